Source: an optimization exercise on an open RTL-to-GDS flow (aim: small area, a short achievable clock period and few clock cycles per item). Production flows keep margins and buffers that such runs may drop.
Where RTL was checked, it was by simulation tests only, not by an equivalence proof against the original.
Order is by start time. A run may have started before the one above it ended, and the first run may already hold edits.
The series may have gaps, and a smaller design here may also do less where the tests do not look.
No functional check of the RTL was part of runs 1 to 4, 6 to 10, 14, 15, 20 to 25 and 32 to 34.
Power figures rest on the tool's default switching activity, not on a simulated workload.

`flow/run.sh`:
```
#!/bin/bash
# synth_recipe.tcl (not shown) runs the flow's synth.tcl, then flattens the netlist and writes it again
# the make line also repeats each setting of config.mk as NAME=value (left out here)
make -C /OpenROAD-flow-scripts/flow DESIGN_CONFIG=/design/flow/config.mk WORK_HOME=/design/flow/orfs CLKGATE_MAP_FILE= SYNTH_SCRIPT=/design/flow/synth_recipe.tcl finish
```
`flow/constraint.sdc`:
```
create_clock -name core_clock -period 4.0 [get_ports {clk}]
set_input_delay 0.8000 -clock core_clock [delete_from_list [all_inputs] [get_ports {clk}]]
set_output_delay 0.8000 -clock core_clock [all_outputs]
set_load 0.01 [all_outputs]
```
`flow/config.mk`:
```
export PLATFORM = sky130hd
export DESIGN_NAME = Neuron
export DESIGN_NICKNAME = Neuron
export VERILOG_FILES = /design/flow/design.v
export SDC_FILE = /design/flow/constraint.sdc
export NUM_CORES = 4
export LEC_CHECK = 0
export CAP_MARGIN = 20
export CORE_MARGIN = 2
export CORE_UTILIZATION = 40
export PLACE_DENSITY = 0.6
export SLEW_MARGIN = 20
```
`flow/design.v`:
```
module synBusSatRnd ( inp, outp);
   parameter inp_width = 16;
   parameter out_width = 16;
   parameter infrac = 0;
   parameter outfrac = 0;
   parameter round = 0;
   parameter sat = 0;
   parameter datatype = "SS";
   input [inp_width-1:0] inp; 
   output reg [out_width-1:0] outp;
   parameter signed inputIntWidth = inp_width - infrac;
   parameter signed outputIntWidth = out_width - outfrac;
   parameter doRnd = (round >= 1) && ( infrac > outfrac);
   parameter rounded = doRnd ? 1 : 0;
   parameter doSat = (sat == 1) && ( datatype == "SU" || ( rounded + (datatype == "US" ? 1 : 0) + inputIntWidth) > outputIntWidth  );
   parameter maximumWidth = inputIntWidth + outputIntWidth + infrac + outfrac + 2;
   parameter shiftLeftAmount = outfrac - infrac;
   parameter ShiftOutputWidth = maximumWidth + (shiftLeftAmount < 0 ? shiftLeftAmount : 0);
   wire [maximumWidth - 1 : 0] rndInput;
   wire [maximumWidth - 1 : 0] rndOutput;
   wire [ShiftOutputWidth - 1 : 0] shiftOutput;
   generate
	  begin
		 if ( datatype == "SU" || datatype == "SS" )
		   assign rndInput = $signed(inp);
		 else
		   assign rndInput = $unsigned(inp);
		 if (doRnd )
		   begin
			  if(round == 1 || ((datatype=="US" || datatype=="UU") && round==5))   
				begin
				   if( shiftLeftAmount == -1)
					 assign rndOutput = rndInput + { 1'b1 };
				   else
					 assign rndOutput = rndInput + { 1'b1, { -shiftLeftAmount-1{1'b0} } };
				end
			  else
				if (round==4)  
				  begin
					 assign rndOutput = rndInput + { -shiftLeftAmount{1'b1} };
				  end
				else
				  if (round==3)	 
					begin
					   if ( datatype == "SS" || datatype == "SU")
						 assign rndOutput = rndInput + { -shiftLeftAmount{rndInput[ maximumWidth-1]} };
					   else
						 assign rndOutput = rndInput;
					end
				  else
					if(round==2)  
					  begin
						 if( shiftLeftAmount == -1)		
						   assign rndOutput = (rndInput & {1'b1}  ) == { 1'b1 } ? 
											  rndInput + rndInput[1]: 
											  rndInput + { 1'b1};		     
						 else
						   assign rndOutput = (rndInput & { (-shiftLeftAmount) {1'b1} } ) == { 1'b1, { (-shiftLeftAmount  - 1) {1'b0} } } ? 
											  rndInput + {rndInput[ -shiftLeftAmount ] , { -shiftLeftAmount -1 {1'b0}}}: 
											  rndInput + { 1'b1, { - shiftLeftAmount - 1 {1'b0} } };
 					  end
					else
					  if(round==5)  
						begin
						   if( shiftLeftAmount == -1)					    
							 assign rndOutput =rndInput[maximumWidth-1]?
											   rndInput : 
											   rndInput + { 1'b1}; 
						   else
							 assign rndOutput =rndInput[maximumWidth-1]?
											   rndInput + { -shiftLeftAmount-1{1'b1} }: 
											   rndInput + { 1'b1, { - shiftLeftAmount - 1 {1'b0} } }; 				  
						end
           end
		 else
		   assign rndOutput = rndInput;     
		 if ( shiftLeftAmount < 0 )
		   assign shiftOutput = rndOutput[maximumWidth -1 : - shiftLeftAmount];
		 else
		   assign shiftOutput = rndOutput << shiftLeftAmount;
	  end
   endgenerate
   generate
	  begin
		 always@(shiftOutput)
		   if ( doSat )
			 begin
				if ( datatype == "SS" && ( { ShiftOutputWidth - out_width {shiftOutput[ ShiftOutputWidth- 1]}} != shiftOutput[ShiftOutputWidth - 2 : out_width - 1] ) )
				  begin
					 if ( shiftOutput[ ShiftOutputWidth- 1] == 1)
					   outp = { 1'b1, { out_width - 1 {1'b0} } };
					 else
					   outp = { 1'b0, { out_width - 1 {1'b1}}};
				  end
				else if ( datatype == "SU" && ( { ShiftOutputWidth - out_width {1'b0}} != shiftOutput[ShiftOutputWidth - 1 : out_width] ) )
				  begin
					 if ( shiftOutput[ ShiftOutputWidth- 1] == 1)
					   outp = { out_width {1'b0} };
					 else
					   outp = { out_width {1'b1} };
				  end
				else if ( datatype == "UU" && ( { ShiftOutputWidth - out_width {1'b0}} != shiftOutput[ShiftOutputWidth - 1 : out_width] ) )
				  outp = { out_width {1'b1} };
				else if ( datatype == "US" && ( { ShiftOutputWidth - out_width + 1 {1'b0}} != shiftOutput[ShiftOutputWidth - 1 : out_width - 1] ) )
				  outp = { 1'b0, { out_width - 1 {1'b1}}};
				else
				  outp = shiftOutput[out_width - 1 : 0];
			 end
		   else
			 outp = shiftOutput[out_width - 1 : 0];
	  end
   endgenerate
endmodule  
module singleDelayWithEnableGeneric(clk, grst, rst, en, inp,outp);
   parameter   bitwidth = 16;
   input  clk, grst, rst, en;
   input [bitwidth-1:0] inp;
   output [bitwidth-1:0] outp;
   reg [bitwidth-1:0] 	 outreg;
   always @(posedge clk or posedge grst)
     begin
        if (grst==1)
          outreg <= {bitwidth{1'b0}};
        else if (rst==1)
          outreg <= {bitwidth{1'b0}};
        else if (en)
          outreg <= inp;
     end
   assign outp = outreg;
endmodule  
module synDelayWithEnableGeneric(clk, grst, rst, en, inp,outp);
   parameter   preferRAMImpl = 1;
   parameter   bitwidth = 16;
   parameter   delaylength = 100;
   parameter decompRegs = 2;
   parameter decompThresholdMin = 9;
   parameter ramThreshold = 68;
   parameter forceRAMThreshold = 4000;
   parameter cntWidth = ((delaylength) <= (1<<0) ? 0 : (delaylength) <= (1<<1) ? 1 :
						(delaylength) <= (1<<2) ? 2 : (delaylength) <= (1<<3) ? 3 :
						(delaylength) <= (1<<4) ? 4 : (delaylength) <= (1<<5) ? 5 :
						(delaylength) <= (1<<6) ? 6 : (delaylength) <= (1<<7) ? 7 :
						(delaylength) <= (1<<8) ? 8 : (delaylength) <= (1<<9) ? 9 :
						(delaylength) <= (1<<10) ? 10 : (delaylength) <= (1<<11) ? 11 :
						(delaylength) <= (1<<12) ? 12 : (delaylength) <= (1<<13) ? 13 :
						(delaylength) <= (1<<14) ? 14 : (delaylength) <= (1<<15) ? 15 :
						(delaylength) <= (1<<16) ? 16 : (delaylength) <= (1<<17) ? 17 :
						(delaylength) <= (1<<18) ? 18 : (delaylength) <= (1<<19) ? 19 :
						(delaylength) <= (1<<20) ? 20 : (delaylength) <= (1<<21) ? 21 :
						(delaylength) <= (1<<22) ? 22 : (delaylength) <= (1<<23) ? 23 :
						(delaylength) <= (1<<24) ? 24 : (delaylength) <= (1<<25) ? 25 :
						(delaylength) <= (1<<26) ? 26 : (delaylength) <= (1<<27) ? 27 :
						(delaylength) <= (1<<28) ? 28 : (delaylength) <= (1<<29) ? 29 :
						(delaylength) <= (1<<30) ? 30 : (delaylength) <= (1<<31) ? 31 : 32);
   parameter decompThresholdBW = (64 / bitwidth) + 2*decompRegs;
   parameter delayNRLen = delaylength-2*decompRegs > 0 ? delaylength-2*decompRegs : 0;
   parameter resetType = "asynch";
   input  clk, grst, rst, en;
   input [bitwidth-1:0] inp;
   output [bitwidth-1:0] outp;
   reg [bitwidth-1:0] 	 delayline [0:delaylength-1];
   reg [bitwidth-1:0] 	 delayLineClip [0:delayNRLen-1];
   reg [bitwidth-1:0] 	 regsL [0:decompRegs-1];
   reg [bitwidth-1:0] 	 regsR [0:decompRegs-1];
   reg [cntWidth-1:0] 	 cnt;
   reg 					 resetExpired;
   reg 					 cntDone;
   generate
	  begin: GenBlock
		 if ( resetType == "asynch" )
		   begin : asynch_implementation
			  if ((preferRAMImpl == 1 && delaylength > ramThreshold) || (delaylength > forceRAMThreshold && preferRAMImpl != 2 ) )
				begin: implementRAM
				   integer i;
				   always @ (posedge clk or posedge grst)
					 begin
						if (grst==1)
						  begin
							 resetExpired <= 1'b0;
							 cnt <= {cntWidth{1'b0}};
							 for (i=0; i < decompRegs; i=i+1)
							   begin
								  regsL[i] <= {bitwidth{1'b0}};
								  regsR[i] <= {bitwidth{1'b0}};
							   end
						  end
						else if (rst==1)
						  begin
							 resetExpired <= 1'b0;
							 cnt <= {cntWidth{1'b0}};
							 for (i=0; i < decompRegs; i=i+1)
							   begin
								  regsL[i] <= {bitwidth{1'b0}};
								  regsR[i] <= {bitwidth{1'b0}};
							   end
						  end
						else if (en)
						  begin
							 if (cnt == delayNRLen - 1) 
							   begin
								  resetExpired <= 1'b1;
								  cnt <= {cntWidth{1'b0}};
							   end
							 else
							   cnt <= cnt + 1;
							 regsL[0] <= inp;
							 for (i=1; i < decompRegs; i=i+1)
							   begin
								  regsL[i] <= regsL[i-1];
								  regsR[i] <= regsR[i-1];
							   end
							 regsR[0] <= resetExpired ? delayLineClip[cnt] : 0;
						  end
					 end  
				   always @ (posedge clk or posedge grst)
					 begin     
						if(grst==1)
						  begin
							 for (i=0; i < delayNRLen; i=i+1)
							   delayLineClip[i] <= 0;
						  end
						else if (en)
      					  delayLineClip[cnt] <= regsL[decompRegs-1];   
					 end 
				   assign outp = regsR[decompRegs-1];
				end
			  else if(preferRAMImpl == 0 && delaylength >= decompThresholdMin && delaylength >= decompThresholdBW)
				begin : norstshift
				   integer i;
				   always @ (posedge clk or posedge grst)
					 begin
						if(grst==1)
						  begin
							 cnt <= $unsigned(0);
							 cntDone <= 1'b0;
							 for (i=0; i < decompRegs; i=i+1)
							   begin
								  regsL[i] <= {bitwidth{1'b0}};
								  regsR[i] <= {bitwidth{1'b0}};
							   end
						  end
						else if(rst==1)
						  begin
							 cnt <= $unsigned(0);
							 cntDone <= 1'b0;
							 for (i=0; i < decompRegs; i=i+1)
							   begin
								  regsL[i] <= {bitwidth{1'b0}};
								  regsR[i] <= {bitwidth{1'b0}};
							   end
						  end
						else if(en)
						  begin
							 if(cnt == $unsigned(delayNRLen-1))
							   cntDone <= 1'b1;
							 if(!cntDone)
							   cnt <= cnt + 1;
							 regsL[0] <= inp;
							 for (i=1; i < decompRegs; i=i+1)
							   begin
								  regsL[i] <= regsL[i-1];
								  regsR[i] <= regsR[i-1];
							   end
							 regsR[0] <= (cntDone) ? delayLineClip[delayNRLen-1] : {bitwidth{1'b0}};
						  end
					 end  
				   always @ (posedge clk or posedge grst)
					 begin     
						if(grst==1)
						  begin
							 for (i=0; i < delayNRLen; i=i+1)
							   delayLineClip[i] <= 0;
						  end
						else if (en) 
						  begin
							 for (i=1; i < delayNRLen; i=i+1)
							   delayLineClip[i] <= delayLineClip[i-1];
							 delayLineClip[0] <= regsL[decompRegs-1];
						  end
					 end
				   assign outp = regsR[decompRegs-1];
				end  
			  else if(delaylength > 0 || preferRAMImpl == 2)
				begin : RegisterStyle
				   integer i;
				   always @(posedge clk or posedge grst)
					 begin
						if (grst==1)
						  for (i = 0; i < delaylength; i = i + 1)
							delayline[i] <= {bitwidth{1'b0}};
						else if (rst==1)
						  for (i = 0; i < delaylength; i = i + 1)
							delayline[i] <= {bitwidth{1'b0}};
						else if (en)
						  begin
							 for(i = delaylength-1; i>=1; i=i-1)
							   delayline[i] <= delayline[i-1];
							 delayline[0] <= inp;
						  end 
					 end
				   assign outp = delayline[delaylength-1];
				end  
			  else
				begin : nodelay
				   assign outp = inp;
				end
		   end  
		 if ( resetType == "synch" )
		   begin : synch_implementation
			  if ((preferRAMImpl == 1 && delaylength > ramThreshold) || (delaylength > forceRAMThreshold && preferRAMImpl != 2 ) )
				begin: implementRAM
				   integer i;
				   always @ (posedge clk or posedge grst)
					 begin
						if (grst==1 || rst==1)
						  begin
							 resetExpired <= 1'b0;
							 cnt <= {cntWidth{1'b0}};
							 for (i=0; i < decompRegs; i=i+1)
							   begin
								  regsL[i] <= {bitwidth{1'b0}};
								  regsR[i] <= {bitwidth{1'b0}};
							   end
						  end
						else if (en)
						  begin
							 if (cnt == delayNRLen - 1) 
							   begin
								  resetExpired <= 1'b1;
								  cnt <= {cntWidth{1'b0}};
							   end
							 else
							   cnt <= cnt + 1;
							 regsL[0] <= inp;
							 for (i=1; i < decompRegs; i=i+1)
							   begin
								  regsL[i] <= regsL[i-1];
								  regsR[i] <= regsR[i-1];
							   end
							 regsR[0] <= resetExpired ? delayLineClip[cnt] : 0;
						  end
					 end  
				   always @ (posedge clk or posedge grst)
					 begin
						if (grst==1)
						  for (i=0; i < delayNRLen; i=i+1)
							delayLineClip[i] <= 0;
						else if (en)
      					  delayLineClip[cnt] <= regsL[decompRegs-1];             
					 end 
				   assign outp = regsR[decompRegs-1];
				end
			  else if(preferRAMImpl == 0 && delaylength >= decompThresholdMin && delaylength >= decompThresholdBW)
				begin : norstshift
				   integer i;
				   always @ (posedge clk or posedge grst)
					 begin
						if(grst==1 || rst==1)
						  begin
							 cnt <= $unsigned(0);
							 cntDone <= 1'b0;
							 for (i=0; i < decompRegs; i=i+1)
							   begin
								  regsL[i] <= {bitwidth{1'b0}};
								  regsR[i] <= {bitwidth{1'b0}};
							   end
						  end
						else if(en)
						  begin
							 if(cnt == $unsigned(delayNRLen-1))
							   cntDone <= 1'b1;
							 if(!cntDone)
							   cnt <= cnt + 1;
							 regsL[0] <= inp;
							 for (i=1; i < decompRegs; i=i+1)
							   begin
								  regsL[i] <= regsL[i-1];
								  regsR[i] <= regsR[i-1];
							   end
							 regsR[0] <= (cntDone) ? delayLineClip[delayNRLen-1] : {bitwidth{1'b0}};
						  end
					 end  
				   always @ (posedge clk or posedge grst)
					 begin
						if (grst==1)
						  for (i=0; i < delayNRLen; i=i+1)
							delayLineClip[i] <= 0;
						else if (en) 
						  begin
							 for (i=1; i < delayNRLen; i=i+1)
							   delayLineClip[i] <= delayLineClip[i-1];
							 delayLineClip[0] <= regsL[decompRegs-1];
						  end
					 end
				   assign outp = regsR[decompRegs-1];
				end  
			  else if(delaylength > 0 || preferRAMImpl == 2)
				begin : RegisterStyle
				   integer i;
				   always @(posedge clk or posedge grst)
					 begin
						if (grst==1 || rst==1)
						  for (i = 0; i < delaylength; i = i + 1)
							delayline[i] <= {bitwidth{1'b0}};
						else if (en)
						  begin
							 for(i = delaylength-1; i>=1; i=i-1)
							   delayline[i] <= delayline[i-1];
							 delayline[0] <= inp;
						  end 
					 end
				   assign outp = delayline[delaylength-1];
				end  
			  else
				begin : nodelay
				   assign outp = inp;
				end
		   end  
	  end  
   endgenerate
endmodule
module synDelayWithEnable(clk, grst, rst, en, inp,outp);
   parameter  preferRAMImpl = 1;
   parameter  bitwidth = 16;
   parameter  delaylength = 100;
   input  clk, grst, rst, en;
   input [bitwidth-1:0] inp;
   output [bitwidth-1:0] outp;
   generate
      begin: GenBlock
		 if (delaylength == 0)
		   assign outp = inp;
		 else if (delaylength == 1)
		   singleDelayWithEnableGeneric #( .bitwidth(bitwidth)) theDelay ( .clk(clk), .en(en), .grst(grst), .rst(rst), .inp(inp), .outp(outp) );
		 else
		   synDelayWithEnableGeneric #( .bitwidth(bitwidth), .delaylength(delaylength), .preferRAMImpl(preferRAMImpl) ) theDelay ( .clk(clk), .en(en), .grst(grst), .rst(rst), .inp(inp), .outp(outp) );
      end  
   endgenerate
endmodule
module FixedPointMultiplier (
  input clk,
  input GlobalReset,
  input [11:0] WeightPort,  
  input [0:0] PixelPort,  
  output [18:0] Output_syn  
);
wire [11:0] N_1;  
wire [0:0] N_2;  
wire [11:0] N_3;  
wire [0:0] GlobalEnableSignal1;  
wire GlobalResetSel;
  wire GlobalEnable1;
  assign GlobalEnable1 = 1;
  assign GlobalEnableSignal1 = GlobalEnable1;
  assign N_3 = WeightPort;
  assign N_2 = PixelPort;
assign Output_syn = {7'b0000000,N_1};
  generate
  begin: Multiplier_12b_11f_block
    wire        [11:0] tmpOut;
    wire  	    [0:0] tmpin1;
    wire        [11:0] tmpin2;
    wire   	    [0:0] tmpin1_dly;
    wire        [11:0] tmpin2_dly;
    wire        [11:0] med;
    assign med = tmpOut ;
    synDelayWithEnable #( .bitwidth(12), .preferRAMImpl(2), .delaylength(5) ) multOut_block ( .clk(clk), .en(GlobalEnable1), .grst(GlobalResetSel), .rst(1'b0), .inp(med), .outp(N_1) );
    assign tmpin1 = N_2;
    assign tmpin2 = N_3;
    synDelayWithEnable #( .bitwidth(1), .preferRAMImpl(2), .delaylength(1) ) multInp1_block ( .clk(clk), .en(GlobalEnable1), .grst(GlobalResetSel), .rst(1'b0), .inp(tmpin1), .outp(tmpin1_dly) );
    synDelayWithEnable #( .bitwidth(12), .preferRAMImpl(2), .delaylength(1) ) multInp2_block ( .clk(clk), .en(GlobalEnable1), .grst(GlobalResetSel), .rst(1'b0), .inp(tmpin2), .outp(tmpin2_dly) );
    assign tmpOut = tmpin1_dly * tmpin2_dly;
  end  
  endgenerate
assign GlobalResetSel = GlobalReset;
endmodule
module FixedPointAdder (
  input clk,
  input GlobalReset,
  input [18:0] Port2,  
  input [18:0] Port1,  
  output [18:0] Output_syn  
);
wire [18:0] N_1;  
wire [18:0] N_2;  
wire [18:0] N_3;  
wire [0:0] GlobalEnableSignal1;  
wire GlobalResetSel;
  wire GlobalEnable1;
  assign GlobalEnable1 = 1;
  assign GlobalEnableSignal1 = GlobalEnable1;
  assign N_3 = Port2;
  assign N_2 = Port1;
assign Output_syn = N_1;
  generate
  begin: Adder_19b_18f_block
    wire enab;
    wire [19:0] tmpOut;
    wire signed [19:0] tmp_N_2_0;
    wire signed [19:0] tmp_N_3_1;
    wire [19:0] tmpOutPre;
    assign  enab= GlobalEnable1;
    assign tmp_N_2_0 = ($signed(N_2) << 0);
    assign tmp_N_3_1 = ($signed(N_3) << 0);
    assign  tmpOutPre =   tmp_N_2_0 + tmp_N_3_1;
    synDelayWithEnable #( .bitwidth(20), .preferRAMImpl(2), .delaylength(2) ) delayForLatency_block ( .clk(clk), .en(enab), .grst(GlobalResetSel), .rst(1'b0), .inp(tmpOutPre), .outp(tmpOut) );
    synBusSatRnd #( .inp_width(20), .out_width(19), .infrac(18), .outfrac(18), .round(0), .sat(0), .datatype("SS") )
    sat_tmpOut ( .inp(tmpOut), .outp(N_1) );
  end  
  endgenerate
assign GlobalResetSel = GlobalReset;
endmodule
module Neuron (
 input clk,
 input GlobalReset,             
 input Input_Valid,             
 input [11:0] Bias,             
 output Idle,
 input [335:0] Row_Wgt,         
 input [27:0] Row_Pix,          
 output Row_Ready,              
 output [18:0] NeuronOutput,
 output OutputReady);
reg busy;
reg [4:0] rowcnt;    
reg o_OutputReady;
wire start = Input_Valid & ~busy;
wire take = Input_Valid | busy;    
assign Idle = ~busy;
assign Row_Ready = take;
assign OutputReady = o_OutputReady;
always @(posedge clk or negedge GlobalReset) begin
  if (!GlobalReset) begin
    busy <= 1'b0;
    rowcnt <= 5'd0;
    o_OutputReady <= 1'b0;
  end else begin
    if (start) begin
      busy <= 1'b1;
      rowcnt <= 5'd1;
      o_OutputReady <= 1'b0;
    end else if (busy) begin
      rowcnt <= rowcnt + 5'd1;
      if (rowcnt == 5'd27) begin
        busy <= 1'b0;
        o_OutputReady <= 1'b1;
      end
    end
  end
end
wire [11:0] pp [0:27];
genvar g;
generate
for (g = 0; g < 28; g = g + 1) begin : PP
  assign pp[g] = Row_Wgt[12*g +: 12] & {12{Row_Pix[g] & take}};
end
endgenerate
wire a19_fs0;
wire a19_fc0;
wire a19_fs1;
wire a19_fc1;
wire a19_fs2;
wire a19_fc2;
wire a19_fs3;
wire a19_fc3;
wire a19_hs0;
wire a19_hc0;
wire a19_fs4;
wire a19_fc4;
wire a19_fs5;
wire a19_fc5;
wire a19_fs6;
wire a19_fc6;
wire a19_fs7;
wire a19_fc7;
wire a19_fs8;
wire a19_fc8;
wire a19_fs9;
wire a19_fc9;
wire a19_fs10;
wire a19_fc10;
wire a19_fs11;
wire a19_fc11;
wire a19_fs12;
wire a19_fc12;
wire a19_fs13;
wire a19_fc13;
wire a19_fs14;
wire a19_fc14;
wire a19_fs15;
wire a19_fc15;
wire a19_fs16;
wire a19_fc16;
wire a19_fs17;
wire a19_fc17;
wire a19_fs18;
wire a19_fc18;
wire a19_fs19;
wire a19_fc19;
wire a19_fs20;
wire a19_fc20;
wire a19_fs21;
wire a19_fc21;
wire a19_fs22;
wire a19_fc22;
wire a19_fs23;
wire a19_fc23;
wire a19_fs24;
wire a19_fc24;
wire a19_fs25;
wire a19_fc25;
wire a19_fs26;
wire a19_fc26;
wire a19_hs1;
wire a19_hc1;
wire a19_fs27;
wire a19_fc27;
wire a19_fs28;
wire a19_fc28;
wire a19_fs29;
wire a19_fc29;
wire a19_fs30;
wire a19_fc30;
wire a19_fs31;
wire a19_fc31;
wire a19_fs32;
wire a19_fc32;
wire a19_fs33;
wire a19_fc33;
wire a19_fs34;
wire a19_fc34;
wire a19_fs35;
wire a19_fc35;
wire a19_fs36;
wire a19_fc36;
wire a19_fs37;
wire a19_fc37;
wire a19_fs38;
wire a19_fc38;
wire a19_fs39;
wire a19_fc39;
wire a19_fs40;
wire a19_fc40;
wire a19_fs41;
wire a19_fc41;
wire a19_fs42;
wire a19_fc42;
wire a19_fs43;
wire a19_fc43;
wire a19_fs44;
wire a19_fc44;
wire a19_fs45;
wire a19_fc45;
wire a19_fs46;
wire a19_fc46;
wire a19_fs47;
wire a19_fc47;
wire a19_fs48;
wire a19_fc48;
wire a19_fs49;
wire a19_fc49;
wire a19_fs50;
wire a19_fc50;
wire a19_fs51;
wire a19_fc51;
wire a19_fs52;
wire a19_fc52;
wire a19_fs53;
wire a19_fc53;
wire a19_fs54;
wire a19_fc54;
wire a19_fs55;
wire a19_fc55;
wire a19_fs56;
wire a19_fc56;
wire a19_fs57;
wire a19_fc57;
wire a19_fs58;
wire a19_fc58;
wire a19_fs59;
wire a19_fc59;
wire a19_fs60;
wire a19_fc60;
wire a19_fs61;
wire a19_fc61;
wire a19_fs62;
wire a19_fc62;
wire a19_fs63;
wire a19_fc63;
wire a19_fs64;
wire a19_fc64;
wire a19_fs65;
wire a19_fc65;
wire a19_fs66;
wire a19_fc66;
wire a19_fs67;
wire a19_fc67;
wire a19_fs68;
wire a19_fc68;
wire a19_fs69;
wire a19_fc69;
wire a19_fs70;
wire a19_fc70;
wire a19_fs71;
wire a19_fc71;
wire a19_fs72;
wire a19_fc72;
wire a19_fs73;
wire a19_fc73;
wire a19_fs74;
wire a19_fc74;
wire a19_fs75;
wire a19_fc75;
wire a19_fs76;
wire a19_fc76;
wire a19_fs77;
wire a19_fc77;
wire a19_fs78;
wire a19_fc78;
wire a19_fs79;
wire a19_fc79;
wire a19_fs80;
wire a19_fc80;
wire a19_fs81;
wire a19_fc81;
wire a19_fs82;
wire a19_fc82;
wire a19_fs83;
wire a19_fc83;
wire a19_fs84;
wire a19_fc84;
wire a19_fs85;
wire a19_fc85;
wire a19_fs86;
wire a19_fc86;
wire a19_fs87;
wire a19_fc87;
wire a19_fs88;
wire a19_fc88;
wire a19_fs89;
wire a19_fc89;
wire a19_fs90;
wire a19_fc90;
wire a19_fs91;
wire a19_fc91;
wire a19_fs92;
wire a19_fc92;
wire a19_fs93;
wire a19_fc93;
wire a19_fs94;
wire a19_fc94;
wire a19_fs95;
wire a19_fc95;
wire a19_fs96;
wire a19_fc96;
wire a19_fs97;
wire a19_fc97;
wire a19_fs98;
wire a19_fc98;
wire a13_fs99;
wire a13_fc99;
wire a13_fs100;
wire a13_fc100;
wire a13_fs101;
wire a13_fc101;
wire a13_fs102;
wire a13_fc102;
wire a13_fs103;
wire a13_fc103;
wire a13_fs104;
wire a13_fc104;
wire a13_fs105;
wire a13_fc105;
wire a13_hs2;
wire a13_hc2;
wire a13_fs106;
wire a13_fc106;
wire a13_fs107;
wire a13_fc107;
wire a13_fs108;
wire a13_fc108;
wire a13_fs109;
wire a13_fc109;
wire a13_fs110;
wire a13_fc110;
wire a13_hs3;
wire a13_hc3;
wire a13_fs111;
wire a13_fc111;
wire a13_fs112;
wire a13_fc112;
wire a13_fs113;
wire a13_fc113;
wire a13_fs114;
wire a13_fc114;
wire a13_fs115;
wire a13_fc115;
wire a13_fs116;
wire a13_fc116;
wire a13_fs117;
wire a13_fc117;
wire a13_fs118;
wire a13_fc118;
wire a13_fs119;
wire a13_fc119;
wire a13_fs120;
wire a13_fc120;
wire a13_fs121;
wire a13_fc121;
wire a13_fs122;
wire a13_fc122;
wire a13_fs123;
wire a13_fc123;
wire a13_fs124;
wire a13_fc124;
wire a13_fs125;
wire a13_fc125;
wire a13_fs126;
wire a13_fc126;
wire a13_fs127;
wire a13_fc127;
wire a13_fs128;
wire a13_fc128;
wire a13_fs129;
wire a13_fc129;
wire a13_fs130;
wire a13_fc130;
wire a13_fs131;
wire a13_fc131;
wire a13_fs132;
wire a13_fc132;
wire a13_fs133;
wire a13_fc133;
wire a13_fs134;
wire a13_fc134;
wire a13_fs135;
wire a13_fc135;
wire a13_fs136;
wire a13_fc136;
wire a13_fs137;
wire a13_fc137;
wire a13_fs138;
wire a13_fc138;
wire a13_fs139;
wire a13_fc139;
wire a13_fs140;
wire a13_fc140;
wire a13_fs141;
wire a13_fc141;
wire a13_fs142;
wire a13_fc142;
wire a13_fs143;
wire a13_fc143;
wire a13_fs144;
wire a13_fc144;
wire a13_fs145;
wire a13_fc145;
wire a13_fs146;
wire a13_fc146;
wire a13_fs147;
wire a13_fc147;
wire a13_fs148;
wire a13_fc148;
wire a13_fs149;
wire a13_fc149;
wire a13_fs150;
wire a13_fc150;
wire a13_fs151;
wire a13_fc151;
wire a13_fs152;
wire a13_fc152;
wire a13_fs153;
wire a13_fc153;
wire a13_fs154;
wire a13_fc154;
wire a13_fs155;
wire a13_fc155;
wire a13_fs156;
wire a13_fc156;
wire a13_fs157;
wire a13_fc157;
wire a13_fs158;
wire a13_fc158;
wire a13_fs159;
wire a13_fc159;
wire a13_fs160;
wire a13_fc160;
wire a13_fs161;
wire a13_fc161;
wire a13_fs162;
wire a13_fc162;
wire a13_fs163;
wire a13_fc163;
wire a13_fs164;
wire a13_fc164;
wire a13_fs165;
wire a13_fc165;
wire a9_fs166;
wire a9_fc166;
wire a9_fs167;
wire a9_fc167;
wire a9_fs168;
wire a9_fc168;
wire a9_fs169;
wire a9_fc169;
wire a9_fs170;
wire a9_fc170;
wire a9_fs171;
wire a9_fc171;
wire a9_fs172;
wire a9_fc172;
wire a9_fs173;
wire a9_fc173;
wire a9_hs4;
wire a9_hc4;
wire a9_fs174;
wire a9_fc174;
wire a9_fs175;
wire a9_fc175;
wire a9_fs176;
wire a9_fc176;
wire a9_fs177;
wire a9_fc177;
wire a9_fs178;
wire a9_fc178;
wire a9_fs179;
wire a9_fc179;
wire a9_fs180;
wire a9_fc180;
wire a9_fs181;
wire a9_fc181;
wire a9_fs182;
wire a9_fc182;
wire a9_fs183;
wire a9_fc183;
wire a9_fs184;
wire a9_fc184;
wire a9_fs185;
wire a9_fc185;
wire a9_fs186;
wire a9_fc186;
wire a9_fs187;
wire a9_fc187;
wire a9_fs188;
wire a9_fc188;
wire a9_fs189;
wire a9_fc189;
wire a9_fs190;
wire a9_fc190;
wire a9_fs191;
wire a9_fc191;
wire a9_fs192;
wire a9_fc192;
wire a9_fs193;
wire a9_fc193;
wire a9_fs194;
wire a9_fc194;
wire a9_fs195;
wire a9_fc195;
wire a9_fs196;
wire a9_fc196;
wire a9_fs197;
wire a9_fc197;
wire a9_fs198;
wire a9_fc198;
wire a9_fs199;
wire a9_fc199;
wire a9_fs200;
wire a9_fc200;
wire a9_fs201;
wire a9_fc201;
wire a9_fs202;
wire a9_fc202;
wire a9_fs203;
wire a9_fc203;
wire a9_fs204;
wire a9_fc204;
wire a9_fs205;
wire a9_fc205;
wire a9_fs206;
wire a9_fc206;
wire a9_fs207;
wire a9_fc207;
wire a9_fs208;
wire a9_fc208;
wire a9_fs209;
wire a9_fc209;
wire a9_fs210;
wire a9_fc210;
wire a9_fs211;
wire a9_fc211;
wire a9_fs212;
wire a9_fc212;
wire a9_fs213;
wire a9_fc213;
wire a6_fs214;
wire a6_fc214;
wire a6_hs5;
wire a6_hc5;
wire a6_fs215;
wire a6_fc215;
wire a6_fs216;
wire a6_fc216;
wire a6_hs6;
wire a6_hc6;
wire a6_fs217;
wire a6_fc217;
wire a6_fs218;
wire a6_fc218;
wire a6_fs219;
wire a6_fc219;
wire a6_fs220;
wire a6_fc220;
wire a6_fs221;
wire a6_fc221;
wire a6_fs222;
wire a6_fc222;
wire a6_fs223;
wire a6_fc223;
wire a6_fs224;
wire a6_fc224;
wire a6_fs225;
wire a6_fc225;
wire a6_fs226;
wire a6_fc226;
wire a6_fs227;
wire a6_fc227;
wire a6_fs228;
wire a6_fc228;
wire a6_fs229;
wire a6_fc229;
wire a6_fs230;
wire a6_fc230;
wire a6_fs231;
wire a6_fc231;
wire a6_fs232;
wire a6_fc232;
wire a6_fs233;
wire a6_fc233;
wire a6_fs234;
wire a6_fc234;
wire a6_fs235;
wire a6_fc235;
wire a6_fs236;
wire a6_fc236;
wire a6_fs237;
wire a6_fc237;
wire a6_fs238;
wire a6_fc238;
wire a6_fs239;
wire a6_fc239;
wire a6_fs240;
wire a6_fc240;
wire a6_fs241;
wire a6_fc241;
wire a6_fs242;
wire a6_fc242;
wire a6_fs243;
wire a6_fc243;
wire a6_fs244;
wire a6_fc244;
wire a6_fs245;
wire a6_fc245;
wire a6_fs246;
wire a6_fc246;
wire a6_fs247;
wire a6_fc247;
wire a6_fs248;
wire a6_fc248;
wire a6_fs249;
wire a6_fc249;
wire a6_fs250;
wire a6_fc250;
assign a19_fs0 = pp[0][0] ^ pp[1][0] ^ pp[2][0];
assign a19_fc0 = (pp[0][0] & pp[1][0]) | (pp[0][0] & pp[2][0]) | (pp[1][0] & pp[2][0]);
assign a19_fs1 = pp[3][0] ^ pp[4][0] ^ pp[5][0];
assign a19_fc1 = (pp[3][0] & pp[4][0]) | (pp[3][0] & pp[5][0]) | (pp[4][0] & pp[5][0]);
assign a19_fs2 = pp[6][0] ^ pp[7][0] ^ pp[8][0];
assign a19_fc2 = (pp[6][0] & pp[7][0]) | (pp[6][0] & pp[8][0]) | (pp[7][0] & pp[8][0]);
assign a19_fs3 = pp[9][0] ^ pp[10][0] ^ pp[11][0];
assign a19_fc3 = (pp[9][0] & pp[10][0]) | (pp[9][0] & pp[11][0]) | (pp[10][0] & pp[11][0]);
assign a19_hs0 = pp[12][0] ^ pp[13][0];
assign a19_hc0 = pp[12][0] & pp[13][0];
assign a19_fs4 = pp[0][1] ^ pp[1][1] ^ pp[2][1];
assign a19_fc4 = (pp[0][1] & pp[1][1]) | (pp[0][1] & pp[2][1]) | (pp[1][1] & pp[2][1]);
assign a19_fs5 = pp[3][1] ^ pp[4][1] ^ pp[5][1];
assign a19_fc5 = (pp[3][1] & pp[4][1]) | (pp[3][1] & pp[5][1]) | (pp[4][1] & pp[5][1]);
assign a19_fs6 = pp[6][1] ^ pp[7][1] ^ pp[8][1];
assign a19_fc6 = (pp[6][1] & pp[7][1]) | (pp[6][1] & pp[8][1]) | (pp[7][1] & pp[8][1]);
assign a19_fs7 = pp[9][1] ^ pp[10][1] ^ pp[11][1];
assign a19_fc7 = (pp[9][1] & pp[10][1]) | (pp[9][1] & pp[11][1]) | (pp[10][1] & pp[11][1]);
assign a19_fs8 = pp[12][1] ^ pp[13][1] ^ pp[14][1];
assign a19_fc8 = (pp[12][1] & pp[13][1]) | (pp[12][1] & pp[14][1]) | (pp[13][1] & pp[14][1]);
assign a19_fs9 = pp[15][1] ^ pp[16][1] ^ pp[17][1];
assign a19_fc9 = (pp[15][1] & pp[16][1]) | (pp[15][1] & pp[17][1]) | (pp[16][1] & pp[17][1]);
assign a19_fs10 = pp[18][1] ^ pp[19][1] ^ pp[20][1];
assign a19_fc10 = (pp[18][1] & pp[19][1]) | (pp[18][1] & pp[20][1]) | (pp[19][1] & pp[20][1]);
assign a19_fs11 = pp[0][2] ^ pp[1][2] ^ pp[2][2];
assign a19_fc11 = (pp[0][2] & pp[1][2]) | (pp[0][2] & pp[2][2]) | (pp[1][2] & pp[2][2]);
assign a19_fs12 = pp[3][2] ^ pp[4][2] ^ pp[5][2];
assign a19_fc12 = (pp[3][2] & pp[4][2]) | (pp[3][2] & pp[5][2]) | (pp[4][2] & pp[5][2]);
assign a19_fs13 = pp[6][2] ^ pp[7][2] ^ pp[8][2];
assign a19_fc13 = (pp[6][2] & pp[7][2]) | (pp[6][2] & pp[8][2]) | (pp[7][2] & pp[8][2]);
assign a19_fs14 = pp[9][2] ^ pp[10][2] ^ pp[11][2];
assign a19_fc14 = (pp[9][2] & pp[10][2]) | (pp[9][2] & pp[11][2]) | (pp[10][2] & pp[11][2]);
assign a19_fs15 = pp[12][2] ^ pp[13][2] ^ pp[14][2];
assign a19_fc15 = (pp[12][2] & pp[13][2]) | (pp[12][2] & pp[14][2]) | (pp[13][2] & pp[14][2]);
assign a19_fs16 = pp[15][2] ^ pp[16][2] ^ pp[17][2];
assign a19_fc16 = (pp[15][2] & pp[16][2]) | (pp[15][2] & pp[17][2]) | (pp[16][2] & pp[17][2]);
assign a19_fs17 = pp[18][2] ^ pp[19][2] ^ pp[20][2];
assign a19_fc17 = (pp[18][2] & pp[19][2]) | (pp[18][2] & pp[20][2]) | (pp[19][2] & pp[20][2]);
assign a19_fs18 = pp[21][2] ^ pp[22][2] ^ pp[23][2];
assign a19_fc18 = (pp[21][2] & pp[22][2]) | (pp[21][2] & pp[23][2]) | (pp[22][2] & pp[23][2]);
assign a19_fs19 = pp[0][3] ^ pp[1][3] ^ pp[2][3];
assign a19_fc19 = (pp[0][3] & pp[1][3]) | (pp[0][3] & pp[2][3]) | (pp[1][3] & pp[2][3]);
assign a19_fs20 = pp[3][3] ^ pp[4][3] ^ pp[5][3];
assign a19_fc20 = (pp[3][3] & pp[4][3]) | (pp[3][3] & pp[5][3]) | (pp[4][3] & pp[5][3]);
assign a19_fs21 = pp[6][3] ^ pp[7][3] ^ pp[8][3];
assign a19_fc21 = (pp[6][3] & pp[7][3]) | (pp[6][3] & pp[8][3]) | (pp[7][3] & pp[8][3]);
assign a19_fs22 = pp[9][3] ^ pp[10][3] ^ pp[11][3];
assign a19_fc22 = (pp[9][3] & pp[10][3]) | (pp[9][3] & pp[11][3]) | (pp[10][3] & pp[11][3]);
assign a19_fs23 = pp[12][3] ^ pp[13][3] ^ pp[14][3];
assign a19_fc23 = (pp[12][3] & pp[13][3]) | (pp[12][3] & pp[14][3]) | (pp[13][3] & pp[14][3]);
assign a19_fs24 = pp[15][3] ^ pp[16][3] ^ pp[17][3];
assign a19_fc24 = (pp[15][3] & pp[16][3]) | (pp[15][3] & pp[17][3]) | (pp[16][3] & pp[17][3]);
assign a19_fs25 = pp[18][3] ^ pp[19][3] ^ pp[20][3];
assign a19_fc25 = (pp[18][3] & pp[19][3]) | (pp[18][3] & pp[20][3]) | (pp[19][3] & pp[20][3]);
assign a19_fs26 = pp[21][3] ^ pp[22][3] ^ pp[23][3];
assign a19_fc26 = (pp[21][3] & pp[22][3]) | (pp[21][3] & pp[23][3]) | (pp[22][3] & pp[23][3]);
assign a19_hs1 = pp[24][3] ^ pp[25][3];
assign a19_hc1 = pp[24][3] & pp[25][3];
assign a19_fs27 = pp[0][4] ^ pp[1][4] ^ pp[2][4];
assign a19_fc27 = (pp[0][4] & pp[1][4]) | (pp[0][4] & pp[2][4]) | (pp[1][4] & pp[2][4]);
assign a19_fs28 = pp[3][4] ^ pp[4][4] ^ pp[5][4];
assign a19_fc28 = (pp[3][4] & pp[4][4]) | (pp[3][4] & pp[5][4]) | (pp[4][4] & pp[5][4]);
assign a19_fs29 = pp[6][4] ^ pp[7][4] ^ pp[8][4];
assign a19_fc29 = (pp[6][4] & pp[7][4]) | (pp[6][4] & pp[8][4]) | (pp[7][4] & pp[8][4]);
assign a19_fs30 = pp[9][4] ^ pp[10][4] ^ pp[11][4];
assign a19_fc30 = (pp[9][4] & pp[10][4]) | (pp[9][4] & pp[11][4]) | (pp[10][4] & pp[11][4]);
assign a19_fs31 = pp[12][4] ^ pp[13][4] ^ pp[14][4];
assign a19_fc31 = (pp[12][4] & pp[13][4]) | (pp[12][4] & pp[14][4]) | (pp[13][4] & pp[14][4]);
assign a19_fs32 = pp[15][4] ^ pp[16][4] ^ pp[17][4];
assign a19_fc32 = (pp[15][4] & pp[16][4]) | (pp[15][4] & pp[17][4]) | (pp[16][4] & pp[17][4]);
assign a19_fs33 = pp[18][4] ^ pp[19][4] ^ pp[20][4];
assign a19_fc33 = (pp[18][4] & pp[19][4]) | (pp[18][4] & pp[20][4]) | (pp[19][4] & pp[20][4]);
assign a19_fs34 = pp[21][4] ^ pp[22][4] ^ pp[23][4];
assign a19_fc34 = (pp[21][4] & pp[22][4]) | (pp[21][4] & pp[23][4]) | (pp[22][4] & pp[23][4]);
assign a19_fs35 = pp[24][4] ^ pp[25][4] ^ pp[26][4];
assign a19_fc35 = (pp[24][4] & pp[25][4]) | (pp[24][4] & pp[26][4]) | (pp[25][4] & pp[26][4]);
assign a19_fs36 = pp[0][5] ^ pp[1][5] ^ pp[2][5];
assign a19_fc36 = (pp[0][5] & pp[1][5]) | (pp[0][5] & pp[2][5]) | (pp[1][5] & pp[2][5]);
assign a19_fs37 = pp[3][5] ^ pp[4][5] ^ pp[5][5];
assign a19_fc37 = (pp[3][5] & pp[4][5]) | (pp[3][5] & pp[5][5]) | (pp[4][5] & pp[5][5]);
assign a19_fs38 = pp[6][5] ^ pp[7][5] ^ pp[8][5];
assign a19_fc38 = (pp[6][5] & pp[7][5]) | (pp[6][5] & pp[8][5]) | (pp[7][5] & pp[8][5]);
assign a19_fs39 = pp[9][5] ^ pp[10][5] ^ pp[11][5];
assign a19_fc39 = (pp[9][5] & pp[10][5]) | (pp[9][5] & pp[11][5]) | (pp[10][5] & pp[11][5]);
assign a19_fs40 = pp[12][5] ^ pp[13][5] ^ pp[14][5];
assign a19_fc40 = (pp[12][5] & pp[13][5]) | (pp[12][5] & pp[14][5]) | (pp[13][5] & pp[14][5]);
assign a19_fs41 = pp[15][5] ^ pp[16][5] ^ pp[17][5];
assign a19_fc41 = (pp[15][5] & pp[16][5]) | (pp[15][5] & pp[17][5]) | (pp[16][5] & pp[17][5]);
assign a19_fs42 = pp[18][5] ^ pp[19][5] ^ pp[20][5];
assign a19_fc42 = (pp[18][5] & pp[19][5]) | (pp[18][5] & pp[20][5]) | (pp[19][5] & pp[20][5]);
assign a19_fs43 = pp[21][5] ^ pp[22][5] ^ pp[23][5];
assign a19_fc43 = (pp[21][5] & pp[22][5]) | (pp[21][5] & pp[23][5]) | (pp[22][5] & pp[23][5]);
assign a19_fs44 = pp[24][5] ^ pp[25][5] ^ pp[26][5];
assign a19_fc44 = (pp[24][5] & pp[25][5]) | (pp[24][5] & pp[26][5]) | (pp[25][5] & pp[26][5]);
assign a19_fs45 = pp[0][6] ^ pp[1][6] ^ pp[2][6];
assign a19_fc45 = (pp[0][6] & pp[1][6]) | (pp[0][6] & pp[2][6]) | (pp[1][6] & pp[2][6]);
assign a19_fs46 = pp[3][6] ^ pp[4][6] ^ pp[5][6];
assign a19_fc46 = (pp[3][6] & pp[4][6]) | (pp[3][6] & pp[5][6]) | (pp[4][6] & pp[5][6]);
assign a19_fs47 = pp[6][6] ^ pp[7][6] ^ pp[8][6];
assign a19_fc47 = (pp[6][6] & pp[7][6]) | (pp[6][6] & pp[8][6]) | (pp[7][6] & pp[8][6]);
assign a19_fs48 = pp[9][6] ^ pp[10][6] ^ pp[11][6];
assign a19_fc48 = (pp[9][6] & pp[10][6]) | (pp[9][6] & pp[11][6]) | (pp[10][6] & pp[11][6]);
assign a19_fs49 = pp[12][6] ^ pp[13][6] ^ pp[14][6];
assign a19_fc49 = (pp[12][6] & pp[13][6]) | (pp[12][6] & pp[14][6]) | (pp[13][6] & pp[14][6]);
assign a19_fs50 = pp[15][6] ^ pp[16][6] ^ pp[17][6];
assign a19_fc50 = (pp[15][6] & pp[16][6]) | (pp[15][6] & pp[17][6]) | (pp[16][6] & pp[17][6]);
assign a19_fs51 = pp[18][6] ^ pp[19][6] ^ pp[20][6];
assign a19_fc51 = (pp[18][6] & pp[19][6]) | (pp[18][6] & pp[20][6]) | (pp[19][6] & pp[20][6]);
assign a19_fs52 = pp[21][6] ^ pp[22][6] ^ pp[23][6];
assign a19_fc52 = (pp[21][6] & pp[22][6]) | (pp[21][6] & pp[23][6]) | (pp[22][6] & pp[23][6]);
assign a19_fs53 = pp[24][6] ^ pp[25][6] ^ pp[26][6];
assign a19_fc53 = (pp[24][6] & pp[25][6]) | (pp[24][6] & pp[26][6]) | (pp[25][6] & pp[26][6]);
assign a19_fs54 = pp[0][7] ^ pp[1][7] ^ pp[2][7];
assign a19_fc54 = (pp[0][7] & pp[1][7]) | (pp[0][7] & pp[2][7]) | (pp[1][7] & pp[2][7]);
assign a19_fs55 = pp[3][7] ^ pp[4][7] ^ pp[5][7];
assign a19_fc55 = (pp[3][7] & pp[4][7]) | (pp[3][7] & pp[5][7]) | (pp[4][7] & pp[5][7]);
assign a19_fs56 = pp[6][7] ^ pp[7][7] ^ pp[8][7];
assign a19_fc56 = (pp[6][7] & pp[7][7]) | (pp[6][7] & pp[8][7]) | (pp[7][7] & pp[8][7]);
assign a19_fs57 = pp[9][7] ^ pp[10][7] ^ pp[11][7];
assign a19_fc57 = (pp[9][7] & pp[10][7]) | (pp[9][7] & pp[11][7]) | (pp[10][7] & pp[11][7]);
assign a19_fs58 = pp[12][7] ^ pp[13][7] ^ pp[14][7];
assign a19_fc58 = (pp[12][7] & pp[13][7]) | (pp[12][7] & pp[14][7]) | (pp[13][7] & pp[14][7]);
assign a19_fs59 = pp[15][7] ^ pp[16][7] ^ pp[17][7];
assign a19_fc59 = (pp[15][7] & pp[16][7]) | (pp[15][7] & pp[17][7]) | (pp[16][7] & pp[17][7]);
assign a19_fs60 = pp[18][7] ^ pp[19][7] ^ pp[20][7];
assign a19_fc60 = (pp[18][7] & pp[19][7]) | (pp[18][7] & pp[20][7]) | (pp[19][7] & pp[20][7]);
assign a19_fs61 = pp[21][7] ^ pp[22][7] ^ pp[23][7];
assign a19_fc61 = (pp[21][7] & pp[22][7]) | (pp[21][7] & pp[23][7]) | (pp[22][7] & pp[23][7]);
assign a19_fs62 = pp[24][7] ^ pp[25][7] ^ pp[26][7];
assign a19_fc62 = (pp[24][7] & pp[25][7]) | (pp[24][7] & pp[26][7]) | (pp[25][7] & pp[26][7]);
assign a19_fs63 = pp[0][8] ^ pp[1][8] ^ pp[2][8];
assign a19_fc63 = (pp[0][8] & pp[1][8]) | (pp[0][8] & pp[2][8]) | (pp[1][8] & pp[2][8]);
assign a19_fs64 = pp[3][8] ^ pp[4][8] ^ pp[5][8];
assign a19_fc64 = (pp[3][8] & pp[4][8]) | (pp[3][8] & pp[5][8]) | (pp[4][8] & pp[5][8]);
assign a19_fs65 = pp[6][8] ^ pp[7][8] ^ pp[8][8];
assign a19_fc65 = (pp[6][8] & pp[7][8]) | (pp[6][8] & pp[8][8]) | (pp[7][8] & pp[8][8]);
assign a19_fs66 = pp[9][8] ^ pp[10][8] ^ pp[11][8];
assign a19_fc66 = (pp[9][8] & pp[10][8]) | (pp[9][8] & pp[11][8]) | (pp[10][8] & pp[11][8]);
assign a19_fs67 = pp[12][8] ^ pp[13][8] ^ pp[14][8];
assign a19_fc67 = (pp[12][8] & pp[13][8]) | (pp[12][8] & pp[14][8]) | (pp[13][8] & pp[14][8]);
assign a19_fs68 = pp[15][8] ^ pp[16][8] ^ pp[17][8];
assign a19_fc68 = (pp[15][8] & pp[16][8]) | (pp[15][8] & pp[17][8]) | (pp[16][8] & pp[17][8]);
assign a19_fs69 = pp[18][8] ^ pp[19][8] ^ pp[20][8];
assign a19_fc69 = (pp[18][8] & pp[19][8]) | (pp[18][8] & pp[20][8]) | (pp[19][8] & pp[20][8]);
assign a19_fs70 = pp[21][8] ^ pp[22][8] ^ pp[23][8];
assign a19_fc70 = (pp[21][8] & pp[22][8]) | (pp[21][8] & pp[23][8]) | (pp[22][8] & pp[23][8]);
assign a19_fs71 = pp[24][8] ^ pp[25][8] ^ pp[26][8];
assign a19_fc71 = (pp[24][8] & pp[25][8]) | (pp[24][8] & pp[26][8]) | (pp[25][8] & pp[26][8]);
assign a19_fs72 = pp[0][9] ^ pp[1][9] ^ pp[2][9];
assign a19_fc72 = (pp[0][9] & pp[1][9]) | (pp[0][9] & pp[2][9]) | (pp[1][9] & pp[2][9]);
assign a19_fs73 = pp[3][9] ^ pp[4][9] ^ pp[5][9];
assign a19_fc73 = (pp[3][9] & pp[4][9]) | (pp[3][9] & pp[5][9]) | (pp[4][9] & pp[5][9]);
assign a19_fs74 = pp[6][9] ^ pp[7][9] ^ pp[8][9];
assign a19_fc74 = (pp[6][9] & pp[7][9]) | (pp[6][9] & pp[8][9]) | (pp[7][9] & pp[8][9]);
assign a19_fs75 = pp[9][9] ^ pp[10][9] ^ pp[11][9];
assign a19_fc75 = (pp[9][9] & pp[10][9]) | (pp[9][9] & pp[11][9]) | (pp[10][9] & pp[11][9]);
assign a19_fs76 = pp[12][9] ^ pp[13][9] ^ pp[14][9];
assign a19_fc76 = (pp[12][9] & pp[13][9]) | (pp[12][9] & pp[14][9]) | (pp[13][9] & pp[14][9]);
assign a19_fs77 = pp[15][9] ^ pp[16][9] ^ pp[17][9];
assign a19_fc77 = (pp[15][9] & pp[16][9]) | (pp[15][9] & pp[17][9]) | (pp[16][9] & pp[17][9]);
assign a19_fs78 = pp[18][9] ^ pp[19][9] ^ pp[20][9];
assign a19_fc78 = (pp[18][9] & pp[19][9]) | (pp[18][9] & pp[20][9]) | (pp[19][9] & pp[20][9]);
assign a19_fs79 = pp[21][9] ^ pp[22][9] ^ pp[23][9];
assign a19_fc79 = (pp[21][9] & pp[22][9]) | (pp[21][9] & pp[23][9]) | (pp[22][9] & pp[23][9]);
assign a19_fs80 = pp[24][9] ^ pp[25][9] ^ pp[26][9];
assign a19_fc80 = (pp[24][9] & pp[25][9]) | (pp[24][9] & pp[26][9]) | (pp[25][9] & pp[26][9]);
assign a19_fs81 = pp[0][10] ^ pp[1][10] ^ pp[2][10];
assign a19_fc81 = (pp[0][10] & pp[1][10]) | (pp[0][10] & pp[2][10]) | (pp[1][10] & pp[2][10]);
assign a19_fs82 = pp[3][10] ^ pp[4][10] ^ pp[5][10];
assign a19_fc82 = (pp[3][10] & pp[4][10]) | (pp[3][10] & pp[5][10]) | (pp[4][10] & pp[5][10]);
assign a19_fs83 = pp[6][10] ^ pp[7][10] ^ pp[8][10];
assign a19_fc83 = (pp[6][10] & pp[7][10]) | (pp[6][10] & pp[8][10]) | (pp[7][10] & pp[8][10]);
assign a19_fs84 = pp[9][10] ^ pp[10][10] ^ pp[11][10];
assign a19_fc84 = (pp[9][10] & pp[10][10]) | (pp[9][10] & pp[11][10]) | (pp[10][10] & pp[11][10]);
assign a19_fs85 = pp[12][10] ^ pp[13][10] ^ pp[14][10];
assign a19_fc85 = (pp[12][10] & pp[13][10]) | (pp[12][10] & pp[14][10]) | (pp[13][10] & pp[14][10]);
assign a19_fs86 = pp[15][10] ^ pp[16][10] ^ pp[17][10];
assign a19_fc86 = (pp[15][10] & pp[16][10]) | (pp[15][10] & pp[17][10]) | (pp[16][10] & pp[17][10]);
assign a19_fs87 = pp[18][10] ^ pp[19][10] ^ pp[20][10];
assign a19_fc87 = (pp[18][10] & pp[19][10]) | (pp[18][10] & pp[20][10]) | (pp[19][10] & pp[20][10]);
assign a19_fs88 = pp[21][10] ^ pp[22][10] ^ pp[23][10];
assign a19_fc88 = (pp[21][10] & pp[22][10]) | (pp[21][10] & pp[23][10]) | (pp[22][10] & pp[23][10]);
assign a19_fs89 = pp[24][10] ^ pp[25][10] ^ pp[26][10];
assign a19_fc89 = (pp[24][10] & pp[25][10]) | (pp[24][10] & pp[26][10]) | (pp[25][10] & pp[26][10]);
assign a19_fs90 = pp[0][11] ^ pp[1][11] ^ pp[2][11];
assign a19_fc90 = (pp[0][11] & pp[1][11]) | (pp[0][11] & pp[2][11]) | (pp[1][11] & pp[2][11]);
assign a19_fs91 = pp[3][11] ^ pp[4][11] ^ pp[5][11];
assign a19_fc91 = (pp[3][11] & pp[4][11]) | (pp[3][11] & pp[5][11]) | (pp[4][11] & pp[5][11]);
assign a19_fs92 = pp[6][11] ^ pp[7][11] ^ pp[8][11];
assign a19_fc92 = (pp[6][11] & pp[7][11]) | (pp[6][11] & pp[8][11]) | (pp[7][11] & pp[8][11]);
assign a19_fs93 = pp[9][11] ^ pp[10][11] ^ pp[11][11];
assign a19_fc93 = (pp[9][11] & pp[10][11]) | (pp[9][11] & pp[11][11]) | (pp[10][11] & pp[11][11]);
assign a19_fs94 = pp[12][11] ^ pp[13][11] ^ pp[14][11];
assign a19_fc94 = (pp[12][11] & pp[13][11]) | (pp[12][11] & pp[14][11]) | (pp[13][11] & pp[14][11]);
assign a19_fs95 = pp[15][11] ^ pp[16][11] ^ pp[17][11];
assign a19_fc95 = (pp[15][11] & pp[16][11]) | (pp[15][11] & pp[17][11]) | (pp[16][11] & pp[17][11]);
assign a19_fs96 = pp[18][11] ^ pp[19][11] ^ pp[20][11];
assign a19_fc96 = (pp[18][11] & pp[19][11]) | (pp[18][11] & pp[20][11]) | (pp[19][11] & pp[20][11]);
assign a19_fs97 = pp[21][11] ^ pp[22][11] ^ pp[23][11];
assign a19_fc97 = (pp[21][11] & pp[22][11]) | (pp[21][11] & pp[23][11]) | (pp[22][11] & pp[23][11]);
assign a19_fs98 = pp[24][11] ^ pp[25][11] ^ pp[26][11];
assign a19_fc98 = (pp[24][11] & pp[25][11]) | (pp[24][11] & pp[26][11]) | (pp[25][11] & pp[26][11]);
assign a13_fs99 = a19_fs0 ^ a19_fs1 ^ a19_fs2;
assign a13_fc99 = (a19_fs0 & a19_fs1) | (a19_fs0 & a19_fs2) | (a19_fs1 & a19_fs2);
assign a13_fs100 = a19_fs3 ^ a19_hs0 ^ pp[14][0];
assign a13_fc100 = (a19_fs3 & a19_hs0) | (a19_fs3 & pp[14][0]) | (a19_hs0 & pp[14][0]);
assign a13_fs101 = pp[15][0] ^ pp[16][0] ^ pp[17][0];
assign a13_fc101 = (pp[15][0] & pp[16][0]) | (pp[15][0] & pp[17][0]) | (pp[16][0] & pp[17][0]);
assign a13_fs102 = a19_fc0 ^ a19_fc1 ^ a19_fc2;
assign a13_fc102 = (a19_fc0 & a19_fc1) | (a19_fc0 & a19_fc2) | (a19_fc1 & a19_fc2);
assign a13_fs103 = a19_fc3 ^ a19_hc0 ^ a19_fs4;
assign a13_fc103 = (a19_fc3 & a19_hc0) | (a19_fc3 & a19_fs4) | (a19_hc0 & a19_fs4);
assign a13_fs104 = a19_fs5 ^ a19_fs6 ^ a19_fs7;
assign a13_fc104 = (a19_fs5 & a19_fs6) | (a19_fs5 & a19_fs7) | (a19_fs6 & a19_fs7);
assign a13_fs105 = a19_fs8 ^ a19_fs9 ^ a19_fs10;
assign a13_fc105 = (a19_fs8 & a19_fs9) | (a19_fs8 & a19_fs10) | (a19_fs9 & a19_fs10);
assign a13_hs2 = pp[21][1] ^ pp[22][1];
assign a13_hc2 = pp[21][1] & pp[22][1];
assign a13_fs106 = a19_fc4 ^ a19_fc5 ^ a19_fc6;
assign a13_fc106 = (a19_fc4 & a19_fc5) | (a19_fc4 & a19_fc6) | (a19_fc5 & a19_fc6);
assign a13_fs107 = a19_fc7 ^ a19_fc8 ^ a19_fc9;
assign a13_fc107 = (a19_fc7 & a19_fc8) | (a19_fc7 & a19_fc9) | (a19_fc8 & a19_fc9);
assign a13_fs108 = a19_fc10 ^ a19_fs11 ^ a19_fs12;
assign a13_fc108 = (a19_fc10 & a19_fs11) | (a19_fc10 & a19_fs12) | (a19_fs11 & a19_fs12);
assign a13_fs109 = a19_fs13 ^ a19_fs14 ^ a19_fs15;
assign a13_fc109 = (a19_fs13 & a19_fs14) | (a19_fs13 & a19_fs15) | (a19_fs14 & a19_fs15);
assign a13_fs110 = a19_fs16 ^ a19_fs17 ^ a19_fs18;
assign a13_fc110 = (a19_fs16 & a19_fs17) | (a19_fs16 & a19_fs18) | (a19_fs17 & a19_fs18);
assign a13_hs3 = pp[24][2] ^ pp[25][2];
assign a13_hc3 = pp[24][2] & pp[25][2];
assign a13_fs111 = a19_fc11 ^ a19_fc12 ^ a19_fc13;
assign a13_fc111 = (a19_fc11 & a19_fc12) | (a19_fc11 & a19_fc13) | (a19_fc12 & a19_fc13);
assign a13_fs112 = a19_fc14 ^ a19_fc15 ^ a19_fc16;
assign a13_fc112 = (a19_fc14 & a19_fc15) | (a19_fc14 & a19_fc16) | (a19_fc15 & a19_fc16);
assign a13_fs113 = a19_fc17 ^ a19_fc18 ^ a19_fs19;
assign a13_fc113 = (a19_fc17 & a19_fc18) | (a19_fc17 & a19_fs19) | (a19_fc18 & a19_fs19);
assign a13_fs114 = a19_fs20 ^ a19_fs21 ^ a19_fs22;
assign a13_fc114 = (a19_fs20 & a19_fs21) | (a19_fs20 & a19_fs22) | (a19_fs21 & a19_fs22);
assign a13_fs115 = a19_fs23 ^ a19_fs24 ^ a19_fs25;
assign a13_fc115 = (a19_fs23 & a19_fs24) | (a19_fs23 & a19_fs25) | (a19_fs24 & a19_fs25);
assign a13_fs116 = a19_fs26 ^ a19_hs1 ^ pp[26][3];
assign a13_fc116 = (a19_fs26 & a19_hs1) | (a19_fs26 & pp[26][3]) | (a19_hs1 & pp[26][3]);
assign a13_fs117 = a19_fc19 ^ a19_fc20 ^ a19_fc21;
assign a13_fc117 = (a19_fc19 & a19_fc20) | (a19_fc19 & a19_fc21) | (a19_fc20 & a19_fc21);
assign a13_fs118 = a19_fc22 ^ a19_fc23 ^ a19_fc24;
assign a13_fc118 = (a19_fc22 & a19_fc23) | (a19_fc22 & a19_fc24) | (a19_fc23 & a19_fc24);
assign a13_fs119 = a19_fc25 ^ a19_fc26 ^ a19_hc1;
assign a13_fc119 = (a19_fc25 & a19_fc26) | (a19_fc25 & a19_hc1) | (a19_fc26 & a19_hc1);
assign a13_fs120 = a19_fs27 ^ a19_fs28 ^ a19_fs29;
assign a13_fc120 = (a19_fs27 & a19_fs28) | (a19_fs27 & a19_fs29) | (a19_fs28 & a19_fs29);
assign a13_fs121 = a19_fs30 ^ a19_fs31 ^ a19_fs32;
assign a13_fc121 = (a19_fs30 & a19_fs31) | (a19_fs30 & a19_fs32) | (a19_fs31 & a19_fs32);
assign a13_fs122 = a19_fs33 ^ a19_fs34 ^ a19_fs35;
assign a13_fc122 = (a19_fs33 & a19_fs34) | (a19_fs33 & a19_fs35) | (a19_fs34 & a19_fs35);
assign a13_fs123 = a19_fc27 ^ a19_fc28 ^ a19_fc29;
assign a13_fc123 = (a19_fc27 & a19_fc28) | (a19_fc27 & a19_fc29) | (a19_fc28 & a19_fc29);
assign a13_fs124 = a19_fc30 ^ a19_fc31 ^ a19_fc32;
assign a13_fc124 = (a19_fc30 & a19_fc31) | (a19_fc30 & a19_fc32) | (a19_fc31 & a19_fc32);
assign a13_fs125 = a19_fc33 ^ a19_fc34 ^ a19_fc35;
assign a13_fc125 = (a19_fc33 & a19_fc34) | (a19_fc33 & a19_fc35) | (a19_fc34 & a19_fc35);
assign a13_fs126 = a19_fs36 ^ a19_fs37 ^ a19_fs38;
assign a13_fc126 = (a19_fs36 & a19_fs37) | (a19_fs36 & a19_fs38) | (a19_fs37 & a19_fs38);
assign a13_fs127 = a19_fs39 ^ a19_fs40 ^ a19_fs41;
assign a13_fc127 = (a19_fs39 & a19_fs40) | (a19_fs39 & a19_fs41) | (a19_fs40 & a19_fs41);
assign a13_fs128 = a19_fs42 ^ a19_fs43 ^ a19_fs44;
assign a13_fc128 = (a19_fs42 & a19_fs43) | (a19_fs42 & a19_fs44) | (a19_fs43 & a19_fs44);
assign a13_fs129 = a19_fc36 ^ a19_fc37 ^ a19_fc38;
assign a13_fc129 = (a19_fc36 & a19_fc37) | (a19_fc36 & a19_fc38) | (a19_fc37 & a19_fc38);
assign a13_fs130 = a19_fc39 ^ a19_fc40 ^ a19_fc41;
assign a13_fc130 = (a19_fc39 & a19_fc40) | (a19_fc39 & a19_fc41) | (a19_fc40 & a19_fc41);
assign a13_fs131 = a19_fc42 ^ a19_fc43 ^ a19_fc44;
assign a13_fc131 = (a19_fc42 & a19_fc43) | (a19_fc42 & a19_fc44) | (a19_fc43 & a19_fc44);
assign a13_fs132 = a19_fs45 ^ a19_fs46 ^ a19_fs47;
assign a13_fc132 = (a19_fs45 & a19_fs46) | (a19_fs45 & a19_fs47) | (a19_fs46 & a19_fs47);
assign a13_fs133 = a19_fs48 ^ a19_fs49 ^ a19_fs50;
assign a13_fc133 = (a19_fs48 & a19_fs49) | (a19_fs48 & a19_fs50) | (a19_fs49 & a19_fs50);
assign a13_fs134 = a19_fs51 ^ a19_fs52 ^ a19_fs53;
assign a13_fc134 = (a19_fs51 & a19_fs52) | (a19_fs51 & a19_fs53) | (a19_fs52 & a19_fs53);
assign a13_fs135 = a19_fc45 ^ a19_fc46 ^ a19_fc47;
assign a13_fc135 = (a19_fc45 & a19_fc46) | (a19_fc45 & a19_fc47) | (a19_fc46 & a19_fc47);
assign a13_fs136 = a19_fc48 ^ a19_fc49 ^ a19_fc50;
assign a13_fc136 = (a19_fc48 & a19_fc49) | (a19_fc48 & a19_fc50) | (a19_fc49 & a19_fc50);
assign a13_fs137 = a19_fc51 ^ a19_fc52 ^ a19_fc53;
assign a13_fc137 = (a19_fc51 & a19_fc52) | (a19_fc51 & a19_fc53) | (a19_fc52 & a19_fc53);
assign a13_fs138 = a19_fs54 ^ a19_fs55 ^ a19_fs56;
assign a13_fc138 = (a19_fs54 & a19_fs55) | (a19_fs54 & a19_fs56) | (a19_fs55 & a19_fs56);
assign a13_fs139 = a19_fs57 ^ a19_fs58 ^ a19_fs59;
assign a13_fc139 = (a19_fs57 & a19_fs58) | (a19_fs57 & a19_fs59) | (a19_fs58 & a19_fs59);
assign a13_fs140 = a19_fs60 ^ a19_fs61 ^ a19_fs62;
assign a13_fc140 = (a19_fs60 & a19_fs61) | (a19_fs60 & a19_fs62) | (a19_fs61 & a19_fs62);
assign a13_fs141 = a19_fc54 ^ a19_fc55 ^ a19_fc56;
assign a13_fc141 = (a19_fc54 & a19_fc55) | (a19_fc54 & a19_fc56) | (a19_fc55 & a19_fc56);
assign a13_fs142 = a19_fc57 ^ a19_fc58 ^ a19_fc59;
assign a13_fc142 = (a19_fc57 & a19_fc58) | (a19_fc57 & a19_fc59) | (a19_fc58 & a19_fc59);
assign a13_fs143 = a19_fc60 ^ a19_fc61 ^ a19_fc62;
assign a13_fc143 = (a19_fc60 & a19_fc61) | (a19_fc60 & a19_fc62) | (a19_fc61 & a19_fc62);
assign a13_fs144 = a19_fs63 ^ a19_fs64 ^ a19_fs65;
assign a13_fc144 = (a19_fs63 & a19_fs64) | (a19_fs63 & a19_fs65) | (a19_fs64 & a19_fs65);
assign a13_fs145 = a19_fs66 ^ a19_fs67 ^ a19_fs68;
assign a13_fc145 = (a19_fs66 & a19_fs67) | (a19_fs66 & a19_fs68) | (a19_fs67 & a19_fs68);
assign a13_fs146 = a19_fs69 ^ a19_fs70 ^ a19_fs71;
assign a13_fc146 = (a19_fs69 & a19_fs70) | (a19_fs69 & a19_fs71) | (a19_fs70 & a19_fs71);
assign a13_fs147 = a19_fc63 ^ a19_fc64 ^ a19_fc65;
assign a13_fc147 = (a19_fc63 & a19_fc64) | (a19_fc63 & a19_fc65) | (a19_fc64 & a19_fc65);
assign a13_fs148 = a19_fc66 ^ a19_fc67 ^ a19_fc68;
assign a13_fc148 = (a19_fc66 & a19_fc67) | (a19_fc66 & a19_fc68) | (a19_fc67 & a19_fc68);
assign a13_fs149 = a19_fc69 ^ a19_fc70 ^ a19_fc71;
assign a13_fc149 = (a19_fc69 & a19_fc70) | (a19_fc69 & a19_fc71) | (a19_fc70 & a19_fc71);
assign a13_fs150 = a19_fs72 ^ a19_fs73 ^ a19_fs74;
assign a13_fc150 = (a19_fs72 & a19_fs73) | (a19_fs72 & a19_fs74) | (a19_fs73 & a19_fs74);
assign a13_fs151 = a19_fs75 ^ a19_fs76 ^ a19_fs77;
assign a13_fc151 = (a19_fs75 & a19_fs76) | (a19_fs75 & a19_fs77) | (a19_fs76 & a19_fs77);
assign a13_fs152 = a19_fs78 ^ a19_fs79 ^ a19_fs80;
assign a13_fc152 = (a19_fs78 & a19_fs79) | (a19_fs78 & a19_fs80) | (a19_fs79 & a19_fs80);
assign a13_fs153 = a19_fc72 ^ a19_fc73 ^ a19_fc74;
assign a13_fc153 = (a19_fc72 & a19_fc73) | (a19_fc72 & a19_fc74) | (a19_fc73 & a19_fc74);
assign a13_fs154 = a19_fc75 ^ a19_fc76 ^ a19_fc77;
assign a13_fc154 = (a19_fc75 & a19_fc76) | (a19_fc75 & a19_fc77) | (a19_fc76 & a19_fc77);
assign a13_fs155 = a19_fc78 ^ a19_fc79 ^ a19_fc80;
assign a13_fc155 = (a19_fc78 & a19_fc79) | (a19_fc78 & a19_fc80) | (a19_fc79 & a19_fc80);
assign a13_fs156 = a19_fs81 ^ a19_fs82 ^ a19_fs83;
assign a13_fc156 = (a19_fs81 & a19_fs82) | (a19_fs81 & a19_fs83) | (a19_fs82 & a19_fs83);
assign a13_fs157 = a19_fs84 ^ a19_fs85 ^ a19_fs86;
assign a13_fc157 = (a19_fs84 & a19_fs85) | (a19_fs84 & a19_fs86) | (a19_fs85 & a19_fs86);
assign a13_fs158 = a19_fs87 ^ a19_fs88 ^ a19_fs89;
assign a13_fc158 = (a19_fs87 & a19_fs88) | (a19_fs87 & a19_fs89) | (a19_fs88 & a19_fs89);
assign a13_fs159 = a19_fc81 ^ a19_fc82 ^ a19_fc83;
assign a13_fc159 = (a19_fc81 & a19_fc82) | (a19_fc81 & a19_fc83) | (a19_fc82 & a19_fc83);
assign a13_fs160 = a19_fc84 ^ a19_fc85 ^ a19_fc86;
assign a13_fc160 = (a19_fc84 & a19_fc85) | (a19_fc84 & a19_fc86) | (a19_fc85 & a19_fc86);
assign a13_fs161 = a19_fc87 ^ a19_fc88 ^ a19_fc89;
assign a13_fc161 = (a19_fc87 & a19_fc88) | (a19_fc87 & a19_fc89) | (a19_fc88 & a19_fc89);
assign a13_fs162 = a19_fs90 ^ a19_fs91 ^ a19_fs92;
assign a13_fc162 = (a19_fs90 & a19_fs91) | (a19_fs90 & a19_fs92) | (a19_fs91 & a19_fs92);
assign a13_fs163 = a19_fs93 ^ a19_fs94 ^ a19_fs95;
assign a13_fc163 = (a19_fs93 & a19_fs94) | (a19_fs93 & a19_fs95) | (a19_fs94 & a19_fs95);
assign a13_fs164 = a19_fs96 ^ a19_fs97 ^ a19_fs98;
assign a13_fc164 = (a19_fs96 & a19_fs97) | (a19_fs96 & a19_fs98) | (a19_fs97 & a19_fs98);
assign a13_fs165 = a19_fc90 ^ a19_fc91 ^ a19_fc92;
assign a13_fc165 = (a19_fc90 & a19_fc91) | (a19_fc90 & a19_fc92) | (a19_fc91 & a19_fc92);
assign a9_fs166 = a13_fs99 ^ a13_fs100 ^ a13_fs101;
assign a9_fc166 = (a13_fs99 & a13_fs100) | (a13_fs99 & a13_fs101) | (a13_fs100 & a13_fs101);
assign a9_fs167 = pp[18][0] ^ pp[19][0] ^ pp[20][0];
assign a9_fc167 = (pp[18][0] & pp[19][0]) | (pp[18][0] & pp[20][0]) | (pp[19][0] & pp[20][0]);
assign a9_fs168 = a13_fc99 ^ a13_fc100 ^ a13_fc101;
assign a9_fc168 = (a13_fc99 & a13_fc100) | (a13_fc99 & a13_fc101) | (a13_fc100 & a13_fc101);
assign a9_fs169 = a13_fs102 ^ a13_fs103 ^ a13_fs104;
assign a9_fc169 = (a13_fs102 & a13_fs103) | (a13_fs102 & a13_fs104) | (a13_fs103 & a13_fs104);
assign a9_fs170 = a13_fs105 ^ a13_hs2 ^ pp[23][1];
assign a9_fc170 = (a13_fs105 & a13_hs2) | (a13_fs105 & pp[23][1]) | (a13_hs2 & pp[23][1]);
assign a9_fs171 = a13_fc102 ^ a13_fc103 ^ a13_fc104;
assign a9_fc171 = (a13_fc102 & a13_fc103) | (a13_fc102 & a13_fc104) | (a13_fc103 & a13_fc104);
assign a9_fs172 = a13_fc105 ^ a13_hc2 ^ a13_fs106;
assign a9_fc172 = (a13_fc105 & a13_hc2) | (a13_fc105 & a13_fs106) | (a13_hc2 & a13_fs106);
assign a9_fs173 = a13_fs107 ^ a13_fs108 ^ a13_fs109;
assign a9_fc173 = (a13_fs107 & a13_fs108) | (a13_fs107 & a13_fs109) | (a13_fs108 & a13_fs109);
assign a9_hs4 = a13_fs110 ^ a13_hs3;
assign a9_hc4 = a13_fs110 & a13_hs3;
assign a9_fs174 = a13_fc106 ^ a13_fc107 ^ a13_fc108;
assign a9_fc174 = (a13_fc106 & a13_fc107) | (a13_fc106 & a13_fc108) | (a13_fc107 & a13_fc108);
assign a9_fs175 = a13_fc109 ^ a13_fc110 ^ a13_hc3;
assign a9_fc175 = (a13_fc109 & a13_fc110) | (a13_fc109 & a13_hc3) | (a13_fc110 & a13_hc3);
assign a9_fs176 = a13_fs111 ^ a13_fs112 ^ a13_fs113;
assign a9_fc176 = (a13_fs111 & a13_fs112) | (a13_fs111 & a13_fs113) | (a13_fs112 & a13_fs113);
assign a9_fs177 = a13_fs114 ^ a13_fs115 ^ a13_fs116;
assign a9_fc177 = (a13_fs114 & a13_fs115) | (a13_fs114 & a13_fs116) | (a13_fs115 & a13_fs116);
assign a9_fs178 = a13_fc111 ^ a13_fc112 ^ a13_fc113;
assign a9_fc178 = (a13_fc111 & a13_fc112) | (a13_fc111 & a13_fc113) | (a13_fc112 & a13_fc113);
assign a9_fs179 = a13_fc114 ^ a13_fc115 ^ a13_fc116;
assign a9_fc179 = (a13_fc114 & a13_fc115) | (a13_fc114 & a13_fc116) | (a13_fc115 & a13_fc116);
assign a9_fs180 = a13_fs117 ^ a13_fs118 ^ a13_fs119;
assign a9_fc180 = (a13_fs117 & a13_fs118) | (a13_fs117 & a13_fs119) | (a13_fs118 & a13_fs119);
assign a9_fs181 = a13_fs120 ^ a13_fs121 ^ a13_fs122;
assign a9_fc181 = (a13_fs120 & a13_fs121) | (a13_fs120 & a13_fs122) | (a13_fs121 & a13_fs122);
assign a9_fs182 = a13_fc117 ^ a13_fc118 ^ a13_fc119;
assign a9_fc182 = (a13_fc117 & a13_fc118) | (a13_fc117 & a13_fc119) | (a13_fc118 & a13_fc119);
assign a9_fs183 = a13_fc120 ^ a13_fc121 ^ a13_fc122;
assign a9_fc183 = (a13_fc120 & a13_fc121) | (a13_fc120 & a13_fc122) | (a13_fc121 & a13_fc122);
assign a9_fs184 = a13_fs123 ^ a13_fs124 ^ a13_fs125;
assign a9_fc184 = (a13_fs123 & a13_fs124) | (a13_fs123 & a13_fs125) | (a13_fs124 & a13_fs125);
assign a9_fs185 = a13_fs126 ^ a13_fs127 ^ a13_fs128;
assign a9_fc185 = (a13_fs126 & a13_fs127) | (a13_fs126 & a13_fs128) | (a13_fs127 & a13_fs128);
assign a9_fs186 = a13_fc123 ^ a13_fc124 ^ a13_fc125;
assign a9_fc186 = (a13_fc123 & a13_fc124) | (a13_fc123 & a13_fc125) | (a13_fc124 & a13_fc125);
assign a9_fs187 = a13_fc126 ^ a13_fc127 ^ a13_fc128;
assign a9_fc187 = (a13_fc126 & a13_fc127) | (a13_fc126 & a13_fc128) | (a13_fc127 & a13_fc128);
assign a9_fs188 = a13_fs129 ^ a13_fs130 ^ a13_fs131;
assign a9_fc188 = (a13_fs129 & a13_fs130) | (a13_fs129 & a13_fs131) | (a13_fs130 & a13_fs131);
assign a9_fs189 = a13_fs132 ^ a13_fs133 ^ a13_fs134;
assign a9_fc189 = (a13_fs132 & a13_fs133) | (a13_fs132 & a13_fs134) | (a13_fs133 & a13_fs134);
assign a9_fs190 = a13_fc129 ^ a13_fc130 ^ a13_fc131;
assign a9_fc190 = (a13_fc129 & a13_fc130) | (a13_fc129 & a13_fc131) | (a13_fc130 & a13_fc131);
assign a9_fs191 = a13_fc132 ^ a13_fc133 ^ a13_fc134;
assign a9_fc191 = (a13_fc132 & a13_fc133) | (a13_fc132 & a13_fc134) | (a13_fc133 & a13_fc134);
assign a9_fs192 = a13_fs135 ^ a13_fs136 ^ a13_fs137;
assign a9_fc192 = (a13_fs135 & a13_fs136) | (a13_fs135 & a13_fs137) | (a13_fs136 & a13_fs137);
assign a9_fs193 = a13_fs138 ^ a13_fs139 ^ a13_fs140;
assign a9_fc193 = (a13_fs138 & a13_fs139) | (a13_fs138 & a13_fs140) | (a13_fs139 & a13_fs140);
assign a9_fs194 = a13_fc135 ^ a13_fc136 ^ a13_fc137;
assign a9_fc194 = (a13_fc135 & a13_fc136) | (a13_fc135 & a13_fc137) | (a13_fc136 & a13_fc137);
assign a9_fs195 = a13_fc138 ^ a13_fc139 ^ a13_fc140;
assign a9_fc195 = (a13_fc138 & a13_fc139) | (a13_fc138 & a13_fc140) | (a13_fc139 & a13_fc140);
assign a9_fs196 = a13_fs141 ^ a13_fs142 ^ a13_fs143;
assign a9_fc196 = (a13_fs141 & a13_fs142) | (a13_fs141 & a13_fs143) | (a13_fs142 & a13_fs143);
assign a9_fs197 = a13_fs144 ^ a13_fs145 ^ a13_fs146;
assign a9_fc197 = (a13_fs144 & a13_fs145) | (a13_fs144 & a13_fs146) | (a13_fs145 & a13_fs146);
assign a9_fs198 = a13_fc141 ^ a13_fc142 ^ a13_fc143;
assign a9_fc198 = (a13_fc141 & a13_fc142) | (a13_fc141 & a13_fc143) | (a13_fc142 & a13_fc143);
assign a9_fs199 = a13_fc144 ^ a13_fc145 ^ a13_fc146;
assign a9_fc199 = (a13_fc144 & a13_fc145) | (a13_fc144 & a13_fc146) | (a13_fc145 & a13_fc146);
assign a9_fs200 = a13_fs147 ^ a13_fs148 ^ a13_fs149;
assign a9_fc200 = (a13_fs147 & a13_fs148) | (a13_fs147 & a13_fs149) | (a13_fs148 & a13_fs149);
assign a9_fs201 = a13_fs150 ^ a13_fs151 ^ a13_fs152;
assign a9_fc201 = (a13_fs150 & a13_fs151) | (a13_fs150 & a13_fs152) | (a13_fs151 & a13_fs152);
assign a9_fs202 = a13_fc147 ^ a13_fc148 ^ a13_fc149;
assign a9_fc202 = (a13_fc147 & a13_fc148) | (a13_fc147 & a13_fc149) | (a13_fc148 & a13_fc149);
assign a9_fs203 = a13_fc150 ^ a13_fc151 ^ a13_fc152;
assign a9_fc203 = (a13_fc150 & a13_fc151) | (a13_fc150 & a13_fc152) | (a13_fc151 & a13_fc152);
assign a9_fs204 = a13_fs153 ^ a13_fs154 ^ a13_fs155;
assign a9_fc204 = (a13_fs153 & a13_fs154) | (a13_fs153 & a13_fs155) | (a13_fs154 & a13_fs155);
assign a9_fs205 = a13_fs156 ^ a13_fs157 ^ a13_fs158;
assign a9_fc205 = (a13_fs156 & a13_fs157) | (a13_fs156 & a13_fs158) | (a13_fs157 & a13_fs158);
assign a9_fs206 = a13_fc153 ^ a13_fc154 ^ a13_fc155;
assign a9_fc206 = (a13_fc153 & a13_fc154) | (a13_fc153 & a13_fc155) | (a13_fc154 & a13_fc155);
assign a9_fs207 = a13_fc156 ^ a13_fc157 ^ a13_fc158;
assign a9_fc207 = (a13_fc156 & a13_fc157) | (a13_fc156 & a13_fc158) | (a13_fc157 & a13_fc158);
assign a9_fs208 = a13_fs159 ^ a13_fs160 ^ a13_fs161;
assign a9_fc208 = (a13_fs159 & a13_fs160) | (a13_fs159 & a13_fs161) | (a13_fs160 & a13_fs161);
assign a9_fs209 = a13_fs162 ^ a13_fs163 ^ a13_fs164;
assign a9_fc209 = (a13_fs162 & a13_fs163) | (a13_fs162 & a13_fs164) | (a13_fs163 & a13_fs164);
assign a9_fs210 = a13_fc159 ^ a13_fc160 ^ a13_fc161;
assign a9_fc210 = (a13_fc159 & a13_fc160) | (a13_fc159 & a13_fc161) | (a13_fc160 & a13_fc161);
assign a9_fs211 = a13_fc162 ^ a13_fc163 ^ a13_fc164;
assign a9_fc211 = (a13_fc162 & a13_fc163) | (a13_fc162 & a13_fc164) | (a13_fc163 & a13_fc164);
assign a9_fs212 = a13_fs165 ^ a19_fc93 ^ a19_fc94;
assign a9_fc212 = (a13_fs165 & a19_fc93) | (a13_fs165 & a19_fc94) | (a19_fc93 & a19_fc94);
assign a9_fs213 = a19_fc95 ^ a19_fc96 ^ a19_fc97;
assign a9_fc213 = (a19_fc95 & a19_fc96) | (a19_fc95 & a19_fc97) | (a19_fc96 & a19_fc97);
assign a6_fs214 = a9_fs166 ^ a9_fs167 ^ pp[21][0];
assign a6_fc214 = (a9_fs166 & a9_fs167) | (a9_fs166 & pp[21][0]) | (a9_fs167 & pp[21][0]);
assign a6_hs5 = pp[22][0] ^ pp[23][0];
assign a6_hc5 = pp[22][0] & pp[23][0];
assign a6_fs215 = a9_fc166 ^ a9_fc167 ^ a9_fs168;
assign a6_fc215 = (a9_fc166 & a9_fc167) | (a9_fc166 & a9_fs168) | (a9_fc167 & a9_fs168);
assign a6_fs216 = a9_fs169 ^ a9_fs170 ^ pp[24][1];
assign a6_fc216 = (a9_fs169 & a9_fs170) | (a9_fs169 & pp[24][1]) | (a9_fs170 & pp[24][1]);
assign a6_hs6 = pp[25][1] ^ pp[26][1];
assign a6_hc6 = pp[25][1] & pp[26][1];
assign a6_fs217 = a9_fc168 ^ a9_fc169 ^ a9_fc170;
assign a6_fc217 = (a9_fc168 & a9_fc169) | (a9_fc168 & a9_fc170) | (a9_fc169 & a9_fc170);
assign a6_fs218 = a9_fs171 ^ a9_fs172 ^ a9_fs173;
assign a6_fc218 = (a9_fs171 & a9_fs172) | (a9_fs171 & a9_fs173) | (a9_fs172 & a9_fs173);
assign a6_fs219 = a9_hs4 ^ pp[26][2] ^ pp[27][2];
assign a6_fc219 = (a9_hs4 & pp[26][2]) | (a9_hs4 & pp[27][2]) | (pp[26][2] & pp[27][2]);
assign a6_fs220 = a9_fc171 ^ a9_fc172 ^ a9_fc173;
assign a6_fc220 = (a9_fc171 & a9_fc172) | (a9_fc171 & a9_fc173) | (a9_fc172 & a9_fc173);
assign a6_fs221 = a9_hc4 ^ a9_fs174 ^ a9_fs175;
assign a6_fc221 = (a9_hc4 & a9_fs174) | (a9_hc4 & a9_fs175) | (a9_fs174 & a9_fs175);
assign a6_fs222 = a9_fs176 ^ a9_fs177 ^ pp[27][3];
assign a6_fc222 = (a9_fs176 & a9_fs177) | (a9_fs176 & pp[27][3]) | (a9_fs177 & pp[27][3]);
assign a6_fs223 = a9_fc174 ^ a9_fc175 ^ a9_fc176;
assign a6_fc223 = (a9_fc174 & a9_fc175) | (a9_fc174 & a9_fc176) | (a9_fc175 & a9_fc176);
assign a6_fs224 = a9_fc177 ^ a9_fs178 ^ a9_fs179;
assign a6_fc224 = (a9_fc177 & a9_fs178) | (a9_fc177 & a9_fs179) | (a9_fs178 & a9_fs179);
assign a6_fs225 = a9_fs180 ^ a9_fs181 ^ pp[27][4];
assign a6_fc225 = (a9_fs180 & a9_fs181) | (a9_fs180 & pp[27][4]) | (a9_fs181 & pp[27][4]);
assign a6_fs226 = a9_fc178 ^ a9_fc179 ^ a9_fc180;
assign a6_fc226 = (a9_fc178 & a9_fc179) | (a9_fc178 & a9_fc180) | (a9_fc179 & a9_fc180);
assign a6_fs227 = a9_fc181 ^ a9_fs182 ^ a9_fs183;
assign a6_fc227 = (a9_fc181 & a9_fs182) | (a9_fc181 & a9_fs183) | (a9_fs182 & a9_fs183);
assign a6_fs228 = a9_fs184 ^ a9_fs185 ^ pp[27][5];
assign a6_fc228 = (a9_fs184 & a9_fs185) | (a9_fs184 & pp[27][5]) | (a9_fs185 & pp[27][5]);
assign a6_fs229 = a9_fc182 ^ a9_fc183 ^ a9_fc184;
assign a6_fc229 = (a9_fc182 & a9_fc183) | (a9_fc182 & a9_fc184) | (a9_fc183 & a9_fc184);
assign a6_fs230 = a9_fc185 ^ a9_fs186 ^ a9_fs187;
assign a6_fc230 = (a9_fc185 & a9_fs186) | (a9_fc185 & a9_fs187) | (a9_fs186 & a9_fs187);
assign a6_fs231 = a9_fs188 ^ a9_fs189 ^ pp[27][6];
assign a6_fc231 = (a9_fs188 & a9_fs189) | (a9_fs188 & pp[27][6]) | (a9_fs189 & pp[27][6]);
assign a6_fs232 = a9_fc186 ^ a9_fc187 ^ a9_fc188;
assign a6_fc232 = (a9_fc186 & a9_fc187) | (a9_fc186 & a9_fc188) | (a9_fc187 & a9_fc188);
assign a6_fs233 = a9_fc189 ^ a9_fs190 ^ a9_fs191;
assign a6_fc233 = (a9_fc189 & a9_fs190) | (a9_fc189 & a9_fs191) | (a9_fs190 & a9_fs191);
assign a6_fs234 = a9_fs192 ^ a9_fs193 ^ pp[27][7];
assign a6_fc234 = (a9_fs192 & a9_fs193) | (a9_fs192 & pp[27][7]) | (a9_fs193 & pp[27][7]);
assign a6_fs235 = a9_fc190 ^ a9_fc191 ^ a9_fc192;
assign a6_fc235 = (a9_fc190 & a9_fc191) | (a9_fc190 & a9_fc192) | (a9_fc191 & a9_fc192);
assign a6_fs236 = a9_fc193 ^ a9_fs194 ^ a9_fs195;
assign a6_fc236 = (a9_fc193 & a9_fs194) | (a9_fc193 & a9_fs195) | (a9_fs194 & a9_fs195);
assign a6_fs237 = a9_fs196 ^ a9_fs197 ^ pp[27][8];
assign a6_fc237 = (a9_fs196 & a9_fs197) | (a9_fs196 & pp[27][8]) | (a9_fs197 & pp[27][8]);
assign a6_fs238 = a9_fc194 ^ a9_fc195 ^ a9_fc196;
assign a6_fc238 = (a9_fc194 & a9_fc195) | (a9_fc194 & a9_fc196) | (a9_fc195 & a9_fc196);
assign a6_fs239 = a9_fc197 ^ a9_fs198 ^ a9_fs199;
assign a6_fc239 = (a9_fc197 & a9_fs198) | (a9_fc197 & a9_fs199) | (a9_fs198 & a9_fs199);
assign a6_fs240 = a9_fs200 ^ a9_fs201 ^ pp[27][9];
assign a6_fc240 = (a9_fs200 & a9_fs201) | (a9_fs200 & pp[27][9]) | (a9_fs201 & pp[27][9]);
assign a6_fs241 = a9_fc198 ^ a9_fc199 ^ a9_fc200;
assign a6_fc241 = (a9_fc198 & a9_fc199) | (a9_fc198 & a9_fc200) | (a9_fc199 & a9_fc200);
assign a6_fs242 = a9_fc201 ^ a9_fs202 ^ a9_fs203;
assign a6_fc242 = (a9_fc201 & a9_fs202) | (a9_fc201 & a9_fs203) | (a9_fs202 & a9_fs203);
assign a6_fs243 = a9_fs204 ^ a9_fs205 ^ pp[27][10];
assign a6_fc243 = (a9_fs204 & a9_fs205) | (a9_fs204 & pp[27][10]) | (a9_fs205 & pp[27][10]);
assign a6_fs244 = a9_fc202 ^ a9_fc203 ^ a9_fc204;
assign a6_fc244 = (a9_fc202 & a9_fc203) | (a9_fc202 & a9_fc204) | (a9_fc203 & a9_fc204);
assign a6_fs245 = a9_fc205 ^ a9_fs206 ^ a9_fs207;
assign a6_fc245 = (a9_fc205 & a9_fs206) | (a9_fc205 & a9_fs207) | (a9_fs206 & a9_fs207);
assign a6_fs246 = a9_fs208 ^ a9_fs209 ^ pp[27][11];
assign a6_fc246 = (a9_fs208 & a9_fs209) | (a9_fs208 & pp[27][11]) | (a9_fs209 & pp[27][11]);
assign a6_fs247 = a9_fc206 ^ a9_fc207 ^ a9_fc208;
assign a6_fc247 = (a9_fc206 & a9_fc207) | (a9_fc206 & a9_fc208) | (a9_fc207 & a9_fc208);
assign a6_fs248 = a9_fc209 ^ a9_fs210 ^ a9_fs211;
assign a6_fc248 = (a9_fc209 & a9_fs210) | (a9_fc209 & a9_fs211) | (a9_fs210 & a9_fs211);
assign a6_fs249 = a9_fs212 ^ a9_fs213 ^ a19_fc98;
assign a6_fc249 = (a9_fs212 & a9_fs213) | (a9_fs212 & a19_fc98) | (a9_fs213 & a19_fc98);
assign a6_fs250 = a9_fc210 ^ a9_fc211 ^ a9_fc212;
assign a6_fc250 = (a9_fc210 & a9_fc211) | (a9_fc210 & a9_fc212) | (a9_fc211 & a9_fc212);
reg r_0_0;
reg r_0_1;
reg r_0_2;
reg r_0_3;
reg r_0_4;
reg r_0_5;
reg r_1_0;
reg r_1_1;
reg r_1_2;
reg r_1_3;
reg r_1_4;
reg r_1_5;
reg r_2_0;
reg r_2_1;
reg r_2_2;
reg r_2_3;
reg r_2_4;
reg r_2_5;
reg r_3_0;
reg r_3_1;
reg r_3_2;
reg r_3_3;
reg r_3_4;
reg r_3_5;
reg r_4_0;
reg r_4_1;
reg r_4_2;
reg r_4_3;
reg r_4_4;
reg r_4_5;
reg r_5_0;
reg r_5_1;
reg r_5_2;
reg r_5_3;
reg r_5_4;
reg r_5_5;
reg r_6_0;
reg r_6_1;
reg r_6_2;
reg r_6_3;
reg r_6_4;
reg r_6_5;
reg r_7_0;
reg r_7_1;
reg r_7_2;
reg r_7_3;
reg r_7_4;
reg r_7_5;
reg r_8_0;
reg r_8_1;
reg r_8_2;
reg r_8_3;
reg r_8_4;
reg r_8_5;
reg r_9_0;
reg r_9_1;
reg r_9_2;
reg r_9_3;
reg r_9_4;
reg r_9_5;
reg r_10_0;
reg r_10_1;
reg r_10_2;
reg r_10_3;
reg r_10_4;
reg r_10_5;
reg r_11_0;
reg r_11_1;
reg r_11_2;
reg r_11_3;
reg r_11_4;
reg r_11_5;
reg r_12_0;
reg r_12_1;
reg r_12_2;
reg r_12_3;
reg r_12_4;
reg r_12_5;
reg r_13_0;
reg r_13_1;
reg r_13_2;
reg r_13_3;
reg r_13_4;
reg r_13_5;
reg r_14_0;
always @(posedge clk) begin
  r_0_0 <= a6_fs214;
  r_0_1 <= a6_hs5;
  r_0_2 <= pp[24][0];
  r_0_3 <= pp[25][0];
  r_0_4 <= pp[26][0];
  r_0_5 <= pp[27][0];
  r_1_0 <= a6_fc214;
  r_1_1 <= a6_hc5;
  r_1_2 <= a6_fs215;
  r_1_3 <= a6_fs216;
  r_1_4 <= a6_hs6;
  r_1_5 <= pp[27][1];
  r_2_0 <= a6_fc215;
  r_2_1 <= a6_fc216;
  r_2_2 <= a6_hc6;
  r_2_3 <= a6_fs217;
  r_2_4 <= a6_fs218;
  r_2_5 <= a6_fs219;
  r_3_0 <= a6_fc217;
  r_3_1 <= a6_fc218;
  r_3_2 <= a6_fc219;
  r_3_3 <= a6_fs220;
  r_3_4 <= a6_fs221;
  r_3_5 <= a6_fs222;
  r_4_0 <= a6_fc220;
  r_4_1 <= a6_fc221;
  r_4_2 <= a6_fc222;
  r_4_3 <= a6_fs223;
  r_4_4 <= a6_fs224;
  r_4_5 <= a6_fs225;
  r_5_0 <= a6_fc223;
  r_5_1 <= a6_fc224;
  r_5_2 <= a6_fc225;
  r_5_3 <= a6_fs226;
  r_5_4 <= a6_fs227;
  r_5_5 <= a6_fs228;
  r_6_0 <= a6_fc226;
  r_6_1 <= a6_fc227;
  r_6_2 <= a6_fc228;
  r_6_3 <= a6_fs229;
  r_6_4 <= a6_fs230;
  r_6_5 <= a6_fs231;
  r_7_0 <= a6_fc229;
  r_7_1 <= a6_fc230;
  r_7_2 <= a6_fc231;
  r_7_3 <= a6_fs232;
  r_7_4 <= a6_fs233;
  r_7_5 <= a6_fs234;
  r_8_0 <= a6_fc232;
  r_8_1 <= a6_fc233;
  r_8_2 <= a6_fc234;
  r_8_3 <= a6_fs235;
  r_8_4 <= a6_fs236;
  r_8_5 <= a6_fs237;
  r_9_0 <= a6_fc235;
  r_9_1 <= a6_fc236;
  r_9_2 <= a6_fc237;
  r_9_3 <= a6_fs238;
  r_9_4 <= a6_fs239;
  r_9_5 <= a6_fs240;
  r_10_0 <= a6_fc238;
  r_10_1 <= a6_fc239;
  r_10_2 <= a6_fc240;
  r_10_3 <= a6_fs241;
  r_10_4 <= a6_fs242;
  r_10_5 <= a6_fs243;
  r_11_0 <= a6_fc241;
  r_11_1 <= a6_fc242;
  r_11_2 <= a6_fc243;
  r_11_3 <= a6_fs244;
  r_11_4 <= a6_fs245;
  r_11_5 <= a6_fs246;
  r_12_0 <= a6_fc244;
  r_12_1 <= a6_fc245;
  r_12_2 <= a6_fc246;
  r_12_3 <= a6_fs247;
  r_12_4 <= a6_fs248;
  r_12_5 <= a6_fs249;
  r_13_0 <= a6_fc247;
  r_13_1 <= a6_fc248;
  r_13_2 <= a6_fc249;
  r_13_3 <= a6_fs250;
  r_13_4 <= a9_fc213;
  r_13_5 <= a13_fc165;
  r_14_0 <= a6_fc250;
end
reg [18:0] acc;
wire [18:0] total;
wire b6_hs7;
wire b6_hc7;
wire b6_fs251;
wire b6_fc251;
wire b6_fs252;
wire b6_fc252;
wire b6_fs253;
wire b6_fc253;
wire b6_fs254;
wire b6_fc254;
wire b6_fs255;
wire b6_fc255;
wire b6_fs256;
wire b6_fc256;
wire b6_fs257;
wire b6_fc257;
wire b6_fs258;
wire b6_fc258;
wire b6_fs259;
wire b6_fc259;
wire b6_fs260;
wire b6_fc260;
wire b6_fs261;
wire b6_fc261;
wire b6_fs262;
wire b6_fc262;
wire b6_fs263;
wire b6_fc263;
wire b4_fs264;
wire b4_fc264;
wire b4_fs265;
wire b4_fc265;
wire b4_hs8;
wire b4_hc8;
wire b4_fs266;
wire b4_fc266;
wire b4_fs267;
wire b4_fc267;
wire b4_fs268;
wire b4_fc268;
wire b4_fs269;
wire b4_fc269;
wire b4_fs270;
wire b4_fc270;
wire b4_fs271;
wire b4_fc271;
wire b4_fs272;
wire b4_fc272;
wire b4_fs273;
wire b4_fc273;
wire b4_fs274;
wire b4_fc274;
wire b4_fs275;
wire b4_fc275;
wire b4_fs276;
wire b4_fc276;
wire b4_fs277;
wire b4_fc277;
wire b4_fs278;
wire b4_fc278;
wire b4_fs279;
wire b4_fc279;
wire b4_fs280;
wire b4_fc280;
wire b4_fs281;
wire b4_fc281;
wire b4_fs282;
wire b4_fc282;
wire b4_fs283;
wire b4_fc283;
wire b4_fs284;
wire b4_fc284;
wire b4_fs285;
wire b4_fc285;
wire b4_fs286;
wire b4_fc286;
wire b4_fs287;
wire b4_fc287;
wire b4_fs288;
wire b4_fc288;
wire b4_fs289;
wire b4_fc289;
wire b4_hs9;
wire b4_hc9;
wire b3_hs10;
wire b3_hc10;
wire b3_fs290;
wire b3_fc290;
wire b3_fs291;
wire b3_fc291;
wire b3_fs292;
wire b3_fc292;
wire b3_fs293;
wire b3_fc293;
wire b3_fs294;
wire b3_fc294;
wire b3_fs295;
wire b3_fc295;
wire b3_fs296;
wire b3_fc296;
wire b3_fs297;
wire b3_fc297;
wire b3_fs298;
wire b3_fc298;
wire b3_fs299;
wire b3_fc299;
wire b3_fs300;
wire b3_fc300;
wire b3_fs301;
wire b3_fc301;
wire b3_fs302;
wire b3_fc302;
wire b3_fs303;
wire b3_fc303;
wire b2_hs11;
wire b2_hc11;
wire b2_fs304;
wire b2_fc304;
wire b2_fs305;
wire b2_fc305;
wire b2_fs306;
wire b2_fc306;
wire b2_fs307;
wire b2_fc307;
wire b2_fs308;
wire b2_fc308;
wire b2_fs309;
wire b2_fc309;
wire b2_fs310;
wire b2_fc310;
wire b2_fs311;
wire b2_fc311;
wire b2_fs312;
wire b2_fc312;
wire b2_fs313;
wire b2_fc313;
wire b2_fs314;
wire b2_fc314;
wire b2_fs315;
wire b2_fc315;
wire b2_fs316;
wire b2_fc316;
wire b2_fs317;
wire b2_fc317;
wire b2_fs318;
wire b2_fc318;
assign b6_hs7 = r_0_0 ^ r_0_1;
assign b6_hc7 = r_0_0 & r_0_1;
assign b6_fs251 = r_1_0 ^ r_1_1 ^ r_1_2;
assign b6_fc251 = (r_1_0 & r_1_1) | (r_1_0 & r_1_2) | (r_1_1 & r_1_2);
assign b6_fs252 = r_2_0 ^ r_2_1 ^ r_2_2;
assign b6_fc252 = (r_2_0 & r_2_1) | (r_2_0 & r_2_2) | (r_2_1 & r_2_2);
assign b6_fs253 = r_3_0 ^ r_3_1 ^ r_3_2;
assign b6_fc253 = (r_3_0 & r_3_1) | (r_3_0 & r_3_2) | (r_3_1 & r_3_2);
assign b6_fs254 = r_4_0 ^ r_4_1 ^ r_4_2;
assign b6_fc254 = (r_4_0 & r_4_1) | (r_4_0 & r_4_2) | (r_4_1 & r_4_2);
assign b6_fs255 = r_5_0 ^ r_5_1 ^ r_5_2;
assign b6_fc255 = (r_5_0 & r_5_1) | (r_5_0 & r_5_2) | (r_5_1 & r_5_2);
assign b6_fs256 = r_6_0 ^ r_6_1 ^ r_6_2;
assign b6_fc256 = (r_6_0 & r_6_1) | (r_6_0 & r_6_2) | (r_6_1 & r_6_2);
assign b6_fs257 = r_7_0 ^ r_7_1 ^ r_7_2;
assign b6_fc257 = (r_7_0 & r_7_1) | (r_7_0 & r_7_2) | (r_7_1 & r_7_2);
assign b6_fs258 = r_8_0 ^ r_8_1 ^ r_8_2;
assign b6_fc258 = (r_8_0 & r_8_1) | (r_8_0 & r_8_2) | (r_8_1 & r_8_2);
assign b6_fs259 = r_9_0 ^ r_9_1 ^ r_9_2;
assign b6_fc259 = (r_9_0 & r_9_1) | (r_9_0 & r_9_2) | (r_9_1 & r_9_2);
assign b6_fs260 = r_10_0 ^ r_10_1 ^ r_10_2;
assign b6_fc260 = (r_10_0 & r_10_1) | (r_10_0 & r_10_2) | (r_10_1 & r_10_2);
assign b6_fs261 = r_11_0 ^ r_11_1 ^ r_11_2;
assign b6_fc261 = (r_11_0 & r_11_1) | (r_11_0 & r_11_2) | (r_11_1 & r_11_2);
assign b6_fs262 = r_12_0 ^ r_12_1 ^ r_12_2;
assign b6_fc262 = (r_12_0 & r_12_1) | (r_12_0 & r_12_2) | (r_12_1 & r_12_2);
assign b6_fs263 = r_13_0 ^ r_13_1 ^ r_13_2;
assign b6_fc263 = (r_13_0 & r_13_1) | (r_13_0 & r_13_2) | (r_13_1 & r_13_2);
assign b4_fs264 = b6_hs7 ^ r_0_2 ^ r_0_3;
assign b4_fc264 = (b6_hs7 & r_0_2) | (b6_hs7 & r_0_3) | (r_0_2 & r_0_3);
assign b4_fs265 = b6_hc7 ^ b6_fs251 ^ r_1_3;
assign b4_fc265 = (b6_hc7 & b6_fs251) | (b6_hc7 & r_1_3) | (b6_fs251 & r_1_3);
assign b4_hs8 = r_1_4 ^ r_1_5;
assign b4_hc8 = r_1_4 & r_1_5;
assign b4_fs266 = b6_fc251 ^ b6_fs252 ^ r_2_3;
assign b4_fc266 = (b6_fc251 & b6_fs252) | (b6_fc251 & r_2_3) | (b6_fs252 & r_2_3);
assign b4_fs267 = r_2_4 ^ r_2_5 ^ acc[2];
assign b4_fc267 = (r_2_4 & r_2_5) | (r_2_4 & acc[2]) | (r_2_5 & acc[2]);
assign b4_fs268 = b6_fc252 ^ b6_fs253 ^ r_3_3;
assign b4_fc268 = (b6_fc252 & b6_fs253) | (b6_fc252 & r_3_3) | (b6_fs253 & r_3_3);
assign b4_fs269 = r_3_4 ^ r_3_5 ^ acc[3];
assign b4_fc269 = (r_3_4 & r_3_5) | (r_3_4 & acc[3]) | (r_3_5 & acc[3]);
assign b4_fs270 = b6_fc253 ^ b6_fs254 ^ r_4_3;
assign b4_fc270 = (b6_fc253 & b6_fs254) | (b6_fc253 & r_4_3) | (b6_fs254 & r_4_3);
assign b4_fs271 = r_4_4 ^ r_4_5 ^ acc[4];
assign b4_fc271 = (r_4_4 & r_4_5) | (r_4_4 & acc[4]) | (r_4_5 & acc[4]);
assign b4_fs272 = b6_fc254 ^ b6_fs255 ^ r_5_3;
assign b4_fc272 = (b6_fc254 & b6_fs255) | (b6_fc254 & r_5_3) | (b6_fs255 & r_5_3);
assign b4_fs273 = r_5_4 ^ r_5_5 ^ acc[5];
assign b4_fc273 = (r_5_4 & r_5_5) | (r_5_4 & acc[5]) | (r_5_5 & acc[5]);
assign b4_fs274 = b6_fc255 ^ b6_fs256 ^ r_6_3;
assign b4_fc274 = (b6_fc255 & b6_fs256) | (b6_fc255 & r_6_3) | (b6_fs256 & r_6_3);
assign b4_fs275 = r_6_4 ^ r_6_5 ^ acc[6];
assign b4_fc275 = (r_6_4 & r_6_5) | (r_6_4 & acc[6]) | (r_6_5 & acc[6]);
assign b4_fs276 = b6_fc256 ^ b6_fs257 ^ r_7_3;
assign b4_fc276 = (b6_fc256 & b6_fs257) | (b6_fc256 & r_7_3) | (b6_fs257 & r_7_3);
assign b4_fs277 = r_7_4 ^ r_7_5 ^ acc[7];
assign b4_fc277 = (r_7_4 & r_7_5) | (r_7_4 & acc[7]) | (r_7_5 & acc[7]);
assign b4_fs278 = b6_fc257 ^ b6_fs258 ^ r_8_3;
assign b4_fc278 = (b6_fc257 & b6_fs258) | (b6_fc257 & r_8_3) | (b6_fs258 & r_8_3);
assign b4_fs279 = r_8_4 ^ r_8_5 ^ acc[8];
assign b4_fc279 = (r_8_4 & r_8_5) | (r_8_4 & acc[8]) | (r_8_5 & acc[8]);
assign b4_fs280 = b6_fc258 ^ b6_fs259 ^ r_9_3;
assign b4_fc280 = (b6_fc258 & b6_fs259) | (b6_fc258 & r_9_3) | (b6_fs259 & r_9_3);
assign b4_fs281 = r_9_4 ^ r_9_5 ^ acc[9];
assign b4_fc281 = (r_9_4 & r_9_5) | (r_9_4 & acc[9]) | (r_9_5 & acc[9]);
assign b4_fs282 = b6_fc259 ^ b6_fs260 ^ r_10_3;
assign b4_fc282 = (b6_fc259 & b6_fs260) | (b6_fc259 & r_10_3) | (b6_fs260 & r_10_3);
assign b4_fs283 = r_10_4 ^ r_10_5 ^ acc[10];
assign b4_fc283 = (r_10_4 & r_10_5) | (r_10_4 & acc[10]) | (r_10_5 & acc[10]);
assign b4_fs284 = b6_fc260 ^ b6_fs261 ^ r_11_3;
assign b4_fc284 = (b6_fc260 & b6_fs261) | (b6_fc260 & r_11_3) | (b6_fs261 & r_11_3);
assign b4_fs285 = r_11_4 ^ r_11_5 ^ acc[11];
assign b4_fc285 = (r_11_4 & r_11_5) | (r_11_4 & acc[11]) | (r_11_5 & acc[11]);
assign b4_fs286 = b6_fc261 ^ b6_fs262 ^ r_12_3;
assign b4_fc286 = (b6_fc261 & b6_fs262) | (b6_fc261 & r_12_3) | (b6_fs262 & r_12_3);
assign b4_fs287 = r_12_4 ^ r_12_5 ^ acc[12];
assign b4_fc287 = (r_12_4 & r_12_5) | (r_12_4 & acc[12]) | (r_12_5 & acc[12]);
assign b4_fs288 = b6_fc262 ^ b6_fs263 ^ r_13_3;
assign b4_fc288 = (b6_fc262 & b6_fs263) | (b6_fc262 & r_13_3) | (b6_fs263 & r_13_3);
assign b4_fs289 = r_13_4 ^ r_13_5 ^ acc[13];
assign b4_fc289 = (r_13_4 & r_13_5) | (r_13_4 & acc[13]) | (r_13_5 & acc[13]);
assign b4_hs9 = b6_fc263 ^ r_14_0;
assign b4_hc9 = b6_fc263 & r_14_0;
assign b3_hs10 = b4_fs264 ^ r_0_4;
assign b3_hc10 = b4_fs264 & r_0_4;
assign b3_fs290 = b4_fc264 ^ b4_fs265 ^ b4_hs8;
assign b3_fc290 = (b4_fc264 & b4_fs265) | (b4_fc264 & b4_hs8) | (b4_fs265 & b4_hs8);
assign b3_fs291 = b4_fc265 ^ b4_hc8 ^ b4_fs266;
assign b3_fc291 = (b4_fc265 & b4_hc8) | (b4_fc265 & b4_fs266) | (b4_hc8 & b4_fs266);
assign b3_fs292 = b4_fc266 ^ b4_fc267 ^ b4_fs268;
assign b3_fc292 = (b4_fc266 & b4_fc267) | (b4_fc266 & b4_fs268) | (b4_fc267 & b4_fs268);
assign b3_fs293 = b4_fc268 ^ b4_fc269 ^ b4_fs270;
assign b3_fc293 = (b4_fc268 & b4_fc269) | (b4_fc268 & b4_fs270) | (b4_fc269 & b4_fs270);
assign b3_fs294 = b4_fc270 ^ b4_fc271 ^ b4_fs272;
assign b3_fc294 = (b4_fc270 & b4_fc271) | (b4_fc270 & b4_fs272) | (b4_fc271 & b4_fs272);
assign b3_fs295 = b4_fc272 ^ b4_fc273 ^ b4_fs274;
assign b3_fc295 = (b4_fc272 & b4_fc273) | (b4_fc272 & b4_fs274) | (b4_fc273 & b4_fs274);
assign b3_fs296 = b4_fc274 ^ b4_fc275 ^ b4_fs276;
assign b3_fc296 = (b4_fc274 & b4_fc275) | (b4_fc274 & b4_fs276) | (b4_fc275 & b4_fs276);
assign b3_fs297 = b4_fc276 ^ b4_fc277 ^ b4_fs278;
assign b3_fc297 = (b4_fc276 & b4_fc277) | (b4_fc276 & b4_fs278) | (b4_fc277 & b4_fs278);
assign b3_fs298 = b4_fc278 ^ b4_fc279 ^ b4_fs280;
assign b3_fc298 = (b4_fc278 & b4_fc279) | (b4_fc278 & b4_fs280) | (b4_fc279 & b4_fs280);
assign b3_fs299 = b4_fc280 ^ b4_fc281 ^ b4_fs282;
assign b3_fc299 = (b4_fc280 & b4_fc281) | (b4_fc280 & b4_fs282) | (b4_fc281 & b4_fs282);
assign b3_fs300 = b4_fc282 ^ b4_fc283 ^ b4_fs284;
assign b3_fc300 = (b4_fc282 & b4_fc283) | (b4_fc282 & b4_fs284) | (b4_fc283 & b4_fs284);
assign b3_fs301 = b4_fc284 ^ b4_fc285 ^ b4_fs286;
assign b3_fc301 = (b4_fc284 & b4_fc285) | (b4_fc284 & b4_fs286) | (b4_fc285 & b4_fs286);
assign b3_fs302 = b4_fc286 ^ b4_fc287 ^ b4_fs288;
assign b3_fc302 = (b4_fc286 & b4_fc287) | (b4_fc286 & b4_fs288) | (b4_fc287 & b4_fs288);
assign b3_fs303 = b4_fc288 ^ b4_fc289 ^ b4_hs9;
assign b3_fc303 = (b4_fc288 & b4_fc289) | (b4_fc288 & b4_hs9) | (b4_fc289 & b4_hs9);
assign b2_hs11 = b3_hs10 ^ r_0_5;
assign b2_hc11 = b3_hs10 & r_0_5;
assign b2_fs304 = b3_hc10 ^ b3_fs290 ^ acc[1];
assign b2_fc304 = (b3_hc10 & b3_fs290) | (b3_hc10 & acc[1]) | (b3_fs290 & acc[1]);
assign b2_fs305 = b3_fc290 ^ b3_fs291 ^ b4_fs267;
assign b2_fc305 = (b3_fc290 & b3_fs291) | (b3_fc290 & b4_fs267) | (b3_fs291 & b4_fs267);
assign b2_fs306 = b3_fc291 ^ b3_fs292 ^ b4_fs269;
assign b2_fc306 = (b3_fc291 & b3_fs292) | (b3_fc291 & b4_fs269) | (b3_fs292 & b4_fs269);
assign b2_fs307 = b3_fc292 ^ b3_fs293 ^ b4_fs271;
assign b2_fc307 = (b3_fc292 & b3_fs293) | (b3_fc292 & b4_fs271) | (b3_fs293 & b4_fs271);
assign b2_fs308 = b3_fc293 ^ b3_fs294 ^ b4_fs273;
assign b2_fc308 = (b3_fc293 & b3_fs294) | (b3_fc293 & b4_fs273) | (b3_fs294 & b4_fs273);
assign b2_fs309 = b3_fc294 ^ b3_fs295 ^ b4_fs275;
assign b2_fc309 = (b3_fc294 & b3_fs295) | (b3_fc294 & b4_fs275) | (b3_fs295 & b4_fs275);
assign b2_fs310 = b3_fc295 ^ b3_fs296 ^ b4_fs277;
assign b2_fc310 = (b3_fc295 & b3_fs296) | (b3_fc295 & b4_fs277) | (b3_fs296 & b4_fs277);
assign b2_fs311 = b3_fc296 ^ b3_fs297 ^ b4_fs279;
assign b2_fc311 = (b3_fc296 & b3_fs297) | (b3_fc296 & b4_fs279) | (b3_fs297 & b4_fs279);
assign b2_fs312 = b3_fc297 ^ b3_fs298 ^ b4_fs281;
assign b2_fc312 = (b3_fc297 & b3_fs298) | (b3_fc297 & b4_fs281) | (b3_fs298 & b4_fs281);
assign b2_fs313 = b3_fc298 ^ b3_fs299 ^ b4_fs283;
assign b2_fc313 = (b3_fc298 & b3_fs299) | (b3_fc298 & b4_fs283) | (b3_fs299 & b4_fs283);
assign b2_fs314 = b3_fc299 ^ b3_fs300 ^ b4_fs285;
assign b2_fc314 = (b3_fc299 & b3_fs300) | (b3_fc299 & b4_fs285) | (b3_fs300 & b4_fs285);
assign b2_fs315 = b3_fc300 ^ b3_fs301 ^ b4_fs287;
assign b2_fc315 = (b3_fc300 & b3_fs301) | (b3_fc300 & b4_fs287) | (b3_fs301 & b4_fs287);
assign b2_fs316 = b3_fc301 ^ b3_fs302 ^ b4_fs289;
assign b2_fc316 = (b3_fc301 & b3_fs302) | (b3_fc301 & b4_fs289) | (b3_fs302 & b4_fs289);
assign b2_fs317 = b3_fc302 ^ b3_fs303 ^ acc[14];
assign b2_fc317 = (b3_fc302 & b3_fs303) | (b3_fc302 & acc[14]) | (b3_fs303 & acc[14]);
assign b2_fs318 = b3_fc303 ^ b4_hc9 ^ acc[15];
assign b2_fc318 = (b3_fc303 & b4_hc9) | (b3_fc303 & acc[15]) | (b4_hc9 & acc[15]);
wire [18:0] ta = {acc[18], acc[17], b2_fc318, b2_fc317, b2_fc316, b2_fc315, b2_fc314, b2_fc313, b2_fc312, b2_fc311, b2_fc310, b2_fc309, b2_fc308, b2_fc307, b2_fc306, b2_fc305, b2_fc304, b2_hc11, b2_hs11};
wire [18:0] tb = {1'b0, 1'b0, acc[16], b2_fs318, b2_fs317, b2_fs316, b2_fs315, b2_fs314, b2_fs313, b2_fs312, b2_fs311, b2_fs310, b2_fs309, b2_fs308, b2_fs307, b2_fs306, b2_fs305, b2_fs304, acc[0]};
assign total = ta + tb;
always @(posedge clk) begin
  if (start)
    acc <= {7'd0, Bias};
  else
    acc <= total;
end
assign NeuronOutput = total;
endmodule
```
==> reports/metrics.cfg, run 1 <==
[outcome]
status = complete, but fails checks
so_faults = setup timing

[sta]
setup_viol = 28
fmax_ghz = 0.193
finalHoldViolations = 0
grt_setup_unrepaired = true
timing.final.crit_share_pct = 129
layout_setup_ws_ns = -1.17
worst_slew_pin_slew_ns = 0.751
slew_violations = 0
slew_headroom_pct = 49.8
skew_ns = 0.0122
period_minus_slack_ns = 5.17

[setup_path]
path_buf_inv = 5
crit_type = flip-flop to output pin
r2r_slack_ns = -0.16
cp_top_family = adder cells
crit_path_end = NeuronOutput[18]
r2r_end = acc[11]$_DFF_P_
critPathLaunch = r_9_0$_DFF_P_
critPathRequiredTime_ns = 3.20
rr_startpoint = r_4_0$_DFF_P_
crit_arrival_ns = 4.37
slowest_stage = or4_4
path_cells = inv_2 > fa_1 > inv_2 > fa_2 > fa_1 > inv_1 > fa_1 > inv_2 > ha_4 > a21oi_4 > o21ai_2 > a41o_1 > or4_4 > nand3_4 > buf_6
critPathCaptureType = output pin
path_depth = 15
slowest_delay_ns = 0.58
crit_path_max_fanout = 3
ff2ff_path_depth = 15
startpoint_type = flip-flop

[layout]
layout.nets = 2658
final_area_mm2 = 0.0209
syn2layout_area_growth_pct = 51.0
utilization_pct = 60.9
max_flop_register = acc
regArea_mm2 = 0.00227
multi_input_area_mm2 = 0.0106
largest_reg_flops = 19
nFillCells = 2902
reg_top3 = acc: 19 flops, rowcnt: 5 flops
drive_above_1_share_pct = 18.5
post_layout_nonfiller_instances = 2398

[floorplan]
rows = 68
die_w_um = 190
io_pins = 401
die_h_um = 190
die_area_mm2 = 0.0361
start_util_pct = 40.3
core-area_mm2 = 0.0343

[route]
wl_per_cell_um = 22.3
vias = 11756
drt_iter0_drc = 692
routed_wl_mm = 53.6
antenna_left = 0
drc = 0
vias_per_cell = 4.90
firstDrtPassIters = 4

[grt]
grt_pass1_vias = 13334
grt_antenna_before_repair = 14
grt_overflow_total = 0
grt_pass1_wl_mm = 79.7
grt_max_degree = 34
track_usage_pct = 30.6

[min_path]
hp-class = flip-flop to flip-flop
holdPathStages = 1
min-delay-start = rowcnt[0]$_DFFE_PN0P_

[yosys]
syn_inst = 1426
synth_area_leaders = fa_1 46%, dfxtp_1 15%, and3_1 12%
ys_warn_count = 1
synth_area_per_cell_um2 = 9.70
synthDominantCellAreaShare_pct = 46.3
synth_edf_count = 0
yosysMostFrequentCell = inv_1
yosys_most_used_dff = dfxtp_1
synth_area_mm2 = 0.0138
ys_seq_elements = 111
synth_top_area_cell = fa_1
yosysUniqueCellTypes = 54
netlist_top_cells_count = 384 x inv_1, 320 x fa_1, 267 x and3_1
async_reset_ff_share_pct = 6.31
yosysSeqAreaShare_pct = 16.3

[place]
dp_hpwl_mm = 44.9
port_buffers = 400
dpl_cell_area_mm2 = 0.0197
globalplace.congestion = 0.937
dp_slack_ns = -1.24
dp_cells = 2336

[clocking]
clk_path_buf_depth = 2
clk_latency_ns = 0.36
root_buffer = clkbuf_16
cts_inserted_buffers = 9
cts_sinks = 111
ctsHoldBuffers = 0
path_clk_slew_ns = 0.08
cts_tree = yes
htreeDepth = 3

[job]
maxCapViolations = 0

-- worst min-delay path by stage --
stage                                  to
floorplan           rowcnt[0]$_DFFE_PN0P_
global placement    rowcnt[0]$_DFFE_PN0P_
detailed placement  rowcnt[0]$_DFFE_PN0P_
CTS                 rowcnt[0]$_DFFE_PN0P_
global route        rowcnt[1]$_DFFE_PN0P_
finish              rowcnt[0]$_DFFE_PN0P_
-- cell type report --
class	instances	share of cell area, %
Antenna cell	9	0.108
Clock buffer	9	1.08
Clock inverter	7	0.294
Inverter	384	6.98
Multi-Input combinational cell	864	50.9
Sequential cell	111	10.9
Tap cell	455	2.73
Timing Repair Buffer	559	27.1
-- repair_timing --
action,in CTS,in global routing
buffers inserted,48,5
gates resized for setup,180,47
endpoints found under the setup margin,82,61
pin swaps,77,46
gates cloned,4,0
-- per-stage QoR --
stage | hold slack [ns] | TNS (ns)
2_1_floorplan | 0.471 | -5.08
3_3_place_gp | 0.488 | -47.61
3_5_place_dp | 0.510 | -48.92
4_1_cts | 0.520 | -18.57
5_1_grt | 0.559 | -21.77
6_report | 0.514 | -17.20
-- routing by layer --
metal	track usage (%)	up-vias	share of wire (%)
met5	0	-	0.050
li1	-	5307	-
met3	4.65	73	6.6
met1	39.3	5914	41
met2	53.1	458	50
met4	9.57	4	2.8
-- placed cells by master (no fill, tap or decap), types with 8 or more instances in the layout --
master	n
and3_4	15
ha_1	17
buf_2	16
a21oi_1	11
ha_4	13
diode_2	9
inv_2	25
buf_12	27
fa_2	18
dfxtp_1	95
fa_1	302
nand2_1	97
buf_4	106
nor2_1	9
o21ai_0	8
inv_1	357
clkdlybuf4s50_1	381
and3_1	252
dfxtp_2	9
clkbuf_16	9
buf_6	22
-- cells by family (layout without fill, tap and decap cells) --
group | after synthesis | count (layout) | share of synthesized area (%)
AND/OR/NAND/NOR | 422 | 422 | 17.0
XOR/XNOR | 16 | 16 | 1.01
other | 0 | 9 | 0
adder cells (fa/ha/maj) | 350 | 350 | 49.0
flip-flops | 111 | 111 | 16.3
multiplexers | 10 | 10 | 0.778
buffers and inverters | 451 | 959 | 12.3
AO/OA/AOI/OAI | 66 | 66 | 3.55
Power of run 1 is not shown: default switching activity piles up to over one toggle a cycle in this logic, so the estimate is an artifact.
## Run 2: large edit since run 1, in outline
flow/design.v: 2066 -> 1988 lines; modules unchanged: 6
  Neuron: edited, 1554 -> 1476 lines, not shown
==> reports/metrics.cfg, run 2 <==
[layout]
drive_above_1_share_pct = 25.1
utilization_pct = 64.2
largest_reg_flops = 19
max_flop_register = acc
final_common_cell = clkdlybuf4s50_1
reg_top3 = acc: 19 flops, rowcnt: 5 flops
regArea_mm2 = 0.00148
multi_input_area_mm2 = 0.0107
syn2layout_area_growth_pct = 59.3
layout.nets = 2580
nFillCells = 2542
final_cell_mix = 364 x clkdlybuf4s50_1, 278 x inv_1, 251 x fa_1

[grt]
grt-busiest-layer = met2
grt_max_degree = 36
use_met1_pct = 43.7
grt_overflow_total = 0
track_usage_pct = 32.5
use_met3_pct = 4.49
grt_pass1_wl_mm = 77.7
grt_antenna_before_repair = 4
grt_pass1_vias = 12752
gr-usage-met2_pct = 55.0

[sta]
setup_viol = 48
fmax_ghz = 0.215
timing.final.crit_share_pct = 117
worst_slew_pin_slew_ns = 0.612
skew_ns = 0.00969
layout_setup_ws_ns = -0.661
slew_headroom_pct = 59.1
grt_setup_unrepaired = true
finalHoldViolations = 0
slew_violations = 0
period_minus_slack_ns = 4.66

[job]
maxCapViolations = 0

[clocking]
ctsHoldBuffers = 0
htreeDepth = 3
clk_latency_ns = 0.33
cts_sinks = 72
cts_tree = yes
root_buffer = clkbuf_16
cts_inserted_buffers = 9
clk_path_buf_depth = 2
path_clk_slew_ns = 0.06

[route]
vias = 11268
drc = 0
routed_wl_mm = 53.0
vias_per_cell = 4.98
firstDrtPassIters = 5
antenna_left = 0
drt_iter0_drc = 622
wl_per_cell_um = 23.5

[yosys]
synth_area_per_cell_um2 = 9.54
yosysUniqueCellTypes = 54
synth_edf_count = 0
synth_area_leaders = fa_1 51%, dfxtp_1 10%, inv_1 9.4%
synth_area_mm2 = 0.0126
yosys_most_used_dff = dfxtp_1
synth_top_area_cell = fa_1
yosysSeqAreaShare_pct = 11.7
syn_inst = 1323
async_reset_ff_share_pct = 9.72
synthDominantCellAreaShare_pct = 50.8
ys_seq_elements = 72
netlist_top_cells_count = 320 x fa_1, 315 x inv_1, 178 x and3_1
ys_warn_count = 1
yosysMostFrequentCell = fa_1

[floorplan]
core-area_mm2 = 0.0313
die_area_mm2 = 0.0330
die_w_um = 182
die_h_um = 182
start_util_pct = 40.3
io_pins = 401
rows = 65

[outcome]
so_faults = setup timing
status = complete, but fails checks

[setup_path]
crit_path_max_fanout = 30
critPathCaptureType = flip-flop
startpoint_type = input port
r2r_slack_ns = -0.54
critPathRequiredTime_ns = 4.27
crit_type = input port to flip-flop
crit_arrival_ns = 4.93

[place]
port_buffers = 400
globalplace.congestion = 0.997
dp_hpwl_mm = 45.3

[min_path]
hp-class = flip-flop to flip-flop

run 2: worst max-delay path, stage by stage:
cell and delay [ns]:
buf_6 0.10, nor2_4 0.12, buf_12 0.13, clkinv_8 0.05
buf_12 0.16, buf_16 0.17, and3_4 0.19, fa_1 0.54
inv_1 0.05, fa_1 0.49, inv_2 0.05, fa_1 0.55
inv_1 0.07, fa_2 0.35, fa_1 0.51, inv_2 0.05
fa_2 0.55
run 2: cell type report:
cell class                 count  share of cell area [%]
clock buffer                  12                    1.28
multi-input combinational    875                    53.0
timing repair buffer         573                    29.3
sequential                    72                    7.36
antenna                        3                  0.0373
timing repair inverter         4                   0.330
clock inverter                 4                   0.255
inverter                     316                    5.96
tap                          402                    2.50
run 2: logic make-up (layout without fill, tap and decap cells):
group / after synthesis / after routing / synth area share [%]
and+or+nand+nor: 441 / 441 / 17.9
buffers and inverters: 376 / 909 / 11.2
adders and majority gates: 350 / 350 / 53.7
DFF: 72 / 72 / 11.7
AOI/OAI and AO/OA: 59 / 59 / 3.61
xor gates and xnor gates: 16 / 16 / 1.11
muxes: 9 / 9 / 0.763
other: 0 / 3 / 0
run 2: stage by stage:
stage | instance area [um2] | setup TNS [ns] | setup WS [ns] | hold WS [ns] | std cells
after floorplan | 13200 | -14.01 | -0.523 | 0.466 | 1323
after global placement | 18500 | -51.51 | -1.47 | 0.492 | 2197
after detailed placement | 18500 | -53.26 | -1.51 | 0.494 | 2197
after CTS | 19800 | -18.62 | -0.664 | 0.506 | 2252
after global routing | 20100 | -23.54 | -0.750 | 0.558 | 2260
final | 20100 | -19.10 | -0.661 | 0.508 | 2261
run 2: timing repair:
item                       CTS  global route
pin swaps                   71            44
setup buffers               34             6
setup endpoints to repair   58            59
gates resized for setup    233            67
gates cloned                 8             3
run 2: path summary, 6_finish.rpt:
| path | from | end | cells past startpoint |
|---|---|---|---|
| min reg2reg | rowcnt[0]$_DFFE_PN0P_ | rowcnt[0]$_DFFE_PN0P_ | 1 |
| max in group asynchronous | GlobalReset | o_OutputReady$_DFFE_PN0P_ | 1 |
| min in group asynchronous | GlobalReset | busy$_DFF_PN0_ | 1 |
| max reg2reg | busy$_DFF_PN0_ | r_11_1$_DFF_P_ | 16 |
| max | Input_Valid | r_11_1$_DFF_P_ | 17 |
| min | rowcnt[0]$_DFFE_PN0P_ | rowcnt[0]$_DFFE_PN0P_ | 1 |
run 2: layer usage:
metal,vias up,part of all wire [%]
met2,440,48
li1,5055,-
met4,2,3.4
met1,5693,42
met3,78,5.8
met5,-,0.025
Power of run 2 is not shown: the default activity estimate is doubtful for this run.
--- run 3: outline of the changes from run 2 ---
flow/design.v: 1988 -> 2245 lines; modules unchanged: 6
  Neuron: edited, 1476 -> 1733 lines, shown in part
==> module Neuron, changes in run 3, first 37 of 3158 lines <==
@@ -10,1467 +10,1724 @@
  output [18:0] NeuronOutput,
  output OutputReady);
 reg busy;
-reg [4:0] rowcnt;    
+reg take_r;
+reg first_r;
+reg [5:0] cyc;       
 reg o_OutputReady;
 wire start = Input_Valid & ~busy;
-wire take = Input_Valid | busy;    
+wire take = start | take_r;
 assign Idle = ~busy;
 assign Row_Ready = take;
 assign OutputReady = o_OutputReady;
 always @(posedge clk or negedge GlobalReset) begin
   if (!GlobalReset) begin
     busy <= 1'b0;
-    rowcnt <= 5'd0;
+    take_r <= 1'b0;
+    first_r <= 1'b0;
+    cyc <= 6'd0;
     o_OutputReady <= 1'b0;
   end else begin
+    first_r <= busy & (cyc == 6'd1);
     if (start) begin
       busy <= 1'b1;
-      rowcnt <= 5'd1;
+      take_r <= 1'b1;
+      cyc <= 6'd1;
       o_OutputReady <= 1'b0;
     end else if (busy) begin
-      rowcnt <= rowcnt + 5'd1;
-      if (rowcnt == 5'd27) begin
+      cyc <= cyc + 6'd1;
+      if (cyc == 6'd27)
+        take_r <= 1'b0;
==> reports/metrics.cfg, run 3 <==
[sta]
setup_viol = 0
skew_ns = 0.0186
worst_slew_pin_slew_ns = 0.604
timing.final.crit_share_pct = 87.8
fin_hold_ws_ns = 0.325
grt_setup_unrepaired = false
slew_headroom_pct = 59.1
finalSetupTns_ns = 0
slew_violations = 0
period_minus_slack_ns = 3.51
finalHoldViolations = 0
fmax_ghz = 0.285

[layout]
drive_above_1_share_pct = 5.29
reg_top3 = acc_s: 19 flops, o_NeuronOutput: 19 flops, acc_c: 15 flops
final_common_cell = clkdlybuf4s50_1
post_layout_nonfiller_instances = 2473
final_cell_mix = 400 x clkdlybuf4s50_1, 367 x inv_1, 335 x fa_1
syn2layout_area_growth_pct = 35.2
layout.nets = 2648

[pwr]
peakVddDrop_uv = 312
leakage_uw = 0.0105
powerDensity_mw_per_mm2 = 734

[place]
dp_cells = 2408
globalplace.congestion = 0.898
dp_hpwl_mm = 44.5
port_buffers = 400

[setup_path]
cp_top_family = adder cells
critPathCaptureType = flip-flop
ff2ff_path_depth = 9
cpMostUsedCell = fa_1
slowest_stage = fa_1
path_buf_inv = 3
r2r_slack_ns = 0.63
rr_startpoint = busy$_DFF_PN0_
crit_arrival_ns = 3.92
startpoint_type = input port
crit_type = input port to flip-flop
r2r_end = p0_6_7$_DFF_P_
critPathRequiredTime_ns = 4.41
path_cells = clkdlybuf4s50_1 > nand2_1 > nand2b_4 > buf_12 > and3_1 > fa_1 > fa_1 > inv_1 > fa_1
crit_path_max_fanout = 97
slowest_delay_ns = 0.56

[floorplan]
die_w_um = 205
core-area_mm2 = 0.0398
die_h_um = 205
rows = 73
start_util_pct = 40.6
die_area_mm2 = 0.0421
io_pins = 401

[clocking]
ctsHoldBuffers = 0
cts_resized = 0
path_clk_slew_ns = 0.06
cts_sinks = 223
clk_latency_ns = 0.53
clk_path_buf_depth = 3
cts_inserted_buffers = 26
postCtsSetupBuffers = 0
cts_tree = yes
root_buffer = clkbuf_16
htreeDepth = 1

[yosys]
ys_warn_count = 1
synth_edf_count = 12
synthDominantCellAreaShare_pct = 41.4
ys_seq_elements = 223
syn_inst = 1504
yosysUniqueCellTypes = 45
yosysSeqAreaShare_pct = 28.6
synth_area_per_cell_um2 = 10.8
yosysMostFrequentCell = inv_1
synth_top_area_cell = fa_1
synth_area_mm2 = 0.0162
yosys_most_used_dff = dfxtp_1
netlist_top_cells_count = 367 x inv_1, 335 x fa_1, 289 x and3_1
synth_area_leaders = fa_1 41%, dfxtp_1 25%, and3_1 11%
async_reset_ff_share_pct = 4.48

[outcome]
status = no timing/DRC/antenna violations

[min_path]
hp-class = flip-flop to flip-flop
min-delay-start = p0_2_7$_DFF_P_
hold_end = p1_2_1$_DFF_P_
holdPathStages = 0

[grt]
grt_max_degree = 98
grt_antenna_before_repair = 35
grt_overflow_total = 0
grt_pass1_wl_mm = 78.7
track_usage_pct = 26.1
grt_pass1_vias = 13417

[job]
maxCapViolations = 0

[route]
vias = 11872
drc = 0
routed_wl_mm = 54.0
antenna_left = 0
drt_iter0_drc = 596
vias_per_cell = 4.80
wl_per_cell_um = 21.8
firstDrtPassIters = 6

## run 3: kinds of logic (layout without fill, tap and decap cells)
family | count (synthesis) | in the layout | share of synthesized area [%]
AND/OR/NAND/NOR | 421 | 421 | 14.9
buffers and inverters | 432 | 856 | 10.1
flip-flops | 223 | 223 | 28.6
AO/OA/AOI/OAI | 51 | 51 | 2.06
XOR/XNOR | 14 | 14 | 0.758
adder cells (fa/ha/maj) | 358 | 358 | 43.2
multiplexers | 5 | 5 | 0.325
other | 0 | 20 | 0
## run 3: per-stage QoR
stage	worst slack [ns]	utilization (%)	area (um2)	total power [uW]
after global placement	0.0113	52.6	21000	13400
final	0.487	54.9	21900	16100
after detailed placement	-0.0654	52.6	21000	13800
after floorplan	0.729	-	16200	10400
after global routing	0.363	54.9	21900	18000
after CTS	0.501	54.8	21800	16300
## run 3: worst max-delay path by stage
stage                 from        endpoint  slack, ns  cells after the start
2_1_floorplan  Input_Valid  p0_1_3$_DFF_P_       0.73                      9
3_3_place_gp   Input_Valid  p0_6_7$_DFF_P_       0.01                      9
3_5_place_dp   Input_Valid  p0_6_7$_DFF_P_      -0.07                      9
4_1_cts        Input_Valid  p0_7_7$_DFF_P_       0.50                      9
5_1_grt        Input_Valid  p0_7_7$_DFF_P_       0.36                      9
6_report       Input_Valid  p0_6_7$_DFF_P_       0.49                      9
## run 3: cell type report
cell class / count / area [um2]
fillers: 3642 / 17900
multi-input cells: 849 / 9930
flip-flops and latches: 223 / 4630
repair buffers: 443 / 4350
inverters: 368 / 1380
clock buffers: 35 / 734
well taps: 525 / 657
clock inverters: 10 / 143
diodes: 20 / 50.0
## run 3: layer usage
metal	vias up	track usage, %	wire [um]
li1	5383	-	-
met1	5843	31.8	20800
met2	494	44.5	26400
met3	134	6.38	4480
met4	18	10.1	2210
met5	-	0	112
## run 3: where the power goes
| group | internal, uW | total, uW | switching [uW] |
|---|---|---|---|
| sequential | 3460 | 3910 | 451 |
| clock | 1480 | 2400 | 920 |
| combinational | 4340 | 9760 | 5420 |
## Run 4: large edit since run 3, in outline
flow/design.v: 2245 -> 2493 lines; modules unchanged: 6
  Neuron: edited, 1733 -> 1981 lines, shown in part
==> module Neuron as of run 4, first 39 of 1981 lines <==
module Neuron (
 input clk,
 input GlobalReset,             
 input Input_Valid,             
 input [11:0] Bias,             
 output Idle,
 input [335:0] Row_Wgt,         
 input [27:0] Row_Pix,          
 output Row_Ready,              
 output [18:0] NeuronOutput,
 output OutputReady);
reg busy;
reg take_r;
reg first_r;
reg [5:0] cyc;       
reg o_OutputReady;
wire start = Input_Valid & ~busy;
wire take = start | take_r;
assign Idle = ~busy;
assign Row_Ready = take;
assign OutputReady = o_OutputReady;
always @(posedge clk or negedge GlobalReset) begin
  if (!GlobalReset) begin
    busy <= 1'b0;
    take_r <= 1'b0;
    first_r <= 1'b0;
    cyc <= 6'd0;
    o_OutputReady <= 1'b0;
  end else begin
    first_r <= busy & (cyc == 6'd2);
    if (start) begin
      busy <= 1'b1;
      take_r <= 1'b1;
      cyc <= 6'd1;
      o_OutputReady <= 1'b0;
    end else if (busy) begin
      cyc <= cyc + 6'd1;
      if (cyc == 6'd27)
        take_r <= 1'b0;
==> reports/metrics.cfg, run 4 <==
[outcome]
status = no timing/DRC/antenna violations

[layout]
syn2layout_area_growth_pct = 32.4
final_cell_mix = 429 x inv_1, 400 x clkdlybuf4s50_1, 335 x fa_1
final_common_cell = inv_1
reg_top3 = acc_s: 19 flops, o_NeuronOutput: 19 flops, acc_c: 15 flops
post_layout_nonfiller_instances = 2746
utilization_pct = 53.4
drive_above_1_share_pct = 5.17
regArea_mm2 = 0.00710
nFillCells = 4069
layout.nets = 2833
multi_input_area_mm2 = 0.00978

[sta]
finalSetupTns_ns = 0
skew_ns = 0.0247
grt_setup_unrepaired = false
slew_headroom_pct = 33.4
fmax_ghz = 0.289
setup_viol = 0
timing.final.crit_share_pct = 86.6
worst_slew_pin_slew_ns = 0.997
finalHoldViolations = 0
slew_violations = 0
period_minus_slack_ns = 3.46

[setup_path]
path_buf_inv = 4
slowest_stage = clkdlybuf4s50_1
cp_top_family = buffers and inverters
crit_arrival_ns = 2.66
startpoint_type = input port
slowest_delay_ns = 0.56
critPathCaptureType = output pin
cpMostUsedCell = clkdlybuf4s50_1
crit_path_max_fanout = 50
path_cells = clkdlybuf4s50_1 > nand2_1 > nand2b_4 > buf_12 > buf_4 > clkdlybuf4s50_1
critPathRequiredTime_ns = 3.20
crit_type = input port to output pin

[pwr]
leakage_uw = 0.0113
power.share.combinational_pct = 46.6
swShare_pct = 37.9
p_sw_uw = 6230
power_frac_seq_pct = 32.9
clockPowerShare_pct = 20.5
powerDensity_mw_per_mm2 = 665
peakVddDrop_uv = 322
p_int_uw = 10200

[clocking]
ctsHoldBuffers = 0
cts_resized = 0
path_clk_slew_ns = 0.06
clk_path_buf_depth = 3
htreeDepth = 2
root_buffer = clkbuf_16
cts_inserted_buffers = 38
postCtsSetupBuffers = 0
clk_latency_ns = 0.54
cts_sinks = 346
cts_tree = yes

[route]
vias_per_cell = 4.67
vias = 12832
drc = 0
drt_iter0_drc = 785
routed_wl_mm = 59.5
antenna_left = 0
wl_per_cell_um = 21.7
firstDrtPassIters = 5

[yosys]
async_reset_ff_share_pct = 2.89
synthDominantCellAreaShare_pct = 35.9
synth_area_mm2 = 0.0187
synth_area_leaders = fa_1 36%, dfxtp_1 35%, inv_1 8.6%
yosys_most_used_dff = dfxtp_1
netlist_top_cells_count = 429 x inv_1, 335 x fa_1, 324 x dfxtp_1
synth_area_per_cell_um2 = 11.1
ys_warn_count = 1
syn_inst = 1685
ys_seq_elements = 346
yosysSeqAreaShare_pct = 37.9
synth_edf_count = 12
synth_top_area_cell = fa_1
yosysUniqueCellTypes = 47
yosysMostFrequentCell = inv_1

[floorplan]
rows = 79
core-area_mm2 = 0.0464
die_w_um = 220
start_util_pct = 40.3
die_area_mm2 = 0.0485
io_pins = 401
die_h_um = 220

[place]
port_buffers = 400
dp_cells = 2664
dp_hpwl_mm = 48.8
globalplace.congestion = 0.937

[grt]
grt_pass1_vias = 14493
grt_max_degree = 78
track_usage_pct = 25.2
grt_pass1_wl_mm = 87.1
grt_overflow_total = 0
grt_antenna_before_repair = 18

[job]
maxCapViolations = 0

[min_path]
hp-class = flip-flop to flip-flop

[run 4: cell types whose count changed after synthesis, moves of 6 or more]
cell | previous run | this run
and3_1 | 289 | 219
dfxtp_1 | 201 | 324
inv_1 | 367 | 429
buf_2 | 7 | 1
nand2_1 | 68 | 134
o21ai_0 | 16 | 9
[run 4: area by class of cell]
| class | count | share of cell area [%] |
|---|---|---|
| tap | 607 | 3.07 |
| clock buffer | 55 | 4.43 |
| sequential | 346 | 28.7 |
| antenna | 12 | 0.121 |
| inverter | 430 | 6.52 |
| clock inverter | 15 | 0.495 |
| timing repair buffer | 430 | 17.2 |
| multi-input combinational | 851 | 39.5 |
[run 4: per-layer routing]
layer	global-route usage (%)	part of all wire (%)
met5	0	0.15
met4	9.08	3.5
met2	42.8	49
met1	31.2	40
met3	6.17	7.4
[run 4: through the flow]
step	setup WS, ns	cell area, um2	hold slack, ns	total power, uW
detailed placement	0.379	23500	0.316	13300
global placement	0.474	23500	0.311	12900
global route	0.423	24800	0.336	18100
CTS	0.544	24700	0.330	16700
finish	0.537	24800	0.328	16500
floorplan	1.18	18700	0.310	10300
[run 4: path summary, 6_finish.rpt]
path                                 from                end  slack [ns]  depth (start not counted)
setup / recovery              Input_Valid          Row_Ready        0.54                          6
hold / removal             p0_1_9$_DFF_P_     p1_1_2$_DFF_P_        0.33                          0
setup reg to reg           busy$_DFF_PN0_    p0_5_11$_DFF_P_        1.09                          9
hold reg to reg            p0_1_9$_DFF_P_     p1_1_2$_DFF_P_        0.33                          0
max in group asynchronous     GlobalReset     busy$_DFF_PN0_        3.10                          1
min in group asynchronous     GlobalReset  first_r$_DFF_PN0_        0.59                          1
[run 4: worst reg2reg max path, stage by stage, from the launching register on]
cell and delay [ns]:
dfrtp_1 0.43, inv_2 0.14, nand2_1 0.16, nand2b_4 0.18, buf_12 0.25, buf_4 0.46
and3_1 0.25, fa_1 0.42, inv_1 0.09, fa_1 0.43
[run 4: kinds of logic after synthesis]
group	share of synthesized area, %
simple gates	12.0
mux	0.435
xor+xnor	0.796
flops	37.9
fa+ha+maj	37.3
compound gates	1.69
buf+inv	9.80
[run 4: power by group through the flow]
stage / registers [uW] / clock network [uW] / logic [uW]
after floorplan: 5360 / 0 / 4950
after global placement: 5480 / 0 / 7410
after detailed placement: 5490 / 0 / 7790
after CTS: 5430 / 3460 / 7800
after global routing: 5540 / 3610 / 8940
final: 5410 / 3380 / 7670
==> run 5: too many edits to list; what changed since run 4 <==
flow/design.v: 2493 -> 1912 lines; modules unchanged: 6
  Neuron: edited, 1981 -> 1392 lines, shown in part
  FA: new, 4 lines
  HAN: new, 4 lines
==> module Neuron as of run 5, first 19 of 1392 lines <==
module Neuron (
 input clk,
 input GlobalReset,             
 input Input_Valid,             
 input [11:0] Bias,             
 output Idle,
 input [335:0] Row_Wgt,         
 input [27:0] Row_Pix,          
 output Row_Ready,              
 output [18:0] NeuronOutput,
 output OutputReady);
reg busy;
reg take_r;
reg first_r;
reg [5:0] cyc;       
reg o_OutputReady;
wire start = Input_Valid & ~busy;
wire take = start | take_r;
assign Idle = ~busy;
==> module FA as of run 5 <==
module FA (input a, input b, input c, output s, output co);
assign s = a ^ b ^ c;
assign co = (a & b) | (a & c) | (b & c);
endmodule
==> module HAN as of run 5 <==
module HAN (input a, input b, output s, output co);
assign s = ~(a ^ b);
assign co = a | b;
endmodule
--- a/flow/config.mk
+++ b/flow/config.mk
@@ -10,3 +10,5 @@
 export CORE_UTILIZATION = 40
 export PLACE_DENSITY = 0.6
 export SLEW_MARGIN = 20
+export SYNTH_HIERARCHICAL = 1
+export SYNTH_MINIMUM_KEEP_SIZE = 0
==> reports/metrics.cfg, run 5 <==
[outcome]
status = no timing/DRC/antenna violations

[route]
wl_per_cell_um = 23.8
routed_wl_mm = 51.1
drc = 0
antenna_left = 0
vias = 10436
firstDrtPassIters = 4
vias_per_cell = 4.86
drt_iter0_drc = 504

[sta]
period_minus_slack_ns = 3.54
worst_slew_pin_slew_ns = 0.975
slew_violations = 0
grt_setup_unrepaired = false
slew_headroom_pct = 35.0
finalHoldViolations = 0
timing.final.crit_share_pct = 88.5
skew_ns = 0.0207
setup_viol = 0
fmax_ghz = 0.282

[clocking]
htreeDepth = 1
root_buffer = clkbuf_16
path_clk_slew_ns = 0.06
ctsHoldBuffers = 0
postCtsSetupBuffers = 0
cts_tree = yes
cts_sinks = 223
clk_path_buf_depth = 3
cts_inserted_buffers = 26
clk_latency_ns = 0.54
cts_resized = 0

[min_path]
hp-class = flip-flop to flip-flop

[grt]
grt_pass1_vias = 12181
grt_pass1_wl_mm = 73.7
grt_max_degree = 33
grt_overflow_total = 0
track_usage_pct = 27.2
grt_antenna_before_repair = 11

[layout]
syn2layout_area_growth_pct = 43.3
reg_top3 = acc_s: 19 flops, o_NeuronOutput: 19 flops, acc_c: 15 flops
utilization_pct = 58.2
multi_input_area_mm2 = 0.00955
nFillCells = 3043
final_common_cell = clkdlybuf4s50_1
post_layout_nonfiller_instances = 2146
drive_above_1_share_pct = 9.30
regArea_mm2 = 0.00463
layout.nets = 2395
final_cell_mix = 400 x clkdlybuf4s50_1, 346 x nand2_1, 338 x fa_1

[floorplan]
start_util_pct = 40.6
io_pins = 401
die_area_mm2 = 0.0376
core-area_mm2 = 0.0356
die_h_um = 194
rows = 69
die_w_um = 194

[setup_path]
cp_top_family = adder cells
slowest_delay_ns = 0.59
slowest_stage = fa_1
critPathRequiredTime_ns = 4.40
crit_type = input port to flip-flop
crit_arrival_ns = 3.94
cpMostUsedCell = fa_1
path_cells = clkdlybuf4s50_1 > nor2b_1 > nor2_4 > nor2b_1 > buf_4 > nand2_1 > fa_1 > fa_1 > fa_1
crit_path_max_fanout = 15
path_buf_inv = 2
startpoint_type = input port
critPathCaptureType = flip-flop

[place]
globalplace.congestion = 0.986
port_buffers = 400
dp_cells = 2090
dp_hpwl_mm = 43.2

[pwr]
peakVddDrop_uv = 583
leakage_uw = 0.00734
powerDensity_mw_per_mm2 = 779

[yosys]
ys_warn_count = 7
synth_area_per_cell_um2 = 12.0
syn_inst = 1203
synth_area_mm2 = 0.0144

[job]
maxCapViolations = 0

-- run 5: power breakdown --
| part | switching, uW | total, uW | internal [uW] |
|---|---|---|---|
| registers | 525 | 3950 | 3430 |
| clock network | 989 | 2600 | 1610 |
| logic | 5030 | 9570 | 4540 |
| total | 6540 | 16100 | 9570 |
-- run 5: area by class of cell --
| cell class | count | area share [%] |
|---|---|---|
| multi-input combinational | 896 | 46.1 |
| timing repair buffer | 461 | 23.1 |
| sequential | 223 | 22.4 |
| clock buffer | 31 | 3.64 |
| tap | 461 | 2.79 |
| clock inverter | 17 | 0.997 |
| inverter | 49 | 0.889 |
| antenna | 8 | 0.0967 |
-- run 5: stage by stage --
step / area, um2 / hold WS, ns / power [uW] / setup slack, ns / TNS [ns]
2_1_floorplan: 14400 / 0.310 / 9770 / 0.0162 / 0
3_3_place_gp: 19700 / 0.312 / 13300 / -0.0402 / -0.174
3_5_place_dp: 19700 / 0.312 / 13700 / -0.104 / -1.10
4_1_cts: 20700 / 0.325 / 16400 / 0.452 / 0
5_1_grt: 20700 / 0.335 / 17600 / 0.341 / 0
6_report: 20700 / 0.326 / 16100 / 0.458 / 0
-- run 5: path summary, 6_finish.rpt --
check	from	to	slack, ns	depth (start not counted)
max in group asynchronous	GlobalReset	cyc[3]$_DFFE_PN0P_	3.11	1
max	Input_Valid	p0_2_6$_DFF_P_	0.46	9
max reg2reg	busy$_DFF_PN0_	p0_2_6$_DFF_P_	0.76	8
min	p0_13_3$_DFF_P_	p1_13_2$_DFF_P_	0.33	0
min in group asynchronous	GlobalReset	take_r$_DFFE_PN0P_	0.57	1
min reg2reg	p0_13_3$_DFF_P_	p1_13_2$_DFF_P_	0.33	0
-- run 5: per-layer routing --
layer  wire (um)  track usage, %  vias up  part of all wire [%]
met4        1970            10.6        6                   3.9
met5          39               0        -                 0.076
li1            -               -     4633                     -
met1       19500            32.3     5260                    38
met3        3290            5.18      107                   6.4
met2       26300            48.6      430                    51
-- run 5: worst reg2reg max path, cell delays in order (launching register included) --
cell and delay [ns]:
dfrtp_1 0.43, nor2b_1 0.25, nor2_4 0.16, nor2b_1 0.19, buf_4 0.28, nand2_1 0.13, fa_1 0.59, fa_1 0.57
fa_1 0.49
Testbench counts for the RTL of run 5, summed over its fixed seeds: cycles 5,960, items 192.
## Run 6: large edit since run 5, in outline
flow/design.v: 1912 -> 1804 lines; modules unchanged: 8
  Neuron: edited, 1392 -> 1284 lines, shown in part
==> module Neuron, changes in run 6, first 42 of 1084 lines <==
@@ -27,7 +27,7 @@
     cyc <= 6'd0;
     o_OutputReady <= 1'b0;
   end else begin
-    first_r <= busy & (cyc == 6'd1);
+    first_r <= start;
     if (start) begin
       busy <= 1'b1;
       take_r <= 1'b1;
@@ -37,7 +37,7 @@
       cyc <= cyc + 6'd1;
       if (cyc == 6'd27)
         take_r <= 1'b0;
-      if (cyc == 6'd30) begin
+      if (cyc == 6'd28) begin
         busy <= 1'b0;
         o_OutputReady <= 1'b1;
       end
@@ -52,7 +52,7 @@
 genvar g;
 generate
 for (g = 0; g < 28; g = g + 1) begin : PP
-  assign pp[g] = ~(Row_Wgt[12*g +: 12] & {12{Row_Pix[g] & take}});
+  assign pp[g] = ~(Row_Wgt[12*g +: 12] & {12{Row_Pix[g]}});
 end
 endgenerate
 wire s0l0_fs0;
@@ -511,6 +511,72 @@
 wire s0l2_fc226;
 wire s0l2_fs227;
 wire s0l2_fc227;
+wire s0l3_fs228;
+wire s0l3_fc228;
+wire s0l3_fs229;
+wire s0l3_fc229;
+wire s0l3_fs230;
+wire s0l3_fc230;
+wire s0l3_fs231;
+wire s0l3_fc231;
+wire s0l3_fs232;
+wire s0l3_fc232;
+wire s0l3_fs233;
==> reports/metrics.cfg, run 6 <==
[layout]
syn2layout_area_growth_pct = 42.6
drive_above_1_share_pct = 11.2
max_flop_register = acc_s
final_cell_mix = 400 x clkdlybuf4s50_1, 356 x nand2_1, 351 x fa_1
largest_reg_flops = 19
reg_top3 = acc_s: 19 flops, acc_c: 15 flops, bias_r: 12 flops
utilization_pct = 58.0
final_common_cell = clkdlybuf4s50_1
final_area_mm2 = 0.0189
layout.nets = 2343

[place]
dp_slack_ns = -0.138
dpl_cell_area_mm2 = 0.0183
globalplace.congestion = 0.969
port_buffers = 400
dp_hpwl_mm = 39.6

[route]
drc = 0
firstDrtPassIters = 5
routed_wl_mm = 46.4
vias = 9867
vias_per_cell = 4.82
antenna_left = 0
wl_per_cell_um = 22.6
drt_iter0_drc = 378

[clocking]
postCtsSetupBuffers = 0
htreeDepth = 4
cts_sinks = 131
clk_path_buf_depth = 2
root_buffer = clkbuf_16
ctsHoldBuffers = 0
path_clk_slew_ns = 0.06
clk_latency_ns = 0.41
cts_tree = yes
cts_resized = 0
cts_inserted_buffers = 17

[sta]
finalHoldViolations = 0
skew_ns = 0.00645
finalSetupTns_ns = 0
setup_viol = 0
period_minus_slack_ns = 3.79
slew_violations = 0
fmax_ghz = 0.264
timing.final.crit_share_pct = 94.7
worst_slew_pin_slew_ns = 0.727
grt_setup_unrepaired = false
layout_setup_ws_ns = 0.212
slew_headroom_pct = 51.5

[setup_path]
path_cells = inv_1 > ha_1 > and3_4 > a221oi_4 > o311a_4 > mux2_4 > o2111ai_2 > clkdlybuf4s50_1
crit_path_max_fanout = 7
cp_top_family = compound AO/OA/AOI/OAI gates
path_buf_inv = 2
rr_startpoint = first_r$_DFF_PN0_
startpoint_type = flip-flop
critPathRequiredTime_ns = 3.20
r2r_slack_ns = 0.72
crit_type = flip-flop to output pin
slowest_stage = clkdlybuf4s50_1
crit_arrival_ns = 2.99
slowest_delay_ns = 0.56
critPathCaptureType = output pin
critPathLaunch = acc_s[10]$_DFF_P_

[grt]
grt_pass1_vias = 11329
use_met1_pct = 34.6
grt-busiest-layer = met2
use_met3_pct = 4.30
grt_pass1_wl_mm = 67.1
grt_antenna_before_repair = 2
gr-usage-met2_pct = 49.0
track_usage_pct = 27.6
grt_overflow_total = 0
grt_max_degree = 74

[yosys]
synth_area_mm2 = 0.0132
synth_area_per_cell_um2 = 11.3
ys_warn_count = 7
syn_inst = 1174

[min_path]
min-delay-start = o_OutputReady$_DFFE_PN0P_
hp-class = flip-flop to flip-flop

[pwr]
peakVddDrop_uv = 383
powerDensity_mw_per_mm2 = 592
leakage_uw = 0.00690
report.power.total_uw = 11200

[floorplan]
die_area_mm2 = 0.0346
die_h_um = 186
core-area_mm2 = 0.0325
io_pins = 401
rows = 66
start_util_pct = 40.7
die_w_um = 186

[outcome]
status = no timing/DRC/antenna violations

[job]
maxCapViolations = 0

run 6: path summary, 6_finish.rpt:
kind	end	cells past startpoint
setup / recovery	NeuronOutput[15]	8
hold / removal	o_OutputReady$_DFFE_PN0P_	1
max in group asynchronous	cyc[1]$_DFFE_PN0P_	1
hold reg to reg	o_OutputReady$_DFFE_PN0P_	1
setup reg to reg	acc_c[11]$_DFF_P_	6
min in group asynchronous	cyc[4]$_DFFE_PN0P_	1
run 6: final cells by class:
type / instances / area (um2)
clock inverters: 14 / 154
well taps: 442 / 553
diodes: 2 / 5.00
repair buffers: 438 / 4640
inverters: 58 / 218
clock buffers: 18 / 429
fillers: 2882 / 13700
flip-flops and latches: 131 / 2790
multi-input cells: 946 / 10100
run 6: power breakdown:
part | switching [uW] | internal (uW)
clock | 610 | 925
sequential | 298 | 1960
combinational | 3620 | 3780
run 6: metal layers:
layer / share of wire [%] / wire length [um]
met4: 2.7 / 1230
met1: 41 / 18900
met3: 4.9 / 2260
met5: 0 / 0
met2: 52 / 23900
run 6: through the flow:
stage | instances | hold WS (ns)
2_1_floorplan | 1177 | 0.456
3_3_place_gp | 2014 | 0.468
3_5_place_dp | 2014 | 0.478
4_1_cts | 2046 | 0.493
5_1_grt | 2049 | 0.525
6_report | 2049 | 0.493
==> inputs of run 7 (changes only) <==
==> flow/flow/run.sh (new file) <==
#!/bin/bash
# The standard layout (standard.sh: standard synthesis, then ORFS to
# finish), with the ports buffered by sky130_fd_sc_hd__buf_1 cells instead of
# the delay buffers buffer_ports picks by default. Make's output goes to
# flow.log; each ORFS step keeps its own log under orfs/logs/.
set -euo pipefail
bash standard.sh "BUFFER_PORTS_ARGS=-buffer_cell sky130_fd_sc_hd__buf_1" finish > flow.log 2>&1
==> flow/standard.sh (new file) <==
#!/bin/bash
# synth_recipe.tcl (not shown) runs the flow's synth.tcl, then flattens the netlist and writes it again
# the make line also repeats each setting of config.mk as NAME=value (left out here)
make -C /OpenROAD-flow-scripts/flow DESIGN_CONFIG=/design/flow/config.mk WORK_HOME=/design/flow/orfs CLKGATE_MAP_FILE= SYNTH_SCRIPT=/design/flow/synth_recipe.tcl "${@:-finish}"
removed: flow/run.sh
==> reports/metrics.cfg, run 7 <==
[outcome]
status = no timing/DRC/antenna violations

[pwr]
leakage_uw = 0.00575
powerDensity_mw_per_mm2 = 652
peakVddDrop_uv = 322
report.power.total_uw = 10600

[clocking]
clk_latency_ns = 0.42
htreeDepth = 4
cts_sinks = 131
cts_inserted_buffers = 17
ctsHoldBuffers = 0
cts_resized = 0
clk_path_buf_depth = 2
path_clk_slew_ns = 0.06
postCtsSetupBuffers = 0
cts_tree = yes
root_buffer = clkbuf_16

[grt]
grt_pass1_wl_mm = 65.0
grt_max_degree = 74
grt_overflow_total = 0
grt_antenna_before_repair = 4
track_usage_pct = 26.6
grt_pass1_vias = 11282

[layout]
largest_reg_flops = 19
max_flop_register = acc_s
syn2layout_area_growth_pct = 22.9
final_common_cell = buf_1
drive_above_1_share_pct = 10.8
reg_top3 = acc_s: 19 flops, acc_c: 15 flops, bias_r: 12 flops
final_cell_mix = 400 x buf_1, 356 x nand2_1, 351 x fa_1
post_layout_nonfiller_instances = 2041
nFillCells = 3095
multi_input_area_mm2 = 0.0101
layout.nets = 2335
regArea_mm2 = 0.00279

[route]
routed_wl_mm = 44.0
antenna_left = 0
firstDrtPassIters = 5
drt_iter0_drc = 597
vias = 9934
vias_per_cell = 4.87
wl_per_cell_um = 21.6
drc = 0

[sta]
period_minus_slack_ns = 3.51
finalSetupTns_ns = 0
timing.final.crit_share_pct = 87.7
skew_ns = 0.0113
fmax_ghz = 0.285
worst_slew_pin_slew_ns = 0.875
slew_headroom_pct = 41.7
slew_violations = 0
grt_setup_unrepaired = false
finalHoldViolations = 0
layout_setup_ws_ns = 0.492
setup_viol = 0

[setup_path]
crit_path_max_fanout = 6
crit_arrival_ns = 2.71
startpoint_type = flip-flop
critPathCaptureType = output pin
crit_type = flip-flop to output pin
critPathRequiredTime_ns = 3.20

[floorplan]
core-area_mm2 = 0.0325
die_area_mm2 = 0.0346
die_h_um = 186
start_util_pct = 40.7
io_pins = 401
rows = 66
die_w_um = 186

[job]
maxCapViolations = 0

[place]
port_buffers = 400
dp_cells = 2007
dp_hpwl_mm = 37.0
globalplace.congestion = 0.905
dp_slack_ns = 0.215

[min_path]
hp-class = input port to asynchronous set/reset pin

[yosys]
synth_area_per_cell_um2 = 11.3
synth_area_mm2 = 0.0132
syn_inst = 1174
ys_warn_count = 7

## run 7: per-stage QoR
| stage | area, um2 | hold slack, ns | util, % |
|---|---|---|---|
| 2_1_floorplan | 13300 | 0.456 | - |
| 3_3_place_gp | 15700 | 0.466 | 48.2 |
| 3_5_place_dp | 15700 | 0.470 | 48.2 |
| 4_1_cts | 16300 | 0.336 | 50.0 |
| 5_1_grt | 16300 | 0.364 | 50.0 |
| 6_report | 16300 | 0.334 | 50.0 |
## run 7: critical path: stages (launching register included)
cell	delay, ns
dfxtp_1	0.36
inv_1	0.06
ha_1	0.36
a21o_1	0.24
a221oi_4	0.38
o311a_4	0.30
mux2_4	0.31
o2111ai_2	0.10
buf_1	0.19
## run 7: path summary, 6_finish.rpt
kind	to	startpoint	cells past startpoint	slack (ns)
max in group asynchronous	cyc[3]$_DFFE_PN0P_	GlobalReset	1	3.31
max	NeuronOutput[15]	acc_s[11]$_DFF_P_	8	0.49
min reg2reg	o_OutputReady$_DFFE_PN0P_	o_OutputReady$_DFFE_PN0P_	1	0.48
min	o_OutputReady$_DFFE_PN0P_	GlobalReset	1	0.33
max reg2reg	acc_c[12]$_DFF_P_	first_r$_DFF_PN0_	6	0.63
min in group core_clock	o_OutputReady$_DFFE_PN0P_	o_OutputReady$_DFFE_PN0P_	1	0.48
## run 7: where the power goes
group / switching (uW) / total, uW / internal, uW
combinational: 3650 / 6840 / 3190
clock: 584 / 1500 / 919
sequential: 309 / 2270 / 1960
## run 7: final cells by class
type                            instances  share of cell area [%]
Sequential cell                       131                    17.2
Clock inverter                          8                   0.385
Inverter                               58                    1.34
Multi-Input combinational cell        946                    62.0
Tap cell                              442                    3.40
Clock buffer                           23                    3.20
Timing Repair Buffer                  430                    12.5
Antenna cell                            3                  0.0461
## run 7: layer usage
layer,part of all wire [%],vias to the layer above,global-route usage [%]
met5,0.030,-,0
met4,3.9,2,11.0
met3,6.9,85,5.07
met2,49,487,44.0
met1,40,4961,34.6
li1,-,4399,-
==> run 8: too many edits to list; what changed since run 7 <==
flow/design.v: 1804 -> 1955 lines; modules unchanged: 8
  Neuron: edited, 1284 -> 1435 lines, shown in part
==> module Neuron as of run 8, first 39 of 1435 lines <==
module Neuron (
 input clk,
 input GlobalReset,             
 input Input_Valid,             
 input [11:0] Bias,             
 output Idle,
 input [335:0] Row_Wgt,         
 input [27:0] Row_Pix,          
 output Row_Ready,              
 output [18:0] NeuronOutput,
 output OutputReady);
reg busy;
reg take_r;
reg first_r;
reg [5:0] cyc;       
reg o_OutputReady;
wire start = Input_Valid & ~busy;
wire take = start | take_r;
assign Idle = ~busy;
assign Row_Ready = take;
assign OutputReady = o_OutputReady;
always @(posedge clk or negedge GlobalReset) begin
  if (!GlobalReset) begin
    busy <= 1'b0;
    take_r <= 1'b0;
    first_r <= 1'b0;
    cyc <= 6'd0;
    o_OutputReady <= 1'b0;
  end else begin
    first_r <= busy & (cyc == 6'd1);
    if (start) begin
      busy <= 1'b1;
      take_r <= 1'b1;
      cyc <= 6'd1;
      o_OutputReady <= 1'b0;
    end else if (busy) begin
      cyc <= cyc + 6'd1;
      if (cyc == 6'd27)
        take_r <= 1'b0;
==> reports/metrics.cfg, run 8 <==
[place]
dp_slack_ns = 0.297
dp_cells = 2208
port_buffers = 400
globalplace.congestion = 0.935
dp_hpwl_mm = 42.0

[yosys]
synth_area_mm2 = 0.0153
ys_warn_count = 7
synth_area_per_cell_um2 = 11.7
syn_inst = 1308

[clocking]
htreeDepth = 1
ctsHoldBuffers = 0
clk_path_buf_depth = 3
cts_inserted_buffers = 25
clk_latency_ns = 0.51
cts_sinks = 224
cts_tree = yes
postCtsSetupBuffers = 0
root_buffer = clkbuf_16
path_clk_slew_ns = 0.06
cts_resized = 0

[setup_path]
startpoint_type = input port
ff2ff_path_depth = 5
slowest_stage = fa_1
crit_type = input port to flip-flop
cp_top_family = adder cells
rr_startpoint = first_r$_DFF_PN0_
crit_path_max_fanout = 7
path_buf_inv = 2
r2r_slack_ns = 1.13
crit_arrival_ns = 3.58
slowest_delay_ns = 0.56
critPathRequiredTime_ns = 4.39
path_cells = buf_1 > buf_4 > nand2_1 > fa_1 > fa_1 > fa_1 > or2_2
cpMostUsedCell = fa_1
critPathCaptureType = flip-flop
r2r_end = acc_c[12]$_DFF_P_

[outcome]
status = no timing/DRC/antenna violations

[pwr]
powerDensity_mw_per_mm2 = 663
power_frac_seq_pct = 29.6
p_int_uw = 7680
peakVddDrop_uv = 428
swShare_pct = 37.4
p_sw_uw = 4590
clockPowerShare_pct = 21.1
leakage_uw = 0.00661
report.power.total_uw = 12300
power.share.combinational_pct = 49.2

[layout]
post_layout_nonfiller_instances = 2252
reg_top3 = acc_s: 19 flops, o_NeuronOutput: 19 flops, acc_c: 16 flops
final_cell_mix = 400 x buf_1, 359 x nand2_1, 350 x fa_1
utilization_pct = 49.1
layout.nets = 2477
final_common_cell = buf_1
syn2layout_area_growth_pct = 20.8
drive_above_1_share_pct = 12.0

[sta]
worst_slew_pin_slew_ns = 0.864
fmax_ghz = 0.314
layout_setup_ws_ns = 0.812
period_minus_slack_ns = 3.19
finalHoldViolations = 0
setup_viol = 0
slew_headroom_pct = 42.4
grt_setup_unrepaired = false
timing.final.crit_share_pct = 79.7
slew_violations = 0
skew_ns = 0.0158
finalSetupTns_ns = 0

[grt]
grt_pass1_wl_mm = 72.3
grt_max_degree = 61
grt_overflow_total = 0
track_usage_pct = 25.5
grt_antenna_before_repair = 4
grt_pass1_vias = 12060

[floorplan]
start_util_pct = 40.6
io_pins = 401
die_h_um = 200
core-area_mm2 = 0.0377
die_area_mm2 = 0.0398
die_w_um = 200
rows = 71

[route]
antenna_left = 0
vias_per_cell = 4.77
drc = 0
wl_per_cell_um = 22.2
firstDrtPassIters = 5
drt_iter0_drc = 449
routed_wl_mm = 50.0
vias = 10750

[min_path]
hp-class = input port to asynchronous set/reset pin

[job]
maxCapViolations = 0

run 8: stage by stage:
stage / hold slack [ns] / instance area, um2
global route: 0.298 / 18500
floorplan: 0.310 / 15300
global placement: 0.311 / 17500
finish: 0.274 / 18500
detailed placement: 0.317 / 17500
CTS: 0.256 / 18500
run 8: metal layers:
| layer | wire (um) | up-vias | global-route usage [%] | share of wire [%] |
|---|---|---|---|---|
| li1 | - | 4825 | - | - |
| met1 | 20500 | 5368 | 33.6 | 41 |
| met2 | 24300 | 469 | 43.3 | 49 |
| met3 | 3390 | 84 | 4.00 | 6.8 |
| met4 | 1770 | 4 | 8.37 | 3.5 |
| met5 | 26 | - | 0 | 0.052 |
run 8: how the worst max path moves through the flow:
| stage | from | to | slack, ns | depth (start not counted) |
|---|---|---|---|---|
| 2_1_floorplan | Row_Pix[0] | p0_10_7$_DFF_P_ | 0.95 | 6 |
| 3_3_place_gp | Row_Pix[2] | p0_5_7$_DFF_P_ | 0.33 | 7 |
| 3_5_place_dp | Row_Pix[2] | p0_1_3$_DFF_P_ | 0.30 | 7 |
| 4_1_cts | Row_Pix[2] | p0_5_7$_DFF_P_ | 0.84 | 7 |
| 5_1_grt | Row_Pix[2] | p0_5_7$_DFF_P_ | 0.76 | 7 |
| 6_report | Row_Pix[2] | p0_5_7$_DFF_P_ | 0.81 | 7 |
run 8: area by class of cell:
type / instances / area (um2)
Antenna cell: 1 / 2.50
Clock buffer: 29 / 681
Clock inverter: 14 / 263
Fill cell: 3577 / 19200
Inverter: 61 / 229
Multi-Input combinational cell: 980 / 10300
Sequential cell: 224 / 4650
Tap cell: 511 / 639
Timing Repair Buffer: 432 / 1750
run 8: power groups by stage:
stage | Clock [uW] | Sequential, uW | Combinational (uW)
after global routing | 2730 | 3730 | 7030
final | 2590 | 3630 | 6040
after detailed placement | 0 | 3690 | 6170
after floorplan | 0 | 3620 | 4290
after CTS | 2650 | 3650 | 6190
after global placement | 0 | 3680 | 5940
==> inputs of run 9 (changes only) <==
==> flow/design.v: back to that of run 6 <==
--- a/flow/config.mk
+++ b/flow/config.mk
@@ -9,6 +9,7 @@
 export CORE_MARGIN = 2
 export CORE_UTILIZATION = 40
 export PLACE_DENSITY = 0.6
+export SETUP_SLACK_MARGIN = 0.8
 export SLEW_MARGIN = 20
 export SYNTH_HIERARCHICAL = 1
 export SYNTH_MINIMUM_KEEP_SIZE = 0
==> reports/metrics.cfg, run 9 <==
[outcome]
status = no timing/DRC/antenna violations

[pwr]
power_frac_seq_pct = 19.6
powerDensity_mw_per_mm2 = 663
power.share.combinational_pct = 67.0
leakage_uw = 0.00615
p_int_uw = 6680
p_sw_uw = 4920
peakVddDrop_uv = 334
swShare_pct = 42.4
clockPowerShare_pct = 13.4

[setup_path]
critPathRequiredTime_ns = 4.31
rr_startpoint = first_r$_DFF_PN0_
crit_path_max_fanout = 6
critPathCaptureType = flip-flop
r2r_end = acc_c[9]$_DFF_P_
crit_type = input port to flip-flop
ff2ff_path_depth = 6
startpoint_type = input port
crit_path_end = p0_7_5$_DFF_P_
critPathLaunch = Row_Pix[18]
crit_arrival_ns = 3.57
r2r_slack_ns = 0.96

[layout]
final_common_cell = buf_1
utilization_pct = 53.8
max_flop_register = acc_s
drive_above_1_share_pct = 25.5
largest_reg_flops = 19
reg_top3 = acc_s: 19 flops, acc_c: 15 flops, bias_r: 12 flops
layout.nets = 2377
final_cell_mix = 379 x buf_1, 311 x nand2_1, 244 x fa_1
nFillCells = 2977
final_area_mm2 = 0.0175
syn2layout_area_growth_pct = 32.3

[sta]
skew_ns = 0.0104
slew_headroom_pct = 35.5
fmax_ghz = 0.307
finalSetupTns_ns = 0
period_minus_slack_ns = 3.26
worst_slew_pin_slew_ns = 0.968
finalHoldViolations = 0
grt_setup_unrepaired = true
slew_violations = 0
setup_viol = 0
fin_hold_ws_ns = 0.323
timing.final.crit_share_pct = 81.4

[floorplan]
die_area_mm2 = 0.0346
die_h_um = 186
start_util_pct = 40.7
die_w_um = 186
core-area_mm2 = 0.0325
io_pins = 401
rows = 66

[job]
maxCapViolations = 0

[clocking]
cts_tree = yes
cts_inserted_buffers = 17
cts_sinks = 131
htreeDepth = 4
clk_path_buf_depth = 2
root_buffer = clkbuf_16
path_clk_slew_ns = 0.06
clk_latency_ns = 0.42

[route]
drc = 0
antenna_left = 0
wl_per_cell_um = 23.5
routed-wl-met2_mm = 23.9
wl_met1_mm = 18.9
routed_wl_mm = 48.8
firstDrtPassIters = 7
top_layer = met5
vias_per_cell = 4.99
vias = 10381
drt_iter0_drc = 698
wl_met3_mm = 3.69

[min_path]
hp-class = input port to asynchronous set/reset pin

[place]
globalplace.congestion = 0.951
dp_hpwl_mm = 38.6
dpl_cell_area_mm2 = 0.0159
port_buffers = 400

[grt]
grt_max_degree = 74
grt_pass1_wl_mm = 67.5
grt_antenna_before_repair = 3
grt_pass1_vias = 11571
grt_overflow_total = 0
track_usage_pct = 27.9

[yosys]
syn_inst = 1174
synth_area_per_cell_um2 = 11.3
ys_warn_count = 7
synth_area_mm2 = 0.0132

run 9: power by group through the flow:
stage	Sequential (uW)	Clock, uW	Combinational (uW)
6_report	2270	1560	7780
2_1_floorplan	2200	0	5130
3_3_place_gp	2280	0	6950
5_1_grt	2330	1660	8870
3_5_place_dp	2290	0	7210
4_1_cts	2270	1590	7610
run 9: worst min path at each step:
| stage | start | endpoint | slack, ns | cells past startpoint |
|---|---|---|---|---|
| floorplan | cyc[5]$_DFFE_PN0P_ | cyc[5]$_DFFE_PN0P_ | 0.46 | 1 |
| global placement | cyc[5]$_DFFE_PN0P_ | cyc[5]$_DFFE_PN0P_ | 0.48 | 1 |
| detailed placement | cyc[5]$_DFFE_PN0P_ | cyc[5]$_DFFE_PN0P_ | 0.48 | 1 |
| CTS | GlobalReset | o_OutputReady$_DFFE_PN0P_ | 0.34 | 1 |
| global route | GlobalReset | o_OutputReady$_DFFE_PN0P_ | 0.36 | 1 |
| finish | GlobalReset | o_OutputReady$_DFFE_PN0P_ | 0.32 | 1 |
run 9: repair_timing:
item | CTS | global route
hold buffers | 0 | 0
endpoints found under the setup margin | 30 | 35
setup buffers | 16 | 14
cloned | 3 | 8
gates resized for setup | 60 | 92
pin swaps | 19 | 48
run 9: cell type report:
type / count / area, um2 / share of cell area [%]
Multi-Input combinational cell: 946 / 10800 / 61.5
Sequential cell: 131 / 2800 / 16.0
Timing Repair Buffer: 472 / 2570 / 14.7
Tap cell: 442 / 553 / 3.16
Clock buffer: 20 / 479 / 2.74
Inverter: 58 / 218 / 1.24
Clock inverter: 12 / 118 / 0.672
Antenna cell: 1 / 2.50 / 0.0143
run 9: per-layer routing:
metal / track usage, % / up-vias
li1: - / 4491
met1: 35.4 / 5289
met2: 46.8 / 489
met3: 5.30 / 110
met4: 11.9 / 2
met5: 0 / -
run 9: worst max-delay path, cell delays in order:
cell and delay (ns):
clkbuf_2 0.16, buf_8 0.17, nand2_1 0.09, fa_1 0.63, fa_2 0.50, fa_2 0.58, fa_1 0.40, or2_4 0.23
run 9: stage by stage:
stage / power (uW) / cells / worst slack, ns
3_3_place_gp: 9230 / 2008 / 0.292
6_report: 11600 / 2082 / 0.743
2_1_floorplan: 7320 / 1177 / 0.676
3_5_place_dp: 9510 / 2008 / 0.259
4_1_cts: 11500 / 2059 / 0.699
5_1_grt: 12900 / 2081 / 0.663
## Run 10: large edit since run 9, in outline
flow/design.v: 1804 -> 1842 lines; modules unchanged: 8
  Neuron: edited, 1284 -> 1322 lines, shown in part
==> module Neuron, changes in run 10, first 27 of 1082 lines <==
@@ -19,6 +19,7 @@
 assign Idle = ~busy;
 assign Row_Ready = take;
 assign OutputReady = o_OutputReady;
+reg [1:0] vld_r;    
 always @(posedge clk or negedge GlobalReset) begin
   if (!GlobalReset) begin
     busy <= 1'b0;
@@ -26,8 +27,10 @@
     first_r <= 1'b0;
     cyc <= 6'd0;
     o_OutputReady <= 1'b0;
+    vld_r <= 0;
   end else begin
-    first_r <= start;
+    first_r <= busy & (cyc == 6'd1);
+    vld_r <= {vld_r[0:0], take};
     if (start) begin
       busy <= 1'b1;
       take_r <= 1'b1;
@@ -37,7 +40,7 @@
       cyc <= cyc + 6'd1;
       if (cyc == 6'd27)
         take_r <= 1'b0;
-      if (cyc == 6'd28) begin
+      if (cyc == 6'd29) begin
         busy <= 1'b0;
--- a/flow/config.mk
+++ b/flow/config.mk
@@ -9,7 +9,6 @@
 export CORE_MARGIN = 2
 export CORE_UTILIZATION = 40
 export PLACE_DENSITY = 0.6
-export SETUP_SLACK_MARGIN = 0.8
 export SLEW_MARGIN = 20
 export SYNTH_HIERARCHICAL = 1
 export SYNTH_MINIMUM_KEEP_SIZE = 0
==> reports/metrics.cfg, run 10 <==
[layout]
final_cell_mix = 400 x buf_1, 347 x nand2_1, 321 x fa_1
max_flop_register = acc
largest_reg_flops = 19
drive_above_1_share_pct = 5.21
nFillCells = 3106
final_common_cell = buf_1
reg_top3 = acc: 19 flops, bias_r: 12 flops, cyc: 6 flops
layout.nets = 2264
syn2layout_area_growth_pct = 20.7

[job]
maxCapViolations = 0

[route]
firstDrtPassIters = 4
vias_per_cell = 4.82
drt_iter0_drc = 523
drc = 0
antenna_left = 0
wl_per_cell_um = 22.6
vias = 9638
routed_wl_mm = 45.3

[sta]
slew_headroom_pct = 35.9
skew_ns = 0.0129
worst_slew_pin_slew_ns = 0.962
fmax_ghz = 0.289
slew_violations = 0
timing.final.crit_share_pct = 86.5
finalSetupTns_ns = 0
setup_viol = 0
grt_setup_unrepaired = false
layout_setup_ws_ns = 0.541
finalHoldViolations = 0
period_minus_slack_ns = 3.46

[yosys]
async_reset_ff_share_pct = 6.63
synth_area_per_cell_um2 = 11.8
synth_edf_count = 31
synth_top_area_cell = fa_1
ys_seq_elements = 181
synth_area_leaders = fa_1 48%, dfxtp_1 21%, nand2_1 9.8%
yosysSeqAreaShare_pct = 29.9
yosys_most_used_dff = dfxtp_1
ys_warn_count = 7
synthDominantCellAreaShare_pct = 48.1
synth_area_mm2 = 0.0133
yosysMostFrequentCell = nand2_1
yosysUniqueCellTypes = 48
syn_inst = 1127
netlist_top_cells_count = 347 x nand2_1, 321 x fa_1, 138 x dfxtp_1

[floorplan]
die_area_mm2 = 0.0348
io_pins = 401
die_w_um = 187
core-area_mm2 = 0.0327
start_util_pct = 40.8
rows = 66
die_h_um = 187

[grt]
grt_pass1_vias = 11043
grt_overflow_total = 0
grt_pass1_wl_mm = 66.0
grt_max_degree = 20
track_usage_pct = 26.6
grt_antenna_before_repair = 4

[clocking]
ctsHoldBuffers = 0
htreeDepth = 4
cts_sinks = 181
clk_path_buf_depth = 2
cts_resized = 0
path_clk_slew_ns = 0.08
postCtsSetupBuffers = 0
clk_latency_ns = 0.44
root_buffer = clkbuf_16
cts_inserted_buffers = 17
cts_tree = yes

[pwr]
leakage_uw = 0.00595
report.power.total_uw = 13100
powerDensity_mw_per_mm2 = 813
peakVddDrop_uv = 357

[setup_path]
startpoint_type = flip-flop
critPathCaptureType = flip-flop
crit_path_end = acc[16]$_DFFE_PP_
crit_type = flip-flop to flip-flop
r2r_slack_ns = 0.54
crit_arrival_ns = 3.64
r2r_end = acc[16]$_DFFE_PP_
critPathRequiredTime_ns = 4.18
crit_path_max_fanout = 19
ff2ff_path_depth = 11
critPathLaunch = first_r$_DFF_PN0_
rr_startpoint = first_r$_DFF_PN0_

[place]
dp_slack_ns = 0.530
port_buffers = 400
dp_hpwl_mm = 39.6
globalplace.congestion = 0.967

[min_path]
hp-class = flip-flop to flip-flop

[outcome]
status = no timing/DRC/antenna violations

==> run 10: cell count changes in the layout (fill, tap and decap cells not counted), moves of 20 or more <==
cell     delta
buf_1      +21
buf_12     -20
buf_6      -23
dfxtp_1    +33
fa_1       +77
fa_2      -107
nand2_1    +36
nand2_2    -34
or2_2      -81
==> run 10: worst min path at each step <==
stage                   start             end  cells after the start
4_1_cts        p0_0_1$_DFF_P_  p1_0_1$_DFF_P_                      0
2_1_floorplan  p0_0_0$_DFF_P_  p1_0_0$_DFF_P_                      0
6_report       p0_0_1$_DFF_P_  p1_0_1$_DFF_P_                      0
3_5_place_dp   p0_0_1$_DFF_P_  p1_0_1$_DFF_P_                      0
5_1_grt        p0_0_1$_DFF_P_  p1_0_1$_DFF_P_                      0
3_3_place_gp   p0_0_1$_DFF_P_  p1_0_1$_DFF_P_                      0
==> run 10: per-module statistics from Yosys, one instance, submodules excluded <==
| module | area, um2 | cells inside |
|---|---|---|
| HAN | 27.5 | 5 |
| Neuron | 6830 | 787 |
| FA | 20.0 | 1 |
==> run 10: area by class of cell <==
| type | instances | area, um2 | area share [%] |
|---|---|---|---|
| clock buffer | 17 | 425 | 2.64 |
| antenna | 3 | 7.51 | 0.0466 |
| clock inverter | 15 | 180 | 1.12 |
| sequential | 181 | 3990 | 24.8 |
| timing repair buffer | 433 | 1750 | 10.9 |
| tap | 442 | 553 | 3.43 |
| multi-input combinational | 837 | 8920 | 55.4 |
| inverter | 72 | 270 | 1.68 |
==> run 10: kinds of logic after synthesis <==
kind of cell | after synthesis | share of synthesized area, %
and+or+nand+nor | 411 | 12.2
adders and majority gates | 343 | 50.2
DFF | 181 | 29.9
buffers and inverters | 109 | 3.22
AOI/OAI and AO/OA | 69 | 3.48
xor gates and xnor gates | 13 | 0.853
muxes | 1 | 0.0750
==> run 10: worst max-delay path: stages, from the launching register on <==
cell and delay (ns):
dfrtp_1 0.76, buf_4 0.31, nor2_1 0.05, a21oi_1 0.23, fa_1 0.46, inv_1 0.06, ha_1 0.34, a21oi_1 0.27
o21ai_0 0.21, o2111ai_1 0.25, nand3_1 0.12, xnor2_1 0.14
==> run 10: layer usage <==
metal  GRT usage (%)  routed length, um  up-vias
li1                -                  -     4314
met2            46.2              22900      419
met3            5.19               2830       74
met5               0                  0        -
met4            11.9               1900        0
met1            32.1              17600     4831
==> run 10: per-stage QoR <==
| stage | instances | hold WS (ns) | util [%] | instance area, um2 |
|---|---|---|---|---|
| floorplan | 1127 | 0.310 | - | 13300 |
| global placement | 1965 | 0.316 | 47.4 | 15500 |
| detailed placement | 1965 | 0.321 | 47.4 | 15500 |
| CTS | 1997 | 0.340 | 49.2 | 16100 |
| global route | 2000 | 0.347 | 49.2 | 16100 |
| finish | 2000 | 0.339 | 49.2 | 16100 |
==> run 10: report_power, final <==
part	internal (uW)	switching [uW]	leakage (uW)	total, uW
Clock	901	820	0.000298	1720
Combinational	3490	4460	0.00406	7950
Sequential	2930	493	0.00159	3420
--- run 11: outline of the changes from run 10 ---
flow/design.v: 1842 -> 1808 lines; modules unchanged: 8
  Neuron: edited, 1322 -> 1288 lines, shown in part
==> module Neuron, changes in run 11, first 41 of 1080 lines <==
@@ -19,7 +19,7 @@
 assign Idle = ~busy;
 assign Row_Ready = take;
 assign OutputReady = o_OutputReady;
-reg [1:0] vld_r;    
+reg [0:0] vld_r;    
 always @(posedge clk or negedge GlobalReset) begin
   if (!GlobalReset) begin
     busy <= 1'b0;
@@ -29,8 +29,8 @@
     o_OutputReady <= 1'b0;
     vld_r <= 0;
   end else begin
-    first_r <= busy & (cyc == 6'd1);
-    vld_r <= {vld_r[0:0], take};
+    first_r <= start;
+    vld_r[0] <= take;
     if (start) begin
       busy <= 1'b1;
       take_r <= 1'b1;
@@ -40,7 +40,7 @@
       cyc <= cyc + 6'd1;
       if (cyc == 6'd27)
         take_r <= 1'b0;
-      if (cyc == 6'd29) begin
+      if (cyc == 6'd28) begin
         busy <= 1'b0;
         o_OutputReady <= 1'b1;
       end
@@ -514,6 +514,72 @@
 wire s0l2_fc226;
 wire s0l2_fs227;
 wire s0l2_fc227;
+wire s0l3_fs228;
+wire s0l3_fc228;
+wire s0l3_fs229;
+wire s0l3_fc229;
+wire s0l3_fs230;
+wire s0l3_fc230;
+wire s0l3_fs231;
+wire s0l3_fc231;
==> reports/metrics.cfg, run 11 <==
[pwr]
power_frac_seq_pct = 23.6
swShare_pct = 43.3
p_int_uw = 7180
leakage_uw = 0.00562
peakVddDrop_uv = 433
p_sw_uw = 5480
powerDensity_mw_per_mm2 = 802
report.power.total_uw = 12700
power.share.combinational_pct = 64.0
clockPowerShare_pct = 12.3

[layout]
final_area_mm2 = 0.0158
drive_above_1_share_pct = 6.69
nFillCells = 3046
max_flop_register = acc_s
final_cell_mix = 400 x buf_1, 360 x nand2_1, 351 x fa_1
syn2layout_area_growth_pct = 21.3
layout.nets = 2247
largest_reg_flops = 19
reg_top3 = acc_s: 19 flops, acc_c: 15 flops, bias_r: 12 flops
final_common_cell = buf_1

[route]
drt_iter0_drc = 489
routed_wl_mm = 42.2
vias_per_cell = 4.83
firstDrtPassIters = 5
wl_per_cell_um = 21.6
drc = 0
vias = 9442
antenna_left = 0

[floorplan]
start_util_pct = 40.3
core-area_mm2 = 0.0323
rows = 66
die_h_um = 184
die_w_um = 184
die_area_mm2 = 0.0340
io_pins = 401

[clocking]
cts_inserted_buffers = 17
cts_resized = 0
ctsHoldBuffers = 0
clk_latency_ns = 0.43
clk_path_buf_depth = 2
cts_sinks = 132
root_buffer = clkbuf_16
cts_tree = yes
htreeDepth = 4
postCtsSetupBuffers = 0
path_clk_slew_ns = 0.07

[yosys]
ys_warn_count = 7
synth_area_per_cell_um2 = 12.1
synth_area_mm2 = 0.0130
syn_inst = 1077

[sta]
slew_violations = 0
skew_ns = 0.0102
finalHoldViolations = 0
worst_slew_pin_slew_ns = 0.602
timing.final.crit_share_pct = 87.1
finalSetupTns_ns = 0
period_minus_slack_ns = 3.48
grt_setup_unrepaired = false
fmax_ghz = 0.287
slew_headroom_pct = 59.8
setup_viol = 0

[grt]
grt_max_degree = 47
grt_pass1_wl_mm = 61.9
grt_antenna_before_repair = 2
grt_overflow_total = 0
grt_pass1_vias = 10750
track_usage_pct = 25.6

[setup_path]
crit_arrival_ns = 2.68
critPathLaunch = acc_s[1]$_DFFE_PP_
crit_path_max_fanout = 5
critPathCaptureType = output pin
critPathRequiredTime_ns = 3.20
crit_type = flip-flop to output pin
startpoint_type = flip-flop
rr_startpoint = first_r$_DFF_PN0_

[min_path]
hp-class = input port to asynchronous set/reset pin

[place]
dpl_cell_area_mm2 = 0.0152
port_buffers = 400
globalplace.congestion = 0.918
dp_hpwl_mm = 36.0

[outcome]
status = no timing/DRC/antenna violations

[job]
maxCapViolations = 0

==> run 11: cell types whose count changed in the layout (fill, tap and decap cells not counted), sizes merged, moves of 14 or more <==
| cell | previous run | this run |
|---|---|---|
| a21oi | 27 | 13 |
| dfxtp | 138 | 75 |
| edfxtp | 31 | 46 |
| fa | 321 | 351 |
| inv | 81 | 63 |
| nor2 | 25 | 5 |
| or2 | 5 | 35 |
==> run 11: worst max-delay path, cell delays in order (launching register included) <==
cell and delay (ns):
edfxtp_1 0.39, inv_1 0.07, ha_1 0.19, ha_1 0.19, nand3b_1 0.12, a22oi_2 0.36, a311oi_4 0.17, nor4_1 0.31
a2bb2oi_1 0.26, buf_1 0.19
==> run 11: through the flow <==
step,setup WS [ns],util [%],hold slack [ns],instances
after floorplan,0.718,-,0.451,1080
after global placement,0.491,47.0,0.461,1919
after detailed placement,0.502,47.0,0.464,1919
after CTS,0.450,48.9,0.369,1951
after global routing,0.347,48.9,0.390,1952
final,0.515,48.9,0.355,1953
==> run 11: power groups by stage <==
stage	registers [uW]	clock network (uW)	logic [uW]
global route	3070	1660	9340
finish	2990	1560	8110
floorplan	2960	0	5680
global placement	3030	0	7910
detailed placement	3030	0	8280
CTS	3010	1600	8310
==> run 11: final timing paths <==
path                       depth (start not counted)  slack (ns)                   endpoint
max                                                9        0.52           NeuronOutput[17]
min                                                1        0.36         cyc[5]$_DFFE_PN0P_
max reg2reg                                        6        0.84        acc_c[11]$_DFFE_PP_
min reg2reg                                        1        0.47  o_OutputReady$_DFFE_PN0P_
max in group asynchronous                          1        3.25         take_r$_DFFE_PN0P_
min in group core_clock                            1        0.47  o_OutputReady$_DFFE_PN0P_
==> run 11: metal layers <==
metal / up-vias / wire length, um / track usage [%] / share of wire (%)
li1: 4163 / - / - / -
met1: 4784 / 17300 / 33.8 / 41
met2: 406 / 20500 / 41.8 / 48
met3: 87 / 2790 / 5.04 / 6.6
met4: 2 / 1630 / 10.5 / 3.9
met5: - / 13 / 0 / 0.031
==> run 11: layout make-up <==
| class | count | area [um2] | area share [%] |
|---|---|---|---|
| Multi-Input combinational cell | 862 | 9540 | 60.4 |
| Sequential cell | 132 | 3160 | 20.0 |
| Timing Repair Buffer | 430 | 1730 | 10.9 |
| Tap cell | 442 | 553 | 3.50 |
| Clock buffer | 17 | 425 | 2.69 |
| Inverter | 53 | 199 | 1.26 |
| Clock inverter | 15 | 179 | 1.13 |
| Antenna cell | 2 | 5.00 | 0.0317 |
Testbench counts for the RTL of run 11, summed over its fixed seeds: cycles 5,576, items 192.
==> inputs of run 12 (changes only) <==
--- a/flow/config.mk
+++ b/flow/config.mk
@@ -5,6 +5,7 @@
 export SDC_FILE = /design/flow/constraint.sdc
 export NUM_CORES = 4
 export LEC_CHECK = 0
+export ABC_CLOCK_PERIOD_IN_PS = 1500
 export CAP_MARGIN = 20
 export CORE_MARGIN = 2
 export CORE_UTILIZATION = 40
==> reports/metrics.cfg, run 12 <==
[outcome]
status = no timing/DRC/antenna violations

[sta]
slew_violations = 0
finalSetupTns_ns = 0
skew_ns = 0.0102
grt_setup_unrepaired = false
setup_viol = 0
timing.final.crit_share_pct = 87.1
fmax_ghz = 0.287
slew_headroom_pct = 59.8
worst_slew_pin_slew_ns = 0.602
period_minus_slack_ns = 3.48
finalHoldViolations = 0

[job]
maxCapViolations = 0

[yosys]
synth_area_mm2 = 0.0130
ys_warn_count = 7
synth_area_per_cell_um2 = 12.1
syn_inst = 1077

[clocking]
cts_sinks = 132
clk_path_buf_depth = 2
ctsHoldBuffers = 0
cts_inserted_buffers = 17
postCtsSetupBuffers = 0
cts_resized = 0
htreeDepth = 4
clk_latency_ns = 0.43
path_clk_slew_ns = 0.07
cts_tree = yes
root_buffer = clkbuf_16

[route]
wl_per_cell_um = 21.6
drt_iter0_drc = 489
vias_per_cell = 4.83
routed_wl_mm = 42.2
drc = 0
firstDrtPassIters = 5
vias = 9442
antenna_left = 0

[floorplan]
core-area_mm2 = 0.0323
die_area_mm2 = 0.0340
die_h_um = 184
die_w_um = 184
io_pins = 401
rows = 66
start_util_pct = 40.3

[layout]
nFillCells = 3046
final_common_cell = buf_1
final_area_mm2 = 0.0158
max_flop_register = acc_s
largest_reg_flops = 19
syn2layout_area_growth_pct = 21.3
layout.nets = 2247
final_cell_mix = 400 x buf_1, 360 x nand2_1, 351 x fa_1
reg_top3 = acc_s: 19 flops, acc_c: 15 flops, bias_r: 12 flops
drive_above_1_share_pct = 6.69

[setup_path]
critPathRequiredTime_ns = 3.20
crit_type = flip-flop to output pin
r2r_slack_ns = 0.84
startpoint_type = flip-flop
critPathCaptureType = output pin
crit_path_max_fanout = 5
crit_arrival_ns = 2.68

[pwr]
swShare_pct = 43.3
leakage_uw = 0.00562
powerDensity_mw_per_mm2 = 802
peakVddDrop_uv = 433
power.share.combinational_pct = 64.0
power_frac_seq_pct = 23.6
p_sw_uw = 5480
p_int_uw = 7180
report.power.total_uw = 12700
clockPowerShare_pct = 12.3

[grt]
grt_overflow_total = 0
track_usage_pct = 25.6
grt_antenna_before_repair = 2
grt_pass1_wl_mm = 61.9
grt_pass1_vias = 10750
grt_max_degree = 47

[place]
globalplace.congestion = 0.918
dpl_cell_area_mm2 = 0.0152
port_buffers = 400
dp_hpwl_mm = 36.0

[min_path]
hp-class = input port to asynchronous set/reset pin

run 12: power groups by stage:
stage	Sequential, uW	Combinational, uW	Clock (uW)
floorplan	2960	5680	0
global placement	3030	7910	0
detailed placement	3030	8280	0
CTS	3010	8310	1600
global route	3070	9340	1660
finish	2990	8110	1560
run 12: final cells by class:
| cell class | instances | area [um2] | share of cell area [%] |
|---|---|---|---|
| sequential | 132 | 3160 | 20.0 |
| clock inverter | 15 | 179 | 1.13 |
| antenna | 2 | 5.00 | 0.0317 |
| timing repair buffer | 430 | 1730 | 10.9 |
| tap | 442 | 553 | 3.50 |
| multi-input combinational | 862 | 9540 | 60.4 |
| inverter | 53 | 199 | 1.26 |
| clock buffer | 17 | 425 | 2.69 |
run 12: path summary, 6_finish.rpt:
path                                        endpoint                      start  cells past startpoint
max                                 NeuronOutput[17]         acc_s[1]$_DFFE_PP_                      9
min                               cyc[5]$_DFFE_PN0P_                GlobalReset                      1
max reg2reg                      acc_c[11]$_DFFE_PP_          first_r$_DFF_PN0_                      6
min reg2reg                o_OutputReady$_DFFE_PN0P_  o_OutputReady$_DFFE_PN0P_                      1
max in group asynchronous         take_r$_DFFE_PN0P_                GlobalReset                      1
min in group core_clock    o_OutputReady$_DFFE_PN0P_  o_OutputReady$_DFFE_PN0P_                      1
run 12: worst max-delay path: stages (launching register included):
cell       delay, ns
edfxtp_1        0.39
inv_1           0.07
ha_1            0.19
ha_1            0.19
nand3b_1        0.12
a22oi_2         0.36
a311oi_4        0.17
nor4_1          0.31
a2bb2oi_1       0.26
buf_1           0.19
run 12: layer usage:
layer	up-vias	track usage, %	part of all wire [%]
li1	4163	-	-
met5	-	0	0.031
met4	2	10.5	3.9
met1	4784	33.8	41
met2	406	41.8	48
met3	87	5.04	6.6
run 12: metrics by stage:
| stage | setup slack [ns] | std cells | hold WS (ns) | util (%) |
|---|---|---|---|---|
| 2_1_floorplan | 0.718 | 1080 | 0.451 | - |
| 3_3_place_gp | 0.491 | 1919 | 0.461 | 47.0 |
| 3_5_place_dp | 0.502 | 1919 | 0.464 | 47.0 |
| 4_1_cts | 0.450 | 1951 | 0.369 | 48.9 |
| 5_1_grt | 0.347 | 1952 | 0.390 | 48.9 |
| 6_report | 0.515 | 1953 | 0.355 | 48.9 |
==> inputs of run 13 (changes only) <==
--- a/flow/config.mk
+++ b/flow/config.mk
@@ -5,11 +5,11 @@
 export SDC_FILE = /design/flow/constraint.sdc
 export NUM_CORES = 4
 export LEC_CHECK = 0
-export ABC_CLOCK_PERIOD_IN_PS = 1500
 export CAP_MARGIN = 20
 export CORE_MARGIN = 2
 export CORE_UTILIZATION = 40
 export PLACE_DENSITY = 0.6
+export SETUP_SLACK_MARGIN = 0.8
 export SLEW_MARGIN = 20
 export SYNTH_HIERARCHICAL = 1
 export SYNTH_MINIMUM_KEEP_SIZE = 0
==> reports/metrics.cfg, run 13 <==
[place]
dp_cells = 1920
globalplace.congestion = 1.01
port_buffers = 400
dpl_cell_area_mm2 = 0.0152
dp_hpwl_mm = 36.4

[setup_path]
rr_startpoint = first_r$_DFF_PN0_
r2r_slack_ns = 0.86
slowest_delay_ns = 0.40
path_cells = inv_1 > ha_2 > a21oi_1 > o21ai_2 > a311oi_4 > nor3b_2 > o311ai_2 > buf_2
crit_arrival_ns = 2.46
r2r_end = acc_c[7]$_DFFE_PP_
crit_type = flip-flop to output pin
startpoint_type = flip-flop
slowest_stage = edfxtp_1
critPathRequiredTime_ns = 3.20
critPathCaptureType = output pin
crit_path_max_fanout = 6
ff2ff_path_depth = 6

[layout]
drive_above_1_share_pct = 10.4
reg_top3 = acc_s: 19 flops, acc_c: 15 flops, bias_r: 12 flops
utilization_pct = 49.8
syn2layout_area_growth_pct = 23.5
layout.nets = 2257
post_layout_nonfiller_instances = 1965
max_flop_register = acc_s
final_common_cell = buf_1
final_cell_mix = 393 x buf_1, 360 x nand2_1, 337 x fa_1
final_area_mm2 = 0.0161
largest_reg_flops = 19
nFillCells = 2993

[pwr]
clockPowerShare_pct = 11.9
leakage_uw = 0.00568
p_sw_uw = 5640
peakVddDrop_uv = 422
swShare_pct = 43.1
power_frac_seq_pct = 22.9
powerDensity_mw_per_mm2 = 815
power.share.combinational_pct = 65.2
p_int_uw = 7460

[job]
maxCapViolations = 0

[sta]
fin_hold_ws_ns = 0.358
finalHoldViolations = 0
slew_violations = 0
timing.final.crit_share_pct = 81.5
slew_headroom_pct = 55.2
finalSetupTns_ns = 0
grt_setup_unrepaired = true
worst_slew_pin_slew_ns = 0.672
period_minus_slack_ns = 3.26
skew_ns = 0.0118
fmax_ghz = 0.307
setup_viol = 0

[clocking]
root_buffer = clkbuf_16
clk_latency_ns = 0.43
cts_tree = yes
ctsHoldBuffers = 0
path_clk_slew_ns = 0.06
htreeDepth = 4
cts_sinks = 132
clk_path_buf_depth = 2
cts_inserted_buffers = 17

[floorplan]
die_w_um = 184
core-area_mm2 = 0.0323
start_util_pct = 40.3
die_area_mm2 = 0.0340
io_pins = 401
rows = 66
die_h_um = 184

[grt]
use_met3_pct = 6.50
grt_pass1_wl_mm = 63.4
track_usage_pct = 26.5
grt_pass1_vias = 11072
grt_max_degree = 35
grt-busiest-layer = met2
gr-usage-met2_pct = 43.8
grt_antenna_before_repair = 6
grt_overflow_total = 0
use_met1_pct = 32.2

[yosys]
ys_warn_count = 7
syn_inst = 1077
synth_area_mm2 = 0.0130
synth_area_per_cell_um2 = 12.1

[route]
vias_per_cell = 4.91
drt_iter0_drc = 591
firstDrtPassIters = 5
drc = 0
routed_wl_mm = 43.7
antenna_left = 0
vias = 9645
wl_per_cell_um = 22.2

[min_path]
hp-class = input port to asynchronous set/reset pin

[outcome]
status = no timing/DRC/antenna violations

[run 13: per-layer routing]
layer / wire length, um / vias to the layer above
li1: - / 4190
met4: 2200 / 4
met2: 21400 / 512
met1: 16600 / 4833
met5: 27 / -
met3: 3570 / 106
[run 13: worst max-delay path by stage]
stage / cells past startpoint / startpoint / to / slack (ns)
2_1_floorplan: 6 / Row_Pix[21] / p0_10_5$_DFF_P_ / 0.80
3_3_place_gp: 7 / Row_Pix[9] / p0_11_5$_DFF_P_ / 0.48
3_5_place_dp: 7 / Row_Pix[0] / p0_10_5$_DFF_P_ / 0.48
4_1_cts: 10 / acc_s[1]$_DFFE_PP_ / NeuronOutput[15] / 0.76
5_1_grt: 10 / acc_c[1]$_DFFE_PP_ / NeuronOutput[15] / 0.61
6_report: 8 / acc_s[10]$_DFFE_PP_ / NeuronOutput[15] / 0.74
[run 13: worst max-delay path, delay by kind of cell (launching register included)]
family                   cells  cell delay (ns)
flip-flops                   1             0.40
AO/OA/AOI/OAI                4             0.92
AND/OR/NAND/NOR              1             0.10
adder cells (fa/ha/maj)      1             0.33
buffers and inverters        2             0.28
[run 13: area by class of cell]
cell class | instances | area (um2) | area share [%]
Clock buffer | 17 | 425 | 2.65
Sequential cell | 132 | 3160 | 19.7
Antenna cell | 4 | 10.0 | 0.0623
Tap cell | 442 | 553 | 3.44
Clock inverter | 15 | 169 | 1.05
Timing Repair Buffer | 440 | 1810 | 11.3
Inverter | 53 | 199 | 1.24
Multi-Input combinational cell | 862 | 9740 | 60.6
[run 13: power groups by stage]
stage / Combinational [uW] / Sequential (uW) / Clock (uW)
floorplan: 5680 / 2960 / 0
global placement: 7930 / 3040 / 0
detailed placement: 8220 / 3040 / 0
CTS: 8530 / 3020 / 1590
global route: 9920 / 3080 / 1650
finish: 8540 / 3000 / 1550
[run 13: through the flow]
stage          setup slack (ns)  total power [uW]
3_5_place_dp              0.483             11300
2_1_floorplan             0.801              8640
5_1_grt                   0.613             14700
6_report                  0.741             13100
4_1_cts                   0.759             13100
3_3_place_gp              0.475             11000
[run 13: repair_timing]
action                     in CTS  in global routing
resized for setup              33                 21
setup endpoints to repair      28                 19
pin swaps                      18                  6
buffers inserted                6                  3
==> inputs of run 14 (changes only) <==
--- a/flow/design.v
+++ b/flow/design.v
@@ -523,7 +523,6 @@
  output OutputReady);
 reg busy;
 reg take_r;
-reg first_r;
 reg [5:0] cyc;       
 reg o_OutputReady;
 wire start = Input_Valid & ~busy;
@@ -531,18 +530,13 @@
 assign Idle = ~busy;
 assign Row_Ready = take;
 assign OutputReady = o_OutputReady;
-reg [0:0] vld_r;    
 always @(posedge clk or negedge GlobalReset) begin
   if (!GlobalReset) begin
     busy <= 1'b0;
     take_r <= 1'b0;
-    first_r <= 1'b0;
     cyc <= 6'd0;
     o_OutputReady <= 1'b0;
-    vld_r <= 0;
   end else begin
-    first_r <= start;
-    vld_r[0] <= take;
     if (start) begin
       busy <= 1'b1;
       take_r <= 1'b1;
@@ -559,15 +553,11 @@
     end
   end
 end
-reg [11:0] bias_r;
-always @(posedge clk)
-  if (start)
-    bias_r <= Bias;
 wire [11:0] pp [0:27];
 genvar g;
 generate
 for (g = 0; g < 28; g = g + 1) begin : PP
-  assign pp[g] = ~(Row_Wgt[12*g +: 12] & {12{Row_Pix[g]}});
+  assign pp[g] = ~(Row_Wgt[12*g +: 12] & {12{Row_Pix[g] & take}});
 end
 endgenerate
 wire s0l0_fs0;
@@ -1506,9 +1496,8 @@
   p0_14_1 <= s0l2_fc227;
 end
 reg [18:0] acc_s, acc_c;
-wire [18:0] as_in = acc_s |{19{first_r}};
-wire [18:0] ac_in = acc_c |{19{first_r}};
-wire [11:0] bias_in = ~(bias_r & {12{first_r}});
+wire [18:0] as_in = acc_s;
+wire [18:0] ac_in = acc_c;
 wire accl0_fs261;
 wire accl0_fc261;
 wire accl0_fs262;
@@ -1563,26 +1552,24 @@
 wire accl0_fc286;
 wire accl0_fs287;
 wire accl0_fc287;
-wire accl0_fs288;
-wire accl0_fc288;
-wire accl0_fs289;
-wire accl0_fc289;
-wire accl0_fs290;
-wire accl0_fc290;
-wire accl0_fs291;
-wire accl0_fc291;
-wire accl0_fs292;
-wire accl0_fc292;
-wire accl0_fs293;
-wire accl0_fc293;
-wire accl0_hs0;
-wire accl0_hc0;
-wire accl0_fs294;
-wire accl0_fc294;
-wire accl0_fs295;
-wire accl0_fc295;
-wire accl0_fs296;
-wire accl0_fc296;
+wire accl1_fs288;
+wire accl1_fc288;
+wire accl1_fs289;
+wire accl1_fc289;
+wire accl1_fs290;
+wire accl1_fc290;
+wire accl1_fs291;
+wire accl1_fc291;
+wire accl1_fs292;
+wire accl1_fc292;
+wire accl1_fs293;
+wire accl1_fc293;
+wire accl1_fs294;
+wire accl1_fc294;
+wire accl1_fs295;
+wire accl1_fc295;
+wire accl1_fs296;
+wire accl1_fc296;
 wire accl1_fs297;
 wire accl1_fc297;
 wire accl1_fs298;
@@ -1597,8 +1584,6 @@
 wire accl1_fc302;
 wire accl1_fs303;
 wire accl1_fc303;
-wire accl1_hs1;
-wire accl1_hc1;
 wire accl1_fs304;
 wire accl1_fc304;
 wire accl1_fs305;
@@ -1615,186 +1600,151 @@
 wire accl1_fc310;
 wire accl1_fs311;
 wire accl1_fc311;
-wire accl1_fs312;
-wire accl1_fc312;
-wire accl1_fs313;
-wire accl1_fc313;
-wire accl1_fs314;
-wire accl1_fc314;
-wire accl1_fs315;
-wire accl1_fc315;
-wire accl1_fs316;
-wire accl1_fc316;
-wire accl1_fs317;
-wire accl1_fc317;
-wire accl1_fs318;
-wire accl1_fc318;
-wire accl1_fs319;
-wire accl1_fc319;
-wire accl1_fs320;
-wire accl1_fc320;
-wire accl1_hs2;
-wire accl1_hc2;
-wire accl1_fs321;
-wire accl1_fc321;
-wire accl1_fs322;
-wire accl1_fc322;
+wire accl2_fs312;
+wire accl2_fc312;
+wire accl2_fs313;
+wire accl2_fc313;
+wire accl2_fs314;
+wire accl2_fc314;
+wire accl2_fs315;
+wire accl2_fc315;
+wire accl2_fs316;
+wire accl2_fc316;
+wire accl2_fs317;
+wire accl2_fc317;
+wire accl2_fs318;
+wire accl2_fc318;
+wire accl2_fs319;
+wire accl2_fc319;
+wire accl2_fs320;
+wire accl2_fc320;
+wire accl2_fs321;
+wire accl2_fc321;
+wire accl2_fs322;
+wire accl2_fc322;
 wire accl2_fs323;
 wire accl2_fc323;
 wire accl2_fs324;
 wire accl2_fc324;
 wire accl2_fs325;
 wire accl2_fc325;
-wire accl2_fs326;
-wire accl2_fc326;
-wire accl2_fs327;
-wire accl2_fc327;
-wire accl2_fs328;
-wire accl2_fc328;
-wire accl2_fs329;
-wire accl2_fc329;
-wire accl2_fs330;
-wire accl2_fc330;
-wire accl2_fs331;
-wire accl2_fc331;
-wire accl2_fs332;
-wire accl2_fc332;
-wire accl2_fs333;
-wire accl2_fc333;
-wire accl2_fs334;
-wire accl2_fc334;
-wire accl2_fs335;
-wire accl2_fc335;
-wire accl2_fs336;
-wire accl2_fc336;
+wire accl3_fs326;
+wire accl3_fc326;
+wire accl3_hs0;
+wire accl3_hc0;
+wire accl3_fs327;
+wire accl3_fc327;
+wire accl3_fs328;
+wire accl3_fc328;
+wire accl3_fs329;
+wire accl3_fc329;
+wire accl3_fs330;
+wire accl3_fc330;
+wire accl3_fs331;
+wire accl3_fc331;
+wire accl3_fs332;
+wire accl3_fc332;
+wire accl3_fs333;
+wire accl3_fc333;
+wire accl3_fs334;
+wire accl3_fc334;
+wire accl3_fs335;
+wire accl3_fc335;
+wire accl3_hs1;
+wire accl3_hc1;
+wire accl3_fs336;
+wire accl3_fc336;
 wire accl3_fs337;
 wire accl3_fc337;
-wire accl3_fs338;
-wire accl3_fc338;
-wire accl3_fs339;
-wire accl3_fc339;
-wire accl3_fs340;
-wire accl3_fc340;
-wire accl3_fs341;
-wire accl3_fc341;
-wire accl3_fs342;
-wire accl3_fc342;
-wire accl3_fs343;
-wire accl3_fc343;
-wire accl3_fs344;
-wire accl3_fc344;
-wire accl3_fs345;
-wire accl3_fc345;
-wire accl3_fs346;
-wire accl3_fc346;
-wire accl3_fs347;
-wire accl3_fc347;
-wire accl3_fs348;
-wire accl3_fc348;
-wire accl3_fs349;
-wire accl3_fc349;
-wire accl3_fs350;
-wire accl3_fc350;
-wire accl3_hs3;
-wire accl3_hc3;
+wire accl3_hs2;
+wire accl3_hc2;
 FA u_accl0_f261 (.a(p0_0_0), .b(p0_0_1), .c(as_in[0]), .s(accl0_fs261), .co(accl0_fc261));
 FA u_accl0_f262 (.a(p0_1_0), .b(p0_1_1), .c(p0_1_2), .s(accl0_fs262), .co(accl0_fc262));
-FA u_accl0_f263 (.a(as_in[1]), .b(ac_in[1]), .c(bias_in[1]), .s(accl0_fs263), .co(accl0_fc263));
-FA u_accl0_f264 (.a(p0_2_0), .b(p0_2_1), .c(p0_2_2), .s(accl0_fs264), .co(accl0_fc264));
-FA u_accl0_f265 (.a(p0_2_3), .b(p0_2_4), .c(as_in[2]), .s(accl0_fs265), .co(accl0_fc265));
-FA u_accl0_f266 (.a(p0_3_0), .b(p0_3_1), .c(p0_3_2), .s(accl0_fs266), .co(accl0_fc266));
-FA u_accl0_f267 (.a(p0_3_3), .b(p0_3_4), .c(as_in[3]), .s(accl0_fs267), .co(accl0_fc267));
-FA u_accl0_f268 (.a(p0_4_0), .b(p0_4_1), .c(p0_4_2), .s(accl0_fs268), .co(accl0_fc268));
-FA u_accl0_f269 (.a(p0_4_3), .b(p0_4_4), .c(p0_4_5), .s(accl0_fs269), .co(accl0_fc269));
-FA u_accl0_f270 (.a(as_in[4]), .b(ac_in[4]), .c(bias_in[4]), .s(accl0_fs270), .co(accl0_fc270));
-FA u_accl0_f271 (.a(p0_5_0), .b(p0_5_1), .c(p0_5_2), .s(accl0_fs271), .co(accl0_fc271));
-FA u_accl0_f272 (.a(p0_5_3), .b(p0_5_4), .c(p0_5_5), .s(accl0_fs272), .co(accl0_fc272));
-FA u_accl0_f273 (.a(as_in[5]), .b(ac_in[5]), .c(bias_in[5]), .s(accl0_fs273), .co(accl0_fc273));
-FA u_accl0_f274 (.a(p0_6_0), .b(p0_6_1), .c(p0_6_2), .s(accl0_fs274), .co(accl0_fc274));
-FA u_accl0_f275 (.a(p0_6_3), .b(p0_6_4), .c(p0_6_5), .s(accl0_fs275), .co(accl0_fc275));
-FA u_accl0_f276 (.a(as_in[6]), .b(ac_in[6]), .c(bias_in[6]), .s(accl0_fs276), .co(accl0_fc276));
-FA u_accl0_f277 (.a(p0_7_0), .b(p0_7_1), .c(p0_7_2), .s(accl0_fs277), .co(accl0_fc277));
-FA u_accl0_f278 (.a(p0_7_3), .b(p0_7_4), .c(p0_7_5), .s(accl0_fs278), .co(accl0_fc278));
-FA u_accl0_f279 (.a(as_in[7]), .b(ac_in[7]), .c(bias_in[7]), .s(accl0_fs279), .co(accl0_fc279));
-FA u_accl0_f280 (.a(p0_8_0), .b(p0_8_1), .c(p0_8_2), .s(accl0_fs280), .co(accl0_fc280));
-FA u_accl0_f281 (.a(p0_8_3), .b(p0_8_4), .c(p0_8_5), .s(accl0_fs281), .co(accl0_fc281));
-FA u_accl0_f282 (.a(as_in[8]), .b(ac_in[8]), .c(bias_in[8]), .s(accl0_fs282), .co(accl0_fc282));
-FA u_accl0_f283 (.a(p0_9_0), .b(p0_9_1), .c(p0_9_2), .s(accl0_fs283), .co(accl0_fc283));
-FA u_accl0_f284 (.a(p0_9_3), .b(p0_9_4), .c(p0_9_5), .s(accl0_fs284), .co(accl0_fc284));
-FA u_accl0_f285 (.a(as_in[9]), .b(ac_in[9]), .c(bias_in[9]), .s(accl0_fs285), .co(accl0_fc285));
-FA u_accl0_f286 (.a(p0_10_0), .b(p0_10_1), .c(p0_10_2), .s(accl0_fs286), .co(accl0_fc286));
-FA u_accl0_f287 (.a(p0_10_3), .b(p0_10_4), .c(p0_10_5), .s(accl0_fs287), .co(accl0_fc287));
-FA u_accl0_f288 (.a(as_in[10]), .b(ac_in[10]), .c(bias_in[10]), .s(accl0_fs288), .co(accl0_fc288));
-FA u_accl0_f289 (.a(p0_11_0), .b(p0_11_1), .c(p0_11_2), .s(accl0_fs289), .co(accl0_fc289));
-FA u_accl0_f290 (.a(p0_11_3), .b(p0_11_4), .c(p0_11_5), .s(accl0_fs290), .co(accl0_fc290));
-FA u_accl0_f291 (.a(as_in[11]), .b(ac_in[11]), .c(bias_in[11]), .s(accl0_fs291), .co(accl0_fc291));
-FA u_accl0_f292 (.a(p0_12_0), .b(p0_12_1), .c(p0_12_2), .s(accl0_fs292), .co(accl0_fc292));
-FA u_accl0_f293 (.a(p0_12_3), .b(p0_12_4), .c(p0_12_5), .s(accl0_fs293), .co(accl0_fc293));
-HAN u_accl0_h0 (.a(as_in[12]), .b(ac_in[12]), .s(accl0_hs0), .co(accl0_hc0));
-FA u_accl0_f294 (.a(p0_13_0), .b(p0_13_1), .c(p0_13_2), .s(accl0_fs294), .co(accl0_fc294));
-FA u_accl0_f295 (.a(p0_13_3), .b(as_in[13]), .c(ac_in[13]), .s(accl0_fs295), .co(accl0_fc295));
-FA u_accl0_f296 (.a(p0_14_0), .b(p0_14_1), .c(as_in[14]), .s(accl0_fs296), .co(accl0_fc296));
-FA u_accl1_f297 (.a(accl0_fs261), .b(ac_in[0]), .c(bias_in[0]), .s(accl1_fs297), .co(accl1_fc297));
-FA u_accl1_f298 (.a(accl0_fc261), .b(accl0_fs262), .c(accl0_fs263), .s(accl1_fs298), .co(accl1_fc298));
-FA u_accl1_f299 (.a(accl0_fc262), .b(accl0_fc263), .c(accl0_fs264), .s(accl1_fs299), .co(accl1_fc299));
-FA u_accl1_f300 (.a(accl0_fs265), .b(ac_in[2]), .c(bias_in[2]), .s(accl1_fs300), .co(accl1_fc300));
-FA u_accl1_f301 (.a(accl0_fc264), .b(accl0_fc265), .c(accl0_fs266), .s(accl1_fs301), .co(accl1_fc301));
-FA u_accl1_f302 (.a(accl0_fs267), .b(ac_in[3]), .c(bias_in[3]), .s(accl1_fs302), .co(accl1_fc302));
-FA u_accl1_f303 (.a(accl0_fc266), .b(accl0_fc267), .c(accl0_fs268), .s(accl1_fs303), .co(accl1_fc303));
-HAN u_accl1_h1 (.a(accl0_fs269), .b(accl0_fs270), .s(accl1_hs1), .co(accl1_hc1));
-FA u_accl1_f304 (.a(accl0_fc268), .b(accl0_fc269), .c(accl0_fc270), .s(accl1_fs304), .co(accl1_fc304));
-FA u_accl1_f305 (.a(accl0_fs271), .b(accl0_fs272), .c(accl0_fs273), .s(accl1_fs305), .co(accl1_fc305));
-FA u_accl1_f306 (.a(accl0_fc271), .b(accl0_fc272), .c(accl0_fc273), .s(accl1_fs306), .co(accl1_fc306));
-FA u_accl1_f307 (.a(accl0_fs274), .b(accl0_fs275), .c(accl0_fs276), .s(accl1_fs307), .co(accl1_fc307));
-FA u_accl1_f308 (.a(accl0_fc274), .b(accl0_fc275), .c(accl0_fc276), .s(accl1_fs308), .co(accl1_fc308));
-FA u_accl1_f309 (.a(accl0_fs277), .b(accl0_fs278), .c(accl0_fs279), .s(accl1_fs309), .co(accl1_fc309));
-FA u_accl1_f310 (.a(accl0_fc277), .b(accl0_fc278), .c(accl0_fc279), .s(accl1_fs310), .co(accl1_fc310));
-FA u_accl1_f311 (.a(accl0_fs280), .b(accl0_fs281), .c(accl0_fs282), .s(accl1_fs311), .co(accl1_fc311));
-FA u_accl1_f312 (.a(accl0_fc280), .b(accl0_fc281), .c(accl0_fc282), .s(accl1_fs312), .co(accl1_fc312));
-FA u_accl1_f313 (.a(accl0_fs283), .b(accl0_fs284), .c(accl0_fs285), .s(accl1_fs313), .co(accl1_fc313));
-FA u_accl1_f314 (.a(accl0_fc283), .b(accl0_fc284), .c(accl0_fc285), .s(accl1_fs314), .co(accl1_fc314));
-FA u_accl1_f315 (.a(accl0_fs286), .b(accl0_fs287), .c(accl0_fs288), .s(accl1_fs315), .co(accl1_fc315));
-FA u_accl1_f316 (.a(accl0_fc286), .b(accl0_fc287), .c(accl0_fc288), .s(accl1_fs316), .co(accl1_fc316));
-FA u_accl1_f317 (.a(accl0_fs289), .b(accl0_fs290), .c(accl0_fs291), .s(accl1_fs317), .co(accl1_fc317));
-FA u_accl1_f318 (.a(accl0_fc289), .b(accl0_fc290), .c(accl0_fc291), .s(accl1_fs318), .co(accl1_fc318));
-FA u_accl1_f319 (.a(accl0_fs292), .b(accl0_fs293), .c(accl0_hs0), .s(accl1_fs319), .co(accl1_fc319));
-FA u_accl1_f320 (.a(accl0_fc292), .b(accl0_fc293), .c(accl0_hc0), .s(accl1_fs320), .co(accl1_fc320));
-HAN u_accl1_h2 (.a(accl0_fs294), .b(accl0_fs295), .s(accl1_hs2), .co(accl1_hc2));
-FA u_accl1_f321 (.a(accl0_fc294), .b(accl0_fc295), .c(accl0_fs296), .s(accl1_fs321), .co(accl1_fc321));
-FA u_accl1_f322 (.a(accl0_fc296), .b(as_in[15]), .c(ac_in[15]), .s(accl1_fs322), .co(accl1_fc322));
-FA u_accl2_f323 (.a(accl1_fc298), .b(accl1_fs299), .c(accl1_fs300), .s(accl2_fs323), .co(accl2_fc323));
-FA u_accl2_f324 (.a(accl1_fc299), .b(accl1_fc300), .c(accl1_fs301), .s(accl2_fs324), .co(accl2_fc324));
-FA u_accl2_f325 (.a(accl1_fc301), .b(accl1_fc302), .c(accl1_fs303), .s(accl2_fs325), .co(accl2_fc325));
-FA u_accl2_f326 (.a(accl1_fc303), .b(accl1_hc1), .c(accl1_fs304), .s(accl2_fs326), .co(accl2_fc326));
-FA u_accl2_f327 (.a(accl1_fc304), .b(accl1_fc305), .c(accl1_fs306), .s(accl2_fs327), .co(accl2_fc327));
-FA u_accl2_f328 (.a(accl1_fc306), .b(accl1_fc307), .c(accl1_fs308), .s(accl2_fs328), .co(accl2_fc328));
-FA u_accl2_f329 (.a(accl1_fc308), .b(accl1_fc309), .c(accl1_fs310), .s(accl2_fs329), .co(accl2_fc329));
-FA u_accl2_f330 (.a(accl1_fc310), .b(accl1_fc311), .c(accl1_fs312), .s(accl2_fs330), .co(accl2_fc330));
-FA u_accl2_f331 (.a(accl1_fc312), .b(accl1_fc313), .c(accl1_fs314), .s(accl2_fs331), .co(accl2_fc331));
-FA u_accl2_f332 (.a(accl1_fc314), .b(accl1_fc315), .c(accl1_fs316), .s(accl2_fs332), .co(accl2_fc332));
-FA u_accl2_f333 (.a(accl1_fc316), .b(accl1_fc317), .c(accl1_fs318), .s(accl2_fs333), .co(accl2_fc333));
-FA u_accl2_f334 (.a(accl1_fc318), .b(accl1_fc319), .c(accl1_fs320), .s(accl2_fs334), .co(accl2_fc334));
-FA u_accl2_f335 (.a(accl1_fc320), .b(accl1_hc2), .c(accl1_fs321), .s(accl2_fs335), .co(accl2_fc335));
-FA u_accl2_f336 (.a(accl1_fc322), .b(as_in[16]), .c(ac_in[16]), .s(accl2_fs336), .co(accl2_fc336));
-FA u_accl3_f337 (.a(accl2_fc323), .b(accl2_fs324), .c(accl1_fs302), .s(accl3_fs337), .co(accl3_fc337));
-FA u_accl3_f338 (.a(accl2_fc324), .b(accl2_fs325), .c(accl1_hs1), .s(accl3_fs338), .co(accl3_fc338));
-FA u_accl3_f339 (.a(accl2_fc325), .b(accl2_fs326), .c(accl1_fs305), .s(accl3_fs339), .co(accl3_fc339));
-FA u_accl3_f340 (.a(accl2_fc326), .b(accl2_fs327), .c(accl1_fs307), .s(accl3_fs340), .co(accl3_fc340));
-FA u_accl3_f341 (.a(accl2_fc327), .b(accl2_fs328), .c(accl1_fs309), .s(accl3_fs341), .co(accl3_fc341));
-FA u_accl3_f342 (.a(accl2_fc328), .b(accl2_fs329), .c(accl1_fs311), .s(accl3_fs342), .co(accl3_fc342));
-FA u_accl3_f343 (.a(accl2_fc329), .b(accl2_fs330), .c(accl1_fs313), .s(accl3_fs343), .co(accl3_fc343));
-FA u_accl3_f344 (.a(accl2_fc330), .b(accl2_fs331), .c(accl1_fs315), .s(accl3_fs344), .co(accl3_fc344));
-FA u_accl3_f345 (.a(accl2_fc331), .b(accl2_fs332), .c(accl1_fs317), .s(accl3_fs345), .co(accl3_fc345));
-FA u_accl3_f346 (.a(accl2_fc332), .b(accl2_fs333), .c(accl1_fs319), .s(accl3_fs346), .co(accl3_fc346));
-FA u_accl3_f347 (.a(accl2_fc333), .b(accl2_fs334), .c(accl1_hs2), .s(accl3_fs347), .co(accl3_fc347));
-FA u_accl3_f348 (.a(accl2_fc334), .b(accl2_fs335), .c(ac_in[14]), .s(accl3_fs348), .co(accl3_fc348));
-FA u_accl3_f349 (.a(accl2_fc335), .b(accl1_fc321), .c(accl1_fs322), .s(accl3_fs349), .co(accl3_fc349));
-FA u_accl3_f350 (.a(accl2_fc336), .b(as_in[17]), .c(ac_in[17]), .s(accl3_fs350), .co(accl3_fc350));
-HAN u_accl3_h3 (.a(as_in[18]), .b(ac_in[18]), .s(accl3_hs3), .co(accl3_hc3));
+FA u_accl0_f263 (.a(p0_2_0), .b(p0_2_1), .c(p0_2_2), .s(accl0_fs263), .co(accl0_fc263));
+FA u_accl0_f264 (.a(p0_2_3), .b(p0_2_4), .c(as_in[2]), .s(accl0_fs264), .co(accl0_fc264));
+FA u_accl0_f265 (.a(p0_3_0), .b(p0_3_1), .c(p0_3_2), .s(accl0_fs265), .co(accl0_fc265));
+FA u_accl0_f266 (.a(p0_3_3), .b(p0_3_4), .c(as_in[3]), .s(accl0_fs266), .co(accl0_fc266));
+FA u_accl0_f267 (.a(p0_4_0), .b(p0_4_1), .c(p0_4_2), .s(accl0_fs267), .co(accl0_fc267));
+FA u_accl0_f268 (.a(p0_4_3), .b(p0_4_4), .c(p0_4_5), .s(accl0_fs268), .co(accl0_fc268));
+FA u_accl0_f269 (.a(p0_5_0), .b(p0_5_1), .c(p0_5_2), .s(accl0_fs269), .co(accl0_fc269));
+FA u_accl0_f270 (.a(p0_5_3), .b(p0_5_4), .c(p0_5_5), .s(accl0_fs270), .co(accl0_fc270));
+FA u_accl0_f271 (.a(p0_6_0), .b(p0_6_1), .c(p0_6_2), .s(accl0_fs271), .co(accl0_fc271));
+FA u_accl0_f272 (.a(p0_6_3), .b(p0_6_4), .c(p0_6_5), .s(accl0_fs272), .co(accl0_fc272));
+FA u_accl0_f273 (.a(p0_7_0), .b(p0_7_1), .c(p0_7_2), .s(accl0_fs273), .co(accl0_fc273));
+FA u_accl0_f274 (.a(p0_7_3), .b(p0_7_4), .c(p0_7_5), .s(accl0_fs274), .co(accl0_fc274));
+FA u_accl0_f275 (.a(p0_8_0), .b(p0_8_1), .c(p0_8_2), .s(accl0_fs275), .co(accl0_fc275));
+FA u_accl0_f276 (.a(p0_8_3), .b(p0_8_4), .c(p0_8_5), .s(accl0_fs276), .co(accl0_fc276));
+FA u_accl0_f277 (.a(p0_9_0), .b(p0_9_1), .c(p0_9_2), .s(accl0_fs277), .co(accl0_fc277));
+FA u_accl0_f278 (.a(p0_9_3), .b(p0_9_4), .c(p0_9_5), .s(accl0_fs278), .co(accl0_fc278));
+FA u_accl0_f279 (.a(p0_10_0), .b(p0_10_1), .c(p0_10_2), .s(accl0_fs279), .co(accl0_fc279));
+FA u_accl0_f280 (.a(p0_10_3), .b(p0_10_4), .c(p0_10_5), .s(accl0_fs280), .co(accl0_fc280));
+FA u_accl0_f281 (.a(p0_11_0), .b(p0_11_1), .c(p0_11_2), .s(accl0_fs281), .co(accl0_fc281));
+FA u_accl0_f282 (.a(p0_11_3), .b(p0_11_4), .c(p0_11_5), .s(accl0_fs282), .co(accl0_fc282));
+FA u_accl0_f283 (.a(p0_12_0), .b(p0_12_1), .c(p0_12_2), .s(accl0_fs283), .co(accl0_fc283));
+FA u_accl0_f284 (.a(p0_12_3), .b(p0_12_4), .c(p0_12_5), .s(accl0_fs284), .co(accl0_fc284));
+FA u_accl0_f285 (.a(p0_13_0), .b(p0_13_1), .c(p0_13_2), .s(accl0_fs285), .co(accl0_fc285));
+FA u_accl0_f286 (.a(p0_13_3), .b(as_in[13]), .c(ac_in[13]), .s(accl0_fs286), .co(accl0_fc286));
+FA u_accl0_f287 (.a(p0_14_0), .b(p0_14_1), .c(as_in[14]), .s(accl0_fs287), .co(accl0_fc287));
+FA u_accl1_f288 (.a(accl0_fc261), .b(accl0_fs262), .c(as_in[1]), .s(accl1_fs288), .co(accl1_fc288));
+FA u_accl1_f289 (.a(accl0_fc262), .b(accl0_fs263), .c(accl0_fs264), .s(accl1_fs289), .co(accl1_fc289));
+FA u_accl1_f290 (.a(accl0_fc263), .b(accl0_fc264), .c(accl0_fs265), .s(accl1_fs290), .co(accl1_fc290));
+FA u_accl1_f291 (.a(accl0_fc265), .b(accl0_fc266), .c(accl0_fs267), .s(accl1_fs291), .co(accl1_fc291));
+FA u_accl1_f292 (.a(accl0_fs268), .b(as_in[4]), .c(ac_in[4]), .s(accl1_fs292), .co(accl1_fc292));
+FA u_accl1_f293 (.a(accl0_fc267), .b(accl0_fc268), .c(accl0_fs269), .s(accl1_fs293), .co(accl1_fc293));
+FA u_accl1_f294 (.a(accl0_fs270), .b(as_in[5]), .c(ac_in[5]), .s(accl1_fs294), .co(accl1_fc294));
+FA u_accl1_f295 (.a(accl0_fc269), .b(accl0_fc270), .c(accl0_fs271), .s(accl1_fs295), .co(accl1_fc295));
+FA u_accl1_f296 (.a(accl0_fs272), .b(as_in[6]), .c(ac_in[6]), .s(accl1_fs296), .co(accl1_fc296));
+FA u_accl1_f297 (.a(accl0_fc271), .b(accl0_fc272), .c(accl0_fs273), .s(accl1_fs297), .co(accl1_fc297));
+FA u_accl1_f298 (.a(accl0_fs274), .b(as_in[7]), .c(ac_in[7]), .s(accl1_fs298), .co(accl1_fc298));
+FA u_accl1_f299 (.a(accl0_fc273), .b(accl0_fc274), .c(accl0_fs275), .s(accl1_fs299), .co(accl1_fc299));
+FA u_accl1_f300 (.a(accl0_fs276), .b(as_in[8]), .c(ac_in[8]), .s(accl1_fs300), .co(accl1_fc300));
+FA u_accl1_f301 (.a(accl0_fc275), .b(accl0_fc276), .c(accl0_fs277), .s(accl1_fs301), .co(accl1_fc301));
+FA u_accl1_f302 (.a(accl0_fs278), .b(as_in[9]), .c(ac_in[9]), .s(accl1_fs302), .co(accl1_fc302));
+FA u_accl1_f303 (.a(accl0_fc277), .b(accl0_fc278), .c(accl0_fs279), .s(accl1_fs303), .co(accl1_fc303));
+FA u_accl1_f304 (.a(accl0_fs280), .b(as_in[10]), .c(ac_in[10]), .s(accl1_fs304), .co(accl1_fc304));
+FA u_accl1_f305 (.a(accl0_fc279), .b(accl0_fc280), .c(accl0_fs281), .s(accl1_fs305), .co(accl1_fc305));
+FA u_accl1_f306 (.a(accl0_fs282), .b(as_in[11]), .c(ac_in[11]), .s(accl1_fs306), .co(accl1_fc306));
+FA u_accl1_f307 (.a(accl0_fc281), .b(accl0_fc282), .c(accl0_fs283), .s(accl1_fs307), .co(accl1_fc307));
+FA u_accl1_f308 (.a(accl0_fs284), .b(as_in[12]), .c(ac_in[12]), .s(accl1_fs308), .co(accl1_fc308));
+FA u_accl1_f309 (.a(accl0_fc283), .b(accl0_fc284), .c(accl0_fs285), .s(accl1_fs309), .co(accl1_fc309));
+FA u_accl1_f310 (.a(accl0_fc285), .b(accl0_fc286), .c(accl0_fs287), .s(accl1_fs310), .co(accl1_fc310));
+FA u_accl1_f311 (.a(accl0_fc287), .b(as_in[15]), .c(ac_in[15]), .s(accl1_fs311), .co(accl1_fc311));
+FA u_accl2_f312 (.a(accl1_fc288), .b(accl1_fs289), .c(ac_in[2]), .s(accl2_fs312), .co(accl2_fc312));
+FA u_accl2_f313 (.a(accl1_fc289), .b(accl1_fs290), .c(accl0_fs266), .s(accl2_fs313), .co(accl2_fc313));
+FA u_accl2_f314 (.a(accl1_fc290), .b(accl1_fs291), .c(accl1_fs292), .s(accl2_fs314), .co(accl2_fc314));
+FA u_accl2_f315 (.a(accl1_fc291), .b(accl1_fc292), .c(accl1_fs293), .s(accl2_fs315), .co(accl2_fc315));
+FA u_accl2_f316 (.a(accl1_fc293), .b(accl1_fc294), .c(accl1_fs295), .s(accl2_fs316), .co(accl2_fc316));
+FA u_accl2_f317 (.a(accl1_fc295), .b(accl1_fc296), .c(accl1_fs297), .s(accl2_fs317), .co(accl2_fc317));
+FA u_accl2_f318 (.a(accl1_fc297), .b(accl1_fc298), .c(accl1_fs299), .s(accl2_fs318), .co(accl2_fc318));
+FA u_accl2_f319 (.a(accl1_fc299), .b(accl1_fc300), .c(accl1_fs301), .s(accl2_fs319), .co(accl2_fc319));
+FA u_accl2_f320 (.a(accl1_fc301), .b(accl1_fc302), .c(accl1_fs303), .s(accl2_fs320), .co(accl2_fc320));
+FA u_accl2_f321 (.a(accl1_fc303), .b(accl1_fc304), .c(accl1_fs305), .s(accl2_fs321), .co(accl2_fc321));
+FA u_accl2_f322 (.a(accl1_fc305), .b(accl1_fc306), .c(accl1_fs307), .s(accl2_fs322), .co(accl2_fc322));
+FA u_accl2_f323 (.a(accl1_fc307), .b(accl1_fc308), .c(accl1_fs309), .s(accl2_fs323), .co(accl2_fc323));
+FA u_accl2_f324 (.a(accl1_fc309), .b(accl1_fs310), .c(ac_in[14]), .s(accl2_fs324), .co(accl2_fc324));
+FA u_accl2_f325 (.a(accl1_fc311), .b(as_in[16]), .c(ac_in[16]), .s(accl2_fs325), .co(accl2_fc325));
+FA u_accl3_f326 (.a(accl2_fc312), .b(accl2_fs313), .c(ac_in[3]), .s(accl3_fs326), .co(accl3_fc326));
+HAN u_accl3_h0 (.a(accl2_fc313), .b(accl2_fs314), .s(accl3_hs0), .co(accl3_hc0));
+FA u_accl3_f327 (.a(accl2_fc314), .b(accl2_fs315), .c(accl1_fs294), .s(accl3_fs327), .co(accl3_fc327));
+FA u_accl3_f328 (.a(accl2_fc315), .b(accl2_fs316), .c(accl1_fs296), .s(accl3_fs328), .co(accl3_fc328));
+FA u_accl3_f329 (.a(accl2_fc316), .b(accl2_fs317), .c(accl1_fs298), .s(accl3_fs329), .co(accl3_fc329));
+FA u_accl3_f330 (.a(accl2_fc317), .b(accl2_fs318), .c(accl1_fs300), .s(accl3_fs330), .co(accl3_fc330));
+FA u_accl3_f331 (.a(accl2_fc318), .b(accl2_fs319), .c(accl1_fs302), .s(accl3_fs331), .co(accl3_fc331));
+FA u_accl3_f332 (.a(accl2_fc319), .b(accl2_fs320), .c(accl1_fs304), .s(accl3_fs332), .co(accl3_fc332));
+FA u_accl3_f333 (.a(accl2_fc320), .b(accl2_fs321), .c(accl1_fs306), .s(accl3_fs333), .co(accl3_fc333));
+FA u_accl3_f334 (.a(accl2_fc321), .b(accl2_fs322), .c(accl1_fs308), .s(accl3_fs334), .co(accl3_fc334));
+FA u_accl3_f335 (.a(accl2_fc322), .b(accl2_fs323), .c(accl0_fs286), .s(accl3_fs335), .co(accl3_fc335));
+HAN u_accl3_h1 (.a(accl2_fc323), .b(accl2_fs324), .s(accl3_hs1), .co(accl3_hc1));
+FA u_accl3_f336 (.a(accl2_fc324), .b(accl1_fc310), .c(accl1_fs311), .s(accl3_fs336), .co(accl3_fc336));
+FA u_accl3_f337 (.a(accl2_fc325), .b(as_in[17]), .c(ac_in[17]), .s(accl3_fs337), .co(accl3_fc337));
+HAN u_accl3_h2 (.a(as_in[18]), .b(ac_in[18]), .s(accl3_hs2), .co(accl3_hc2));
 always @(posedge clk)
-  if (vld_r[0]) begin
-    acc_s <= {accl3_fc350, accl3_fs350, accl3_fc349, accl3_fc348, accl3_fc347, accl3_fc346, accl3_fc345, accl3_fc344, accl3_fc343, accl3_fc342, accl3_fc341, accl3_fc340, accl3_fc339, accl3_fc338, accl3_fc337, accl3_fs337, accl2_fs323, accl1_fc297, accl1_fs297};
-    acc_c <= {accl3_hs3, 1'b1, accl2_fs336, accl3_fs349, accl3_fs348, accl3_fs347, accl3_fs346, accl3_fs345, accl3_fs344, accl3_fs343, accl3_fs342, accl3_fs341, accl3_fs340, accl3_fs339, accl3_fs338, 1'b1, 1'b1, accl1_fs298, 1'b1};
+  if (start) begin
+    acc_s <= ~{7'd0, Bias};
+    acc_c <= {19{1'b1}};
+  end else begin
+    acc_s <= {accl3_fc337, accl3_fs337, accl3_fc336, accl3_hc1, accl3_fc335, accl3_fc334, accl3_fc333, accl3_fc332, accl3_fc331, accl3_fc330, accl3_fc329, accl3_fc328, accl3_fc327, accl3_hc0, accl3_fc326, accl3_fs326, accl2_fs312, accl1_fs288, accl0_fs261};
+    acc_c <= {accl3_hs2, 1'b1, accl2_fs325, accl3_fs336, accl3_hs1, accl3_fs335, accl3_fs334, accl3_fs333, accl3_fs332, accl3_fs331, accl3_fs330, accl3_fs329, accl3_fs328, accl3_fs327, accl3_hs0, 1'b1, 1'b1, ac_in[1], ac_in[0]};
   end
 assign NeuronOutput = ~acc_s + ~acc_c;
 endmodule
--- a/flow/config.mk
+++ b/flow/config.mk
@@ -9,7 +9,6 @@
 export CORE_MARGIN = 2
 export CORE_UTILIZATION = 40
 export PLACE_DENSITY = 0.6
-export SETUP_SLACK_MARGIN = 0.8
 export SLEW_MARGIN = 20
 export SYNTH_HIERARCHICAL = 1
 export SYNTH_MINIMUM_KEEP_SIZE = 0
==> reports/metrics.cfg, run 14 <==
[grt]
grt_pass1_vias = 10266
grt_antenna_before_repair = 4
grt_overflow_total = 0
grt_max_degree = 30
track_usage_pct = 29.3
grt_pass1_wl_mm = 64.5

[pwr]
report.power.total_uw = 16100
powerDensity_mw_per_mm2 = 1080
peakVddDrop_uv = 521
leakage_uw = 0.00502

[setup_path]
crit_path_max_fanout = 17
cp_top_family = adder cells
crit_type = input port to flip-flop
slowest_delay_ns = 0.61
path_cells = buf_1 > a21oi_2 > buf_12 > buf_4 > nor2b_1 > buf_4 > buf_4 > nand2_1 > fa_1 > fa_1 > fa_1 > fa_1
crit_path_end = p0_3_4$_DFF_P_
critPathRequiredTime_ns = 4.30
r2r_slack_ns = 0.24
slowest_stage = fa_1
r2r_end = p0_3_4$_DFF_P_
path_depth = 12
path_buf_inv = 5
critPathCaptureType = flip-flop
startpoint_type = input port
cpMostUsedCell = fa_1
rr_startpoint = busy$_DFF_PN0_
critPathLaunch = Input_Valid
crit_arrival_ns = 4.12
ff2ff_path_depth = 12

[yosys]
ys_warn_count = 7
synth_area_mm2 = 0.0121
synth_area_per_cell_um2 = 11.3
syn_inst = 1068

[floorplan]
die_area_mm2 = 0.0315
start_util_pct = 40.7
rows = 63
die_h_um = 178
core-area_mm2 = 0.0296
die_w_um = 178
io_pins = 401

[sta]
finalSetupTns_ns = 0
grt_setup_unrepaired = false
setup_viol = 0
fin_hold_ws_ns = 0.326
slew_headroom_pct = 38.9
slew_violations = 0
period_minus_slack_ns = 3.83
fmax_ghz = 0.261
worst_slew_pin_slew_ns = 0.913
timing.final.crit_share_pct = 95.6
finalHoldViolations = 0
skew_ns = 0.00838

[clocking]
path_clk_slew_ns = 0.06
htreeDepth = 4
cts_resized = 0
clk_path_buf_depth = 2
root_buffer = clkbuf_16
postCtsSetupBuffers = 0
cts_inserted_buffers = 17
cts_sinks = 117
ctsHoldBuffers = 0
cts_tree = yes
clk_latency_ns = 0.41

[route]
antenna_left = 0
firstDrtPassIters = 5
routed_wl_mm = 45.0
vias = 9438
vias_per_cell = 4.96
drt_iter0_drc = 759
drc = 0
wl_per_cell_um = 23.7

[layout]
regArea_mm2 = 0.00239
syn2layout_area_growth_pct = 23.6
nFillCells = 2805
post_layout_nonfiller_instances = 1901
max_flop_register = acc_s
multi_input_area_mm2 = 0.00931
reg_top3 = acc_s: 19 flops, acc_c: 14 flops, cyc: 6 flops
final_cell_mix = 400 x buf_1, 361 x nand2_1, 339 x fa_1
drive_above_1_share_pct = 5.37
largest_reg_flops = 19
final_common_cell = buf_1
layout.nets = 2232
utilization_pct = 50.3

[place]
globalplace.congestion = 0.993
dp_hpwl_mm = 40.4
dp_cells = 1867
port_buffers = 400

[job]
maxCapViolations = 0

[outcome]
status = no timing/DRC/antenna violations

[min_path]
hp-class = input port to asynchronous set/reset pin

[run 14: cell types whose count changed in the layout (fill, tap and decap cells not counted), sizes merged, moves of 12 or more]
cell / change
edfxtp: -46
nor2b: +29
nand2b: +22
fa: -12
or2: -34
dfxtp: +33
[run 14: worst min-delay path by stage]
| stage | start | end | slack [ns] | cells after the start |
|---|---|---|---|---|
| after floorplan | cyc[5]$_DFFE_PN0P_ | cyc[5]$_DFFE_PN0P_ | 0.48 | 1 |
| after global placement | o_OutputReady$_DFFE_PN0P_ | o_OutputReady$_DFFE_PN0P_ | 0.47 | 1 |
| after detailed placement | o_OutputReady$_DFFE_PN0P_ | o_OutputReady$_DFFE_PN0P_ | 0.47 | 1 |
| after CTS | GlobalReset | cyc[1]$_DFFE_PN0P_ | 0.33 | 1 |
| after global routing | GlobalReset | cyc[1]$_DFFE_PN0P_ | 0.35 | 1 |
| final | GlobalReset | busy$_DFF_PN0_ | 0.33 | 1 |
[run 14: area by class of cell]
| type | instances | area share, % |
|---|---|---|
| diodes | 2 | 0.0336 |
| clock buffers | 19 | 3.05 |
| clock inverters | 13 | 0.915 |
| inverters | 47 | 1.18 |
| multi-input cells | 869 | 62.5 |
| flip-flops and latches | 117 | 16.0 |
| well taps | 390 | 3.27 |
| repair buffers | 444 | 13.0 |
[run 14: where the power goes]
group          leakage (uW)  switching, uW  internal, uW  total, uW
clock network      0.000281            597           911       1510
logic               0.00374           6470          5660      12100
registers           0.00101            384          2050       2440
[run 14: routing by layer]
layer	share of wire, %	track usage, %	vias up	wire length, um
met5	0.029	0	-	13
met4	1.9	5.81	2	835
met3	7.7	5.81	46	3450
met2	48	47.5	451	21500
met1	43	41.2	4830	19200
li1	-	-	4109	-
[run 14: through the flow]
stage / instance area (um2) / setup slack [ns]
after CTS: 14900 / 0.194
after floorplan: 12100 / 0.344
after global placement: 14300 / -0.534
after global routing: 14900 / 0.0631
after detailed placement: 14300 / -0.233
final: 14900 / 0.175
==> inputs of run 15 (changes only) <==
--- a/flow/design.v
+++ b/flow/design.v
@@ -530,13 +530,16 @@
 assign Idle = ~busy;
 assign Row_Ready = take;
 assign OutputReady = o_OutputReady;
+reg [0:0] vld_r;    
 always @(posedge clk or negedge GlobalReset) begin
   if (!GlobalReset) begin
     busy <= 1'b0;
     take_r <= 1'b0;
     cyc <= 6'd0;
     o_OutputReady <= 1'b0;
+    vld_r <= 0;
   end else begin
+    vld_r[0] <= take;
     if (start) begin
       busy <= 1'b1;
       take_r <= 1'b1;
@@ -557,7 +560,7 @@
 genvar g;
 generate
 for (g = 0; g < 28; g = g + 1) begin : PP
-  assign pp[g] = ~(Row_Wgt[12*g +: 12] & {12{Row_Pix[g] & take}});
+  assign pp[g] = ~(Row_Wgt[12*g +: 12] & {12{Row_Pix[g]}});
 end
 endgenerate
 wire s0l0_fs0;
@@ -1742,11 +1745,11 @@
   if (start) begin
     acc_s <= ~{7'd0, Bias};
     acc_c <= {19{1'b1}};
-  end else begin
+  end else if (vld_r[0]) begin
     acc_s <= {accl3_fc337, accl3_fs337, accl3_fc336, accl3_hc1, accl3_fc335, accl3_fc334, accl3_fc333, accl3_fc332, accl3_fc331, accl3_fc330, accl3_fc329, accl3_fc328, accl3_fc327, accl3_hc0, accl3_fc326, accl3_fs326, accl2_fs312, accl1_fs288, accl0_fs261};
     acc_c <= {accl3_hs2, 1'b1, accl2_fs325, accl3_fs336, accl3_hs1, accl3_fs335, accl3_fs334, accl3_fs333, accl3_fs332, accl3_fs331, accl3_fs330, accl3_fs329, accl3_fs328, accl3_fs327, accl3_hs0, 1'b1, 1'b1, ac_in[1], ac_in[0]};
   end
-assign NeuronOutput = ~acc_s + ~acc_c;
+assign NeuronOutput = ~(acc_s + acc_c + 19'd1);
 endmodule
 module FA (input a, input b, input c, output s, output co);
 assign s = a ^ b ^ c;
--- a/flow/config.mk
+++ b/flow/config.mk
@@ -9,6 +9,7 @@
 export CORE_MARGIN = 2
 export CORE_UTILIZATION = 40
 export PLACE_DENSITY = 0.6
+export SETUP_SLACK_MARGIN = 0.8
 export SLEW_MARGIN = 20
 export SYNTH_HIERARCHICAL = 1
 export SYNTH_MINIMUM_KEEP_SIZE = 0
==> reports/metrics.cfg, run 15 <==
[setup_path]
critPathRequiredTime_ns = 3.20
cp_top_family = compound AO/OA/AOI/OAI gates
startpoint_type = flip-flop
path_depth = 10
critPathCaptureType = output pin
r2r_slack_ns = 1.23
r2r_end = acc_s[10]$_DFFE_PP_
crit_type = flip-flop to output pin
path_buf_inv = 3
slowest_stage = edfxtp_1
rr_startpoint = p0_8_3$_DFF_P_
path_cells = inv_1 > ha_2 > inv_2 > fa_2 > a21oi_4 > o211ai_4 > a2111oi_4 > nor3_2 > xnor2_1 > buf_2
slowest_delay_ns = 0.39
crit_arrival_ns = 2.52
crit_path_max_fanout = 3
ff2ff_path_depth = 6

[floorplan]
die_area_mm2 = 0.0317
die_h_um = 178
io_pins = 401
rows = 63
start_util_pct = 40.7
die_w_um = 178
core-area_mm2 = 0.0297

[layout]
largest_reg_flops = 19
max_flop_register = acc_s
layout.nets = 2194
drive_above_1_share_pct = 6.87
final_cell_mix = 392 x buf_1, 374 x nand2_1, 338 x fa_1
final_common_cell = buf_1
post_layout_nonfiller_instances = 1869
final_area_mm2 = 0.0150
nFillCells = 2769
reg_top3 = acc_s: 19 flops, acc_c: 14 flops, cyc: 6 flops
syn2layout_area_growth_pct = 24.2

[sta]
layout_setup_ws_ns = 0.683
skew_ns = 0.00929
period_minus_slack_ns = 3.32
worst_slew_pin_slew_ns = 1.05
slew_headroom_pct = 30.1
fin_hold_ws_ns = 0.343
finalHoldViolations = 0
slew_violations = 0
grt_setup_unrepaired = true
timing.final.crit_share_pct = 82.9
setup_viol = 0
finalSetupTns_ns = 0
fmax_ghz = 0.302

[route]
antenna_left = 0
vias = 9315
drt_iter0_drc = 523
routed_wl_mm = 43.5
drc = 0
firstDrtPassIters = 5
vias_per_cell = 4.98
wl_per_cell_um = 23.3

[clocking]
cts_sinks = 118
htreeDepth = 4
cts_tree = yes
clk_path_buf_depth = 2
cts_inserted_buffers = 17
root_buffer = clkbuf_16
path_clk_slew_ns = 0.06
clk_latency_ns = 0.42

[min_path]
hp-class = input port to asynchronous set/reset pin

[place]
dpl_cell_area_mm2 = 0.0142
port_buffers = 400
dp_cells = 1820
dp_slack_ns = 0.433
globalplace.congestion = 0.932
dp_hpwl_mm = 36.1

[grt]
grt_overflow_total = 0
grt_antenna_before_repair = 10
track_usage_pct = 28.3
grt_pass1_vias = 10491
grt_pass1_wl_mm = 61.9
grt_max_degree = 49

[job]
maxCapViolations = 0

[outcome]
status = no timing/DRC/antenna violations

[pwr]
peakVddDrop_uv = 540
powerDensity_mw_per_mm2 = 905
leakage_uw = 0.00542

[yosys]
ys_warn_count = 7
synth_area_per_cell_um2 = 11.7
syn_inst = 1033
synth_area_mm2 = 0.0121

==> run 15: power by group <==
part | total [uW] | switching [uW] | internal (uW)
Sequential | 2590 | 433 | 2160
Combinational | 9390 | 5010 | 4380
Clock | 1620 | 539 | 1080
==> run 15: worst reg2reg max path, cell delays in order (launching register included) <==
cell     delay [ns]
dfxtp_1        0.32
fa_1           0.56
fa_1           0.49
fa_1           0.54
fa_1           0.44
nand2_1        0.07
o21ai_0        0.09
==> run 15: final cells by class <==
class,instances,area [um2],area share (%)
timing repair buffer,441,1840,12.2
tap,390,488,3.25
inverter,25,93.8,0.624
multi-input combinational,855,9360,62.3
antenna,8,20.0,0.133
clock inverter,7,114,0.758
sequential,118,2600,17.3
clock buffer,25,517,3.44
==> run 15: worst max-delay path by stage <==
stage / slack (ns) / to / from
2_1_floorplan: 0.80 / p0_10_5$_DFF_P_ / Row_Pix[21]
3_3_place_gp: 0.44 / p0_7_5$_DFF_P_ / Row_Pix[22]
3_5_place_dp: 0.43 / p0_5_5$_DFF_P_ / Row_Pix[22]
4_1_cts: 0.69 / NeuronOutput[16] / acc_s[4]$_DFFE_PP_
5_1_grt: 0.58 / NeuronOutput[16] / acc_s[4]$_DFFE_PP_
6_report: 0.68 / NeuronOutput[16] / acc_s[4]$_DFFE_PP_
==> run 15: metrics by stage <==
stage | utilization [%] | power (uW)
after floorplan | - | 9070
final | 50.6 | 13600
after global placement | 47.8 | 11300
after CTS | 50.3 | 13600
after global routing | 50.5 | 15200
after detailed placement | 47.8 | 11800
==> run 15: repair_timing <==
action / 4_1_cts / 5_1_grt
endpoints found under the hold margin: 0 / 0
cloned: 0 / 0
setup buffers: 4 / 5
endpoints found under the setup margin: 9 / 12
pin swaps: 4 / 6
hold buffers: 0 / 0
gates resized for setup: 16 / 20
==> run 15: routing by layer <==
metal  global-route usage (%)  wire length (um)
met1                     36.0             17000
met3                     8.50              3980
met5                        0                36
met4                     12.8              1620
met2                     44.8             20900
==> inputs of run 16 (changes only) <==
--- a/flow/design.v
+++ b/flow/design.v
@@ -549,7 +549,7 @@
       cyc <= cyc + 6'd1;
       if (cyc == 6'd27)
         take_r <= 1'b0;
-      if (cyc == 6'd28) begin
+      if (cyc == 6'd29) begin
         busy <= 1'b0;
         o_OutputReady <= 1'b1;
       end
@@ -1749,7 +1749,10 @@
     acc_s <= {accl3_fc337, accl3_fs337, accl3_fc336, accl3_hc1, accl3_fc335, accl3_fc334, accl3_fc333, accl3_fc332, accl3_fc331, accl3_fc330, accl3_fc329, accl3_fc328, accl3_fc327, accl3_hc0, accl3_fc326, accl3_fs326, accl2_fs312, accl1_fs288, accl0_fs261};
     acc_c <= {accl3_hs2, 1'b1, accl2_fs325, accl3_fs336, accl3_hs1, accl3_fs335, accl3_fs334, accl3_fs333, accl3_fs332, accl3_fs331, accl3_fs330, accl3_fs329, accl3_fs328, accl3_fs327, accl3_hs0, 1'b1, 1'b1, ac_in[1], ac_in[0]};
   end
-assign NeuronOutput = ~(acc_s + acc_c + 19'd1);
+reg [18:0] o_NeuronOutput;
+always @(posedge clk)
+  o_NeuronOutput <= ~(acc_s + acc_c + 19'd1);
+assign NeuronOutput = o_NeuronOutput;
 endmodule
 module FA (input a, input b, input c, output s, output co);
 assign s = a ^ b ^ c;
--- a/flow/config.mk
+++ b/flow/config.mk
@@ -9,7 +9,7 @@
 export CORE_MARGIN = 2
 export CORE_UTILIZATION = 40
 export PLACE_DENSITY = 0.6
-export SETUP_SLACK_MARGIN = 0.8
+export SETUP_SLACK_MARGIN = 1.1
 export SLEW_MARGIN = 20
 export SYNTH_HIERARCHICAL = 1
 export SYNTH_MINIMUM_KEEP_SIZE = 0
==> reports/metrics.cfg, run 16 <==
[pwr]
power.share.combinational_pct = 65.8
power_frac_seq_pct = 21.8
p_int_uw = 7560
p_sw_uw = 5730
powerDensity_mw_per_mm2 = 805
clockPowerShare_pct = 12.4
peakVddDrop_uv = 461
swShare_pct = 43.1
leakage_uw = 0.00597

[floorplan]
io_pins = 401
core-area_mm2 = 0.0307
die_h_um = 181
die_area_mm2 = 0.0326
start_util_pct = 40.6
die_w_um = 181
rows = 64

[yosys]
ys_warn_count = 7
synth_area_mm2 = 0.0125
synth_area_per_cell_um2 = 11.8
syn_inst = 1056

[route]
antenna_left = 0
vias_per_cell = 5.28
firstDrtPassIters = 5
drc = 0
vias = 10125
drt_iter0_drc = 617
routed_wl_mm = 52.8
wl_per_cell_um = 27.6

[sta]
grt_setup_unrepaired = true
setup_viol = 0
slew_violations = 0
fin_hold_ws_ns = 0.338
skew_ns = 0.00793
worst_slew_pin_slew_ns = 0.609
period_minus_slack_ns = 2.98
fmax_ghz = 0.336
layout_setup_ws_ns = 1.02
finalHoldViolations = 0
slew_headroom_pct = 59.4
timing.final.crit_share_pct = 74.5
finalSetupTns_ns = 0

[setup_path]
critPathCaptureType = flip-flop
slowest_delay_ns = 0.61
crit_type = input port to flip-flop
crit_arrival_ns = 3.28
cpMostUsedCell = fa_1
path_cells = buf_1 > buf_6 > nand2_1 > fa_1 > fa_1 > fa_1 > fa_1
critPathRequiredTime_ns = 4.30
r2r_slack_ns = 1.19
crit_path_max_fanout = 12
startpoint_type = input port
slowest_stage = fa_1

[place]
dp_slack_ns = 0.240
port_buffers = 400
dp_hpwl_mm = 40.4
dpl_cell_area_mm2 = 0.0148
dp_cells = 1846
globalplace.congestion = 0.985

[grt]
use_met3_pct = 7.88
grt-busiest-layer = met2
grt_antenna_before_repair = 3
grt_max_degree = 48
use_met1_pct = 39.0
grt_overflow_total = 0
gr-usage-met2_pct = 52.5
track_usage_pct = 31.7
grt_pass1_vias = 11201
grt_pass1_wl_mm = 72.0

[layout]
final_cell_mix = 376 x buf_1, 319 x nand2_1, 265 x fa_1
reg_top3 = acc_s: 19 flops, o_NeuronOutput: 19 flops, acc_c: 14 flops
post_layout_nonfiller_instances = 1918
syn2layout_area_growth_pct = 32.5
final_common_cell = buf_1
drive_above_1_share_pct = 17.0
layout.nets = 2243
final_area_mm2 = 0.0165

[clocking]
ctsHoldBuffers = 0
path_clk_slew_ns = 0.06
root_buffer = clkbuf_16
htreeDepth = 4
cts_sinks = 137
cts_inserted_buffers = 17
clk_path_buf_depth = 2
cts_tree = yes
clk_latency_ns = 0.42

[outcome]
status = no timing/DRC/antenna violations

[job]
maxCapViolations = 0

[min_path]
hp-class = input port to asynchronous set/reset pin

==> run 16: power groups by stage <==
| stage | Clock [uW] | Combinational (uW) | Sequential [uW] |
|---|---|---|---|
| 2_1_floorplan | 0 | 6230 | 2860 |
| 3_3_place_gp | 0 | 8270 | 2930 |
| 3_5_place_dp | 0 | 8580 | 2940 |
| 4_1_cts | 1660 | 8730 | 2910 |
| 5_1_grt | 1730 | 10100 | 2980 |
| 6_report | 1640 | 8750 | 2900 |
==> run 16: path summary, 6_finish.rpt <==
| kind | startpoint | endpoint | cells past startpoint |
|---|---|---|---|
| setup / recovery | Row_Pix[18] | p0_4_5$_DFF_P_ | 7 |
| hold / removal | GlobalReset | o_OutputReady$_DFFE_PN0P_ | 1 |
| setup reg to reg | p0_3_0$_DFF_P_ | acc_s[3]$_DFFE_PP_ | 6 |
| hold reg to reg | acc_s[0]$_DFFE_PP_ | o_NeuronOutput[0]$_DFF_P_ | 1 |
| max in group asynchronous | GlobalReset | cyc[4]$_DFFE_PN0P_ | 1 |
| min in group core_clock | acc_s[0]$_DFFE_PP_ | o_NeuronOutput[0]$_DFF_P_ | 1 |
==> run 16: area by class of cell <==
| class | count | area (um2) |
|---|---|---|
| Fill cell | 2721 | 14200 |
| Multi-Input combinational cell | 860 | 9610 |
| Sequential cell | 137 | 2980 |
| Timing Repair Buffer | 467 | 2720 |
| Tap cell | 396 | 495 |
| Clock buffer | 18 | 429 |
| Clock inverter | 14 | 185 |
| Inverter | 24 | 90.1 |
| Antenna cell | 2 | 5.00 |
==> run 16: per-layer routing <==
metal / vias to the layer above / share of wire (%)
li1: 4191 / -
met1: 5170 / 37
met5: - / 0.025
met2: 608 / 48
met4: 2 / 5.6
met3: 154 / 8.8
==> run 16: timing repair <==
action / in CTS / in global routing
gates resized for setup: 108 / 101
endpoints found under the setup margin: 67 / 36
buffers inserted: 11 / 8
gates cloned: 13 / 6
pin swaps: 32 / 42
==> run 16: stage by stage <==
| stage | total power, uW | utilization, % |
|---|---|---|
| after floorplan | 9090 | - |
| after global placement | 11200 | 48.2 |
| after detailed placement | 11500 | 48.2 |
| after CTS | 13300 | 52.5 |
| after global routing | 14800 | 53.9 |
| final | 13300 | 53.9 |
==> run 16: critical path, delay by kind of cell <==
kind                     cells  cell delay, ns
buffers and inverters        2            0.27
AND/OR/NAND/NOR              1            0.10
adder cells (fa/ha/maj)      4            2.09
Testbench counts for the RTL of run 16, summed over its fixed seeds: cycles 5,768, items 192.
==> inputs of run 17 (changes only) <==
--- a/flow/config.mk
+++ b/flow/config.mk
@@ -9,7 +9,7 @@
 export CORE_MARGIN = 2
 export CORE_UTILIZATION = 40
 export PLACE_DENSITY = 0.6
-export SETUP_SLACK_MARGIN = 1.1
+export SETUP_SLACK_MARGIN = 1.4
 export SLEW_MARGIN = 20
 export SYNTH_HIERARCHICAL = 1
 export SYNTH_MINIMUM_KEEP_SIZE = 0
==> reports/metrics.cfg, run 17 <==
[outcome]
status = no timing/DRC/antenna violations

[layout]
regArea_mm2 = 0.00300
final_cell_mix = 368 x buf_1, 254 x fa_2, 203 x nand2_1
multi_input_area_mm2 = 0.0107
syn2layout_area_growth_pct = 46.2
nFillCells = 2520
final_common_cell = buf_1
layout.nets = 2268
reg_top3 = acc_s: 19 flops, o_NeuronOutput: 19 flops, acc_c: 14 flops
drive_above_1_share_pct = 39.0

[clocking]
cts_tree = yes
root_buffer = clkbuf_16
cts_inserted_buffers = 17
cts_sinks = 137
ctsHoldBuffers = 0
htreeDepth = 4
path_clk_slew_ns = 0.06
clk_latency_ns = 0.43
clk_path_buf_depth = 2

[route]
routed_wl_mm = 54.7
wl_per_cell_um = 28.1
firstDrtPassIters = 4
vias_per_cell = 5.27
drt_iter0_drc = 638
vias = 10243
antenna_left = 0
drc = 0

[pwr]
peakVddDrop_uv = 509
powerDensity_mw_per_mm2 = 780
leakage_uw = 0.00655

[sta]
layout_setup_ws_ns = 1.10
slew_headroom_pct = 39.9
worst_slew_pin_slew_ns = 0.901
skew_ns = 0.00949
finalHoldViolations = 0
slew_violations = 0
period_minus_slack_ns = 2.90
timing.final.crit_share_pct = 72.6
finalSetupTns_ns = 0
fmax_ghz = 0.344
setup_viol = 0
grt_setup_unrepaired = true

[floorplan]
die_w_um = 181
die_h_um = 181
die_area_mm2 = 0.0326
rows = 64
core-area_mm2 = 0.0307
io_pins = 401
start_util_pct = 40.6

[yosys]
synth_area_mm2 = 0.0125
ys_warn_count = 7
synth_area_per_cell_um2 = 11.8
syn_inst = 1056

[job]
maxCapViolations = 0

[grt]
grt_antenna_before_repair = 4
track_usage_pct = 34.1
grt_overflow_total = 0
grt_max_degree = 32
grt_pass1_vias = 11712
grt_pass1_wl_mm = 77.0

[setup_path]
critPathRequiredTime_ns = 4.31
cpMostUsedCell = fa_2
crit_arrival_ns = 3.21
crit_path_max_fanout = 5
startpoint_type = input port
crit_type = input port to flip-flop
path_cells = buf_8 > buf_8 > buf_12 > nand2_2 > fa_2 > fa_2 > fa_2 > fa_2
slowest_stage = fa_2
critPathCaptureType = flip-flop
slowest_delay_ns = 0.59

[min_path]
hp-class = input port to asynchronous set/reset pin

[place]
globalplace.congestion = 0.967
port_buffers = 400
dp_slack_ns = 0.190
dp_hpwl_mm = 40.6

-- run 17: power by group --
| part | internal [uW] | switching [uW] |
|---|---|---|
| Sequential | 2460 | 484 |
| Clock | 944 | 646 |
| Combinational | 4770 | 4910 |
| Total | 8170 | 6040 |
-- run 17: timing repair --
item                       in CTS  in global routing
gates resized for setup       461                144
buffers inserted               31                  8
pin swaps                     151                127
cloned                         24                  0
setup endpoints to repair      93                 83
-- run 17: through the flow --
step | util (%) | total power [uW] | hold WS [ns] | cells | cell area [um2]
floorplan | - | 9150 | 0.423 | 1058 | 13200
global placement | 48.8 | 11300 | 0.448 | 1846 | 15000
detailed placement | 48.9 | 11600 | 0.465 | 1846 | 15000
CTS | 57.7 | 13900 | 0.321 | 1933 | 17700
global route | 59.4 | 15800 | 0.365 | 1943 | 18200
finish | 59.4 | 14200 | 0.327 | 1943 | 18200
-- run 17: final timing paths --
check | from | end | slack, ns | cells after the start
worst max-delay path | Row_Pix[21] | p0_3_4$_DFF_P_ | 1.10 | 8
worst min-delay path | GlobalReset | cyc[2]$_DFFE_PN0P_ | 0.33 | 1
worst max register to register | p0_3_2$_DFF_P_ | acc_s[3]$_DFFE_PP_ | 1.25 | 6
worst min register to register | acc_s[2]$_DFFE_PP_ | o_NeuronOutput[2]$_DFF_P_ | 0.47 | 1
max in group asynchronous | GlobalReset | cyc[3]$_DFFE_PN0P_ | 3.32 | 1
min in group core_clock | acc_s[2]$_DFFE_PP_ | o_NeuronOutput[2]$_DFF_P_ | 0.47 | 1
-- run 17: per-layer routing --
metal | GRT usage (%) | share of wire, % | vias to the layer above
met5 | 0 | 0.020 | -
met2 | 55.3 | 47 | 566
met4 | 20.0 | 6.8 | 2
met3 | 8.33 | 7.6 | 156
met1 | 41.6 | 38 | 5272
li1 | - | - | 4247
-- run 17: area by class of cell --
cell class | instances | area share, %
Timing Repair Buffer | 492 | 18.4
Clock buffer | 20 | 2.45
Multi-Input combinational cell | 860 | 58.6
Inverter | 24 | 0.494
Antenna cell | 2 | 0.0275
Tap cell | 396 | 2.72
Sequential cell | 137 | 16.5
Clock inverter | 12 | 0.783
-- run 17: critical path: cells and delay by family --
family	cells	cell delay, ns
fa+ha+maj	4	2.02
buf+inv	3	0.34
simple gates	1	0.05
==> inputs of run 18 (changes only) <==
--- a/flow/config.mk
+++ b/flow/config.mk
@@ -9,7 +9,7 @@
 export CORE_MARGIN = 2
 export CORE_UTILIZATION = 40
 export PLACE_DENSITY = 0.6
-export SETUP_SLACK_MARGIN = 1.4
+export SETUP_SLACK_MARGIN = 0.8
 export SLEW_MARGIN = 20
 export SYNTH_HIERARCHICAL = 1
 export SYNTH_MINIMUM_KEEP_SIZE = 0
==> reports/metrics.cfg, run 18 <==
[outcome]
status = no timing/DRC/antenna violations

[route]
wl_met1_mm = 17.3
top_layer = met4
firstDrtPassIters = 5
routed-wl-met2_mm = 21.4
routed_wl_mm = 43.2
vias = 9367
vias_per_cell = 4.98
wl_met3_mm = 2.88
drc = 0
antenna_left = 0
drt_iter0_drc = 527
wl_per_cell_um = 23.0

[setup_path]
crit_arrival_ns = 3.40
ff2ff_path_depth = 6
crit_type = input port to flip-flop
critPathRequiredTime_ns = 4.29
slowest_delay_ns = 0.60
startpoint_type = input port
critPathCaptureType = flip-flop
r2r_slack_ns = 1.29
slowest_stage = fa_1
r2r_end = acc_s[3]$_DFFE_PP_
rr_startpoint = acc_s[2]$_DFFE_PP_
path_cells = buf_1 > buf_4 > nand2_1 > fa_1 > fa_1 > fa_1 > fa_1
crit_path_max_fanout = 12
cpMostUsedCell = fa_1

[layout]
layout.nets = 2208
final_cell_mix = 400 x buf_1, 376 x nand2_1, 339 x fa_1
syn2layout_area_growth_pct = 21.8
drive_above_1_share_pct = 4.51
reg_top3 = acc_s: 19 flops, o_NeuronOutput: 19 flops, acc_c: 14 flops
utilization_pct = 49.5
final_common_cell = buf_1
final_area_mm2 = 0.0152

[pwr]
swShare_pct = 43.2
power_frac_seq_pct = 22.3
clockPowerShare_pct = 12.6
powerDensity_mw_per_mm2 = 856
peakVddDrop_uv = 411
power.share.combinational_pct = 65.1
leakage_uw = 0.00545
p_sw_uw = 5600
p_int_uw = 7380

[floorplan]
die_area_mm2 = 0.0326
core-area_mm2 = 0.0307
io_pins = 401
rows = 64
die_h_um = 181
die_w_um = 181
start_util_pct = 40.6

[yosys]
syn_inst = 1056
ys_warn_count = 7
synth_area_mm2 = 0.0125
synth_area_per_cell_um2 = 11.8

[clocking]
cts_resized = 0
clk_path_buf_depth = 2
cts_sinks = 137
htreeDepth = 4
clk_latency_ns = 0.42
root_buffer = clkbuf_16
cts_inserted_buffers = 17
path_clk_slew_ns = 0.06
ctsHoldBuffers = 0
cts_tree = yes
postCtsSetupBuffers = 0

[min_path]
hp-class = input port to asynchronous set/reset pin

[sta]
finalSetupTns_ns = 0
period_minus_slack_ns = 3.10
timing.final.crit_share_pct = 77.6
setup_viol = 0
skew_ns = 0.00839
fmax_ghz = 0.322
finalHoldViolations = 0
worst_slew_pin_slew_ns = 1.10
grt_setup_unrepaired = false
slew_violations = 0
slew_headroom_pct = 26.8

[place]
port_buffers = 400
globalplace.congestion = 0.973
dp_hpwl_mm = 35.8
dpl_cell_area_mm2 = 0.0146

[grt]
track_usage_pct = 27.3
grt_overflow_total = 0
grt_max_degree = 29
grt_pass1_vias = 10776
grt_pass1_wl_mm = 63.8
grt_antenna_before_repair = 1

[job]
maxCapViolations = 0

## run 18: final cells by class
cell class              count  area (um2)
fillers                  2863       15500
multi-input cells         860        9250
flip-flops and latches    137        2980
repair buffers            432        1740
well taps                 396         495
clock buffers              20         479
clock inverters            12         134
inverters                  24        90.1
diodes                      1        2.50
## run 18: worst max-delay path by stage
stage | start | to | slack [ns] | cells past startpoint
CTS | Row_Pix[0] | p0_8_5$_DFF_P_ | 0.90 | 7
global route | Row_Pix[0] | p0_8_5$_DFF_P_ | 0.82 | 7
detailed placement | Row_Pix[0] | p0_8_5$_DFF_P_ | 0.45 | 7
finish | Row_Pix[18] | p0_11_5$_DFF_P_ | 0.90 | 7
floorplan | Row_Pix[21] | p0_10_5$_DFF_P_ | 0.80 | 6
global placement | Row_Pix[9] | p0_5_5$_DFF_P_ | 0.49 | 7
## run 18: routing by layer
layer	global-route usage [%]	up-vias
met5	0	-
met4	10.3	0
met3	5.66	88
met2	46.3	446
met1	34.5	4728
li1	-	4105
## run 18: worst max-delay path, delay by kind of cell
| family | cells | cell delay (ns) |
|---|---|---|
| buffers and inverters | 2 | 0.35 |
| AND/OR/NAND/NOR | 1 | 0.14 |
| adder cells (fa/ha/maj) | 4 | 2.11 |
## run 18: stage by stage
stage | worst slack [ns] | hold slack, ns | total power (uW) | instances
floorplan | 0.801 | 0.423 | 9050 | 1058
finish | 0.896 | 0.344 | 13000 | 1882
detailed placement | 0.455 | 0.443 | 11500 | 1849
CTS | 0.898 | 0.343 | 13200 | 1881
global route | 0.818 | 0.363 | 14600 | 1882
global placement | 0.492 | 0.439 | 11200 | 1849
## run 18: power by group through the flow
stage,sequential [uW],combinational [uW],clock [uW]
floorplan,2860,6190,0
global placement,2920,8260,0
detailed placement,2930,8570,0
CTS,2910,8610,1660
global route,2980,9860,1720
finish,2900,8450,1630
==> inputs of run 19 (changes only) <==
--- a/flow/config.mk
+++ b/flow/config.mk
@@ -9,7 +9,7 @@
 export CORE_MARGIN = 2
 export CORE_UTILIZATION = 40
 export PLACE_DENSITY = 0.6
-export SETUP_SLACK_MARGIN = 0.8
+export SETUP_SLACK_MARGIN = 0.5
 export SLEW_MARGIN = 20
 export SYNTH_HIERARCHICAL = 1
 export SYNTH_MINIMUM_KEEP_SIZE = 0
==> reports/metrics.cfg, run 19 <==
[outcome]
status = no timing/DRC/antenna violations

[setup_path]
cp_top_family = adder cells
cpMostUsedCell = fa_1
path_cells = buf_1 > buf_4 > nand2_1 > fa_1 > fa_1 > fa_1 > fa_1
slowest_stage = fa_1
path_buf_inv = 2
critPathCaptureType = flip-flop
startpoint_type = input port
crit_arrival_ns = 3.42
crit_path_max_fanout = 12
r2r_slack_ns = 1.31
rr_startpoint = acc_s[2]$_DFFE_PP_
critPathLaunch = Row_Pix[3]
critPathRequiredTime_ns = 4.29
slowest_delay_ns = 0.61
crit_type = input port to flip-flop

[floorplan]
core-area_mm2 = 0.0307
io_pins = 401
die_w_um = 181
start_util_pct = 40.6
rows = 64
die_area_mm2 = 0.0326
die_h_um = 181

[grt]
grt_overflow_total = 0
grt_antenna_before_repair = 3
grt_pass1_wl_mm = 62.9
grt_pass1_vias = 10791
track_usage_pct = 26.7
grt_max_degree = 28

[sta]
period_minus_slack_ns = 3.13
worst_slew_pin_slew_ns = 0.903
skew_ns = 0.0143
setup_viol = 0
finalHoldViolations = 0
finalSetupTns_ns = 0
fmax_ghz = 0.319
fin_hold_ws_ns = 0.364
layout_setup_ws_ns = 0.869
slew_violations = 0
slew_headroom_pct = 39.8
timing.final.crit_share_pct = 78.3
grt_setup_unrepaired = false

[layout]
layout.nets = 2207
syn2layout_area_growth_pct = 21.4
drive_above_1_share_pct = 4.45
final_cell_mix = 400 x buf_1, 376 x nand2_1, 339 x fa_1
post_layout_nonfiller_instances = 1882
final_common_cell = buf_1
nFillCells = 2834
reg_top3 = acc_s: 19 flops, o_NeuronOutput: 19 flops, acc_c: 14 flops

[clocking]
ctsHoldBuffers = 0
cts_resized = 0
cts_tree = yes
htreeDepth = 4
path_clk_slew_ns = 0.06
clk_path_buf_depth = 2
root_buffer = clkbuf_16
clk_latency_ns = 0.42
cts_sinks = 137
postCtsSetupBuffers = 0
cts_inserted_buffers = 17

[route]
vias = 9379
vias_per_cell = 4.98
antenna_left = 0
wl_per_cell_um = 22.5
drt_iter0_drc = 609
firstDrtPassIters = 4
drc = 0
routed_wl_mm = 42.4

[pwr]
powerDensity_mw_per_mm2 = 844
peakVddDrop_uv = 428
leakage_uw = 0.00543

[min_path]
hp-class = input port to asynchronous set/reset pin

[yosys]
synth_area_mm2 = 0.0125
syn_inst = 1056
synth_area_per_cell_um2 = 11.8
ys_warn_count = 7

[place]
dp_cells = 1848
globalplace.congestion = 1.01
dp_hpwl_mm = 35.4
dp_slack_ns = 0.470
port_buffers = 400

[job]
maxCapViolations = 0

## run 19: changes by cell type in the layout (fill, tap and decap cells not counted), sizes merged
| cell | change |
|---|---|
| clkinv | +4 |
| inv | -3 |
| bufinv | -2 |
| diode | +2 |
| buf | -1 |
| clkbuf | +1 |
| clkinvlp | -1 |
## run 19: where the power goes
part	internal (uW)	switching (uW)	total [uW]	leakage, uW
logic	3920	4470	8390	0.00395
registers	2450	444	2890	0.00120
clock network	877	600	1480	0.000275
total	7240	5520	12800	0.00543
## run 19: final cells by class
type                    instances  area (um2)  area share [%]
well taps                     396         495            3.28
clock buffers                  21         493            3.26
repair buffers                431        1730            11.5
diodes                          3        7.51          0.0496
clock inverters                10        66.3           0.438
inverters                      24        90.1           0.596
multi-input cells             860        9260            61.2
flip-flops and latches        137        2980            19.7
## run 19: path summary, 6_finish.rpt
check / endpoint / cells after the start
min reg2reg: o_NeuronOutput[1]$_DFF_P_ / 1
min: take_r$_DFFE_PN0P_ / 1
max reg2reg: acc_s[3]$_DFFE_PP_ / 6
min in group core_clock: o_NeuronOutput[1]$_DFF_P_ / 1
max in group asynchronous: cyc[3]$_DFFE_PN0P_ / 1
max: p0_9_5$_DFF_P_ / 7
## run 19: per-layer routing
metal  part of all wire (%)  up-vias  track usage [%]  wire [um]
met4                    4.7        0             12.5       2010
met2                     48      480             44.2      20600
met5                      0        -                0          0
li1                       -     4104                -          -
met1                     40     4704             34.4      17100
met3                    6.5       91             4.69       2760
## run 19: worst register-to-register path, cell delays in order, from the launching register on
cell and delay (ns):
edfxtp_1 0.43, fa_1 0.52, fa_1 0.43, fa_1 0.43, fa_1 0.49, nand2_1 0.08, o21ai_0 0.07
## run 19: stage by stage
step           util (%)  power, uW  area, um2
6_report           49.3      12800      15100
3_3_place_gp       47.5      11100      14600
3_5_place_dp       47.5      11500      14600
5_1_grt            49.3      14400      15100
4_1_cts            49.3      13000      15100
2_1_floorplan         -       9050      12500
## Run 20: large edit since run 19, in outline
flow/design.v: 1764 -> 1912 lines; modules unchanged: 8
  Neuron: edited, 1244 -> 1392 lines, shown in part
==> module Neuron as of run 20, first 26 of 1392 lines <==
module Neuron (
 input clk,
 input GlobalReset,             
 input Input_Valid,             
 input [11:0] Bias,             
 output Idle,
 input [335:0] Row_Wgt,         
 input [27:0] Row_Pix,          
 output Row_Ready,              
 output [18:0] NeuronOutput,
 output OutputReady);
reg busy;
reg take_r;
reg [5:0] cyc;       
reg o_OutputReady;
wire start = Input_Valid & ~busy;
wire take = start | take_r;
assign Idle = ~busy;
assign Row_Ready = take;
assign OutputReady = o_OutputReady;
reg [1:0] vld_r;    
always @(posedge clk or negedge GlobalReset) begin
  if (!GlobalReset) begin
    busy <= 1'b0;
    take_r <= 1'b0;
    cyc <= 6'd0;
--- a/flow/config.mk
+++ b/flow/config.mk
@@ -9,7 +9,7 @@
 export CORE_MARGIN = 2
 export CORE_UTILIZATION = 40
 export PLACE_DENSITY = 0.6
-export SETUP_SLACK_MARGIN = 0.5
+export SETUP_SLACK_MARGIN = 1.3
 export SLEW_MARGIN = 20
 export SYNTH_HIERARCHICAL = 1
 export SYNTH_MINIMUM_KEEP_SIZE = 0
==> reports/metrics.cfg, run 20 <==
[outcome]
status = no timing/DRC/antenna violations

[sta]
setup_viol = 0
finalSetupTns_ns = 0
worst_slew_pin_slew_ns = 1.02
skew_ns = 0.0218
grt_setup_unrepaired = false
fmax_ghz = 0.380
period_minus_slack_ns = 2.63
slew_headroom_pct = 32.3
finalHoldViolations = 0
slew_violations = 0
timing.final.crit_share_pct = 65.8

[setup_path]
critPathCaptureType = flip-flop
critPathRequiredTime_ns = 4.38
crit_type = input port to flip-flop
crit_path_max_fanout = 9
path_buf_inv = 2
slowest_delay_ns = 0.61
cp_top_family = adder cells
startpoint_type = input port
cpMostUsedCell = fa_1
crit_arrival_ns = 3.01
slowest_stage = fa_1
path_cells = buf_1 > buf_4 > nand2_1 > fa_1 > fa_1 > fa_1

[yosys]
syn_inst = 1128
synth_area_mm2 = 0.0140
synth_area_per_cell_um2 = 12.4
ys_warn_count = 7

[route]
vias_per_cell = 4.93
firstDrtPassIters = 5
wl_per_cell_um = 23.1
drt_iter0_drc = 584
vias = 10007
antenna_left = 0
drc = 0
routed_wl_mm = 46.9

[min_path]
hp-class = input port to asynchronous set/reset pin

[place]
dp_hpwl_mm = 40.5
globalplace.congestion = 0.954
port_buffers = 400
dp_cells = 1980

[grt]
grt_pass1_vias = 11482
grt_overflow_total = 0
track_usage_pct = 26.3
grt_antenna_before_repair = 9
grt_max_degree = 26
grt_pass1_wl_mm = 68.4

[pwr]
powerDensity_mw_per_mm2 = 750
peakVddDrop_uv = 364
report.power.total_uw = 12700
leakage_uw = 0.00621

[floorplan]
core-area_mm2 = 0.0345
io_pins = 401
die_area_mm2 = 0.0365
die_h_um = 191
die_w_um = 191
rows = 68
start_util_pct = 40.5

[clocking]
clk_latency_ns = 0.51
cts_sinks = 212
htreeDepth = 1
clk_path_buf_depth = 3
cts_resized = 4
postCtsSetupBuffers = 0
ctsHoldBuffers = 0
cts_tree = yes
cts_inserted_buffers = 23
root_buffer = clkbuf_16
path_clk_slew_ns = 0.06

[job]
maxCapViolations = 0

[layout]
regArea_mm2 = 0.00449
nFillCells = 3244
reg_top3 = acc_s: 19 flops, o_NeuronOutput: 19 flops, acc_c: 15 flops
post_layout_nonfiller_instances = 2029
multi_input_area_mm2 = 0.00931
final_common_cell = buf_1
layout.nets = 2287
utilization_pct = 49.1
final_cell_mix = 396 x buf_1, 378 x nand2_1, 338 x fa_1
syn2layout_area_growth_pct = 21.1
drive_above_1_share_pct = 4.98

[run 20: metal layers]
| layer | GRT usage [%] | part of all wire, % |
|---|---|---|
| met1 | 32.8 | 40 |
| met2 | 45.0 | 49 |
| met3 | 4.72 | 6.4 |
| met4 | 11.4 | 4.9 |
| met5 | 0 | 0.058 |
[run 20: where the power goes]
group          internal [uW]  leakage (uW)  total [uW]  switching [uW]
clock network           1270      0.000376        2110             846
registers               3340       0.00184        3930             589
logic                   3100       0.00400        6670            3580
total                   7700       0.00621       12700            5010
[run 20: layout make-up]
cell class	count	area share (%)
Clock inverter	11	0.656
Clock buffer	31	3.81
Multi-Input combinational cell	861	54.9
Sequential cell	212	26.5
Antenna cell	7	0.103
Timing Repair Buffer	431	10.3
Inverter	21	0.465
Tap cell	455	3.36
[run 20: path summary, 6_finish.rpt]
| path | to | startpoint | slack [ns] | depth (start not counted) |
|---|---|---|---|---|
| max in group asynchronous | cyc[4]$_DFFE_PN0P_ | GlobalReset | 3.35 | 1 |
| min in group core_clock | p1_0_1$_DFF_P_ | p0_0_1$_DFF_P_ | 0.32 | 0 |
| min reg2reg | p1_0_1$_DFF_P_ | p0_0_1$_DFF_P_ | 0.32 | 0 |
| max | p0_10_7$_DFF_P_ | Row_Pix[24] | 1.37 | 6 |
| min | vld_r[0]$_DFF_PN0_ | GlobalReset | 0.26 | 1 |
| max reg2reg | acc_s[3]$_DFFE_PP_ | acc_s[2]$_DFFE_PP_ | 1.73 | 5 |
[run 20: worst reg2reg max path, cell delays in order (launching register included)]
cell and delay, ns:
edfxtp_1 0.46, fa_1 0.43, fa_1 0.57, fa_1 0.42, nand2_1 0.07, o21ai_0 0.07
[run 20: metrics by stage]
| stage | area [um2] | hold WS (ns) | setup WS [ns] |
|---|---|---|---|
| global route | 17000 | 0.298 | 1.31 |
| global placement | 16200 | 0.311 | 0.665 |
| detailed placement | 16200 | 0.313 | 0.601 |
| finish | 17000 | 0.262 | 1.37 |
| floorplan | 14000 | 0.310 | 1.31 |
| CTS | 16900 | 0.264 | 1.41 |
==> inputs of run 21 (changes only) <==
--- a/flow/config.mk
+++ b/flow/config.mk
@@ -9,7 +9,7 @@
 export CORE_MARGIN = 2
 export CORE_UTILIZATION = 40
 export PLACE_DENSITY = 0.6
-export SETUP_SLACK_MARGIN = 1.3
+export SETUP_SLACK_MARGIN = 1.6
 export SLEW_MARGIN = 20
 export SYNTH_HIERARCHICAL = 1
 export SYNTH_MINIMUM_KEEP_SIZE = 0
==> reports/metrics.cfg, run 21 <==
[pwr]
power_frac_seq_pct = 30.6
powerDensity_mw_per_mm2 = 718
clockPowerShare_pct = 15.5
swShare_pct = 39.7
power.share.combinational_pct = 53.9
peakVddDrop_uv = 450
p_int_uw = 7710
leakage_uw = 0.00655
report.power.total_uw = 12800
p_sw_uw = 5070

[floorplan]
start_util_pct = 40.5
die_area_mm2 = 0.0365
rows = 68
die_h_um = 191
die_w_um = 191
io_pins = 401
core-area_mm2 = 0.0345

[route]
antenna_left = 0
drt_iter0_drc = 669
drc = 0
wl_per_cell_um = 25.0
vias_per_cell = 5.00
firstDrtPassIters = 7
vias = 10227
routed_wl_mm = 51.0

[sta]
period_minus_slack_ns = 2.43
slew_headroom_pct = 53.4
grt_setup_unrepaired = true
setup_viol = 0
worst_slew_pin_slew_ns = 0.699
timing.final.crit_share_pct = 60.8
finalSetupTns_ns = 0
skew_ns = 0.0107
fmax_ghz = 0.411
finalHoldViolations = 0
fin_hold_ws_ns = 0.285
slew_violations = 0

[yosys]
synth_area_mm2 = 0.0140
syn_inst = 1128
ys_warn_count = 7
synth_area_per_cell_um2 = 12.4

[setup_path]
crit_path_max_fanout = 6
critPathRequiredTime_ns = 4.38
critPathCaptureType = flip-flop
cpMostUsedCell = fa_1
crit_arrival_ns = 2.81
path_cells = clkbuf_4 > clkbuf_16 > nand2_1 > fa_1 > fa_2 > fa_1
startpoint_type = input port
slowest_delay_ns = 0.60
crit_type = input port to flip-flop
slowest_stage = fa_2

[grt]
grt_overflow_total = 0
grt_antenna_before_repair = 4
grt_pass1_wl_mm = 69.0
grt_max_degree = 33
grt_pass1_vias = 11424
track_usage_pct = 26.6

[outcome]
status = no timing/DRC/antenna violations

[job]
maxCapViolations = 0

[layout]
final_cell_mix = 378 x buf_1, 324 x nand2_1, 306 x fa_1
nFillCells = 3146
post_layout_nonfiller_instances = 2044
utilization_pct = 51.5
multi_input_area_mm2 = 0.00958
final_common_cell = buf_1
regArea_mm2 = 0.00449
syn2layout_area_growth_pct = 27.1
layout.nets = 2311
drive_above_1_share_pct = 12.7
reg_top3 = acc_s: 19 flops, o_NeuronOutput: 19 flops, acc_c: 15 flops

[clocking]
ctsHoldBuffers = 0
path_clk_slew_ns = 0.06
htreeDepth = 1
clk_path_buf_depth = 3
cts_tree = yes
clk_latency_ns = 0.50
cts_sinks = 212
cts_inserted_buffers = 23
root_buffer = clkbuf_16

[min_path]
hp-class = input port to asynchronous set/reset pin

[place]
globalplace.congestion = 0.944
port_buffers = 400
dp_cells = 1978
dp_hpwl_mm = 39.8

run 21: layer usage:
layer  wire length, um  vias to the layer above  GRT usage [%]
met4              2870                        4           10.2
met3              3810                      130           4.85
li1                  -                     4385              -
met2             25400                      538           46.8
met1             18900                     5170           32.6
met5                26                        -              0
run 21: path summary, 6_finish.rpt:
check,start,end,slack (ns),cells past startpoint
setup / recovery,Row_Pix[26],p0_5_7$_DFF_P_,1.57,6
max in group asynchronous,GlobalReset,busy$_DFF_PN0_,3.28,1
setup reg to reg,acc_s[2]$_DFFE_PP_,acc_s[3]$_DFFE_PP_,1.74,5
min in group core_clock,p0_2_7$_DFF_P_,p1_2_1$_DFF_P_,0.32,0
hold reg to reg,p0_2_7$_DFF_P_,p1_2_1$_DFF_P_,0.32,0
hold / removal,GlobalReset,vld_r[1]$_DFF_PN0_,0.29,1
run 21: power groups by stage:
stage                     registers (uW)  clock network (uW)  logic (uW)
after floorplan                     3860                   0        4760
after global placement              3960                   0        6510
after detailed placement            3980                   0        6820
after CTS                           3930                2020        6890
after global routing                4020                2120        7960
final                               3910                1990        6890
run 21: critical path, delay by kind of cell:
family        cells  cell delay, ns
buf+inv           2            0.34
simple gates      1            0.09
fa+ha+maj         3            1.56
run 21: stage by stage:
step	instance area, um2	setup WS [ns]
3_3_place_gp	16400	0.645
4_1_cts	17400	1.55
5_1_grt	17800	1.57
2_1_floorplan	14500	1.41
6_report	17800	1.57
3_5_place_dp	16400	0.638
run 21: layout make-up:
cell class,instances,area share (%)
flip-flops and latches,212,25.2
repair buffers,455,13.4
clock buffers,35,3.78
well taps,455,3.20
clock inverters,3,0.105
diodes,2,0.0281
multi-input cells,861,53.8
inverters,21,0.443
run 21: what timing repair did:
action	CTS	global route
resized for setup	67	75
endpoints found under the setup margin	97	30
gates cloned	2	10
setup buffers	9	5
pin swaps	7	37
==> inputs of run 22 (changes only) <==
--- a/flow/config.mk
+++ b/flow/config.mk
@@ -8,6 +8,8 @@
 export CAP_MARGIN = 20
 export CORE_MARGIN = 2
 export CORE_UTILIZATION = 40
+export CTS_CLUSTER_DIAMETER = 100
+export CTS_CLUSTER_SIZE = 30
 export PLACE_DENSITY = 0.6
 export SETUP_SLACK_MARGIN = 1.6
 export SLEW_MARGIN = 20
==> reports/metrics.cfg, run 22 <==
[outcome]
status = no timing/DRC/antenna violations

[sta]
worst_slew_pin_slew_ns = 0.685
fmax_ghz = 0.412
grt_setup_unrepaired = true
timing.final.crit_share_pct = 60.7
finalSetupTns_ns = 0
skew_ns = 0.0187
setup_viol = 0
fin_hold_ws_ns = 0.296
slew_headroom_pct = 54.3
layout_setup_ws_ns = 1.57
slew_violations = 0
period_minus_slack_ns = 2.43
finalHoldViolations = 0

[route]
drc = 0
firstDrtPassIters = 5
routed_wl_mm = 49.9
drt_iter0_drc = 721
vias_per_cell = 4.98
antenna_left = 0
vias = 10128
wl_per_cell_um = 24.5

[floorplan]
core-area_mm2 = 0.0345
die_area_mm2 = 0.0365
die_h_um = 191
rows = 68
start_util_pct = 40.5
die_w_um = 191
io_pins = 401

[place]
dp_hpwl_mm = 39.8
dp_slack_ns = 0.638
globalplace.congestion = 0.944
port_buffers = 400

[pwr]
powerDensity_mw_per_mm2 = 689
peakVddDrop_uv = 442
leakage_uw = 0.00644

[grt]
grt_max_degree = 33
use_met1_pct = 32.6
grt_pass1_wl_mm = 68.0
grt-busiest-layer = met2
grt_overflow_total = 0
track_usage_pct = 26.2
grt_pass1_vias = 11243
gr-usage-met2_pct = 46.5
grt_antenna_before_repair = 5
use_met3_pct = 4.30

[clocking]
cts_tree = yes
root_buffer = clkbuf_16
clk_path_buf_depth = 3
cts_inserted_buffers = 11
htreeDepth = 1
path_clk_slew_ns = 0.12
cts_sinks = 212
clk_latency_ns = 0.47

[yosys]
synth_area_mm2 = 0.0140
synth_area_per_cell_um2 = 12.4
syn_inst = 1128
ys_warn_count = 7

[setup_path]
crit_path_end = p0_2_6$_DFF_P_
crit_path_max_fanout = 5
crit_arrival_ns = 2.79
startpoint_type = input port
crit_type = input port to flip-flop
critPathCaptureType = flip-flop
critPathLaunch = Row_Pix[3]
r2r_slack_ns = 1.74
ff2ff_path_depth = 5
r2r_end = acc_s[3]$_DFFE_PP_
critPathRequiredTime_ns = 4.36
rr_startpoint = acc_s[2]$_DFFE_PP_

[min_path]
hp-class = input port to asynchronous set/reset pin

[layout]
reg_top3 = acc_s: 19 flops, o_NeuronOutput: 19 flops, acc_c: 15 flops
final_common_cell = buf_1
final_cell_mix = 378 x buf_1, 315 x nand2_1, 306 x fa_1
utilization_pct = 51.0
syn2layout_area_growth_pct = 25.7
drive_above_1_share_pct = 12.9
layout.nets = 2307
nFillCells = 3153

[job]
maxCapViolations = 0

run 22: how the worst min path moves through the flow:
stage	start	to	cells after the start
floorplan	p0_0_0$_DFF_P_	p1_0_0$_DFF_P_	0
global placement	p0_13_3$_DFF_P_	p1_13_2$_DFF_P_	0
detailed placement	p0_13_3$_DFF_P_	p1_13_2$_DFF_P_	0
CTS	GlobalReset	vld_r[1]$_DFF_PN0_	1
global route	GlobalReset	vld_r[1]$_DFF_PN0_	1
finish	GlobalReset	vld_r[1]$_DFF_PN0_	1
run 22: final cells by class:
cell class | count | area [um2] | share of cell area (%)
Sequential cell | 212 | 4490 | 25.5
Multi-Input combinational cell | 861 | 9600 | 54.5
Antenna cell | 3 | 7.51 | 0.0427
Inverter | 21 | 78.8 | 0.448
Clock inverter | 4 | 83.8 | 0.476
Tap cell | 455 | 569 | 3.23
Clock buffer | 13 | 283 | 1.61
Timing Repair Buffer | 463 | 2490 | 14.2
run 22: report_power, final:
| part | switching (uW) | leakage, uW | internal [uW] |
|---|---|---|---|
| Combinational | 3650 | 0.00443 | 3220 |
| Clock | 707 | 0.000174 | 654 |
| Sequential | 572 | 0.00184 | 3330 |
run 22: per-layer routing:
metal	share of wire, %	wire (um)
met1	38	19000
met2	50	25200
met4	4.9	2430
met3	6.5	3250
met5	0.052	26
run 22: through the flow:
step | area, um2 | instances | power [uW]
6_report | 17600 | 2032 | 12100
5_1_grt | 17600 | 2031 | 13500
4_1_cts | 17100 | 2009 | 12200
3_5_place_dp | 16400 | 1978 | 10800
3_3_place_gp | 16400 | 1978 | 10500
2_1_floorplan | 14500 | 1130 | 8610
run 22: critical path, cell delays in order:
cell and delay (ns):
buf_4 0.12, buf_4 0.21, nand2_1 0.11, fa_1 0.59, fa_1 0.46, fa_1 0.49
run 22: what timing repair did:
item | CTS | global route
pin swaps | 7 | 59
hold buffers | 0 | 0
gates resized for setup | 61 | 90
endpoints found under the setup margin | 97 | 27
buffers inserted | 13 | 12
gates cloned | 1 | 8
==> inputs of run 23 (changes only) <==
--- a/flow/config.mk
+++ b/flow/config.mk
@@ -8,8 +8,9 @@
 export CAP_MARGIN = 20
 export CORE_MARGIN = 2
 export CORE_UTILIZATION = 40
-export CTS_CLUSTER_DIAMETER = 100
-export CTS_CLUSTER_SIZE = 30
+export CTS_BUF_LIST = sky130_fd_sc_hd__clkbuf_8
+export CTS_CLUSTER_DIAMETER = 60
+export CTS_CLUSTER_SIZE = 16
 export PLACE_DENSITY = 0.6
 export SETUP_SLACK_MARGIN = 1.6
 export SLEW_MARGIN = 20
==> reports/metrics.cfg, run 23 <==
[clocking]
cts_tree = yes
htreeDepth = 1
clk_latency_ns = 0.52
clk_path_buf_depth = 3
root_buffer = clkbuf_8
cts_sinks = 212
cts_inserted_buffers = 18
path_clk_slew_ns = 0.10

[sta]
skew_ns = 0.0203
worst_slew_pin_slew_ns = 0.674
timing.final.crit_share_pct = 60.7
fin_hold_ws_ns = 0.258
slew_violations = 0
period_minus_slack_ns = 2.43
finalSetupTns_ns = 0
finalHoldViolations = 0
setup_viol = 0
layout_setup_ws_ns = 1.57
slew_headroom_pct = 55.1
grt_setup_unrepaired = true
fmax_ghz = 0.412

[outcome]
status = no timing/DRC/antenna violations

[floorplan]
die_h_um = 191
io_pins = 401
die_area_mm2 = 0.0365
rows = 68
die_w_um = 191
core-area_mm2 = 0.0345
start_util_pct = 40.5

[yosys]
ys_warn_count = 7
synth_area_per_cell_um2 = 12.4
synth_area_mm2 = 0.0140
syn_inst = 1128

[place]
dpl_cell_area_mm2 = 0.0164
dp_hpwl_mm = 39.8
dp_slack_ns = 0.638
port_buffers = 400
globalplace.congestion = 0.944

[route]
drt_iter0_drc = 480
firstDrtPassIters = 4
wl_per_cell_um = 23.4
routed_wl_mm = 47.3
vias = 9866
vias_per_cell = 4.89
drc = 0
antenna_left = 0

[grt]
grt_pass1_wl_mm = 67.7
grt_antenna_before_repair = 5
track_usage_pct = 26.1
grt_overflow_total = 0
grt_pass1_vias = 11258
grt_max_degree = 33

[setup_path]
crit_arrival_ns = 2.82
slowest_stage = fa_1
cp_top_family = adder cells
slowest_delay_ns = 0.61
crit_path_max_fanout = 12
critPathCaptureType = flip-flop
startpoint_type = input port
path_cells = buf_1 > buf_4 > nand2_1 > fa_1 > fa_1 > fa_1
cpMostUsedCell = fa_1
crit_type = input port to flip-flop
path_buf_inv = 2
critPathRequiredTime_ns = 4.39

[layout]
drive_above_1_share_pct = 10.3
final_area_mm2 = 0.0171
reg_top3 = acc_s: 19 flops, o_NeuronOutput: 19 flops, acc_c: 15 flops
nFillCells = 3204
final_cell_mix = 387 x buf_1, 325 x nand2_1, 312 x fa_1
layout.nets = 2288
utilization_pct = 49.4
syn2layout_area_growth_pct = 21.8
final_common_cell = buf_1

[pwr]
peakVddDrop_uv = 435
leakage_uw = 0.00621
powerDensity_mw_per_mm2 = 701

[min_path]
hp-class = input port to asynchronous set/reset pin

[job]
maxCapViolations = 0

run 23: layout make-up:
type	instances	area, um2	area share, %
diodes	4	10.0	0.0586
clock buffers	20	275	1.61
clock inverters	9	72.6	0.425
inverters	21	78.8	0.462
multi-input cells	861	9550	56.0
flip-flops and latches	212	4490	26.3
well taps	455	569	3.34
repair buffers	437	2020	11.8
run 23: stage by stage:
step,std cells,total power (uW)
after floorplan,1130,8610
after global placement,1978,10500
after detailed placement,1978,10800
after CTS,2009,12100
after global routing,2016,13300
final,2019,12000
run 23: worst reg2reg max path, cell delays in order (launching register included):
cell	delay, ns
edfxtp_1	0.47
fa_1	0.43
fa_1	0.58
fa_1	0.42
nand2_1	0.06
o21ai_0	0.07
run 23: where the power goes:
part           switching [uW]  internal [uW]  total, uW
clock                     729            535       1260
sequential                573           3330       3900
combinational            3620           3170       6790
run 23: per-layer routing:
metal  vias up  GRT usage (%)  wire length, um
met5         -              0               26
met4         4           8.73             2040
met3       100           4.44             2580
met2       436           46.1            23900
met1      4988           32.4            18800
li1       4338              -                -
run 23: worst paths after layout:
| path | from | to | slack [ns] | cells after the start |
|---|---|---|---|---|
| max | Row_Pix[22] | p0_5_7$_DFF_P_ | 1.57 | 6 |
| min | GlobalReset | take_r$_DFFE_PN0P_ | 0.26 | 1 |
| min reg2reg | p0_13_3$_DFF_P_ | p1_13_2$_DFF_P_ | 0.34 | 0 |
| min in group core_clock | p0_13_3$_DFF_P_ | p1_13_2$_DFF_P_ | 0.34 | 0 |
| max in group asynchronous | GlobalReset | vld_r[0]$_DFF_PN0_ | 3.35 | 1 |
| max reg2reg | acc_s[2]$_DFFE_PP_ | acc_s[3]$_DFFE_PP_ | 1.74 | 5 |
run 23: timing repair:
| action | CTS | global route |
|---|---|---|
| setup endpoints to repair | 97 | 17 |
| pin swaps | 1 | 4 |
| resized for setup | 44 | 25 |
| hold buffers | 0 | 0 |
| setup buffers | 2 | 2 |
| endpoints found under the hold margin | 0 | 0 |
| gates cloned | 0 | 4 |
==> inputs of run 24 (changes only) <==
--- a/flow/config.mk
+++ b/flow/config.mk
@@ -8,9 +8,9 @@
 export CAP_MARGIN = 20
 export CORE_MARGIN = 2
 export CORE_UTILIZATION = 40
-export CTS_BUF_LIST = sky130_fd_sc_hd__clkbuf_8
-export CTS_CLUSTER_DIAMETER = 60
-export CTS_CLUSTER_SIZE = 16
+export CTS_BUF_LIST = sky130_fd_sc_hd__clkbuf_4
+export CTS_CLUSTER_DIAMETER = 40
+export CTS_CLUSTER_SIZE = 10
 export PLACE_DENSITY = 0.6
 export SETUP_SLACK_MARGIN = 1.6
 export SLEW_MARGIN = 20
==> reports/metrics.cfg, run 24 <==
[outcome]
status = no timing/DRC/antenna violations

[layout]
syn2layout_area_growth_pct = 22.4
multi_input_area_mm2 = 0.00955
final_cell_mix = 390 x buf_1, 326 x nand2_1, 317 x fa_1
reg_top3 = acc_s: 19 flops, o_NeuronOutput: 19 flops, acc_c: 15 flops
layout.nets = 2301
post_layout_nonfiller_instances = 2047
utilization_pct = 49.7
final_common_cell = buf_1
regArea_mm2 = 0.00449
nFillCells = 3238
drive_above_1_share_pct = 11.7

[setup_path]
rr_startpoint = acc_s[2]$_DFFE_PP_
critPathCaptureType = flip-flop
slowest_stage = fa_1
r2r_end = acc_s[3]$_DFFE_PP_
ff2ff_path_depth = 5
crit_path_end = p0_0_0$_DFF_P_
cpMostUsedCell = fa_1
path_cells = buf_1 > buf_4 > nand2_1 > fa_1 > fa_1 > fa_1
critPathLaunch = Row_Pix[3]
crit_path_max_fanout = 12
r2r_slack_ns = 1.74
critPathRequiredTime_ns = 4.46
startpoint_type = input port
crit_type = input port to flip-flop
crit_arrival_ns = 2.89
slowest_delay_ns = 0.59

[sta]
slew_violations = 0
timing.final.crit_share_pct = 60.7
skew_ns = 0.0345
fmax_ghz = 0.412
period_minus_slack_ns = 2.43
finalSetupTns_ns = 0
worst_slew_pin_slew_ns = 0.693
fin_hold_ws_ns = 0.165
finalHoldViolations = 0
setup_viol = 0
grt_setup_unrepaired = true
slew_headroom_pct = 53.8

[pwr]
report.power.total_uw = 12500
powerDensity_mw_per_mm2 = 729
leakage_uw = 0.00628
peakVddDrop_uv = 377

[grt]
grt_pass1_vias = 11391
grt_max_degree = 33
use_met3_pct = 4.83
grt-busiest-layer = met2
gr-usage-met2_pct = 46.3
use_met1_pct = 32.6
track_usage_pct = 26.3
grt_overflow_total = 0
grt_pass1_wl_mm = 68.0
grt_antenna_before_repair = 8

[route]
routed_wl_mm = 47.0
antenna_left = 0
drc = 0
drt_iter0_drc = 513
firstDrtPassIters = 5
wl_per_cell_um = 22.9
vias = 10070
vias_per_cell = 4.92

[clocking]
cts_tree = yes
cts_sinks = 212
htreeDepth = 2
clk_path_buf_depth = 3
clk_latency_ns = 0.61
path_clk_slew_ns = 0.09
ctsHoldBuffers = 0
root_buffer = clkbuf_4
cts_inserted_buffers = 35

[yosys]
synth_area_mm2 = 0.0140
synth_area_per_cell_um2 = 12.4
syn_inst = 1128
ys_warn_count = 7

[place]
dp_cells = 1978
port_buffers = 400
dp_hpwl_mm = 39.8
globalplace.congestion = 0.944

[floorplan]
io_pins = 401
die_h_um = 191
die_w_um = 191
rows = 68
start_util_pct = 40.5
core-area_mm2 = 0.0345
die_area_mm2 = 0.0365

[min_path]
hp-class = input port to asynchronous set/reset pin

[job]
maxCapViolations = 0

==> run 24: area by class of cell <==
cell class | count | share of cell area [%]
multi-input combinational | 861 | 55.7
timing repair buffer | 433 | 10.7
tap | 455 | 3.32
sequential | 212 | 26.2
antenna | 4 | 0.0584
clock buffer | 47 | 2.06
clock inverter | 14 | 1.57
inverter | 21 | 0.460
==> run 24: power by group <==
group | total, uW | internal, uW | switching (uW)
clock | 1860 | 1030 | 836
sequential | 3900 | 3330 | 569
combinational | 6740 | 3150 | 3600
==> run 24: worst max-delay path: cells and delay by family <==
family                   cells  cell delay, ns
adder cells (fa/ha/maj)      3            1.58
buffers and inverters        2            0.39
AND/OR/NAND/NOR              1            0.12
==> run 24: worst min-delay path by stage <==
stage,from,end,slack [ns],depth (start not counted)
floorplan,p0_0_0$_DFF_P_,p1_0_0$_DFF_P_,0.31,0
global placement,p0_13_3$_DFF_P_,p1_13_2$_DFF_P_,0.32,0
detailed placement,p0_13_3$_DFF_P_,p1_13_2$_DFF_P_,0.31,0
CTS,GlobalReset,vld_r[0]$_DFF_PN0_,0.12,1
global route,GlobalReset,vld_r[0]$_DFF_PN0_,0.15,1
finish,GlobalReset,vld_r[0]$_DFF_PN0_,0.17,1
==> run 24: timing repair <==
action                     in CTS  in global routing
resized for setup              19                 14
setup buffers                   2                  1
cloned                          0                  1
setup endpoints to repair      97                 12
==> run 24: per-layer routing <==
| layer | up-vias | routed length (um) |
|---|---|---|
| met5 | - | 47 |
| met4 | 8 | 1720 |
| met3 | 107 | 2750 |
| met2 | 437 | 23700 |
| met1 | 5131 | 18700 |
| li1 | 4387 | - |
==> run 24: through the flow <==
step	setup WS, ns	instance area, um2
global placement	0.645	16400
floorplan	1.41	14500
detailed placement	0.638	16400
finish	1.57	17200
CTS	1.52	17100
global route	1.60	17100
==> inputs of run 25 (changes only) <==
--- a/flow/config.mk
+++ b/flow/config.mk
@@ -8,11 +8,11 @@
 export CAP_MARGIN = 20
 export CORE_MARGIN = 2
 export CORE_UTILIZATION = 40
-export CTS_BUF_LIST = sky130_fd_sc_hd__clkbuf_4
-export CTS_CLUSTER_DIAMETER = 40
-export CTS_CLUSTER_SIZE = 10
+export CTS_BUF_LIST = sky130_fd_sc_hd__clkbuf_8
+export CTS_CLUSTER_DIAMETER = 60
+export CTS_CLUSTER_SIZE = 16
 export PLACE_DENSITY = 0.6
-export SETUP_SLACK_MARGIN = 1.6
+export SETUP_SLACK_MARGIN = 1.9
 export SLEW_MARGIN = 20
 export SYNTH_HIERARCHICAL = 1
 export SYNTH_MINIMUM_KEEP_SIZE = 0
==> reports/metrics.cfg, run 25 <==
[layout]
syn2layout_area_growth_pct = 40.2
nFillCells = 2905
post_layout_nonfiller_instances = 2066
final_common_cell = buf_1
final_cell_mix = 363 x buf_1, 198 x fa_2, 189 x nand2_1
reg_top3 = acc_s: 19 flops, o_NeuronOutput: 19 flops, acc_c: 15 flops
layout.nets = 2333
drive_above_1_share_pct = 36.0

[floorplan]
start_util_pct = 40.5
die_w_um = 191
core-area_mm2 = 0.0345
rows = 68
die_area_mm2 = 0.0365
io_pins = 401
die_h_um = 191

[sta]
grt_setup_unrepaired = true
timing.final.crit_share_pct = 57.0
period_minus_slack_ns = 2.28
setup_viol = 0
slew_headroom_pct = 31.0
finalHoldViolations = 0
slew_violations = 0
finalSetupTns_ns = 0
layout_setup_ws_ns = 1.72
skew_ns = 0.0254
fmax_ghz = 0.438
worst_slew_pin_slew_ns = 1.03

[clocking]
htreeDepth = 1
clk_path_buf_depth = 3
clk_latency_ns = 0.53
cts_sinks = 212
ctsHoldBuffers = 0
path_clk_slew_ns = 0.10
root_buffer = clkbuf_8
cts_tree = yes
cts_inserted_buffers = 20

[min_path]
hp-class = input port to asynchronous set/reset pin

[yosys]
ys_warn_count = 7
syn_inst = 1128
synth_area_mm2 = 0.0140
synth_area_per_cell_um2 = 12.4

[pwr]
report.power.total_uw = 13100
peakVddDrop_uv = 506
powerDensity_mw_per_mm2 = 668
leakage_uw = 0.00709

[route]
firstDrtPassIters = 5
wl_per_cell_um = 26.1
vias = 10486
vias_per_cell = 5.08
drt_iter0_drc = 605
antenna_left = 0
routed_wl_mm = 53.8
drc = 0

[grt]
grt_overflow_total = 0
track_usage_pct = 30.0
grt_max_degree = 35
grt_antenna_before_repair = 4
grt_pass1_vias = 12018
grt_pass1_wl_mm = 76.1

[setup_path]
startpoint_type = input port
crit_type = input port to flip-flop
critPathCaptureType = flip-flop
critPathRequiredTime_ns = 4.42
crit_path_max_fanout = 6
rr_startpoint = p1_13_1$_DFF_P_
critPathLaunch = Row_Pix[1]
crit_arrival_ns = 2.70

[place]
dp_hpwl_mm = 40.4
dp_slack_ns = 0.610
port_buffers = 400
dp_cells = 1978
globalplace.congestion = 0.975

[job]
maxCapViolations = 0

[outcome]
status = no timing/DRC/antenna violations

run 25: where the power goes:
part / switching [uW] / internal, uW
logic: 3940 / 3750
registers: 630 / 3350
clock network: 797 / 642
run 25: timing repair:
action / in CTS / in global routing
gates cloned: 20 / 0
gates resized for setup: 425 / 145
setup buffers: 18 / 13
setup endpoints to repair: 143 / 84
pin swaps: 162 / 119
run 25: through the flow:
step / hold WS (ns) / utilization (%) / area [um2]
floorplan: 0.310 / - / 14900
CTS: 0.227 / 55.0 / 19000
detailed placement: 0.317 / 48.5 / 16700
global route: 0.257 / 56.8 / 19600
finish: 0.241 / 56.8 / 19600
global placement: 0.317 / 48.5 / 16700
run 25: path summary, 6_finish.rpt:
| path | to | slack, ns | cells after the start |
|---|---|---|---|
| setup / recovery | p0_3_7$_DFF_P_ | 1.72 | 6 |
| hold / removal | vld_r[1]$_DFF_PN0_ | 0.24 | 1 |
| setup reg to reg | acc_c[13]$_SDFFE_PP1P_ | 1.81 | 5 |
| hold reg to reg | p1_13_2$_DFF_P_ | 0.33 | 0 |
| max in group asynchronous | cyc[5]$_DFFE_PN0P_ | 3.35 | 1 |
| min in group core_clock | p1_13_2$_DFF_P_ | 0.33 | 0 |
run 25: cell type report:
| class | count | area, um2 | share of cell area (%) |
|---|---|---|---|
| clock inverter | 13 | 138 | 0.701 |
| sequential | 212 | 4510 | 23.0 |
| inverter | 21 | 78.8 | 0.402 |
| multi-input combinational | 861 | 10800 | 55.1 |
| tap | 455 | 569 | 2.90 |
| timing repair buffer | 480 | 3220 | 16.4 |
| antenna | 3 | 7.51 | 0.0382 |
| clock buffer | 21 | 289 | 1.47 |
run 25: metal layers:
metal  vias up  global-route usage (%)  routed length (um)
met4         2                    13.1                2870
met2       527                    52.4               27100
met3       137                    5.51                3580
met5         -                       0                  14
li1       4448                       -                   -
met1      5372                    36.3               20300
run 25: worst max-delay path: stages:
cell,delay [ns]
buf_12,0.11
buf_12,0.14
nand2_1,0.10
fa_2,0.47
fa_2,0.63
fa_2,0.44
==> inputs of run 26 (changes only) <==
--- a/flow/design.v
+++ b/flow/design.v
@@ -1710,46 +1710,46 @@
 reg p1_14_1;
 reg p1_15_0;
 always @(posedge clk) begin
-  p1_0_0 <= p0_0_0;
-  p1_0_1 <= p0_0_1;
-  p1_1_0 <= s1l1_fs261;
-  p1_2_0 <= s1l2_fs283;
-  p1_2_1 <= p0_2_7;
-  p1_3_0 <= s1l2_fc283;
-  p1_3_1 <= s1l2_fs284;
-  p1_3_2 <= s1l0_fs233;
-  p1_4_0 <= s1l2_fc284;
-  p1_4_1 <= s1l2_fs285;
-  p1_5_0 <= s1l2_fc285;
-  p1_5_1 <= s1l2_fs286;
-  p1_5_2 <= s1l1_fs267;
-  p1_6_0 <= s1l2_fc286;
-  p1_6_1 <= s1l2_fs287;
-  p1_6_2 <= s1l1_fs269;
-  p1_7_0 <= s1l2_fc287;
-  p1_7_1 <= s1l2_fs288;
-  p1_7_2 <= s1l1_fs271;
-  p1_8_0 <= s1l2_fc288;
-  p1_8_1 <= s1l2_fs289;
-  p1_8_2 <= s1l1_fs273;
-  p1_9_0 <= s1l2_fc289;
-  p1_9_1 <= s1l2_fs290;
-  p1_9_2 <= s1l1_fs275;
-  p1_10_0 <= s1l2_fc290;
-  p1_10_1 <= s1l2_fs291;
-  p1_10_2 <= s1l1_fs277;
-  p1_11_0 <= s1l2_fc291;
-  p1_11_1 <= s1l2_fs292;
-  p1_11_2 <= s1l1_fs279;
-  p1_12_0 <= s1l2_fc292;
-  p1_12_1 <= s1l2_fs293;
-  p1_12_2 <= s1l1_fs281;
-  p1_13_0 <= s1l2_fc293;
-  p1_13_1 <= s1l2_fs294;
-  p1_13_2 <= p0_13_3;
-  p1_14_0 <= s1l2_fc294;
-  p1_14_1 <= s1l2_fs295;
-  p1_15_0 <= s1l2_fc295;
+  p1_0_0 <= p0_0_0 | ~vld_r[0];
+  p1_0_1 <= p0_0_1 | ~vld_r[0];
+  p1_1_0 <= s1l1_fs261 | ~vld_r[0];
+  p1_2_0 <= s1l2_fs283 | ~vld_r[0];
+  p1_2_1 <= p0_2_7 | ~vld_r[0];
+  p1_3_0 <= s1l2_fc283 | ~vld_r[0];
+  p1_3_1 <= s1l2_fs284 | ~vld_r[0];
+  p1_3_2 <= s1l0_fs233 | ~vld_r[0];
+  p1_4_0 <= s1l2_fc284 | ~vld_r[0];
+  p1_4_1 <= s1l2_fs285 | ~vld_r[0];
+  p1_5_0 <= s1l2_fc285 | ~vld_r[0];
+  p1_5_1 <= s1l2_fs286 | ~vld_r[0];
+  p1_5_2 <= s1l1_fs267 | ~vld_r[0];
+  p1_6_0 <= s1l2_fc286 | ~vld_r[0];
+  p1_6_1 <= s1l2_fs287 | ~vld_r[0];
+  p1_6_2 <= s1l1_fs269 | ~vld_r[0];
+  p1_7_0 <= s1l2_fc287 | ~vld_r[0];
+  p1_7_1 <= s1l2_fs288 | ~vld_r[0];
+  p1_7_2 <= s1l1_fs271 | ~vld_r[0];
+  p1_8_0 <= s1l2_fc288 | ~vld_r[0];
+  p1_8_1 <= s1l2_fs289 | ~vld_r[0];
+  p1_8_2 <= s1l1_fs273 | ~vld_r[0];
+  p1_9_0 <= s1l2_fc289 | ~vld_r[0];
+  p1_9_1 <= s1l2_fs290 | ~vld_r[0];
+  p1_9_2 <= s1l1_fs275 | ~vld_r[0];
+  p1_10_0 <= s1l2_fc290 | ~vld_r[0];
+  p1_10_1 <= s1l2_fs291 | ~vld_r[0];
+  p1_10_2 <= s1l1_fs277 | ~vld_r[0];
+  p1_11_0 <= s1l2_fc291 | ~vld_r[0];
+  p1_11_1 <= s1l2_fs292 | ~vld_r[0];
+  p1_11_2 <= s1l1_fs279 | ~vld_r[0];
+  p1_12_0 <= s1l2_fc292 | ~vld_r[0];
+  p1_12_1 <= s1l2_fs293 | ~vld_r[0];
+  p1_12_2 <= s1l1_fs281 | ~vld_r[0];
+  p1_13_0 <= s1l2_fc293 | ~vld_r[0];
+  p1_13_1 <= s1l2_fs294 | ~vld_r[0];
+  p1_13_2 <= p0_13_3 | ~vld_r[0];
+  p1_14_0 <= s1l2_fc294 | ~vld_r[0];
+  p1_14_1 <= s1l2_fs295 | ~vld_r[0];
+  p1_15_0 <= s1l2_fc295 | ~vld_r[0];
 end
 reg [18:0] acc_s, acc_c;
 wire [18:0] as_in = acc_s;
@@ -1893,7 +1893,7 @@
   if (start) begin
     acc_s <= ~{7'd0, Bias};
     acc_c <= {19{1'b1}};
-  end else if (vld_r[1]) begin
+  end else begin
     acc_s <= {accl2_fc337, accl2_fs337, accl2_fc336, accl2_hc1, accl2_fc335, accl2_fc334, accl2_fc333, accl2_fc332, accl2_fc331, accl2_fc330, accl2_fc329, accl2_fc328, accl2_fc327, accl2_hc0, accl2_fc326, accl2_fs326, accl1_fs312, accl0_fc296, accl0_fs296};
     acc_c <= {accl2_hs2, 1'b1, accl1_fs325, accl2_fs336, accl2_hs1, accl2_fs335, accl2_fs334, accl2_fs333, accl2_fs332, accl2_fs331, accl2_fs330, accl2_fs329, accl2_fs328, accl2_fs327, accl2_hs0, 1'b1, 1'b1, accl0_fs297, ac_in[0]};
   end
--- a/flow/config.mk
+++ b/flow/config.mk
@@ -12,7 +12,7 @@
 export CTS_CLUSTER_DIAMETER = 60
 export CTS_CLUSTER_SIZE = 16
 export PLACE_DENSITY = 0.6
-export SETUP_SLACK_MARGIN = 1.9
+export SETUP_SLACK_MARGIN = 1.6
 export SLEW_MARGIN = 20
 export SYNTH_HIERARCHICAL = 1
 export SYNTH_MINIMUM_KEEP_SIZE = 0
==> reports/metrics.cfg, run 26 <==
[outcome]
status = no timing/DRC/antenna violations

[sta]
worst_slew_pin_slew_ns = 0.958
finalHoldViolations = 0
timing.final.crit_share_pct = 61.3
slew_violations = 0
finalSetupTns_ns = 0
fin_hold_ws_ns = 0.230
slew_headroom_pct = 36.1
period_minus_slack_ns = 2.45
layout_setup_ws_ns = 1.55
fmax_ghz = 0.408
setup_viol = 0
skew_ns = 0.0141
grt_setup_unrepaired = true

[setup_path]
crit_path_max_fanout = 12
critPathRequiredTime_ns = 4.39
crit_type = input port to flip-flop
r2r_slack_ns = 1.83
crit_arrival_ns = 2.85
r2r_end = p1_2_0$_DFF_P_
startpoint_type = input port
critPathCaptureType = flip-flop
rr_startpoint = p0_2_0$_DFF_P_
ff2ff_path_depth = 4

[clocking]
path_clk_slew_ns = 0.10
root_buffer = clkbuf_8
ctsHoldBuffers = 0
cts_tree = yes
clk_path_buf_depth = 3
cts_inserted_buffers = 18
clk_latency_ns = 0.52
htreeDepth = 1
cts_sinks = 211

[yosys]
ys_warn_count = 7
synth_area_mm2 = 0.0139
syn_inst = 1153
synth_area_per_cell_um2 = 12.1

[grt]
track_usage_pct = 26.0
grt_pass1_wl_mm = 67.6
grt_pass1_vias = 11436
grt_max_degree = 50
grt_overflow_total = 0
grt_antenna_before_repair = 3

[floorplan]
start_util_pct = 40.4
io_pins = 401
die_h_um = 191
die_area_mm2 = 0.0363
core-area_mm2 = 0.0345
die_w_um = 191
rows = 68

[route]
antenna_left = 0
drc = 0
vias = 9891
firstDrtPassIters = 4
drt_iter0_drc = 445
routed_wl_mm = 46.3
vias_per_cell = 4.86
wl_per_cell_um = 22.7

[place]
dp_hpwl_mm = 39.7
dp_slack_ns = 0.615
port_buffers = 400
globalplace.congestion = 0.952

[layout]
final_cell_mix = 386 x buf_1, 315 x fa_1, 312 x nand2_1
syn2layout_area_growth_pct = 21.4
layout.nets = 2308
final_common_cell = buf_1
reg_top3 = acc_s: 19 flops, o_NeuronOutput: 19 flops, acc_c: 15 flops
drive_above_1_share_pct = 9.75

[job]
maxCapViolations = 0

[pwr]
leakage_uw = 0.00607
peakVddDrop_uv = 391
powerDensity_mw_per_mm2 = 651

[min_path]
hp-class = input port to asynchronous set/reset pin

run 26: worst max-delay path by stage:
stage | from | end | slack (ns) | cells past startpoint
detailed placement | Row_Pix[14] | p0_3_7$_DFF_P_ | 0.62 | 6
global route | Row_Pix[17] | p0_5_7$_DFF_P_ | 1.55 | 6
global placement | Row_Pix[14] | p0_5_7$_DFF_P_ | 0.66 | 6
floorplan | Row_Pix[8] | p0_2_6$_DFF_P_ | 1.41 | 5
CTS | Row_Pix[12] | p0_5_7$_DFF_P_ | 1.59 | 6
finish | Row_Pix[19] | p0_5_7$_DFF_P_ | 1.55 | 6
run 26: per-layer routing:
metal / global-route usage [%] / part of all wire [%] / vias up
li1: - / - / 4356
met1: 32.1 / 39 / 5028
met2: 47.4 / 51 / 414
met3: 4.03 / 6.0 / 91
met4: 7.01 / 3.7 / 2
met5: 0 / 0.035 / -
run 26: cell type report:
class / count / area, um2
fillers: 3215 / 17500
multi-input cells: 885 / 9670
diodes: 1 / 2.50
clock inverters: 9 / 100
inverters: 21 / 78.8
repair buffers: 434 / 1950
well taps: 455 / 569
flip-flops and latches: 211 / 4270
clock buffers: 19 / 262
run 26: worst max-delay path: stages:
cell and delay (ns):
buf_1 0.07, buf_4 0.25, nand2_1 0.12, fa_1 0.51, fa_1 0.66, fa_1 0.45
run 26: report_power, final:
group | internal, uW | total [uW] | switching (uW)
logic | 3010 | 6180 | 3160
clock network | 576 | 1300 | 725
registers | 3030 | 3530 | 500
run 26: repair_timing:
| action | CTS | global route |
|---|---|---|
| setup buffers | 0 | 2 |
| gates resized for setup | 32 | 25 |
| cloned | 0 | 2 |
| setup endpoints to repair | 97 | 22 |
| pin swaps | 2 | 3 |
| endpoints found under the hold margin | 0 | 0 |
run 26: stage by stage:
step	util [%]	std cells	area (um2)	power [uW]
global route	49.1	2035	16900	12300
detailed placement	47.3	2002	16300	9860
floorplan	-	1155	14400	7840
finish	49.1	2035	16900	11000
CTS	48.6	2030	16800	11200
global placement	47.3	2002	16300	9610
Testbench counts for the RTL of run 26, summed over its fixed seeds: cycles 5,960, items 192.
==> inputs of run 27 (changes only) <==
--- a/flow/config.mk
+++ b/flow/config.mk
@@ -7,11 +7,11 @@
 export LEC_CHECK = 0
 export CAP_MARGIN = 20
 export CORE_MARGIN = 2
-export CORE_UTILIZATION = 40
+export CORE_UTILIZATION = 65
 export CTS_BUF_LIST = sky130_fd_sc_hd__clkbuf_8
 export CTS_CLUSTER_DIAMETER = 60
 export CTS_CLUSTER_SIZE = 16
-export PLACE_DENSITY = 0.6
+export PLACE_DENSITY = 0.85
 export SETUP_SLACK_MARGIN = 1.6
 export SLEW_MARGIN = 20
 export SYNTH_HIERARCHICAL = 1
==> reports/metrics.cfg, run 27 <==
[route]
antenna_left = 0
routed_wl_mm = 45.7
vias_per_cell = 5.79
drt_iter0_drc = 893
drc = 0
wl_per_cell_um = 24.7
vias = 10706
firstDrtPassIters = 5

[setup_path]
cp_top_family = adder cells
startpoint_type = input port
slowest_stage = fa_1
rr_startpoint = p0_12_0$_DFF_P_
path_buf_inv = 2
slowest_delay_ns = 0.61
critPathLaunch = Row_Pix[17]
cpMostUsedCell = fa_1
critPathCaptureType = flip-flop
critPathRequiredTime_ns = 4.38
crit_type = input port to flip-flop
crit_arrival_ns = 2.82
crit_path_max_fanout = 6
path_cells = clkbuf_4 > buf_12 > nand2_2 > fa_1 > fa_1 > fa_1

[sta]
slew_headroom_pct = 49.5
skew_ns = 0.0294
slew_violations = 0
finalHoldViolations = 0
grt_setup_unrepaired = true
timing.final.crit_share_pct = 61.0
finalSetupTns_ns = 0
setup_viol = 0
fmax_ghz = 0.410
fin_hold_ws_ns = 0.217
worst_slew_pin_slew_ns = 0.758
period_minus_slack_ns = 2.44

[pwr]
power_frac_seq_pct = 32.5
power.share.combinational_pct = 57.6
peakVddDrop_uv = 327
p_sw_uw = 4510
clockPowerShare_pct = 9.9
p_int_uw = 6560
powerDensity_mw_per_mm2 = 663
leakage_uw = 0.00607
swShare_pct = 40.7

[clocking]
cts_sinks = 211
path_clk_slew_ns = 0.11
cts_tree = yes
htreeDepth = 1
cts_inserted_buffers = 17
clk_path_buf_depth = 3
clk_latency_ns = 0.53
root_buffer = clkbuf_8

[place]
dpl_cell_area_mm2 = 0.0160
globalplace.congestion = 1.02
dp_hpwl_mm = 36.9
port_buffers = 400
dp_cells = 1816

[floorplan]
die_h_um = 150
io_pins = 401
core-area_mm2 = 0.0210
rows = 53
start_util_pct = 66.3
die_w_um = 150
die_area_mm2 = 0.0226

[grt]
grt_overflow_total = 0
grt_antenna_before_repair = 3
grt_pass1_wl_mm = 63.5
grt_max_degree = 50
grt_pass1_vias = 11667
track_usage_pct = 40.0

[layout]
post_layout_nonfiller_instances = 1848
final_area_mm2 = 0.0167
drive_above_1_share_pct = 9.61
reg_top3 = acc_s: 19 flops, o_NeuronOutput: 19 flops, acc_c: 15 flops
final_common_cell = buf_1
utilization_pct = 79.4
layout.nets = 2305
final_cell_mix = 381 x buf_1, 318 x fa_1, 312 x nand2_1
syn2layout_area_growth_pct = 19.8
nFillCells = 1271

[job]
maxCapViolations = 0

[yosys]
synth_area_per_cell_um2 = 12.1
ys_warn_count = 7
syn_inst = 1153
synth_area_mm2 = 0.0139

[min_path]
hp-class = input port to asynchronous set/reset pin

[outcome]
status = no timing/DRC/antenna violations

run 27: changes by cell type in the layout (fill, tap and decap cells not counted), sizes merged:
cell      delta
clkbuf       -2
diode        +1
inv          -1
clkinv       -1
buf          -1
bufinv       -2
clkinvlp     -1
run 27: final timing paths:
kind	depth (start not counted)	slack, ns	end
min	1	0.22	cyc[0]$_DFFE_PN0P_
max	6	1.56	p0_4_7$_DFF_P_
max in group asynchronous	1	3.38	vld_r$_DFF_PN0_
min reg2reg	1	0.42	p1_2_1$_DFF_P_
max reg2reg	4	1.77	p1_14_1$_DFF_P_
min in group core_clock	1	0.42	p1_2_1$_DFF_P_
run 27: power by group through the flow:
| stage | sequential [uW] | clock (uW) | combinational [uW] |
|---|---|---|---|
| after CTS | 3600 | 1110 | 6270 |
| final | 3600 | 1090 | 6380 |
| after global routing | 3700 | 1180 | 7160 |
| after detailed placement | 3650 | 0 | 6210 |
| after global placement | 3620 | 0 | 5660 |
| after floorplan | 3510 | 0 | 4330 |
run 27: area by class of cell:
| type | instances | area [um2] | share of cell area, % |
|---|---|---|---|
| multi-input combinational | 885 | 9660 | 57.9 |
| clock buffer | 18 | 248 | 1.48 |
| antenna | 2 | 5.00 | 0.0300 |
| timing repair buffer | 432 | 2050 | 12.3 |
| sequential | 211 | 4280 | 25.6 |
| tap | 275 | 344 | 2.06 |
| inverter | 21 | 78.8 | 0.472 |
| clock inverter | 4 | 25.0 | 0.150 |
run 27: timing repair:
item	in CTS	in global routing
pin swaps	1	9
gates resized for setup	43	39
hold buffers	0	0
buffers inserted	2	2
gates cloned	0	4
endpoints found under the setup margin	96	27
run 27: stage by stage:
step	worst slack (ns)	total power [uW]
6_report	1.56	11100
5_1_grt	1.54	12000
4_1_cts	1.57	11000
3_5_place_dp	0.628	9860
3_3_place_gp	0.638	9280
2_1_floorplan	1.41	7840
run 27: layer usage:
metal	track usage, %	part of all wire [%]	vias up
met1	50.3	35	5399
li1	-	-	4359
met2	66.3	48	765
met4	20.8	6.9	0
met5	0	0	-
met3	8.03	9.6	183
==> inputs of run 28 (changes only) <==
--- a/flow/config.mk
+++ b/flow/config.mk
@@ -7,12 +7,12 @@
 export LEC_CHECK = 0
 export CAP_MARGIN = 20
 export CORE_MARGIN = 2
-export CORE_UTILIZATION = 65
+export CORE_UTILIZATION = 55
 export CTS_BUF_LIST = sky130_fd_sc_hd__clkbuf_8
 export CTS_CLUSTER_DIAMETER = 60
 export CTS_CLUSTER_SIZE = 16
-export PLACE_DENSITY = 0.85
-export SETUP_SLACK_MARGIN = 1.6
+export PLACE_DENSITY = 0.75
+export SETUP_SLACK_MARGIN = 1.45
 export SLEW_MARGIN = 20
 export SYNTH_HIERARCHICAL = 1
 export SYNTH_MINIMUM_KEEP_SIZE = 0
==> reports/metrics.cfg, run 28 <==
[outcome]
status = no timing/DRC/antenna violations

[layout]
final_common_cell = buf_1
nFillCells = 2027
drive_above_1_share_pct = 6.89
final_cell_mix = 387 x buf_1, 338 x fa_1, 326 x nand2_1
utilization_pct = 65.3
syn2layout_area_growth_pct = 17.3
reg_top3 = acc_s: 19 flops, o_NeuronOutput: 19 flops, acc_c: 15 flops
layout.nets = 2299

[sta]
finalSetupTns_ns = 0
timing.final.crit_share_pct = 63.0
slew_violations = 0
layout_setup_ws_ns = 1.48
worst_slew_pin_slew_ns = 0.857
grt_setup_unrepaired = false
fmax_ghz = 0.397
setup_viol = 0
skew_ns = 0.0282
slew_headroom_pct = 42.9
period_minus_slack_ns = 2.52
fin_hold_ws_ns = 0.204
finalHoldViolations = 0

[floorplan]
die_area_mm2 = 0.0266
io_pins = 401
start_util_pct = 55.7
die_h_um = 163
core-area_mm2 = 0.0250
rows = 58
die_w_um = 163

[clocking]
cts_sinks = 211
htreeDepth = 1
ctsHoldBuffers = 0
cts_tree = yes
root_buffer = clkbuf_8
clk_latency_ns = 0.53
path_clk_slew_ns = 0.09
postCtsSetupBuffers = 0
cts_inserted_buffers = 18
clk_path_buf_depth = 3

[setup_path]
crit_type = input port to flip-flop
r2r_end = p1_4_1$_DFF_P_
startpoint_type = input port
r2r_slack_ns = 1.82
critPathRequiredTime_ns = 4.39
ff2ff_path_depth = 4
rr_startpoint = p0_4_0$_DFF_P_
crit_arrival_ns = 2.91
crit_path_max_fanout = 8
critPathCaptureType = flip-flop
critPathLaunch = Row_Pix[9]

[yosys]
synth_area_mm2 = 0.0139
synth_area_per_cell_um2 = 12.1
syn_inst = 1153
ys_warn_count = 7

[grt]
grt_overflow_total = 0
grt_max_degree = 51
grt_antenna_before_repair = 2
use_met3_pct = 5.51
grt-busiest-layer = met2
track_usage_pct = 33.7
gr-usage-met2_pct = 56.8
grt_pass1_wl_mm = 63.8
use_met1_pct = 44.4
grt_pass1_vias = 11098

[route]
firstDrtPassIters = 5
vias = 10130
drt_iter0_drc = 801
drc = 0
wl_per_cell_um = 23.1
routed_wl_mm = 43.8
vias_per_cell = 5.33
antenna_left = 0

[pwr]
powerDensity_mw_per_mm2 = 658
leakage_uw = 0.00592
report.power.total_uw = 10800
peakVddDrop_uv = 435

[place]
dp_slack_ns = 0.650
globalplace.congestion = 1.00
dp_hpwl_mm = 37.3
port_buffers = 400

[job]
maxCapViolations = 0

[min_path]
hp-class = input port to asynchronous set/reset pin

run 28: how the worst max path moves through the flow:
stage | to | cells past startpoint
after detailed placement | p0_8_6$_DFF_P_ | 6
after global routing | Row_Ready | 5
final | p0_9_6$_DFF_P_ | 6
after CTS | Row_Ready | 5
after floorplan | p0_2_6$_DFF_P_ | 5
after global placement | p0_7_7$_DFF_P_ | 5
run 28: through the flow:
step / instance area (um2) / std cells
after floorplan: 14300 / 1155
after global placement: 16000 / 1872
after detailed placement: 16000 / 1872
after CTS: 16300 / 1898
after global routing: 16300 / 1900
final: 16300 / 1900
run 28: where the power goes:
part           internal (uW)  switching (uW)  total (uW)
clock network            435             698        1130
logic                   2970            3060        6030
registers               3030             550        3580
total                   6440            4310       10800
run 28: repair_timing:
item                                    in CTS  in global routing
hold endpoints to repair                     0                  0
gates resized for setup                     15                  5
cloned                                       0                  0
endpoints found under the setup margin      96                 20
run 28: worst max-delay path: stages:
cell and delay (ns):
buf_2 0.31, buf_4 0.25, nand2_1 0.09, fa_1 0.41, fa_1 0.60, fa_1 0.43
run 28: final cells by class:
| cell class | instances | area (um2) | share of cell area, % |
|---|---|---|---|
| Clock buffer | 18 | 248 | 1.52 |
| Inverter | 21 | 78.8 | 0.482 |
| Clock inverter | 8 | 53.8 | 0.329 |
| Antenna cell | 2 | 5.00 | 0.0306 |
| Tap cell | 330 | 413 | 2.53 |
| Sequential cell | 211 | 4280 | 26.2 |
| Timing Repair Buffer | 425 | 1720 | 10.5 |
| Multi-Input combinational cell | 885 | 9550 | 58.4 |
run 28: metal layers:
layer  part of all wire (%)  routed length, um
met3                    7.2               3170
met5                      0                  0
met1                     39              17100
met2                     49              21600
met4                    4.5               1990
==> inputs of run 29 (changes only) <==
--- a/flow/config.mk
+++ b/flow/config.mk
@@ -12,7 +12,7 @@
 export CTS_CLUSTER_DIAMETER = 60
 export CTS_CLUSTER_SIZE = 16
 export PLACE_DENSITY = 0.75
-export SETUP_SLACK_MARGIN = 1.45
+export SETUP_SLACK_MARGIN = 1.75
 export SLEW_MARGIN = 20
 export SYNTH_HIERARCHICAL = 1
 export SYNTH_MINIMUM_KEEP_SIZE = 0
==> reports/metrics.cfg, run 29 <==
[layout]
utilization_pct = 72.6
final_common_cell = buf_1
final_cell_mix = 373 x buf_1, 252 x nand2_1, 239 x fa_1
multi_input_area_mm2 = 0.0102
post_layout_nonfiller_instances = 1949
final_area_mm2 = 0.0182
reg_top3 = acc_s: 19 flops, o_NeuronOutput: 19 flops, acc_c: 15 flops
nFillCells = 1709
layout.nets = 2345
regArea_mm2 = 0.00427
syn2layout_area_growth_pct = 30.5
drive_above_1_share_pct = 21.1

[sta]
slew_headroom_pct = 48.9
slew_violations = 0
fmax_ghz = 0.430
grt_setup_unrepaired = true
setup_viol = 0
finalSetupTns_ns = 0
worst_slew_pin_slew_ns = 0.767
timing.final.crit_share_pct = 58.2
period_minus_slack_ns = 2.33
finalHoldViolations = 0
skew_ns = 0.0102

[floorplan]
die_w_um = 163
core-area_mm2 = 0.0250
die_area_mm2 = 0.0266
start_util_pct = 55.7
die_h_um = 163
io_pins = 401
rows = 58

[clocking]
clk_path_buf_depth = 3
htreeDepth = 1
cts_inserted_buffers = 18
cts_sinks = 211
cts_tree = yes
path_clk_slew_ns = 0.10
root_buffer = clkbuf_8
clk_latency_ns = 0.52

[grt]
grt_pass1_vias = 11903
track_usage_pct = 38.3
grt_overflow_total = 0
grt_pass1_wl_mm = 71.1
grt_antenna_before_repair = 5
grt_max_degree = 41

[route]
vias_per_cell = 5.61
wl_per_cell_um = 25.8
routed-wl-met2_mm = 23.7
drc = 0
wl_met3_mm = 4.68
routed_wl_mm = 50.2
antenna_left = 0
firstDrtPassIters = 5
drt_iter0_drc = 1080
wl_met1_mm = 17.1
vias = 10931
top_layer = met4

[pwr]
p_sw_uw = 4450
clockPowerShare_pct = 11.0
swShare_pct = 39.8
leakage_uw = 0.00666
powerDensity_mw_per_mm2 = 614
power.share.combinational_pct = 57.3
p_int_uw = 6720
power_frac_seq_pct = 31.6
peakVddDrop_uv = 431

[place]
dp_cells = 1877
globalplace.congestion = 0.975
port_buffers = 400
dpl_cell_area_mm2 = 0.0164
dp_hpwl_mm = 36.0

[setup_path]
path_cells = buf_4 > buf_8 > nand2_1 > fa_2 > fa_2 > fa_2
cpMostUsedCell = fa_2
path_buf_inv = 2
slowest_stage = fa_2
startpoint_type = input port
cp_top_family = adder cells
crit_path_max_fanout = 6
critPathCaptureType = flip-flop
crit_arrival_ns = 2.79
critPathRequiredTime_ns = 4.46
crit_type = input port to flip-flop
slowest_delay_ns = 0.58

[yosys]
synth_area_per_cell_um2 = 12.1
synth_area_mm2 = 0.0139
ys_warn_count = 7
syn_inst = 1153

[job]
maxCapViolations = 0

[min_path]
hp-class = input port to asynchronous set/reset pin

[outcome]
status = no timing/DRC/antenna violations

run 29: cell count changes in the layout (fill, tap and decap cells not counted), sizes merged:
cell	change
clkinvlp	-1
diode	+3
bufinv	+1
buf	+45
clkbuf	-1
bufbuf	+3
inv	-4
clkinv	+3
run 29: worst paths after layout:
path                           startpoint                   endpoint  slack, ns  cells after the start
setup / recovery               Row_Pix[4]            p0_11_7$_DFF_P_       1.67                      6
hold / removal                GlobalReset  o_OutputReady$_DFFE_PN0P_       0.22                      1
setup reg to reg           p0_4_0$_DFF_P_             p1_4_1$_DFF_P_       1.82                      4
hold reg to reg            p0_0_1$_DFF_P_             p1_0_1$_DFF_P_       0.41                      1
max in group asynchronous     GlobalReset             busy$_DFF_PN0_       3.44                      1
min in group core_clock    p0_0_1$_DFF_P_             p1_0_1$_DFF_P_       0.41                      1
run 29: final cells by class:
cell class,count,share of cell area [%]
clock buffers,19,1.44
repair buffers,471,16.0
multi-input cells,885,55.9
flip-flops and latches,211,23.5
inverters,21,0.433
clock inverters,7,0.406
well taps,330,2.27
diodes,5,0.0688
run 29: timing repair:
item,4_1_cts,5_1_grt
hold buffers,0,0
pin swaps,72,41
setup buffers,16,3
endpoints found under the setup margin,96,33
cloned,22,0
resized for setup,214,37
run 29: power by group through the flow:
stage | Combinational (uW) | Clock, uW | Sequential (uW)
after floorplan | 4370 | 0 | 3510
after global placement | 5780 | 0 | 3570
after detailed placement | 6120 | 0 | 3590
after CTS | 6330 | 1240 | 3540
after global routing | 7280 | 1330 | 3630
final | 6400 | 1230 | 3530
run 29: metal layers:
layer | global-route usage, % | vias up
li1 | - | 4448
met1 | 44.0 | 5450
met2 | 63.3 | 782
met3 | 8.94 | 251
met4 | 27.3 | 0
met5 | 0 | -
run 29: through the flow:
step                      setup slack, ns  hold WS, ns  total power, uW
after floorplan                      1.41        0.366             7880
after global placement              0.739        0.382             9350
after detailed placement            0.688        0.389             9710
after CTS                            1.72        0.226            11100
after global routing                 1.68        0.256            12200
final                                1.67        0.218            11200
==> inputs of run 30 (changes only) <==
--- a/flow/config.mk
+++ b/flow/config.mk
@@ -12,7 +12,7 @@
 export CTS_CLUSTER_DIAMETER = 60
 export CTS_CLUSTER_SIZE = 16
 export PLACE_DENSITY = 0.75
-export SETUP_SLACK_MARGIN = 1.75
+export SETUP_SLACK_MARGIN = 1.6
 export SLEW_MARGIN = 20
 export SYNTH_HIERARCHICAL = 1
 export SYNTH_MINIMUM_KEEP_SIZE = 0
==> reports/metrics.cfg, run 30 <==
[clocking]
clk_latency_ns = 0.52
root_buffer = clkbuf_8
cts_inserted_buffers = 17
cts_sinks = 211
path_clk_slew_ns = 0.10
cts_tree = yes
clk_path_buf_depth = 3
htreeDepth = 1

[layout]
final_cell_mix = 383 x buf_1, 317 x fa_1, 312 x nand2_1
final_area_mm2 = 0.0167
n_antenna_cell = 0
nFillCells = 2011
layout.nets = 2305
drive_above_1_share_pct = 9.54
final_common_cell = buf_1
reg_top3 = acc_s: 19 flops, o_NeuronOutput: 19 flops, acc_c: 15 flops
syn2layout_area_growth_pct = 19.7
utilization_pct = 66.6

[route]
drt_iter0_drc = 888
firstDrtPassIters = 5
drc = 0
antenna_left = 0
wl_per_cell_um = 23.2
vias_per_cell = 5.41
vias = 10300
routed_wl_mm = 44.2

[sta]
worst_slew_pin_slew_ns = 1.07
layout_setup_ws_ns = 1.58
slew_headroom_pct = 28.6
fin_hold_ws_ns = 0.220
fmax_ghz = 0.414
slew_violations = 0
timing.final.crit_share_pct = 60.4
setup_viol = 0
finalSetupTns_ns = 0
grt_setup_unrepaired = true
finalHoldViolations = 0
period_minus_slack_ns = 2.42
skew_ns = 0.0205

[yosys]
synth_area_per_cell_um2 = 12.1
ys_warn_count = 7
synth_area_mm2 = 0.0139
syn_inst = 1153

[setup_path]
critPathCaptureType = flip-flop
crit_path_max_fanout = 6
slowest_delay_ns = 0.61
crit_arrival_ns = 2.81
crit_type = input port to flip-flop
path_buf_inv = 2
startpoint_type = input port
slowest_stage = fa_1
cp_top_family = adder cells
cpMostUsedCell = fa_1
critPathRequiredTime_ns = 4.40
path_cells = buf_2 > clkbuf_16 > nand2_2 > fa_1 > fa_1 > fa_1

[grt]
grt_pass1_vias = 11359
grt_antenna_before_repair = 1
grt_max_degree = 50
track_usage_pct = 33.5
grt_pass1_wl_mm = 63.8
grt_overflow_total = 0

[place]
dp_slack_ns = 0.626
dpl_cell_area_mm2 = 0.0161
globalplace.congestion = 1.01
dp_hpwl_mm = 36.8
port_buffers = 400

[floorplan]
core-area_mm2 = 0.0250
die_h_um = 163
start_util_pct = 55.7
io_pins = 401
die_w_um = 163
rows = 58
die_area_mm2 = 0.0266

[pwr]
peakVddDrop_uv = 445
leakage_uw = 0.00604
powerDensity_mw_per_mm2 = 644

[job]
maxCapViolations = 0

[min_path]
hp-class = input port to asynchronous set/reset pin

[outcome]
status = no timing/DRC/antenna violations

==> run 30: cell types whose count changed in the layout (fill, tap and decap cells not counted), moves of 10 or more <==
cell,previous run,this run
fa_1,239,317
nand2_1,252,312
fa_2,99,21
nand2_2,83,46
nand2_4,22,3
buf_1,373,383
buf_12,31,4
==> run 30: worst paths after layout <==
kind                           startpoint                  to  slack (ns)  cells after the start
min in group core_clock    p0_2_7$_DFF_P_      p1_2_1$_DFF_P_        0.41                      1
min                           GlobalReset  cyc[1]$_DFFE_PN0P_        0.22                      1
max reg2reg                p0_4_0$_DFF_P_      p1_4_1$_DFF_P_        1.85                      4
max in group asynchronous     GlobalReset  cyc[4]$_DFFE_PN0P_        3.42                      1
min reg2reg                p0_2_7$_DFF_P_      p1_2_1$_DFF_P_        0.41                      1
max                            Row_Pix[8]     p0_11_7$_DFF_P_        1.58                      6
==> run 30: metrics by stage <==
step	instances	total power, uW
global placement	1875	9290
CTS	1899	10800
global route	1903	12000
finish	1903	10700
floorplan	1155	7840
detailed placement	1875	9670
==> run 30: routing by layer <==
layer / up-vias / GRT usage [%] / routed length [um] / part of all wire (%)
met1: 5149 / 44.9 / 16700 / 38
met2: 659 / 55.7 / 21100 / 48
met4: 2 / 13.3 / 2440 / 5.5
li1: 4357 / - / - / -
met5: - / 0 / 13 / 0.029
met3: 133 / 5.03 / 3960 / 9.0
==> run 30: worst reg2reg max path, stage by stage (launching register included) <==
cell	delay [ns]
dfxtp_1	0.34
fa_1	0.57
fa_1	0.58
fa_1	0.40
nand2b_1	0.16
==> run 30: final cells by class <==
type | instances | area [um2] | area share, %
Tap cell | 330 | 413 | 2.47
Sequential cell | 211 | 4270 | 25.6
Clock buffer | 18 | 248 | 1.48
Timing Repair Buffer | 432 | 1950 | 11.7
Clock inverter | 6 | 55.1 | 0.330
Multi-Input combinational cell | 885 | 9670 | 57.9
Inverter | 21 | 78.8 | 0.472
==> run 30: power by group <==
group / switching, uW / leakage (uW) / internal [uW]
clock network: 683 / 0.000162 / 481
registers: 521 / 0.00180 / 3030
logic: 3060 / 0.00408 / 2970
total: 4270 / 0.00604 / 6480
==> run 30: timing repair <==
action / 4_1_cts / 5_1_grt
hold buffers: 0 / 0
pin swaps: 0 / 3
setup endpoints to repair: 96 / 31
gates cloned: 0 / 3
setup buffers: 0 / 1
gates resized for setup: 39 / 32
==> inputs of run 31 (changes only) <==
--- a/flow/design.v
+++ b/flow/design.v
@@ -522,18 +522,20 @@
  output [18:0] NeuronOutput,
  output OutputReady);
 reg busy;
+reg idle_r;
 reg take_r;
 reg [5:0] cyc;       
 reg o_OutputReady;
-wire start = Input_Valid & ~busy;
+wire start = Input_Valid & idle_r;
 wire take = start | take_r;
-assign Idle = ~busy;
+assign Idle = idle_r;
 assign Row_Ready = take;
 assign OutputReady = o_OutputReady;
 reg [1:0] vld_r;    
 always @(posedge clk or negedge GlobalReset) begin
   if (!GlobalReset) begin
     busy <= 1'b0;
+    idle_r <= 1'b0;
     take_r <= 1'b0;
     cyc <= 6'd0;
     o_OutputReady <= 1'b0;
@@ -542,6 +544,7 @@
     vld_r <= {vld_r[0:0], take};
     if (start) begin
       busy <= 1'b1;
+      idle_r <= 1'b0;
       take_r <= 1'b1;
       cyc <= 6'd1;
       o_OutputReady <= 1'b0;
@@ -551,9 +554,11 @@
         take_r <= 1'b0;
       if (cyc == 6'd30) begin
         busy <= 1'b0;
+        idle_r <= 1'b1;
         o_OutputReady <= 1'b1;
       end
-    end
+    end else
+      idle_r <= 1'b1;
   end
 end
 wire [11:0] pp [0:27];
==> reports/metrics.cfg, run 31 <==
[outcome]
status = no timing/DRC/antenna violations

[floorplan]
core-area_mm2 = 0.0250
rows = 58
die_w_um = 163
io_pins = 401
die_h_um = 163
die_area_mm2 = 0.0267
start_util_pct = 55.8

[place]
dp_cells = 1879
dp_slack_ns = 0.668
globalplace.congestion = 0.948
dp_hpwl_mm = 36.6
port_buffers = 400

[clocking]
clk_path_buf_depth = 3
cts_sinks = 212
cts_tree = yes
cts_inserted_buffers = 18
root_buffer = clkbuf_8
htreeDepth = 1
path_clk_slew_ns = 0.10
clk_latency_ns = 0.50

[sta]
setup_viol = 0
layout_setup_ws_ns = 1.59
finalSetupTns_ns = 0
finalHoldViolations = 0
timing.final.crit_share_pct = 60.2
slew_violations = 0
worst_slew_pin_slew_ns = 0.865
fmax_ghz = 0.415
period_minus_slack_ns = 2.41
grt_setup_unrepaired = true
skew_ns = 0.0173
slew_headroom_pct = 42.4

[layout]
layout.nets = 2308
syn2layout_area_growth_pct = 19.8
drive_above_1_share_pct = 9.14
utilization_pct = 66.9
nFillCells = 1984
final_common_cell = buf_1
reg_top3 = acc_s: 19 flops, o_NeuronOutput: 19 flops, acc_c: 15 flops
post_layout_nonfiller_instances = 1909
final_cell_mix = 390 x buf_1, 315 x fa_1, 314 x nand2_1

[pwr]
power_frac_seq_pct = 30.9
clockPowerShare_pct = 10.0
power.share.combinational_pct = 59.2
p_int_uw = 7290
report.power.total_uw = 12200
swShare_pct = 40.4
peakVddDrop_uv = 605
p_sw_uw = 4940
powerDensity_mw_per_mm2 = 731
leakage_uw = 0.00616

[yosys]
synth_area_per_cell_um2 = 12.1
synth_area_mm2 = 0.0140
syn_inst = 1159
ys_warn_count = 7

[job]
maxCapViolations = 0

[route]
antenna_left = 0
firstDrtPassIters = 7
vias_per_cell = 5.33
routed_wl_mm = 43.7
wl_per_cell_um = 22.9
vias = 10180
drt_iter0_drc = 874
drc = 0

[grt]
grt_antenna_before_repair = 3
grt_overflow_total = 0
grt_pass1_vias = 11318
grt_pass1_wl_mm = 62.8
grt_max_degree = 51
track_usage_pct = 33.0

[setup_path]
crit_path_max_fanout = 12
cp_top_family = adder cells
path_cells = buf_1 > buf_4 > nand2_1 > fa_1 > fa_2 > fa_1
critPathRequiredTime_ns = 4.39
slowest_stage = fa_2
startpoint_type = input port
path_buf_inv = 2
crit_type = input port to flip-flop
crit_arrival_ns = 2.80
slowest_delay_ns = 0.62
r2r_slack_ns = 1.85
critPathCaptureType = flip-flop
cpMostUsedCell = fa_1

[min_path]
hp-class = input port to asynchronous set/reset pin

-- run 31: path summary, 6_finish.rpt --
path / startpoint / to / depth (start not counted)
worst min register to register: acc_s[0]$_DFF_P_ / o_NeuronOutput[0]$_DFF_P_ / 1
worst min-delay path: GlobalReset / cyc[4]$_DFFE_PN0P_ / 1
worst max-delay path: Row_Pix[2] / p0_6_6$_DFF_P_ / 6
max in group asynchronous: GlobalReset / vld_r$_DFF_PN0_ / 1
worst max register to register: p0_1_0$_DFF_P_ / p1_2_0$_DFF_P_ / 4
min in group core_clock: acc_s[0]$_DFF_P_ / o_NeuronOutput[0]$_DFF_P_ / 1
-- run 31: repair_timing --
| item | in CTS | in global routing |
|---|---|---|
| endpoints found under the hold margin | 0 | 0 |
| pin swaps | 1 | 5 |
| setup endpoints to repair | 97 | 29 |
| hold buffers | 0 | 0 |
| resized for setup | 25 | 33 |
| cloned | 0 | 2 |
| setup buffers | 0 | 0 |
-- run 31: area by class of cell --
class	instances	area, um2	share of cell area [%]
Tap cell	330	413	2.47
Inverter	21	78.8	0.471
Sequential cell	212	4300	25.7
Timing Repair Buffer	430	1920	11.5
Clock inverter	6	70.1	0.418
Multi-Input combinational cell	888	9690	57.9
Antenna cell	3	7.51	0.0448
Clock buffer	19	262	1.56
-- run 31: per-layer routing --
metal / share of wire, % / global-route usage, %
met4: 5.0 / 13.9
met1: 37 / 41.0
met2: 50 / 56.6
met3: 8.1 / 6.73
met5: 0 / 0
-- run 31: stage by stage --
step | instance area [um2] | hold slack (ns)
floorplan | 14400 | 0.366
global placement | 16200 | 0.381
detailed placement | 16200 | 0.396
CTS | 16600 | 0.231
global route | 16700 | 0.278
finish | 16700 | 0.251
-- run 31: power groups by stage --
stage	Sequential [uW]	Clock (uW)	Combinational (uW)
global route	3880	1330	8400
detailed placement	3840	0	7200
floorplan	3720	0	5180
CTS	3800	1250	7260
global placement	3810	0	6840
finish	3780	1220	7240
Testbench counts for the RTL of run 31, summed over its fixed seeds: cycles 5,960, items 192.
==> run 32: too many edits to list; what changed since run 31 <==
flow/design.v: 1917 -> 2039 lines; modules unchanged: 8
  Neuron: edited, 1397 -> 1519 lines, shown in part
==> module Neuron as of run 32, first 25 of 1519 lines <==
module Neuron (
 input clk,
 input GlobalReset,             
 input Input_Valid,             
 input [11:0] Bias,             
 output Idle,
 input [335:0] Row_Wgt,         
 input [27:0] Row_Pix,          
 output Row_Ready,              
 output [18:0] NeuronOutput,
 output OutputReady);
reg busy;
reg idle_r;
reg take_r;
reg [5:0] cyc;       
reg o_OutputReady;
wire start = Input_Valid & idle_r;
wire take = start | take_r;
assign Idle = idle_r;
assign Row_Ready = take;
assign OutputReady = o_OutputReady;
reg [1:0] vld_r;    
always @(posedge clk or negedge GlobalReset) begin
  if (!GlobalReset) begin
    busy <= 1'b0;
--- a/flow/config.mk
+++ b/flow/config.mk
@@ -12,7 +12,7 @@
 export CTS_CLUSTER_DIAMETER = 60
 export CTS_CLUSTER_SIZE = 16
 export PLACE_DENSITY = 0.75
-export SETUP_SLACK_MARGIN = 1.6
+export SETUP_SLACK_MARGIN = 1.75
 export SLEW_MARGIN = 20
 export SYNTH_HIERARCHICAL = 1
 export SYNTH_MINIMUM_KEEP_SIZE = 0
==> reports/metrics.cfg, run 32 <==
[outcome]
status = no timing/DRC/antenna violations

[sta]
slew_headroom_pct = 26.8
skew_ns = 0.0237
worst_slew_pin_slew_ns = 1.10
period_minus_slack_ns = 2.28
layout_setup_ws_ns = 1.72
fmax_ghz = 0.438
grt_setup_unrepaired = true
finalHoldViolations = 0
slew_violations = 0
finalSetupTns_ns = 0
fin_hold_ws_ns = 0.240
setup_viol = 0
timing.final.crit_share_pct = 57.1

[setup_path]
startpoint_type = input port
cpMostUsedCell = fa_1
path_buf_inv = 2
critPathLaunch = Row_Pix[8]
critPathRequiredTime_ns = 4.41
crit_arrival_ns = 2.69
cp_top_family = adder cells
r2r_end = p1_1_0$_DFF_P_
slowest_stage = fa_1
rr_startpoint = p0_1_2$_DFF_P_
crit_type = input port to flip-flop
path_cells = buf_1 > buf_4 > nand2_1 > fa_1 > fa_1
slowest_delay_ns = 0.54
r2r_slack_ns = 1.81
crit_path_max_fanout = 7
critPathCaptureType = flip-flop
ff2ff_path_depth = 4

[clocking]
ctsHoldBuffers = 0
cts_sinks = 274
path_clk_slew_ns = 0.10
cts_inserted_buffers = 22
root_buffer = clkbuf_8
clk_latency_ns = 0.55
htreeDepth = 1
clk_path_buf_depth = 3
cts_tree = yes

[yosys]
synth_area_per_cell_um2 = 12.4
ys_warn_count = 7
syn_inst = 1243
synth_area_mm2 = 0.0154

[floorplan]
die_w_um = 171
die_h_um = 171
start_util_pct = 55.7
core-area_mm2 = 0.0276
die_area_mm2 = 0.0293
io_pins = 401
rows = 61

[min_path]
hp-class = input port to asynchronous set/reset pin

[grt]
grt_overflow_total = 0
grt_antenna_before_repair = 6
use_met3_pct = 5.66
grt-busiest-layer = met2
use_met1_pct = 40.1
track_usage_pct = 31.5
grt_pass1_vias = 11733
grt_pass1_wl_mm = 65.6
gr-usage-met2_pct = 52.7
grt_max_degree = 37

[route]
wl_per_cell_um = 22.3
drc = 0
antenna_left = 0
firstDrtPassIters = 5
vias_per_cell = 5.22
drt_iter0_drc = 681
vias = 10675
routed_wl_mm = 45.6

[layout]
syn2layout_area_growth_pct = 16.6
final_common_cell = buf_1
drive_above_1_share_pct = 4.76
utilization_pct = 64.9
final_cell_mix = 388 x buf_1, 361 x nand2_1, 337 x fa_1
nFillCells = 2155
reg_top3 = acc_s: 19 flops, o_NeuronOutput: 19 flops, acc_c: 16 flops
layout.nets = 2392

[place]
globalplace.congestion = 0.953
dp_slack_ns = 1.06
dp_hpwl_mm = 36.7
port_buffers = 400

[pwr]
peakVddDrop_uv = 326
powerDensity_mw_per_mm2 = 752
p_sw_uw = 5260
clockPowerShare_pct = 11.1
p_int_uw = 8230
power.share.combinational_pct = 55.7
swShare_pct = 39.0
leakage_uw = 0.00668
power_frac_seq_pct = 33.2

[job]
maxCapViolations = 0

run 32: what timing repair did:
action                     4_1_cts  5_1_grt
gates cloned                     1        1
setup endpoints to repair       61       13
pin swaps                        0        1
gates resized for setup         22        5
setup buffers                    0        3
hold endpoints to repair         0        0
run 32: layout make-up:
cell class	count	area, um2	area share [%]
Antenna cell	6	15.0	0.0837
Clock buffer	23	317	1.77
Clock inverter	7	72.6	0.405
Inverter	23	86.3	0.481
Multi-Input combinational cell	907	9610	53.6
Sequential cell	274	5540	30.9
Tap cell	378	473	2.64
Timing Repair Buffer	426	1820	10.1
run 32: worst max-delay path by stage:
stage                                  end  cells after the start  slack, ns
after CTS                        Row_Ready                      4       1.69
after global routing             Row_Ready                      4       1.74
after global placement      p0_5_9$_DFF_P_                      5       1.08
after detailed placement    p0_0_2$_DFF_P_                      4       1.06
after floorplan           p0_10_10$_DFF_P_                      4       1.76
final                      p0_10_9$_DFF_P_                      5       1.72
run 32: power by group through the flow:
stage	sequential, uW	clock [uW]	combinational, uW
6_report	4480	1490	7520
5_1_grt	4600	1620	8810
4_1_cts	4490	1530	7610
3_5_place_dp	4560	0	7570
3_3_place_gp	4530	0	7210
2_1_floorplan	4430	0	5480
run 32: per-stage QoR:
step	total power, uW	std cells	cell area (um2)
floorplan	9920	1244	15400
global placement	11700	2003	17400
detailed placement	12100	2003	17400
CTS	13600	2034	17900
global route	15000	2042	17900
finish	13500	2044	17900
run 32: metal layers:
metal / up-vias / wire [um] / part of all wire, %
li1: 4616 / - / -
met1: 5288 / 17700 / 39
met2: 621 / 22000 / 48
met3: 150 / 3530 / 7.7
met4: 0 / 2350 / 5.2
met5: - / 0 / 0
==> run 33: too many edits to list; what changed since run 32 <==
flow/design.v: 2039 -> 1917 lines; modules unchanged: 8
  Neuron: edited, 1519 -> 1397 lines, shown in part
==> module Neuron as of run 33, first 25 of 1397 lines <==
module Neuron (
 input clk,
 input GlobalReset,             
 input Input_Valid,             
 input [11:0] Bias,             
 output Idle,
 input [335:0] Row_Wgt,         
 input [27:0] Row_Pix,          
 output Row_Ready,              
 output [18:0] NeuronOutput,
 output OutputReady);
reg busy;
reg idle_r;
reg take_r;
reg [5:0] cyc;       
reg o_OutputReady;
wire start = Input_Valid & idle_r;
wire take = start | take_r;
assign Idle = idle_r;
assign Row_Ready = take;
assign OutputReady = o_OutputReady;
reg [1:0] vld_r;    
always @(posedge clk or negedge GlobalReset) begin
  if (!GlobalReset) begin
    busy <= 1'b0;
--- a/flow/config.mk
+++ b/flow/config.mk
@@ -12,7 +12,7 @@
 export CTS_CLUSTER_DIAMETER = 60
 export CTS_CLUSTER_SIZE = 16
 export PLACE_DENSITY = 0.75
-export SETUP_SLACK_MARGIN = 1.75
+export SETUP_SLACK_MARGIN = 1.6
 export SLEW_MARGIN = 20
 export SYNTH_HIERARCHICAL = 1
 export SYNTH_MINIMUM_KEEP_SIZE = 0
==> reports/metrics.cfg, run 33 <==
[pwr]
peakVddDrop_uv = 512
report.power.total_uw = 12900
powerDensity_mw_per_mm2 = 763
leakage_uw = 0.00619

[floorplan]
die_area_mm2 = 0.0269
die_w_um = 164
die_h_um = 164
start_util_pct = 55.9
core-area_mm2 = 0.0252
rows = 58
io_pins = 401

[route]
wl_per_cell_um = 24.0
firstDrtPassIters = 5
routed_wl_mm = 46.0
antenna_left = 0
drc = 0
vias = 10184
drt_iter0_drc = 757
routed-wl-met2_mm = 22.7
wl_met1_mm = 17.0
wl_met3_mm = 3.57
vias_per_cell = 5.30
top_layer = met4

[layout]
layout.nets = 2319
syn2layout_area_growth_pct = 20.3
final_common_cell = buf_1
reg_top3 = acc_s: 19 flops, o_NeuronOutput: 19 flops, acc_c: 16 flops
regArea_mm2 = 0.00432
nFillCells = 1937
drive_above_1_share_pct = 13.2
multi_input_area_mm2 = 0.00994
final_area_mm2 = 0.0169
final_cell_mix = 391 x buf_1, 302 x nand2_1, 259 x fa_1

[clocking]
cts_sinks = 213
cts_tree = yes
root_buffer = clkbuf_8
clk_path_buf_depth = 3
path_clk_slew_ns = 0.10
clk_latency_ns = 0.52
htreeDepth = 1
cts_inserted_buffers = 18
postCtsSetupBuffers = 0

[grt]
grt_pass1_vias = 11414
grt_max_degree = 52
grt_antenna_before_repair = 3
grt_overflow_total = 0
track_usage_pct = 35.2
grt_pass1_wl_mm = 66.1

[min_path]
hp-class = input port to asynchronous set/reset pin

[place]
port_buffers = 400
dpl_cell_area_mm2 = 0.0164
globalplace.congestion = 1.01
dp_hpwl_mm = 39.8

[sta]
slew_violations = 0
finalHoldViolations = 0
fin_hold_ws_ns = 0.242
finalSetupTns_ns = 0
fmax_ghz = 0.416
skew_ns = 0.0127
timing.final.crit_share_pct = 60.1
grt_setup_unrepaired = true
period_minus_slack_ns = 2.41
setup_viol = 0
worst_slew_pin_slew_ns = 0.640
slew_headroom_pct = 57.3

[yosys]
syn_inst = 1169
synth_area_mm2 = 0.0141
ys_warn_count = 7
synth_area_per_cell_um2 = 12.0

[job]
maxCapViolations = 0

[setup_path]
cp_top_family = adder cells
critPathRequiredTime_ns = 4.41
cpMostUsedCell = fa_1
path_cells = buf_1 > buf_4 > nand2_1 > fa_1 > fa_1 > fa_2
path_buf_inv = 2
slowest_delay_ns = 0.60
critPathCaptureType = flip-flop
slowest_stage = fa_1
crit_arrival_ns = 2.81
startpoint_type = input port
crit_path_max_fanout = 12
crit_type = input port to flip-flop

[outcome]
status = no timing/DRC/antenna violations

run 33: cell type report:
class / instances / share of cell area (%)
Timing Repair Buffer: 429 / 10.8
Multi-Input combinational cell: 900 / 58.7
Tap cell: 330 / 2.44
Sequential cell: 213 / 25.5
Inverter: 19 / 0.421
Clock buffer: 21 / 1.71
Clock inverter: 6 / 0.362
Antenna cell: 2 / 0.0296
run 33: final timing paths:
kind	from	to	slack, ns	cells after the start
max	Row_Pix[22]	p0_3_5$_DFF_P_	1.59	6
min	GlobalReset	idle_r$_DFFE_PN0P_	0.24	1
max reg2reg	acc_s[0]$_DFF_P_	o_NeuronOutput[16]$_DFF_P_	1.69	10
min reg2reg	p0_0_1$_DFF_P_	p1_0_1$_DFF_P_	0.41	1
max in group asynchronous	GlobalReset	vld_r$_DFF_PN0_	3.35	1
min in group core_clock	p0_0_1$_DFF_P_	p1_0_1$_DFF_P_	0.41	1
run 33: metrics by stage:
step           util [%]  worst slack, ns  std cells
5_1_grt            67.2             1.57       1920
4_1_cts            66.8             1.61       1917
3_5_place_dp       65.3            0.814       1890
6_report           67.2             1.59       1920
3_3_place_gp       65.3            0.853       1890
2_1_floorplan         -             1.45       1171
run 33: metal layers:
| metal | track usage, % | vias to the layer above |
|---|---|---|
| li1 | - | 4401 |
| met1 | 43.6 | 5117 |
| met2 | 59.3 | 553 |
| met3 | 6.62 | 113 |
| met4 | 17.9 | 0 |
| met5 | 0 | - |
run 33: repair_timing:
item	CTS	global route
setup endpoints to repair	84	20
pin swaps	1	1
gates cloned	0	1
hold buffers	0	0
gates resized for setup	16	22
run 33: where the power goes:
| group | internal (uW) | leakage [uW] | switching [uW] | total, uW |
|---|---|---|---|---|
| Combinational | 3820 | 0.00417 | 3830 | 7660 |
| Clock | 551 | 0.000192 | 704 | 1250 |
| Sequential | 3320 | 0.00183 | 685 | 4000 |
==> run 34: too many edits to list; what changed since run 33 <==
flow/design.v: 1917 -> 1842 lines; modules unchanged: 8
  Neuron: edited, 1397 -> 1322 lines, shown in part
==> module Neuron as of run 34, first 39 of 1322 lines <==
module Neuron (
 input clk,
 input GlobalReset,             
 input Input_Valid,             
 input [11:0] Bias,             
 output Idle,
 input [335:0] Row_Wgt,         
 input [27:0] Row_Pix,          
 output Row_Ready,              
 output [18:0] NeuronOutput,
 output OutputReady);
reg busy;
reg idle_r;
reg take_r;
reg [5:0] cyc;       
reg o_OutputReady;
wire start = Input_Valid & idle_r;
wire take = start | take_r;
assign Idle = idle_r;
assign Row_Ready = take;
assign OutputReady = o_OutputReady;
reg [1:0] vld_r;    
always @(posedge clk or negedge GlobalReset) begin
  if (!GlobalReset) begin
    busy <= 1'b0;
    idle_r <= 1'b0;
    take_r <= 1'b0;
    cyc <= 6'd0;
    o_OutputReady <= 1'b0;
    vld_r <= 0;
  end else begin
    vld_r <= {vld_r[0:0], take};
    if (start) begin
      busy <= 1'b1;
      idle_r <= 1'b0;
      take_r <= 1'b1;
      cyc <= 6'd1;
      o_OutputReady <= 1'b0;
    end else if (busy) begin
==> reports/metrics.cfg, run 34 <==
[outcome]
status = no timing/DRC/antenna violations

[floorplan]
rows = 55
core-area_mm2 = 0.0228
die_w_um = 157
io_pins = 401
start_util_pct = 56.3
die_area_mm2 = 0.0246
die_h_um = 157

[grt]
grt_pass1_vias = 11138
grt_antenna_before_repair = 6
grt_pass1_wl_mm = 63.9
grt_max_degree = 31
track_usage_pct = 37.3
grt_overflow_total = 0

[sta]
skew_ns = 0.0162
slew_violations = 0
setup_viol = 0
timing.final.crit_share_pct = 67.4
finalHoldViolations = 0
worst_slew_pin_slew_ns = 1.14
slew_headroom_pct = 24.0
finalSetupTns_ns = 0
grt_setup_unrepaired = true
period_minus_slack_ns = 2.69
fmax_ghz = 0.371

[route]
vias_per_cell = 5.58
firstDrtPassIters = 5
drt_iter0_drc = 950
antenna_left = 0
routed_wl_mm = 48.4
vias = 10559
wl_per_cell_um = 25.6
drc = 0

[setup_path]
critPathCaptureType = flip-flop
r2r_end = p1_3_0$_DFF_P_
r2r_slack_ns = 1.31
crit_type = flip-flop to flip-flop
ff2ff_path_depth = 5
crit_path_max_fanout = 1
rr_startpoint = p0_3_0$_DFF_P_
crit_arrival_ns = 3.03
critPathLaunch = p0_3_0$_DFF_P_
startpoint_type = flip-flop
critPathRequiredTime_ns = 4.34

[clocking]
path_clk_slew_ns = 0.10
cts_tree = yes
clk_path_buf_depth = 2
root_buffer = clkbuf_8
htreeDepth = 4
clk_latency_ns = 0.48
cts_inserted_buffers = 17
cts_sinks = 168

[yosys]
synth_area_leaders = fa_1 50%, dfxtp_1 25%, nand2_1 10%
syn_inst = 1113
yosys_most_used_dff = dfxtp_1
yosysUniqueCellTypes = 47
netlist_top_cells_count = 353 x nand2_1, 321 x fa_1, 157 x dfxtp_1
synth_area_mm2 = 0.0128
yosysMostFrequentCell = nand2_1
yosysSeqAreaShare_pct = 26.7
synth_edf_count = 0
async_reset_ff_share_pct = 6.55
ys_seq_elements = 168
synth_area_per_cell_um2 = 11.5
synthDominantCellAreaShare_pct = 50.1
synth_top_area_cell = fa_1
ys_warn_count = 7

[layout]
layout.nets = 2281
reg_top3 = acc: 19 flops, cyc: 6 flops
syn2layout_area_growth_pct = 30.6
final_area_mm2 = 0.0168
final_cell_mix = 376 x buf_1, 287 x nand2_1, 236 x fa_1
max_flop_register = acc
final_common_cell = buf_1
drive_above_1_share_pct = 22.1
largest_reg_flops = 19
nFillCells = 1552

[pwr]
powerDensity_mw_per_mm2 = 898
peakVddDrop_uv = 585
leakage_uw = 0.00613

[min_path]
hp-class = input port to asynchronous set/reset pin

[place]
dp_hpwl_mm = 35.2
port_buffers = 400
dpl_cell_area_mm2 = 0.0150
globalplace.congestion = 0.996

[job]
maxCapViolations = 0

## run 34: cell count changes in the layout (fill, tap and decap cells not counted), sizes merged, moves of 11 or more
cell / change
buf: +30
dfxtp: -45
fa: -18
inv: +24
nand2: -11
nand2b: -35
nor2: +13
## run 34: metrics by stage
step / hold WS (ns) / setup slack [ns] / utilization (%) / cells / total power [uW]
after floorplan: 0.386 / 1.41 / - / 1113 / 9580
after global placement: 0.394 / 0.866 / 66.1 / 1814 / 11800
after detailed placement: 0.405 / 0.803 / 66.1 / 1814 / 12200
after CTS: 0.275 / 1.39 / 70.2 / 1856 / 14100
after global routing: 0.308 / 1.26 / 73.5 / 1890 / 16400
final: 0.277 / 1.31 / 73.5 / 1891 / 15000
## run 34: logic make-up after synthesis
logic type | after synthesis | share of synthesized area [%]
and+or+nand+nor | 437 | 13.9
adders and majority gates | 343 | 52.3
DFF | 168 | 26.7
buffers and inverters | 82 | 2.47
AOI/OAI and AO/OA | 63 | 3.25
xor gates and xnor gates | 11 | 0.751
muxes | 9 | 0.703
## run 34: worst max path at each step
stage / depth (start not counted) / slack [ns] / endpoint
2_1_floorplan: 5 / 1.41 / p0_2_6$_DFF_P_
3_3_place_gp: 6 / 0.87 / p0_10_7$_DFF_P_
3_5_place_dp: 6 / 0.80 / p0_8_7$_DFF_P_
4_1_cts: 5 / 1.39 / p1_3_0$_DFF_P_
5_1_grt: 9 / 1.26 / acc[17]$_SDFF_PP1_
6_report: 5 / 1.31 / p1_3_0$_DFF_P_
## run 34: per-module statistics from Yosys (local to each module, per instance)
module	flip-flops and latches	area, um2	times used	cells inside
Neuron	168	6310	1	773
FA	0	20.0	320	1
HAN	0	27.5	4	5
## run 34: final cells by class
type	count	area, um2	share of cell area, %
diodes	6	15.0	0.0896
clock buffers	18	248	1.48
clock inverters	14	136	0.814
inverters	42	158	0.941
multi-input cells	863	9710	58.0
flip-flops and latches	168	3470	20.7
well taps	313	392	2.34
repair buffers	467	2620	15.7
## run 34: what timing repair did
action / 4_1_cts / 5_1_grt
cloned: 5 / 7
setup endpoints to repair: 127 / 59
hold buffers: 0 / 0
pin swaps: 49 / 83
gates resized for setup: 135 / 148
setup buffers: 5 / 22
## run 34: power by group
group	total [uW]	leakage [uW]	switching (uW)	internal (uW)
sequential	3070	0.00144	501	2570
combinational	10800	0.00450	5440	5340
clock	1200	0.000193	674	522
total	15000	0.00613	6620	8430
## run 34: per-layer routing
| layer | up-vias | wire, um | global-route usage (%) |
|---|---|---|---|
| met3 | 234 | 5270 | 8.47 |
| li1 | 4330 | - | - |
| met1 | 5140 | 16200 | 46.1 |
| met5 | - | 30 | 0 |
| met2 | 851 | 22900 | 61.4 |
| met4 | 4 | 3980 | 20.6 |
## run 34: critical path, stage by stage (launching register included)
cell and delay, ns:
dfxtp_2 0.34, fa_2 0.59, fa_2 0.48, fa_1 0.55, fa_2 0.44, nand2b_1 0.14
==> inputs of run 35 (changes only) <==
==> flow/design.v: back to that of run 31 <==
--- a/flow/config.mk
+++ b/flow/config.mk
@@ -9,8 +9,8 @@
 export CORE_MARGIN = 2
 export CORE_UTILIZATION = 55
 export CTS_BUF_LIST = sky130_fd_sc_hd__clkbuf_8
-export CTS_CLUSTER_DIAMETER = 60
-export CTS_CLUSTER_SIZE = 16
+export CTS_CLUSTER_DIAMETER = 50
+export CTS_CLUSTER_SIZE = 24
 export PLACE_DENSITY = 0.75
 export SETUP_SLACK_MARGIN = 1.6
 export SLEW_MARGIN = 20
==> reports/metrics.cfg, run 35 <==
[outcome]
status = no timing/DRC/antenna violations

[clocking]
clk_path_buf_depth = 3
cts_tree = yes
cts_inserted_buffers = 21
cts_sinks = 212
htreeDepth = 1
clk_latency_ns = 0.53
root_buffer = clkbuf_8
path_clk_slew_ns = 0.11

[sta]
finalHoldViolations = 0
skew_ns = 0.0251
slew_headroom_pct = 44.1
fin_hold_ws_ns = 0.229
finalSetupTns_ns = 0
timing.final.crit_share_pct = 60.2
period_minus_slack_ns = 2.41
fmax_ghz = 0.415
slew_violations = 0
grt_setup_unrepaired = true
setup_viol = 0
worst_slew_pin_slew_ns = 0.839

[layout]
nFillCells = 1945
layout.nets = 2312
final_cell_mix = 390 x buf_1, 315 x fa_1, 314 x nand2_1
final_area_mm2 = 0.0169
multi_input_area_mm2 = 0.00970
syn2layout_area_growth_pct = 20.9
drive_above_1_share_pct = 10.0
utilization_pct = 67.5
final_common_cell = buf_1
reg_top3 = acc_s: 19 flops, o_NeuronOutput: 19 flops, acc_c: 15 flops
regArea_mm2 = 0.00430

[pwr]
power.share.combinational_pct = 57.8
swShare_pct = 40.6
leakage_uw = 0.00624
peakVddDrop_uv = 511
p_int_uw = 7440
p_sw_uw = 5080
powerDensity_mw_per_mm2 = 740
clockPowerShare_pct = 12.0
power_frac_seq_pct = 30.2
report.power.total_uw = 12500

[grt]
track_usage_pct = 33.0
grt_pass1_vias = 11303
grt_max_degree = 51
grt_overflow_total = 0
grt_antenna_before_repair = 4
grt_pass1_wl_mm = 62.7

[setup_path]
crit_arrival_ns = 2.83
critPathLaunch = Row_Pix[26]
critPathRequiredTime_ns = 4.42
slowest_stage = fa_1
cpMostUsedCell = fa_1
cp_top_family = adder cells
critPathCaptureType = flip-flop
ff2ff_path_depth = 4
slowest_delay_ns = 0.64
r2r_end = p1_2_0$_DFF_P_
crit_path_max_fanout = 12
r2r_slack_ns = 1.84
crit_type = input port to flip-flop
startpoint_type = input port
path_cells = buf_1 > buf_8 > nand2_1 > fa_1 > fa_1 > fa_1
path_buf_inv = 2
rr_startpoint = p0_1_0$_DFF_P_

[floorplan]
die_w_um = 163
core-area_mm2 = 0.0250
rows = 58
start_util_pct = 55.8
die_h_um = 163
io_pins = 401
die_area_mm2 = 0.0267

[place]
port_buffers = 400
dp_hpwl_mm = 36.6
globalplace.congestion = 0.948
dpl_cell_area_mm2 = 0.0162

[yosys]
synth_area_per_cell_um2 = 12.1
synth_area_mm2 = 0.0140
syn_inst = 1159
ys_warn_count = 7

[route]
top_layer = met4
wl_met3_mm = 3.61
vias = 10273
routed-wl-met2_mm = 21.8
vias_per_cell = 5.34
firstDrtPassIters = 6
antenna_left = 0
drc = 0
drt_iter0_drc = 915
wl_met1_mm = 16.3
wl_per_cell_um = 22.9
routed_wl_mm = 44.0

[job]
maxCapViolations = 0

[min_path]
hp-class = input port to asynchronous set/reset pin

run 35: worst max-delay path by stage:
stage / to / slack [ns] / depth (start not counted)
after CTS: p0_5_7$_DFF_P_ / 1.55 / 6
after detailed placement: p0_9_7$_DFF_P_ / 0.67 / 6
after floorplan: p0_2_6$_DFF_P_ / 1.41 / 5
after global placement: p0_5_7$_DFF_P_ / 0.66 / 6
after global routing: p0_3_7$_DFF_P_ / 1.59 / 6
final: p0_3_7$_DFF_P_ / 1.59 / 6
run 35: area by class of cell:
cell class	count	share of cell area [%]
Multi-Input combinational cell	888	57.4
Sequential cell	212	25.4
Timing Repair Buffer	431	11.4
Tap cell	330	2.44
Clock buffer	23	1.87
Clock inverter	14	0.962
Inverter	21	0.466
Antenna cell	4	0.0592
run 35: worst register-to-register path, delay by kind of cell, from the launching register on:
| family | cells | cell delay, ns |
|---|---|---|
| adders and majority gates | 3 | 1.58 |
| DFF | 1 | 0.34 |
| and+or+nand+nor | 1 | 0.14 |
run 35: power by group through the flow:
| stage | Clock [uW] | Combinational, uW | Sequential (uW) |
|---|---|---|---|
| 6_report | 1510 | 7230 | 3770 |
| 3_3_place_gp | 0 | 6840 | 3810 |
| 2_1_floorplan | 0 | 5180 | 3720 |
| 3_5_place_dp | 0 | 7200 | 3840 |
| 5_1_grt | 1620 | 8380 | 3880 |
| 4_1_cts | 1530 | 7230 | 3790 |
run 35: timing repair:
item,CTS,global route
setup buffers,0,0
endpoints found under the setup margin,97,24
hold buffers,0,0
gates cloned,0,3
pin swaps,0,0
resized for setup,20,33
run 35: routing by layer:
layer  vias to the layer above  GRT usage (%)
met5                         -              0
met3                       142           6.75
met1                      5156           41.3
met4                         0           14.2
li1                       4377              -
met2                       598           55.9
run 35: through the flow:
step | setup WS (ns) | std cells
global placement | 0.662 | 1879
CTS | 1.55 | 1916
floorplan | 1.41 | 1161
global route | 1.59 | 1922
finish | 1.59 | 1923
detailed placement | 0.668 | 1879
Testbench counts for the RTL of run 35, summed over its fixed seeds: cycles 5,960, items 192.
==> inputs of run 36 (changes only) <==
--- a/flow/config.mk
+++ b/flow/config.mk
@@ -5,12 +5,13 @@
 export SDC_FILE = /design/flow/constraint.sdc
 export NUM_CORES = 4
 export LEC_CHECK = 0
+export ABC_AREA = 1
 export CAP_MARGIN = 20
 export CORE_MARGIN = 2
 export CORE_UTILIZATION = 55
 export CTS_BUF_LIST = sky130_fd_sc_hd__clkbuf_8
-export CTS_CLUSTER_DIAMETER = 50
-export CTS_CLUSTER_SIZE = 24
+export CTS_CLUSTER_DIAMETER = 60
+export CTS_CLUSTER_SIZE = 16
 export PLACE_DENSITY = 0.75
 export SETUP_SLACK_MARGIN = 1.6
 export SLEW_MARGIN = 20
==> reports/metrics.cfg, run 36 <==
[setup_path]
crit_type = input port to flip-flop
critPathLaunch = Row_Pix[8]
critPathCaptureType = flip-flop
rr_startpoint = p1_13_0$_DFF_P_
r2r_slack_ns = 1.73
startpoint_type = input port
crit_arrival_ns = 2.89
r2r_end = acc_c[13]$_SDFF_PP1_
crit_path_max_fanout = 6
critPathRequiredTime_ns = 4.47
ff2ff_path_depth = 4

[layout]
syn2layout_area_growth_pct = 20.3
utilization_pct = 67.7
final_cell_mix = 420 x nand2_1, 387 x buf_1, 318 x fa_1
drive_above_1_share_pct = 11.4
final_area_mm2 = 0.0172
layout.nets = 2449
final_common_cell = nand2_1
reg_top3 = acc_s: 19 flops, o_NeuronOutput: 19 flops, acc_c: 15 flops

[yosys]
synth_area_per_cell_um2 = 11.1
ys_warn_count = 7
syn_inst = 1285
synth_area_mm2 = 0.0143

[grt]
grt_pass1_wl_mm = 64.5
grt_antenna_before_repair = 7
track_usage_pct = 33.4
grt_pass1_vias = 11625
grt_overflow_total = 0
grt_max_degree = 28

[sta]
finalHoldViolations = 0
slew_headroom_pct = 42.4
skew_ns = 0.0280
timing.final.crit_share_pct = 60.5
period_minus_slack_ns = 2.42
grt_setup_unrepaired = true
worst_slew_pin_slew_ns = 0.864
fmax_ghz = 0.413
setup_viol = 0
finalSetupTns_ns = 0
fin_hold_ws_ns = 0.253
slew_violations = 0

[min_path]
hp-class = input port to asynchronous set/reset pin

[pwr]
powerDensity_mw_per_mm2 = 693
peakVddDrop_uv = 488
leakage_uw = 0.00669

[job]
maxCapViolations = 0

[place]
dpl_cell_area_mm2 = 0.0165
globalplace.congestion = 1.00
port_buffers = 400
dp_hpwl_mm = 36.7

[outcome]
status = no timing/DRC/antenna violations

[clocking]
cts_inserted_buffers = 18
path_clk_slew_ns = 0.09
clk_latency_ns = 0.53
htreeDepth = 1
root_buffer = clkbuf_8
cts_tree = yes
clk_path_buf_depth = 3
ctsHoldBuffers = 0
cts_sinks = 212

[route]
antenna_left = 0
vias = 10686
firstDrtPassIters = 5
drc = 0
drt_iter0_drc = 800
wl_per_cell_um = 21.7
routed_wl_mm = 44.7
vias_per_cell = 5.20

[floorplan]
die_area_mm2 = 0.0272
start_util_pct = 56.3
io_pins = 401
die_w_um = 165
die_h_um = 165
core-area_mm2 = 0.0253
rows = 58

==> run 36: final cells by class <==
cell class	instances	area [um2]
timing repair inverter	1	5.00
antenna	6	15.0
fill	1995	8170
tap	330	413
clock buffer	19	262
inverter	92	349
sequential	212	4300
timing repair buffer	441	2060
clock inverter	9	52.6
multi-input combinational	946	9700
==> run 36: worst max path at each step <==
stage	slack, ns	depth (start not counted)	endpoint
after floorplan	1.41	5	p0_2_6$_DFF_P_
after global placement	0.63	6	p0_4_7$_DFF_P_
after detailed placement	0.65	6	p0_3_7$_DFF_P_
after CTS	1.60	5	Row_Ready
after global routing	1.55	5	Row_Ready
final	1.58	6	p0_4_7$_DFF_P_
==> run 36: worst max-delay path: stages <==
cell,delay [ns]
clkbuf_4,0.19
clkbuf_16,0.21
nand2_2,0.08
fa_1,0.54
fa_1,0.53
fa_1,0.54
==> run 36: per-stage QoR <==
stage | worst slack (ns) | cells | total power, uW
floorplan | 1.41 | 1287 | 8750
global placement | 0.630 | 2010 | 10400
detailed placement | 0.648 | 2010 | 10700
CTS | 1.60 | 2044 | 12000
global route | 1.55 | 2054 | 13300
finish | 1.58 | 2056 | 11900
==> run 36: power by group <==
group / leakage (uW) / internal, uW / total [uW] / switching, uW
combinational: 0.00470 / 3290 / 7110 / 3830
sequential: 0.00182 / 3110 / 3620 / 509
clock: 0.000172 / 452 / 1150 / 703
==> run 36: layer usage <==
layer,vias up,GRT usage [%],wire length (um)
met4,0,15.5,2800
met2,570,56.2,21700
met1,5283,41.8,16400
li1,4700,-,-
met3,133,6.63,3850
met5,-,0,0
==> run 36: what timing repair did <==
action | 4_1_cts | 5_1_grt
resized for setup | 31 | 30
cloned | 2 | 3
endpoints found under the setup margin | 97 | 33
setup buffers | 4 | 3
pin swaps | 1 | 2
==> inputs of run 37 (changes only) <==
--- a/flow/config.mk
+++ b/flow/config.mk
@@ -5,15 +5,16 @@
 export SDC_FILE = /design/flow/constraint.sdc
 export NUM_CORES = 4
 export LEC_CHECK = 0
-export ABC_AREA = 1
 export CAP_MARGIN = 20
 export CORE_MARGIN = 2
 export CORE_UTILIZATION = 55
 export CTS_BUF_LIST = sky130_fd_sc_hd__clkbuf_8
 export CTS_CLUSTER_DIAMETER = 60
 export CTS_CLUSTER_SIZE = 16
+export HOLD_SLACK_MARGIN = 0
 export PLACE_DENSITY = 0.75
 export SETUP_SLACK_MARGIN = 1.6
 export SLEW_MARGIN = 20
 export SYNTH_HIERARCHICAL = 1
 export SYNTH_MINIMUM_KEEP_SIZE = 0
+export TNS_END_PERCENT = 100
==> reports/metrics.cfg, run 37 <==
[outcome]
status = no timing/DRC/antenna violations

[setup_path]
critPathRequiredTime_ns = 4.39
critPathCaptureType = flip-flop
crit_path_max_fanout = 12
crit_arrival_ns = 2.80
startpoint_type = input port
crit_type = input port to flip-flop

[floorplan]
io_pins = 401
rows = 58
start_util_pct = 55.8
die_area_mm2 = 0.0267
die_h_um = 163
die_w_um = 163
core-area_mm2 = 0.0250

[route]
drc = 0
wl_per_cell_um = 22.9
vias = 10180
routed_wl_mm = 43.7
vias_per_cell = 5.33
drt_iter0_drc = 874
firstDrtPassIters = 7
antenna_left = 0

[clocking]
clk_latency_ns = 0.50
cts_sinks = 212
root_buffer = clkbuf_8
path_clk_slew_ns = 0.10
postCtsSetupBuffers = 0
clk_path_buf_depth = 3
cts_tree = yes
htreeDepth = 1
cts_inserted_buffers = 18

[sta]
worst_slew_pin_slew_ns = 0.865
grt_setup_unrepaired = true
fin_hold_ws_ns = 0.251
fmax_ghz = 0.415
finalSetupTns_ns = 0
slew_violations = 0
timing.final.crit_share_pct = 60.2
finalHoldViolations = 0
setup_viol = 0
layout_setup_ws_ns = 1.59
skew_ns = 0.0173
period_minus_slack_ns = 2.41
slew_headroom_pct = 42.4

[pwr]
leakage_uw = 0.00616
powerDensity_mw_per_mm2 = 731
report.power.total_uw = 12200
peakVddDrop_uv = 605

[layout]
nFillCells = 1984
final_area_mm2 = 0.0167
final_common_cell = buf_1
layout.nets = 2308
final_cell_mix = 390 x buf_1, 315 x fa_1, 314 x nand2_1
drive_above_1_share_pct = 9.14
syn2layout_area_growth_pct = 19.8
reg_top3 = acc_s: 19 flops, o_NeuronOutput: 19 flops, acc_c: 15 flops

[place]
dpl_cell_area_mm2 = 0.0162
globalplace.congestion = 0.948
port_buffers = 400
dp_slack_ns = 0.668
dp_hpwl_mm = 36.6

[yosys]
ys_warn_count = 7
syn_inst = 1159
synth_area_per_cell_um2 = 12.1
synth_area_mm2 = 0.0140

[grt]
grt_pass1_wl_mm = 62.8
grt_max_degree = 51
grt_overflow_total = 0
grt_antenna_before_repair = 3
grt_pass1_vias = 11318
track_usage_pct = 33.0

[job]
maxCapViolations = 0

[min_path]
hp-class = input port to asynchronous set/reset pin

[run 37: final timing paths]
| kind | startpoint | slack, ns | depth (start not counted) | to |
|---|---|---|---|---|
| min in group core_clock | acc_s[0]$_DFF_P_ | 0.41 | 1 | o_NeuronOutput[0]$_DFF_P_ |
| worst max-delay path | Row_Pix[2] | 1.59 | 6 | p0_6_6$_DFF_P_ |
| worst max register to register | p0_1_0$_DFF_P_ | 1.85 | 4 | p1_2_0$_DFF_P_ |
| worst min-delay path | GlobalReset | 0.25 | 1 | cyc[4]$_DFFE_PN0P_ |
| worst min register to register | acc_s[0]$_DFF_P_ | 0.41 | 1 | o_NeuronOutput[0]$_DFF_P_ |
| max in group asynchronous | GlobalReset | 3.37 | 1 | vld_r$_DFF_PN0_ |
[run 37: final cells by class]
class	count	area, um2	share of cell area, %
Multi-Input combinational cell	888	9690	57.9
Sequential cell	212	4300	25.7
Timing Repair Buffer	430	1920	11.5
Tap cell	330	413	2.47
Clock buffer	19	262	1.56
Inverter	21	78.8	0.471
Clock inverter	6	70.1	0.418
Antenna cell	3	7.51	0.0448
[run 37: routing by layer]
layer  wire (um)  share of wire (%)  track usage, %  vias to the layer above
met4        2170                5.0            13.9                        0
met1       16100                 37            41.0                     5124
li1            -                  -               -                     4355
met5           0                  0               0                        -
met3        3540                8.1            6.73                      130
met2       21900                 50            56.6                      571
[run 37: per-stage QoR]
| step | utilization (%) | cells |
|---|---|---|
| floorplan | - | 1161 |
| global placement | 64.6 | 1879 |
| detailed placement | 64.6 | 1879 |
| CTS | 66.2 | 1904 |
| global route | 66.9 | 1908 |
| finish | 66.9 | 1909 |
[run 37: power breakdown]
group	internal, uW	total [uW]	switching (uW)	leakage (uW)
Clock	514	1220	704	0.000178
Combinational	3580	7240	3660	0.00417
Sequential	3200	3780	573	0.00182
[run 37: timing repair]
action                     4_1_cts  5_1_grt
gates resized for setup         25       33
pin swaps                        1        5
hold buffers                     0        0
gates cloned                     0        2
setup endpoints to repair       97       29
[run 37: worst max-delay path: stages]
cell,delay (ns)
buf_1,0.06
buf_4,0.26
nand2_1,0.19
fa_1,0.45
fa_2,0.62
fa_1,0.39
==> inputs of run 38 (changes only) <==
==> flow/config.mk (replaced) <==
export PLATFORM = sky130hd
export DESIGN_NAME = Neuron
export DESIGN_NICKNAME = Neuron
export VERILOG_FILES = /design/flow/design.v
export SDC_FILE = /design/flow/constraint.sdc
export NUM_CORES = 4
export LEC_CHECK = 0
export CAP_MARGIN = 5
export CORE_MARGIN = 2
export CORE_UTILIZATION = 55
export CTS_BUF_LIST = sky130_fd_sc_hd__clkbuf_8
export CTS_CLUSTER_DIAMETER = 60
export CTS_CLUSTER_SIZE = 16
export PLACE_DENSITY = 0.75
export SETUP_SLACK_MARGIN = 1.6
export SLEW_MARGIN = 5
export SYNTH_HIERARCHICAL = 1
export SYNTH_MINIMUM_KEEP_SIZE = 0
==> reports/metrics.cfg, run 38 <==
[outcome]
status = no timing/DRC/antenna violations

[pwr]
power_frac_seq_pct = 30.9
p_sw_uw = 4940
leakage_uw = 0.00616
power.share.combinational_pct = 59.2
peakVddDrop_uv = 605
clockPowerShare_pct = 10.0
report.power.total_uw = 12200
p_int_uw = 7290
swShare_pct = 40.4
powerDensity_mw_per_mm2 = 731

[setup_path]
rr_startpoint = p0_1_0$_DFF_P_
cpMostUsedCell = fa_1
critPathLaunch = Row_Pix[2]
critPathRequiredTime_ns = 4.39
cp_top_family = adder cells
startpoint_type = input port
crit_type = input port to flip-flop
path_buf_inv = 2
crit_path_max_fanout = 12
slowest_stage = fa_2
slowest_delay_ns = 0.62
critPathCaptureType = flip-flop
path_cells = buf_1 > buf_4 > nand2_1 > fa_1 > fa_2 > fa_1
crit_arrival_ns = 2.80

[yosys]
syn_inst = 1159
ys_warn_count = 7
synth_area_mm2 = 0.0140
synth_area_per_cell_um2 = 12.1

[job]
maxCapViolations = 0

[clocking]
cts_sinks = 212
htreeDepth = 1
cts_inserted_buffers = 18
clk_latency_ns = 0.50
ctsHoldBuffers = 0
clk_path_buf_depth = 3
cts_tree = yes
root_buffer = clkbuf_8
path_clk_slew_ns = 0.10

[layout]
final_area_mm2 = 0.0167
final_cell_mix = 390 x buf_1, 315 x fa_1, 314 x nand2_1
reg_top3 = acc_s: 19 flops, o_NeuronOutput: 19 flops, acc_c: 15 flops
layout.nets = 2308
syn2layout_area_growth_pct = 19.8
drive_above_1_share_pct = 9.14
final_common_cell = buf_1

[sta]
period_minus_slack_ns = 2.41
layout_setup_ws_ns = 1.59
timing.final.crit_share_pct = 60.2
finalHoldViolations = 0
slew_violations = 0
skew_ns = 0.0173
setup_viol = 0
fin_hold_ws_ns = 0.251
slew_headroom_pct = 42.4
finalSetupTns_ns = 0
worst_slew_pin_slew_ns = 0.865
grt_setup_unrepaired = true
fmax_ghz = 0.415

[grt]
gr-usage-met2_pct = 56.6
grt_pass1_vias = 11318
grt_max_degree = 51
use_met3_pct = 6.73
grt_overflow_total = 0
grt-busiest-layer = met2
grt_antenna_before_repair = 3
track_usage_pct = 33.0
grt_pass1_wl_mm = 62.8
use_met1_pct = 41.0

[floorplan]
io_pins = 401
rows = 58
core-area_mm2 = 0.0250
die_h_um = 163
die_area_mm2 = 0.0267
start_util_pct = 55.8
die_w_um = 163

[place]
dp_slack_ns = 0.668
dpl_cell_area_mm2 = 0.0162
port_buffers = 400
globalplace.congestion = 0.948
dp_hpwl_mm = 36.6

[route]
vias_per_cell = 5.33
drt_iter0_drc = 874
drc = 0
vias = 10180
firstDrtPassIters = 7
routed_wl_mm = 43.7
wl_per_cell_um = 22.9
antenna_left = 0

[min_path]
hp-class = input port to asynchronous set/reset pin

==> run 38: layer usage <==
layer  vias to the layer above  share of wire, %
met1                      5124                37
met5                         -                 0
met3                       130               8.1
li1                       4355                 -
met4                         0               5.0
met2                       571                50
==> run 38: worst paths after layout <==
check                      slack (ns)  cells past startpoint                         to
max in group asynchronous        3.37                      1            vld_r$_DFF_PN0_
min reg2reg                      0.41                      1  o_NeuronOutput[0]$_DFF_P_
min                              0.25                      1         cyc[4]$_DFFE_PN0P_
min in group core_clock          0.41                      1  o_NeuronOutput[0]$_DFF_P_
max                              1.59                      6             p0_6_6$_DFF_P_
max reg2reg                      1.85                      4             p1_2_0$_DFF_P_
==> run 38: area by class of cell <==
type	instances	area (um2)
clock inverter	6	70.1
inverter	21	78.8
timing repair buffer	430	1920
multi-input combinational	888	9690
clock buffer	19	262
fill	1984	8290
antenna	3	7.51
tap	330	413
sequential	212	4300
==> run 38: per-stage QoR <==
| stage | cells | util [%] |
|---|---|---|
| floorplan | 1161 | - |
| global placement | 1879 | 64.6 |
| detailed placement | 1879 | 64.6 |
| CTS | 1904 | 66.2 |
| global route | 1908 | 66.9 |
| finish | 1909 | 66.9 |
==> run 38: worst reg2reg max path, stage by stage, from the launching register on <==
cell and delay (ns):
dfxtp_1 0.34, fa_1 0.46, fa_1 0.66, fa_1 0.43, nand2b_1 0.14
==> run 38: what timing repair did <==
action                                  in CTS  in global routing
cloned                                       0                  2
gates resized for setup                     25                 33
buffers inserted                             0                  0
pin swaps                                    1                  5
endpoints found under the setup margin      97                 29
==> run 38: power groups by stage <==
stage	registers, uW	logic [uW]	clock network (uW)
final	3780	7240	1220
after detailed placement	3840	7200	0
after CTS	3800	7260	1250
after global routing	3880	8400	1330
after global placement	3810	6840	0
after floorplan	3720	5180	0

## static timing again, ports no longer ideal
In the flow no input, the clock included, has a driving cell. The finished layouts below were timed again as built, in two steps.
Step 1 sets driving cells, clkbuf_16 on the clock port and buf_2 on the other inputs (assumed; they add their load-dependent delay and slew).
Step 2 moves the port delays by t, midway between the first and last clock arrival at a register: inputs arrive t later, outputs are due t later. That takes back most of the time a late clock gives input paths.
a / b / c = ideal ports / drivers / drivers and shift; a / b = the first two.
| run | shift t [ns] | setup slack, ns | latest minus earliest clock arrival (ns) | worst register clock-pin slew, ns | pins driven straight from the clock port |
|---|---|---|---|---|---|
| run 1 | 0.403 | -1.168 / -1.216 / -0.813 | 0.012 / 0.013 | 0.08 / 0.08 | 1 |
| run 2 | 0.366 | -0.661 / -0.657 / -1.023 | 0.010 / 0.010 | 0.06 / 0.06 | 1 |
| run 3 | 0.568 | 0.487 / 0.505 / -0.063 | 0.021 / 0.021 | 0.06 / 0.06 | 1 |
| run 4 | 0.583 | 0.537 / 0.515 / 0.326 | 0.025 / 0.026 | 0.06 / 0.06 | 1 |
| run 5 | 0.581 | 0.458 / 0.487 / -0.094 | 0.021 / 0.021 | 0.06 / 0.06 | 1 |
| run 6 | 0.453 | 0.212 / 0.171 / -0.136 | 0.008 / 0.007 | 0.06 / 0.06 | 1 |
| run 7 | 0.457 | 0.492 / 0.449 / 0.169 | 0.011 / 0.011 | 0.06 / 0.06 | 1 |
| run 8 | 0.552 | 0.812 / 0.836 / 0.285 | 0.016 / 0.017 | 0.06 / 0.06 | 1 |
| run 9 | 0.460 | 0.743 / 0.735 / 0.295 | 0.013 / 0.013 | 0.07 / 0.07 | 1 |
| run 10 | 0.483 | 0.541 / 0.541 / 0.526 | 0.013 / 0.013 | 0.08 / 0.08 | 1 |
| run 11 | 0.460 | 0.515 / 0.474 / 0.485 | 0.013 / 0.013 | 0.07 / 0.07 | 1 |
| run 12 | 0.460 | 0.515 / 0.474 / 0.485 | 0.013 / 0.013 | 0.07 / 0.07 | 1 |
| run 13 | 0.463 | 0.741 / 0.700 / 0.487 | 0.015 / 0.014 | 0.07 / 0.07 | 1 |
| run 14 | 0.448 | 0.175 / 0.185 / -0.262 | 0.009 / 0.009 | 0.06 / 0.06 | 1 |
| run 15 | 0.464 | 0.683 / 0.636 / 0.383 | 0.009 / 0.010 | 0.06 / 0.06 | 1 |
| run 16 | 0.459 | 1.021 / 1.041 / 0.582 | 0.010 / 0.010 | 0.07 / 0.07 | 1 |
| run 17 | 0.468 | 1.095 / 1.076 / 0.609 | 0.011 / 0.011 | 0.07 / 0.07 | 1 |
| run 18 | 0.464 | 0.896 / 0.919 / 0.455 | 0.008 / 0.009 | 0.06 / 0.06 | 1 |
| run 19 | 0.462 | 0.869 / 0.894 / 0.433 | 0.015 / 0.015 | 0.07 / 0.07 | 1 |
| run 20 | 0.550 | 1.369 / 1.388 / 0.837 | 0.023 / 0.023 | 0.07 / 0.07 | 1 |
| run 21 | 0.543 | 1.568 / 1.578 / 1.035 | 0.012 / 0.012 | 0.07 / 0.07 | 1 |
| run 22 | 0.510 | 1.574 / 1.596 / 1.086 | 0.022 / 0.021 | 0.12 / 0.12 | 1 |
| run 23 | 0.555 | 1.570 / 1.592 / 1.036 | 0.021 / 0.021 | 0.10 / 0.10 | 1 |
| run 24 | 0.633 | 1.574 / 1.588 / 0.955 | 0.051 / 0.050 | 0.12 / 0.12 | 1 |
| run 25 | 0.568 | 1.718 / 1.702 / 1.134 | 0.032 / 0.032 | 0.11 / 0.11 | 1 |
| run 26 | 0.562 | 1.548 / 1.568 / 1.006 | 0.018 / 0.018 | 0.10 / 0.10 | 1 |
| run 27 | 0.554 | 1.560 / 1.577 / 1.022 | 0.029 / 0.029 | 0.11 / 0.11 | 1 |
| run 28 | 0.555 | 1.481 / 1.498 / 0.943 | 0.033 / 0.032 | 0.10 / 0.10 | 1 |
| run 29 | 0.557 | 1.672 / 1.636 / 1.079 | 0.013 / 0.012 | 0.10 / 0.10 | 1 |
| run 30 | 0.550 | 1.584 / 1.599 / 1.049 | 0.021 / 0.021 | 0.10 / 0.10 | 1 |
| run 31 | 0.536 | 1.590 / 1.605 / 1.069 | 0.022 / 0.022 | 0.10 / 0.10 | 1 |
| run 32 | 0.581 | 1.717 / 1.739 / 1.158 | 0.024 / 0.024 | 0.10 / 0.10 | 1 |
| run 33 | 0.544 | 1.594 / 1.601 / 1.057 | 0.017 / 0.017 | 0.10 / 0.10 | 1 |
| run 34 | 0.506 | 1.305 / 1.305 / 1.034 | 0.017 / 0.017 | 0.10 / 0.10 | 1 |
| run 35 | 0.559 | 1.591 / 1.612 / 1.053 | 0.026 / 0.026 | 0.11 / 0.11 | 1 |
| run 36 | 0.555 | 1.581 / 1.585 / 1.044 | 0.028 / 0.028 | 0.10 / 0.10 | 1 |
| run 37 | 0.536 | 1.590 / 1.605 / 1.069 | 0.022 / 0.022 | 0.10 / 0.10 | 1 |
| run 38 | 0.536 | 1.590 / 1.605 / 1.069 | 0.022 / 0.022 | 0.10 / 0.10 | 1 |
Met with ideal ports but missed after step 2: setup timing in run 3, run 5, run 6 and run 14. For run 24, which loses most, drivers alone change the setup slack by +0.014 ns; drivers and shift together by -0.619 ns.
